From an optimization exercise on the open Yosys and OpenROAD flow, aimed at small area and a short achievable clock period; shortcuts taken in it are not production practice.
At most, simulation tests tie the RTL to the original design; equivalence was not proved.
The runs stand in the order in which they began. Some may have run side by side, so a run need not build on the results above it, and the first need not be the original design.
Some runs may be left out. An edit can pass the tests and still lose a function that they never use.
No functional check of the RTL was part of runs 1 to 9, 12 to 14, 23 and 24.
Power figures rest on the tool's default switching activity, not on a simulated workload.

## constraint.sdc

```tcl
create_clock -name core_clock -period 8.5 [get_ports {i_clk}]
set_input_delay 1.7000 -clock core_clock [delete_from_list [all_inputs] [get_ports {i_clk}]]
set_output_delay 1.7000 -clock core_clock [all_outputs]
set_load 0.01 [all_outputs]
```

## run.sh

```bash
#!/bin/bash
# synth_recipe.tcl (not shown) runs the flow's synth.tcl, then flattens the netlist and writes it again
# the make line also repeats each setting of config.mk as NAME=value (left out here)
make -C /OpenROAD-flow-scripts/flow DESIGN_CONFIG=/design/flow/config.mk WORK_HOME=/design/flow/orfs CLKGATE_MAP_FILE= SYNTH_SCRIPT=/design/flow/synth_recipe.tcl finish
```

## config.mk

```make
export PLATFORM = sky130hd
export DESIGN_NAME = alu
export DESIGN_NICKNAME = alu
export VERILOG_FILES = /design/flow/design.v
export SDC_FILE = /design/flow/constraint.sdc
export NUM_CORES = 4
export LEC_CHECK = 0
export CAP_MARGIN = 20
export CORE_MARGIN = 2
export CORE_UTILIZATION = 40
export SLEW_MARGIN = 20
```

## design.v

```verilog
module alu #(
    parameter INST_W = 4,
    parameter INT_W  = 6,
    parameter FRAC_W = 10,
    parameter DATA_W = INT_W + FRAC_W
)(
    input                      i_clk,
    input                      i_rst_n,
    input                      i_in_valid,
    output                     o_busy,
    input         [INST_W-1:0] i_inst,
    input  signed [DATA_W-1:0] i_data_a,
    input  signed [DATA_W-1:0] i_data_b,
    output                     o_out_valid,
    output        [DATA_W-1:0] o_data
);
    localparam ADD = 4'b0000,
	       	   SUB = 4'b0001,
	           MUL = 4'b0010,
	           ACC = 4'b0011,
	           SOFTPLUS = 4'b0100,
	       	   XOR = 4'b0101,
	       	   RS = 4'b0110,
	           LR = 4'b0111,
	           CNTZERO = 4'b1000,
	           RMATCH = 4'b1001,
			   DIV3 = 16'b0101_0101_0101_0101,  
			   DIV9 = 16'b0001_1100_0111_0001,
			   BUSY = 1;
	reg signed [DATA_W-1:0] i_data_a_R;
	reg signed [DATA_W-1:0] i_data_b_R;
	reg signed [DATA_W-1:0] o_data_R;
	reg		   [DATA_W-1:0] o_data_lock;
	reg	       [INST_W-1:0]	op;
	reg		   				o_busy_R;
	reg						valid_R;
	reg					    valid_lock;
	reg	signed [31:0]       mul_o;
	reg						mul_busy;
	reg						mul_valid;
	reg						mem_rst;
	reg						acc_valid;
	reg signed [DATA_W:0] add_ext1;
	reg signed [DATA_W:0] sub_ext1;
	reg signed [DATA_W*2-1:0] tmp;
	reg mul_cnt;
	reg 	   [3:0] idx;
	reg signed [DATA_W+3:0] acc_mem[15:0];
	reg signed [DATA_W+3:0] acc_tmp;
	reg 	   [DATA_W-1:0] tmp_lr;
	reg		   [4:0] zcnt;
	reg					fnd;
	reg 	   [DATA_W-4:0] match4;
	integer i;
	integer k;
	assign o_data = o_data_lock;
	assign o_busy = o_busy_R;
	assign o_out_valid = valid_lock;
	function automatic [DATA_W-1:0] rnd32_sat16;
		input [DATA_W*2-1:0] x;
		reg carry;
		reg [DATA_W*2-FRAC_W+1:0] round;		
		begin
			carry = x[FRAC_W-1];
			round = $signed({x[DATA_W*2-1], x[(DATA_W*2-1)-:22]}) + carry;
			rnd32_sat16 = (round[(DATA_W*2-FRAC_W)-:8] == {8{1'b0}} || round[(DATA_W*2-FRAC_W)-:8] == {8{1'b1}})? round[0+:16]: {round[DATA_W*2-FRAC_W], {15{!round[DATA_W*2-FRAC_W]}}};
		end	
	endfunction
	function automatic [DATA_W-1:0] rnd32_sat16_sh4;
		input [DATA_W*2-1:0] x;
		reg carry;
		reg [DATA_W*2-FRAC_W:0] round;
		reg [DATA_W*2-1:0] shift;		
		begin
			shift = x >> 6;
			carry = shift[FRAC_W-1];
			round = $signed({shift[DATA_W*2-1], shift[(DATA_W*2-1)-:22]}) + carry;
			rnd32_sat16_sh4 = (round[(DATA_W*2-FRAC_W)-:8] == {8{1'b0}} || round[(DATA_W*2-FRAC_W)-:8] == {8{1'b1}})? round[0+:16]: {round[DATA_W*2-FRAC_W], {15{!round[DATA_W*2-FRAC_W]}}};
		end	
	endfunction
	function automatic [DATA_W-1:0] sat_ext1;
		input [DATA_W:0] ext1;
		begin
			sat_ext1 = (ext1[DATA_W:DATA_W-1] == 2'b00 || ext1[DATA_W:DATA_W-1] == 2'b11)? ext1[DATA_W-1:0]: {ext1[DATA_W], {15{!ext1[DATA_W]}}};
		end
	endfunction
	function automatic [DATA_W-1:0] softplus;
		input signed [DATA_W-1:0] x;
		reg signed [DATA_W*2-1:0] sf_tmp;
		begin
			if(x >= 2048) begin
				softplus = x;
			end else if((x >= 0) && (x < 2048)) begin
				sf_tmp = $signed($signed({{x[DATA_W-1]}, x[0+:14], {1'b0}}) + 2048) * DIV3;
				softplus = rnd32_sat16_sh4(sf_tmp);
			end else if((x >= -1024) && (x < 0)) begin
				sf_tmp = $signed(x + 2048) * DIV3;
				softplus = rnd32_sat16_sh4(sf_tmp);
			end else if((x >= -2048) && (x < -1024)) begin
				sf_tmp = $signed($signed({{x[DATA_W-1]}, x[0+:14], {1'b0}}) + 5120) * DIV9;
				softplus = rnd32_sat16_sh4(sf_tmp);
			end else if((x >= -3072) && (x < -2048)) begin
				sf_tmp = $signed(x + 3072) * DIV9;
				softplus = rnd32_sat16_sh4(sf_tmp);
			end else if(x < -3072) begin
				softplus = 0;
			end else begin
				softplus = 0;
			end
		end
	endfunction
	always@(*) begin
		add_ext1 = 0;
		sub_ext1 = 0;
		mul_o = 0;
		acc_tmp = 0;
		zcnt = 0;
		match4 = 0;
		i = 0;
		case(op)
			ADD: begin
				add_ext1 = {i_data_a_R[DATA_W-1], i_data_a_R} + {i_data_b_R[DATA_W-1], i_data_b_R};
				o_data_R = sat_ext1(add_ext1);
			end
			SUB: begin
				sub_ext1 = {i_data_a_R[DATA_W-1], i_data_a_R} - {i_data_b_R[DATA_W-1], i_data_b_R};
				o_data_R = sat_ext1(sub_ext1);
			end
			MUL: begin
				mul_o = i_data_a_R * i_data_b_R;
				o_data_R = rnd32_sat16(mul_o);
			end
			ACC: begin 			
				acc_tmp = {{1'b0}, acc_mem[idx]} + {{4{i_data_b_R[DATA_W-1]}}, i_data_b_R};
				o_data_R = (acc_tmp[(DATA_W+3)-:5] == {5{1'b0}} || acc_tmp[(DATA_W+3)-:5] == {5{1'b1}})? acc_tmp[(DATA_W-1)-:16]: {acc_tmp[DATA_W+3], {15{!acc_tmp[DATA_W+3]}}};
			end
			SOFTPLUS: o_data_R = softplus(i_data_a_R);
			XOR: o_data_R = i_data_a_R ^ i_data_b_R;
			RS: o_data_R = i_data_a_R >>> i_data_b_R;
			LR: o_data_R = (i_data_a_R >> (DATA_W - i_data_b_R)) ^ (i_data_a_R << i_data_b_R);
			CNTZERO: begin
				zcnt = 0;
				for(i = 0; i < DATA_W; i = i + 1) begin
					if(i_data_a_R[i] && 1) zcnt = ((DATA_W-1) - i);
				end
				o_data_R = {{11{1'b0}}, zcnt};
			end
			RMATCH: begin
				for(i = 0; i <= DATA_W-4; i = i + 1) begin
					match4[i] = (i_data_a_R[i+:4] == i_data_b_R[(DATA_W-1-i)-:4]);
				end
				o_data_R = {{3{1'b0}}, match4};
			end
			default: o_data_R = 0;
		endcase
	end
	always@(*) begin
		idx = i_data_a_R[0+:4];
	end
    always@(posedge i_clk or negedge i_rst_n) begin
    	if(!i_rst_n) begin
			for(k = 0; k < 16; k = k + 1) begin
				acc_mem[k] <= 0;
			end
		end else if(op == ACC) begin
			acc_mem[idx] <= acc_mem[idx] + {{4{i_data_b_R[DATA_W-1]}}, i_data_b_R};
		end
	end
    always@(posedge i_clk or negedge i_rst_n) begin
    	if(!i_rst_n) begin
			i_data_a_R <= 0;
			i_data_b_R <= 0;
			op <= 0;		
		end else if(i_in_valid) begin
			i_data_a_R <= i_data_a;
			i_data_b_R <= i_data_b;
			op <= i_inst;
		end else begin
			i_data_a_R <= 0;
			i_data_b_R <= 0;
			op <= op;
		end           
    end
	always@(posedge i_clk or negedge i_rst_n) begin
    	if(!i_rst_n) begin
    		o_busy_R <= 0;
    	end else if(i_in_valid) begin
    		o_busy_R <= 1;
    	end else if(valid_R) begin
    		o_busy_R <= 0;
    	end else begin
    		o_busy_R <= 0;
    	end
    end
	always@(posedge i_clk or negedge i_rst_n) begin
    	if(!i_rst_n) begin
    		valid_R <= 0;
    	end else if(i_in_valid) begin
    		valid_R <= 1;
    	end else begin
    		valid_R <= 0;
    	end
    end
	always@(posedge i_clk or negedge i_rst_n) begin
    	if(!i_rst_n) begin
			o_data_lock <= 0;
		end else if(valid_R) begin
			o_data_lock <= o_data_R;
		end else begin
			o_data_lock <= 0;
		end           
    end
    always@(posedge i_clk or negedge i_rst_n) begin
    	if(!i_rst_n) begin
    		valid_lock <= 0;
    	end else if(valid_R) begin
    		valid_lock <= 1;
    	end else begin
    		valid_lock <= 0;
    	end
    end
endmodule
```

==> metrics.cfg, run 1 <==
[power]
static-leakage-power_nw=26.4
worst_ir_drop_vdd_mv=0.483
cell_pwr_density_nw_per_um2=348

[critical_path]
r2r_cells=28
ff2ff_setup_slack_ps=240
critPathLaunch=i_data_a_R[11]$_DFF_PN0_
cp.depth=28
crit_type=reg -> reg
worst_reg2reg_startpoint=i_data_a_R[11]$_DFF_PN0_
crit_family=adder cells
number_of_buffers_and_inverters_on_the_critical_path=7
cp.arrival_ps=8690
required_ps=8930
critPathSlowestCell=fa_1
critical_path_peak_fanout=12
cp-start-kind=flop
cp_common_cell=ha_1
critPathCaptureType=flop
critPathMaxStageDelay_ps=560

[logic_synthesis]
synth.cell_area_um2=49600
number_of_flops_mapped_to_enable_cells_by_yosys=0
synth.largest_area_cell=fa_1
synth_top_cell_area_share=0.213
synth_ff_type=dfrtp_1
yosys-top-cells-count=832 x inv_1, 681 x nand2_1, 528 x fa_1
ys_seq_elements=374
syn-instance-count=5820
ys_top_cells_by_area=fa_1 21%, dfrtp_1 19%, ha_1 13%, inv_1 6.3%, o21ai_0 5.2%
syn-num-nets=6890
netlist-cell-type-count=116
yosys_warnings=2
syn_avg_cell_area_um2=8.53
yosysSeqAreaShare=0.189
yosys.cell_count.top_type=inv_1
synth-async-reset-ratio=1.00

[layout]
drive_above_1_share=0.0928
layout.nets=7004
final_cell_area_um2=55300
utilization=0.448
finish.cell_count_without_fillers=7599
n_fill_cell=12161
layout-area-overhead-vs-synth_pct=11.4

[grt]
remaining_global_route_overflow=0
groute.usage.overall=0.288
grt_first_pass_wirelength_um=277000
largest_net_degree_at_the_start_of_global_routing=149
antenna_violations_before_repair=7
first_global_vias=43315

[run]
maxCapViolCount=0

[clock_network]
clk_pin_slew_worst_paths_ps=60
numCtsBuffers=40
cts_hold_buf=0
clock_root_buffer=clkbuf_16
cts_sinks=374
h-tree-depth=2
clock_tree_from_tritoncts=yes
clockBufferDepth=3
worstSkewPairLatency_ps=620

[route]
num_vias=43289
detail_route.wl_per_cell_um=24.0
detailedRoute.firstPassIterationCount=6
vias_per_cell=5.70
antenna_violating_nets_post_route=0
drt_wl_total_um=183000
drcViolationCount=0
detail_route.iter0.violations=4458

[timing]
final_max_slew_viol_count=0
final.period_utilization=0.971
tightestPinTransition_ps=1120
maximum_clock_rate_mhz=121
final.min_clock_period_ps=8260
final.setup_skew_ps=37.0
hold_violations=0
final-setup-viol-count=0
slew_headroom=0.247

[placed_design]
final_estimated_routing_congestion_in_global_placement=1.01
place_hpwl_um=146000
dpl.cell_count=7511
io_buffers=56
placed_cell_area_um2=53400

[die]
num_rows=129
floorplan.initialDensity=0.402
die_width_um=356
core_um2=123000
num_io_pins=57
die_area_um2=127000
die_h_um=356

[run_status]
outcome=finished clean

[worst_hold_path]
hold-path-cell-count=2
hold_path_startpoint=acc_mem[14][6]$_DFFE_PN0P_
min_path_type=reg -> reg

==> metal layers <==
metal,up-vias,track usage,wire [um]
li1,19853,-,-
met1,21505,0.410,81400
met2,1621,0.438,79300
met3,306,0.0616,15900
met4,4,0.0850,5870
met5,-,0,27
==> state kept, by name, indices dropped and copies added, names as in the netlist <==
name         cells
acc_mem        320
i_data_a_R      16
i_data_b_R      16
o_data_lock     16
op               4
valid_R          1
valid_lock       1
==> cells in the final DEF, fill, tap and decap left out, types with 15 or more instances in the layout <==
cell,instances
xnor2_1,159
o21ai_0,517
clkbuf_16,41
inv_1,826
a31oi_1,21
mux2_2,26
nor4_1,16
ha_1,493
a21oi_1,258
nand2b_1,34
nand4_1,53
nor2b_1,21
o31ai_1,25
xor2_1,79
dfrtp_1,354
nor2_1,341
mux2i_1,24
o21a_1,26
a211oi_1,41
fa_1,528
nand2_1,679
nor3_1,75
nand3_1,125
and3_1,31
o22ai_1,23
a222oi_1,21
a22oi_1,109
dfrtp_2,18
and2_1,92
a21oi_2,15
buf_4,275
a21o_1,46
o221ai_1,19
o211ai_1,51
or4_1,18
or3_1,28
clkdlybuf4s50_1,54
==> worst register-to-register path: cells and delay by family (launching register included) <==
family | cells | cell delay, ps
compound gates | 6 | 1400
xor+xnor | 1 | 140
flops | 1 | 390
fa+ha+maj | 9 | 3630
buf+inv | 7 | 870
simple gates | 5 | 1700
==> power by group <==
group	switching, mW	internal, mW	leakage, nW	total [mW]
Sequential	0.159	2.00	5.07	2.16
Clock	0.817	1.08	0.672	1.90
Combinational	9.60	5.57	20.7	15.2
Total	10.6	8.65	26.4	19.2
==> cell type report <==
class                      count  area [um2]  area share
timing repair buffer         345        2870      0.0518
clock inverter                15         275     0.00498
antenna                        2        5.00   0.0000905
multi-input combinational   4328       36400       0.658
sequential                   374        9390       0.170
clock buffer                  53        1110      0.0201
inverter                     845        3200      0.0578
tap                         1637        2050      0.0370
==> cell families after synthesis <==
logic type               Yosys count  synth area share
AND/OR/NAND/NOR                 1593             0.149
AO/OA/AOI/OAI                   1399             0.180
buffers and inverters           1118            0.0855
adder cells (fa/ha/maj)         1032             0.340
flip-flops                       374             0.189
XOR/XNOR                         249            0.0445
multiplexers                      55            0.0128
==> through the flow <==
step / setup WS [ps] / setup TNS, ps / total power [mW] / hold slack, ps
after floorplan: 49.3 / 0 / 11.8 / 446
after global placement: -116 / -822 / 16.5 / 461
after detailed placement: -192 / -1400 / 16.6 / 470
after CTS: 24.4 / 0 / 18.6 / 484
after global routing: -28.7 / -93.1 / 20.8 / 501
final: 243 / 0 / 19.2 / 480
==> final timing paths <==
path	to
max	o_data_lock[13]$_DFF_PN0_
min	acc_mem[14][6]$_DFFE_PN0P_
max reg2reg	o_data_lock[13]$_DFF_PN0_
min reg2reg	acc_mem[14][6]$_DFFE_PN0P_
max in group asynchronous	i_data_a_R[13]$_DFF_PN0_
min in group asynchronous	i_data_a_R[2]$_DFF_PN0_
==> timing repair <==
action,in CTS,in global routing
cloned,0,1
gates resized for setup,8,93
setup buffers,0,17
endpoints found under the setup margin,15,15
pin swaps,0,16
==> run 2: changes to the inputs <==
==> design.v (replaced) <==
module alu #(
    parameter INST_W = 4,
    parameter INT_W  = 6,
    parameter FRAC_W = 10,
    parameter DATA_W = INT_W + FRAC_W
)(
    input                      i_clk,
    input                      i_rst_n,
    input                      i_in_valid,
    output                     o_busy,
    input         [INST_W-1:0] i_inst,
    input  signed [DATA_W-1:0] i_data_a,
    input  signed [DATA_W-1:0] i_data_b,
    output                     o_out_valid,
    output        [DATA_W-1:0] o_data
);
    reg busy_r;      
    reg ovalid_r;
    always @(posedge i_clk or negedge i_rst_n) begin
        if (!i_rst_n) begin
            busy_r   <= 1'b0;
            ovalid_r <= 1'b0;
        end else begin
            busy_r   <= i_in_valid;
            ovalid_r <= busy_r;
        end
    end
    assign o_busy      = busy_r;
    assign o_out_valid = ovalid_r;
    wire [3:0]  op = i_inst;
    wire [15:0] a  = i_data_a;
    wire [15:0] b  = i_data_b;
    wire op_add = (op == 4'd0);
    wire op_sub = (op == 4'd1);
    wire op_mul = (op == 4'd2);
    wire op_acc = (op == 4'd3);
    wire op_sp  = (op == 4'd4);
    wire op_xor = (op == 4'd5);
    wire op_rs  = (op == 4'd6);
    wire op_lr  = (op == 4'd7);
    wire op_clz = (op == 4'd8);
    wire op_rm  = (op == 4'd9);
    wire a_neg   = a[15];
    wire a_hi    = ~a_neg & (|a[14:11]);           
    wire a_p0    = ~a_neg & ~(|a[14:11]);          
    wire a_top1  = &a[14:10];                      
    wire a_m1    = a_neg & a_top1;
    wire a_m2    = a_neg & (&a[14:11]) & ~a[10];   
    wire a_m3    = a_neg & (&a[14:12]) & ~a[11] & a[10];   
    wire [15:0] sp_v = a_p0 ? {3'b000, a[10], ~a[10], a[9:0], 1'b0} :       
                       a_m1 ? {5'b00000, a[10:0]} :                         
                       a_m2 ? {4'b0000, a[9], ~a[9], a[8:0], 1'b0} :       
                              {6'b000000, a[9:0]};                          
    wire sp_k3 = a_p0 | a_m1;
    wire sp_mid = a_p0 | a_m1 | a_m2 | a_m3;
    wire [15:0] sp_k = sp_k3 ? 16'd21845 : 16'd7281;
    wire [15:0] x_d = (op_sp & sp_mid) ? sp_v : a;
    wire [15:0] y_d = op_sub ? ~b :
                      op_lr  ? {b[15:4], 4'd0 - b[3:0]} :
                      op_sp  ? (sp_mid ? sp_k : 16'd0) :
                      b;
    reg [15:0] x_r, y_r;
    reg s_addsub_r, s_acc_r, s_sum_r, s_cin_r, s_mul_r, s_sp_r, s_xor_r;
    reg s_rs_r, s_lr_r, s_clz_r, s_rm_r;
    always @(posedge i_clk) begin
        x_r        <= x_d;
        y_r        <= y_d;
        s_addsub_r <= op_add | op_sub;
        s_acc_r    <= op_acc;
        s_sum_r    <= op_add | op_sub | op_acc;
        s_cin_r    <= op_sub;
        s_mul_r    <= op_mul;
        s_sp_r     <= op_sp & sp_mid;
        s_xor_r    <= op_xor | (op_sp & a_hi);
        s_rs_r     <= op_rs;
        s_lr_r     <= op_lr;
        s_clz_r    <= op_clz;
        s_rm_r     <= op_rm;
    end
    wire [16:0] ye = {y_r, 1'b0};
    wire [7:0]  m_one, m_two, m_neg;
    genvar gi;
    generate for (gi = 0; gi < 8; gi = gi + 1) begin : g_benc
        assign m_one[gi] = ye[2*gi+1] ^ ye[2*gi];
        assign m_two[gi] = (ye[2*gi+2] & ~ye[2*gi+1] & ~ye[2*gi]) | (~ye[2*gi+2] & ye[2*gi+1] & ye[2*gi]);
        assign m_neg[gi] = ye[2*gi+2];
    end endgenerate
    reg  [19:0] acc [0:15];
    reg  [15:0] acc_v;
    wire [15:0] idx_dec = 16'd1 << x_r[3:0];
    reg  [19:0] op1;
    integer k;
    always @(*) begin
        op1 = {20{s_addsub_r}} & {{4{x_r[15]}}, x_r};
        for (k = 0; k < 16; k = k + 1)
            op1 = op1 | ({20{s_acc_r & idx_dec[k] & acc_v[k]}} & acc[k]);
    end
    wire [19:0] sum = op1 + {{4{y_r[15]}}, y_r} + {19'd0, s_cin_r};
    wire        sum_ok = (sum[19:15] == 5'b00000) | (sum[19:15] == 5'b11111);
    wire [15:0] sum_sat = sum_ok ? sum[15:0] : {sum[19], {15{~sum[19]}}};
    wire acc_we = busy_r & s_acc_r;
    always @(posedge i_clk or negedge i_rst_n) begin
        if (!i_rst_n)
            acc_v <= 16'd0;
        else if (acc_we)
            acc_v <= acc_v | idx_dec;
    end
    always @(posedge i_clk) begin
        for (k = 0; k < 16; k = k + 1)
            if (acc_we & idx_dec[k])
                acc[k] <= sum;
    end
    wire [16:0] xe = {x_r[15], x_r};
    wire [17:0] xs = {x_r[15], x_r, 1'b0};
    wire [16:0] pp0 = ({17{m_one[0]}} & xe | {17{m_two[0]}} & xs[16:0]) ^ {17{m_neg[0]}};
    wire [16:0] pp1 = ({17{m_one[1]}} & xe | {17{m_two[1]}} & xs[16:0]) ^ {17{m_neg[1]}};
    wire [16:0] pp2 = ({17{m_one[2]}} & xe | {17{m_two[2]}} & xs[16:0]) ^ {17{m_neg[2]}};
    wire [16:0] pp3 = ({17{m_one[3]}} & xe | {17{m_two[3]}} & xs[16:0]) ^ {17{m_neg[3]}};
    wire [16:0] pp4 = ({17{m_one[4]}} & xe | {17{m_two[4]}} & xs[16:0]) ^ {17{m_neg[4]}};
    wire [16:0] pp5 = ({17{m_one[5]}} & xe | {17{m_two[5]}} & xs[16:0]) ^ {17{m_neg[5]}};
    wire [16:0] pp6 = ({17{m_one[6]}} & xe | {17{m_two[6]}} & xs[16:0]) ^ {17{m_neg[6]}};
    wire [16:0] pp7 = ({17{m_one[7]}} & xe | {17{m_two[7]}} & xs[16:0]) ^ {17{m_neg[7]}};
    wire hs1;
    wire hc2;
    wire hs3;
    wire hc4;
    wire fs5;
    wire fc6;
    wire hs7;
    wire hc8;
    wire fs9;
    wire fc10;
    wire hs11;
    wire hc12;
    wire fs13;
    wire fc14;
    wire fs15;
    wire fc16;
    wire hs17;
    wire hc18;
    wire fs19;
    wire fc20;
    wire fs21;
    wire fc22;
    wire fs23;
    wire fc24;
    wire fs25;
    wire fc26;
    wire fs27;
    wire fc28;
    wire fs29;
    wire fc30;
    wire fs31;
    wire fc32;
    wire fs33;
    wire fc34;
    wire hs35;
    wire hc36;
    wire fs37;
    wire fc38;
    wire fs39;
    wire fc40;
    wire fs41;
    wire fc42;
    wire hs43;
    wire hc44;
    wire fs45;
    wire fc46;
    wire hs47;
    wire hc48;
    wire hs49;
    wire hc50;
    wire hs51;
    wire hc52;
    wire fs53;
    wire fc54;
    wire hs55;
    wire hc56;
    wire fs57;
    wire fc58;
    wire fs59;
    wire fc60;
    wire fs61;
    wire fc62;
    wire fs63;
    wire fc64;
    wire fs65;
    wire fc66;
    wire fs67;
    wire fc68;
    wire fs69;
    wire fc70;
    wire fs71;
    wire fc72;
    wire fs73;
    wire fc74;
    wire fs75;
    wire fc76;
    wire fs77;
    wire fc78;
    wire fs79;
    wire fc80;
    wire fs81;
    wire fc82;
    wire fs83;
    wire fc84;
    wire fs85;
    wire fc86;
    wire fs87;
    wire fc88;
    wire fs89;
    wire fc90;
    wire fs91;
    wire fc92;
    wire fs93;
    wire fc94;
    wire fs95;
    wire fc96;
    wire fs97;
    wire fc98;
    wire fs99;
    wire fc100;
    wire fs101;
    wire fc102;
    wire fs103;
    wire fc104;
    wire fs105;
    wire fc106;
    wire fs107;
    wire fc108;
    wire fs109;
    wire fc110;
    wire fs111;
    wire fc112;
    wire fs113;
    wire fc114;
    wire hs115;
    wire hc116;
    wire fs117;
    wire fc118;
    wire hs119;
    wire hc120;
    wire hs121;
    wire hc122;
    wire hs123;
    wire hc124;
    wire fs125;
    wire fc126;
    wire fs127;
    wire fc128;
    wire fs129;
    wire fc130;
    wire fs131;
    wire fc132;
    wire fs133;
    wire fc134;
    wire fs135;
    wire fc136;
    wire fs137;
    wire fc138;
    wire fs139;
    wire fc140;
    wire fs141;
    wire fc142;
    wire fs143;
    wire fc144;
    wire fs145;
    wire fc146;
    wire fs147;
    wire fc148;
    wire fs149;
    wire fc150;
    wire fs151;
    wire fc152;
    wire fs153;
    wire fc154;
    wire fs155;
    wire fc156;
    wire fs157;
    wire fc158;
    wire fs159;
    wire fc160;
    wire fs161;
    wire fc162;
    wire fs163;
    wire fc164;
    wire fs165;
    wire fc166;
    wire hs167;
    wire hc168;
    wire hs169;
    wire hc170;
    wire hs171;
    wire hc172;
    wire fs173;
    wire fc174;
    wire fs175;
    wire fc176;
    wire fs177;
    wire fc178;
    wire fs179;
    wire fc180;
    wire fs181;
    wire fc182;
    wire fs183;
    wire fc184;
    wire fs185;
    wire fc186;
    wire fs187;
    wire fc188;
    wire fs189;
    wire fc190;
    wire fs191;
    wire fc192;
    wire fs193;
    wire fc194;
    wire fs195;
    wire fc196;
    wire fs197;
    wire fc198;
    wire fs199;
    wire fc200;
    wire fs201;
    wire fc202;
    wire fs203;
    wire fc204;
    wire fs205;
    wire fc206;
    wire fs207;
    wire fc208;
    wire fs209;
    wire fc210;
    wire fs211;
    wire fc212;
    wire fs213;
    wire fc214;
    wire fs215;
    wire fc216;
    wire fs217;
    wire fc218;
    wire fs219;
    wire fc220;
    wire fs221;
    wire fc222;
    wire hs223;
    wire hc224;
    assign hs1 = m_neg[5] ^ pp0[10];
    assign hc2 = m_neg[5] & pp0[10];
    assign hs3 = pp0[11] ^ pp1[9];
    assign hc4 = pp0[11] & pp1[9];
    assign fs5 = m_neg[6] ^ pp0[12] ^ pp1[10];
    assign fc6 = (m_neg[6] & pp0[12]) | (m_neg[6] & pp1[10]) | (pp0[12] & pp1[10]);
    assign hs7 = pp2[8] ^ pp3[6];
    assign hc8 = pp2[8] & pp3[6];
    assign fs9 = pp0[13] ^ pp1[11] ^ pp2[9];
    assign fc10 = (pp0[13] & pp1[11]) | (pp0[13] & pp2[9]) | (pp1[11] & pp2[9]);
    assign hs11 = pp3[7] ^ pp4[5];
    assign hc12 = pp3[7] & pp4[5];
    assign fs13 = m_neg[7] ^ pp0[14] ^ pp1[12];
    assign fc14 = (m_neg[7] & pp0[14]) | (m_neg[7] & pp1[12]) | (pp0[14] & pp1[12]);
    assign fs15 = pp2[10] ^ pp3[8] ^ pp4[6];
    assign fc16 = (pp2[10] & pp3[8]) | (pp2[10] & pp4[6]) | (pp3[8] & pp4[6]);
    assign hs17 = pp5[4] ^ pp6[2];
    assign hc18 = pp5[4] & pp6[2];
    assign fs19 = s_sp_r ^ pp0[15] ^ pp1[13];
    assign fc20 = (s_sp_r & pp0[15]) | (s_sp_r & pp1[13]) | (pp0[15] & pp1[13]);
    assign fs21 = pp2[11] ^ pp3[9] ^ pp4[7];
    assign fc22 = (pp2[11] & pp3[9]) | (pp2[11] & pp4[7]) | (pp3[9] & pp4[7]);
    assign fs23 = pp5[5] ^ pp6[3] ^ pp7[1];
    assign fc24 = (pp5[5] & pp6[3]) | (pp5[5] & pp7[1]) | (pp6[3] & pp7[1]);
    assign fs25 = 1'b1 ^ pp1[14] ^ pp2[12];
    assign fc26 = (1'b1 & pp1[14]) | (1'b1 & pp2[12]) | (pp1[14] & pp2[12]);
    assign fs27 = pp3[10] ^ pp4[8] ^ pp5[6];
    assign fc28 = (pp3[10] & pp4[8]) | (pp3[10] & pp5[6]) | (pp4[8] & pp5[6]);
    assign fs29 = pp6[4] ^ pp7[2] ^ ~pp0[16];
    assign fc30 = (pp6[4] & pp7[2]) | (pp6[4] & ~pp0[16]) | (pp7[2] & ~pp0[16]);
    assign fs31 = 1'b1 ^ pp1[15] ^ pp2[13];
    assign fc32 = (1'b1 & pp1[15]) | (1'b1 & pp2[13]) | (pp1[15] & pp2[13]);
    assign fs33 = pp3[11] ^ pp4[9] ^ pp5[7];
    assign fc34 = (pp3[11] & pp4[9]) | (pp3[11] & pp5[7]) | (pp4[9] & pp5[7]);
    assign hs35 = pp6[5] ^ pp7[3];
    assign hc36 = pp6[5] & pp7[3];
    assign fs37 = pp2[14] ^ pp3[12] ^ pp4[10];
    assign fc38 = (pp2[14] & pp3[12]) | (pp2[14] & pp4[10]) | (pp3[12] & pp4[10]);
    assign fs39 = pp5[8] ^ pp6[6] ^ pp7[4];
    assign fc40 = (pp5[8] & pp6[6]) | (pp5[8] & pp7[4]) | (pp6[6] & pp7[4]);
    assign fs41 = 1'b1 ^ pp2[15] ^ pp3[13];
    assign fc42 = (1'b1 & pp2[15]) | (1'b1 & pp3[13]) | (pp2[15] & pp3[13]);
    assign hs43 = pp4[11] ^ pp5[9];
    assign hc44 = pp4[11] & pp5[9];
    assign fs45 = pp3[14] ^ pp4[12] ^ pp5[10];
    assign fc46 = (pp3[14] & pp4[12]) | (pp3[14] & pp5[10]) | (pp4[12] & pp5[10]);
    assign hs47 = 1'b1 ^ pp3[15];
    assign hc48 = 1'b1 & pp3[15];
    assign hs49 = m_neg[3] ^ pp0[6];
    assign hc50 = m_neg[3] & pp0[6];
    assign hs51 = pp0[7] ^ pp1[5];
    assign hc52 = pp0[7] & pp1[5];
    assign fs53 = m_neg[4] ^ pp0[8] ^ pp1[6];
    assign fc54 = (m_neg[4] & pp0[8]) | (m_neg[4] & pp1[6]) | (pp0[8] & pp1[6]);
    assign hs55 = pp2[4] ^ pp3[2];
    assign hc56 = pp2[4] & pp3[2];
    assign fs57 = s_mul_r ^ pp0[9] ^ pp1[7];
    assign fc58 = (s_mul_r & pp0[9]) | (s_mul_r & pp1[7]) | (pp0[9] & pp1[7]);
    assign fs59 = pp2[5] ^ pp3[3] ^ pp4[1];
    assign fc60 = (pp2[5] & pp3[3]) | (pp2[5] & pp4[1]) | (pp3[3] & pp4[1]);
    assign fs61 = pp1[8] ^ pp2[6] ^ pp3[4];
    assign fc62 = (pp1[8] & pp2[6]) | (pp1[8] & pp3[4]) | (pp2[6] & pp3[4]);
    assign fs63 = pp4[2] ^ pp5[0] ^ hs1;
    assign fc64 = (pp4[2] & pp5[0]) | (pp4[2] & hs1) | (pp5[0] & hs1);
    assign fs65 = pp2[7] ^ pp3[5] ^ pp4[3];
    assign fc66 = (pp2[7] & pp3[5]) | (pp2[7] & pp4[3]) | (pp3[5] & pp4[3]);
    assign fs67 = pp5[1] ^ hc2 ^ hs3;
    assign fc68 = (pp5[1] & hc2) | (pp5[1] & hs3) | (hc2 & hs3);
    assign fs69 = pp4[4] ^ pp5[2] ^ pp6[0];
    assign fc70 = (pp4[4] & pp5[2]) | (pp4[4] & pp6[0]) | (pp5[2] & pp6[0]);
    assign fs71 = hc4 ^ hs7 ^ fs5;
    assign fc72 = (hc4 & hs7) | (hc4 & fs5) | (hs7 & fs5);
    assign fs73 = pp5[3] ^ pp6[1] ^ hc8;
    assign fc74 = (pp5[3] & pp6[1]) | (pp5[3] & hc8) | (pp6[1] & hc8);
    assign fs75 = hs11 ^ fc6 ^ fs9;
    assign fc76 = (hs11 & fc6) | (hs11 & fs9) | (fc6 & fs9);
    assign fs77 = pp7[0] ^ hc12 ^ hs17;
    assign fc78 = (pp7[0] & hc12) | (pp7[0] & hs17) | (hc12 & hs17);
    assign fs79 = fc10 ^ fs13 ^ fs15;
    assign fc80 = (fc10 & fs13) | (fc10 & fs15) | (fs13 & fs15);
    assign fs81 = hc18 ^ fc14 ^ fc16;
    assign fc82 = (hc18 & fc14) | (hc18 & fc16) | (fc14 & fc16);
    assign fs83 = fs19 ^ fs21 ^ fs23;
    assign fc84 = (fs19 & fs21) | (fs19 & fs23) | (fs21 & fs23);
    assign fs85 = fc20 ^ fc22 ^ fc24;
    assign fc86 = (fc20 & fc22) | (fc20 & fc24) | (fc22 & fc24);
    assign fs87 = fs25 ^ fs27 ^ fs29;
    assign fc88 = (fs25 & fs27) | (fs25 & fs29) | (fs27 & fs29);
    assign fs89 = hs35 ^ fc26 ^ fc28;
    assign fc90 = (hs35 & fc26) | (hs35 & fc28) | (fc26 & fc28);
    assign fs91 = fc30 ^ fs31 ^ fs33;
    assign fc92 = (fc30 & fs31) | (fc30 & fs33) | (fs31 & fs33);
    assign fs93 = ~pp1[16] ^ hc36 ^ fc32;
    assign fc94 = (~pp1[16] & hc36) | (~pp1[16] & fc32) | (hc36 & fc32);
    assign fs95 = fc34 ^ fs37 ^ fs39;
    assign fc96 = (fc34 & fs37) | (fc34 & fs39) | (fs37 & fs39);
    assign fs97 = pp6[7] ^ pp7[5] ^ hs43;
    assign fc98 = (pp6[7] & pp7[5]) | (pp6[7] & hs43) | (pp7[5] & hs43);
    assign fs99 = fc38 ^ fc40 ^ fs41;
    assign fc100 = (fc38 & fc40) | (fc38 & fs41) | (fc40 & fs41);
    assign fs101 = pp6[8] ^ pp7[6] ^ ~pp2[16];
    assign fc102 = (pp6[8] & pp7[6]) | (pp6[8] & ~pp2[16]) | (pp7[6] & ~pp2[16]);
    assign fs103 = hc44 ^ fc42 ^ fs45;
    assign fc104 = (hc44 & fc42) | (hc44 & fs45) | (fc42 & fs45);
    assign fs105 = pp4[13] ^ pp5[11] ^ pp6[9];
    assign fc106 = (pp4[13] & pp5[11]) | (pp4[13] & pp6[9]) | (pp5[11] & pp6[9]);
    assign fs107 = pp7[7] ^ hs47 ^ fc46;
    assign fc108 = (pp7[7] & hs47) | (pp7[7] & fc46) | (hs47 & fc46);
    assign fs109 = pp4[14] ^ pp5[12] ^ pp6[10];
    assign fc110 = (pp4[14] & pp5[12]) | (pp4[14] & pp6[10]) | (pp5[12] & pp6[10]);
    assign fs111 = pp7[8] ^ ~pp3[16] ^ hc48;
    assign fc112 = (pp7[8] & ~pp3[16]) | (pp7[8] & hc48) | (~pp3[16] & hc48);
    assign fs113 = 1'b1 ^ pp4[15] ^ pp5[13];
    assign fc114 = (1'b1 & pp4[15]) | (1'b1 & pp5[13]) | (pp4[15] & pp5[13]);
    assign hs115 = pp6[11] ^ pp7[9];
    assign hc116 = pp6[11] & pp7[9];
    assign fs117 = pp5[14] ^ pp6[12] ^ pp7[10];
    assign fc118 = (pp5[14] & pp6[12]) | (pp5[14] & pp7[10]) | (pp6[12] & pp7[10]);
    assign hs119 = 1'b1 ^ pp5[15];
    assign hc120 = 1'b1 & pp5[15];
    assign hs121 = m_neg[2] ^ pp0[4];
    assign hc122 = m_neg[2] & pp0[4];
    assign hs123 = pp0[5] ^ pp1[3];
    assign hc124 = pp0[5] & pp1[3];
    assign fs125 = pp1[4] ^ pp2[2] ^ pp3[0];
    assign fc126 = (pp1[4] & pp2[2]) | (pp1[4] & pp3[0]) | (pp2[2] & pp3[0]);
    assign fs127 = pp2[3] ^ pp3[1] ^ hc50;
    assign fc128 = (pp2[3] & pp3[1]) | (pp2[3] & hc50) | (pp3[1] & hc50);
    assign fs129 = pp4[0] ^ hc52 ^ hs55;
    assign fc130 = (pp4[0] & hc52) | (pp4[0] & hs55) | (hc52 & hs55);
    assign fs131 = hc56 ^ fc54 ^ fs57;
    assign fc132 = (hc56 & fc54) | (hc56 & fs57) | (fc54 & fs57);
    assign fs133 = fc58 ^ fc60 ^ fs61;
    assign fc134 = (fc58 & fc60) | (fc58 & fs61) | (fc60 & fs61);
    assign fs135 = fc62 ^ fs65 ^ fc64;
    assign fc136 = (fc62 & fs65) | (fc62 & fc64) | (fs65 & fc64);
    assign fs137 = fc66 ^ fs69 ^ fc68;
    assign fc138 = (fc66 & fs69) | (fc66 & fc68) | (fs69 & fc68);
    assign fs139 = fc70 ^ fs73 ^ fc72;
    assign fc140 = (fc70 & fs73) | (fc70 & fc72) | (fs73 & fc72);
    assign fs141 = fc74 ^ fs77 ^ fc76;
    assign fc142 = (fc74 & fs77) | (fc74 & fc76) | (fs77 & fc76);
    assign fs143 = fc78 ^ fs81 ^ fc80;
    assign fc144 = (fc78 & fs81) | (fc78 & fc80) | (fs81 & fc80);
    assign fs145 = fc82 ^ fs85 ^ fc84;
    assign fc146 = (fc82 & fs85) | (fc82 & fc84) | (fs85 & fc84);
    assign fs147 = fc86 ^ fs89 ^ fc88;
    assign fc148 = (fc86 & fs89) | (fc86 & fc88) | (fs89 & fc88);
    assign fs149 = fc90 ^ fs93 ^ fc92;
    assign fc150 = (fc90 & fs93) | (fc90 & fc92) | (fs93 & fc92);
    assign fs151 = fs97 ^ fc94 ^ fc96;
    assign fc152 = (fs97 & fc94) | (fs97 & fc96) | (fc94 & fc96);
    assign fs153 = fs101 ^ fc98 ^ fc100;
    assign fc154 = (fs101 & fc98) | (fs101 & fc100) | (fc98 & fc100);
    assign fs155 = fc102 ^ fs105 ^ fs107;
    assign fc156 = (fc102 & fs105) | (fc102 & fs107) | (fs105 & fs107);
    assign fs157 = fc106 ^ fs109 ^ fs111;
    assign fc158 = (fc106 & fs109) | (fc106 & fs111) | (fs109 & fs111);
    assign fs159 = hs115 ^ fc110 ^ fs113;
    assign fc160 = (hs115 & fc110) | (hs115 & fs113) | (fc110 & fs113);
    assign fs161 = ~pp4[16] ^ hc116 ^ fc114;
    assign fc162 = (~pp4[16] & hc116) | (~pp4[16] & fc114) | (hc116 & fc114);
    assign fs163 = pp6[13] ^ pp7[11] ^ hs119;
    assign fc164 = (pp6[13] & pp7[11]) | (pp6[13] & hs119) | (pp7[11] & hs119);
    assign fs165 = pp6[14] ^ pp7[12] ^ ~pp5[16];
    assign fc166 = (pp6[14] & pp7[12]) | (pp6[14] & ~pp5[16]) | (pp7[12] & ~pp5[16]);
    assign hs167 = 1'b1 ^ pp6[15];
    assign hc168 = 1'b1 & pp6[15];
    assign hs169 = m_neg[1] ^ pp0[2];
    assign hc170 = m_neg[1] & pp0[2];
    assign hs171 = pp0[3] ^ pp1[1];
    assign hc172 = pp0[3] & pp1[1];
    assign fs173 = pp1[2] ^ pp2[0] ^ hs121;
    assign fc174 = (pp1[2] & pp2[0]) | (pp1[2] & hs121) | (pp2[0] & hs121);
    assign fs175 = pp2[1] ^ hc122 ^ hs123;
    assign fc176 = (pp2[1] & hc122) | (pp2[1] & hs123) | (hc122 & hs123);
    assign fs177 = hc124 ^ hs49 ^ fs125;
    assign fc178 = (hc124 & hs49) | (hc124 & fs125) | (hs49 & fs125);
    assign fs179 = hs51 ^ fc126 ^ fs127;
    assign fc180 = (hs51 & fc126) | (hs51 & fs127) | (fc126 & fs127);
    assign fs181 = fs53 ^ fc128 ^ fs129;
    assign fc182 = (fs53 & fc128) | (fs53 & fs129) | (fc128 & fs129);
    assign fs183 = fs59 ^ fc130 ^ fs131;
    assign fc184 = (fs59 & fc130) | (fs59 & fs131) | (fc130 & fs131);
    assign fs185 = fs63 ^ fc132 ^ fs133;
    assign fc186 = (fs63 & fc132) | (fs63 & fs133) | (fc132 & fs133);
    assign fs187 = fs67 ^ fc134 ^ fs135;
    assign fc188 = (fs67 & fc134) | (fs67 & fs135) | (fc134 & fs135);
    assign fs189 = fs71 ^ fc136 ^ fs137;
    assign fc190 = (fs71 & fc136) | (fs71 & fs137) | (fc136 & fs137);
    assign fs191 = fs75 ^ fc138 ^ fs139;
    assign fc192 = (fs75 & fc138) | (fs75 & fs139) | (fc138 & fs139);
    assign fs193 = fs79 ^ fc140 ^ fs141;
    assign fc194 = (fs79 & fc140) | (fs79 & fs141) | (fc140 & fs141);
    assign fs195 = fs83 ^ fc142 ^ fs143;
    assign fc196 = (fs83 & fc142) | (fs83 & fs143) | (fc142 & fs143);
    assign fs197 = fs87 ^ fc144 ^ fs145;
    assign fc198 = (fs87 & fc144) | (fs87 & fs145) | (fc144 & fs145);
    assign fs199 = fs91 ^ fc146 ^ fs147;
    assign fc200 = (fs91 & fc146) | (fs91 & fs147) | (fc146 & fs147);
    assign fs201 = fs95 ^ fc148 ^ fs149;
    assign fc202 = (fs95 & fc148) | (fs95 & fs149) | (fc148 & fs149);
    assign fs203 = fs99 ^ fc150 ^ fs151;
    assign fc204 = (fs99 & fc150) | (fs99 & fs151) | (fc150 & fs151);
    assign fs205 = fs103 ^ fc152 ^ fs153;
    assign fc206 = (fs103 & fc152) | (fs103 & fs153) | (fc152 & fs153);
    assign fs207 = fc104 ^ fc154 ^ fs155;
    assign fc208 = (fc104 & fc154) | (fc104 & fs155) | (fc154 & fs155);
    assign fs209 = fc108 ^ fs157 ^ fc156;
    assign fc210 = (fc108 & fs157) | (fc108 & fc156) | (fs157 & fc156);
    assign fs211 = fc112 ^ fs159 ^ fc158;
    assign fc212 = (fc112 & fs159) | (fc112 & fc158) | (fs159 & fc158);
    assign fs213 = fs117 ^ fs161 ^ fc160;
    assign fc214 = (fs117 & fs161) | (fs117 & fc160) | (fs161 & fc160);
    assign fs215 = fc118 ^ fs163 ^ fc162;
    assign fc216 = (fc118 & fs163) | (fc118 & fc162) | (fs163 & fc162);
    assign fs217 = hc120 ^ fs165 ^ fc164;
    assign fc218 = (hc120 & fs165) | (hc120 & fc164) | (fs165 & fc164);
    assign fs219 = pp7[13] ^ hs167 ^ fc166;
    assign fc220 = (pp7[13] & hs167) | (pp7[13] & fc166) | (hs167 & fc166);
    assign fs221 = pp7[14] ^ ~pp6[16] ^ hc168;
    assign fc222 = (pp7[14] & ~pp6[16]) | (pp7[14] & hc168) | (~pp6[16] & hc168);
    assign hs223 = 1'b1 ^ pp7[15];
    assign hc224 = 1'b1 & pp7[15];
    wire [31:0] pr_a = {1'b1, ~pp7[16], hs223, fs221, fs219, fs217, fs215, fs213, fs211, fs209, fs207, fs205, fs203, fs201, fs199, fs197, fs195, fs193, fs191, fs189, fs187, fs185, fs183, fs181, fs179, fs177, fs175, fs173, hs171, pp1[0], pp0[1], m_neg[0]};
    wire [31:0] pr_b = {1'b0, hc224, fc222, fc220, fc218, fc216, fc214, fc212, fc210, fc208, fc206, fc204, fc202, fc200, fc198, fc196, fc194, fc192, fc190, fc188, fc186, fc184, fc182, fc180, fc178, fc176, fc174, hc172, hc170, hs169, 1'b0, pp0[0]};
    wire [31:0] prod = pr_a + pr_b;    
    wire        mul_ok = (prod[31:25] == 7'b0000000) | (prod[31:25] == 7'b1111111);
    wire [15:0] mul_res = mul_ok ? prod[25:10] : {prod[31], {15{~prod[31]}}};
    wire [15:0] sp_res  = prod[31:16];
    wire [31:0] rot2 = {x_r, x_r} >> y_r[3:0];
    wire [15:0] rot  = rot2[15:0];
    reg  [15:0] rs_res;
    integer j;
    always @(*) begin
        for (j = 0; j < 16; j = j + 1)
            rs_res[j] = (y_r[4] | (j + y_r[3:0] > 15)) ? x_r[15] : rot[j];
    end
    reg [4:0] zcnt;
    always @(*) begin
        zcnt = 5'd0;
        for (j = 0; j < 16; j = j + 1)
            if (x_r[j]) zcnt = 15 - j;
    end
    reg [12:0] match4;
    always @(*) begin
        for (j = 0; j < 13; j = j + 1)
            match4[j] = (x_r[j+:4] == y_r[(15-j)-:4]);
    end
    wire [15:0] res = ({16{s_sum_r}} & sum_sat)
                    | ({16{s_mul_r}} & mul_res)
                    | ({16{s_sp_r }} & sp_res)
                    | ({16{s_xor_r}} & (x_r ^ y_r))
                    | ({16{s_rs_r }} & rs_res)
                    | ({16{s_lr_r }} & rot)
                    | ({16{s_clz_r}} & {11'd0, zcnt})
                    | ({16{s_rm_r }} & {3'd0, match4});
    reg [15:0] odata_r;
    always @(posedge i_clk)
        odata_r <= res;
    assign o_data = odata_r;
endmodule
==> run 2 against run 1 <==
Clock skew shrank 25 ps. Area after synthesis fell by 48%. First-iteration DRC count down 52%. Clock-buffer cell count is 7 lower. Largest power group unchanged. Highest routed layer is now met4.
==> metrics.cfg, run 2 <==
[route]
drt_wl_total_um=94800
num_vias=21374
vias_per_cell=6.30
detailedRoute.firstPassIterationCount=6
detail_route.iter0.violations=2124
detail_route.wl_per_cell_um=27.9
drcViolationCount=0
antenna_violating_nets_post_route=0

[clock_network]
clk_pin_slew_worst_paths_ps=60
worstSkewPairLatency_ps=540
cts_sinks=397
clock_root_buffer=clkbuf_16
clock_tree_from_tritoncts=yes
post_cts.repair.setup_buffers=0
postCtsResizedCells=0
numCtsBuffers=40
clockBufferDepth=3
h-tree-depth=2
cts_hold_buf=0

[logic_synthesis]
netlist-cell-type-count=90
syn_avg_cell_area_um2=10.2
synth_ff_type=edfxtp_1
ys_seq_elements=397
yosys_warnings=2
yosys.cell_count.top_type=edfxtp_1
ys_top_cells_by_area=edfxtp_1 37%, fa_1 7.0%, dfxtp_1 4.5%, ha_1 4.1%, a22oi_1 3.9%
yosysSeqAreaShare=0.433
yosys-top-cells-count=320 x edfxtp_1, 210 x nand2_1, 173 x clkbuf_1
synth.largest_area_cell=edfxtp_1
synth_top_cell_area_share=0.370
synth.cell_area_um2=26000
syn-num-nets=2762
number_of_flops_mapped_to_enable_cells_by_yosys=320
syn-instance-count=2547
synth-async-reset-ratio=0.0453

[grt]
grt_first_pass_wirelength_um=139000
groute.usage.overall=0.279
remaining_global_route_overflow=0
antenna_violations_before_repair=0
first_global_vias=20828
largest_net_degree_at_the_start_of_global_routing=47

[die]
die_area_um2=67000
core_um2=64300
floorplan.initialDensity=0.404
die_width_um=259
die_h_um=259
num_rows=93
num_io_pins=57

[worst_hold_path]
min_path_type=reg -> reg
hold_path_startpoint=acc_v[14]$_DFFE_PN0P_

[layout]
layout.nets=2726
antenna_cells=0
largest-register=acc
final_common_cell=edfxtp_1
n_fill_cell=5971
final_cell_area_um2=28900
drive_above_1_share=0.109
most-common-layout-cells=320 x edfxtp_1, 210 x nand2_1, 152 x o21ai_0, 150 x a21oi_1, 148 x nor2_1
layout-area-overhead-vs-synth_pct=11.2
largest_register_ffs=320

[placed_design]
final_estimated_routing_congestion_in_global_placement=0.960
place_hpwl_um=66000
io_buffers=56
placed_cell_area_um2=27500

[power]
worst_ir_drop_vdd_mv=0.637
cell_pwr_density_nw_per_um2=370
static-leakage-power_nw=10.5

[critical_path]
cp-start-kind=flop
number_of_buffers_and_inverters_on_the_critical_path=1
critPathSlowestCell=dfxtp_1
cp_cell_sequence=nand2_1 > nand2_1 > a21oi_1 > o21ai_0 > fa_1 > fa_1 > inv_1 > fa_1 > fa_1 > ha_1 > nand4_1 > nor3_1 > nand2_1 > a211o_1 > a31oi_2 > a21oi_1 > or3_1 > o41ai_2 > a21boi_2 > o2111ai_1
crit_family=compound AO/OA/AOI/OAI gates
critical_path_peak_fanout=16
cp.arrival_ps=8190
worst_reg2reg_startpoint=y_r[10]$_DFF_P_
required_ps=8870
critPathMaxStageDelay_ps=970
critPathLaunch=y_r[10]$_DFF_P_
crit_type=reg -> reg
critPathCaptureType=flop
cp_common_cell=fa_1

[timing]
final.period_utilization=0.921
tightestPinTransition_ps=1080
slew_headroom=0.278
final_max_slew_viol_count=0
final-setup-viol-count=0
grt_setup_unrepaired=false
final.setup_skew_ps=12.0
hold_violations=0
maximum_clock_rate_mhz=128
timing.setup.tns_ps=0
final.min_clock_period_ps=7820

[run]
maxCapViolCount=0

[run_status]
outcome=finished clean

## run 2: area by class of cell
type                    instances  area (um2)  share of cell area
clock inverters                25         320              0.0111
well taps                     855        1070              0.0370
flip-flops and latches        397       11300               0.390
inverters                     121         454              0.0157
repair buffers                153        1290              0.0447
multi-input cells            1798       13500               0.465
clock buffers                  46        1050              0.0363
## run 2: worst paths after layout
path,to,slack [ps],cells after the start
max reg2reg,odata_r[12]$_DFF_P_,680,20
max,odata_r[12]$_DFF_P_,680,20
min in group asynchronous,acc_v[8]$_DFFE_PN0P_,1660,1
max in group asynchronous,acc_v[6]$_DFFE_PN0P_,6290,1
min,acc_v[14]$_DFFE_PN0P_,460,1
min reg2reg,acc_v[14]$_DFFE_PN0P_,460,1
## run 2: power by group
group / internal, mW / switching (mW)
combinational: 2.23 / 4.35
clock: 1.10 / 0.742
sequential: 2.18 / 0.0831
## run 2: stage by stage
step	instances	worst slack, ps	hold slack [ps]	util	total power, mW
2_1_floorplan	2547	1160	430	-	6.51
3_3_place_gp	3323	1080	442	0.428	8.76
3_5_place_dp	3324	873	444	0.428	8.76
4_1_cts	3395	869	459	0.449	10.6
5_1_grt	3395	341	476	0.449	11.3
6_report	3395	675	458	0.449	10.7
## run 2: routing by layer
metal | share of wire | track usage
met3 | 0.070 | 0.0314
met1 | 0.39 | 0.353
met5 | 0 | 0
met2 | 0.48 | 0.470
met4 | 0.058 | 0.144
## run 2: kinds of logic (layout without fill, tap and decap cells)
family,count (synthesis),in the layout,share of synthesized area
AOI/OAI and AO/OA,799,799,0.217
xor gates and xnor gates,136,136,0.0458
adders and majority gates,196,196,0.119
buffers and inverters,352,345,0.0517
DFF,397,397,0.433
muxes,40,40,0.0209
and+or+nand+nor,627,627,0.114
==> run 3: changes to the inputs <==
--- a/design.v
+++ b/design.v
@@ -77,13 +77,16 @@
         s_clz_r    <= op_clz;
         s_rm_r     <= op_rm;
     end
-    wire [16:0] ye = {y_r, 1'b0};
-    wire [7:0]  m_one, m_two, m_neg;
+    wire [16:0] ye_d = {y_d, 1'b0};
+    reg  [7:0]  m_one, m_two;
+    wire [7:0]  m_neg;
     genvar gi;
     generate for (gi = 0; gi < 8; gi = gi + 1) begin : g_benc
-        assign m_one[gi] = ye[2*gi+1] ^ ye[2*gi];
-        assign m_two[gi] = (ye[2*gi+2] & ~ye[2*gi+1] & ~ye[2*gi]) | (~ye[2*gi+2] & ye[2*gi+1] & ye[2*gi]);
-        assign m_neg[gi] = ye[2*gi+2];
+        always @(posedge i_clk) begin
+            m_one[gi] <= ye_d[2*gi+1] ^ ye_d[2*gi];
+            m_two[gi] <= (ye_d[2*gi+2] & ~ye_d[2*gi+1] & ~ye_d[2*gi]) | (~ye_d[2*gi+2] & ye_d[2*gi+1] & ye_d[2*gi]);
+        end
+        assign m_neg[gi] = y_r[2*gi+1];
     end endgenerate
     reg  [19:0] acc [0:15];
     reg  [15:0] acc_v;
--- a/config.mk
+++ b/config.mk
@@ -5,7 +5,9 @@
 export SDC_FILE = /design/flow/constraint.sdc
 export NUM_CORES = 4
 export LEC_CHECK = 0
+export ABC_CLOCK_PERIOD_IN_PS = 3500
 export CAP_MARGIN = 20
 export CORE_MARGIN = 2
-export CORE_UTILIZATION = 40
+export CORE_UTILIZATION = 60
+export SETUP_SLACK_MARGIN = 5
 export SLEW_MARGIN = 20
==> run 3 against run 2 <==
Final area is 7.1% higher. Area after synthesis is 4.5% lower. Sequential share of layout area is 1.3 points lower. Register-to-register slack better by 2000 ps. Hold slack better by 8.8 ps. Clock-buffer cell count is 3 higher. Clock skew is 31 ps higher. Global-route usage is 12 points higher. Utilization is 31 points higher. Critical path type unchanged.
==> metrics.cfg, run 3 <==
[grt]
antenna_violations_before_repair=0
groute.usage.overall=0.401
first_global_vias=20033
remaining_global_route_overflow=0
grt_first_pass_wirelength_um=129000
largest_net_degree_at_the_start_of_global_routing=43

[worst_hold_path]
hold_path_startpoint=acc_v[15]$_DFFE_PN0P_
min_path_type=reg -> reg

[logic_synthesis]
synth-compound-area-share=0.176
synth.area.mux_share=0.0224
simple_logic_cell_fraction_of_the_synthesized_area=0.0892
synth.largest_area_cell=edfxtp_1
synth.cell_area_um2=24800
yosys-top-cells-count=320 x edfxtp_1, 195 x a22oi_1, 183 x xnor2_1
syn-instance-count=2222
ys_seq_elements=412
yosys_warnings=2
yosysSeqAreaShare=0.465
synth_ff_type=edfxtp_1
ys_top_cells_by_area=edfxtp_1 39%, fa_1 7.3%, xnor2_1 6.5%, dfxtp_1 6.0%, a22oi_1 5.9%
yosys.cell_count.top_type=edfxtp_1
number_of_flops_mapped_to_enable_cells_by_yosys=320
post_synth_fa_ha_maj_area_fraction=0.117
syn-num-nets=2438
syn_avg_cell_area_um2=11.2
synth_top_cell_area_share=0.387
netlist-cell-type-count=81
synth-async-reset-ratio=0.0437
synth_top_family_by_area=compound AO/OA/AOI/OAI gates
synth_area_in_xor_xnor=0.0826

[timing]
timing.hold.ws_ps=467
final.min_clock_period_ps=5790
maximum_clock_rate_mhz=173
final.period_utilization=0.681
grt_setup_unrepaired=true
final_max_slew_viol_count=0
final.setup_skew_ps=42.6
tightestPinTransition_ps=1190
timing.setup.tns_ps=0
slew_headroom=0.203
hold_violations=0
final-setup-viol-count=0

[critical_path]
critPathLaunch=m_one[1]$_DFF_P_
critical_path_peak_fanout=17
worst_reg2reg_startpoint=m_one[1]$_DFF_P_
cp-start-kind=flop
cp.arrival_ps=6310
ff2ff_setup_slack_ps=2710
critPathCaptureType=flop
crit_type=reg -> reg
required_ps=9020

[die]
floorplan.initialDensity=0.608
num_rows=74
num_io_pins=57
die_width_um=207
die_h_um=207
core_um2=40800
die_area_um2=43000

[run]
maxCapViolCount=0

[clock_network]
cts_sinks=412
clock_tree_from_tritoncts=yes
clk_pin_slew_worst_paths_ps=70
h-tree-depth=2
clock_root_buffer=clkbuf_16
clockBufferDepth=3
worstSkewPairLatency_ps=600
numCtsBuffers=41
cts_hold_buf=0

[layout]
largest_register_ffs=320
most-common-layout-cells=320 x edfxtp_1, 179 x a22oi_1, 165 x xnor2_1, 156 x buf_4, 127 x nand2_1
final_common_cell=edfxtp_1
layout.nets=2598
antenna_cells=0
layout-area-overhead-vs-synth_pct=24.8
n_fill_cell=2535
largest-register=acc
drive_above_1_share=0.267

[route]
vias_per_cell=6.97
detail_route.wl_per_cell_um=30.1
detailedRoute.firstPassIterationCount=9
detail_route.iter0.violations=3097
drcViolationCount=0
num_vias=20551
drt_wl_total_um=88600
antenna_violating_nets_post_route=0

[run_status]
outcome=finished clean

[placed_design]
final_estimated_routing_congestion_in_global_placement=0.977
place_hpwl_um=54700
io_buffers=56

## run 3: area by class of cell
cell class,instances,area (um2),share of cell area
clock buffers,49,1110,0.0358
flip-flops and latches,412,11700,0.377
multi-input cells,1507,13800,0.444
inverters,137,567,0.0183
clock inverters,27,299,0.00966
well taps,532,666,0.0215
repair buffers,283,2910,0.0939
## run 3: metrics by stage
step,std cells,util,worst slack [ps],area [um2]
after floorplan,2222,-,2750,25500
after global placement,2702,0.643,1660,26200
after detailed placement,2702,0.643,1380,26300
after CTS,2888,0.735,2920,30000
after global routing,2947,0.759,2580,31000
final,2947,0.759,2710,31000
## run 3: critical path, cell delays in order, from the launching register on
cell and delay, ps:
dfxtp_1 330, buf_6 210, a22oi_2 120, xnor2_1 260, fa_2 500, fa_2 370
inv_2 70, fa_1 440, fa_1 600, ha_4 240, a21oi_4 160, o21ai_2 90
a311oi_2 340, buf_4 180, a21oi_4 60, a21o_1 170, or4_1 500, or4_4 600
o31a_4 200, o2111ai_2 220
## run 3: path summary, 6_finish.rpt
path | to | cells after the start
setup / recovery | odata_r[0]$_DFF_P_ | 19
setup reg to reg | odata_r[0]$_DFF_P_ | 19
min in group asynchronous | acc_v[5]$_DFFE_PN0P_ | 1
hold reg to reg | acc_v[15]$_DFFE_PN0P_ | 1
max in group asynchronous | acc_v[3]$_DFFE_PN0P_ | 1
hold / removal | acc_v[15]$_DFFE_PN0P_ | 1
## run 3: kinds of logic (layout without fill, tap and decap cells)
group           after synthesis  count (layout)
mux                          43              43
buf+inv                     307             496
fa+ha+maj                   177             177
xor+xnor                    234             234
flops                       412             412
simple gates                454             457
compound gates              595             596
## run 3: repair_timing
| action | 4_1_cts | 5_1_grt |
|---|---|---|
| gates cloned | 10 | 3 |
| pin swaps | 83 | 72 |
| setup buffers | 100 | 56 |
| setup endpoints to repair | 368 | 284 |
| resized for setup | 319 | 99 |
## run 3: metal layers
layer	vias up	GRT usage	wire, um
met5	-	0	0
met4	0	0.281	8150
met3	460	0.0809	9420
met2	1521	0.630	39900
met1	9950	0.502	31100
li1	8620	-	-
Power of run 3 is not shown: the default activity estimate is doubtful for this run.
==> run 4: changes to the inputs <==
==> design.v (replaced) <==
module alu #(
    parameter INST_W = 4,
    parameter INT_W  = 6,
    parameter FRAC_W = 10,
    parameter DATA_W = INT_W + FRAC_W
)(
    input                      i_clk,
    input                      i_rst_n,
    input                      i_in_valid,
    output                     o_busy,
    input         [INST_W-1:0] i_inst,
    input  signed [DATA_W-1:0] i_data_a,
    input  signed [DATA_W-1:0] i_data_b,
    output                     o_out_valid,
    output        [DATA_W-1:0] o_data
);
    reg busy_r;      
    reg ovalid_r;
    always @(posedge i_clk or negedge i_rst_n) begin
        if (!i_rst_n) begin
            busy_r   <= 1'b0;
            ovalid_r <= 1'b0;
        end else begin
            busy_r   <= i_in_valid;
            ovalid_r <= busy_r;
        end
    end
    assign o_busy      = busy_r;
    assign o_out_valid = ovalid_r;
    wire [3:0]  op = i_inst;
    wire [15:0] a  = i_data_a;
    wire [15:0] b  = i_data_b;
    wire op_add = (op == 4'd0);
    wire op_sub = (op == 4'd1);
    wire op_mul = (op == 4'd2);
    wire op_acc = (op == 4'd3);
    wire op_sp  = (op == 4'd4);
    wire op_xor = (op == 4'd5);
    wire op_rs  = (op == 4'd6);
    wire op_lr  = (op == 4'd7);
    wire op_clz = (op == 4'd8);
    wire op_rm  = (op == 4'd9);
    wire a_neg   = a[15];
    wire a_hi    = ~a_neg & (|a[14:11]);           
    wire a_p0    = ~a_neg & ~(|a[14:11]);          
    wire a_m1    = a_neg & (&a[14:10]);            
    wire a_m2    = a_neg & (&a[14:11]) & ~a[10];   
    wire a_m3    = a_neg & (&a[14:12]) & ~a[11] & a[10];   
    wire sp_mid = a_p0 | a_m1 | a_m2 | a_m3;
    wire [16:0] ye = {b, 1'b0};
    wire [7:0]  b_one, b_two, b_neg;
    wire [7:0]  m_one, m_two, m_neg;
    wire [16:0] xe = {a[15], a};
    wire [16:0] xs = {a, 1'b0};
    genvar gi;
    generate for (gi = 0; gi < 8; gi = gi + 1) begin : g_benc
        assign b_one[gi] = ye[2*gi+1] ^ ye[2*gi];
        assign b_two[gi] = (ye[2*gi+2] & ~ye[2*gi+1] & ~ye[2*gi]) | (~ye[2*gi+2] & ye[2*gi+1] & ye[2*gi]);
        assign b_neg[gi] = ye[2*gi+2];
    end endgenerate
    wire [7:0] sp_one = {(a[15] ? (a[11] ? (a[10] ? 1'b1 : 1'b1) : 1'b0) : 1'b0), (a[15] ? (a[11] ? (a[10] ? 1'b1 : 1'b0) : 1'b0) : 1'b0), (a[15] ? (a[11] ? (a[10] ? 1'b1 : 1'b0) : 1'b1) : 1'b0), (a[15] ? (a[11] ? (a[10] ? 1'b1 : 1'b1) : 1'b0) : 1'b0), (a[15] ? (a[11] ? (a[10] ? 1'b1 : 1'b0) : 1'b0) : 1'b0), (a[15] ? (a[11] ? (a[10] ? 1'b1 : 1'b0) : 1'b1) : 1'b0), (a[15] ? (a[11] ? (a[10] ? 1'b1 : 1'b1) : 1'b0) : 1'b0), (a[15] ? (a[11] ? (a[10] ? 1'b1 : 1'b0) : 1'b1) : 1'b0)};
    wire [7:0] sp_two = {(a[15] ? (a[11] ? (a[10] ? 1'b0 : 1'b0) : 1'b0) : 1'b1), (a[15] ? (a[11] ? (a[10] ? 1'b0 : 1'b0) : 1'b1) : 1'b1), (a[15] ? (a[11] ? (a[10] ? 1'b0 : 1'b1) : 1'b0) : 1'b1), (a[15] ? (a[11] ? (a[10] ? 1'b0 : 1'b0) : 1'b0) : 1'b1), (a[15] ? (a[11] ? (a[10] ? 1'b0 : 1'b0) : 1'b1) : 1'b1), (a[15] ? (a[11] ? (a[10] ? 1'b0 : 1'b1) : 1'b0) : 1'b1), (a[15] ? (a[11] ? (a[10] ? 1'b0 : 1'b0) : 1'b0) : 1'b1), (a[15] ? (a[11] ? (a[10] ? 1'b0 : 1'b1) : 1'b0) : 1'b1)};
    wire [7:0] sp_neg = {(a[15] ? (a[11] ? (a[10] ? 1'b0 : 1'b0) : 1'b0) : 1'b0), (a[15] ? (a[11] ? (a[10] ? 1'b0 : 1'b0) : 1'b0) : 1'b0), (a[15] ? (a[11] ? (a[10] ? 1'b0 : 1'b1) : 1'b1) : 1'b0), (a[15] ? (a[11] ? (a[10] ? 1'b0 : 1'b0) : 1'b0) : 1'b0), (a[15] ? (a[11] ? (a[10] ? 1'b0 : 1'b0) : 1'b0) : 1'b0), (a[15] ? (a[11] ? (a[10] ? 1'b0 : 1'b1) : 1'b1) : 1'b0), (a[15] ? (a[11] ? (a[10] ? 1'b0 : 1'b0) : 1'b0) : 1'b0), (a[15] ? (a[11] ? (a[10] ? 1'b0 : 1'b1) : 1'b0) : 1'b0)};
    assign m_one = op_sp ? sp_one : b_one;
    assign m_two = op_sp ? sp_two : b_two;
    assign m_neg = op_sp ? sp_neg : b_neg;
    wire [16:0] pp0 = ({17{m_one[0]}} & xe | {17{m_two[0]}} & xs) ^ {17{m_neg[0]}};
    wire [16:0] pp1 = ({17{m_one[1]}} & xe | {17{m_two[1]}} & xs) ^ {17{m_neg[1]}};
    wire [16:0] pp2 = ({17{m_one[2]}} & xe | {17{m_two[2]}} & xs) ^ {17{m_neg[2]}};
    wire [16:0] pp3 = ({17{m_one[3]}} & xe | {17{m_two[3]}} & xs) ^ {17{m_neg[3]}};
    wire [16:0] pp4 = ({17{m_one[4]}} & xe | {17{m_two[4]}} & xs) ^ {17{m_neg[4]}};
    wire [16:0] pp5 = ({17{m_one[5]}} & xe | {17{m_two[5]}} & xs) ^ {17{m_neg[5]}};
    wire [16:0] pp6 = ({17{m_one[6]}} & xe | {17{m_two[6]}} & xs) ^ {17{m_neg[6]}};
    wire [16:0] pp7 = ({17{m_one[7]}} & xe | {17{m_two[7]}} & xs) ^ {17{m_neg[7]}};
    wire fs1;
    wire fc2;
    wire fs3;
    wire fc4;
    wire fs5;
    wire fc6;
    wire fs7;
    wire fc8;
    wire fs9;
    wire fc10;
    wire fs11;
    wire fc12;
    wire hs13;
    wire hc14;
    wire fs15;
    wire fc16;
    wire fs17;
    wire fc18;
    wire fs19;
    wire fc20;
    wire fs21;
    wire fc22;
    wire fs23;
    wire fc24;
    wire fs25;
    wire fc26;
    wire fs27;
    wire fc28;
    wire fs29;
    wire fc30;
    wire fs31;
    wire fc32;
    wire fs33;
    wire fc34;
    wire fs35;
    wire fc36;
    wire hs37;
    wire hc38;
    wire fs39;
    wire fc40;
    wire fs41;
    wire fc42;
    wire hs43;
    wire hc44;
    wire fs45;
    wire fc46;
    wire fs47;
    wire fc48;
    wire fs49;
    wire fc50;
    wire hs51;
    wire hc52;
    wire fs53;
    wire fc54;
    wire hs55;
    wire hc56;
    wire hs57;
    wire hc58;
    wire hs59;
    wire hc60;
    wire fs61;
    wire fc62;
    wire hs63;
    wire hc64;
    wire fs65;
    wire fc66;
    wire fs67;
    wire fc68;
    wire fs69;
    wire fc70;
    wire fs71;
    wire fc72;
    wire fs73;
    wire fc74;
    wire fs75;
    wire fc76;
    wire fs77;
    wire fc78;
    wire fs79;
    wire fc80;
    wire fs81;
    wire fc82;
    wire fs83;
    wire fc84;
    wire fs85;
    wire fc86;
    wire fs87;
    wire fc88;
    wire fs89;
    wire fc90;
    wire fs91;
    wire fc92;
    wire fs93;
    wire fc94;
    wire fs95;
    wire fc96;
    wire fs97;
    wire fc98;
    wire fs99;
    wire fc100;
    wire fs101;
    wire fc102;
    wire fs103;
    wire fc104;
    wire fs105;
    wire fc106;
    wire fs107;
    wire fc108;
    wire fs109;
    wire fc110;
    wire fs111;
    wire fc112;
    wire fs113;
    wire fc114;
    wire fs115;
    wire fc116;
    wire fs117;
    wire fc118;
    wire fs119;
    wire fc120;
    wire fs121;
    wire fc122;
    wire fs123;
    wire fc124;
    wire fs125;
    wire fc126;
    wire hs127;
    wire hc128;
    wire fs129;
    wire fc130;
    wire hs131;
    wire hc132;
    wire hs133;
    wire hc134;
    wire hs135;
    wire hc136;
    wire fs137;
    wire fc138;
    wire fs139;
    wire fc140;
    wire fs141;
    wire fc142;
    wire fs143;
    wire fc144;
    wire fs145;
    wire fc146;
    wire fs147;
    wire fc148;
    wire fs149;
    wire fc150;
    wire fs151;
    wire fc152;
    wire fs153;
    wire fc154;
    wire fs155;
    wire fc156;
    wire fs157;
    wire fc158;
    wire fs159;
    wire fc160;
    wire fs161;
    wire fc162;
    wire fs163;
    wire fc164;
    wire fs165;
    wire fc166;
    wire fs167;
    wire fc168;
    wire fs169;
    wire fc170;
    wire fs171;
    wire fc172;
    wire fs173;
    wire fc174;
    wire fs175;
    wire fc176;
    wire fs177;
    wire fc178;
    wire fs179;
    wire fc180;
    wire hs181;
    wire hc182;
    wire hs183;
    wire hc184;
    wire fs185;
    wire fc186;
    wire fs187;
    wire fc188;
    wire fs189;
    wire fc190;
    wire fs191;
    wire fc192;
    wire fs193;
    wire fc194;
    wire fs195;
    wire fc196;
    wire fs197;
    wire fc198;
    wire fs199;
    wire fc200;
    wire fs201;
    wire fc202;
    wire fs203;
    wire fc204;
    wire fs205;
    wire fc206;
    wire fs207;
    wire fc208;
    wire fs209;
    wire fc210;
    wire fs211;
    wire fc212;
    wire fs213;
    wire fc214;
    wire fs215;
    wire fc216;
    wire fs217;
    wire fc218;
    wire fs219;
    wire fc220;
    wire fs221;
    wire fc222;
    wire fs223;
    wire fc224;
    wire fs225;
    wire fc226;
    wire fs227;
    wire fc228;
    wire fs229;
    wire fc230;
    wire fs231;
    wire fc232;
    wire fs233;
    wire fc234;
    wire hs235;
    wire hc236;
    wire kc9_0 = op_sp ? (a[15] ? (a[11] ? (a[10] ? 1'b0 : 1'b0) : 1'b0) : 1'b0) : 1'b1;
    wire kc10_0 = op_sp ? (a[15] ? (a[11] ? (a[10] ? 1'b0 : 1'b1) : 1'b1) : 1'b0) : 1'b0;
    wire kc11_0 = op_sp ? (a[15] ? (a[11] ? (a[10] ? 1'b1 : 1'b0) : 1'b1) : 1'b1) : 1'b0;
    wire kc12_0 = op_sp ? (a[15] ? (a[11] ? (a[10] ? 1'b0 : 1'b1) : 1'b0) : 1'b0) : 1'b0;
    wire kc13_0 = op_sp ? (a[15] ? (a[11] ? (a[10] ? 1'b1 : 1'b1) : 1'b1) : 1'b1) : 1'b0;
    wire kc13_1 = op_sp ? (a[15] ? (a[11] ? (a[10] ? 1'b0 : 1'b1) : 1'b1) : 1'b0) : 1'b0;
    wire kc15_0 = op_sp ? (a[15] ? (a[11] ? (a[10] ? 1'b0 : 1'b0) : 1'b1) : 1'b0) : 1'b0;
    wire kc16_0 = op_sp ? (a[15] ? (a[11] ? (a[10] ? 1'b0 : 1'b0) : 1'b0) : 1'b0) : 1'b1;
    wire kc17_0 = op_sp ? (a[15] ? (a[11] ? (a[10] ? 1'b1 : 1'b0) : 1'b0) : 1'b1) : 1'b1;
    wire kc18_0 = op_sp ? (a[15] ? (a[11] ? (a[10] ? 1'b1 : 1'b1) : 1'b0) : 1'b1) : 1'b0;
    wire kc19_0 = op_sp ? (a[15] ? (a[11] ? (a[10] ? 1'b0 : 1'b0) : 1'b0) : 1'b0) : 1'b1;
    wire kc20_0 = op_sp ? (a[15] ? (a[11] ? (a[10] ? 1'b1 : 1'b0) : 1'b0) : 1'b1) : 1'b0;
    wire kc21_0 = op_sp ? (a[15] ? (a[11] ? (a[10] ? 1'b0 : 1'b1) : 1'b0) : 1'b0) : 1'b1;
    wire kc22_0 = op_sp ? (a[15] ? (a[11] ? (a[10] ? 1'b1 : 1'b1) : 1'b0) : 1'b1) : 1'b0;
    wire kc23_0 = op_sp ? (a[15] ? (a[11] ? (a[10] ? 1'b0 : 1'b1) : 1'b0) : 1'b0) : 1'b1;
    wire kc24_0 = op_sp ? (a[15] ? (a[11] ? (a[10] ? 1'b1 : 1'b0) : 1'b0) : 1'b1) : 1'b0;
    wire kc25_0 = op_sp ? (a[15] ? (a[11] ? (a[10] ? 1'b0 : 1'b0) : 1'b0) : 1'b0) : 1'b1;
    wire kc26_0 = op_sp ? (a[15] ? (a[11] ? (a[10] ? 1'b1 : 1'b1) : 1'b1) : 1'b1) : 1'b0;
    assign fs1 = m_neg[5] ^ kc10_0 ^ pp0[10];
    assign fc2 = (m_neg[5] & kc10_0) | (m_neg[5] & pp0[10]) | (kc10_0 & pp0[10]);
    assign fs3 = kc11_0 ^ pp0[11] ^ pp1[9];
    assign fc4 = (kc11_0 & pp0[11]) | (kc11_0 & pp1[9]) | (pp0[11] & pp1[9]);
    assign fs5 = m_neg[6] ^ kc12_0 ^ pp0[12];
    assign fc6 = (m_neg[6] & kc12_0) | (m_neg[6] & pp0[12]) | (kc12_0 & pp0[12]);
    assign fs7 = pp1[10] ^ pp2[8] ^ pp3[6];
    assign fc8 = (pp1[10] & pp2[8]) | (pp1[10] & pp3[6]) | (pp2[8] & pp3[6]);
    assign fs9 = kc13_0 ^ kc13_1 ^ pp0[13];
    assign fc10 = (kc13_0 & kc13_1) | (kc13_0 & pp0[13]) | (kc13_1 & pp0[13]);
    assign fs11 = pp1[11] ^ pp2[9] ^ pp3[7];
    assign fc12 = (pp1[11] & pp2[9]) | (pp1[11] & pp3[7]) | (pp2[9] & pp3[7]);
    assign hs13 = pp4[5] ^ pp5[3];
    assign hc14 = pp4[5] & pp5[3];
    assign fs15 = m_neg[7] ^ pp0[14] ^ pp1[12];
    assign fc16 = (m_neg[7] & pp0[14]) | (m_neg[7] & pp1[12]) | (pp0[14] & pp1[12]);
    assign fs17 = pp2[10] ^ pp3[8] ^ pp4[6];
    assign fc18 = (pp2[10] & pp3[8]) | (pp2[10] & pp4[6]) | (pp3[8] & pp4[6]);
    assign fs19 = pp5[4] ^ pp6[2] ^ pp7[0];
    assign fc20 = (pp5[4] & pp6[2]) | (pp5[4] & pp7[0]) | (pp6[2] & pp7[0]);
    assign fs21 = kc15_0 ^ pp0[15] ^ pp1[13];
    assign fc22 = (kc15_0 & pp0[15]) | (kc15_0 & pp1[13]) | (pp0[15] & pp1[13]);
    assign fs23 = pp2[11] ^ pp3[9] ^ pp4[7];
    assign fc24 = (pp2[11] & pp3[9]) | (pp2[11] & pp4[7]) | (pp3[9] & pp4[7]);
    assign fs25 = pp5[5] ^ pp6[3] ^ pp7[1];
    assign fc26 = (pp5[5] & pp6[3]) | (pp5[5] & pp7[1]) | (pp6[3] & pp7[1]);
    assign fs27 = kc16_0 ^ pp1[14] ^ pp2[12];
    assign fc28 = (kc16_0 & pp1[14]) | (kc16_0 & pp2[12]) | (pp1[14] & pp2[12]);
    assign fs29 = pp3[10] ^ pp4[8] ^ pp5[6];
    assign fc30 = (pp3[10] & pp4[8]) | (pp3[10] & pp5[6]) | (pp4[8] & pp5[6]);
    assign fs31 = pp6[4] ^ pp7[2] ^ ~pp0[16];
    assign fc32 = (pp6[4] & pp7[2]) | (pp6[4] & ~pp0[16]) | (pp7[2] & ~pp0[16]);
    assign fs33 = kc17_0 ^ pp1[15] ^ pp2[13];
    assign fc34 = (kc17_0 & pp1[15]) | (kc17_0 & pp2[13]) | (pp1[15] & pp2[13]);
    assign fs35 = pp3[11] ^ pp4[9] ^ pp5[7];
    assign fc36 = (pp3[11] & pp4[9]) | (pp3[11] & pp5[7]) | (pp4[9] & pp5[7]);
    assign hs37 = pp6[5] ^ pp7[3];
    assign hc38 = pp6[5] & pp7[3];
    assign fs39 = kc18_0 ^ pp2[14] ^ pp3[12];
    assign fc40 = (kc18_0 & pp2[14]) | (kc18_0 & pp3[12]) | (pp2[14] & pp3[12]);
    assign fs41 = pp4[10] ^ pp5[8] ^ pp6[6];
    assign fc42 = (pp4[10] & pp5[8]) | (pp4[10] & pp6[6]) | (pp5[8] & pp6[6]);
    assign hs43 = pp7[4] ^ ~pp1[16];
    assign hc44 = pp7[4] & ~pp1[16];
    assign fs45 = kc19_0 ^ pp2[15] ^ pp3[13];
    assign fc46 = (kc19_0 & pp2[15]) | (kc19_0 & pp3[13]) | (pp2[15] & pp3[13]);
    assign fs47 = pp4[11] ^ pp5[9] ^ pp6[7];
    assign fc48 = (pp4[11] & pp5[9]) | (pp4[11] & pp6[7]) | (pp5[9] & pp6[7]);
    assign fs49 = kc20_0 ^ pp3[14] ^ pp4[12];
    assign fc50 = (kc20_0 & pp3[14]) | (kc20_0 & pp4[12]) | (pp3[14] & pp4[12]);
    assign hs51 = pp5[10] ^ pp6[8];
    assign hc52 = pp5[10] & pp6[8];
    assign fs53 = kc21_0 ^ pp3[15] ^ pp4[13];
    assign fc54 = (kc21_0 & pp3[15]) | (kc21_0 & pp4[13]) | (pp3[15] & pp4[13]);
    assign hs55 = kc22_0 ^ pp4[14];
    assign hc56 = kc22_0 & pp4[14];
    reg  [19:0] acc [0:15];
    reg  [15:0] acc_v;
    wire [15:0] a_dec = 16'd1 << a[3:0];
    reg  [19:0] acc_rd;
    integer k;
    always @(*) begin
        acc_rd = 20'd0;
        for (k = 0; k < 16; k = k + 1)
            acc_rd = acc_rd | ({20{a_dec[k] & acc_v[k]}} & acc[k]);
    end
    wire [19:0] x_d = op_acc ? acc_rd : {{4{a[15]}}, a};
    wire [15:0] y_d = op_sub ? ~b :
                      op_lr  ? {b[15:4], 4'd0 - b[3:0]} :
                      op_sp  ? 16'd0 :
                      b;
    reg [19:0] x_r;
    reg [15:0] y_r;
    reg [3:0]  idx_r;
    reg [138:0] mr;
    reg s_acc_r, s_sum_r, s_cin_r, s_mul_r, s_sp_r, s_xor_r;
    reg s_rs_r, s_lr_r, s_clz_r, s_rm_r;
    always @(posedge i_clk) begin
        x_r        <= x_d;
        y_r        <= y_d;
        idx_r      <= a[3:0];
        mr         <= {~pp7[16], pp7[15], ~pp6[16], pp7[14], pp7[13], pp6[15], ~pp5[16], pp7[12], pp6[14], kc26_0, pp7[11], pp6[13], pp5[15], kc25_0, ~pp4[16], pp7[10], pp6[12], pp5[14], kc24_0, hc56, pp7[9], pp6[11], pp5[13], pp4[15], kc23_0, fc54, hs55, ~pp3[16], pp7[8], pp6[10], pp5[12], hc52, fc50, fs53, pp7[7], pp6[9], pp5[11], fc48, fc46, fs49, hs51, ~pp2[16], pp7[6], hc44, fc42, fc40, fs47, fs45, pp7[5], hc38, fc36, fc34, fs41, fs39, hs43, fc32, fc30, fc28, fs35, fs33, hs37, fc26, fc24, fc22, fs31, fs29, fs27, fc20, fc18, fc16, fs25, fs23, fs21, hc14, fc12, fc10, fs19, fs17, fs15, fc8, fc6, fs11, fs9, hs13, pp6[1], fc4, fs7, fs5, pp6[0], pp5[2], pp4[4], fc2, fs3, pp5[1], pp4[3], pp3[5], pp2[7], fs1, pp5[0], pp4[2], pp3[4], pp2[6], pp1[8], pp4[1], pp3[3], pp2[5], pp1[7], pp0[9], kc9_0, pp4[0], pp3[2], pp2[4], pp1[6], pp0[8], m_neg[4], pp3[1], pp2[3], pp1[5], pp0[7], pp3[0], pp2[2], pp1[4], pp0[6], m_neg[3], pp2[1], pp1[3], pp0[5], pp2[0], pp1[2], pp0[4], m_neg[2], pp1[1], pp0[3], pp1[0], pp0[2], m_neg[1], pp0[1], pp0[0], m_neg[0]};
        s_acc_r    <= op_acc;
        s_sum_r    <= op_add | op_sub | op_acc;
        s_cin_r    <= op_sub;
        s_mul_r    <= op_mul;
        s_sp_r     <= op_sp & sp_mid;
        s_xor_r    <= op_xor | (op_sp & a_hi);
        s_rs_r     <= op_rs;
        s_lr_r     <= op_lr;
        s_clz_r    <= op_clz;
        s_rm_r     <= op_rm;
    end
    wire [15:0] idx_dec = 16'd1 << idx_r;
    wire [19:0] sum = x_r + {{4{y_r[15]}}, y_r} + {19'd0, s_cin_r};
    wire        sum_ok = (sum[19:15] == 5'b00000) | (sum[19:15] == 5'b11111);
    wire [15:0] sum_sat = sum_ok ? sum[15:0] : {sum[19], {15{~sum[19]}}};
    wire acc_we = busy_r & s_acc_r;
    always @(posedge i_clk or negedge i_rst_n) begin
        if (!i_rst_n)
            acc_v <= 16'd0;
        else if (acc_we)
            acc_v <= acc_v | idx_dec;
    end
    always @(posedge i_clk) begin
        for (k = 0; k < 16; k = k + 1)
            if (acc_we & idx_dec[k])
                acc[k] <= sum;
    end
    assign hs57 = mr[15] ^ mr[16];
    assign hc58 = mr[15] & mr[16];
    assign hs59 = mr[20] ^ mr[21];
    assign hc60 = mr[20] & mr[21];
    assign fs61 = mr[24] ^ mr[25] ^ mr[26];
    assign fc62 = (mr[24] & mr[25]) | (mr[24] & mr[26]) | (mr[25] & mr[26]);
    assign hs63 = mr[27] ^ mr[28];
    assign hc64 = mr[27] & mr[28];
    assign fs65 = mr[30] ^ mr[31] ^ mr[32];
    assign fc66 = (mr[30] & mr[31]) | (mr[30] & mr[32]) | (mr[31] & mr[32]);
    assign fs67 = mr[33] ^ mr[34] ^ mr[35];
    assign fc68 = (mr[33] & mr[34]) | (mr[33] & mr[35]) | (mr[34] & mr[35]);
    assign fs69 = mr[36] ^ mr[37] ^ mr[38];
    assign fc70 = (mr[36] & mr[37]) | (mr[36] & mr[38]) | (mr[37] & mr[38]);
    assign fs71 = mr[39] ^ mr[40] ^ mr[41];
    assign fc72 = (mr[39] & mr[40]) | (mr[39] & mr[41]) | (mr[40] & mr[41]);
    assign fs73 = mr[42] ^ mr[43] ^ mr[44];
    assign fc74 = (mr[42] & mr[43]) | (mr[42] & mr[44]) | (mr[43] & mr[44]);
    assign fs75 = mr[45] ^ mr[46] ^ mr[47];
    assign fc76 = (mr[45] & mr[46]) | (mr[45] & mr[47]) | (mr[46] & mr[47]);
    assign fs77 = mr[48] ^ mr[49] ^ mr[50];
    assign fc78 = (mr[48] & mr[49]) | (mr[48] & mr[50]) | (mr[49] & mr[50]);
    assign fs79 = mr[51] ^ mr[52] ^ mr[53];
    assign fc80 = (mr[51] & mr[52]) | (mr[51] & mr[53]) | (mr[52] & mr[53]);
    assign fs81 = mr[54] ^ mr[55] ^ mr[56];
    assign fc82 = (mr[54] & mr[55]) | (mr[54] & mr[56]) | (mr[55] & mr[56]);
    assign fs83 = mr[57] ^ mr[58] ^ mr[59];
    assign fc84 = (mr[57] & mr[58]) | (mr[57] & mr[59]) | (mr[58] & mr[59]);
    assign fs85 = mr[60] ^ mr[61] ^ mr[62];
    assign fc86 = (mr[60] & mr[61]) | (mr[60] & mr[62]) | (mr[61] & mr[62]);
    assign fs87 = mr[63] ^ mr[64] ^ mr[65];
    assign fc88 = (mr[63] & mr[64]) | (mr[63] & mr[65]) | (mr[64] & mr[65]);
    assign fs89 = mr[66] ^ mr[67] ^ mr[68];
    assign fc90 = (mr[66] & mr[67]) | (mr[66] & mr[68]) | (mr[67] & mr[68]);
    assign fs91 = mr[69] ^ mr[70] ^ mr[71];
    assign fc92 = (mr[69] & mr[70]) | (mr[69] & mr[71]) | (mr[70] & mr[71]);
    assign fs93 = mr[72] ^ mr[73] ^ mr[74];
    assign fc94 = (mr[72] & mr[73]) | (mr[72] & mr[74]) | (mr[73] & mr[74]);
    assign fs95 = mr[75] ^ mr[76] ^ mr[77];
    assign fc96 = (mr[75] & mr[76]) | (mr[75] & mr[77]) | (mr[76] & mr[77]);
    assign fs97 = mr[78] ^ mr[79] ^ mr[80];
    assign fc98 = (mr[78] & mr[79]) | (mr[78] & mr[80]) | (mr[79] & mr[80]);
    assign fs99 = mr[81] ^ mr[82] ^ mr[83];
    assign fc100 = (mr[81] & mr[82]) | (mr[81] & mr[83]) | (mr[82] & mr[83]);
    assign fs101 = mr[84] ^ mr[85] ^ mr[86];
    assign fc102 = (mr[84] & mr[85]) | (mr[84] & mr[86]) | (mr[85] & mr[86]);
    assign fs103 = mr[87] ^ mr[88] ^ mr[89];
    assign fc104 = (mr[87] & mr[88]) | (mr[87] & mr[89]) | (mr[88] & mr[89]);
    assign fs105 = mr[90] ^ mr[91] ^ mr[92];
    assign fc106 = (mr[90] & mr[91]) | (mr[90] & mr[92]) | (mr[91] & mr[92]);
    assign fs107 = mr[93] ^ mr[94] ^ mr[95];
    assign fc108 = (mr[93] & mr[94]) | (mr[93] & mr[95]) | (mr[94] & mr[95]);
    assign fs109 = mr[96] ^ mr[97] ^ mr[98];
    assign fc110 = (mr[96] & mr[97]) | (mr[96] & mr[98]) | (mr[97] & mr[98]);
    assign fs111 = mr[99] ^ mr[100] ^ mr[101];
    assign fc112 = (mr[99] & mr[100]) | (mr[99] & mr[101]) | (mr[100] & mr[101]);
    assign fs113 = mr[102] ^ mr[103] ^ mr[104];
    assign fc114 = (mr[102] & mr[103]) | (mr[102] & mr[104]) | (mr[103] & mr[104]);
    assign fs115 = mr[105] ^ mr[106] ^ mr[107];
    assign fc116 = (mr[105] & mr[106]) | (mr[105] & mr[107]) | (mr[106] & mr[107]);
    assign fs117 = mr[108] ^ mr[109] ^ mr[110];
    assign fc118 = (mr[108] & mr[109]) | (mr[108] & mr[110]) | (mr[109] & mr[110]);
    assign fs119 = mr[111] ^ mr[112] ^ mr[113];
    assign fc120 = (mr[111] & mr[112]) | (mr[111] & mr[113]) | (mr[112] & mr[113]);
    assign fs121 = mr[114] ^ mr[115] ^ mr[116];
    assign fc122 = (mr[114] & mr[115]) | (mr[114] & mr[116]) | (mr[115] & mr[116]);
    assign fs123 = mr[117] ^ mr[118] ^ mr[119];
    assign fc124 = (mr[117] & mr[118]) | (mr[117] & mr[119]) | (mr[118] & mr[119]);
    assign fs125 = mr[120] ^ mr[121] ^ mr[122];
    assign fc126 = (mr[120] & mr[121]) | (mr[120] & mr[122]) | (mr[121] & mr[122]);
    assign hs127 = mr[123] ^ mr[124];
    assign hc128 = mr[123] & mr[124];
    assign fs129 = mr[125] ^ mr[126] ^ mr[127];
    assign fc130 = (mr[125] & mr[126]) | (mr[125] & mr[127]) | (mr[126] & mr[127]);
    assign hs131 = mr[129] ^ mr[130];
    assign hc132 = mr[129] & mr[130];
    assign hs133 = mr[8] ^ mr[9];
    assign hc134 = mr[8] & mr[9];
    assign hs135 = mr[12] ^ mr[13];
    assign hc136 = mr[12] & mr[13];
    assign fs137 = mr[17] ^ mr[18] ^ mr[19];
    assign fc138 = (mr[17] & mr[18]) | (mr[17] & mr[19]) | (mr[18] & mr[19]);
    assign fs139 = mr[22] ^ mr[23] ^ hc58;
    assign fc140 = (mr[22] & mr[23]) | (mr[22] & hc58) | (mr[23] & hc58);
    assign fs141 = mr[29] ^ hc60 ^ hs63;
    assign fc142 = (mr[29] & hc60) | (mr[29] & hs63) | (hc60 & hs63);
    assign fs143 = hc64 ^ fc62 ^ fs65;
    assign fc144 = (hc64 & fc62) | (hc64 & fs65) | (fc62 & fs65);
    assign fs145 = fc66 ^ fc68 ^ fs69;
    assign fc146 = (fc66 & fc68) | (fc66 & fs69) | (fc68 & fs69);
    assign fs147 = fc70 ^ fc72 ^ fs73;
    assign fc148 = (fc70 & fc72) | (fc70 & fs73) | (fc72 & fs73);
    assign fs149 = fc74 ^ fc76 ^ fs77;
    assign fc150 = (fc74 & fc76) | (fc74 & fs77) | (fc76 & fs77);
    assign fs151 = fc78 ^ fc80 ^ fs81;
    assign fc152 = (fc78 & fc80) | (fc78 & fs81) | (fc80 & fs81);
    assign fs153 = fc82 ^ fc84 ^ fs85;
    assign fc154 = (fc82 & fc84) | (fc82 & fs85) | (fc84 & fs85);
    assign fs155 = fc86 ^ fc88 ^ fs89;
    assign fc156 = (fc86 & fc88) | (fc86 & fs89) | (fc88 & fs89);
    assign fs157 = fc90 ^ fc92 ^ fs93;
    assign fc158 = (fc90 & fc92) | (fc90 & fs93) | (fc92 & fs93);
    assign fs159 = fc94 ^ fc96 ^ fs97;
    assign fc160 = (fc94 & fc96) | (fc94 & fs97) | (fc96 & fs97);
    assign fs161 = fc98 ^ fc100 ^ fs101;
    assign fc162 = (fc98 & fc100) | (fc98 & fs101) | (fc100 & fs101);
    assign fs163 = fc102 ^ fc104 ^ fs105;
    assign fc164 = (fc102 & fc104) | (fc102 & fs105) | (fc104 & fs105);
    assign fs165 = fc106 ^ fc108 ^ fs109;
    assign fc166 = (fc106 & fc108) | (fc106 & fs109) | (fc108 & fs109);
    assign fs167 = fc110 ^ fc112 ^ fs113;
    assign fc168 = (fc110 & fc112) | (fc110 & fs113) | (fc112 & fs113);
    assign fs169 = fc114 ^ fc116 ^ fs117;
    assign fc170 = (fc114 & fc116) | (fc114 & fs117) | (fc116 & fs117);
    assign fs171 = fc118 ^ fc120 ^ fs121;
    assign fc172 = (fc118 & fc120) | (fc118 & fs121) | (fc120 & fs121);
    assign fs173 = hs127 ^ fc122 ^ fc124;
    assign fc174 = (hs127 & fc122) | (hs127 & fc124) | (fc122 & fc124);
    assign fs175 = mr[128] ^ hc128 ^ fc126;
    assign fc176 = (mr[128] & hc128) | (mr[128] & fc126) | (hc128 & fc126);
    assign fs177 = mr[131] ^ mr[132] ^ hs131;
    assign fc178 = (mr[131] & mr[132]) | (mr[131] & hs131) | (mr[132] & hs131);
    assign fs179 = 1'b1 ^ mr[133] ^ mr[134];
    assign fc180 = (1'b1 & mr[133]) | (1'b1 & mr[134]) | (mr[133] & mr[134]);
    assign hs181 = mr[3] ^ mr[4];
    assign hc182 = mr[3] & mr[4];
    assign hs183 = mr[6] ^ mr[7];
    assign hc184 = mr[6] & mr[7];
    assign fs185 = mr[10] ^ mr[11] ^ hs133;
    assign fc186 = (mr[10] & mr[11]) | (mr[10] & hs133) | (mr[11] & hs133);
    assign fs187 = mr[14] ^ hc134 ^ hs135;
    assign fc188 = (mr[14] & hc134) | (mr[14] & hs135) | (hc134 & hs135);
    assign fs189 = hc136 ^ hs57 ^ fs137;
    assign fc190 = (hc136 & hs57) | (hc136 & fs137) | (hs57 & fs137);
    assign fs191 = hs59 ^ fc138 ^ fs139;
    assign fc192 = (hs59 & fc138) | (hs59 & fs139) | (fc138 & fs139);
    assign fs193 = fs61 ^ fc140 ^ fs141;
    assign fc194 = (fs61 & fc140) | (fs61 & fs141) | (fc140 & fs141);
    assign fs195 = fs67 ^ fc142 ^ fs143;
    assign fc196 = (fs67 & fc142) | (fs67 & fs143) | (fc142 & fs143);
    assign fs197 = fs71 ^ fc144 ^ fs145;
    assign fc198 = (fs71 & fc144) | (fs71 & fs145) | (fc144 & fs145);
    assign fs199 = fs75 ^ fc146 ^ fs147;
    assign fc200 = (fs75 & fc146) | (fs75 & fs147) | (fc146 & fs147);
    assign fs201 = fs79 ^ fc148 ^ fs149;
    assign fc202 = (fs79 & fc148) | (fs79 & fs149) | (fc148 & fs149);
    assign fs203 = fs83 ^ fc150 ^ fs151;
    assign fc204 = (fs83 & fc150) | (fs83 & fs151) | (fc150 & fs151);
    assign fs205 = fs87 ^ fc152 ^ fs153;
    assign fc206 = (fs87 & fc152) | (fs87 & fs153) | (fc152 & fs153);
    assign fs207 = fs91 ^ fc154 ^ fs155;
    assign fc208 = (fs91 & fc154) | (fs91 & fs155) | (fc154 & fs155);
    assign fs209 = fs95 ^ fc156 ^ fs157;
    assign fc210 = (fs95 & fc156) | (fs95 & fs157) | (fc156 & fs157);
    assign fs211 = fs99 ^ fc158 ^ fs159;
    assign fc212 = (fs99 & fc158) | (fs99 & fs159) | (fc158 & fs159);
    assign fs213 = fs103 ^ fc160 ^ fs161;
    assign fc214 = (fs103 & fc160) | (fs103 & fs161) | (fc160 & fs161);
    assign fs215 = fs107 ^ fc162 ^ fs163;
    assign fc216 = (fs107 & fc162) | (fs107 & fs163) | (fc162 & fs163);
    assign fs217 = fs111 ^ fc164 ^ fs165;
    assign fc218 = (fs111 & fc164) | (fs111 & fs165) | (fc164 & fs165);
    assign fs219 = fs115 ^ fc166 ^ fs167;
    assign fc220 = (fs115 & fc166) | (fs115 & fs167) | (fc166 & fs167);
    assign fs221 = fs119 ^ fc168 ^ fs169;
    assign fc222 = (fs119 & fc168) | (fs119 & fs169) | (fc168 & fs169);
    assign fs223 = fs123 ^ fc170 ^ fs171;
    assign fc224 = (fs123 & fc170) | (fs123 & fs171) | (fc170 & fs171);
    assign fs225 = fs125 ^ fs173 ^ fc172;
    assign fc226 = (fs125 & fs173) | (fs125 & fc172) | (fs173 & fc172);
    assign fs227 = fs129 ^ fc174 ^ fs175;
    assign fc228 = (fs129 & fc174) | (fs129 & fs175) | (fc174 & fs175);
    assign fs229 = fc130 ^ fs177 ^ fc176;
    assign fc230 = (fc130 & fs177) | (fc130 & fc176) | (fs177 & fc176);
    assign fs231 = hc132 ^ fs179 ^ fc178;
    assign fc232 = (hc132 & fs179) | (hc132 & fc178) | (fs179 & fc178);
    assign fs233 = mr[135] ^ mr[136] ^ fc180;
    assign fc234 = (mr[135] & mr[136]) | (mr[135] & fc180) | (mr[136] & fc180);
    assign hs235 = 1'b1 ^ mr[137];
    assign hc236 = 1'b1 & mr[137];
    wire [31:0] pr_a = {1'b1, mr[138], hs235, fs233, fs231, fs229, fs227, fs225, fs223, fs221, fs219, fs217, fs215, fs213, fs211, fs209, fs207, fs205, fs203, fs201, fs199, fs197, fs195, fs193, fs191, fs189, fs187, fs185, hs183, mr[5], mr[2], mr[0]};
    wire [31:0] pr_b = {1'b0, hc236, fc234, fc232, fc230, fc228, fc226, fc224, fc222, fc220, fc218, fc216, fc214, fc212, fc210, fc208, fc206, fc204, fc202, fc200, fc198, fc196, fc194, fc192, fc190, fc188, fc186, hc184, hc182, hs181, 1'b0, mr[1]};
    wire [31:0] prod = pr_a + pr_b;    
    wire        mul_ok = (prod[31:25] == 7'b0000000) | (prod[31:25] == 7'b1111111);
    wire [15:0] mul_res = mul_ok ? prod[25:10] : {prod[31], {15{~prod[31]}}};
    wire [15:0] sp_res  = prod[31:16];
    wire [15:0] xa = x_r[15:0];
    wire [31:0] rot2 = {xa, xa} >> y_r[3:0];
    wire [15:0] rot  = rot2[15:0];
    reg  [15:0] rs_res;
    integer j;
    always @(*) begin
        for (j = 0; j < 16; j = j + 1)
            rs_res[j] = (y_r[4] | (j + y_r[3:0] > 15)) ? xa[15] : rot[j];
    end
    reg [4:0] zcnt;
    always @(*) begin
        zcnt = 5'd0;
        for (j = 0; j < 16; j = j + 1)
            if (xa[j]) zcnt = 15 - j;
    end
    reg [12:0] match4;
    always @(*) begin
        for (j = 0; j < 13; j = j + 1)
            match4[j] = (xa[j+:4] == y_r[(15-j)-:4]);
    end
    wire [15:0] res = ({16{s_sum_r}} & sum_sat)
                    | ({16{s_mul_r}} & mul_res)
                    | ({16{s_sp_r }} & sp_res)
                    | ({16{s_xor_r}} & (xa ^ y_r))
                    | ({16{s_rs_r }} & rs_res)
                    | ({16{s_lr_r }} & rot)
                    | ({16{s_clz_r}} & {11'd0, zcnt})
                    | ({16{s_rm_r }} & {3'd0, match4});
    reg [15:0] odata_r;
    always @(posedge i_clk)
        odata_r <= res;
    assign o_data = odata_r;
endmodule
--- a/config.mk
+++ b/config.mk
@@ -8,6 +8,6 @@
 export ABC_CLOCK_PERIOD_IN_PS = 3500
 export CAP_MARGIN = 20
 export CORE_MARGIN = 2
-export CORE_UTILIZATION = 60
+export CORE_UTILIZATION = 50
 export SETUP_SLACK_MARGIN = 5
 export SLEW_MARGIN = 20
==> run 4 against run 3 <==
Still clean on timing, DRC and antenna. Synthesized cell count is 14% higher. Highest routed layer unchanged. Critical path type unchanged. Final area is 10% higher. First-iteration DRC count is 29% lower. Cell count is 17% higher.
==> metrics.cfg, run 4 <==
[critical_path]
critPathSlowestCell=fa_1
ff2ff_setup_slack_ps=3770
cp_cell_sequence=inv_2 > fa_1 > inv_1 > fa_1 > fa_1 > ha_4 > nand2_4 > o21ai_4 > a31oi_4 > or4b_4 > o211a_4 > buf_4 > xnor2_1 > nand3_1 > o21ai_1 > o221ai_1
required_ps=8990
cp_common_cell=fa_1
critPathCaptureType=flop
cp.arrival_ps=5210
cp-start-kind=flop
critical_path_peak_fanout=5
worst_r2r_endpoint=odata_r[14]$_DFF_P_
crit_type=reg -> reg
critPathMaxStageDelay_ps=580
r2r_cells=16
critPathLaunch=mr[60]$_DFF_P_
worst_reg2reg_startpoint=mr[60]$_DFF_P_

[grt]
globalRouteMet2Util=0.496
first_global_vias=20557
grt_first_pass_wirelength_um=136000
remaining_global_route_overflow=0
groute.layer.met1.usage=0.437
grt_most_used_layer=met2
largest_net_degree_at_the_start_of_global_routing=39
groute.usage.overall=0.310
antenna_violations_before_repair=2
met3_usage=0.0463

[logic_synthesis]
netlist-cell-type-count=83
syn-instance-count=2532
synth.cell_area_um2=28300
syn_avg_cell_area_um2=11.2
synth-async-reset-ratio=0.0332
yosys-top-cells-count=320 x edfxtp_1, 234 x inv_1, 211 x a22oi_1
yosysSeqAreaShare=0.501
synth.largest_area_cell=edfxtp_1
number_of_flops_mapped_to_enable_cells_by_yosys=320
ys_seq_elements=542
yosys.cell_count.top_type=edfxtp_1
yosys_warnings=2
ys_top_cells_by_area=edfxtp_1 34%, dfxtp_1 14%, fa_1 7.2%, a22oi_1 5.6%, xnor2_1 4.4%
syn-num-nets=2755
synth_ff_type=edfxtp_1
synth_top_cell_area_share=0.340

[die]
die_area_um2=58400
core_um2=56200
floorplan.initialDensity=0.503
die_h_um=242
die_width_um=242
num_io_pins=57
num_rows=87

[worst_hold_path]
hold_path_startpoint=acc_v[0]$_DFFE_PN0P_
min_path_type=reg -> reg
hold-path-cell-count=1
min_delay_worst_endpoint=acc_v[0]$_DFFE_PN0P_

[layout]
drive_above_1_share=0.204
largest_register_ffs=320
most-common-layout-cells=320 x edfxtp_1, 227 x inv_1, 199 x dfxtp_1, 165 x a22oi_1, 139 x nand2_1
layout-area-overhead-vs-synth_pct=21.0
largestRegisters=acc (320), mr (138), x_r (20)
n_fill_cell=4485
final_common_cell=edfxtp_1
largest-register=acc
layout.nets=2867

[clock_network]
cts_hold_buf=0
clk_pin_slew_worst_paths_ps=60
h-tree-depth=2
cts_sinks=542
clock_tree_from_tritoncts=yes
numCtsBuffers=57
worstSkewPairLatency_ps=630
clockBufferDepth=3
clock_root_buffer=clkbuf_16

[placed_design]
io_buffers=56
place_hpwl_um=58300
final_estimated_routing_congestion_in_global_placement=0.955

[timing]
maximum_clock_rate_mhz=212
final.setup_skew_ps=28.4
final.min_clock_period_ps=4730
final-setup-viol-count=0
hold_violations=0
final.period_utilization=0.556
final_max_slew_viol_count=0
timing.setup.tns_ps=0
grt_setup_unrepaired=true
slew_headroom=0.232
tightestPinTransition_ps=1150

[route]
detail_route.iter0.violations=2209
num_vias=21292
vias_per_cell=6.18
drcViolationCount=0
detail_route.wl_per_cell_um=26.9
detailedRoute.firstPassIterationCount=8
antenna_violating_nets_post_route=0
drt_wl_total_um=92700

[run]
maxCapViolCount=0

[run_status]
outcome=finished clean

run 4: cell type report:
type	count	area, um2	area share
Antenna cell	1	2.50	0.0000732
Clock buffer	80	1600	0.0469
Clock inverter	26	299	0.00875
Inverter	242	933	0.0273
Multi-Input combinational cell	1588	14000	0.410
Sequential cell	542	14100	0.414
Tap cell	756	946	0.0277
Timing Repair Buffer	213	2230	0.0652
run 4: kinds of logic (layout without fill, tap and decap cells):
| kind of cell | Yosys count | count (layout) | share of synthesized area |
|---|---|---|---|
| flops | 542 | 542 | 0.501 |
| xor+xnor | 223 | 223 | 0.0691 |
| compound gates | 632 | 634 | 0.163 |
| other cells | 0 | 1 | 0 |
| fa+ha+maj | 184 | 184 | 0.108 |
| buf+inv | 407 | 561 | 0.0550 |
| simple gates | 508 | 511 | 0.0846 |
| mux | 36 | 36 | 0.0195 |
run 4: worst max-delay path by stage:
stage / slack (ps) / endpoint / depth (start not counted)
6_report: 3770 / odata_r[14]$_DFF_P_ / 16
2_1_floorplan: 4090 / odata_r[0]$_DFF_P_ / 16
3_3_place_gp: 3110 / mr[92]$_DFF_P_ / 11
5_1_grt: 3680 / odata_r[9]$_DFF_P_ / 15
4_1_cts: 3830 / odata_r[4]$_DFF_P_ / 15
3_5_place_dp: 3030 / mr[91]$_DFF_P_ / 12
run 4: per-stage QoR:
| stage | instance area (um2) | setup WS [ps] | utilization | hold WS (ps) | std cells |
|---|---|---|---|---|---|
| 6_report | 34200 | 3770 | 0.608 | 458 | 3448 |
| 3_5_place_dp | 30300 | 3030 | 0.540 | 445 | 3235 |
| 3_3_place_gp | 30300 | 3110 | 0.540 | 445 | 3235 |
| 5_1_grt | 34200 | 3680 | 0.608 | 479 | 3447 |
| 2_1_floorplan | 29300 | 4090 | - | 430 | 2532 |
| 4_1_cts | 33600 | 3830 | 0.598 | 461 | 3421 |
run 4: layer usage:
layer / wire [um] / vias to the layer above / share of wire
met5: 0 / - / 0
met4: 2880 / 0 / 0.031
met3: 7860 / 165 / 0.085
met2: 43100 / 1076 / 0.46
met1: 38900 / 10703 / 0.42
li1: - / 9348 / -
run 4: worst max-delay path, delay by kind of cell (launching register included):
| family | cells | cell delay, ps |
|---|---|---|
| AO/OA/AOI/OAI | 5 | 920 |
| AND/OR/NAND/NOR | 3 | 740 |
| adder cells (fa/ha/maj) | 4 | 1890 |
| XOR/XNOR | 1 | 470 |
| flip-flops | 1 | 320 |
| buffers and inverters | 3 | 250 |
run 4: timing repair:
item | 4_1_cts | 5_1_grt
resized for setup | 151 | 65
endpoints found under the setup margin | 243 | 166
cloned | 7 | 3
pin swaps | 39 | 31
setup buffers | 73 | 23
Power of run 4 is not shown: the default activity estimate is doubtful for this run.
==> run 5: changes to the inputs <==
--- a/design.v
+++ b/design.v
@@ -382,6 +382,82 @@
     assign fc54 = (kc21_0 & pp3[15]) | (kc21_0 & pp4[13]) | (pp3[15] & pp4[13]);
     assign hs55 = kc22_0 ^ pp4[14];
     assign hc56 = kc22_0 & pp4[14];
+    assign hs57 = m_neg[3] ^ pp0[6];
+    assign hc58 = m_neg[3] & pp0[6];
+    assign hs59 = pp0[7] ^ pp1[5];
+    assign hc60 = pp0[7] & pp1[5];
+    assign fs61 = m_neg[4] ^ pp0[8] ^ pp1[6];
+    assign fc62 = (m_neg[4] & pp0[8]) | (m_neg[4] & pp1[6]) | (pp0[8] & pp1[6]);
+    assign hs63 = pp2[4] ^ pp3[2];
+    assign hc64 = pp2[4] & pp3[2];
+    assign fs65 = kc9_0 ^ pp0[9] ^ pp1[7];
+    assign fc66 = (kc9_0 & pp0[9]) | (kc9_0 & pp1[7]) | (pp0[9] & pp1[7]);
+    assign fs67 = pp2[5] ^ pp3[3] ^ pp4[1];
+    assign fc68 = (pp2[5] & pp3[3]) | (pp2[5] & pp4[1]) | (pp3[3] & pp4[1]);
+    assign fs69 = pp1[8] ^ pp2[6] ^ pp3[4];
+    assign fc70 = (pp1[8] & pp2[6]) | (pp1[8] & pp3[4]) | (pp2[6] & pp3[4]);
+    assign fs71 = pp4[2] ^ pp5[0] ^ fs1;
+    assign fc72 = (pp4[2] & pp5[0]) | (pp4[2] & fs1) | (pp5[0] & fs1);
+    assign fs73 = pp2[7] ^ pp3[5] ^ pp4[3];
+    assign fc74 = (pp2[7] & pp3[5]) | (pp2[7] & pp4[3]) | (pp3[5] & pp4[3]);
+    assign fs75 = pp5[1] ^ fc2 ^ fs3;
+    assign fc76 = (pp5[1] & fc2) | (pp5[1] & fs3) | (fc2 & fs3);
+    assign fs77 = pp4[4] ^ pp5[2] ^ pp6[0];
+    assign fc78 = (pp4[4] & pp5[2]) | (pp4[4] & pp6[0]) | (pp5[2] & pp6[0]);
+    assign fs79 = fc4 ^ fs5 ^ fs7;
+    assign fc80 = (fc4 & fs5) | (fc4 & fs7) | (fs5 & fs7);
+    assign fs81 = pp6[1] ^ hs13 ^ fc6;
+    assign fc82 = (pp6[1] & hs13) | (pp6[1] & fc6) | (hs13 & fc6);
+    assign fs83 = fc8 ^ fs9 ^ fs11;
+    assign fc84 = (fc8 & fs9) | (fc8 & fs11) | (fs9 & fs11);
+    assign fs85 = hc14 ^ fc10 ^ fc12;
+    assign fc86 = (hc14 & fc10) | (hc14 & fc12) | (fc10 & fc12);
+    assign fs87 = fs15 ^ fs17 ^ fs19;
+    assign fc88 = (fs15 & fs17) | (fs15 & fs19) | (fs17 & fs19);
+    assign fs89 = fc16 ^ fc18 ^ fc20;
+    assign fc90 = (fc16 & fc18) | (fc16 & fc20) | (fc18 & fc20);
+    assign fs91 = fs21 ^ fs23 ^ fs25;
+    assign fc92 = (fs21 & fs23) | (fs21 & fs25) | (fs23 & fs25);
+    assign fs93 = fc22 ^ fc24 ^ fc26;
+    assign fc94 = (fc22 & fc24) | (fc22 & fc26) | (fc24 & fc26);
+    assign fs95 = fs27 ^ fs29 ^ fs31;
+    assign fc96 = (fs27 & fs29) | (fs27 & fs31) | (fs29 & fs31);
+    assign fs97 = hs37 ^ fc28 ^ fc30;
+    assign fc98 = (hs37 & fc28) | (hs37 & fc30) | (fc28 & fc30);
+    assign fs99 = fc32 ^ fs33 ^ fs35;
+    assign fc100 = (fc32 & fs33) | (fc32 & fs35) | (fs33 & fs35);
+    assign fs101 = hc38 ^ hs43 ^ fc34;
+    assign fc102 = (hc38 & hs43) | (hc38 & fc34) | (hs43 & fc34);
+    assign fs103 = fc36 ^ fs39 ^ fs41;
+    assign fc104 = (fc36 & fs39) | (fc36 & fs41) | (fs39 & fs41);
+    assign fs105 = pp7[5] ^ hc44 ^ fc40;
+    assign fc106 = (pp7[5] & hc44) | (pp7[5] & fc40) | (hc44 & fc40);
+    assign fs107 = fc42 ^ fs45 ^ fs47;
+    assign fc108 = (fc42 & fs45) | (fc42 & fs47) | (fs45 & fs47);
+    assign fs109 = pp7[6] ^ ~pp2[16] ^ hs51;
+    assign fc110 = (pp7[6] & ~pp2[16]) | (pp7[6] & hs51) | (~pp2[16] & hs51);
+    assign fs111 = fc46 ^ fc48 ^ fs49;
+    assign fc112 = (fc46 & fc48) | (fc46 & fs49) | (fc48 & fs49);
+    assign fs113 = pp5[11] ^ pp6[9] ^ pp7[7];
+    assign fc114 = (pp5[11] & pp6[9]) | (pp5[11] & pp7[7]) | (pp6[9] & pp7[7]);
+    assign fs115 = hc52 ^ fc50 ^ fs53;
+    assign fc116 = (hc52 & fc50) | (hc52 & fs53) | (fc50 & fs53);
+    assign fs117 = pp5[12] ^ pp6[10] ^ pp7[8];
+    assign fc118 = (pp5[12] & pp6[10]) | (pp5[12] & pp7[8]) | (pp6[10] & pp7[8]);
+    assign fs119 = ~pp3[16] ^ hs55 ^ fc54;
+    assign fc120 = (~pp3[16] & hs55) | (~pp3[16] & fc54) | (hs55 & fc54);
+    assign fs121 = kc23_0 ^ pp4[15] ^ pp5[13];
+    assign fc122 = (kc23_0 & pp4[15]) | (kc23_0 & pp5[13]) | (pp4[15] & pp5[13]);
+    assign fs123 = pp6[11] ^ pp7[9] ^ hc56;
+    assign fc124 = (pp6[11] & pp7[9]) | (pp6[11] & hc56) | (pp7[9] & hc56);
+    assign fs125 = kc24_0 ^ pp5[14] ^ pp6[12];
+    assign fc126 = (kc24_0 & pp5[14]) | (kc24_0 & pp6[12]) | (pp5[14] & pp6[12]);
+    assign hs127 = pp7[10] ^ ~pp4[16];
+    assign hc128 = pp7[10] & ~pp4[16];
+    assign fs129 = kc25_0 ^ pp5[15] ^ pp6[13];
+    assign fc130 = (kc25_0 & pp5[15]) | (kc25_0 & pp6[13]) | (pp5[15] & pp6[13]);
+    assign hs131 = kc26_0 ^ pp6[14];
+    assign hc132 = kc26_0 & pp6[14];
     reg  [19:0] acc [0:15];
     reg  [15:0] acc_v;
     wire [15:0] a_dec = 16'd1 << a[3:0];
@@ -400,14 +476,14 @@
     reg [19:0] x_r;
     reg [15:0] y_r;
     reg [3:0]  idx_r;
-    reg [138:0] mr;
+    reg [105:0] mr;
     reg s_acc_r, s_sum_r, s_cin_r, s_mul_r, s_sp_r, s_xor_r;
     reg s_rs_r, s_lr_r, s_clz_r, s_rm_r;
     always @(posedge i_clk) begin
         x_r        <= x_d;
         y_r        <= y_d;
         idx_r      <= a[3:0];
-        mr         <= {~pp7[16], pp7[15], ~pp6[16], pp7[14], pp7[13], pp6[15], ~pp5[16], pp7[12], pp6[14], kc26_0, pp7[11], pp6[13], pp5[15], kc25_0, ~pp4[16], pp7[10], pp6[12], pp5[14], kc24_0, hc56, pp7[9], pp6[11], pp5[13], pp4[15], kc23_0, fc54, hs55, ~pp3[16], pp7[8], pp6[10], pp5[12], hc52, fc50, fs53, pp7[7], pp6[9], pp5[11], fc48, fc46, fs49, hs51, ~pp2[16], pp7[6], hc44, fc42, fc40, fs47, fs45, pp7[5], hc38, fc36, fc34, fs41, fs39, hs43, fc32, fc30, fc28, fs35, fs33, hs37, fc26, fc24, fc22, fs31, fs29, fs27, fc20, fc18, fc16, fs25, fs23, fs21, hc14, fc12, fc10, fs19, fs17, fs15, fc8, fc6, fs11, fs9, hs13, pp6[1], fc4, fs7, fs5, pp6[0], pp5[2], pp4[4], fc2, fs3, pp5[1], pp4[3], pp3[5], pp2[7], fs1, pp5[0], pp4[2], pp3[4], pp2[6], pp1[8], pp4[1], pp3[3], pp2[5], pp1[7], pp0[9], kc9_0, pp4[0], pp3[2], pp2[4], pp1[6], pp0[8], m_neg[4], pp3[1], pp2[3], pp1[5], pp0[7], pp3[0], pp2[2], pp1[4], pp0[6], m_neg[3], pp2[1], pp1[3], pp0[5], pp2[0], pp1[2], pp0[4], m_neg[2], pp1[1], pp0[3], pp1[0], pp0[2], m_neg[1], pp0[1], pp0[0], m_neg[0]};
+        mr         <= {~pp7[16], pp7[15], ~pp6[16], pp7[14], hc132, pp7[13], pp6[15], fc130, hs131, ~pp5[16], pp7[12], hc128, fc126, fs129, pp7[11], fc124, fc122, fs125, hs127, fc120, fc118, fs123, fs121, fc116, fc114, fs119, fs117, fc112, fc110, fs115, fs113, fc108, fc106, fs111, fs109, fc104, fc102, fs107, fs105, fc100, fc98, fs103, fs101, fc96, fc94, fs99, fs97, fc92, fc90, fs95, fs93, fc88, fc86, fs91, fs89, fc84, fc82, fs87, fs85, fc80, fc78, fs83, fs81, fc76, fc74, fs79, fs77, fc72, fc70, fs75, fs73, fc68, fc66, fs71, fs69, hc64, fc62, fs67, fs65, hc60, fs61, hs63, pp4[0], hc58, hs59, pp3[1], pp2[3], hs57, pp3[0], pp2[2], pp1[4], pp2[1], pp1[3], pp0[5], pp2[0], pp1[2], pp0[4], m_neg[2], pp1[1], pp0[3], pp1[0], pp0[2], m_neg[1], pp0[1], pp0[0], m_neg[0]};
         s_acc_r    <= op_acc;
         s_sum_r    <= op_add | op_sub | op_acc;
         s_cin_r    <= op_sub;
@@ -435,130 +511,54 @@
             if (acc_we & idx_dec[k])
                 acc[k] <= sum;
     end
-    assign hs57 = mr[15] ^ mr[16];
-    assign hc58 = mr[15] & mr[16];
-    assign hs59 = mr[20] ^ mr[21];
-    assign hc60 = mr[20] & mr[21];
-    assign fs61 = mr[24] ^ mr[25] ^ mr[26];
-    assign fc62 = (mr[24] & mr[25]) | (mr[24] & mr[26]) | (mr[25] & mr[26]);
-    assign hs63 = mr[27] ^ mr[28];
-    assign hc64 = mr[27] & mr[28];
-    assign fs65 = mr[30] ^ mr[31] ^ mr[32];
-    assign fc66 = (mr[30] & mr[31]) | (mr[30] & mr[32]) | (mr[31] & mr[32]);
-    assign fs67 = mr[33] ^ mr[34] ^ mr[35];
-    assign fc68 = (mr[33] & mr[34]) | (mr[33] & mr[35]) | (mr[34] & mr[35]);
-    assign fs69 = mr[36] ^ mr[37] ^ mr[38];
-    assign fc70 = (mr[36] & mr[37]) | (mr[36] & mr[38]) | (mr[37] & mr[38]);
-    assign fs71 = mr[39] ^ mr[40] ^ mr[41];
-    assign fc72 = (mr[39] & mr[40]) | (mr[39] & mr[41]) | (mr[40] & mr[41]);
-    assign fs73 = mr[42] ^ mr[43] ^ mr[44];
-    assign fc74 = (mr[42] & mr[43]) | (mr[42] & mr[44]) | (mr[43] & mr[44]);
-    assign fs75 = mr[45] ^ mr[46] ^ mr[47];
-    assign fc76 = (mr[45] & mr[46]) | (mr[45] & mr[47]) | (mr[46] & mr[47]);
-    assign fs77 = mr[48] ^ mr[49] ^ mr[50];
-    assign fc78 = (mr[48] & mr[49]) | (mr[48] & mr[50]) | (mr[49] & mr[50]);
-    assign fs79 = mr[51] ^ mr[52] ^ mr[53];
-    assign fc80 = (mr[51] & mr[52]) | (mr[51] & mr[53]) | (mr[52] & mr[53]);
-    assign fs81 = mr[54] ^ mr[55] ^ mr[56];
-    assign fc82 = (mr[54] & mr[55]) | (mr[54] & mr[56]) | (mr[55] & mr[56]);
-    assign fs83 = mr[57] ^ mr[58] ^ mr[59];
-    assign fc84 = (mr[57] & mr[58]) | (mr[57] & mr[59]) | (mr[58] & mr[59]);
-    assign fs85 = mr[60] ^ mr[61] ^ mr[62];
-    assign fc86 = (mr[60] & mr[61]) | (mr[60] & mr[62]) | (mr[61] & mr[62]);
-    assign fs87 = mr[63] ^ mr[64] ^ mr[65];
-    assign fc88 = (mr[63] & mr[64]) | (mr[63] & mr[65]) | (mr[64] & mr[65]);
-    assign fs89 = mr[66] ^ mr[67] ^ mr[68];
-    assign fc90 = (mr[66] & mr[67]) | (mr[66] & mr[68]) | (mr[67] & mr[68]);
-    assign fs91 = mr[69] ^ mr[70] ^ mr[71];
-    assign fc92 = (mr[69] & mr[70]) | (mr[69] & mr[71]) | (mr[70] & mr[71]);
-    assign fs93 = mr[72] ^ mr[73] ^ mr[74];
-    assign fc94 = (mr[72] & mr[73]) | (mr[72] & mr[74]) | (mr[73] & mr[74]);
-    assign fs95 = mr[75] ^ mr[76] ^ mr[77];
-    assign fc96 = (mr[75] & mr[76]) | (mr[75] & mr[77]) | (mr[76] & mr[77]);
-    assign fs97 = mr[78] ^ mr[79] ^ mr[80];
-    assign fc98 = (mr[78] & mr[79]) | (mr[78] & mr[80]) | (mr[79] & mr[80]);
-    assign fs99 = mr[81] ^ mr[82] ^ mr[83];
-    assign fc100 = (mr[81] & mr[82]) | (mr[81] & mr[83]) | (mr[82] & mr[83]);
-    assign fs101 = mr[84] ^ mr[85] ^ mr[86];
-    assign fc102 = (mr[84] & mr[85]) | (mr[84] & mr[86]) | (mr[85] & mr[86]);
-    assign fs103 = mr[87] ^ mr[88] ^ mr[89];
-    assign fc104 = (mr[87] & mr[88]) | (mr[87] & mr[89]) | (mr[88] & mr[89]);
-    assign fs105 = mr[90] ^ mr[91] ^ mr[92];
-    assign fc106 = (mr[90] & mr[91]) | (mr[90] & mr[92]) | (mr[91] & mr[92]);
-    assign fs107 = mr[93] ^ mr[94] ^ mr[95];
-    assign fc108 = (mr[93] & mr[94]) | (mr[93] & mr[95]) | (mr[94] & mr[95]);
-    assign fs109 = mr[96] ^ mr[97] ^ mr[98];
-    assign fc110 = (mr[96] & mr[97]) | (mr[96] & mr[98]) | (mr[97] & mr[98]);
-    assign fs111 = mr[99] ^ mr[100] ^ mr[101];
-    assign fc112 = (mr[99] & mr[100]) | (mr[99] & mr[101]) | (mr[100] & mr[101]);
-    assign fs113 = mr[102] ^ mr[103] ^ mr[104];
-    assign fc114 = (mr[102] & mr[103]) | (mr[102] & mr[104]) | (mr[103] & mr[104]);
-    assign fs115 = mr[105] ^ mr[106] ^ mr[107];
-    assign fc116 = (mr[105] & mr[106]) | (mr[105] & mr[107]) | (mr[106] & mr[107]);
-    assign fs117 = mr[108] ^ mr[109] ^ mr[110];
-    assign fc118 = (mr[108] & mr[109]) | (mr[108] & mr[110]) | (mr[109] & mr[110]);
-    assign fs119 = mr[111] ^ mr[112] ^ mr[113];
-    assign fc120 = (mr[111] & mr[112]) | (mr[111] & mr[113]) | (mr[112] & mr[113]);
-    assign fs121 = mr[114] ^ mr[115] ^ mr[116];
-    assign fc122 = (mr[114] & mr[115]) | (mr[114] & mr[116]) | (mr[115] & mr[116]);
-    assign fs123 = mr[117] ^ mr[118] ^ mr[119];
-    assign fc124 = (mr[117] & mr[118]) | (mr[117] & mr[119]) | (mr[118] & mr[119]);
-    assign fs125 = mr[120] ^ mr[121] ^ mr[122];
-    assign fc126 = (mr[120] & mr[121]) | (mr[120] & mr[122]) | (mr[121] & mr[122]);
-    assign hs127 = mr[123] ^ mr[124];
-    assign hc128 = mr[123] & mr[124];
-    assign fs129 = mr[125] ^ mr[126] ^ mr[127];
-    assign fc130 = (mr[125] & mr[126]) | (mr[125] & mr[127]) | (mr[126] & mr[127]);
-    assign hs131 = mr[129] ^ mr[130];
-    assign hc132 = mr[129] & mr[130];
     assign hs133 = mr[8] ^ mr[9];
     assign hc134 = mr[8] & mr[9];
     assign hs135 = mr[12] ^ mr[13];
     assign hc136 = mr[12] & mr[13];
-    assign fs137 = mr[17] ^ mr[18] ^ mr[19];
-    assign fc138 = (mr[17] & mr[18]) | (mr[17] & mr[19]) | (mr[18] & mr[19]);
-    assign fs139 = mr[22] ^ mr[23] ^ hc58;
-    assign fc140 = (mr[22] & mr[23]) | (mr[22] & hc58) | (mr[23] & hc58);
-    assign fs141 = mr[29] ^ hc60 ^ hs63;
-    assign fc142 = (mr[29] & hc60) | (mr[29] & hs63) | (hc60 & hs63);
-    assign fs143 = hc64 ^ fc62 ^ fs65;
-    assign fc144 = (hc64 & fc62) | (hc64 & fs65) | (fc62 & fs65);
-    assign fs145 = fc66 ^ fc68 ^ fs69;
-    assign fc146 = (fc66 & fc68) | (fc66 & fs69) | (fc68 & fs69);
-    assign fs147 = fc70 ^ fc72 ^ fs73;
-    assign fc148 = (fc70 & fc72) | (fc70 & fs73) | (fc72 & fs73);
-    assign fs149 = fc74 ^ fc76 ^ fs77;
-    assign fc150 = (fc74 & fc76) | (fc74 & fs77) | (fc76 & fs77);
-    assign fs151 = fc78 ^ fc80 ^ fs81;
-    assign fc152 = (fc78 & fc80) | (fc78 & fs81) | (fc80 & fs81);
-    assign fs153 = fc82 ^ fc84 ^ fs85;
-    assign fc154 = (fc82 & fc84) | (fc82 & fs85) | (fc84 & fs85);
-    assign fs155 = fc86 ^ fc88 ^ fs89;
-    assign fc156 = (fc86 & fc88) | (fc86 & fs89) | (fc88 & fs89);
-    assign fs157 = fc90 ^ fc92 ^ fs93;
-    assign fc158 = (fc90 & fc92) | (fc90 & fs93) | (fc92 & fs93);
-    assign fs159 = fc94 ^ fc96 ^ fs97;
-    assign fc160 = (fc94 & fc96) | (fc94 & fs97) | (fc96 & fs97);
-    assign fs161 = fc98 ^ fc100 ^ fs101;
-    assign fc162 = (fc98 & fc100) | (fc98 & fs101) | (fc100 & fs101);
-    assign fs163 = fc102 ^ fc104 ^ fs105;
-    assign fc164 = (fc102 & fc104) | (fc102 & fs105) | (fc104 & fs105);
-    assign fs165 = fc106 ^ fc108 ^ fs109;
-    assign fc166 = (fc106 & fc108) | (fc106 & fs109) | (fc108 & fs109);
-    assign fs167 = fc110 ^ fc112 ^ fs113;
-    assign fc168 = (fc110 & fc112) | (fc110 & fs113) | (fc112 & fs113);
-    assign fs169 = fc114 ^ fc116 ^ fs117;
-    assign fc170 = (fc114 & fc116) | (fc114 & fs117) | (fc116 & fs117);
-    assign fs171 = fc118 ^ fc120 ^ fs121;
-    assign fc172 = (fc118 & fc120) | (fc118 & fs121) | (fc120 & fs121);
-    assign fs173 = hs127 ^ fc122 ^ fc124;
-    assign fc174 = (hs127 & fc122) | (hs127 & fc124) | (fc122 & fc124);
-    assign fs175 = mr[128] ^ hc128 ^ fc126;
-    assign fc176 = (mr[128] & hc128) | (mr[128] & fc126) | (hc128 & fc126);
-    assign fs177 = mr[131] ^ mr[132] ^ hs131;
-    assign fc178 = (mr[131] & mr[132]) | (mr[131] & hs131) | (mr[132] & hs131);
-    assign fs179 = 1'b1 ^ mr[133] ^ mr[134];
-    assign fc180 = (1'b1 & mr[133]) | (1'b1 & mr[134]) | (mr[133] & mr[134]);
+    assign fs137 = mr[15] ^ mr[16] ^ mr[17];
+    assign fc138 = (mr[15] & mr[16]) | (mr[15] & mr[17]) | (mr[16] & mr[17]);
+    assign fs139 = mr[19] ^ mr[20] ^ mr[21];
+    assign fc140 = (mr[19] & mr[20]) | (mr[19] & mr[21]) | (mr[20] & mr[21]);
+    assign fs141 = mr[23] ^ mr[24] ^ mr[25];
+    assign fc142 = (mr[23] & mr[24]) | (mr[23] & mr[25]) | (mr[24] & mr[25]);
+    assign fs143 = mr[27] ^ mr[28] ^ mr[29];
+    assign fc144 = (mr[27] & mr[28]) | (mr[27] & mr[29]) | (mr[28] & mr[29]);
+    assign fs145 = mr[31] ^ mr[32] ^ mr[33];
+    assign fc146 = (mr[31] & mr[32]) | (mr[31] & mr[33]) | (mr[32] & mr[33]);
+    assign fs147 = mr[35] ^ mr[36] ^ mr[37];
+    assign fc148 = (mr[35] & mr[36]) | (mr[35] & mr[37]) | (mr[36] & mr[37]);
+    assign fs149 = mr[39] ^ mr[40] ^ mr[41];
+    assign fc150 = (mr[39] & mr[40]) | (mr[39] & mr[41]) | (mr[40] & mr[41]);
+    assign fs151 = mr[43] ^ mr[44] ^ mr[45];
+    assign fc152 = (mr[43] & mr[44]) | (mr[43] & mr[45]) | (mr[44] & mr[45]);
+    assign fs153 = mr[47] ^ mr[48] ^ mr[49];
+    assign fc154 = (mr[47] & mr[48]) | (mr[47] & mr[49]) | (mr[48] & mr[49]);
+    assign fs155 = mr[51] ^ mr[52] ^ mr[53];
+    assign fc156 = (mr[51] & mr[52]) | (mr[51] & mr[53]) | (mr[52] & mr[53]);
+    assign fs157 = mr[55] ^ mr[56] ^ mr[57];
+    assign fc158 = (mr[55] & mr[56]) | (mr[55] & mr[57]) | (mr[56] & mr[57]);
+    assign fs159 = mr[59] ^ mr[60] ^ mr[61];
+    assign fc160 = (mr[59] & mr[60]) | (mr[59] & mr[61]) | (mr[60] & mr[61]);
+    assign fs161 = mr[63] ^ mr[64] ^ mr[65];
+    assign fc162 = (mr[63] & mr[64]) | (mr[63] & mr[65]) | (mr[64] & mr[65]);
+    assign fs163 = mr[67] ^ mr[68] ^ mr[69];
+    assign fc164 = (mr[67] & mr[68]) | (mr[67] & mr[69]) | (mr[68] & mr[69]);
+    assign fs165 = mr[71] ^ mr[72] ^ mr[73];
+    assign fc166 = (mr[71] & mr[72]) | (mr[71] & mr[73]) | (mr[72] & mr[73]);
+    assign fs167 = mr[75] ^ mr[76] ^ mr[77];
+    assign fc168 = (mr[75] & mr[76]) | (mr[75] & mr[77]) | (mr[76] & mr[77]);
+    assign fs169 = mr[79] ^ mr[80] ^ mr[81];
+    assign fc170 = (mr[79] & mr[80]) | (mr[79] & mr[81]) | (mr[80] & mr[81]);
+    assign fs171 = mr[83] ^ mr[84] ^ mr[85];
+    assign fc172 = (mr[83] & mr[84]) | (mr[83] & mr[85]) | (mr[84] & mr[85]);
+    assign fs173 = mr[87] ^ mr[88] ^ mr[89];
+    assign fc174 = (mr[87] & mr[88]) | (mr[87] & mr[89]) | (mr[88] & mr[89]);
+    assign fs175 = mr[91] ^ mr[92] ^ mr[93];
+    assign fc176 = (mr[91] & mr[92]) | (mr[91] & mr[93]) | (mr[92] & mr[93]);
+    assign fs177 = mr[95] ^ mr[96] ^ mr[97];
+    assign fc178 = (mr[95] & mr[96]) | (mr[95] & mr[97]) | (mr[96] & mr[97]);
+    assign fs179 = 1'b1 ^ mr[99] ^ mr[100];
+    assign fc180 = (1'b1 & mr[99]) | (1'b1 & mr[100]) | (mr[99] & mr[100]);
     assign hs181 = mr[3] ^ mr[4];
     assign hc182 = mr[3] & mr[4];
     assign hs183 = mr[6] ^ mr[7];
@@ -567,55 +567,55 @@
     assign fc186 = (mr[10] & mr[11]) | (mr[10] & hs133) | (mr[11] & hs133);
     assign fs187 = mr[14] ^ hc134 ^ hs135;
     assign fc188 = (mr[14] & hc134) | (mr[14] & hs135) | (hc134 & hs135);
-    assign fs189 = hc136 ^ hs57 ^ fs137;
-    assign fc190 = (hc136 & hs57) | (hc136 & fs137) | (hs57 & fs137);
-    assign fs191 = hs59 ^ fc138 ^ fs139;
-    assign fc192 = (hs59 & fc138) | (hs59 & fs139) | (fc138 & fs139);
-    assign fs193 = fs61 ^ fc140 ^ fs141;
-    assign fc194 = (fs61 & fc140) | (fs61 & fs141) | (fc140 & fs141);
-    assign fs195 = fs67 ^ fc142 ^ fs143;
-    assign fc196 = (fs67 & fc142) | (fs67 & fs143) | (fc142 & fs143);
-    assign fs197 = fs71 ^ fc144 ^ fs145;
-    assign fc198 = (fs71 & fc144) | (fs71 & fs145) | (fc144 & fs145);
-    assign fs199 = fs75 ^ fc146 ^ fs147;
-    assign fc200 = (fs75 & fc146) | (fs75 & fs147) | (fc146 & fs147);
-    assign fs201 = fs79 ^ fc148 ^ fs149;
-    assign fc202 = (fs79 & fc148) | (fs79 & fs149) | (fc148 & fs149);
-    assign fs203 = fs83 ^ fc150 ^ fs151;
-    assign fc204 = (fs83 & fc150) | (fs83 & fs151) | (fc150 & fs151);
-    assign fs205 = fs87 ^ fc152 ^ fs153;
-    assign fc206 = (fs87 & fc152) | (fs87 & fs153) | (fc152 & fs153);
-    assign fs207 = fs91 ^ fc154 ^ fs155;
-    assign fc208 = (fs91 & fc154) | (fs91 & fs155) | (fc154 & fs155);
-    assign fs209 = fs95 ^ fc156 ^ fs157;
-    assign fc210 = (fs95 & fc156) | (fs95 & fs157) | (fc156 & fs157);
-    assign fs211 = fs99 ^ fc158 ^ fs159;
-    assign fc212 = (fs99 & fc158) | (fs99 & fs159) | (fc158 & fs159);
-    assign fs213 = fs103 ^ fc160 ^ fs161;
-    assign fc214 = (fs103 & fc160) | (fs103 & fs161) | (fc160 & fs161);
-    assign fs215 = fs107 ^ fc162 ^ fs163;
-    assign fc216 = (fs107 & fc162) | (fs107 & fs163) | (fc162 & fs163);
-    assign fs217 = fs111 ^ fc164 ^ fs165;
-    assign fc218 = (fs111 & fc164) | (fs111 & fs165) | (fc164 & fs165);
-    assign fs219 = fs115 ^ fc166 ^ fs167;
-    assign fc220 = (fs115 & fc166) | (fs115 & fs167) | (fc166 & fs167);
-    assign fs221 = fs119 ^ fc168 ^ fs169;
-    assign fc222 = (fs119 & fc168) | (fs119 & fs169) | (fc168 & fs169);
-    assign fs223 = fs123 ^ fc170 ^ fs171;
-    assign fc224 = (fs123 & fc170) | (fs123 & fs171) | (fc170 & fs171);
-    assign fs225 = fs125 ^ fs173 ^ fc172;
-    assign fc226 = (fs125 & fs173) | (fs125 & fc172) | (fs173 & fc172);
-    assign fs227 = fs129 ^ fc174 ^ fs175;
-    assign fc228 = (fs129 & fc174) | (fs129 & fs175) | (fc174 & fs175);
-    assign fs229 = fc130 ^ fs177 ^ fc176;
-    assign fc230 = (fc130 & fs177) | (fc130 & fc176) | (fs177 & fc176);
-    assign fs231 = hc132 ^ fs179 ^ fc178;
-    assign fc232 = (hc132 & fs179) | (hc132 & fc178) | (fs179 & fc178);
-    assign fs233 = mr[135] ^ mr[136] ^ fc180;
-    assign fc234 = (mr[135] & mr[136]) | (mr[135] & fc180) | (mr[136] & fc180);
-    assign hs235 = 1'b1 ^ mr[137];
-    assign hc236 = 1'b1 & mr[137];
-    wire [31:0] pr_a = {1'b1, mr[138], hs235, fs233, fs231, fs229, fs227, fs225, fs223, fs221, fs219, fs217, fs215, fs213, fs211, fs209, fs207, fs205, fs203, fs201, fs199, fs197, fs195, fs193, fs191, fs189, fs187, fs185, hs183, mr[5], mr[2], mr[0]};
+    assign fs189 = mr[18] ^ hc136 ^ fs137;
+    assign fc190 = (mr[18] & hc136) | (mr[18] & fs137) | (hc136 & fs137);
+    assign fs191 = mr[22] ^ fc138 ^ fs139;
+    assign fc192 = (mr[22] & fc138) | (mr[22] & fs139) | (fc138 & fs139);
+    assign fs193 = mr[26] ^ fc140 ^ fs141;
+    assign fc194 = (mr[26] & fc140) | (mr[26] & fs141) | (fc140 & fs141);
+    assign fs195 = mr[30] ^ fc142 ^ fs143;
+    assign fc196 = (mr[30] & fc142) | (mr[30] & fs143) | (fc142 & fs143);
+    assign fs197 = mr[34] ^ fc144 ^ fs145;
+    assign fc198 = (mr[34] & fc144) | (mr[34] & fs145) | (fc144 & fs145);
+    assign fs199 = mr[38] ^ fc146 ^ fs147;
+    assign fc200 = (mr[38] & fc146) | (mr[38] & fs147) | (fc146 & fs147);
+    assign fs201 = mr[42] ^ fc148 ^ fs149;
+    assign fc202 = (mr[42] & fc148) | (mr[42] & fs149) | (fc148 & fs149);
+    assign fs203 = mr[46] ^ fc150 ^ fs151;
+    assign fc204 = (mr[46] & fc150) | (mr[46] & fs151) | (fc150 & fs151);
+    assign fs205 = mr[50] ^ fc152 ^ fs153;
+    assign fc206 = (mr[50] & fc152) | (mr[50] & fs153) | (fc152 & fs153);
+    assign fs207 = mr[54] ^ fc154 ^ fs155;
+    assign fc208 = (mr[54] & fc154) | (mr[54] & fs155) | (fc154 & fs155);
+    assign fs209 = mr[58] ^ fc156 ^ fs157;
+    assign fc210 = (mr[58] & fc156) | (mr[58] & fs157) | (fc156 & fs157);
+    assign fs211 = mr[62] ^ fc158 ^ fs159;
+    assign fc212 = (mr[62] & fc158) | (mr[62] & fs159) | (fc158 & fs159);
+    assign fs213 = mr[66] ^ fc160 ^ fs161;
+    assign fc214 = (mr[66] & fc160) | (mr[66] & fs161) | (fc160 & fs161);
+    assign fs215 = mr[70] ^ fc162 ^ fs163;
+    assign fc216 = (mr[70] & fc162) | (mr[70] & fs163) | (fc162 & fs163);
+    assign fs217 = mr[74] ^ fc164 ^ fs165;
+    assign fc218 = (mr[74] & fc164) | (mr[74] & fs165) | (fc164 & fs165);
+    assign fs219 = mr[78] ^ fc166 ^ fs167;
+    assign fc220 = (mr[78] & fc166) | (mr[78] & fs167) | (fc166 & fs167);
+    assign fs221 = mr[82] ^ fc168 ^ fs169;
+    assign fc222 = (mr[82] & fc168) | (mr[82] & fs169) | (fc168 & fs169);
+    assign fs223 = mr[86] ^ fc170 ^ fs171;
+    assign fc224 = (mr[86] & fc170) | (mr[86] & fs171) | (fc170 & fs171);
+    assign fs225 = mr[90] ^ fc172 ^ fs173;
+    assign fc226 = (mr[90] & fc172) | (mr[90] & fs173) | (fc172 & fs173);
+    assign fs227 = mr[94] ^ fc174 ^ fs175;
+    assign fc228 = (mr[94] & fc174) | (mr[94] & fs175) | (fc174 & fs175);
+    assign fs229 = mr[98] ^ fc176 ^ fs177;
+    assign fc230 = (mr[98] & fc176) | (mr[98] & fs177) | (fc176 & fs177);
+    assign fs231 = mr[101] ^ fc178 ^ fs179;
+    assign fc232 = (mr[101] & fc178) | (mr[101] & fs179) | (fc178 & fs179);
+    assign fs233 = mr[102] ^ mr[103] ^ fc180;
+    assign fc234 = (mr[102] & mr[103]) | (mr[102] & fc180) | (mr[103] & fc180);
+    assign hs235 = 1'b1 ^ mr[104];
+    assign hc236 = 1'b1 & mr[104];
+    wire [31:0] pr_a = {1'b1, mr[105], hs235, fs233, fs231, fs229, fs227, fs225, fs223, fs221, fs219, fs217, fs215, fs213, fs211, fs209, fs207, fs205, fs203, fs201, fs199, fs197, fs195, fs193, fs191, fs189, fs187, fs185, hs183, mr[5], mr[2], mr[0]};
     wire [31:0] pr_b = {1'b0, hc236, fc234, fc232, fc230, fc228, fc226, fc224, fc222, fc220, fc218, fc216, fc214, fc212, fc210, fc208, fc206, fc204, fc202, fc200, fc198, fc196, fc194, fc192, fc190, fc188, fc186, hc184, hc182, hs181, 1'b0, mr[1]};
     wire [31:0] prod = pr_a + pr_b;    
     wire        mul_ok = (prod[31:25] == 7'b0000000) | (prod[31:25] == 7'b1111111);
==> run 5 against run 4 <==
Still clean on timing, DRC and antenna. Clock-buffer cell count fell by 13. Final area fell by 0.80%. First-iteration DRC count is 16% higher. Non-clock buffer count increased by 78. Die area down 3.3%. Synthesized cell count decreased by 2.9%. Largest cell class is now multi-input combinational cells.
==> metrics.cfg, run 5 <==
[timing]
final.setup_skew_ps=27.5
slew_headroom=0.151
hold_violations=0
timing.setup.tns_ps=0
final_max_slew_viol_count=0
final.period_utilization=0.522
maximum_clock_rate_mhz=225
grt_setup_unrepaired=true
final.min_clock_period_ps=4440
final-setup-viol-count=0
tightestPinTransition_ps=1270

[route]
detail_route.wl_per_cell_um=28.3
num_vias=21563
drt_wl_total_um=95500
detailedRoute.firstPassIterationCount=5
antenna_violating_nets_post_route=0
vias_per_cell=6.39
detail_route.iter0.violations=2567
drcViolationCount=0

[die]
die_width_um=238
core_um2=53900
num_io_pins=57
die_area_um2=56500
num_rows=85
floorplan.initialDensity=0.506
die_h_um=238

[critical_path]
required_ps=8970
crit_type=reg -> reg
critical_path_peak_fanout=7
cp-start-kind=flop
worst_reg2reg_startpoint=mr[61]$_DFF_P_
critPathCaptureType=flop
critPathLaunch=mr[61]$_DFF_P_
cp.arrival_ps=4910

[power]
power.switching_fraction=0.440
static-leakage-power_nw=13.1
seq_power_share=0.235
report.power.total_mw=13.1
worst_ir_drop_vdd_mv=0.465
power.combinational.fraction=0.587
internal_power_mw=7.34
cell_pwr_density_nw_per_um2=387
clock_power_share=0.179
power_switching_mw=5.77

[grt]
groute.usage.overall=0.334
largest_net_degree_at_the_start_of_global_routing=33
grt_first_pass_wirelength_um=138000
remaining_global_route_overflow=0
antenna_violations_before_repair=6
first_global_vias=20879

[logic_synthesis]
synth_top_cell_area_share=0.352
syn_avg_cell_area_um2=11.1
ys_seq_elements=510
yosys_warnings=2
yosysSeqAreaShare=0.494
synth-async-reset-ratio=0.0353
synth.largest_area_cell=edfxtp_1
yosys.cell_count.top_type=edfxtp_1
syn-instance-count=2459
syn-num-nets=2682
number_of_flops_mapped_to_enable_cells_by_yosys=320
synth.cell_area_um2=27300
netlist-cell-type-count=80
yosys-top-cells-count=320 x edfxtp_1, 210 x a22oi_1, 206 x inv_1
synth_ff_type=edfxtp_1
ys_top_cells_by_area=edfxtp_1 35%, dfxtp_1 13%, fa_1 7.4%, a22oi_1 5.8%, xnor2_1 4.9%

[placed_design]
place_hpwl_um=58000
final_estimated_routing_congestion_in_global_placement=0.958
io_buffers=56

[worst_hold_path]
hold_path_startpoint=acc_v[3]$_DFFE_PN0P_
min_path_type=reg -> reg

[layout]
layout.nets=2863
final_common_cell=edfxtp_1
drive_above_1_share=0.255
layout-area-overhead-vs-synth_pct=24.1
largest_register_ffs=320
most-common-layout-cells=320 x edfxtp_1, 176 x inv_1, 162 x a22oi_1, 162 x dfxtp_1, 150 x buf_4
largest-register=acc
largestRegisters=acc (320), mr (106), x_r (20)

[clock_network]
numCtsBuffers=53
cts_hold_buf=0
clock_root_buffer=clkbuf_16
h-tree-depth=2
worstSkewPairLatency_ps=630
clock_tree_from_tritoncts=yes
clockBufferDepth=3
cts_sinks=510
clk_pin_slew_worst_paths_ps=70

[run_status]
outcome=finished clean

[run]
maxCapViolCount=0

==> run 5: cell count changes after synthesis, moves of 8 or more <==
cell | before | now
o21a_1 | 11 | 3
o21ai_1 | 16 | 8
a21oi_2 | 1 | 10
nand2_1 | 151 | 135
dfxtp_1 | 204 | 172
o221ai_2 | 10 | 0
a21oi_1 | 88 | 114
nor3_1 | 34 | 42
nand3_1 | 73 | 60
xnor2_1 | 143 | 152
nor2_1 | 128 | 110
o21ai_0 | 81 | 95
inv_1 | 234 | 206
==> run 5: routing by layer <==
| layer | vias up | share of wire | GRT usage |
|---|---|---|---|
| met5 | - | 0.00066 | 0 |
| met4 | 10 | 0.056 | 0.157 |
| met3 | 377 | 0.092 | 0.0646 |
| met2 | 1272 | 0.46 | 0.533 |
| met1 | 10646 | 0.39 | 0.440 |
| li1 | 9258 | - | - |
==> run 5: cells by family after synthesis <==
| group | count (synthesis) | share of synthesized area |
|---|---|---|
| muxes | 33 | 0.0159 |
| adders and majority gates | 184 | 0.112 |
| and+or+nand+nor | 464 | 0.0808 |
| DFF | 510 | 0.494 |
| buffers and inverters | 383 | 0.0541 |
| xor gates and xnor gates | 231 | 0.0741 |
| AOI/OAI and AO/OA | 654 | 0.168 |
==> run 5: layout make-up <==
type / count / area, um2
Clock buffer: 67 / 1400
Tap cell: 696 / 871
Antenna cell: 1 / 2.50
Clock inverter: 27 / 320
Multi-Input combinational cell: 1570 / 14000
Fill cell: 4085 / 20000
Timing Repair Buffer: 291 / 2970
Sequential cell: 510 / 13500
Inverter: 214 / 848
==> run 5: power by group through the flow <==
| stage | logic (mW) | clock network, mW | registers (mW) |
|---|---|---|---|
| global placement | 5.97 | 0 | 3.11 |
| floorplan | 4.16 | 0 | 3.07 |
| finish | 7.69 | 2.34 | 3.08 |
| detailed placement | 5.95 | 0 | 3.12 |
| CTS | 6.85 | 2.35 | 3.07 |
| global route | 8.11 | 2.46 | 3.09 |
==> run 5: repair_timing <==
action                     4_1_cts  5_1_grt
cloned                          12        0
setup endpoints to repair      219      185
resized for setup              340      129
pin swaps                      156      111
setup buffers                  138       33
==> run 5: path summary, 6_finish.rpt <==
| path | slack (ps) | depth (start not counted) | end |
|---|---|---|---|
| max | 4060 | 18 | odata_r[3]$_DFF_P_ |
| min | 460 | 1 | acc_v[3]$_DFFE_PN0P_ |
| max reg2reg | 4060 | 18 | odata_r[3]$_DFF_P_ |
| min reg2reg | 460 | 1 | acc_v[3]$_DFFE_PN0P_ |
| max in group asynchronous | 6410 | 1 | acc_v[1]$_DFFE_PN0P_ |
| min in group asynchronous | 1570 | 1 | acc_v[14]$_DFFE_PN0P_ |
==> run 5: critical path: stages, from the launching register on <==
cell	delay [ps]
dfxtp_1	380
inv_1	80
fa_1	460
fa_1	510
inv_1	40
ha_2	380
nand2_1	110
nor2_2	190
nor2_1	80
o311ai_2	300
o41a_4	240
buf_4	120
o2111ai_1	130
a311o_1	310
or4_4	460
buf_12	160
buf_4	130
a21oi_2	110
o211ai_1	90
==> run 5: metrics by stage <==
stage / utilization / instance area, um2 / std cells / hold slack [ps] / worst slack, ps
floorplan: - / 27700 / 2459 / 430 / 4000
global placement: 0.534 / 28800 / 3098 / 432 / 2500
detailed placement: 0.534 / 28800 / 3098 / 447 / 2400
CTS: 0.614 / 33100 / 3342 / 462 / 3880
global route: 0.629 / 33900 / 3375 / 471 / 3940
finish: 0.629 / 33900 / 3376 / 461 / 4060
==> run 6: changes to the inputs <==
--- a/design.v
+++ b/design.v
@@ -495,9 +495,16 @@
         s_clz_r    <= op_clz;
         s_rm_r     <= op_rm;
     end
+    wire [15:0] xa = x_r[15:0];
     wire [15:0] idx_dec = 16'd1 << idx_r;
-    wire [19:0] sum = x_r + {{4{y_r[15]}}, y_r} + {19'd0, s_cin_r};
-    wire        sum_ok = (sum[19:15] == 5'b00000) | (sum[19:15] == 5'b11111);
+    wire [15:0] slo = {1'b0, x_r[14:0]} + {1'b0, y_r[14:0]} + {15'd0, s_cin_r};
+    wire        c15 = slo[15];
+    wire [4:0]  shi = x_r[19:15] + {5{y_r[15]}};
+    wire [4:0]  shi1 = shi + 5'd1;
+    wire [19:0] sum = {c15 ? shi1 : shi, slo[14:0]};
+    wire        sok0 = (shi == 5'd0)  | (shi == 5'd31);
+    wire        sok1 = (shi == 5'd31) | (shi == 5'd30);
+    wire        sum_ok = c15 ? sok1 : sok0;
     wire [15:0] sum_sat = sum_ok ? sum[15:0] : {sum[19], {15{~sum[19]}}};
     wire acc_we = busy_r & s_acc_r;
     always @(posedge i_clk or negedge i_rst_n) begin
@@ -617,11 +624,17 @@
     assign hc236 = 1'b1 & mr[104];
     wire [31:0] pr_a = {1'b1, mr[105], hs235, fs233, fs231, fs229, fs227, fs225, fs223, fs221, fs219, fs217, fs215, fs213, fs211, fs209, fs207, fs205, fs203, fs201, fs199, fs197, fs195, fs193, fs191, fs189, fs187, fs185, hs183, mr[5], mr[2], mr[0]};
     wire [31:0] pr_b = {1'b0, hc236, fc234, fc232, fc230, fc228, fc226, fc224, fc222, fc220, fc218, fc216, fc214, fc212, fc210, fc208, fc206, fc204, fc202, fc200, fc198, fc196, fc194, fc192, fc190, fc188, fc186, hc184, hc182, hs181, 1'b0, mr[1]};
-    wire [31:0] prod = pr_a + pr_b;    
-    wire        mul_ok = (prod[31:25] == 7'b0000000) | (prod[31:25] == 7'b1111111);
-    wire [15:0] mul_res = mul_ok ? prod[25:10] : {prod[31], {15{~prod[31]}}};
-    wire [15:0] sp_res  = prod[31:16];
-    wire [15:0] xa = x_r[15:0];
+    wire [25:0] lo  = {1'b0, pr_a[24:0]} + {1'b0, pr_b[24:0]};
+    wire        c25 = lo[25];
+    wire [6:0]  hi  = pr_a[31:25] + pr_b[31:25];
+    wire        ok0 = (hi == 7'd0)   | (hi == 7'd127);    
+    wire        ok1 = (hi == 7'd127) | (hi == 7'd126);
+    wire        mul_ok = c25 ? ok1 : ok0;
+    wire        p25 = hi[0] ^ c25;
+    wire        p26 = hi[1] ^ (hi[0] & c25);
+    wire        mul_sgn = xa[15] ^ y_r[15];    
+    wire [15:0] mul_res = mul_ok ? {p25, lo[24:10]} : {mul_sgn, {15{~mul_sgn}}};
+    wire [15:0] sp_res  = {5'd0, p26, p25, lo[24:16]};    
     wire [31:0] rot2 = {xa, xa} >> y_r[3:0];
     wire [15:0] rot  = rot2[15:0];
     reg  [15:0] rs_res;
==> flow/run.sh (new file) <==
#!/bin/bash
# Standard layout, with the port buffers made as buf_2 cells (the standard
# port buffering picks a slow delay cell).
set -euo pipefail
bash standard.sh BUFFER_PORTS_ARGS="-buffer_cell sky130_fd_sc_hd__buf_2" finish > flow_standard.log 2>&1
==> standard.sh (new file) <==
#!/bin/bash
# synth_recipe.tcl (not shown) runs the flow's synth.tcl, then flattens the netlist and writes it again
# the make line also repeats each setting of config.mk as NAME=value (left out here)
make -C /OpenROAD-flow-scripts/flow DESIGN_CONFIG=/design/flow/config.mk WORK_HOME=/design/flow/orfs CLKGATE_MAP_FILE= SYNTH_SCRIPT=/design/flow/synth_recipe.tcl "${@:-finish}"
removed: run.sh
==> run 6 against run 5 <==
Critical path type is now in -> reg. Largest power group unchanged. Final area shrank 2.8%. Routed wire length fell by 6.3%. Register-to-register slack better by 510 ps. First-iteration DRC count down 17%. Combinational power shrank 5.7%. Clock power about the same. Highest routed layer is now met4. Flip-flop and latch count is the same. Clock-buffer cell count decreased by 2.
==> metrics.cfg, run 6 <==
[timing]
final.setup_skew_ps=41.5
final_max_slew_viol_count=0
final.period_utilization=0.480
final-setup-viol-count=0
slew_headroom=0.255
timing.hold.ws_ps=459
timing.setup.tns_ps=0
maximum_clock_rate_mhz=245
final.min_clock_period_ps=4080
tightestPinTransition_ps=1110
hold_violations=0
grt_setup_unrepaired=true

[critical_path]
r2r_cells=14
crit_type=in -> reg
crit_family=adder cells
cp_cell_sequence=buf_8 > nand2b_4 > or3_4 > inv_8 > nand2_4 > a21oi_4 > buf_6 > a21oi_4 > mux2i_4 > buf_6 > a22oi_2 > xnor2_2 > fa_2 > inv_1 > fa_2
critPathSlowestCell=fa_2
critical_path_peak_fanout=8
cp.arrival_ps=4650
cp-start-kind=input pin
critPathMaxStageDelay_ps=530
number_of_buffers_and_inverters_on_the_critical_path=5
worst_reg2reg_startpoint=mr[59]$_DFF_P_
critPathLaunch=i_inst[3]
required_ps=9070
critPathCaptureType=flop
worst_r2r_endpoint=odata_r[9]$_DFF_P_
ff2ff_setup_slack_ps=4570

[layout]
antenna_cells=0
finish.cell_count_without_fillers=3250
largest_register_ffs=320
layout.nets=2742
largestRegisters=acc (320), mr (106), x_r (20)
layout-area-overhead-vs-synth_pct=21.4
final_common_cell=edfxtp_1
most-common-layout-cells=320 x edfxtp_1, 175 x inv_1, 167 x a22oi_1, 159 x dfxtp_1, 141 x buf_4
largest-register=acc
utilization=0.613
drive_above_1_share=0.267
final_cell_area_um2=32900

[grt]
largest_net_degree_at_the_start_of_global_routing=34
grt_first_pass_wirelength_um=131000
met3_usage=0.0512
grt_most_used_layer=met2
remaining_global_route_overflow=0
groute.layer.met1.usage=0.430
globalRouteMet2Util=0.511
first_global_vias=20010
antenna_violations_before_repair=2
groute.usage.overall=0.316

[clock_network]
cts_sinks=510
clock_root_buffer=clkbuf_16
worstSkewPairLatency_ps=640
h-tree-depth=2
clockBufferDepth=3
numCtsBuffers=51
clk_pin_slew_worst_paths_ps=70
clock_tree_from_tritoncts=yes

[route]
detail_route.iter0.violations=2126
detailedRoute.firstPassIterationCount=7
detail_route.wl_per_cell_um=27.5
num_vias=20292
antenna_violating_nets_post_route=0
drt_wl_total_um=89500
vias_per_cell=6.24
drcViolationCount=0

[power]
power.switching_fraction=0.420
cell_pwr_density_nw_per_um2=384
worst_ir_drop_vdd_mv=0.568
static-leakage-power_nw=12.7
internal_power_mw=7.35
seq_power_share=0.242
power.combinational.fraction=0.572
clock_power_share=0.185
power_switching_mw=5.32

[placed_design]
place_hpwl_um=56300
dpl.cell_count=3007
placed_cell_area_um2=28500
io_buffers=56
final_estimated_routing_congestion_in_global_placement=0.946

[worst_hold_path]
hold-path-cell-count=1
min_delay_worst_endpoint=acc_v[1]$_DFFE_PN0P_
min_path_type=reg -> reg
hold_path_startpoint=acc_v[1]$_DFFE_PN0P_

[logic_synthesis]
synth.largest_area_cell=edfxtp_1
syn-instance-count=2347
synth_top_cell_area_share=0.354
syn_avg_cell_area_um2=11.6
yosys-top-cells-count=320 x edfxtp_1, 212 x a22oi_1, 198 x inv_1
netlist-cell-type-count=84
ys_top_cells_by_area=edfxtp_1 35%, dfxtp_1 13%, fa_1 7.6%, a22oi_1 5.9%, xnor2_1 5.0%
synth.cell_area_um2=27100
number_of_flops_mapped_to_enable_cells_by_yosys=320
syn-num-nets=2577
synth_ff_type=edfxtp_1
yosysSeqAreaShare=0.497
yosys.cell_count.top_type=edfxtp_1
ys_seq_elements=510
yosys_warnings=2
synth-async-reset-ratio=0.0353

[die]
num_rows=85
die_area_um2=56200
die_width_um=237
num_io_pins=57
die_h_um=237
floorplan.initialDensity=0.505
core_um2=53700

[run]
maxCapViolCount=0

[run_status]
outcome=finished clean

==> run 6: changes by cell type in the layout (fill, tap and decap cells not counted), moves of 12 or more <==
cell             before  now
xnor2_2              34   21
xnor2_1             118  132
nand3_1              60   47
mux4_2                8   20
dlygate4sd2_1        12    0
a21o_1               26   12
buf_2                 1   50
buf_6                58   39
nand2_1             126  113
nor3_1               33   19
a21oi_1              83   58
clkdlybuf4s50_1      32    0
==> run 6: layout make-up <==
class | count | area, um2
Multi-Input combinational cell | 1490 | 13700
Inverter | 204 | 798
Tap cell | 696 | 871
Fill cell | 4059 | 20800
Clock buffer | 65 | 1360
Timing Repair Buffer | 255 | 2260
Clock inverter | 30 | 405
Sequential cell | 510 | 13500
==> run 6: logic make-up after synthesis <==
| family | after synthesis | synth area share |
|---|---|---|
| and+or+nand+nor | 427 | 0.0757 |
| buffers and inverters | 348 | 0.0519 |
| AOI/OAI and AO/OA | 599 | 0.158 |
| DFF | 510 | 0.497 |
| xor gates and xnor gates | 226 | 0.0729 |
| adders and majority gates | 191 | 0.117 |
| muxes | 46 | 0.0277 |
==> run 6: layer usage <==
metal  vias up  routed length [um]
li1       8848                   -
met1     10143               36200
met2      1088               42300
met3       213                7750
met4         0                3300
met5         -                   0
==> run 6: worst reg2reg max path, delay by kind of cell, from the launching register on <==
family	cells	cell delay, ps
AOI/OAI and AO/OA	5	1090
DFF	1	350
and+or+nand+nor	3	530
buffers and inverters	2	150
adders and majority gates	4	1660
==> run 6: through the flow <==
stage	power [mW]	setup WS, ps
finish	12.7	4420
global route	13.3	4400
CTS	12.0	4560
detailed placement	8.69	2770
global placement	8.67	2880
floorplan	6.94	4100
==> run 6: worst max path at each step <==
| stage | to | slack [ps] | depth (start not counted) |
|---|---|---|---|
| after floorplan | mr[56]$_DFF_P_ | 4100 | 11 |
| after global placement | mr[60]$_DFF_P_ | 2880 | 10 |
| after detailed placement | mr[52]$_DFF_P_ | 2770 | 9 |
| after CTS | mr[64]$_DFF_P_ | 4560 | 14 |
| after global routing | mr[48]$_DFF_P_ | 4400 | 15 |
| final | mr[48]$_DFF_P_ | 4420 | 15 |
==> run 6: power by group through the flow <==
stage | combinational, mW | clock (mW) | sequential [mW]
final | 7.25 | 2.35 | 3.07
after global routing | 7.72 | 2.48 | 3.09
after CTS | 6.60 | 2.37 | 3.06
after detailed placement | 5.58 | 0 | 3.11
after global placement | 5.55 | 0 | 3.11
after floorplan | 3.87 | 0 | 3.07
==> run 6: repair_timing <==
action	CTS	global route
cloned	4	2
setup endpoints to repair	168	156
pin swaps	91	99
hold buffers	0	0
setup buffers	98	44
resized for setup	176	139
==> run 7: changes to the inputs <==
==> run.sh (new file) <==
#!/bin/bash
# synth_recipe.tcl (not shown) runs the flow's synth.tcl, then flattens the netlist and writes it again
# the make line also repeats each setting of config.mk as NAME=value (left out here)
make -C /OpenROAD-flow-scripts/flow DESIGN_CONFIG=/design/flow/config.mk WORK_HOME=/design/flow/orfs CLKGATE_MAP_FILE= SYNTH_SCRIPT=/design/flow/synth_recipe.tcl finish
removed: flow/run.sh
removed: standard.sh
==> run 7 against run 6 <==
Final area barely moved. Synthesized cell count unchanged. Via count about the same. Critical path depth is 1 higher. Area after synthesis is the same. Setup slack lost 79 ps. Utilization about the same. Hold slack improved by 2.9 ps. Largest cell class unchanged. Cell count decreased by 0.80%. Clock power is essentially flat. Maximum frequency fell by 1.9%. Register-to-register slack lost 80 ps.
==> metrics.cfg, run 7 <==
[logic_synthesis]
syn_avg_cell_area_um2=11.6
netlist-cell-type-count=84
ys_seq_elements=510
synth_top_cell_area_share=0.354
yosys_warnings=2
yosys.cell_count.top_type=edfxtp_1
synth_ff_type=edfxtp_1
synth-async-reset-ratio=0.0353
synth.largest_area_cell=edfxtp_1
syn-instance-count=2347
yosys-top-cells-count=320 x edfxtp_1, 212 x a22oi_1, 198 x inv_1
number_of_flops_mapped_to_enable_cells_by_yosys=320
syn-num-nets=2577
synth.cell_area_um2=27100
ys_top_cells_by_area=edfxtp_1 35%, dfxtp_1 13%, fa_1 7.6%, a22oi_1 5.9%, xnor2_1 5.0%
yosysSeqAreaShare=0.497

[placed_design]
placed_cell_area_um2=28900
io_buffers=56
final_estimated_routing_congestion_in_global_placement=0.970
place_hpwl_um=56800

[route]
detail_route.wl_per_cell_um=27.9
detail_route.iter0.violations=2027
num_vias=20274
drcViolationCount=0
detailedRoute.firstPassIterationCount=6
drt_wl_total_um=90100
antenna_violating_nets_post_route=0
vias_per_cell=6.29

[timing]
slew_headroom=0.120
maximum_clock_rate_mhz=240
hold_violations=0
tightestPinTransition_ps=1320
final.period_utilization=0.489
final.setup_skew_ps=45.5
timing.setup.tns_ps=0
final.min_clock_period_ps=4160
grt_setup_unrepaired=true
final-setup-viol-count=0
final_max_slew_viol_count=0

[layout]
largestRegisters=acc (320), mr (106), x_r (20)
sequential_cell_area_um2=13500
multi_input_comb_area_um2=13700
most-common-layout-cells=320 x edfxtp_1, 182 x inv_1, 172 x a22oi_1, 168 x dfxtp_1, 128 x xnor2_1
largest_register_ffs=320
antenna_cells=0
largest-register=acc
layout-area-overhead-vs-synth_pct=21.5
drive_above_1_share=0.229
final_common_cell=edfxtp_1
n_fill_cell=4187
layout.nets=2715
final_cell_area_um2=33000

[run_status]
outcome=finished clean

[clock_network]
h-tree-depth=2
clockBufferDepth=3
numCtsBuffers=52
clock_tree_from_tritoncts=yes
cts_sinks=510
cts_hold_buf=0
worstSkewPairLatency_ps=630
clock_root_buffer=clkbuf_16
clk_pin_slew_worst_paths_ps=60

[critical_path]
cp.arrival_ps=4720
required_ps=9060
critPathCaptureType=flop
crit_type=in -> reg
critPathLaunch=i_inst[3]
critical_path_peak_fanout=5
cp-start-kind=input pin
worst_reg2reg_startpoint=mr[55]$_DFF_P_

[die]
num_rows=85
core_um2=53700
die_width_um=237
die_h_um=237
die_area_um2=56200
num_io_pins=57
floorplan.initialDensity=0.505

[grt]
first_global_vias=20138
grt_first_pass_wirelength_um=131000
antenna_violations_before_repair=2
remaining_global_route_overflow=0
groute.usage.overall=0.314
largest_net_degree_at_the_start_of_global_routing=34

[worst_hold_path]
hold_path_startpoint=acc_v[3]$_DFFE_PN0P_
min_path_type=reg -> reg

[power]
static-leakage-power_nw=12.6
worst_ir_drop_vdd_mv=0.422
cell_pwr_density_nw_per_um2=365

[run]
maxCapViolCount=0

run 7: changes by cell type in the layout (fill, tap and decap cells not counted), sizes merged:
cell / before / now
buf: 253 / 170
clkdlybuf4s50: 0 / 30
dlygate4sd2: 0 / 11
clkbuf: 66 / 76
dlymetal6s2s: 0 / 5
inv: 202 / 199
bufbuf: 1 / 3
clkdlybuf4s15: 0 / 2
a21o: 15 / 14
and3: 20 / 21
clkinv: 21 / 20
or3: 7 / 8
run 7: cell families after synthesis:
family                   after synthesis  synth area share
XOR/XNOR                             226            0.0729
buffers and inverters                348            0.0519
AND/OR/NAND/NOR                      427            0.0757
AO/OA/AOI/OAI                        599             0.158
adder cells (fa/ha/maj)              191             0.117
flip-flops                           510             0.497
multiplexers                          46            0.0277
run 7: through the flow:
step,std cells,power [mW],util,setup slack (ps),hold slack (ps)
3_3_place_gp,3010,8.69,0.537,2570,447
6_report,3224,12.0,0.614,4340,462
4_1_cts,3190,11.7,0.600,4480,462
2_1_floorplan,2347,6.94,-,4100,430
3_5_place_dp,3010,8.76,0.537,2460,447
5_1_grt,3224,12.6,0.614,4290,468
run 7: timing repair:
action | 4_1_cts | 5_1_grt
setup buffers | 77 | 30
pin swaps | 84 | 74
hold endpoints to repair | 0 | 0
gates resized for setup | 235 | 110
endpoints found under the setup margin | 192 | 137
cloned | 6 | 4
run 7: path summary, 6_finish.rpt:
path	end	slack, ps	cells past startpoint
min in group asynchronous	ovalid_r$_DFF_PN0_	1540	1
hold reg to reg	acc_v[3]$_DFFE_PN0P_	460	1
setup reg to reg	odata_r[9]$_DFF_P_	4490	15
hold / removal	acc_v[3]$_DFFE_PN0P_	460	1
setup / recovery	mr[52]$_DFF_P_	4340	16
max in group asynchronous	acc_v[10]$_DFFE_PN0P_	6440	1
run 7: metal layers:
layer	share of wire	global-route usage
met1	0.40	0.424
met2	0.47	0.517
met3	0.091	0.0471
met4	0.037	0.115
met5	0	0
run 7: layout make-up:
type / count / share of cell area
Clock inverter: 26 / 0.0104
Tap cell: 696 / 0.0264
Inverter: 204 / 0.0241
Timing Repair Buffer: 226 / 0.0708
Sequential cell: 510 / 0.410
Clock buffer: 71 / 0.0428
Multi-Input combinational cell: 1491 / 0.416
run 7: worst max-delay path, cell delays in order:
cell,delay (ps)
buf_8,100
nand2b_4,130
or3_4,490
inv_8,90
nand2_4,60
a21oi_4,200
buf_6,140
a21oi_4,30
mux2i_4,190
buf_6,140
buf_6,110
a22oi_2,60
xnor2_2,200
fa_1,520
inv_2,50
fa_2,500
run 7: power breakdown:
group | total [mW] | internal [mW] | switching [mW]
registers | 3.07 | 2.96 | 0.110
logic | 6.63 | 2.66 | 3.97
clock network | 2.35 | 1.36 | 0.989
total | 12.0 | 6.98 | 5.07
==> run 8: changes to the inputs <==
--- a/design.v
+++ b/design.v
@@ -61,9 +61,10 @@
     wire [7:0] sp_one = {(a[15] ? (a[11] ? (a[10] ? 1'b1 : 1'b1) : 1'b0) : 1'b0), (a[15] ? (a[11] ? (a[10] ? 1'b1 : 1'b0) : 1'b0) : 1'b0), (a[15] ? (a[11] ? (a[10] ? 1'b1 : 1'b0) : 1'b1) : 1'b0), (a[15] ? (a[11] ? (a[10] ? 1'b1 : 1'b1) : 1'b0) : 1'b0), (a[15] ? (a[11] ? (a[10] ? 1'b1 : 1'b0) : 1'b0) : 1'b0), (a[15] ? (a[11] ? (a[10] ? 1'b1 : 1'b0) : 1'b1) : 1'b0), (a[15] ? (a[11] ? (a[10] ? 1'b1 : 1'b1) : 1'b0) : 1'b0), (a[15] ? (a[11] ? (a[10] ? 1'b1 : 1'b0) : 1'b1) : 1'b0)};
     wire [7:0] sp_two = {(a[15] ? (a[11] ? (a[10] ? 1'b0 : 1'b0) : 1'b0) : 1'b1), (a[15] ? (a[11] ? (a[10] ? 1'b0 : 1'b0) : 1'b1) : 1'b1), (a[15] ? (a[11] ? (a[10] ? 1'b0 : 1'b1) : 1'b0) : 1'b1), (a[15] ? (a[11] ? (a[10] ? 1'b0 : 1'b0) : 1'b0) : 1'b1), (a[15] ? (a[11] ? (a[10] ? 1'b0 : 1'b0) : 1'b1) : 1'b1), (a[15] ? (a[11] ? (a[10] ? 1'b0 : 1'b1) : 1'b0) : 1'b1), (a[15] ? (a[11] ? (a[10] ? 1'b0 : 1'b0) : 1'b0) : 1'b1), (a[15] ? (a[11] ? (a[10] ? 1'b0 : 1'b1) : 1'b0) : 1'b1)};
     wire [7:0] sp_neg = {(a[15] ? (a[11] ? (a[10] ? 1'b0 : 1'b0) : 1'b0) : 1'b0), (a[15] ? (a[11] ? (a[10] ? 1'b0 : 1'b0) : 1'b0) : 1'b0), (a[15] ? (a[11] ? (a[10] ? 1'b0 : 1'b1) : 1'b1) : 1'b0), (a[15] ? (a[11] ? (a[10] ? 1'b0 : 1'b0) : 1'b0) : 1'b0), (a[15] ? (a[11] ? (a[10] ? 1'b0 : 1'b0) : 1'b0) : 1'b0), (a[15] ? (a[11] ? (a[10] ? 1'b0 : 1'b1) : 1'b1) : 1'b0), (a[15] ? (a[11] ? (a[10] ? 1'b0 : 1'b0) : 1'b0) : 1'b0), (a[15] ? (a[11] ? (a[10] ? 1'b0 : 1'b1) : 1'b0) : 1'b0)};
-    assign m_one = op_sp ? sp_one : b_one;
-    assign m_two = op_sp ? sp_two : b_two;
-    assign m_neg = op_sp ? sp_neg : b_neg;
+    wire use_sp = op[2];
+    assign m_one = use_sp ? sp_one : b_one;
+    assign m_two = use_sp ? sp_two : b_two;
+    assign m_neg = use_sp ? sp_neg : b_neg;
     wire [16:0] pp0 = ({17{m_one[0]}} & xe | {17{m_two[0]}} & xs) ^ {17{m_neg[0]}};
     wire [16:0] pp1 = ({17{m_one[1]}} & xe | {17{m_two[1]}} & xs) ^ {17{m_neg[1]}};
     wire [16:0] pp2 = ({17{m_one[2]}} & xe | {17{m_two[2]}} & xs) ^ {17{m_neg[2]}};
@@ -308,24 +309,24 @@
     wire fc234;
     wire hs235;
     wire hc236;
-    wire kc9_0 = op_sp ? (a[15] ? (a[11] ? (a[10] ? 1'b0 : 1'b0) : 1'b0) : 1'b0) : 1'b1;
-    wire kc10_0 = op_sp ? (a[15] ? (a[11] ? (a[10] ? 1'b0 : 1'b1) : 1'b1) : 1'b0) : 1'b0;
-    wire kc11_0 = op_sp ? (a[15] ? (a[11] ? (a[10] ? 1'b1 : 1'b0) : 1'b1) : 1'b1) : 1'b0;
-    wire kc12_0 = op_sp ? (a[15] ? (a[11] ? (a[10] ? 1'b0 : 1'b1) : 1'b0) : 1'b0) : 1'b0;
-    wire kc13_0 = op_sp ? (a[15] ? (a[11] ? (a[10] ? 1'b1 : 1'b1) : 1'b1) : 1'b1) : 1'b0;
-    wire kc13_1 = op_sp ? (a[15] ? (a[11] ? (a[10] ? 1'b0 : 1'b1) : 1'b1) : 1'b0) : 1'b0;
-    wire kc15_0 = op_sp ? (a[15] ? (a[11] ? (a[10] ? 1'b0 : 1'b0) : 1'b1) : 1'b0) : 1'b0;
-    wire kc16_0 = op_sp ? (a[15] ? (a[11] ? (a[10] ? 1'b0 : 1'b0) : 1'b0) : 1'b0) : 1'b1;
-    wire kc17_0 = op_sp ? (a[15] ? (a[11] ? (a[10] ? 1'b1 : 1'b0) : 1'b0) : 1'b1) : 1'b1;
-    wire kc18_0 = op_sp ? (a[15] ? (a[11] ? (a[10] ? 1'b1 : 1'b1) : 1'b0) : 1'b1) : 1'b0;
-    wire kc19_0 = op_sp ? (a[15] ? (a[11] ? (a[10] ? 1'b0 : 1'b0) : 1'b0) : 1'b0) : 1'b1;
-    wire kc20_0 = op_sp ? (a[15] ? (a[11] ? (a[10] ? 1'b1 : 1'b0) : 1'b0) : 1'b1) : 1'b0;
-    wire kc21_0 = op_sp ? (a[15] ? (a[11] ? (a[10] ? 1'b0 : 1'b1) : 1'b0) : 1'b0) : 1'b1;
-    wire kc22_0 = op_sp ? (a[15] ? (a[11] ? (a[10] ? 1'b1 : 1'b1) : 1'b0) : 1'b1) : 1'b0;
-    wire kc23_0 = op_sp ? (a[15] ? (a[11] ? (a[10] ? 1'b0 : 1'b1) : 1'b0) : 1'b0) : 1'b1;
-    wire kc24_0 = op_sp ? (a[15] ? (a[11] ? (a[10] ? 1'b1 : 1'b0) : 1'b0) : 1'b1) : 1'b0;
-    wire kc25_0 = op_sp ? (a[15] ? (a[11] ? (a[10] ? 1'b0 : 1'b0) : 1'b0) : 1'b0) : 1'b1;
-    wire kc26_0 = op_sp ? (a[15] ? (a[11] ? (a[10] ? 1'b1 : 1'b1) : 1'b1) : 1'b1) : 1'b0;
+    wire kc9_0 = use_sp ? (a[15] ? (a[11] ? (a[10] ? 1'b0 : 1'b0) : 1'b0) : 1'b0) : 1'b1;
+    wire kc10_0 = use_sp ? (a[15] ? (a[11] ? (a[10] ? 1'b0 : 1'b1) : 1'b1) : 1'b0) : 1'b0;
+    wire kc11_0 = use_sp ? (a[15] ? (a[11] ? (a[10] ? 1'b1 : 1'b0) : 1'b1) : 1'b1) : 1'b0;
+    wire kc12_0 = use_sp ? (a[15] ? (a[11] ? (a[10] ? 1'b0 : 1'b1) : 1'b0) : 1'b0) : 1'b0;
+    wire kc13_0 = use_sp ? (a[15] ? (a[11] ? (a[10] ? 1'b1 : 1'b1) : 1'b1) : 1'b1) : 1'b0;
+    wire kc13_1 = use_sp ? (a[15] ? (a[11] ? (a[10] ? 1'b0 : 1'b1) : 1'b1) : 1'b0) : 1'b0;
+    wire kc15_0 = use_sp ? (a[15] ? (a[11] ? (a[10] ? 1'b0 : 1'b0) : 1'b1) : 1'b0) : 1'b0;
+    wire kc16_0 = use_sp ? (a[15] ? (a[11] ? (a[10] ? 1'b0 : 1'b0) : 1'b0) : 1'b0) : 1'b1;
+    wire kc17_0 = use_sp ? (a[15] ? (a[11] ? (a[10] ? 1'b1 : 1'b0) : 1'b0) : 1'b1) : 1'b1;
+    wire kc18_0 = use_sp ? (a[15] ? (a[11] ? (a[10] ? 1'b1 : 1'b1) : 1'b0) : 1'b1) : 1'b0;
+    wire kc19_0 = use_sp ? (a[15] ? (a[11] ? (a[10] ? 1'b0 : 1'b0) : 1'b0) : 1'b0) : 1'b1;
+    wire kc20_0 = use_sp ? (a[15] ? (a[11] ? (a[10] ? 1'b1 : 1'b0) : 1'b0) : 1'b1) : 1'b0;
+    wire kc21_0 = use_sp ? (a[15] ? (a[11] ? (a[10] ? 1'b0 : 1'b1) : 1'b0) : 1'b0) : 1'b1;
+    wire kc22_0 = use_sp ? (a[15] ? (a[11] ? (a[10] ? 1'b1 : 1'b1) : 1'b0) : 1'b1) : 1'b0;
+    wire kc23_0 = use_sp ? (a[15] ? (a[11] ? (a[10] ? 1'b0 : 1'b1) : 1'b0) : 1'b0) : 1'b1;
+    wire kc24_0 = use_sp ? (a[15] ? (a[11] ? (a[10] ? 1'b1 : 1'b0) : 1'b0) : 1'b1) : 1'b0;
+    wire kc25_0 = use_sp ? (a[15] ? (a[11] ? (a[10] ? 1'b0 : 1'b0) : 1'b0) : 1'b0) : 1'b1;
+    wire kc26_0 = use_sp ? (a[15] ? (a[11] ? (a[10] ? 1'b1 : 1'b1) : 1'b1) : 1'b1) : 1'b0;
     assign fs1 = m_neg[5] ^ kc10_0 ^ pp0[10];
     assign fc2 = (m_neg[5] & kc10_0) | (m_neg[5] & pp0[10]) | (kc10_0 & pp0[10]);
     assign fs3 = kc11_0 ^ pp0[11] ^ pp1[9];
@@ -654,16 +655,19 @@
         for (j = 0; j < 13; j = j + 1)
             match4[j] = (xa[j+:4] == y_r[(15-j)-:4]);
     end
-    wire [15:0] res = ({16{s_sum_r}} & sum_sat)
-                    | ({16{s_mul_r}} & mul_res)
-                    | ({16{s_sp_r }} & sp_res)
-                    | ({16{s_xor_r}} & (xa ^ y_r))
-                    | ({16{s_rs_r }} & rs_res)
-                    | ({16{s_lr_r }} & rot)
-                    | ({16{s_clz_r}} & {11'd0, zcnt})
-                    | ({16{s_rm_r }} & {3'd0, match4});
-    reg [15:0] odata_r;
-    always @(posedge i_clk)
-        odata_r <= res;
-    assign o_data = odata_r;
+    wire [15:0] res_m = s_sp_r ? sp_res : mul_res;
+    wire [15:0] res_o = ({16{s_sum_r}} & sum_sat)
+                      | ({16{s_xor_r}} & (xa ^ y_r))
+                      | ({16{s_rs_r }} & rs_res)
+                      | ({16{s_lr_r }} & rot)
+                      | ({16{s_clz_r}} & {11'd0, zcnt})
+                      | ({16{s_rm_r }} & {3'd0, match4});
+    reg [15:0] odata_m, odata_o;
+    reg        osel_m;
+    always @(posedge i_clk) begin
+        odata_m <= res_m;
+        odata_o <= res_o;
+        osel_m  <= s_mul_r | s_sp_r;
+    end
+    assign o_data = osel_m ? odata_m : odata_o;
 endmodule
==> flow/run.sh (new file) <==
#!/bin/bash
# Standard layout, except: synthesis leaves full/half adders to ABC's
# timing-driven mapping (no adder cell extraction), and the port buffers are
# buf_2 cells (the standard port buffering picks a slow delay cell).
set -euo pipefail
bash standard.sh ADDER_MAP_FILE= BUFFER_PORTS_ARGS="-buffer_cell sky130_fd_sc_hd__buf_2" finish > flow_standard.log 2>&1
==> standard.sh (new file) <==
#!/bin/bash
# synth_recipe.tcl (not shown) runs the flow's synth.tcl, then flattens the netlist and writes it again
# the make line also repeats each setting of config.mk as NAME=value (left out here)
make -C /OpenROAD-flow-scripts/flow DESIGN_CONFIG=/design/flow/config.mk WORK_HOME=/design/flow/orfs CLKGATE_MAP_FILE= SYNTH_SCRIPT=/design/flow/synth_recipe.tcl "${@:-finish}"
removed: run.sh
==> run 8 against run 7 <==
Still clean. Maximum frequency rose by 5.8%. Routed wire length up 3.6%. Cell count is 9.5% higher. Sequential share of layout area grew 0.062 points. Hold slack got worse by 53 ps. Clock skew fell by 7.7 ps. Power down 0.99%. First-iteration DRC count is 12% higher. Register-to-register slack better by 80 ps. Setup slack improved by 230 ps. Via count up 8.5%. Critical path type is now reg -> reg. Critical endpoint is now odata_m[2]$_DFF_P_. Largest cell class unchanged. Largest power group unchanged.
==> metrics.cfg, run 8 <==
[logic_synthesis]
yosys.cell_count.top_type=edfxtp_1
yosysSeqAreaShare=0.496
syn-num-nets=2624
yosys-top-cells-count=320 x edfxtp_1, 303 x xnor2_1, 202 x nor2_1
synth_ff_type=edfxtp_1
yosys_warnings=2
synth.largest_area_cell=edfxtp_1
number_of_flops_mapped_to_enable_cells_by_yosys=320
ys_top_cells_by_area=edfxtp_1 34%, dfxtp_1 14%, xnor2_1 9.5%, a22oi_1 5.1%, xor2_1 3.7%
netlist-cell-type-count=88
syn-instance-count=2585
synth-async-reset-ratio=0.0342
ys_seq_elements=527
syn_avg_cell_area_um2=10.8
synth_top_cell_area_share=0.344
synth.cell_area_um2=27900

[timing]
final.setup_skew_ps=37.8
timing.setup.tns_ps=0
maximum_clock_rate_mhz=254
final_max_slew_viol_count=0
slew_headroom=0.227
hold_violations=0
grt_setup_unrepaired=true
final.min_clock_period_ps=3930
final-setup-viol-count=0
tightestPinTransition_ps=1150
final.period_utilization=0.463

[clock_network]
numCtsBuffers=56
cts_sinks=527
clock_tree_from_tritoncts=yes
clock_root_buffer=clkbuf_16
cts_hold_buf=0
clk_pin_slew_worst_paths_ps=60
h-tree-depth=2
clockBufferDepth=3
worstSkewPairLatency_ps=640

[placed_design]
place_hpwl_um=57100
final_estimated_routing_congestion_in_global_placement=0.919
dpl.cell_count=3273
io_buffers=56

[route]
detail_route.iter0.violations=2267
vias_per_cell=6.23
detailedRoute.firstPassIterationCount=6
detail_route.wl_per_cell_um=26.4
drcViolationCount=0
num_vias=21989
drt_wl_total_um=93300
antenna_violating_nets_post_route=0

[layout]
layout-area-overhead-vs-synth_pct=21.3
layout.nets=2769
largestRegisters=acc (320), mr (106), x_r (20)
n_fill_cell=4441
final_common_cell=edfxtp_1
most-common-layout-cells=320 x edfxtp_1, 280 x xnor2_1, 175 x a22oi_1, 172 x nor2_1, 164 x dfxtp_1
largest_register_ffs=320
largest-register=acc
drive_above_1_share=0.229
finish.cell_count_without_fillers=3530

[run_status]
outcome=finished clean

[critical_path]
r2r_cells=13
critical_path_peak_fanout=6
critPathSlowestCell=or4b_4
ff2ff_setup_slack_ps=4570
worst_reg2reg_startpoint=mr[48]$_DFF_P_
crit_type=reg -> reg
required_ps=9030
cp.arrival_ps=4460
cp_cell_sequence=xor3_1 > maj3_2 > a21o_1 > a211o_4 > or4_1 > and3_4 > or4b_4 > a221o_1 > buf_4 > nor2_4 > buf_4 > o32ai_1 > a31oi_1
critPathCaptureType=flop
number_of_buffers_and_inverters_on_the_critical_path=2
crit_family=simple AND/OR/NAND/NOR gates
worst_r2r_endpoint=odata_m[2]$_DFF_P_
critPathLaunch=mr[48]$_DFF_P_
cp_common_cell=buf_4
critPathMaxStageDelay_ps=550
cp-start-kind=flop

[die]
num_rows=86
core_um2=55200
floorplan.initialDensity=0.506
num_io_pins=57
die_width_um=240
die_h_um=240
die_area_um2=57700

[power]
worst_ir_drop_vdd_mv=0.593
static-leakage-power_nw=12.4
cell_pwr_density_nw_per_um2=352

[grt]
groute.usage.overall=0.317
first_global_vias=20693
antenna_violations_before_repair=6
remaining_global_route_overflow=0
grt_first_pass_wirelength_um=135000
largest_net_degree_at_the_start_of_global_routing=48

[worst_hold_path]
min_delay_worst_endpoint=osel_m$_DFF_P_
min_path_type=reg -> reg
hold_path_startpoint=s_mul_r$_DFF_P_
hold-path-cell-count=1

[run]
maxCapViolCount=0

run 8: cell types whose count changed after synthesis, sizes merged, moves of 86 or more:
| cell | change |
|---|---|
| fa | -103 |
| ha | -88 |
| xnor2 | +147 |
| nor2 | +97 |
| maj3 | +86 |
| inv | -166 |
run 8: where the power goes:
part	switching, mW	internal, mW	total (mW)	leakage (nW)
clock	1.04	1.47	2.52	0.934
sequential	0.264	3.07	3.33	4.71
combinational	3.53	2.54	6.07	6.71
total	4.84	7.08	11.9	12.4
run 8: how the worst max path moves through the flow:
| stage | depth (start not counted) | endpoint |
|---|---|---|
| 2_1_floorplan | 11 | odata_m[9]$_DFF_P_ |
| 3_3_place_gp | 7 | mr[62]$_DFF_P_ |
| 3_5_place_dp | 9 | mr[54]$_DFF_P_ |
| 4_1_cts | 12 | odata_m[9]$_DFF_P_ |
| 5_1_grt | 13 | odata_m[2]$_DFF_P_ |
| 6_report | 13 | odata_m[2]$_DFF_P_ |
run 8: area by class of cell:
class,count,area (um2),share of cell area
antenna,4,10.0,0.000296
inverter,36,158,0.00466
timing repair buffer,261,2390,0.0705
clock buffer,68,1460,0.0430
multi-input combinational,1848,14600,0.430
sequential,527,13900,0.410
clock inverter,38,458,0.0135
tap,748,936,0.0276
run 8: stage by stage:
stage | area, um2 | worst slack [ps] | total power, mW | hold slack, ps | util
2_1_floorplan | 28500 | 4680 | 7.31 | 389 | -
3_3_place_gp | 29400 | 3800 | 8.59 | 394 | 0.532
3_5_place_dp | 29400 | 3690 | 8.70 | 395 | 0.532
4_1_cts | 32800 | 4530 | 11.5 | 409 | 0.594
5_1_grt | 33900 | 4500 | 12.4 | 427 | 0.613
6_report | 33900 | 4570 | 11.9 | 408 | 0.613
run 8: per-layer routing:
layer	vias to the layer above	part of all wire	GRT usage
met4	2	0.045	0.137
met1	10816	0.41	0.428
met3	247	0.083	0.0491
met2	1072	0.46	0.506
li1	9852	-	-
met5	-	0.00011	0
run 8: cells by family after synthesis:
| group | after synthesis | share of synthesized area |
|---|---|---|
| adder cells (fa/ha/maj) | 86 | 0.0309 |
| buffers and inverters | 211 | 0.0286 |
| multiplexers | 55 | 0.0220 |
| AO/OA/AOI/OAI | 662 | 0.166 |
| flip-flops | 527 | 0.496 |
| XOR/XNOR | 449 | 0.155 |
| AND/OR/NAND/NOR | 595 | 0.101 |
run 8: worst register-to-register path, cell delays in order (launching register included):
cell	delay, ps
dfxtp_2	330
xor3_1	440
maj3_2	360
a21o_1	180
a211o_4	370
or4_1	400
and3_4	200
or4b_4	550
a221o_1	340
buf_4	150
nor2_4	140
buf_4	160
o32ai_1	70
a31oi_1	170
run 8: repair_timing:
item	CTS	global route
resized for setup	147	118
gates cloned	9	5
pin swaps	53	52
setup buffers	71	62
endpoints found under the setup margin	264	213
==> run 9: changes to the inputs <==
==> run.sh (new file) <==
#!/bin/bash
# synth_recipe.tcl (not shown) runs the flow's synth.tcl, then flattens the netlist and writes it again
# the make line also repeats each setting of config.mk as NAME=value (left out here)
make -C /OpenROAD-flow-scripts/flow DESIGN_CONFIG=/design/flow/config.mk WORK_HOME=/design/flow/orfs CLKGATE_MAP_FILE= SYNTH_SCRIPT=/design/flow/synth_recipe.tcl finish
removed: flow/run.sh
removed: standard.sh
==> run 9 against run 8 <==
Sequential share of layout area grew 0.53 points. Cell count fell by 7.7%. Highest routed layer is now met4. Setup slack better by 13 ps. Clock power down 7%. Routed wire length decreased by 2.6%. Critical path depth fell by 1. Final area shrank 1.6%. Critical path type unchanged.
==> metrics.cfg, run 9 <==
[run_status]
outcome=finished clean

[die]
num_rows=85
num_io_pins=57
core_um2=53900
die_area_um2=56600
floorplan.initialDensity=0.508
die_h_um=238
die_width_um=238

[power]
worst_ir_drop_vdd_mv=0.608
static-leakage-power_nw=13.0
power.combinational.fraction=0.540
power_switching_mw=5.40
cell_pwr_density_nw_per_um2=362
clock_power_share=0.195
internal_power_mw=6.68
seq_power_share=0.266
power.switching_fraction=0.447

[placed_design]
place_hpwl_um=55200
pre_cts_slack_ps=3400
io_buffers=56
final_estimated_routing_congestion_in_global_placement=0.929

[clock_network]
cts_sinks=527
h-tree-depth=2
clk_pin_slew_worst_paths_ps=60
clockBufferDepth=3
worstSkewPairLatency_ps=660
numCtsBuffers=54
clock_tree_from_tritoncts=yes
clock_root_buffer=clkbuf_16

[grt]
remaining_global_route_overflow=0
groute.usage.overall=0.315
largest_net_degree_at_the_start_of_global_routing=36
first_global_vias=19934
antenna_violations_before_repair=3
grt_first_pass_wirelength_um=131000

[logic_synthesis]
synth_ff_type=edfxtp_1
yosys_warnings=2
yosys-top-cells-count=320 x edfxtp_1, 211 x a22oi_1, 189 x dfxtp_1
syn_avg_cell_area_um2=11.6
synth.cell_area_um2=27400
yosys.cell_count.top_type=edfxtp_1
netlist-cell-type-count=83
syn-num-nets=2596
synth.largest_area_cell=edfxtp_1
synth-async-reset-ratio=0.0342
ys_top_cells_by_area=edfxtp_1 35%, dfxtp_1 14%, fa_1 7.5%, a22oi_1 5.8%, xnor2_1 5.0%
ys_seq_elements=527
number_of_flops_mapped_to_enable_cells_by_yosys=320
syn-instance-count=2366
yosysSeqAreaShare=0.506
synth_top_cell_area_share=0.351

[critical_path]
cp.arrival_ps=4390
required_ps=8970
cp-start-kind=flop
ff2ff_setup_slack_ps=4580
critPathCaptureType=flop
worst_r2r_endpoint=odata_m[7]$_DFF_P_
worst_reg2reg_startpoint=mr[93]$_DFF_P_
crit_type=reg -> reg
r2r_cells=12
critical_path_peak_fanout=6

[route]
detail_route.wl_per_cell_um=27.9
detail_route.iter0.violations=2544
detailedRoute.firstPassIterationCount=6
drt_wl_total_um=90900
num_vias=20694
vias_per_cell=6.35
drcViolationCount=0
antenna_violating_nets_post_route=0

[layout]
layout-area-overhead-vs-synth_pct=21.8
n_fill_cell=4180
sequential_cell_area_um2=13900
multi_input_comb_area_um2=13600
most-common-layout-cells=320 x edfxtp_1, 181 x dfxtp_1, 175 x a22oi_1, 166 x inv_1, 134 x xnor2_1
final_common_cell=edfxtp_1
layout.nets=2745
largestRegisters=acc (320), mr (106), x_r (20)
largest-register=acc
largest_register_ffs=320
drive_above_1_share=0.229

[timing]
slew_headroom=0.290
final.setup_skew_ps=63.1
layout_setup_ws_ps=4580
final_max_slew_viol_count=0
final.min_clock_period_ps=3920
hold_violations=0
timing.setup.tns_ps=0
grt_setup_unrepaired=true
maximum_clock_rate_mhz=255
tightestPinTransition_ps=1060
final.period_utilization=0.461
final-setup-viol-count=0

[worst_hold_path]
min_delay_worst_endpoint=osel_m$_DFF_P_
hold-path-cell-count=1
min_path_type=reg -> reg
hold_path_startpoint=s_mul_r$_DFF_P_

[run]
maxCapViolCount=0

==> run 9: cell types whose count changed after synthesis, moves of 28 or more <==
cell,delta
nand2_1,-36
xnor2_1,-148
clkbuf_1,-28
fa_1,+103
xor2_1,-44
maj3_1,-84
nor2_1,-82
inv_1,+151
ha_1,+88
a21oi_1,-34
==> run 9: logic make-up after synthesis <==
| logic type | count (synthesis) | synth area share |
|---|---|---|
| xor+xnor | 230 | 0.0736 |
| flops | 527 | 0.506 |
| simple gates | 448 | 0.0796 |
| buf+inv | 337 | 0.0470 |
| compound gates | 583 | 0.154 |
| fa+ha+maj | 191 | 0.116 |
| mux | 50 | 0.0245 |
==> run 9: what timing repair did <==
action / CTS / global route
hold buffers: 0 / 0
resized for setup: 248 / 163
setup buffers: 83 / 32
cloned: 6 / 4
endpoints found under the setup margin: 254 / 122
pin swaps: 46 / 85
==> run 9: per-layer routing <==
metal,global-route usage,vias up,part of all wire
met2,0.482,1190,0.45
met5,0,-,0
met1,0.445,10391,0.41
met3,0.0729,217,0.11
met4,0.0993,0,0.036
li1,-,8896,-
==> run 9: power by group through the flow <==
stage	registers, mW	clock network, mW	logic [mW]
6_report	3.21	2.35	6.52
3_5_place_dp	3.26	0	5.37
3_3_place_gp	3.26	0	5.29
2_1_floorplan	3.19	0	3.55
4_1_cts	3.21	2.38	5.89
5_1_grt	3.23	2.48	7.02
==> run 9: layout make-up <==
cell class	count	share of cell area
repair buffers	240	0.0745
flip-flops and latches	527	0.416
clock inverters	35	0.00995
multi-input cells	1503	0.408
well taps	696	0.0261
clock buffers	67	0.0432
diodes	1	0.0000751
inverters	189	0.0228
==> run 9: worst max-delay path: stages, from the launching register on <==
cell and delay (ps):
dfxtp_1 320, fa_1 620, fa_1 450, ha_2 220
fa_2 420, a21o_1 200, a21oi_2 200, xnor2_1 170
nand3_2 180, nor3_4 290, a31o_4 270, nor4_4 80
a221o_1 340
==> run 9: metrics by stage <==
step	power (mW)	utilization	std cells	hold WS, ps	area, um2
3_3_place_gp	8.55	0.539	3030	408	29100
4_1_cts	11.5	0.600	3221	425	32300
6_report	12.1	0.618	3258	417	33300
3_5_place_dp	8.63	0.540	3030	405	29100
5_1_grt	12.7	0.618	3258	442	33300
2_1_floorplan	6.75	-	2366	389	28000
==> run 9: worst max path at each step <==
stage	cells after the start	endpoint	from	slack, ps
2_1_floorplan	9	mr[48]$_DFF_P_	i_data_b[3]	4550
3_3_place_gp	8	mr[76]$_DFF_P_	i_data_b[7]	3460
3_5_place_dp	8	mr[64]$_DFF_P_	i_data_a[11]	3400
4_1_cts	13	odata_m[7]$_DFF_P_	mr[15]$_DFF_P_	4600
5_1_grt	14	odata_m[7]$_DFF_P_	mr[15]$_DFF_P_	4490
6_report	12	odata_m[7]$_DFF_P_	mr[93]$_DFF_P_	4580
==> run 10: changes to the inputs <==
--- a/design.v
+++ b/design.v
@@ -627,12 +627,15 @@
     wire [31:0] pr_b = {1'b0, hc236, fc234, fc232, fc230, fc228, fc226, fc224, fc222, fc220, fc218, fc216, fc214, fc212, fc210, fc208, fc206, fc204, fc202, fc200, fc198, fc196, fc194, fc192, fc190, fc188, fc186, hc184, hc182, hs181, 1'b0, mr[1]};
     wire [25:0] lo  = {1'b0, pr_a[24:0]} + {1'b0, pr_b[24:0]};
     wire        c25 = lo[25];
-    wire [6:0]  hi  = pr_a[31:25] + pr_b[31:25];
-    wire        ok0 = (hi == 7'd0)   | (hi == 7'd127);    
-    wire        ok1 = (hi == 7'd127) | (hi == 7'd126);
+    wire [6:0]  ha_ = pr_a[31:25], hb_ = pr_b[31:25];
+    wire [6:0]  hx  = ha_ ^ hb_;
+    wire        z0  = &(hx[6:1] ~^ (ha_[5:0] | hb_[5:0]));    
+    wire        z1  = &(~hx[6:1] ~^ (ha_[5:0] & hb_[5:0]));   
+    wire        ok0 = (z0 & ~hx[0]) | (z1 & hx[0]);           
+    wire        ok1 = (z0 & hx[0]) | (z1 & ~hx[0]);           
     wire        mul_ok = c25 ? ok1 : ok0;
-    wire        p25 = hi[0] ^ c25;
-    wire        p26 = hi[1] ^ (hi[0] & c25);
+    wire        p25 = hx[0] ^ c25;
+    wire        p26 = hx[1] ^ ((ha_[0] & hb_[0]) | (hx[0] & c25));
     wire        mul_sgn = xa[15] ^ y_r[15];    
     wire [15:0] mul_res = mul_ok ? {p25, lo[24:10]} : {mul_sgn, {15{~mul_sgn}}};
     wire [15:0] sp_res  = {5'd0, p26, p25, lo[24:16]};    
--- a/config.mk
+++ b/config.mk
@@ -8,6 +8,8 @@
 export ABC_CLOCK_PERIOD_IN_PS = 3500
 export CAP_MARGIN = 20
 export CORE_MARGIN = 2
-export CORE_UTILIZATION = 50
+export CORE_UTILIZATION = 55
+export CTS_BUF_LIST = sky130_fd_sc_hd__clkbuf_4 sky130_fd_sc_hd__clkbuf_8
 export SETUP_SLACK_MARGIN = 5
 export SLEW_MARGIN = 20
+export TNS_END_PERCENT = 10
==> run 10 against run 9 <==
Hold slack about the same. Sequential power about the same. Clock power decreased by 3%.
==> metrics.cfg, run 10 <==
[power]
worst_ir_drop_vdd_mv=0.494
cell_pwr_density_nw_per_um2=348
static-leakage-power_nw=12.4
report.power.total_mw=11.2

[logic_synthesis]
synth_area_in_xor_xnor=0.0756
synth_ff_type=edfxtp_1
yosys.cell_count.top_type=edfxtp_1
ys_seq_elements=527
syn_avg_cell_area_um2=11.6
synth_top_family_by_area=compound AO/OA/AOI/OAI gates
synth.largest_area_cell=edfxtp_1
netlist-cell-type-count=83
simple_logic_cell_fraction_of_the_synthesized_area=0.0743
ys_top_cells_by_area=edfxtp_1 35%, dfxtp_1 14%, fa_1 7.5%, a22oi_1 5.8%, xnor2_1 5.1%
yosys-top-cells-count=320 x edfxtp_1, 212 x a22oi_1, 189 x dfxtp_1, 189 x inv_1, 161 x xnor2_1
synth-async-reset-ratio=0.0342
synth_top_cell_area_share=0.349
number_of_flops_mapped_to_enable_cells_by_yosys=320
post_synth_fa_ha_maj_area_fraction=0.117
synth-compound-area-share=0.154
syn-instance-count=2368
yosysSeqAreaShare=0.502
synth.area.mux_share=0.0274
yosys_warnings=2
synth.cell_area_um2=27600
syn-num-nets=2602

[clock_network]
clock_root_buffer=clkbuf_8
clk_pin_slew_worst_paths_ps=50
cts_sinks=527
numCtsBuffers=88
h-tree-depth=3
clockBufferDepth=3
clock_tree_from_tritoncts=yes
worstSkewPairLatency_ps=710

[timing]
timing.setup.tns_ps=0
hold_violations=0
final-setup-viol-count=0
final.min_clock_period_ps=3860
maximum_clock_rate_mhz=259
tightestPinTransition_ps=1080
final.setup_skew_ps=45.6
final_max_slew_viol_count=0
final.period_utilization=0.454
slew_headroom=0.281
grt_setup_unrepaired=true
timing.hold.ws_ps=416

[placed_design]
dpl.cell_count=2999
io_buffers=56
place_hpwl_um=56300
final_estimated_routing_congestion_in_global_placement=0.900

[critical_path]
required_ps=9060
critPathCaptureType=flop
worst_reg2reg_startpoint=mr[31]$_DFF_P_
crit_type=in -> reg
cp-start-kind=input pin
critPathLaunch=i_data_a[0]
critical_path_peak_fanout=22
cp.arrival_ps=4420
ff2ff_setup_slack_ps=4720

[layout]
finish.cell_count_without_fillers=3246
layout.nets=2735
most-common-layout-cells=320 x edfxtp_1, 201 x a22oi_1, 185 x dfxtp_1, 177 x inv_1, 155 x xnor2_1
largestRegisters=acc (320), mr (106), x_r (20)
layout-area-overhead-vs-synth_pct=17.3
final_common_cell=edfxtp_1
drive_above_1_share=0.196
largest_register_ffs=320
largest-register=acc

[worst_hold_path]
min_path_type=reg -> reg
hold_path_startpoint=s_mul_r$_DFF_P_

[route]
antenna_violating_nets_post_route=0
vias_per_cell=6.22
drt_wl_total_um=88100
drcViolationCount=0
detailedRoute.firstPassIterationCount=6
detail_route.wl_per_cell_um=27.1
num_vias=20196
detail_route.iter0.violations=2286

[grt]
remaining_global_route_overflow=0
antenna_violations_before_repair=9
grt_first_pass_wirelength_um=131000
largest_net_degree_at_the_start_of_global_routing=38
first_global_vias=20274
groute.usage.overall=0.340

[run]
maxCapViolCount=0

[die]
num_io_pins=57
die_width_um=228
core_um2=49800
num_rows=82
floorplan.initialDensity=0.554
die_h_um=228
die_area_um2=51900

[run_status]
outcome=finished clean

[run 10: layout make-up]
class / instances / area [um2]
flip-flops and latches: 527 / 13900
clock inverters: 30 / 220
diodes: 3 / 7.51
multi-input cells: 1497 / 13300
clock buffers: 130 / 1570
fillers: 3911 / 17400
well taps: 672 / 841
repair buffers: 192 / 1800
inverters: 195 / 771
[run 10: report_power, final]
part / leakage [nW] / internal (mW) / total [mW] / switching [mW]
combinational: 6.79 / 2.23 / 5.76 / 3.52
sequential: 4.72 / 3.09 / 3.22 / 0.126
clock: 0.943 / 1.25 / 2.27 / 1.02
[run 10: logic make-up (layout without fill, tap and decap cells)]
group / Yosys count / count (layout)
compound gates: 596 / 600
xor+xnor: 238 / 238
fa+ha+maj: 195 / 195
buf+inv: 349 / 547
flops: 527 / 527
mux: 49 / 49
other cells: 0 / 3
simple gates: 414 / 415
[run 10: worst max-delay path, cell delays in order]
cell and delay, ps:
clkdlybuf4s50_1 450, buf_4 340, nor2b_1 390, and3_2 500
buf_4 360, a22o_1 190, a221oi_1 50, nand3_1 120
nor2_1 60, a21oi_1 240
[run 10: layer usage]
| layer | track usage | routed length, um |
|---|---|---|
| met4 | 0.131 | 3600 |
| met5 | 0 | 77 |
| met3 | 0.0786 | 8000 |
| met2 | 0.544 | 41300 |
| met1 | 0.453 | 35100 |
[run 10: stage by stage]
stage	setup WS [ps]	instance area (um2)	util
after floorplan	4570	28000	-
after global placement	3050	29000	0.583
after detailed placement	2920	29000	0.583
after CTS	4750	32000	0.642
after global routing	4640	32300	0.650
final	4640	32300	0.650
[run 10: path summary, 6_finish.rpt]
| kind | endpoint | cells past startpoint |
|---|---|---|
| setup reg to reg | odata_m[5]$_DFF_P_ | 14 |
| setup / recovery | x_r[3]$_DFF_P_ | 10 |
| hold reg to reg | osel_m$_DFF_P_ | 1 |
| min in group asynchronous | acc_v[5]$_DFFE_PN0P_ | 1 |
| max in group asynchronous | acc_v[6]$_DFFE_PN0P_ | 1 |
| hold / removal | osel_m$_DFF_P_ | 1 |
[run 10: timing repair]
action	4_1_cts	5_1_grt
hold buffers	0	0
resized for setup	169	43
endpoints found under the setup margin	250	241
hold endpoints to repair	0	0
pin swaps	24	25
cloned	9	0
setup buffers	59	16
==> run 11: changes to the inputs <==
--- a/config.mk
+++ b/config.mk
@@ -8,8 +8,6 @@
 export ABC_CLOCK_PERIOD_IN_PS = 3500
 export CAP_MARGIN = 20
 export CORE_MARGIN = 2
-export CORE_UTILIZATION = 55
-export CTS_BUF_LIST = sky130_fd_sc_hd__clkbuf_4 sky130_fd_sc_hd__clkbuf_8
+export CORE_UTILIZATION = 50
 export SETUP_SLACK_MARGIN = 5
 export SLEW_MARGIN = 20
-export TNS_END_PERCENT = 10
==> run 11 against run 10 <==
Largest power group unchanged. Largest cell class unchanged. Register-to-register slack improved by 70 ps. Routed wire length increased by 3.6%. Critical endpoint is now odata_m[8]$_DFF_P_. Critical path depth increased by 5. Synthesized cell count unchanged. Still clean. Via count increased by 1.8%.
==> metrics.cfg, run 11 <==
[power]
internal_power_mw=6.80
cell_pwr_density_nw_per_um2=348
power.switching_fraction=0.418
worst_ir_drop_vdd_mv=0.531
power_switching_mw=4.88
power.combinational.fraction=0.528
seq_power_share=0.275
static-leakage-power_nw=13.0
clock_power_share=0.196

[critical_path]
number_of_buffers_and_inverters_on_the_critical_path=4
critPathMaxStageDelay_ps=620
cp_cell_sequence=inv_1 > fa_1 > fa_1 > inv_2 > ha_4 > a21o_1 > a21o_1 > a31oi_2 > o211ai_1 > a211oi_2 > buf_4 > nor3_4 > buf_6 > o21ai_4 > o221ai_2
crit_type=reg -> reg
crit_family=compound AO/OA/AOI/OAI gates
critPathSlowestCell=fa_1
cp.arrival_ps=4170
required_ps=8960
critPathCaptureType=flop
cp-start-kind=flop
critical_path_peak_fanout=6

[clock_network]
clockBufferDepth=3
clk_pin_slew_worst_paths_ps=60
h-tree-depth=2
cts_sinks=527
clock_root_buffer=clkbuf_16
cts_hold_buf=0
clock_tree_from_tritoncts=yes
numCtsBuffers=55
worstSkewPairLatency_ps=650

[timing]
grt_setup_unrepaired=true
final.min_clock_period_ps=3710
final-setup-viol-count=0
timing.setup.tns_ps=0
layout_setup_ws_ps=4790
timing.hold.ws_ps=427
final.setup_skew_ps=51.6
hold_violations=0
maximum_clock_rate_mhz=269
slew_headroom=0.400
final_max_slew_viol_count=0
tightestPinTransition_ps=897
final.period_utilization=0.437

[logic_synthesis]
ys_seq_elements=527
synth.largest_area_cell=edfxtp_1
number_of_flops_mapped_to_enable_cells_by_yosys=320
syn-num-nets=2602
syn_avg_cell_area_um2=11.6
yosys.cell_count.top_type=edfxtp_1
ys_top_cells_by_area=edfxtp_1 35%, dfxtp_1 14%, fa_1 7.5%, a22oi_1 5.8%, xnor2_1 5.1%
synth-compound-area-share=0.154
synth-async-reset-ratio=0.0342
synth.area.mux_share=0.0274
synth.cell_area_um2=27600
synth_top_cell_area_share=0.349
yosysSeqAreaShare=0.502
netlist-cell-type-count=83
synth_area_in_xor_xnor=0.0756
yosys-top-cells-count=320 x edfxtp_1, 212 x a22oi_1, 189 x dfxtp_1, 189 x inv_1, 161 x xnor2_1
yosys_warnings=2
synth_top_family_by_area=compound AO/OA/AOI/OAI gates
post_synth_fa_ha_maj_area_fraction=0.117
syn-instance-count=2368
simple_logic_cell_fraction_of_the_synthesized_area=0.0743
synth_ff_type=edfxtp_1

[grt]
grt_first_pass_wirelength_um=132000
groute.usage.overall=0.315
largest_net_degree_at_the_start_of_global_routing=38
antenna_violations_before_repair=1
remaining_global_route_overflow=0
first_global_vias=20088

[die]
die_area_um2=57000
die_width_um=239
floorplan.initialDensity=0.503
num_rows=86
core_um2=54800
die_h_um=239
num_io_pins=57

[route]
detailedRoute.firstPassIterationCount=6
vias_per_cell=6.29
detail_route.iter0.violations=2113
drcViolationCount=0
detail_route.wl_per_cell_um=27.9
drt_wl_total_um=91200
antenna_violating_nets_post_route=0
num_vias=20555

[run_status]
outcome=finished clean

[placed_design]
place_hpwl_um=55500
final_estimated_routing_congestion_in_global_placement=0.919
dpl.cell_count=3040
pre_cts_slack_ps=3140
io_buffers=56

[layout]
drive_above_1_share=0.234
final_common_cell=edfxtp_1
most-common-layout-cells=320 x edfxtp_1, 177 x dfxtp_1, 172 x a22oi_1, 169 x inv_1, 141 x xnor2_1
multi_input_comb_area_um2=13800
n_fill_cell=4293
layout-area-overhead-vs-synth_pct=21.7
largestRegisters=acc (320), mr (106), x_r (20)
sequential_cell_area_um2=13900
finish.cell_count_without_fillers=3268
layout.nets=2754
largest_register_ffs=320
antenna_cells=0
largest-register=acc

[worst_hold_path]
min_path_type=reg -> reg

[run]
maxCapViolCount=0

## run 11: cell counts after synthesis
No cell type changed its count.
## run 11: final timing paths
check / startpoint / end / slack [ps] / cells past startpoint
min in group asynchronous: i_rst_n / busy_r$_DFF_PN0_ / 1570 / 1
setup / recovery: mr[48]$_DFF_P_ / odata_m[8]$_DFF_P_ / 4790 / 15
hold reg to reg: s_mul_r$_DFF_P_ / osel_m$_DFF_P_ / 430 / 1
hold / removal: s_mul_r$_DFF_P_ / osel_m$_DFF_P_ / 430 / 1
max in group asynchronous: i_rst_n / acc_v[3]$_DFFE_PN0P_ / 6370 / 1
setup reg to reg: mr[48]$_DFF_P_ / odata_m[8]$_DFF_P_ / 4790 / 15
## run 11: layout make-up
class / instances / area share
Multi-Input combinational cell: 1496 / 0.411
Clock buffer: 71 / 0.0431
Sequential cell: 527 / 0.413
Timing Repair Buffer: 245 / 0.0756
Tap cell: 704 / 0.0263
Inverter: 195 / 0.0232
Clock inverter: 30 / 0.00798
## run 11: stage by stage
stage / utilization / total power [mW] / instance area (um2)
after floorplan: - / 6.60 / 28100
after global placement: 0.533 / 7.98 / 29200
after detailed placement: 0.533 / 8.07 / 29200
after CTS: 0.596 / 11.2 / 32700
after global routing: 0.613 / 12.3 / 33600
final: 0.613 / 11.7 / 33600
## run 11: repair_timing
| item | in CTS | in global routing |
|---|---|---|
| cloned | 9 | 5 |
| pin swaps | 55 | 93 |
| endpoints found under the setup margin | 225 | 157 |
| resized for setup | 283 | 155 |
| buffers inserted | 81 | 32 |
## run 11: cells by family after synthesis
| logic type | after synthesis |
|---|---|
| AO/OA/AOI/OAI | 596 |
| XOR/XNOR | 238 |
| adder cells (fa/ha/maj) | 195 |
| buffers and inverters | 349 |
| flip-flops | 527 |
| multiplexers | 49 |
| AND/OR/NAND/NOR | 414 |
## run 11: power groups by stage
stage	clock [mW]	combinational (mW)	sequential, mW
after floorplan	0	3.40	3.21
after global placement	0	4.72	3.26
after detailed placement	0	4.81	3.27
after CTS	2.33	5.66	3.21
after global routing	2.43	6.65	3.24
final	2.29	6.17	3.22
## run 11: routing by layer
metal,part of all wire,track usage,up-vias
li1,-,-,8940
met2,0.47,0.509,1058
met1,0.41,0.426,10312
met4,0.042,0.129,0
met3,0.085,0.0484,245
met5,0,0,-
==> run 12: changes to the inputs <==
--- a/design.v
+++ b/design.v
@@ -637,7 +637,6 @@
     wire        p25 = hx[0] ^ c25;
     wire        p26 = hx[1] ^ ((ha_[0] & hb_[0]) | (hx[0] & c25));
     wire        mul_sgn = xa[15] ^ y_r[15];    
-    wire [15:0] mul_res = mul_ok ? {p25, lo[24:10]} : {mul_sgn, {15{~mul_sgn}}};
     wire [15:0] sp_res  = {5'd0, p26, p25, lo[24:16]};    
     wire [31:0] rot2 = {xa, xa} >> y_r[3:0];
     wire [15:0] rot  = rot2[15:0];
@@ -658,8 +657,9 @@
         for (j = 0; j < 13; j = j + 1)
             match4[j] = (xa[j+:4] == y_r[(15-j)-:4]);
     end
-    wire [15:0] res_m = s_sp_r ? sp_res : mul_res;
+    wire [15:0] res_m = s_sp_r ? sp_res : {p25, lo[24:10]};
     wire [15:0] res_o = ({16{s_sum_r}} & sum_sat)
+                      | ({16{s_mul_r}} & {mul_sgn, {15{~mul_sgn}}})
                       | ({16{s_xor_r}} & (xa ^ y_r))
                       | ({16{s_rs_r }} & rs_res)
                       | ({16{s_lr_r }} & rot)
@@ -670,7 +670,7 @@
     always @(posedge i_clk) begin
         odata_m <= res_m;
         odata_o <= res_o;
-        osel_m  <= s_mul_r | s_sp_r;
+        osel_m  <= s_sp_r | (s_mul_r & mul_ok);
     end
     assign o_data = osel_m ? odata_m : odata_o;
 endmodule
==> run 12 against run 11 <==
Non-clock buffer count fell by 11. Final area fell by 2.0%. Flip-flop and latch count did not move. Clock skew fell by 9.2 ps. Critical endpoint is now odata_m[10]$_DFF_P_. Largest cell class unchanged. Area after synthesis fell by 2.0%. Die area fell by 2.0%. Cell count fell by 1.8%. Clock-buffer cell count rose by 5. Hold slack improved by 31 ps.
==> metrics.cfg, run 12 <==
[layout]
layout-area-overhead-vs-synth_pct=21.7
drive_above_1_share=0.235
largest-register=acc
largestRegisters=acc (320), mr (106), x_r (20)
n_fill_cell=4169
most-common-layout-cells=320 x edfxtp_1, 181 x dfxtp_1, 170 x a22oi_1, 159 x inv_1, 127 x buf_4
antenna_cells=0
largest_register_ffs=320
sequential_cell_area_um2=13900
final_common_cell=edfxtp_1
layout.nets=2701
multi_input_comb_area_um2=13200

[worst_hold_path]
min_path_type=reg -> reg

[logic_synthesis]
yosysSeqAreaShare=0.513
syn-instance-count=2323
syn_avg_cell_area_um2=11.6
yosys-top-cells-count=320 x edfxtp_1, 213 x a22oi_1, 189 x dfxtp_1
synth_ff_type=edfxtp_1
synth-async-reset-ratio=0.0342
number_of_flops_mapped_to_enable_cells_by_yosys=320
synth.cell_area_um2=27000
ys_seq_elements=527
synth.largest_area_cell=edfxtp_1
netlist-cell-type-count=71
syn-num-nets=2557
yosys_warnings=2
yosys.cell_count.top_type=edfxtp_1
synth_top_cell_area_share=0.356
ys_top_cells_by_area=edfxtp_1 36%, dfxtp_1 14%, fa_1 7.6%, a22oi_1 5.9%, xnor2_1 5.1%

[die]
die_area_um2=55900
floorplan.initialDensity=0.504
core_um2=53600
die_h_um=236
num_rows=85
num_io_pins=57
die_width_um=236

[critical_path]
cp_cell_sequence=inv_2 > fa_1 > fa_1 > inv_1 > ha_2 > a21o_1 > a21oi_2 > and3_4 > a22oi_2 > a31o_2 > a211o_4 > a21oi_2 > a211o_2 > inv_2 > fa_2 > xor2_4 > nand2_1 > o21ai_2
critical_path_peak_fanout=2
critPathMaxStageDelay_ps=550
cp.arrival_ps=4690
crit_type=reg -> reg
critPathCaptureType=flop
critPathSlowestCell=fa_1
required_ps=8970
cp-start-kind=flop

[power]
worst_ir_drop_vdd_mv=0.414
static-leakage-power_nw=12.8
cell_pwr_density_nw_per_um2=352
report.power.total_mw=11.6

[grt]
groute.usage.overall=0.305
antenna_violations_before_repair=2
remaining_global_route_overflow=0
largest_net_degree_at_the_start_of_global_routing=38
first_global_vias=19540
grt_first_pass_wirelength_um=126000

[route]
detail_route.wl_per_cell_um=27.0
vias_per_cell=6.22
num_vias=19972
drcViolationCount=0
detailedRoute.firstPassIterationCount=6
antenna_violating_nets_post_route=0
detail_route.iter0.violations=1992
drt_wl_total_um=86800

[placed_design]
io_buffers=56
place_hpwl_um=52800
final_estimated_routing_congestion_in_global_placement=0.897

[timing]
final.min_clock_period_ps=4220
grt_setup_unrepaired=true
tightestPinTransition_ps=977
final_max_slew_viol_count=0
slew_headroom=0.346
final.period_utilization=0.496
final.setup_skew_ps=42.4
hold_violations=0
final-setup-viol-count=0
timing.setup.tns_ps=0
maximum_clock_rate_mhz=237

[clock_network]
clk_pin_slew_worst_paths_ps=60
clock_root_buffer=clkbuf_16
clockBufferDepth=3
h-tree-depth=2
cts_hold_buf=0
worstSkewPairLatency_ps=630
clock_tree_from_tritoncts=yes
numCtsBuffers=55
cts_sinks=527

[run]
maxCapViolCount=0

[run_status]
outcome=finished clean

## run 12: changes by cell type in the layout (fill, tap and decap cells not counted), sizes merged, moves of 11 or more
cell / before / now
o221ai: 12 / 1
nand2: 91 / 117
a21oi: 110 / 69
buf: 196 / 184
o2111ai: 3 / 14
o21ai: 74 / 92
## run 12: cells by family (layout without fill, tap and decap cells)
group,count (synthesis),after routing,share of synthesized area
flops,527,527,0.513
xor+xnor,239,239,0.0775
simple gates,435,435,0.0784
mux,49,49,0.0220
buf+inv,335,523,0.0470
fa+ha+maj,195,195,0.119
compound gates,543,546,0.143
## run 12: layout make-up
| cell class | count | share of cell area |
|---|---|---|
| inverters | 185 | 0.0222 |
| repair buffers | 234 | 0.0711 |
| flip-flops and latches | 527 | 0.421 |
| clock buffers | 76 | 0.0470 |
| clock inverters | 28 | 0.00963 |
| well taps | 696 | 0.0265 |
| multi-input cells | 1464 | 0.402 |
## run 12: stage by stage
| step | hold WS [ps] | setup WS (ps) | util | cells | area [um2] |
|---|---|---|---|---|---|
| 2_1_floorplan | 430 | 4570 | - | 2323 | 27700 |
| 3_3_place_gp | 439 | 3390 | 0.537 | 2986 | 28800 |
| 3_5_place_dp | 440 | 3360 | 0.537 | 2987 | 28800 |
| 4_1_cts | 455 | 4340 | 0.596 | 3176 | 32000 |
| 5_1_grt | 471 | 4140 | 0.613 | 3210 | 32900 |
| 6_report | 458 | 4280 | 0.613 | 3210 | 32900 |
## run 12: critical path, delay by kind of cell (launching register included)
kind            cells  cell delay, ps
fa+ha+maj           4            1610
compound gates      8            1530
xor+xnor            1             180
flops               1             320
buf+inv             3             120
simple gates        2             320
## run 12: timing repair
action	in CTS	in global routing
pin swaps	39	93
gates cloned	6	5
buffers inserted	79	29
resized for setup	226	157
endpoints found under the setup margin	185	118
## run 12: where the power goes
part,switching (mW),internal [mW],total (mW)
combinational,3.27,2.61,5.88
clock,1.03,1.41,2.44
sequential,0.128,3.14,3.27
## run 12: worst paths after layout
check	startpoint	endpoint	slack, ps	depth (start not counted)
max in group asynchronous	i_rst_n	acc_v[11]$_DFFE_PN0P_	6350	1
min in group asynchronous	i_rst_n	acc_v[7]$_DFFE_PN0P_	1570	1
setup reg to reg	mr[29]$_DFF_P_	odata_m[10]$_DFF_P_	4280	18
setup / recovery	mr[29]$_DFF_P_	odata_m[10]$_DFF_P_	4280	18
hold reg to reg	busy_r$_DFF_PN0_	ovalid_r$_DFF_PN0_	460	0
hold / removal	busy_r$_DFF_PN0_	ovalid_r$_DFF_PN0_	460	0
## run 12: per-layer routing
| metal | part of all wire | global-route usage |
|---|---|---|
| met2 | 0.48 | 0.510 |
| met3 | 0.085 | 0.0444 |
| met1 | 0.40 | 0.409 |
| met5 | 0.00015 | 0 |
| met4 | 0.035 | 0.104 |
==> run 13: changes to the inputs <==
--- a/design.v
+++ b/design.v
@@ -625,7 +625,43 @@
     assign hc236 = 1'b1 & mr[104];
     wire [31:0] pr_a = {1'b1, mr[105], hs235, fs233, fs231, fs229, fs227, fs225, fs223, fs221, fs219, fs217, fs215, fs213, fs211, fs209, fs207, fs205, fs203, fs201, fs199, fs197, fs195, fs193, fs191, fs189, fs187, fs185, hs183, mr[5], mr[2], mr[0]};
     wire [31:0] pr_b = {1'b0, hc236, fc234, fc232, fc230, fc228, fc226, fc224, fc222, fc220, fc218, fc216, fc214, fc212, fc210, fc208, fc206, fc204, fc202, fc200, fc198, fc196, fc194, fc192, fc190, fc188, fc186, hc184, hc182, hs181, 1'b0, mr[1]};
-    wire [25:0] lo  = {1'b0, pr_a[24:0]} + {1'b0, pr_b[24:0]};
+    wire [24:0] kg0 = pr_a[24:0] & pr_b[24:0];
+    wire [24:0] kp0 = pr_a[24:0] ^ pr_b[24:0];
+    wire [24:0] kg1, kp1;
+    assign kg1[0:0] = kg0[0:0];
+    assign kp1[0:0] = kp0[0:0];
+    assign kg1[24:1] = kg0[24:1] | (kp0[24:1] & kg0[23:0]);
+    assign kp1[24:1] = kp0[24:1] & kp0[23:0];
+    wire [24:0] kg2, kp2;
+    assign kg2[1:0] = kg1[1:0];
+    assign kp2[1:0] = kp1[1:0];
+    assign kg2[24:2] = kg1[24:2] | (kp1[24:2] & kg1[22:0]);
+    assign kp2[24:2] = kp1[24:2] & kp1[22:0];
+    wire [24:0] kg3, kp3;
+    assign kg3[3:0] = kg2[3:0];
+    assign kp3[3:0] = kp2[3:0];
+    assign kg3[24:4] = kg2[24:4] | (kp2[24:4] & kg2[20:0]);
+    assign kp3[24:4] = kp2[24:4] & kp2[20:0];
+    wire [24:0] kg4, kp4;
+    assign kg4[7:0] = kg3[7:0];
+    assign kp4[7:0] = kp3[7:0];
+    assign kg4[24:8] = kg3[24:8] | (kp3[24:8] & kg3[16:0]);
+    assign kp4[24:8] = kp3[24:8] & kp3[16:0];
+    wire [24:0] kg5, kp5;
+    assign kg5[15:0] = kg4[15:0];
+    assign kp5[15:0] = kp4[15:0];
+    assign kg5[24:16] = kg4[24:16] | (kp4[24:16] & kg4[8:0]);
+    assign kp5[24:16] = kp4[24:16] & kp4[8:0];
+    wire [25:0] kc  = {kg5, 1'b0};             
+    wire [24:0] ksel1 = {kp0[24:1] ^ (kg0[23:0] | kp0[23:0]), kp0[0]};    
+    wire [24:0] ksel0 = {kp0[24:1] ^ kg0[23:0], kp0[0]};                 
+    wire [25:0] lo;
+    assign lo[25] = kc[25];
+    assign lo[0]  = kp0[0];
+    genvar gk;
+    generate for (gk = 1; gk < 25; gk = gk + 1) begin : g_sum
+        assign lo[gk] = kc[gk-1] ? ksel1[gk] : ksel0[gk];
+    end endgenerate
     wire        c25 = lo[25];
     wire [6:0]  ha_ = pr_a[31:25], hb_ = pr_b[31:25];
     wire [6:0]  hx  = ha_ ^ hb_;
@@ -634,7 +670,7 @@
     wire        ok0 = (z0 & ~hx[0]) | (z1 & hx[0]);           
     wire        ok1 = (z0 & hx[0]) | (z1 & ~hx[0]);           
     wire        mul_ok = c25 ? ok1 : ok0;
-    wire        p25 = hx[0] ^ c25;
+    wire        p25 = kc[24] ? (hx[0] ^ (kg0[24] | kp0[24])) : (hx[0] ^ kg0[24]);
     wire        p26 = hx[1] ^ ((ha_[0] & hb_[0]) | (hx[0] & c25));
     wire        mul_sgn = xa[15] ^ y_r[15];    
     wire [15:0] sp_res  = {5'd0, p26, p25, lo[24:16]};    
--- a/config.mk
+++ b/config.mk
@@ -8,6 +8,8 @@
 export ABC_CLOCK_PERIOD_IN_PS = 3500
 export CAP_MARGIN = 20
 export CORE_MARGIN = 2
-export CORE_UTILIZATION = 50
+export CORE_UTILIZATION = 55
+export CTS_CLUSTER_DIAMETER = 60
+export CTS_CLUSTER_SIZE = 30
 export SETUP_SLACK_MARGIN = 5
 export SLEW_MARGIN = 20
==> run 13 against run 12 <==
Still clean. Utilization increased by 5.8 points. Synthesized cell count increased by 4.2%. Non-clock buffer count grew 17. Routed wire length increased by 5.4%. Combinational power up 44%. Setup slack better by 450 ps. Die area fell by 5.1%. Power is 19% higher.
==> metrics.cfg, run 13 <==
[run_status]
outcome=finished clean

[die]
num_rows=82
num_io_pins=57
floorplan.initialDensity=0.559
die_area_um2=53000
die_h_um=230
die_width_um=230
core_um2=50400

[route]
drcViolationCount=0
detailedRoute.firstPassIterationCount=6
num_vias=20616
antenna_violating_nets_post_route=0
detail_route.wl_per_cell_um=28.1
vias_per_cell=6.33
drt_wl_total_um=91500
detail_route.iter0.violations=2360

[placed_design]
final_estimated_routing_congestion_in_global_placement=0.915
placed_cell_area_um2=29800
dpl.cell_count=3053
place_hpwl_um=58400
io_buffers=56

[timing]
grt_setup_unrepaired=true
final_max_slew_viol_count=0
timing.hold.ws_ps=461
final.min_clock_period_ps=3770
slew_headroom=0.259
hold_violations=0
final.setup_skew_ps=55.9
timing.setup.tns_ps=0
tightestPinTransition_ps=1110
final-setup-viol-count=0
maximum_clock_rate_mhz=265
final.period_utilization=0.443

[critical_path]
critPathMaxStageDelay_ps=600
cp-start-kind=flop
cp_cell_sequence=inv_2 > fa_2 > fa_1 > inv_2 > ha_4 > fa_2 > nor4_4 > nand2b_1 > nor4_4 > buf_4 > buf_4 > buf_6 > buf_6 > o31ai_2 > o21ai_2 > mux2i_1
cp.arrival_ps=4210
r2r_cells=16
critical_path_peak_fanout=3
crit_type=reg -> reg
critPathCaptureType=flop
critPathSlowestCell=fa_1
required_ps=8940

[logic_synthesis]
syn-num-nets=2686
netlist-cell-type-count=81
number_of_flops_mapped_to_enable_cells_by_yosys=320
yosys-top-cells-count=320 x edfxtp_1, 211 x a22oi_1, 192 x inv_1
synth.cell_area_um2=28200
yosys.cell_count.top_type=edfxtp_1
ys_top_cells_by_area=edfxtp_1 34%, dfxtp_1 13%, fa_1 8.3%, a22oi_1 5.6%, xnor2_1 5.0%
synth-async-reset-ratio=0.0342
synth_ff_type=edfxtp_1
yosys_warnings=2
syn-instance-count=2421
ys_seq_elements=527
syn_avg_cell_area_um2=11.6
synth_top_cell_area_share=0.341
yosysSeqAreaShare=0.492
synth.largest_area_cell=edfxtp_1

[grt]
antenna_violations_before_repair=2
remaining_global_route_overflow=0
first_global_vias=19890
met3_usage=0.0675
globalRouteMet2Util=0.544
grt_most_used_layer=met2
groute.layer.met1.usage=0.441
grt_first_pass_wirelength_um=129000
groute.usage.overall=0.333
largest_net_degree_at_the_start_of_global_routing=36

[layout]
layout-area-overhead-vs-synth_pct=20.0
finish.cell_count_without_fillers=3258
largestRegisters=acc (320), mr (106), x_r (20)
largest_register_ffs=320
antenna_cells=0
largest-register=acc
drive_above_1_share=0.234
most-common-layout-cells=320 x edfxtp_1, 179 x dfxtp_1, 175 x a22oi_1, 174 x inv_1, 146 x buf_4
final_cell_area_um2=33800
utilization=0.671
layout.nets=2821
final_common_cell=edfxtp_1

[power]
cell_pwr_density_nw_per_um2=407
worst_ir_drop_vdd_mv=0.580
static-leakage-power_nw=13.0

[clock_network]
clock_tree_from_tritoncts=yes
numCtsBuffers=38
cts_sinks=527
clockBufferDepth=3
clk_pin_slew_worst_paths_ps=100
h-tree-depth=2
worstSkewPairLatency_ps=630
clock_root_buffer=clkbuf_16

[run]
maxCapViolCount=0

[worst_hold_path]
min_path_type=reg -> reg
hold-path-cell-count=0

run 13: changes by cell type after synthesis, moves of 12 or more:
cell,previous run,this run
buf_2,8,23
inv_1,180,192
fa_1,103,117
ha_1,92,109
o2111ai_1,14,1
clkbuf_1,116,102
a21oi_1,68,100
o21ai_0,84,69
run 13: worst paths after layout:
| check | startpoint | endpoint | slack [ps] |
|---|---|---|---|
| setup / recovery | mr[36]$_DFF_P_ | odata_m[4]$_DFF_P_ | 4730 |
| hold / removal | busy_r$_DFF_PN0_ | ovalid_r$_DFF_PN0_ | 460 |
| setup reg to reg | mr[36]$_DFF_P_ | odata_m[4]$_DFF_P_ | 4730 |
| hold reg to reg | busy_r$_DFF_PN0_ | ovalid_r$_DFF_PN0_ | 460 |
| max in group asynchronous | i_rst_n | acc_v[9]$_DFFE_PN0P_ | 6480 |
| min in group asynchronous | i_rst_n | busy_r$_DFF_PN0_ | 1520 |
run 13: worst max-delay path: cells and delay by family (launching register included):
family / cells / cell delay, ps
adder cells (fa/ha/maj): 4 / 1650
AO/OA/AOI/OAI: 2 / 310
multiplexers: 1 / 140
AND/OR/NAND/NOR: 3 / 580
flip-flops: 1 / 350
buffers and inverters: 6 / 560
run 13: through the flow:
| step | total power, mW | worst slack (ps) |
|---|---|---|
| 2_1_floorplan | 7.52 | 4570 |
| 3_5_place_dp | 9.61 | 2900 |
| 4_1_cts | 12.8 | 4660 |
| 3_3_place_gp | 9.39 | 2940 |
| 5_1_grt | 14.6 | 4600 |
| 6_report | 13.8 | 4730 |
run 13: layout make-up:
type                            count  area (um2)
Fill cell                        3638       16600
Clock inverter                     31         484
Timing Repair Buffer              251        2600
Clock buffer                       39         965
Inverter                          198         783
Sequential cell                   527       13900
Tap cell                          672         841
Multi-Input combinational cell   1540       14300
run 13: logic make-up (layout without fill, tap and decap cells):
| logic type | after synthesis | after routing | synth area share |
|---|---|---|---|
| adders and majority gates | 226 | 226 | 0.132 |
| DFF | 527 | 527 | 0.492 |
| buffers and inverters | 356 | 519 | 0.0497 |
| and+or+nand+nor | 427 | 427 | 0.0747 |
| xor gates and xnor gates | 239 | 239 | 0.0746 |
| muxes | 68 | 68 | 0.0322 |
| AOI/OAI and AO/OA | 578 | 580 | 0.146 |
run 13: power breakdown:
group	internal (mW)	switching, mW	total [mW]
Clock	0.960	1.08	2.04
Combinational	3.65	4.80	8.45
Sequential	3.13	0.138	3.27
run 13: per-layer routing:
layer,vias to the layer above,wire [um]
met5,-,23
met4,4,4270
met3,292,9270
met2,1142,42600
met1,10159,35400
li1,9019,-
run 13: timing repair:
item | in CTS | in global routing
buffers inserted | 71 | 49
pin swaps | 59 | 81
hold buffers | 0 | 0
gates resized for setup | 285 | 158
endpoints found under the setup margin | 184 | 98
gates cloned | 3 | 12
==> run 14: changes to the inputs <==
--- a/config.mk
+++ b/config.mk
@@ -8,8 +8,6 @@
 export ABC_CLOCK_PERIOD_IN_PS = 3500
 export CAP_MARGIN = 20
 export CORE_MARGIN = 2
-export CORE_UTILIZATION = 55
-export CTS_CLUSTER_DIAMETER = 60
-export CTS_CLUSTER_SIZE = 30
+export CORE_UTILIZATION = 50
 export SETUP_SLACK_MARGIN = 5
 export SLEW_MARGIN = 20
==> run 14 against run 13 <==
Non-clock buffer count down 16. Synthesized cell count unchanged. Via count down 0.58%. Sequential power about the same. Power about the same. Routed wire length up 1.3%. Clock power up 25%. Clock-buffer cell count up 20. Critical endpoint is now odata_m[8]$_DFF_P_. Largest cell class unchanged.
==> metrics.cfg, run 14 <==
[layout]
largest_register_ffs=320
drive_above_1_share=0.239
antenna_cells=0
final_common_cell=edfxtp_1
utilization=0.617
layout.nets=2820
largest-register=acc
sequential_cell_area_um2=13900
largestRegisters=acc (320), mr (106), x_r (20)
finish.cell_count_without_fillers=3347
multi_input_comb_area_um2=14300
layout-area-overhead-vs-synth_pct=21.4
most-common-layout-cells=320 x edfxtp_1, 182 x a22oi_1, 179 x dfxtp_1, 167 x inv_1, 143 x xnor2_1
n_fill_cell=4377

[logic_synthesis]
synth_top_family_by_area=compound AO/OA/AOI/OAI gates
yosys.cell_count.top_type=edfxtp_1
synth_top_cell_area_share=0.341
ys_seq_elements=527
synth_ff_type=edfxtp_1
yosysSeqAreaShare=0.492
synth_area_in_xor_xnor=0.0746
synth-compound-area-share=0.146
netlist-cell-type-count=81
syn-num-nets=2686
simple_logic_cell_fraction_of_the_synthesized_area=0.0747
yosys-top-cells-count=320 x edfxtp_1, 211 x a22oi_1, 192 x inv_1
ys_top_cells_by_area=edfxtp_1 34%, dfxtp_1 13%, fa_1 8.3%, a22oi_1 5.6%, xnor2_1 5.0%
number_of_flops_mapped_to_enable_cells_by_yosys=320
yosys_warnings=2
synth-async-reset-ratio=0.0342
syn_avg_cell_area_um2=11.6
synth.cell_area_um2=28200
post_synth_fa_ha_maj_area_fraction=0.132
syn-instance-count=2421
synth.area.mux_share=0.0322
synth.largest_area_cell=edfxtp_1

[placed_design]
pre_cts_slack_ps=3220
dpl.cell_count=3129
io_buffers=56
final_estimated_routing_congestion_in_global_placement=0.905
place_hpwl_um=59300

[critical_path]
critical_path_peak_fanout=4
required_ps=9050
crit_type=reg -> reg
r2r_cells=14
ff2ff_setup_slack_ps=4820
worst_reg2reg_startpoint=mr[44]$_DFF_P_
worst_r2r_endpoint=odata_m[8]$_DFF_P_
cp.arrival_ps=4230
cp-start-kind=flop
critPathCaptureType=flop

[die]
floorplan.initialDensity=0.508
die_h_um=241
num_io_pins=57
die_width_um=241
die_area_um2=58200
num_rows=86
core_um2=55400

[worst_hold_path]
hold-path-cell-count=0
min_path_type=reg -> reg
hold_path_startpoint=busy_r$_DFF_PN0_
min_delay_worst_endpoint=ovalid_r$_DFF_PN0_

[clock_network]
worstSkewPairLatency_ps=630
clock_tree_from_tritoncts=yes
cts_sinks=527
h-tree-depth=2
cts_hold_buf=0
clock_root_buffer=clkbuf_16
clockBufferDepth=3
numCtsBuffers=53
clk_pin_slew_worst_paths_ps=70

[power]
power.switching_fraction=0.413
clock_power_share=0.185
power_switching_mw=5.69
worst_ir_drop_vdd_mv=0.665
power.combinational.fraction=0.578
internal_power_mw=8.09
static-leakage-power_nw=13.2
seq_power_share=0.238
report.power.total_mw=13.8
cell_pwr_density_nw_per_um2=403

[route]
detailedRoute.firstPassIterationCount=8
drt_wl_total_um=92800
vias_per_cell=6.12
detail_route.wl_per_cell_um=27.7
antenna_violating_nets_post_route=0
drcViolationCount=0
num_vias=20496
detail_route.iter0.violations=2141

[grt]
largest_net_degree_at_the_start_of_global_routing=36
grt_first_pass_wirelength_um=132000
remaining_global_route_overflow=0
antenna_violations_before_repair=5
groute.usage.overall=0.314
first_global_vias=20388

[run]
maxCapViolCount=0

[timing]
final.period_utilization=0.433
slew_headroom=0.417
final-setup-viol-count=0
grt_setup_unrepaired=true
hold_violations=0
final.setup_skew_ps=22.0
final_max_slew_viol_count=0
final.min_clock_period_ps=3680
layout_setup_ws_ps=4820
maximum_clock_rate_mhz=272
timing.setup.tns_ps=0
tightestPinTransition_ps=870

[run_status]
outcome=finished clean

## run 14: how the worst max path moves through the flow
stage / startpoint / endpoint / slack, ps / depth (start not counted)
finish: mr[44]$_DFF_P_ / odata_m[8]$_DFF_P_ / 4820 / 14
global route: mr[44]$_DFF_P_ / odata_m[8]$_DFF_P_ / 4680 / 14
CTS: mr[37]$_DFF_P_ / odata_m[8]$_DFF_P_ / 4770 / 14
detailed placement: i_data_a[15] / mr[44]$_DFF_P_ / 3220 / 10
global placement: i_data_a[15] / mr[48]$_DFF_P_ / 3370 / 10
floorplan: i_data_b[3] / mr[64]$_DFF_P_ / 4570 / 8
## run 14: power by group through the flow
| stage | clock network, mW | registers, mW | logic [mW] |
|---|---|---|---|
| after CTS | 2.58 | 3.27 | 7.45 |
| final | 2.54 | 3.27 | 7.96 |
| after global placement | 0 | 3.32 | 6.12 |
| after detailed placement | 0 | 3.32 | 6.26 |
| after global routing | 2.67 | 3.29 | 8.58 |
| after floorplan | 0 | 3.25 | 4.27 |
## run 14: critical path, stage by stage (launching register included)
cell      delay, ps
dfxtp_2         330
inv_2            40
fa_1            470
fa_1            570
inv_2            70
ha_4            160
fa_2            390
nor4_4          330
nand2b_1        140
nor4_4          140
buf_4           180
o31ai_4         100
a31oi_1         210
mux2_4          350
mux2i_1         130
## run 14: layer usage
layer,up-vias,part of all wire,GRT usage
li1,9019,-,-
met1,10278,0.40,0.403
met2,956,0.48,0.522
met3,237,0.082,0.0657
met4,6,0.041,0.123
met5,-,0.00037,0
## run 14: cell families after synthesis
group	after synthesis
flip-flops	527
buffers and inverters	356
AND/OR/NAND/NOR	427
adder cells (fa/ha/maj)	226
XOR/XNOR	239
AO/OA/AOI/OAI	578
multiplexers	68
## run 14: through the flow
step | instance area [um2] | hold slack (ps)
6_report | 34200 | 428
5_1_grt | 34200 | 441
4_1_cts | 33200 | 434
3_5_place_dp | 29900 | 421
3_3_place_gp | 29900 | 416
2_1_floorplan | 28700 | 430
## run 14: cell type report
| cell class | count | share of cell area |
|---|---|---|
| inverter | 198 | 0.0229 |
| clock inverter | 40 | 0.0161 |
| timing repair buffer | 235 | 0.0697 |
| sequential | 527 | 0.405 |
| multi-input combinational | 1540 | 0.418 |
| tap | 748 | 0.0274 |
| clock buffer | 59 | 0.0400 |
## run 14: what timing repair did
action                                  4_1_cts  5_1_grt
endpoints found under the setup margin      181      127
endpoints found under the hold margin         0        0
pin swaps                                    49       80
gates cloned                                  4        7
resized for setup                           275      168
setup buffers                                80       28
==> run 15: changes to the inputs <==
--- a/design.v
+++ b/design.v
@@ -653,15 +653,7 @@
     assign kg5[24:16] = kg4[24:16] | (kp4[24:16] & kg4[8:0]);
     assign kp5[24:16] = kp4[24:16] & kp4[8:0];
     wire [25:0] kc  = {kg5, 1'b0};             
-    wire [24:0] ksel1 = {kp0[24:1] ^ (kg0[23:0] | kp0[23:0]), kp0[0]};    
-    wire [24:0] ksel0 = {kp0[24:1] ^ kg0[23:0], kp0[0]};                 
-    wire [25:0] lo;
-    assign lo[25] = kc[25];
-    assign lo[0]  = kp0[0];
-    genvar gk;
-    generate for (gk = 1; gk < 25; gk = gk + 1) begin : g_sum
-        assign lo[gk] = kc[gk-1] ? ksel1[gk] : ksel0[gk];
-    end endgenerate
+    wire [25:0] lo  = {kc[25], kp0 ^ kc[24:0]};
     wire        c25 = lo[25];
     wire [6:0]  ha_ = pr_a[31:25], hb_ = pr_b[31:25];
     wire [6:0]  hx  = ha_ ^ hb_;
@@ -670,7 +662,7 @@
     wire        ok0 = (z0 & ~hx[0]) | (z1 & hx[0]);           
     wire        ok1 = (z0 & hx[0]) | (z1 & ~hx[0]);           
     wire        mul_ok = c25 ? ok1 : ok0;
-    wire        p25 = kc[24] ? (hx[0] ^ (kg0[24] | kp0[24])) : (hx[0] ^ kg0[24]);
+    wire        p25 = hx[0] ^ c25;
     wire        p26 = hx[1] ^ ((ha_[0] & hb_[0]) | (hx[0] & c25));
     wire        mul_sgn = xa[15] ^ y_r[15];    
     wire [15:0] sp_res  = {5'd0, p26, p25, lo[24:16]};    
==> run 15 against run 14 <==
Largest cell class is now sequential cells. First-iteration DRC count down 4.6%. Utilization down 0.90 points. Routed wire length down 7.3%.
==> metrics.cfg, run 15 <==
[run_status]
outcome=finished clean

[critical_path]
crit_family=adder cells
critPathLaunch=mr[53]$_DFF_P_
critPathSlowestCell=fa_1
crit_type=reg -> reg
cp.arrival_ps=4270
critical_path_peak_fanout=4
number_of_buffers_and_inverters_on_the_critical_path=3
critPathMaxStageDelay_ps=540
critPathCaptureType=flop
cp-start-kind=flop
required_ps=9040
cp_cell_sequence=inv_1 > fa_2 > fa_1 > inv_2 > ha_4 > a2111o_1 > o2111a_1 > o2111a_1 > a21oi_2 > a211o_2 > inv_2 > fa_2 > nand2_1 > o21ai_1
worst_reg2reg_startpoint=mr[53]$_DFF_P_

[timing]
slew_headroom=0.268
grt_setup_unrepaired=true
final.min_clock_period_ps=3740
timing.setup.tns_ps=0
tightestPinTransition_ps=1090
maximum_clock_rate_mhz=267
final_max_slew_viol_count=0
final.setup_skew_ps=35.9
final.period_utilization=0.440
hold_violations=0
final-setup-viol-count=0

[clock_network]
clock_root_buffer=clkbuf_16
numCtsBuffers=54
clock_tree_from_tritoncts=yes
h-tree-depth=2
clk_pin_slew_worst_paths_ps=60
clockBufferDepth=3
worstSkewPairLatency_ps=630
cts_sinks=527

[placed_design]
dpl.cell_count=2991
io_buffers=56
place_hpwl_um=54500
final_estimated_routing_congestion_in_global_placement=0.900
placed_cell_area_um2=28800

[logic_synthesis]
synth.cell_area_um2=27100
syn-instance-count=2329
yosys.cell_count.top_type=edfxtp_1
ys_seq_elements=527
synth-async-reset-ratio=0.0342
syn_avg_cell_area_um2=11.6
syn-num-nets=2556
netlist-cell-type-count=81
synth_top_cell_area_share=0.355
synth.largest_area_cell=edfxtp_1
ys_top_cells_by_area=edfxtp_1 35%, dfxtp_1 14%, fa_1 7.6%, a22oi_1 5.8%, xnor2_1 5.5%
synth_ff_type=edfxtp_1
number_of_flops_mapped_to_enable_cells_by_yosys=320
yosysSeqAreaShare=0.511
yosys-top-cells-count=320 x edfxtp_1, 210 x a22oi_1, 189 x dfxtp_1
yosys_warnings=2

[route]
detailedRoute.firstPassIterationCount=6
num_vias=19636
detail_route.wl_per_cell_um=26.8
antenna_violating_nets_post_route=0
drcViolationCount=0
drt_wl_total_um=85900
detail_route.iter0.violations=2043
vias_per_cell=6.13

[power]
internal_power_mw=7.10
static-leakage-power_nw=12.6
power_switching_mw=4.55
cell_pwr_density_nw_per_um2=357
power.switching_fraction=0.391
worst_ir_drop_vdd_mv=0.529
report.power.total_mw=11.7
power.combinational.fraction=0.508
seq_power_share=0.281
clock_power_share=0.211

[worst_hold_path]
min_path_type=reg -> reg
hold_path_startpoint=acc_v[10]$_DFFE_PN0P_

[layout]
most-common-layout-cells=320 x edfxtp_1, 183 x dfxtp_1, 174 x a22oi_1, 164 x inv_1, 147 x xnor2_1
layout-area-overhead-vs-synth_pct=20.5
final_cell_area_um2=32600
largest_register_ffs=320
final_common_cell=edfxtp_1
largestRegisters=acc (320), mr (106), x_r (20)
antenna_cells=0
layout.nets=2688
largest-register=acc
drive_above_1_share=0.225
finish.cell_count_without_fillers=3203

[run]
maxCapViolCount=0

[die]
core_um2=53700
num_io_pins=57
num_rows=85
die_area_um2=56100
die_width_um=237
die_h_um=237
floorplan.initialDensity=0.504

[grt]
largest_net_degree_at_the_start_of_global_routing=40
first_global_vias=19314
grt_first_pass_wirelength_um=125000
antenna_violations_before_repair=4
remaining_global_route_overflow=0
groute.usage.overall=0.304

## run 15: cell count changes after synthesis, sizes merged, moves of 7 or more
cell   delta
a31oi     -7
fa       -14
ha       -24
inv      -13
mux2i    -11
nor2     +21
nor3      +7
or3       -7
xnor2     +9
xor2     -11
## run 15: what timing repair did
action | in CTS | in global routing
hold buffers | 0 | 0
pin swaps | 45 | 56
gates cloned | 8 | 2
setup buffers | 72 | 28
endpoints found under the setup margin | 185 | 126
resized for setup | 241 | 132
## run 15: power groups by stage
stage	sequential, mW	clock [mW]	combinational [mW]
after floorplan	3.26	0	3.24
after global placement	3.33	0	4.67
after detailed placement	3.33	0	4.79
after CTS	3.28	2.49	5.50
after global routing	3.30	2.59	6.43
final	3.28	2.46	5.92
## run 15: worst paths after layout
check / end / slack [ps] / cells after the start
max: odata_m[9]$_DFF_P_ / 4760 / 14
min: acc_v[10]$_DFFE_PN0P_ / 460 / 1
max reg2reg: odata_m[9]$_DFF_P_ / 4760 / 14
min reg2reg: acc_v[10]$_DFFE_PN0P_ / 460 / 1
max in group asynchronous: acc_v[3]$_DFFE_PN0P_ / 6410 / 1
min in group asynchronous: acc_v[9]$_DFFE_PN0P_ / 1560 / 1
## run 15: worst reg2reg max path, stage by stage (launching register included)
cell and delay, ps:
dfxtp_1 310, inv_1 50, fa_2 480, fa_1 540, inv_2 50, ha_4 160, a2111o_1 440, o2111a_1 300
o2111a_1 290, a21oi_2 170, a211o_2 180, inv_2 40, fa_2 530, nand2_1 50, o21ai_1 100
## run 15: cell type report
type,count,area [um2]
fillers,4231,21100
flip-flops and latches,527,13900
multi-input cells,1468,13100
well taps,696,871
clock buffers,77,1550
inverters,186,737
repair buffers,224,2210
clock inverters,25,329
## run 15: per-stage QoR
step,setup WS [ps],util,hold slack [ps]
2_1_floorplan,4580,-,430
3_3_place_gp,3330,0.536,442
3_5_place_dp,3230,0.537,446
4_1_cts,4740,0.594,460
5_1_grt,4650,0.608,468
6_report,4760,0.608,458
## run 15: cells by family (layout without fill, tap and decap cells)
logic type               count (synthesis)  count (layout)  share of synthesized area
AO/OA/AOI/OAI                          556             560                      0.144
XOR/XNOR                               237             237                     0.0766
adder cells (fa/ha/maj)                188             188                      0.115
flip-flops                             527             527                      0.511
buffers and inverters                  338             512                     0.0486
AND/OR/NAND/NOR                        427             427                     0.0751
multiplexers                            56              56                     0.0291
## run 15: per-layer routing
layer	part of all wire	routed length [um]	track usage	up-vias
met5	0.00015	13	0	-
met4	0.043	3670	0.124	2
met3	0.083	7170	0.0497	250
met2	0.47	40800	0.500	997
met1	0.40	34300	0.403	9715
li1	-	-	-	8672
==> run 16: changes to the inputs <==
--- a/config.mk
+++ b/config.mk
@@ -9,5 +9,5 @@
 export CAP_MARGIN = 20
 export CORE_MARGIN = 2
 export CORE_UTILIZATION = 50
-export SETUP_SLACK_MARGIN = 5
+export SETUP_SLACK_MARGIN = 4.8
 export SLEW_MARGIN = 20
==> run 16 against run 15 <==
Clock power is 7% lower. Largest power group unchanged. Largest cell class unchanged. Highest routed layer unchanged. Maximum frequency is 2.4% lower. Non-clock buffer count is 32 lower.
==> metrics.cfg, run 16 <==
[timing]
final.setup_skew_ps=38.1
final-setup-viol-count=0
final.period_utilization=0.451
tightestPinTransition_ps=1160
timing.hold.ws_ps=452
layout_setup_ws_ps=4670
hold_violations=0
grt_setup_unrepaired=true
timing.setup.tns_ps=0
final_max_slew_viol_count=0
final.min_clock_period_ps=3830
maximum_clock_rate_mhz=261
slew_headroom=0.226

[logic_synthesis]
yosys-top-cells-count=320 x edfxtp_1, 210 x a22oi_1, 189 x dfxtp_1
yosysSeqAreaShare=0.511
netlist-cell-type-count=81
synth.area.mux_share=0.0291
synth_top_family_by_area=compound AO/OA/AOI/OAI gates
synth_ff_type=edfxtp_1
synth.largest_area_cell=edfxtp_1
simple_logic_cell_fraction_of_the_synthesized_area=0.0751
syn-num-nets=2556
yosys.cell_count.top_type=edfxtp_1
yosys_warnings=2
syn-instance-count=2329
post_synth_fa_ha_maj_area_fraction=0.115
ys_seq_elements=527
synth-async-reset-ratio=0.0342
ys_top_cells_by_area=edfxtp_1 35%, dfxtp_1 14%, fa_1 7.6%, a22oi_1 5.8%, xnor2_1 5.5%
synth_top_cell_area_share=0.355
synth.cell_area_um2=27100
synth_area_in_xor_xnor=0.0766
number_of_flops_mapped_to_enable_cells_by_yosys=320
synth-compound-area-share=0.144
syn_avg_cell_area_um2=11.6

[layout]
sequential_cell_area_um2=13900
layout-area-overhead-vs-synth_pct=17.0
largest_register_ffs=320
multi_input_comb_area_um2=12700
most-common-layout-cells=320 x edfxtp_1, 187 x a22oi_1, 185 x dfxtp_1, 170 x inv_1, 151 x xnor2_1
layout.nets=2653
drive_above_1_share=0.180
largest-register=acc
largestRegisters=acc (320), mr (106), x_r (20)
utilization=0.590
n_fill_cell=4408
final_common_cell=edfxtp_1

[route]
vias_per_cell=6.15
antenna_violating_nets_post_route=0
drt_wl_total_um=85200
detail_route.wl_per_cell_um=26.9
detail_route.iter0.violations=2075
detailedRoute.firstPassIterationCount=6
num_vias=19467
drcViolationCount=0

[power]
worst_ir_drop_vdd_mv=0.440
static-leakage-power_nw=12.2
cell_pwr_density_nw_per_um2=343

[worst_hold_path]
min_path_type=reg -> reg

[critical_path]
cp_common_cell=inv_2
critPathMaxStageDelay_ps=530
critPathSlowestCell=fa_1
critical_path_peak_fanout=3
crit_family=adder cells
required_ps=8960
critPathCaptureType=flop
cp-start-kind=flop
crit_type=reg -> reg
number_of_buffers_and_inverters_on_the_critical_path=3
cp_cell_sequence=inv_2 > fa_1 > fa_1 > inv_2 > ha_4 > a2111o_1 > o2111a_2 > o2111a_1 > a21oi_2 > a211o_2 > inv_2 > fa_2 > xor2_1 > nand2_1 > o21ai_1
cp.arrival_ps=4290

[grt]
grt_first_pass_wirelength_um=125000
groute.usage.overall=0.303
antenna_violations_before_repair=5
first_global_vias=19261
remaining_global_route_overflow=0
largest_net_degree_at_the_start_of_global_routing=40

[clock_network]
clk_pin_slew_worst_paths_ps=60
numCtsBuffers=54
worstSkewPairLatency_ps=640
clockBufferDepth=3
clock_tree_from_tritoncts=yes
clock_root_buffer=clkbuf_16
cts_sinks=527
h-tree-depth=2

[die]
die_area_um2=56100
die_width_um=237
floorplan.initialDensity=0.504
num_rows=85
die_h_um=237
num_io_pins=57
core_um2=53700

[placed_design]
final_estimated_routing_congestion_in_global_placement=0.871
io_buffers=56
place_hpwl_um=53800
pre_cts_slack_ps=3210

[run_status]
outcome=finished clean

[run]
maxCapViolCount=0

[run 16: cell counts after synthesis]
No cell type changed its count.
[run 16: timing repair]
| action | in CTS | in global routing |
|---|---|---|
| hold buffers | 0 | 0 |
| setup endpoints to repair | 127 | 75 |
| setup buffers | 51 | 22 |
| pin swaps | 27 | 23 |
| gates resized for setup | 120 | 70 |
| cloned | 4 | 1 |
[run 16: layer usage]
layer  routed length (um)  GRT usage  part of all wire  up-vias
li1                     -          -                 -     8609
met1                34100      0.400              0.40     9740
met2                40800      0.501              0.48      911
met3                 6940     0.0505             0.082      199
met4                 3350      0.119             0.039        8
met5                   50          0           0.00059        -
[run 16: path summary, 6_finish.rpt]
check                           cells past startpoint                   end  slack [ps]              from
max in group asynchronous                           1  acc_v[9]$_DFFE_PN0P_        6440           i_rst_n
worst min-delay path                                0    ovalid_r$_DFF_PN0_         450  busy_r$_DFF_PN0_
worst min register to register                      0    ovalid_r$_DFF_PN0_         450  busy_r$_DFF_PN0_
worst max register to register                     15   odata_m[10]$_DFF_P_        4670    mr[55]$_DFF_P_
min in group asynchronous                           1      busy_r$_DFF_PN0_        1540           i_rst_n
worst max-delay path                               15   odata_m[10]$_DFF_P_        4670    mr[55]$_DFF_P_
[run 16: cell families (layout without fill, tap and decap cells)]
group | Yosys count | after routing
buf+inv | 338 | 477
xor+xnor | 237 | 237
other cells | 0 | 2
simple gates | 427 | 427
mux | 56 | 56
flops | 527 | 527
fa+ha+maj | 188 | 188
compound gates | 556 | 557
[run 16: metrics by stage]
step	instances	total power, mW	instance area, um2
floorplan	2329	6.47	27700
global placement	2988	7.93	28800
detailed placement	2988	8.05	28800
CTS	3142	10.6	31300
global route	3165	11.5	31700
finish	3167	10.9	31700
[run 16: power by group]
part,switching [mW],leakage [nW],internal [mW]
registers,0.136,4.71,3.15
clock network,1.01,0.822,1.27
logic,3.18,6.62,2.12
[run 16: area by class of cell]
type	instances	share of cell area
flip-flops and latches	527	0.437
multi-input cells	1465	0.402
repair buffers	192	0.0575
clock buffers	79	0.0475
well taps	696	0.0275
inverters	186	0.0229
clock inverters	20	0.00596
diodes	2	0.000158
==> run 17: changes to the inputs <==
--- a/config.mk
+++ b/config.mk
@@ -9,5 +9,6 @@
 export CAP_MARGIN = 20
 export CORE_MARGIN = 2
 export CORE_UTILIZATION = 50
-export SETUP_SLACK_MARGIN = 4.8
+export CTS_BUF_LIST = sky130_fd_sc_hd__clkbuf_8
+export SETUP_SLACK_MARGIN = 5
 export SLEW_MARGIN = 20
==> run 17 against run 16 <==
Clock power is 2% higher. Setup slack better by 110 ps. Clock-buffer cell count is 21 higher. Critical path depth is 1 lower. Final area is 1.9% higher. Maximum frequency is 2.9% higher. Critical endpoint is now odata_m[9]$_DFF_P_. Die area stayed put.
==> metrics.cfg, run 17 <==
[run_status]
outcome=finished clean

[die]
floorplan.initialDensity=0.504
die_area_um2=56100
core_um2=53700
die_h_um=237
num_io_pins=57
num_rows=85
die_width_um=237

[clock_network]
clk_pin_slew_worst_paths_ps=60
cts_sinks=527
h-tree-depth=3
worstSkewPairLatency_ps=720
cts_hold_buf=0
clock_root_buffer=clkbuf_8
clockBufferDepth=3
numCtsBuffers=88
clock_tree_from_tritoncts=yes

[timing]
hold_violations=0
tightestPinTransition_ps=1100
final.min_clock_period_ps=3720
maximum_clock_rate_mhz=269
slew_headroom=0.265
final.setup_skew_ps=33.6
final.period_utilization=0.438
timing.setup.tns_ps=0
final_max_slew_viol_count=0
final-setup-viol-count=0
grt_setup_unrepaired=true

[power]
seq_power_share=0.281
clock_power_share=0.199
power.combinational.fraction=0.520
power.switching_fraction=0.403
static-leakage-power_nw=12.6
cell_pwr_density_nw_per_um2=361
power_switching_mw=4.70
worst_ir_drop_vdd_mv=0.548
internal_power_mw=6.97

[layout]
largest-register=acc
largest_register_ffs=320
layout.nets=2712
largestRegisters=acc (320), mr (106), x_r (20)
antenna_cells=0
final_cell_area_um2=32300
layout-area-overhead-vs-synth_pct=19.2
finish.cell_count_without_fillers=3257
most-common-layout-cells=320 x edfxtp_1, 199 x inv_1, 183 x dfxtp_1, 180 x a22oi_1, 153 x xnor2_1
drive_above_1_share=0.232
final_common_cell=edfxtp_1

[logic_synthesis]
ys_top_cells_by_area=edfxtp_1 35%, dfxtp_1 14%, fa_1 7.6%, a22oi_1 5.8%, xnor2_1 5.5%
yosysSeqAreaShare=0.511
number_of_flops_mapped_to_enable_cells_by_yosys=320
syn-instance-count=2329
ys_seq_elements=527
syn_avg_cell_area_um2=11.6
synth_top_cell_area_share=0.355
synth.cell_area_um2=27100
yosys.cell_count.top_type=edfxtp_1
netlist-cell-type-count=81
synth_ff_type=edfxtp_1
syn-num-nets=2556
synth.largest_area_cell=edfxtp_1
synth-async-reset-ratio=0.0342
yosys-top-cells-count=320 x edfxtp_1, 210 x a22oi_1, 189 x dfxtp_1
yosys_warnings=2

[grt]
largest_net_degree_at_the_start_of_global_routing=40
antenna_violations_before_repair=8
groute.usage.overall=0.305
grt_first_pass_wirelength_um=126000
remaining_global_route_overflow=0
first_global_vias=19550

[run]
maxCapViolCount=0

[critical_path]
cp-start-kind=flop
required_ps=9110
worst_r2r_endpoint=odata_m[9]$_DFF_P_
r2r_cells=14
cp.arrival_ps=4340
worst_setup_path_endpoint=odata_m[9]$_DFF_P_
critPathLaunch=mr[57]$_DFF_P_
critical_path_peak_fanout=2
ff2ff_setup_slack_ps=4780
crit_type=reg -> reg
worst_reg2reg_startpoint=mr[57]$_DFF_P_
critPathCaptureType=flop

[placed_design]
final_estimated_routing_congestion_in_global_placement=0.900
placed_cell_area_um2=28800
dpl.cell_count=2991
place_hpwl_um=54500
io_buffers=56

[route]
detailedRoute.firstPassIterationCount=8
detail_route.iter0.violations=2251
detail_route.wl_per_cell_um=26.6
antenna_violating_nets_post_route=0
drcViolationCount=0
drt_wl_total_um=86700
vias_per_cell=6.09
num_vias=19846

[worst_hold_path]
min_path_type=reg -> reg

-- run 17: worst min path at each step --
stage               slack (ps)                     to  depth (start not counted)                  start
global placement           440   acc_v[6]$_DFFE_PN0P_                          1   acc_v[6]$_DFFE_PN0P_
detailed placement         450   acc_v[2]$_DFFE_PN0P_                          1   acc_v[2]$_DFFE_PN0P_
finish                     460  acc_v[10]$_DFFE_PN0P_                          1  acc_v[10]$_DFFE_PN0P_
global route               470   acc_v[2]$_DFFE_PN0P_                          1   acc_v[2]$_DFFE_PN0P_
floorplan                  430   acc_v[0]$_DFFE_PN0P_                          1   acc_v[0]$_DFFE_PN0P_
CTS                        460   acc_v[1]$_DFFE_PN0P_                          1   acc_v[1]$_DFFE_PN0P_
-- run 17: layer usage --
layer / GRT usage / up-vias / share of wire / wire length (um)
met2: 0.508 / 976 / 0.48 / 41400
li1: - / 8738 / - / -
met4: 0.109 / 8 / 0.035 / 3000
met1: 0.399 / 9904 / 0.40 / 34800
met3: 0.0603 / 220 / 0.086 / 7450
met5: 0 / - / 0.00061 / 53
-- run 17: power by group through the flow --
stage | Sequential [mW] | Clock (mW) | Combinational, mW
final | 3.28 | 2.32 | 6.07
after global routing | 3.30 | 2.47 | 6.58
after CTS | 3.28 | 2.36 | 5.59
after detailed placement | 3.33 | 0 | 4.79
after global placement | 3.33 | 0 | 4.67
after floorplan | 3.26 | 0 | 3.24
-- run 17: repair_timing --
action	CTS	global route
pin swaps	40	31
gates resized for setup	219	126
buffers inserted	65	27
cloned	4	4
setup endpoints to repair	180	127
endpoints found under the hold margin	0	0
-- run 17: layout make-up --
type	instances	area [um2]
sequential	527	13900
tap	696	871
clock buffer	100	1380
fill	4345	21400
multi-input combinational	1468	13000
inverter	186	731
clock inverter	66	473
timing repair buffer	214	1980
-- run 17: worst max-delay path, cell delays in order, from the launching register on --
cell and delay (ps):
dfxtp_2 330, inv_2 40, fa_1 480, fa_1 510, inv_2 50, ha_4 230
a2111o_1 400, o2111a_1 290, o2111a_1 270, a21oi_2 160, a211o_2 180, inv_2 40
fa_2 530, nand2_1 50, o21ai_1 100
-- run 17: cell families after synthesis --
logic type      Yosys count  synth area share
buf+inv                 338            0.0486
xor+xnor                237            0.0766
mux                      56            0.0291
simple gates            427            0.0751
fa+ha+maj               188             0.115
compound gates          556             0.144
flops                   527             0.511
-- run 17: metrics by stage --
stage	utilization	power (mW)	setup slack (ps)	hold slack (ps)
after floorplan	-	6.50	4580	430
after global placement	0.536	8.00	3330	442
after detailed placement	0.537	8.12	3230	446
after CTS	0.592	11.2	4780	459
after global routing	0.601	12.4	4640	468
final	0.601	11.7	4780	455
==> run 18: changes to the inputs <==
--- a/config.mk
+++ b/config.mk
@@ -5,7 +5,7 @@
 export SDC_FILE = /design/flow/constraint.sdc
 export NUM_CORES = 4
 export LEC_CHECK = 0
-export ABC_CLOCK_PERIOD_IN_PS = 3500
+export ABC_AREA = 1
 export CAP_MARGIN = 20
 export CORE_MARGIN = 2
 export CORE_UTILIZATION = 50
==> run 18 against run 17 <==
Still clean. Utilization grew 0.20 points. Power grew 4.9%. Die area grew 3.8%. Setup slack gained 130 ps. Global-route usage grew 3.0 points. Via count grew 14%. Register-to-register slack gained 170 ps. Maximum frequency grew 3.6%. Routed wire length grew 12%. Largest cell class unchanged.
==> metrics.cfg, run 18 <==
[critical_path]
worst_reg2reg_startpoint=mr[52]$_DFF_P_
critPathMaxStageDelay_ps=530
number_of_buffers_and_inverters_on_the_critical_path=4
critical_path_peak_fanout=7
critPathLaunch=i_data_b[8]
cp-start-kind=input pin
cp.arrival_ps=4130
required_ps=9040
cp_cell_sequence=clkbuf_4 > nor2_2 > inv_1 > nand2_1 > o21ai_4 > clkinvlp_4 > buf_4 > o22ai_2 > xor2_1 > fa_2 > fa_1
critPathCaptureType=flop
ff2ff_setup_slack_ps=4950
crit_family=adder cells
critPathSlowestCell=fa_2
worst_setup_path_endpoint=mr[64]$_DFF_P_
worst_r2r_endpoint=odata_m[4]$_DFF_P_
r2r_cells=13
cp.depth=11
crit_type=in -> reg

[route]
detailedRoute.firstPassIterationCount=7
drcViolationCount=0
num_vias=22630
vias_per_cell=5.82
detail_route.wl_per_cell_um=24.9
detail_route.iter0.violations=2255
drt_wl_total_um=96800
antenna_violating_nets_post_route=0

[layout]
final_cell_area_um2=33400
drive_above_1_share=0.179
finish.cell_count_without_fillers=3887
largest_register_ffs=320
largestRegisters=acc (320), mr (106), x_r (20)
most-common-layout-cells=519 x nand2_1, 331 x inv_1, 320 x edfxtp_1, 185 x dfxtp_1, 147 x xor2_1
final_common_cell=nand2_1
utilization=0.603
layout.nets=3291
n_fill_cell=4763
largest-register=acc
layout-area-overhead-vs-synth_pct=18.6

[run]
maxCapViolCount=0

[placed_design]
pre_cts_slack_ps=3100
placed_cell_area_um2=29600
dpl.cell_count=3597
place_hpwl_um=65400
io_buffers=56
final_estimated_routing_congestion_in_global_placement=0.960

[grt]
largest_net_degree_at_the_start_of_global_routing=41
first_global_vias=21786
grt_first_pass_wirelength_um=140000
groute.usage.overall=0.335
antenna_violations_before_repair=7
remaining_global_route_overflow=0

[power]
report.power.total_mw=12.2
cell_pwr_density_nw_per_um2=367
worst_ir_drop_vdd_mv=0.559
static-leakage-power_nw=14.0

[logic_synthesis]
syn-instance-count=2868
netlist-cell-type-count=60
synth_ff_type=edfxtp_1
yosys_warnings=2
yosys.cell_count.top_type=nand2_1
ys_seq_elements=527
synth.cell_area_um2=28100
yosys-top-cells-count=523 x nand2_1, 326 x inv_1, 320 x edfxtp_1
number_of_flops_mapped_to_enable_cells_by_yosys=320
ys_top_cells_by_area=edfxtp_1 34%, dfxtp_1 13%, fa_1 7.3%, nand2_1 7.0%, xor2_1 5.0%
synth-async-reset-ratio=0.0342
synth_top_cell_area_share=0.342
syn_avg_cell_area_um2=9.81
yosysSeqAreaShare=0.492
synth.largest_area_cell=edfxtp_1
syn-num-nets=3096

[run_status]
outcome=finished clean

[die]
num_io_pins=57
num_rows=86
die_width_um=241
die_h_um=241
die_area_um2=58200
floorplan.initialDensity=0.509
core_um2=55300

[timing]
tightestPinTransition_ps=1090
layout_setup_ws_ps=4910
timing.setup.tns_ps=0
slew_headroom=0.274
final-setup-viol-count=0
final.min_clock_period_ps=3590
hold_violations=0
final.period_utilization=0.423
timing.hold.ws_ps=456
grt_setup_unrepaired=true
final_max_slew_viol_count=0
maximum_clock_rate_mhz=278
final.setup_skew_ps=45.2

[clock_network]
cts_hold_buf=0
clock_tree_from_tritoncts=yes
clockBufferDepth=3
worstSkewPairLatency_ps=700
cts_sinks=527
clock_root_buffer=clkbuf_8
clk_pin_slew_worst_paths_ps=50
h-tree-depth=3
numCtsBuffers=88

[worst_hold_path]
min_path_type=reg -> reg

run 18: final cells by class:
class,instances,area (um2),area share
antenna,2,5.00,0.000150
clock buffer,107,1470,0.0441
clock inverter,57,460,0.0138
inverter,352,1440,0.0431
multi-input combinational,1874,13200,0.395
sequential,527,13900,0.415
tap,748,936,0.0280
timing repair buffer,219,2010,0.0602
timing repair inverter,1,5.00,0.000150
run 18: routing by layer:
metal / up-vias / share of wire / track usage
met5: - / 0.00032 / 0
met4: 4 / 0.046 / 0.143
met3: 287 / 0.079 / 0.0607
met2: 1189 / 0.46 / 0.546
met1: 10941 / 0.41 / 0.442
li1: 10209 / - / -
run 18: power breakdown:
| group | internal, mW | switching [mW] | leakage, nW | total [mW] |
|---|---|---|---|---|
| logic | 2.30 | 4.26 | 8.20 | 6.57 |
| clock network | 1.34 | 1.05 | 1.09 | 2.40 |
| registers | 3.14 | 0.139 | 4.70 | 3.28 |
run 18: logic make-up after synthesis:
logic type / count (synthesis) / synth area share
AND/OR/NAND/NOR: 919 / 0.140
buffers and inverters: 468 / 0.0678
AO/OA/AOI/OAI: 569 / 0.125
flip-flops: 527 / 0.492
multiplexers: 22 / 0.00854
XOR/XNOR: 174 / 0.0542
adder cells (fa/ha/maj): 189 / 0.112
run 18: worst min-delay path by stage:
stage          depth (start not counted)                  from              endpoint
6_report                               0      busy_r$_DFF_PN0_    ovalid_r$_DFF_PN0_
3_5_place_dp                           0      busy_r$_DFF_PN0_    ovalid_r$_DFF_PN0_
4_1_cts                                0      busy_r$_DFF_PN0_    ovalid_r$_DFF_PN0_
3_3_place_gp                           2  acc_v[2]$_DFFE_PN0P_  acc_v[2]$_DFFE_PN0P_
5_1_grt                                2  acc_v[2]$_DFFE_PN0P_  acc_v[2]$_DFFE_PN0P_
2_1_floorplan                          2  acc_v[2]$_DFFE_PN0P_  acc_v[2]$_DFFE_PN0P_
run 18: what timing repair did:
| action | 4_1_cts | 5_1_grt |
|---|---|---|
| setup buffers | 96 | 23 |
| gates cloned | 4 | 1 |
| gates resized for setup | 198 | 96 |
| pin swaps | 34 | 34 |
| endpoints found under the setup margin | 155 | 87 |
==> run 19: changes to the inputs <==
--- a/config.mk
+++ b/config.mk
@@ -5,10 +5,10 @@
 export SDC_FILE = /design/flow/constraint.sdc
 export NUM_CORES = 4
 export LEC_CHECK = 0
-export ABC_AREA = 1
+export ABC_CLOCK_PERIOD_IN_PS = 3500
 export CAP_MARGIN = 20
 export CORE_MARGIN = 2
-export CORE_UTILIZATION = 50
+export CORE_UTILIZATION = 58
 export CTS_BUF_LIST = sky130_fd_sc_hd__clkbuf_8
 export SETUP_SLACK_MARGIN = 5
 export SLEW_MARGIN = 20
==> run 19 against run 18 <==
Routed wire length decreased by 12%. Still clean. First-iteration DRC count decreased by 16%. Cell count decreased by 19%. Area after synthesis decreased by 3.7%. Clock-buffer cell count decreased by 10. Highest routed layer unchanged. Critical path type is now reg -> reg. Clock skew decreased by 2.7 ps. Utilization increased by 8.7 points. Clock power decreased by 6%. Maximum frequency decreased by 4.0%. Critical path depth increased by 4.
==> metrics.cfg, run 19 <==
[grt]
first_global_vias=19389
largest_net_degree_at_the_start_of_global_routing=40
antenna_violations_before_repair=3
grt_first_pass_wirelength_um=124000
remaining_global_route_overflow=0
groute.usage.overall=0.353

[route]
detailedRoute.firstPassIterationCount=5
antenna_violating_nets_post_route=0
drcViolationCount=0
detail_route.wl_per_cell_um=26.8
detail_route.iter0.violations=1899
drt_wl_total_um=84700
num_vias=19878
vias_per_cell=6.30

[logic_synthesis]
ys_top_cells_by_area=edfxtp_1 35%, dfxtp_1 14%, fa_1 7.6%, a22oi_1 5.8%, xnor2_1 5.5%
post_synth_fa_ha_maj_area_fraction=0.115
syn-instance-count=2329
synth_top_cell_area_share=0.355
ys_seq_elements=527
yosys.cell_count.top_type=edfxtp_1
yosysSeqAreaShare=0.511
synth_ff_type=edfxtp_1
yosys_warnings=2
netlist-cell-type-count=81
number_of_flops_mapped_to_enable_cells_by_yosys=320
simple_logic_cell_fraction_of_the_synthesized_area=0.0751
synth-async-reset-ratio=0.0342
syn_avg_cell_area_um2=11.6
synth-compound-area-share=0.144
yosys-top-cells-count=320 x edfxtp_1, 210 x a22oi_1, 189 x dfxtp_1
synth_top_family_by_area=compound AO/OA/AOI/OAI gates
synth.cell_area_um2=27100
syn-num-nets=2556
synth_area_in_xor_xnor=0.0766
synth.area.mux_share=0.0291
synth.largest_area_cell=edfxtp_1

[timing]
grt_setup_unrepaired=true
hold_violations=0
final-setup-viol-count=0
slew_headroom=0.302
final.setup_skew_ps=42.5
maximum_clock_rate_mhz=267
timing.setup.tns_ps=0
final.min_clock_period_ps=3750
final_max_slew_viol_count=0
final.period_utilization=0.441
tightestPinTransition_ps=1040

[worst_hold_path]
hold-path-cell-count=1
min_path_type=reg -> reg
min_delay_worst_endpoint=acc_v[4]$_DFFE_PN0P_
hold_path_startpoint=acc_v[4]$_DFFE_PN0P_

[critical_path]
r2r_cells=15
number_of_buffers_and_inverters_on_the_critical_path=3
ff2ff_setup_slack_ps=4750
cp.depth=15
required_ps=9020
cp_cell_sequence=inv_2 > fa_1 > fa_1 > inv_2 > ha_4 > a2111o_1 > o2111a_1 > o2111a_1 > a21oi_2 > a211o_2 > inv_2 > fa_2 > xor2_1 > nand2_1 > o21ai_1
cp.arrival_ps=4260
critical_path_peak_fanout=2
crit_family=adder cells
critPathMaxStageDelay_ps=500
worst_reg2reg_startpoint=mr[57]$_DFF_P_
cp-start-kind=flop
critPathSlowestCell=fa_1
crit_type=reg -> reg
worst_r2r_endpoint=odata_m[10]$_DFF_P_
critPathCaptureType=flop
cp_common_cell=inv_2

[power]
static-leakage-power_nw=12.5
power.combinational.fraction=0.513
internal_power_mw=6.80
power_switching_mw=4.56
cell_pwr_density_nw_per_um2=355
power.switching_fraction=0.402
clock_power_share=0.198
worst_ir_drop_vdd_mv=1.07
seq_power_share=0.290

[die]
num_io_pins=57
num_rows=79
die_width_um=220
die_area_um2=48500
floorplan.initialDensity=0.584
core_um2=46400
die_h_um=220

[layout]
most-common-layout-cells=320 x edfxtp_1, 190 x inv_1, 180 x a22oi_1, 176 x dfxtp_1, 152 x xnor2_1
layout-area-overhead-vs-synth_pct=18.2
n_fill_cell=3373
largestRegisters=acc (320), mr (106), x_r (20)
layout.nets=2702
final_common_cell=edfxtp_1
drive_above_1_share=0.221
largest_register_ffs=320
utilization=0.690
largest-register=acc

[placed_design]
io_buffers=56
place_hpwl_um=52900
final_estimated_routing_congestion_in_global_placement=0.937

[clock_network]
clk_pin_slew_worst_paths_ps=60
clock_tree_from_tritoncts=yes
cts_sinks=527
numCtsBuffers=85
cts_hold_buf=0
worstSkewPairLatency_ps=690
clockBufferDepth=3
clock_root_buffer=clkbuf_8
h-tree-depth=3

[run_status]
outcome=finished clean

[run]
maxCapViolCount=0

## run 19: cell count changes after synthesis, moves of 34 or more
cell      previous run  this run
a22oi_1             12       210
clkbuf_1            38        96
inv_1              326       180
nand2_1            523       112
nand3_1            105        56
nand4_1             47        13
nor2_1             156       118
o21ai_0            146        63
o22ai_1            140         0
xnor2_1             14       170
xor2_1             160        67
## run 19: power by group through the flow
stage / clock network, mW / registers (mW) / logic [mW]
after floorplan: 0 / 3.26 / 3.24
after global placement: 0 / 3.34 / 4.63
after detailed placement: 0 / 3.34 / 4.73
after CTS: 2.27 / 3.29 / 5.39
after global routing: 2.38 / 3.31 / 6.23
final: 2.25 / 3.29 / 5.82
## run 19: through the flow
stage               setup WS, ps  hold WS (ps)  cells  total power, mW  cell area [um2]
finish                      4750           455   3157             11.4            32000
floorplan                   4580           430   2329             6.50            27700
CTS                         4750           458   3138             10.9            31600
global placement            3330           440   2899             7.97            28700
detailed placement          3230           444   2899             8.07            28700
global route                4660           465   3155             11.9            32000
## run 19: repair_timing
action / CTS / global route
resized for setup: 209 / 109
pin swaps: 35 / 26
setup buffers: 74 / 17
cloned: 5 / 0
hold endpoints to repair: 0 / 0
endpoints found under the setup margin: 238 / 102
## run 19: cell type report
class | count | area [um2] | share of cell area
clock buffers | 97 | 1340 | 0.0417
clock inverters | 63 | 439 | 0.0137
well taps | 607 | 759 | 0.0237
multi-input cells | 1465 | 12900 | 0.403
diodes | 2 | 5.00 | 0.000156
repair buffers | 210 | 1970 | 0.0616
flip-flops and latches | 527 | 13900 | 0.433
inverters | 186 | 733 | 0.0229
## run 19: logic make-up after synthesis
family	count (synthesis)
mux	56
xor+xnor	237
buf+inv	338
fa+ha+maj	188
flops	527
compound gates	556
simple gates	427
## run 19: metal layers
| metal | vias up | wire, um | track usage | part of all wire |
|---|---|---|---|---|
| met5 | - | 45 | 0 | 0.00053 |
| met4 | 6 | 4270 | 0.166 | 0.050 |
| met3 | 274 | 8150 | 0.0701 | 0.096 |
| met2 | 1107 | 39100 | 0.556 | 0.46 |
| met1 | 9780 | 33200 | 0.475 | 0.39 |
| li1 | 8711 | - | - | - |
## run 19: worst max path at each step
stage / start / end / slack [ps]
floorplan: i_data_b[3] / mr[68]$_DFF_P_ / 4580
global placement: i_data_a[11] / mr[48]$_DFF_P_ / 3330
detailed placement: i_data_a[11] / mr[48]$_DFF_P_ / 3230
CTS: mr[57]$_DFF_P_ / odata_m[10]$_DFF_P_ / 4750
global route: mr[31]$_DFF_P_ / odata_m[9]$_DFF_P_ / 4660
finish: mr[57]$_DFF_P_ / odata_m[10]$_DFF_P_ / 4750
==> run 20: changes to the inputs <==
--- a/config.mk
+++ b/config.mk
@@ -5,7 +5,7 @@
 export SDC_FILE = /design/flow/constraint.sdc
 export NUM_CORES = 4
 export LEC_CHECK = 0
-export ABC_CLOCK_PERIOD_IN_PS = 3500
+export ABC_AREA = 1
 export CAP_MARGIN = 20
 export CORE_MARGIN = 2
 export CORE_UTILIZATION = 58
==> run 20 against run 19 <==
Critical endpoint is now mr[40]$_DFF_P_. Clock-buffer cell count grew 5. Die area grew 3.8%. Maximum frequency grew 0.85%.
==> metrics.cfg, run 20 <==
[timing]
slew_headroom=0.345
final.min_clock_period_ps=3710
final.period_utilization=0.437
tightestPinTransition_ps=982
timing.hold.ws_ps=433
timing.setup.tns_ps=0
maximum_clock_rate_mhz=269
layout_setup_ws_ps=4790
final.setup_skew_ps=33.5
hold_violations=0
grt_setup_unrepaired=true
final_max_slew_viol_count=0
final-setup-viol-count=0

[logic_synthesis]
syn-num-nets=3096
synth_ff_type=edfxtp_1
syn-instance-count=2868
ys_seq_elements=527
ys_top_cells_by_area=edfxtp_1 34%, dfxtp_1 13%, fa_1 7.3%, nand2_1 7.0%, xor2_1 5.0%
yosys_warnings=2
synth-async-reset-ratio=0.0342
yosysSeqAreaShare=0.492
synth_top_cell_area_share=0.342
yosys-top-cells-count=523 x nand2_1, 326 x inv_1, 320 x edfxtp_1
netlist-cell-type-count=60
synth.largest_area_cell=edfxtp_1
syn_avg_cell_area_um2=9.81
number_of_flops_mapped_to_enable_cells_by_yosys=320
synth.cell_area_um2=28100
yosys.cell_count.top_type=nand2_1

[die]
num_rows=80
core_um2=47800
die_area_um2=50300
floorplan.initialDensity=0.588
num_io_pins=57
die_width_um=224
die_h_um=224

[placed_design]
place_hpwl_um=62500
pre_cts_slack_ps=2830
final_estimated_routing_congestion_in_global_placement=1.00
io_buffers=56

[clock_network]
clockBufferDepth=3
clock_tree_from_tritoncts=yes
clk_pin_slew_worst_paths_ps=60
h-tree-depth=3
numCtsBuffers=85
worstSkewPairLatency_ps=690
cts_hold_buf=0
clock_root_buffer=clkbuf_8
cts_sinks=527

[layout]
final_common_cell=nand2_1
layout-area-overhead-vs-synth_pct=16.8
utilization=0.687
largest-register=acc
largest_register_ffs=320
layout.nets=3280
drive_above_1_share=0.171
most-common-layout-cells=520 x nand2_1, 345 x inv_1, 320 x edfxtp_1, 186 x dfxtp_1, 145 x xor2_1
largestRegisters=acc (320), mr (106), x_r (20)
n_fill_cell=3616

[run]
maxCapViolCount=0

[grt]
remaining_global_route_overflow=0
antenna_violations_before_repair=2
largest_net_degree_at_the_start_of_global_routing=41
grt_first_pass_wirelength_um=136000
groute.usage.overall=0.367
first_global_vias=22110

[route]
drt_wl_total_um=94700
detail_route.iter0.violations=2932
detail_route.wl_per_cell_um=25.3
antenna_violating_nets_post_route=0
num_vias=23027
detailedRoute.firstPassIterationCount=8
vias_per_cell=6.15
drcViolationCount=0

[critical_path]
critPathCaptureType=flop
cp.depth=9
worst_reg2reg_startpoint=mr[19]$_DFF_P_
cp_cell_sequence=buf_2 > nand2_1 > inv_1 > nor2_4 > a21oi_4 > inv_4 > xor2_1 > fa_1 > fa_1
critPathLaunch=i_data_a[10]
cp.arrival_ps=4250
cp-start-kind=input pin
critPathMaxStageDelay_ps=540
cp_common_cell=fa_1
required_ps=9030
r2r_cells=13
worst_setup_path_endpoint=mr[40]$_DFF_P_
critPathSlowestCell=fa_1
number_of_buffers_and_inverters_on_the_critical_path=3
crit_family=adder cells
critical_path_peak_fanout=13
crit_type=in -> reg
ff2ff_setup_slack_ps=5100
worst_r2r_endpoint=odata_m[9]$_DFF_P_

[worst_hold_path]
min_path_type=reg -> reg

[power]
report.power.total_mw=11.7
cell_pwr_density_nw_per_um2=357
worst_ir_drop_vdd_mv=0.371
static-leakage-power_nw=13.7

[run_status]
outcome=finished clean

==> run 20: how the worst min path moves through the flow <==
stage	startpoint	to	depth (start not counted)
CTS	busy_r$_DFF_PN0_	ovalid_r$_DFF_PN0_	0
finish	busy_r$_DFF_PN0_	ovalid_r$_DFF_PN0_	0
global placement	busy_r$_DFF_PN0_	ovalid_r$_DFF_PN0_	0
global route	busy_r$_DFF_PN0_	ovalid_r$_DFF_PN0_	0
detailed placement	busy_r$_DFF_PN0_	ovalid_r$_DFF_PN0_	0
floorplan	acc_v[2]$_DFFE_PN0P_	acc_v[2]$_DFFE_PN0P_	2
==> run 20: kinds of logic after synthesis <==
group	Yosys count	share of synthesized area
XOR/XNOR	174	0.0542
flip-flops	527	0.492
adder cells (fa/ha/maj)	189	0.112
multiplexers	22	0.00854
AND/OR/NAND/NOR	919	0.140
buffers and inverters	468	0.0678
AO/OA/AOI/OAI	569	0.125
==> run 20: through the flow <==
stage,instances,area (um2)
after floorplan,2868,28400
after global placement,3462,29400
after detailed placement,3463,29400
after CTS,3705,32200
after global routing,3742,32800
final,3743,32800
==> run 20: layer usage <==
layer  up-vias  global-route usage  part of all wire
met5         -                   0          0.000084
met4         2               0.192             0.057
met3       371              0.0703              0.11
met2      1488               0.586              0.46
met1     10997               0.481              0.38
li1      10169                   -                 -
==> run 20: power breakdown <==
part / switching, mW / internal, mW / total [mW] / leakage (nW)
registers: 0.137 / 3.14 / 3.28 / 4.70
clock network: 1.04 / 1.13 / 2.17 / 1.03
logic: 4.03 / 2.26 / 6.29 / 8.01
==> run 20: repair_timing <==
action / CTS / global route
gates cloned: 2 / 2
pin swaps: 20 / 30
buffers inserted: 80 / 33
endpoints found under the setup margin: 166 / 72
endpoints found under the hold margin: 0 / 0
resized for setup: 201 / 110
==> run 20: layout make-up <==
| type | instances | area, um2 | share of cell area |
|---|---|---|---|
| Antenna cell | 3 | 7.51 | 0.000229 |
| Clock buffer | 102 | 1400 | 0.0427 |
| Clock inverter | 58 | 313 | 0.00952 |
| Inverter | 352 | 1430 | 0.0436 |
| Multi-Input combinational cell | 1874 | 13200 | 0.402 |
| Sequential cell | 527 | 13800 | 0.422 |
| Tap cell | 615 | 769 | 0.0234 |
| Timing Repair Buffer | 209 | 1850 | 0.0563 |
| Timing Repair inverter | 3 | 20.0 | 0.000609 |
==> run 21: changes to the inputs <==
--- a/config.mk
+++ b/config.mk
@@ -8,7 +8,7 @@
 export ABC_AREA = 1
 export CAP_MARGIN = 20
 export CORE_MARGIN = 2
-export CORE_UTILIZATION = 58
+export CORE_UTILIZATION = 50
 export CTS_BUF_LIST = sky130_fd_sc_hd__clkbuf_8
-export SETUP_SLACK_MARGIN = 5
+export SETUP_SLACK_MARGIN = 4.8
 export SLEW_MARGIN = 20
==> run 21 against run 20 <==
Largest cell class unchanged. Utilization shrank 9.8 points. Setup slack gained 5.2 ps. Sequential share of layout area grew 0.36 points. Routed wire length grew 2.0%. Global-route usage shrank 3.6 points. Clock skew shrank 6.5 ps. Non-clock buffer count shrank 21. Cell count grew 3.0%. Hold slack gained 8.6 ps. Register-to-register slack lost 130 ps. Critical path type unchanged.
==> metrics.cfg, run 21 <==
[route]
drt_wl_total_um=96600
detailedRoute.firstPassIterationCount=6
antenna_violating_nets_post_route=0
vias_per_cell=5.82
drcViolationCount=0
num_vias=22440
detail_route.wl_per_cell_um=25.1
detail_route.iter0.violations=2458

[placed_design]
io_buffers=56
place_hpwl_um=64800
pre_cts_slack_ps=3130
final_estimated_routing_congestion_in_global_placement=0.937

[run_status]
outcome=finished clean

[logic_synthesis]
synth_top_cell_area_share=0.342
ys_seq_elements=527
syn-num-nets=3096
post_synth_fa_ha_maj_area_fraction=0.112
synth.largest_area_cell=edfxtp_1
synth_area_in_xor_xnor=0.0542
synth_ff_type=edfxtp_1
number_of_flops_mapped_to_enable_cells_by_yosys=320
yosys_warnings=2
synth.area.mux_share=0.00854
yosys-top-cells-count=523 x nand2_1, 326 x inv_1, 320 x edfxtp_1
syn-instance-count=2868
synth_top_family_by_area=simple AND/OR/NAND/NOR gates
synth-compound-area-share=0.125
netlist-cell-type-count=60
synth-async-reset-ratio=0.0342
ys_top_cells_by_area=edfxtp_1 34%, dfxtp_1 13%, fa_1 7.3%, nand2_1 7.0%, xor2_1 5.0%
syn_avg_cell_area_um2=9.81
yosys.cell_count.top_type=nand2_1
synth.cell_area_um2=28100
simple_logic_cell_fraction_of_the_synthesized_area=0.140
yosysSeqAreaShare=0.492

[worst_hold_path]
min_path_type=reg -> reg
hold-path-cell-count=0
min_delay_worst_endpoint=ovalid_r$_DFF_PN0_
hold_path_startpoint=busy_r$_DFF_PN0_

[timing]
timing.setup.tns_ps=0
grt_setup_unrepaired=true
final.period_utilization=0.436
final-setup-viol-count=0
final.min_clock_period_ps=3710
final.setup_skew_ps=27.0
tightestPinTransition_ps=1050
final_max_slew_viol_count=0
maximum_clock_rate_mhz=270
slew_headroom=0.299
hold_violations=0
layout_setup_ws_ps=4790

[critical_path]
ff2ff_setup_slack_ps=4970
r2r_cells=13
required_ps=9020
crit_type=in -> reg
critPathCaptureType=flop
cp.arrival_ps=4230
cp-start-kind=input pin
critical_path_peak_fanout=25
worst_r2r_endpoint=odata_m[9]$_DFF_P_
worst_reg2reg_startpoint=mr[39]$_DFF_P_

[layout]
final_common_cell=nand2_1
largest-register=acc
layout.nets=3263
utilization=0.589
largestRegisters=acc (320), mr (106), x_r (20)
largest_register_ffs=320
drive_above_1_share=0.142
layout-area-overhead-vs-synth_pct=15.8
most-common-layout-cells=521 x nand2_1, 345 x inv_1, 320 x edfxtp_1, 188 x dfxtp_1, 155 x xor2_1

[clock_network]
clockBufferDepth=3
clk_pin_slew_worst_paths_ps=60
cts_sinks=527
numCtsBuffers=88
clock_tree_from_tritoncts=yes
clock_root_buffer=clkbuf_8
worstSkewPairLatency_ps=700
h-tree-depth=3

[die]
die_area_um2=58200
die_width_um=241
floorplan.initialDensity=0.509
num_rows=86
core_um2=55300
die_h_um=241
num_io_pins=57

[power]
cell_pwr_density_nw_per_um2=349
static-leakage-power_nw=13.8
worst_ir_drop_vdd_mv=0.462

[run]
maxCapViolCount=0

[grt]
antenna_violations_before_repair=6
first_global_vias=21563
remaining_global_route_overflow=0
groute.usage.overall=0.331
largest_net_degree_at_the_start_of_global_routing=41
grt_first_pass_wirelength_um=140000

==> run 21: cell types whose count changed in the layout (fill, tap and decap cells not counted), moves of 9 or more <==
cell and delta:
o22ai_1 +17, o22ai_2 -14, xor2_1 +10, clkdlybuf4s15_1 -12, ha_1 +9, buf_4 -17
dlymetal6s2s_1 +17, xor2_2 -10
==> run 21: report_power, final <==
group | internal [mW] | total (mW) | switching (mW) | leakage, nW
combinational | 2.04 | 5.88 | 3.84 | 8.06
clock | 1.15 | 2.22 | 1.06 | 0.999
sequential | 3.14 | 3.27 | 0.128 | 4.70
total | 6.33 | 11.4 | 5.03 | 13.8
==> run 21: final cells by class <==
cell class                      count  area [um2]
Multi-Input combinational cell   1875       12900
Fill cell                        4819       22700
Timing Repair inverter              3        20.0
Clock buffer                      100        1380
Sequential cell                   527       13800
Antenna cell                        3        7.51
Clock inverter                     59         372
Inverter                          352        1420
Tap cell                          748         936
Timing Repair Buffer              188        1730
==> run 21: kinds of logic after synthesis <==
| family | after synthesis |
|---|---|
| buffers and inverters | 468 |
| multiplexers | 22 |
| AO/OA/AOI/OAI | 569 |
| flip-flops | 527 |
| AND/OR/NAND/NOR | 919 |
| XOR/XNOR | 174 |
| adder cells (fa/ha/maj) | 189 |
==> run 21: routing by layer <==
metal | vias up | track usage | share of wire
met1 | 10893 | 0.432 | 0.40
li1 | 10145 | - | -
met5 | - | 0 | 0.00040
met2 | 1147 | 0.543 | 0.47
met4 | 6 | 0.148 | 0.045
met3 | 249 | 0.0576 | 0.083
==> run 21: worst max-delay path by stage <==
stage	start	to	cells past startpoint
5_1_grt	i_inst[3]	x_r[12]$_DFF_P_	10
6_report	i_inst[3]	x_r[12]$_DFF_P_	10
2_1_floorplan	i_inst[2]	mr[52]$_DFF_P_	10
3_5_place_dp	i_inst[2]	mr[52]$_DFF_P_	12
3_3_place_gp	i_data_a[15]	mr[36]$_DFF_P_	10
4_1_cts	i_data_a[7]	mr[52]$_DFF_P_	7
==> run 21: worst max-delay path, cell delays in order <==
cell and delay, ps:
clkdlybuf4s50_1 560, nor2_1 160, inv_1 90, nor2_2 100, buf_4 430, inv_1 490
a21oi_1 250, nand4_1 110, nor2_1 220, a21oi_1 90
==> run 21: what timing repair did <==
| action | CTS | global route |
|---|---|---|
| endpoints found under the setup margin | 109 | 78 |
| resized for setup | 89 | 76 |
| cloned | 3 | 4 |
| pin swaps | 15 | 11 |
| hold buffers | 0 | 0 |
| hold endpoints to repair | 0 | 0 |
| buffers inserted | 62 | 31 |
==> run 21: metrics by stage <==
stage / instances / area (um2) / hold WS [ps] / total power, mW
after CTS: 3817 / 32100 / 436 / 11.3
after detailed placement: 3593 / 29600 / 421 / 8.86
after global routing: 3854 / 32600 / 456 / 12.1
final: 3855 / 32600 / 442 / 11.4
after global placement: 3592 / 29500 / 422 / 8.83
after floorplan: 2868 / 28400 / 427 / 6.92
==> run 22: changes to the inputs <==
--- a/config.mk
+++ b/config.mk
@@ -5,7 +5,7 @@
 export SDC_FILE = /design/flow/constraint.sdc
 export NUM_CORES = 4
 export LEC_CHECK = 0
-export ABC_AREA = 1
+export ABC_CLOCK_PERIOD_IN_PS = 3500
 export CAP_MARGIN = 20
 export CORE_MARGIN = 2
 export CORE_UTILIZATION = 50
==> run 22 against run 21 <==
Still clean. Die area fell by 3.6%. Clock-buffer cell count unchanged. Maximum frequency fell by 2.9%. Setup slack got worse by 110 ps. Critical path depth up 5. Via count is 13% lower. Largest power group unchanged. Highest routed layer unchanged.
==> metrics.cfg, run 22 <==
[power]
seq_power_share=0.310
power.combinational.fraction=0.494
power_switching_mw=4.32
internal_power_mw=6.29
static-leakage-power_nw=12.4
cell_pwr_density_nw_per_um2=337
clock_power_share=0.197
worst_ir_drop_vdd_mv=0.472
power.switching_fraction=0.407

[die]
num_io_pins=57
die_area_um2=56100
num_rows=85
core_um2=53700
floorplan.initialDensity=0.504
die_width_um=237
die_h_um=237

[logic_synthesis]
synth-compound-area-share=0.144
ys_seq_elements=527
syn-num-nets=2556
yosysSeqAreaShare=0.511
synth.area.mux_share=0.0291
synth_ff_type=edfxtp_1
yosys-top-cells-count=320 x edfxtp_1, 210 x a22oi_1, 189 x dfxtp_1
yosys.cell_count.top_type=edfxtp_1
yosys_warnings=2
syn_avg_cell_area_um2=11.6
synth.largest_area_cell=edfxtp_1
post_synth_fa_ha_maj_area_fraction=0.115
syn-instance-count=2329
netlist-cell-type-count=81
synth_top_cell_area_share=0.355
synth_top_family_by_area=compound AO/OA/AOI/OAI gates
synth.cell_area_um2=27100
simple_logic_cell_fraction_of_the_synthesized_area=0.0751
number_of_flops_mapped_to_enable_cells_by_yosys=320
synth_area_in_xor_xnor=0.0766
synth-async-reset-ratio=0.0342
ys_top_cells_by_area=edfxtp_1 35%, dfxtp_1 14%, fa_1 7.6%, a22oi_1 5.8%, xnor2_1 5.5%

[layout]
largestRegisters=acc (320), mr (106), x_r (20)
sequential_cell_area_um2=13800
utilization=0.586
final_common_cell=edfxtp_1
layout-area-overhead-vs-synth_pct=16.2
multi_input_comb_area_um2=12700
n_fill_cell=4451
layout.nets=2668
most-common-layout-cells=320 x edfxtp_1, 206 x inv_1, 187 x a22oi_1, 186 x dfxtp_1, 153 x xnor2_1
largest-register=acc
finish.cell_count_without_fillers=3208
drive_above_1_share=0.180
largest_register_ffs=320
final_cell_area_um2=31500

[grt]
globalRouteMet2Util=0.499
largest_net_degree_at_the_start_of_global_routing=40
antenna_violations_before_repair=5
remaining_global_route_overflow=0
met3_usage=0.0588
groute.layer.met1.usage=0.399
groute.usage.overall=0.304
first_global_vias=19572
grt_first_pass_wirelength_um=125000
grt_most_used_layer=met2

[placed_design]
io_buffers=56
placed_cell_area_um2=28800
pre_cts_slack_ps=3210
dpl.cell_count=2988
place_hpwl_um=53800
final_estimated_routing_congestion_in_global_placement=0.871

[worst_hold_path]
min_path_type=reg -> reg
hold-path-cell-count=0

[route]
drt_wl_total_um=85500
drcViolationCount=0
detail_route.wl_per_cell_um=26.7
detailedRoute.firstPassIterationCount=5
detail_route.iter0.violations=1976
antenna_violating_nets_post_route=0
num_vias=19604
vias_per_cell=6.11

[critical_path]
r2r_cells=15
critPathCaptureType=flop
required_ps=9010
cp.arrival_ps=4330
cp-start-kind=flop
crit_type=reg -> reg
critical_path_peak_fanout=3

[timing]
final.period_utilization=0.449
grt_setup_unrepaired=true
final.setup_skew_ps=39.2
hold_violations=0
maximum_clock_rate_mhz=262
tightestPinTransition_ps=1140
final-setup-viol-count=0
timing.setup.tns_ps=0
final_max_slew_viol_count=0
slew_headroom=0.237
layout_setup_ws_ps=4680
final.min_clock_period_ps=3820

[run_status]
outcome=finished clean

[clock_network]
cts_hold_buf=0
worstSkewPairLatency_ps=680
clockBufferDepth=3
cts_sinks=527
h-tree-depth=3
clock_root_buffer=clkbuf_8
clock_tree_from_tritoncts=yes
numCtsBuffers=85
clk_pin_slew_worst_paths_ps=60

[run]
maxCapViolCount=0

==> run 22: cell count changes after synthesis, moves of 93 or more <==
| cell | delta |
|---|---|
| a22oi_1 | +198 |
| inv_1 | -146 |
| o22ai_1 | -140 |
| nand2_1 | -411 |
| xor2_1 | -93 |
| xnor2_1 | +156 |
==> run 22: timing repair <==
action,CTS,global route
cloned,3,4
buffers inserted,49,6
resized for setup,104,75
pin swaps,23,26
hold endpoints to repair,0,0
endpoints found under the setup margin,120,84
==> run 22: final timing paths <==
check / from / end / slack [ps]
worst min register to register: busy_r$_DFF_PN0_ / ovalid_r$_DFF_PN0_ / 450
worst min-delay path: busy_r$_DFF_PN0_ / ovalid_r$_DFF_PN0_ / 450
min in group asynchronous: i_rst_n / busy_r$_DFF_PN0_ / 1490
worst max-delay path: mr[55]$_DFF_P_ / odata_m[10]$_DFF_P_ / 4680
max in group asynchronous: i_rst_n / acc_v[7]$_DFFE_PN0P_ / 6500
worst max register to register: mr[55]$_DFF_P_ / odata_m[10]$_DFF_P_ / 4680
==> run 22: cell type report <==
class / count / area share
antenna: 3 / 0.000239
timing repair buffer: 174 / 0.0535
multi-input combinational: 1467 / 0.404
clock inverter: 55 / 0.00799
clock buffer: 100 / 0.0437
inverter: 186 / 0.0231
sequential: 527 / 0.440
tap: 696 / 0.0277
==> run 22: through the flow <==
step | hold slack [ps] | power (mW)
5_1_grt | 465 | 11.2
2_1_floorplan | 430 | 6.47
6_report | 452 | 10.6
3_3_place_gp | 430 | 7.93
3_5_place_dp | 440 | 8.05
4_1_cts | 451 | 10.4
==> run 22: logic make-up (layout without fill, tap and decap cells) <==
logic type,Yosys count,after routing
buf+inv,338,515
fa+ha+maj,188,188
compound gates,556,559
simple gates,427,427
xor+xnor,237,237
flops,527,527
mux,56,56
other cells,0,3
==> run 22: power by group through the flow <==
stage | clock network, mW | registers, mW | logic (mW)
floorplan | 0 | 3.26 | 3.21
global placement | 0 | 3.34 | 4.59
detailed placement | 0 | 3.34 | 4.71
finish | 2.09 | 3.28 | 5.24
global route | 2.24 | 3.30 | 5.70
CTS | 2.12 | 3.28 | 4.98
==> run 22: metal layers <==
layer,wire (um),share of wire,vias up
li1,-,-,8635
met1,34400,0.40,9812
met2,40700,0.48,947
met3,7130,0.083,202
met4,3310,0.039,8
met5,54,0.00063,-
==> run 22: critical path, cell delays in order (launching register included) <==
cell and delay, ps:
dfxtp_2 370, inv_2 50, fa_1 490, fa_1 530, inv_2 50, ha_4 210, a2111o_1 380, o2111a_2 280
o2111a_1 260, a21oi_2 180, a211o_2 190, inv_2 40, fa_2 350, xor2_1 140, nand2_1 60, o21ai_1 70
==> run 23: changes to the inputs <==
--- a/design.v
+++ b/design.v
@@ -653,7 +653,15 @@
     assign kg5[24:16] = kg4[24:16] | (kp4[24:16] & kg4[8:0]);
     assign kp5[24:16] = kp4[24:16] & kp4[8:0];
     wire [25:0] kc  = {kg5, 1'b0};             
-    wire [25:0] lo  = {kc[25], kp0 ^ kc[24:0]};
+    wire [24:0] ksel1 = {kp0[24:1] ^ (kg0[23:0] | kp0[23:0]), kp0[0]};    
+    wire [24:0] ksel0 = {kp0[24:1] ^ kg0[23:0], kp0[0]};                 
+    wire [25:0] lo;
+    assign lo[25] = kc[25];
+    assign lo[0]  = kp0[0];
+    genvar gk;
+    generate for (gk = 1; gk < 25; gk = gk + 1) begin : g_sum
+        assign lo[gk] = kc[gk-1] ? ksel1[gk] : ksel0[gk];
+    end endgenerate
     wire        c25 = lo[25];
     wire [6:0]  ha_ = pr_a[31:25], hb_ = pr_b[31:25];
     wire [6:0]  hx  = ha_ ^ hb_;
@@ -662,7 +670,7 @@
     wire        ok0 = (z0 & ~hx[0]) | (z1 & hx[0]);           
     wire        ok1 = (z0 & hx[0]) | (z1 & ~hx[0]);           
     wire        mul_ok = c25 ? ok1 : ok0;
-    wire        p25 = hx[0] ^ c25;
+    wire        p25 = kc[24] ? (hx[0] ^ (kg0[24] | kp0[24])) : (hx[0] ^ kg0[24]);
     wire        p26 = hx[1] ^ ((ha_[0] & hb_[0]) | (hx[0] & c25));
     wire        mul_sgn = xa[15] ^ y_r[15];    
     wire [15:0] sp_res  = {5'd0, p26, p25, lo[24:16]};    
==> run 23 against run 22 <==
Hold slack lost 13 ps. Synthesized cell count grew 4.0%. Combinational power grew 35%. Clock power is essentially flat. Final area grew 3.7%. Routed wire length grew 3.8%. Non-clock buffer count grew 13. Flip-flop and latch count is the same. Largest cell class unchanged. Largest power group unchanged.
==> metrics.cfg, run 23 <==
[timing]
final.setup_skew_ps=40.2
final_max_slew_viol_count=0
final.period_utilization=0.435
layout_setup_ws_ps=4800
slew_headroom=0.238
tightestPinTransition_ps=1140
maximum_clock_rate_mhz=270
final-setup-viol-count=0
grt_setup_unrepaired=true
timing.setup.tns_ps=0
hold_violations=0
final.min_clock_period_ps=3700

[logic_synthesis]
ys_seq_elements=527
synth.largest_area_cell=edfxtp_1
syn-instance-count=2421
yosys_warnings=2
yosys.cell_count.top_type=edfxtp_1
netlist-cell-type-count=81
yosysSeqAreaShare=0.492
synth-async-reset-ratio=0.0342
synth_top_cell_area_share=0.341
syn_avg_cell_area_um2=11.6
ys_top_cells_by_area=edfxtp_1 34%, dfxtp_1 13%, fa_1 8.3%, a22oi_1 5.6%, xnor2_1 5.0%
syn-num-nets=2686
synth_ff_type=edfxtp_1
number_of_flops_mapped_to_enable_cells_by_yosys=320
synth.cell_area_um2=28200
yosys-top-cells-count=320 x edfxtp_1, 211 x a22oi_1, 192 x inv_1

[power]
cell_pwr_density_nw_per_um2=381
static-leakage-power_nw=12.9
worst_ir_drop_vdd_mv=0.665

[critical_path]
ff2ff_setup_slack_ps=4800
critical_path_peak_fanout=15
critPathLaunch=x_r[15]$_DFF_P_
required_ps=9040
worst_r2r_endpoint=odata_o[2]$_DFF_P_
cp_cell_sequence=ha_1 > fa_1 > a21o_1 > a21oi_1 > xnor2_2 > ha_1 > nor2b_1 > and4_4 > or3_1 > o221ai_1
critPathMaxStageDelay_ps=610
worst_reg2reg_startpoint=x_r[15]$_DFF_P_
crit_type=reg -> reg
r2r_cells=10
crit_family=adder cells
number_of_buffers_and_inverters_on_the_critical_path=0
critPathCaptureType=flop
cp_common_cell=ha_1
cp.arrival_ps=4240
cp-start-kind=flop
critPathSlowestCell=or3_1

[route]
detail_route.iter0.violations=1916
detail_route.wl_per_cell_um=26.4
drt_wl_total_um=88800
vias_per_cell=6.03
detailedRoute.firstPassIterationCount=6
drcViolationCount=0
antenna_violating_nets_post_route=0
num_vias=20258

[placed_design]
place_hpwl_um=57300
dpl.cell_count=3124
final_estimated_routing_congestion_in_global_placement=0.909
io_buffers=56
pre_cts_slack_ps=3000
placed_cell_area_um2=29800

[clock_network]
clock_tree_from_tritoncts=yes
h-tree-depth=3
clock_root_buffer=clkbuf_8
clk_pin_slew_worst_paths_ps=60
numCtsBuffers=87
cts_sinks=527
clockBufferDepth=3
worstSkewPairLatency_ps=700

[grt]
grt_first_pass_wirelength_um=130000
groute.usage.overall=0.309
first_global_vias=20226
remaining_global_route_overflow=0
antenna_violations_before_repair=9
largest_net_degree_at_the_start_of_global_routing=36

[die]
die_width_um=241
core_um2=55400
num_rows=86
num_io_pins=57
floorplan.initialDensity=0.508
die_area_um2=58200
die_h_um=241

[layout]
finish.cell_count_without_fillers=3359
layout.nets=2804
final_common_cell=edfxtp_1
layout-area-overhead-vs-synth_pct=15.9
final_cell_area_um2=32700
largest-register=acc
drive_above_1_share=0.183
most-common-layout-cells=320 x edfxtp_1, 217 x inv_1, 200 x a22oi_1, 179 x dfxtp_1, 153 x xnor2_1
largest_register_ffs=320
largestRegisters=acc (320), mr (106), x_r (20)

[worst_hold_path]
hold_path_startpoint=busy_r$_DFF_PN0_
min_delay_worst_endpoint=ovalid_r$_DFF_PN0_
min_path_type=reg -> reg
hold-path-cell-count=0

[run]
maxCapViolCount=0

[run_status]
outcome=finished clean

[run 23: cell types whose count changed after synthesis, sizes merged, moves of 7 or more]
cell / delta
fa: +14
xnor2: -9
nor2: -21
or3: +7
a31oi: +7
mux2i: +11
xor2: +11
inv: +13
ha: +24
nor3: -7
[run 23: report_power, final]
| part | total [mW] | internal [mW] | switching (mW) |
|---|---|---|---|
| combinational | 7.06 | 2.91 | 4.15 |
| clock | 2.11 | 1.09 | 1.01 |
| sequential | 3.28 | 3.14 | 0.145 |
[run 23: logic make-up after synthesis]
family | count (synthesis) | share of synthesized area
AO/OA/AOI/OAI | 578 | 0.146
flip-flops | 527 | 0.492
AND/OR/NAND/NOR | 427 | 0.0747
buffers and inverters | 356 | 0.0497
XOR/XNOR | 239 | 0.0746
adder cells (fa/ha/maj) | 226 | 0.132
multiplexers | 68 | 0.0322
[run 23: what timing repair did]
item / 4_1_cts / 5_1_grt
resized for setup: 132 / 71
gates cloned: 2 / 0
endpoints found under the setup margin: 121 / 94
setup buffers: 67 / 5
pin swaps: 36 / 12
hold endpoints to repair: 0 / 0
hold buffers: 0 / 0
[run 23: worst register-to-register path: stages (launching register included)]
cell	delay, ps
dfxtp_2	450
ha_1	300
fa_1	440
a21o_1	190
a21oi_1	240
xnor2_2	210
ha_1	300
nor2b_1	140
and4_4	200
or3_1	610
o221ai_1	490
[run 23: routing by layer]
layer | up-vias | routed length (um) | track usage
met5 | - | 47 | 0
met4 | 8 | 3580 | 0.129
met3 | 220 | 8300 | 0.0720
met2 | 1004 | 41800 | 0.497
met1 | 10027 | 35000 | 0.403
li1 | 8999 | - | -
[run 23: per-stage QoR]
| step | power, mW | utilization | hold WS, ps |
|---|---|---|---|
| global placement | 9.23 | 0.537 | 438 |
| global route | 13.3 | 0.589 | 447 |
| detailed placement | 9.36 | 0.538 | 445 |
| finish | 12.5 | 0.589 | 440 |
| floorplan | 7.42 | - | 430 |
| CTS | 12.2 | 0.585 | 451 |
[run 23: how the worst max path moves through the flow]
| stage | slack (ps) | cells after the start | to |
|---|---|---|---|
| detailed placement | 3000 | 9 | mr[48]$_DFF_P_ |
| global placement | 3050 | 9 | mr[48]$_DFF_P_ |
| CTS | 4740 | 3 | o_data[9] |
| global route | 4710 | 14 | odata_m[0]$_DFF_P_ |
| floorplan | 4570 | 8 | mr[64]$_DFF_P_ |
| finish | 4800 | 10 | odata_o[2]$_DFF_P_ |
[run 23: layout make-up]
cell class / instances / area (um2)
flip-flops and latches: 527 / 13900
diodes: 3 / 7.51
repair buffers: 187 / 1710
well taps: 748 / 936
clock buffers: 98 / 1350
multi-input cells: 1538 / 13700
inverters: 198 / 769
clock inverters: 60 / 317
fillers: 4657 / 22800
==> run 24: changes to the inputs <==
--- a/design.v
+++ b/design.v
@@ -459,22 +459,12 @@
     assign fc130 = (kc25_0 & pp5[15]) | (kc25_0 & pp6[13]) | (pp5[15] & pp6[13]);
     assign hs131 = kc26_0 ^ pp6[14];
     assign hc132 = kc26_0 & pp6[14];
-    reg  [19:0] acc [0:15];
-    reg  [15:0] acc_v;
-    wire [15:0] a_dec = 16'd1 << a[3:0];
-    reg  [19:0] acc_rd;
-    integer k;
-    always @(*) begin
-        acc_rd = 20'd0;
-        for (k = 0; k < 16; k = k + 1)
-            acc_rd = acc_rd | ({20{a_dec[k] & acc_v[k]}} & acc[k]);
-    end
-    wire [19:0] x_d = op_acc ? acc_rd : {{4{a[15]}}, a};
+    wire [15:0] x_d = a;
     wire [15:0] y_d = op_sub ? ~b :
                       op_lr  ? {b[15:4], 4'd0 - b[3:0]} :
                       op_sp  ? 16'd0 :
                       b;
-    reg [19:0] x_r;
+    reg [15:0] x_r;
     reg [15:0] y_r;
     reg [3:0]  idx_r;
     reg [105:0] mr;
@@ -496,11 +486,20 @@
         s_clz_r    <= op_clz;
         s_rm_r     <= op_rm;
     end
-    wire [15:0] xa = x_r[15:0];
+    wire [15:0] xa = x_r;
+    reg  [19:0] acc [0:15];
+    reg  [15:0] acc_v;
     wire [15:0] idx_dec = 16'd1 << idx_r;
-    wire [15:0] slo = {1'b0, x_r[14:0]} + {1'b0, y_r[14:0]} + {15'd0, s_cin_r};
+    reg  [19:0] op1;
+    integer k;
+    always @(*) begin
+        op1 = {20{~s_acc_r}} & {{4{x_r[15]}}, x_r};
+        for (k = 0; k < 16; k = k + 1)
+            op1 = op1 | ({20{s_acc_r & idx_dec[k] & acc_v[k]}} & acc[k]);
+    end
+    wire [15:0] slo = {1'b0, op1[14:0]} + {1'b0, y_r[14:0]} + {15'd0, s_cin_r};
     wire        c15 = slo[15];
-    wire [4:0]  shi = x_r[19:15] + {5{y_r[15]}};
+    wire [4:0]  shi = op1[19:15] + {5{y_r[15]}};
     wire [4:0]  shi1 = shi + 5'd1;
     wire [19:0] sum = {c15 ? shi1 : shi, slo[14:0]};
     wire        sok0 = (shi == 5'd0)  | (shi == 5'd31);
@@ -653,15 +652,7 @@
     assign kg5[24:16] = kg4[24:16] | (kp4[24:16] & kg4[8:0]);
     assign kp5[24:16] = kp4[24:16] & kp4[8:0];
     wire [25:0] kc  = {kg5, 1'b0};             
-    wire [24:0] ksel1 = {kp0[24:1] ^ (kg0[23:0] | kp0[23:0]), kp0[0]};    
-    wire [24:0] ksel0 = {kp0[24:1] ^ kg0[23:0], kp0[0]};                 
-    wire [25:0] lo;
-    assign lo[25] = kc[25];
-    assign lo[0]  = kp0[0];
-    genvar gk;
-    generate for (gk = 1; gk < 25; gk = gk + 1) begin : g_sum
-        assign lo[gk] = kc[gk-1] ? ksel1[gk] : ksel0[gk];
-    end endgenerate
+    wire [25:0] lo  = {kc[25], kp0 ^ kc[24:0]};
     wire        c25 = lo[25];
     wire [6:0]  ha_ = pr_a[31:25], hb_ = pr_b[31:25];
     wire [6:0]  hx  = ha_ ^ hb_;
@@ -670,7 +661,7 @@
     wire        ok0 = (z0 & ~hx[0]) | (z1 & hx[0]);           
     wire        ok1 = (z0 & hx[0]) | (z1 & ~hx[0]);           
     wire        mul_ok = c25 ? ok1 : ok0;
-    wire        p25 = kc[24] ? (hx[0] ^ (kg0[24] | kp0[24])) : (hx[0] ^ kg0[24]);
+    wire        p25 = hx[0] ^ c25;
     wire        p26 = hx[1] ^ ((ha_[0] & hb_[0]) | (hx[0] & c25));
     wire        mul_sgn = xa[15] ^ y_r[15];    
     wire [15:0] sp_res  = {5'd0, p26, p25, lo[24:16]};    
==> run 24 against run 23 <==
Combinational power decreased by 21%. Die area fell by 5.4%. Register-to-register slack lost 690 ps. First-iteration DRC count up 7.3%. Still clean. Clock-buffer cell count increased by 1. Critical path type unchanged. Final area up 0.87%. Cell count shrank 5.3%. Area after synthesis shrank 5.4%.
==> metrics.cfg, run 24 <==
[logic_synthesis]
syn_avg_cell_area_um2=11.9
ys_top_cells_by_area=edfxtp_1 36%, dfxtp_1 14%, fa_1 7.7%, xnor2_1 5.8%, a22oi_1 5.5%
synth_top_cell_area_share=0.361
ys_seq_elements=519
syn-instance-count=2241
netlist-cell-type-count=72
number_of_flops_mapped_to_enable_cells_by_yosys=320
yosys-top-cells-count=320 x edfxtp_1, 195 x a22oi_1, 181 x dfxtp_1
synth.cell_area_um2=26600
yosysSeqAreaShare=0.514
synth.largest_area_cell=edfxtp_1
synth-async-reset-ratio=0.0347
yosys_warnings=2
syn-num-nets=2467
yosys.cell_count.top_type=edfxtp_1
synth_ff_type=edfxtp_1

[die]
num_io_pins=57
core_um2=52700
floorplan.initialDensity=0.506
die_width_um=235
die_h_um=235
num_rows=84
die_area_um2=55100

[power]
cell_pwr_density_nw_per_um2=333
power_switching_mw=4.26
seq_power_share=0.297
worst_ir_drop_vdd_mv=0.321
power.combinational.fraction=0.506
report.power.total_mw=11.0
power.switching_fraction=0.388
clock_power_share=0.197
static-leakage-power_nw=12.6
internal_power_mw=6.71

[route]
drcViolationCount=0
num_vias=19936
detail_route.iter0.violations=2055
detailedRoute.firstPassIterationCount=6
drt_wl_total_um=90600
antenna_violating_nets_post_route=0
detail_route.wl_per_cell_um=28.5
vias_per_cell=6.27

[grt]
first_global_vias=20302
remaining_global_route_overflow=0
groute.usage.overall=0.325
antenna_violations_before_repair=3
largest_net_degree_at_the_start_of_global_routing=35
grt_first_pass_wirelength_um=133000

[layout]
most-common-layout-cells=320 x edfxtp_1, 177 x a22oi_1, 172 x dfxtp_1, 162 x xnor2_1, 132 x buf_4
layout.nets=2654
drive_above_1_share=0.260
largest-register=acc
layout-area-overhead-vs-synth_pct=23.7
largestRegisters=acc (320), mr (106)
largest_register_ffs=320
final_common_cell=edfxtp_1

[timing]
maximum_clock_rate_mhz=228
final.min_clock_period_ps=4400
layout_setup_ws_ps=4100
grt_setup_unrepaired=true
timing.setup.tns_ps=0
final.period_utilization=0.517
final-setup-viol-count=0
hold_violations=0
tightestPinTransition_ps=1200
slew_headroom=0.193
final.setup_skew_ps=46.2
final_max_slew_viol_count=0
timing.hold.ws_ps=464

[clock_network]
cts_sinks=519
numCtsBuffers=87
clk_pin_slew_worst_paths_ps=60
h-tree-depth=3
worstSkewPairLatency_ps=700
cts_hold_buf=0
clockBufferDepth=3
clock_root_buffer=clkbuf_8
clock_tree_from_tritoncts=yes

[critical_path]
critPathCaptureType=flop
cp.arrival_ps=5000
crit_type=reg -> reg
ff2ff_setup_slack_ps=4100
cp-start-kind=flop
critical_path_peak_fanout=7
number_of_buffers_and_inverters_on_the_critical_path=0
crit_family=compound AO/OA/AOI/OAI gates
cp_cell_sequence=and3b_2 > and3_4 > a22o_1 > a221oi_2 > nand4_1 > a211o_1 > ha_1 > nor2b_1 > o21a_1 > o21ai_2 > a21oi_2 > o2111ai_2 > a21oi_2 > o211a_4 > o311a_4 > o32ai_4 > a221o_1
critPathSlowestCell=o311a_4
critPathMaxStageDelay_ps=420
cp_common_cell=a21oi_2
required_ps=9110

[worst_hold_path]
min_path_type=reg -> reg

[placed_design]
final_estimated_routing_congestion_in_global_placement=0.909
pre_cts_slack_ps=2740
io_buffers=56
place_hpwl_um=55400

[run_status]
outcome=finished clean

[run]
maxCapViolCount=0

[run 24: cell types whose count changed after synthesis, moves of 15 or more]
cell	before	now
inv_1	192	95
nand3_1	58	25
nor3_1	28	54
ha_1	109	84
clkbuf_1	102	123
buf_2	23	3
o21ai_0	69	49
xnor2_1	160	177
a22oi_1	211	195
a21oi_1	100	85
[run 24: layer usage]
layer  GRT usage  up-vias  wire length [um]
met5           0        -                 0
met4       0.153        0              4900
met3      0.0552      280              7530
met2       0.550     1089             44300
met1       0.406     9952             33900
li1            -     8615                 -
[run 24: worst paths after layout]
check	from	endpoint	cells past startpoint
min	acc_v[1]$_DFFE_PN0P_	acc_v[1]$_DFFE_PN0P_	1
max	x_r[3]$_DFF_P_	odata_o[15]$_DFF_P_	17
min in group asynchronous	i_rst_n	acc_v[11]$_DFFE_PN0P_	1
max reg2reg	x_r[3]$_DFF_P_	odata_o[15]$_DFF_P_	17
max in group asynchronous	i_rst_n	acc_v[7]$_DFFE_PN0P_	1
min reg2reg	acc_v[1]$_DFFE_PN0P_	acc_v[1]$_DFFE_PN0P_	1
[run 24: cell families after synthesis]
| kind of cell | Yosys count | synth area share |
|---|---|---|
| AND/OR/NAND/NOR | 406 | 0.0749 |
| adder cells (fa/ha/maj) | 187 | 0.117 |
| AO/OA/AOI/OAI | 549 | 0.148 |
| flip-flops | 519 | 0.514 |
| XOR/XNOR | 249 | 0.0826 |
| multiplexers | 62 | 0.0257 |
| buffers and inverters | 269 | 0.0384 |
[run 24: power groups by stage]
stage          registers (mW)  logic [mW]  clock network, mW
5_1_grt                  3.28        6.02               2.31
4_1_cts                  3.26        4.96               2.19
6_report                 3.26        5.55               2.16
2_1_floorplan            3.24        2.97                  0
3_5_place_dp             3.32        4.25                  0
3_3_place_gp             3.32        4.18                  0
[run 24: what timing repair did]
item / CTS / global route
buffers inserted: 107 / 32
pin swaps: 79 / 43
gates cloned: 12 / 4
gates resized for setup: 245 / 90
setup endpoints to repair: 448 / 339
[run 24: layout make-up]
type / count / area [um2]
diodes: 1 / 2.50
clock inverters: 55 / 323
well taps: 688 / 861
multi-input cells: 1462 / 13700
flip-flops and latches: 519 / 13700
clock buffers: 99 / 1360
fillers: 4081 / 19700
inverters: 104 / 420
repair buffers: 254 / 2590
[run 24: metrics by stage]
| step | instances | utilization | cell area (um2) |
|---|---|---|---|
| final | 3182 | 0.625 | 32900 |
| after global routing | 3182 | 0.625 | 32900 |
| after CTS | 3145 | 0.613 | 32300 |
| after detailed placement | 2872 | 0.542 | 28600 |
| after global placement | 2872 | 0.542 | 28500 |
| after floorplan | 2241 | - | 27800 |
==> run 25: changes to the inputs <==
--- a/design.v
+++ b/design.v
@@ -459,12 +459,22 @@
     assign fc130 = (kc25_0 & pp5[15]) | (kc25_0 & pp6[13]) | (pp5[15] & pp6[13]);
     assign hs131 = kc26_0 ^ pp6[14];
     assign hc132 = kc26_0 & pp6[14];
-    wire [15:0] x_d = a;
+    reg  [19:0] acc [0:15];
+    reg  [15:0] acc_v;
+    wire [15:0] a_dec = 16'd1 << a[3:0];
+    reg  [19:0] acc_rd;
+    integer k;
+    always @(*) begin
+        acc_rd = 20'd0;
+        for (k = 0; k < 16; k = k + 1)
+            acc_rd = acc_rd | ({20{a_dec[k] & acc_v[k]}} & acc[k]);
+    end
+    wire [19:0] x_d = op_acc ? acc_rd : {{4{a[15]}}, a};
     wire [15:0] y_d = op_sub ? ~b :
                       op_lr  ? {b[15:4], 4'd0 - b[3:0]} :
                       op_sp  ? 16'd0 :
                       b;
-    reg [15:0] x_r;
+    reg [19:0] x_r;
     reg [15:0] y_r;
     reg [3:0]  idx_r;
     reg [105:0] mr;
@@ -486,20 +496,11 @@
         s_clz_r    <= op_clz;
         s_rm_r     <= op_rm;
     end
-    wire [15:0] xa = x_r;
-    reg  [19:0] acc [0:15];
-    reg  [15:0] acc_v;
+    wire [15:0] xa = x_r[15:0];
     wire [15:0] idx_dec = 16'd1 << idx_r;
-    reg  [19:0] op1;
-    integer k;
-    always @(*) begin
-        op1 = {20{~s_acc_r}} & {{4{x_r[15]}}, x_r};
-        for (k = 0; k < 16; k = k + 1)
-            op1 = op1 | ({20{s_acc_r & idx_dec[k] & acc_v[k]}} & acc[k]);
-    end
-    wire [15:0] slo = {1'b0, op1[14:0]} + {1'b0, y_r[14:0]} + {15'd0, s_cin_r};
+    wire [15:0] slo = {1'b0, x_r[14:0]} + {1'b0, y_r[14:0]} + {15'd0, s_cin_r};
     wire        c15 = slo[15];
-    wire [4:0]  shi = op1[19:15] + {5{y_r[15]}};
+    wire [4:0]  shi = x_r[19:15] + {5{y_r[15]}};
     wire [4:0]  shi1 = shi + 5'd1;
     wire [19:0] sum = {c15 ? shi1 : shi, slo[14:0]};
     wire        sok0 = (shi == 5'd0)  | (shi == 5'd31);
==> flow/run.sh (new file) <==
#!/bin/bash
# The standard layout (standard.sh, all ORFS steps to finish), with one
# change: the port buffers are made as buf_2 cells instead of the slow delay
# buffer ORFS's port buffering picks by default. The tools' full output goes
# to flow_standard.log.
set -euo pipefail
bash standard.sh BUFFER_PORTS_ARGS="-buffer_cell sky130_fd_sc_hd__buf_2" finish > flow_standard.log 2>&1
==> standard.sh (new file) <==
#!/bin/bash
# synth_recipe.tcl (not shown) runs the flow's synth.tcl, then flattens the netlist and writes it again
# the make line also repeats each setting of config.mk as NAME=value (left out here)
make -C /OpenROAD-flow-scripts/flow DESIGN_CONFIG=/design/flow/config.mk WORK_HOME=/design/flow/orfs CLKGATE_MAP_FILE= SYNTH_SCRIPT=/design/flow/synth_recipe.tcl "${@:-finish}"
removed: run.sh
==> run 25 against run 24 <==
Still clean. Cell count increased by 0.22%. Synthesized cell count grew 3.9%. Sequential share of layout area increased by 3.2 points. Via count decreased by 2.9%. Utilization fell by 5.1 points. Routed wire length is 8.1% lower. Clock power about the same. Die area up 1.7%. Final area decreased by 6.3%. Register-to-register slack improved by 550 ps. Clock skew down 9.5 ps. Area after synthesis rose by 1.7%. Largest cell class unchanged. Largest power group unchanged. Highest routed layer is now met5.
==> metrics.cfg, run 25 <==
[critical_path]
crit_family=adder cells
critical_path_peak_fanout=5
r2r_cells=15
worst_reg2reg_startpoint=mr[51]$_DFF_P_
cp_cell_sequence=inv_1 > fa_2 > fa_1 > inv_1 > ha_2 > a2111o_1 > o2111a_2 > o2111a_1 > a21oi_2 > a211o_2 > inv_2 > fa_2 > xor2_1 > nand2_1 > o21ai_1
ff2ff_setup_slack_ps=4650
worst_r2r_endpoint=odata_m[10]$_DFF_P_
required_ps=9030
critPathLaunch=mr[51]$_DFF_P_
critPathMaxStageDelay_ps=560
critPathCaptureType=flop
crit_type=reg -> reg
cp-start-kind=flop
number_of_buffers_and_inverters_on_the_critical_path=3
cp.depth=15
cp.arrival_ps=4380
critPathSlowestCell=fa_1
worst_setup_path_endpoint=odata_m[10]$_DFF_P_

[timing]
final.setup_skew_ps=36.7
final-setup-viol-count=0
grt_setup_unrepaired=true
slew_headroom=0.279
tightestPinTransition_ps=1080
hold_violations=0
timing.setup.tns_ps=0
maximum_clock_rate_mhz=260
timing.hold.ws_ps=455
final.min_clock_period_ps=3850
final_max_slew_viol_count=0
final.period_utilization=0.452

[run]
maxCapViolCount=0

[power]
worst_ir_drop_vdd_mv=0.442
static-leakage-power_nw=12.0
cell_pwr_density_nw_per_um2=336

[layout]
final_common_cell=edfxtp_1
layout.nets=2651
largest_register_ffs=320
drive_above_1_share=0.187
most-common-layout-cells=320 x edfxtp_1, 195 x inv_1, 187 x a22oi_1, 184 x dfxtp_1, 158 x xnor2_1
largestRegisters=acc (320), mr (106), x_r (20)
n_fill_cell=4440
layout-area-overhead-vs-synth_pct=14.0
largest-register=acc

[clock_network]
cts_sinks=527
clock_root_buffer=clkbuf_8
clock_tree_from_tritoncts=yes
h-tree-depth=3
clk_pin_slew_worst_paths_ps=60
clockBufferDepth=3
cts_hold_buf=0
worstSkewPairLatency_ps=700
numCtsBuffers=86

[placed_design]
place_hpwl_um=52800
final_estimated_routing_congestion_in_global_placement=0.908
io_buffers=56

[worst_hold_path]
hold-path-cell-count=0
min_path_type=reg -> reg

[logic_synthesis]
ys_seq_elements=527
syn-num-nets=2556
synth.largest_area_cell=edfxtp_1
ys_top_cells_by_area=edfxtp_1 35%, dfxtp_1 14%, fa_1 7.6%, a22oi_1 5.8%, xnor2_1 5.5%
synth_top_family_by_area=compound AO/OA/AOI/OAI gates
syn_avg_cell_area_um2=11.6
simple_logic_cell_fraction_of_the_synthesized_area=0.0751
synth.cell_area_um2=27100
netlist-cell-type-count=81
post_synth_fa_ha_maj_area_fraction=0.115
yosys_warnings=2
synth_ff_type=edfxtp_1
yosys-top-cells-count=320 x edfxtp_1, 210 x a22oi_1, 189 x dfxtp_1
yosys.cell_count.top_type=edfxtp_1
yosysSeqAreaShare=0.511
number_of_flops_mapped_to_enable_cells_by_yosys=320
synth_top_cell_area_share=0.355
syn-instance-count=2329
synth.area.mux_share=0.0291
synth-compound-area-share=0.144
synth-async-reset-ratio=0.0342
synth_area_in_xor_xnor=0.0766

[die]
die_width_um=237
num_rows=85
core_um2=53700
num_io_pins=57
floorplan.initialDensity=0.504
die_h_um=237
die_area_um2=56100

[grt]
groute.usage.overall=0.297
remaining_global_route_overflow=0
antenna_violations_before_repair=7
first_global_vias=19383
grt_first_pass_wirelength_um=123000
largest_net_degree_at_the_start_of_global_routing=40

[route]
num_vias=19362
detailedRoute.firstPassIterationCount=6
antenna_violating_nets_post_route=0
detail_route.wl_per_cell_um=26.1
drt_wl_total_um=83200
drcViolationCount=0
detail_route.iter0.violations=1887
vias_per_cell=6.07

[run_status]
outcome=finished clean

==> run 25: cell count changes in the layout (fill, tap and decap cells not counted), moves of 27 or more <==
cell     previous run  this run
a21oi_1            67        94
buf_2               4        53
buf_4             132        94
buf_6              35         2
inv_1             121       195
nand3_1            24        54
nor2_1             72       104
==> run 25: final cells by class <==
class	instances	area (um2)	share of cell area
clock inverter	59	370	0.0120
multi-input combinational	1464	12500	0.406
antenna	2	5.00	0.000162
clock buffer	96	1320	0.0428
tap	696	871	0.0282
timing repair buffer	159	1200	0.0388
inverter	186	724	0.0235
sequential	527	13800	0.449
==> run 25: how the worst min path moves through the flow <==
stage	startpoint	to	slack (ps)
floorplan	acc_v[0]$_DFFE_PN0P_	acc_v[0]$_DFFE_PN0P_	430
global placement	busy_r$_DFF_PN0_	ovalid_r$_DFF_PN0_	430
detailed placement	acc_v[11]$_DFFE_PN0P_	acc_v[11]$_DFFE_PN0P_	440
CTS	acc_v[11]$_DFFE_PN0P_	acc_v[11]$_DFFE_PN0P_	460
global route	acc_v[8]$_DFFE_PN0P_	acc_v[8]$_DFFE_PN0P_	470
finish	busy_r$_DFF_PN0_	ovalid_r$_DFF_PN0_	460
==> run 25: power breakdown <==
group	internal, mW	switching (mW)	leakage, nW
clock network	1.14	1.02	0.941
logic	1.95	2.98	6.31
registers	3.15	0.134	4.71
total	6.23	4.14	12.0
==> run 25: logic make-up after synthesis <==
group / count (synthesis)
AO/OA/AOI/OAI: 556
XOR/XNOR: 237
adder cells (fa/ha/maj): 188
buffers and inverters: 338
flip-flops: 527
multiplexers: 56
AND/OR/NAND/NOR: 427
==> run 25: timing repair <==
action | CTS | global route
resized for setup | 41 | 21
pin swaps | 13 | 17
setup endpoints to repair | 75 | 55
setup buffers | 24 | 30
gates cloned | 0 | 1
==> run 25: worst register-to-register path: cells and delay by family, from the launching register on <==
kind            cells  cell delay [ps]
buf+inv             3              160
flops               1              320
xor+xnor            1              140
fa+ha+maj           4             1580
simple gates        1               70
compound gates      6             1400
==> run 25: per-layer routing <==
metal	vias up	global-route usage	wire (um)
met1	9638	0.396	34300
met3	214	0.0564	6550
met2	919	0.482	39200
met4	8	0.116	3110
met5	-	0	49
li1	8583	-	-
==> run 25: through the flow <==
stage | setup WS [ps] | utilization | power, mW | std cells | area [um2]
floorplan | 4580 | - | 6.47 | 2329 | 27700
global placement | 3470 | 0.529 | 7.84 | 2977 | 28400
detailed placement | 3410 | 0.529 | 7.94 | 2977 | 28400
CTS | 4670 | 0.567 | 10.3 | 3156 | 30500
global route | 4510 | 0.575 | 11.0 | 3187 | 30900
finish | 4650 | 0.575 | 10.4 | 3189 | 30900
==> run 26: changes to the inputs <==
--- a/config.mk
+++ b/config.mk
@@ -10,5 +10,5 @@
 export CORE_MARGIN = 2
 export CORE_UTILIZATION = 50
 export CTS_BUF_LIST = sky130_fd_sc_hd__clkbuf_8
-export SETUP_SLACK_MARGIN = 4.8
+export SETUP_SLACK_MARGIN = 5
 export SLEW_MARGIN = 20
==> run 26 against run 25 <==
Power is 7.1% higher. Setup slack better by 17 ps. Die area stayed put. Cell count rose by 0.72%. Critical path type unchanged. Largest cell class unchanged. Largest power group unchanged.
==> metrics.cfg, run 26 <==
[run_status]
outcome=finished clean

[logic_synthesis]
synth-compound-area-share=0.144
yosys-top-cells-count=320 x edfxtp_1, 210 x a22oi_1, 189 x dfxtp_1
number_of_flops_mapped_to_enable_cells_by_yosys=320
netlist-cell-type-count=81
yosys_warnings=2
ys_seq_elements=527
syn_avg_cell_area_um2=11.6
post_synth_fa_ha_maj_area_fraction=0.115
synth_top_family_by_area=compound AO/OA/AOI/OAI gates
syn-instance-count=2329
yosys.cell_count.top_type=edfxtp_1
synth_ff_type=edfxtp_1
syn-num-nets=2556
yosysSeqAreaShare=0.511
simple_logic_cell_fraction_of_the_synthesized_area=0.0751
ys_top_cells_by_area=edfxtp_1 35%, dfxtp_1 14%, fa_1 7.6%, a22oi_1 5.8%, xnor2_1 5.5%
synth_top_cell_area_share=0.355
synth.cell_area_um2=27100
synth_area_in_xor_xnor=0.0766
synth.area.mux_share=0.0291
synth.largest_area_cell=edfxtp_1
synth-async-reset-ratio=0.0342

[timing]
grt_setup_unrepaired=true
final.min_clock_period_ps=3830
final.period_utilization=0.450
timing.hold.ws_ps=457
slew_headroom=0.277
layout_setup_ws_ps=4670
final_max_slew_viol_count=0
final.setup_skew_ps=40.8
hold_violations=0
maximum_clock_rate_mhz=261
final-setup-viol-count=0
tightestPinTransition_ps=1080
timing.setup.tns_ps=0

[placed_design]
place_hpwl_um=53800
pre_cts_slack_ps=3380
final_estimated_routing_congestion_in_global_placement=0.908
placed_cell_area_um2=28500
io_buffers=56
dpl.cell_count=2982

[layout]
most-common-layout-cells=320 x edfxtp_1, 198 x inv_1, 182 x a22oi_1, 179 x dfxtp_1, 156 x xnor2_1
utilization=0.585
layout.nets=2665
largest-register=acc
largest_register_ffs=320
largestRegisters=acc (320), mr (106), x_r (20)
final_common_cell=edfxtp_1
drive_above_1_share=0.211
finish.cell_count_without_fillers=3212
layout-area-overhead-vs-synth_pct=15.9
final_cell_area_um2=31400

[route]
drcViolationCount=0
detail_route.wl_per_cell_um=26.3
detail_route.iter0.violations=2059
antenna_violating_nets_post_route=0
detailedRoute.firstPassIterationCount=5
num_vias=19359
vias_per_cell=6.03
drt_wl_total_um=84300

[die]
core_um2=53700
num_rows=85
die_area_um2=56100
num_io_pins=57
die_h_um=237
die_width_um=237
floorplan.initialDensity=0.504

[power]
seq_power_share=0.295
report.power.total_mw=11.1
cell_pwr_density_nw_per_um2=354
static-leakage-power_nw=12.2
internal_power_mw=6.67
power.switching_fraction=0.400
power_switching_mw=4.45
worst_ir_drop_vdd_mv=0.617
power.combinational.fraction=0.509
clock_power_share=0.196

[clock_network]
clk_pin_slew_worst_paths_ps=60
clock_root_buffer=clkbuf_8
clockBufferDepth=3
h-tree-depth=3
worstSkewPairLatency_ps=700
cts_sinks=527
clock_tree_from_tritoncts=yes
numCtsBuffers=87

[worst_hold_path]
hold_path_startpoint=acc_v[5]$_DFFE_PN0P_
min_path_type=reg -> reg

[critical_path]
number_of_buffers_and_inverters_on_the_critical_path=3
crit_family=adder cells
critPathMaxStageDelay_ps=540
cp-start-kind=flop
cp_cell_sequence=inv_2 > fa_1 > fa_1 > inv_2 > ha_4 > a2111o_1 > o2111a_1 > o2111a_1 > a21oi_2 > a211o_2 > inv_2 > fa_2 > xor2_1 > nand2_1 > o21ai_2
critPathLaunch=mr[57]$_DFF_P_
cp.arrival_ps=4360
critPathSlowestCell=fa_1
critPathCaptureType=flop
crit_type=reg -> reg
critical_path_peak_fanout=2
worst_reg2reg_startpoint=mr[57]$_DFF_P_
required_ps=9040
cp_common_cell=inv_2

[grt]
largest_net_degree_at_the_start_of_global_routing=40
first_global_vias=19169
antenna_violations_before_repair=6
groute.usage.overall=0.299
remaining_global_route_overflow=0
grt_first_pass_wirelength_um=123000

[run]
maxCapViolCount=0

run 26: cell families (layout without fill, tap and decap cells):
kind of cell	count (synthesis)	after routing
AO/OA/AOI/OAI	556	558
flip-flops	527	527
AND/OR/NAND/NOR	427	427
buffers and inverters	338	518
XOR/XNOR	237	237
adder cells (fa/ha/maj)	188	188
multiplexers	56	56
other	0	5
run 26: area by class of cell:
class                           count  area (um2)
Fill cell                        4465       22300
Sequential cell                   527       13900
Multi-Input combinational cell   1466       12800
Timing Repair Buffer              170        1360
Clock buffer                       95        1310
Tap cell                          696         871
Inverter                          186         729
Clock inverter                     67         420
Antenna cell                        5        12.5
run 26: final timing paths:
check / depth (start not counted) / endpoint / slack (ps)
min in group asynchronous: 1 / ovalid_r$_DFF_PN0_ / 950
max in group asynchronous: 1 / acc_v[12]$_DFFE_PN0P_ / 7240
min reg2reg: 1 / acc_v[5]$_DFFE_PN0P_ / 460
min: 1 / acc_v[5]$_DFFE_PN0P_ / 460
max: 15 / odata_m[10]$_DFF_P_ / 4670
max reg2reg: 15 / odata_m[10]$_DFF_P_ / 4670
run 26: power by group through the flow:
stage          sequential, mW  combinational, mW  clock, mW
3_3_place_gp             3.33               4.55          0
4_1_cts                  3.28               5.17       2.23
5_1_grt                  3.30               6.13       2.33
2_1_floorplan            3.26               3.24          0
6_report                 3.28               5.66       2.18
3_5_place_dp             3.33               4.68          0
run 26: routing by layer:
metal  routed length, um  share of wire  vias to the layer above  track usage
li1                    -              -                     8637            -
met1               34900           0.41                     9643        0.404
met2               39600           0.47                      877        0.482
met3                6670          0.079                      198       0.0536
met4                3160          0.037                        4        0.116
met5                  22        0.00026                        -            0
run 26: timing repair:
item,in CTS,in global routing
buffers inserted,37,22
hold buffers,0,0
resized for setup,66,66
endpoints found under the setup margin,134,134
pin swaps,23,28
gates cloned,0,4
==> run 27: changes to the inputs <==
--- a/config.mk
+++ b/config.mk
@@ -8,7 +8,7 @@
 export ABC_CLOCK_PERIOD_IN_PS = 3500
 export CAP_MARGIN = 20
 export CORE_MARGIN = 2
-export CORE_UTILIZATION = 50
+export CORE_UTILIZATION = 58
 export CTS_BUF_LIST = sky130_fd_sc_hd__clkbuf_8
-export SETUP_SLACK_MARGIN = 5
+export SETUP_SLACK_MARGIN = 4.8
 export SLEW_MARGIN = 20
==> run 27 against run 26 <==
Utilization grew 7.6 points. Global-route usage grew 4.1 points. Sequential share of layout area grew 1.1 points. Still clean on timing, DRC and antenna. Setup slack lost 26 ps. Cell count shrank 3.8%. Register-to-register slack lost 30 ps.
==> metrics.cfg, run 27 <==
[logic_synthesis]
ys_seq_elements=527
synth.largest_area_cell=edfxtp_1
synth_top_family_by_area=compound AO/OA/AOI/OAI gates
yosys.cell_count.top_type=edfxtp_1
synth_ff_type=edfxtp_1
syn-num-nets=2556
syn-instance-count=2329
ys_top_cells_by_area=edfxtp_1 35%, dfxtp_1 14%, fa_1 7.6%, a22oi_1 5.8%, xnor2_1 5.5%
synth-compound-area-share=0.144
synth_top_cell_area_share=0.355
yosysSeqAreaShare=0.511
syn_avg_cell_area_um2=11.6
synth_area_in_xor_xnor=0.0766
yosys_warnings=2
simple_logic_cell_fraction_of_the_synthesized_area=0.0751
post_synth_fa_ha_maj_area_fraction=0.115
netlist-cell-type-count=81
number_of_flops_mapped_to_enable_cells_by_yosys=320
synth-async-reset-ratio=0.0342
synth.cell_area_um2=27100
yosys-top-cells-count=320 x edfxtp_1, 210 x a22oi_1, 189 x dfxtp_1
synth.area.mux_share=0.0291

[critical_path]
crit_family=adder cells
number_of_buffers_and_inverters_on_the_critical_path=3
critPathMaxStageDelay_ps=580
critical_path_peak_fanout=4
required_ps=9030
cp.arrival_ps=4380
crit_type=reg -> reg
critPathCaptureType=flop
cp-start-kind=flop
cp_common_cell=inv_2
critPathSlowestCell=fa_1
cp_cell_sequence=inv_2 > fa_1 > fa_1 > inv_2 > ha_4 > a2111o_1 > o2111a_1 > o2111a_1 > a21oi_2 > a211o_2 > inv_2 > fa_2 > xor2_1 > nand2_1 > o21ai_2

[timing]
slew_headroom=0.273
final-setup-viol-count=0
final.setup_skew_ps=43.1
final.min_clock_period_ps=3850
tightestPinTransition_ps=1090
final_max_slew_viol_count=0
maximum_clock_rate_mhz=259
timing.hold.ws_ps=459
final.period_utilization=0.453
hold_violations=0
timing.setup.tns_ps=0
grt_setup_unrepaired=true

[grt]
first_global_vias=18833
remaining_global_route_overflow=0
grt_first_pass_wirelength_um=119000
antenna_violations_before_repair=4
largest_net_degree_at_the_start_of_global_routing=40
groute.usage.overall=0.340

[placed_design]
place_hpwl_um=53100
final_estimated_routing_congestion_in_global_placement=0.911
io_buffers=56

[die]
die_h_um=220
num_rows=79
floorplan.initialDensity=0.584
num_io_pins=57
core_um2=46400
die_area_um2=48500
die_width_um=220

[layout]
layout.nets=2643
largestRegisters=acc (320), mr (106), x_r (20)
final_common_cell=edfxtp_1
most-common-layout-cells=320 x edfxtp_1, 193 x inv_1, 187 x a22oi_1, 185 x dfxtp_1, 159 x xnor2_1
largest-register=acc
layout-area-overhead-vs-synth_pct=13.1
largest_register_ffs=320
drive_above_1_share=0.185

[clock_network]
clockBufferDepth=3
clock_root_buffer=clkbuf_8
numCtsBuffers=85
cts_sinks=527
clock_tree_from_tritoncts=yes
worstSkewPairLatency_ps=710
h-tree-depth=3
cts_hold_buf=0
clk_pin_slew_worst_paths_ps=60

[power]
clock_power_share=0.192
power.combinational.fraction=0.497
internal_power_mw=6.28
cell_pwr_density_nw_per_um2=345
static-leakage-power_nw=11.9
power.switching_fraction=0.405
worst_ir_drop_vdd_mv=0.878
power_switching_mw=4.28
seq_power_share=0.310

[route]
detail_route.iter0.violations=1858
antenna_violating_nets_post_route=0
detail_route.wl_per_cell_um=26.3
drcViolationCount=0
drt_wl_total_um=81400
detailedRoute.firstPassIterationCount=6
vias_per_cell=6.26
num_vias=19345

[worst_hold_path]
min_path_type=reg -> reg

[run]
maxCapViolCount=0

[run_status]
outcome=finished clean

-- run 27: what timing repair did --
item	4_1_cts	5_1_grt
hold endpoints to repair	0	0
buffers inserted	18	27
resized for setup	43	35
pin swaps	13	16
setup endpoints to repair	77	78
cloned	0	0
-- run 27: cell type report --
cell class	count	area (um2)
fillers	3620	15700
inverters	186	724
flip-flops and latches	527	13800
repair buffers	152	1140
well taps	607	759
clock buffers	93	1280
clock inverters	58	293
diodes	2	5.00
multi-input cells	1464	12600
-- run 27: through the flow --
stage	util	instance area [um2]	setup WS, ps	power, mW	instances
2_1_floorplan	-	27700	4580	6.47	2329
3_3_place_gp	0.611	28300	3490	7.83	2891
3_5_place_dp	0.611	28300	3390	7.96	2891
4_1_cts	0.652	30200	4620	10.3	3060
5_1_grt	0.661	30600	4550	11.2	3088
6_report	0.661	30600	4650	10.6	3089
-- run 27: cells by family after synthesis --
| kind of cell | count (synthesis) |
|---|---|
| AOI/OAI and AO/OA | 556 |
| xor gates and xnor gates | 237 |
| adders and majority gates | 188 |
| buffers and inverters | 338 |
| DFF | 527 |
| muxes | 56 |
| and+or+nand+nor | 427 |
-- run 27: worst paths after layout --
kind	slack, ps	from	endpoint	cells past startpoint
worst min register to register	460	busy_r$_DFF_PN0_	ovalid_r$_DFF_PN0_	0
worst max register to register	4650	mr[51]$_DFF_P_	odata_m[10]$_DFF_P_	15
max in group asynchronous	7270	i_rst_n	acc_v[6]$_DFFE_PN0P_	1
min in group asynchronous	920	i_rst_n	acc_v[15]$_DFFE_PN0P_	1
worst max-delay path	4650	mr[51]$_DFF_P_	odata_m[10]$_DFF_P_	15
worst min-delay path	460	busy_r$_DFF_PN0_	ovalid_r$_DFF_PN0_	0
-- run 27: layer usage --
metal,global-route usage,share of wire
met1,0.452,0.40
met2,0.553,0.48
met3,0.0650,0.086
met4,0.139,0.038
met5,0,0.00028
-- run 27: power by group through the flow --
| stage | combinational, mW | sequential [mW] | clock (mW) |
|---|---|---|---|
| global placement | 4.51 | 3.33 | 0 |
| global route | 5.68 | 3.30 | 2.18 |
| floorplan | 3.21 | 3.26 | 0 |
| finish | 5.25 | 3.28 | 2.03 |
| detailed placement | 4.63 | 3.33 | 0 |
| CTS | 4.94 | 3.28 | 2.07 |
-- run 27: worst register-to-register path, delay by kind of cell, from the launching register on --
kind | cells | cell delay, ps
AND/OR/NAND/NOR | 1 | 90
adder cells (fa/ha/maj) | 4 | 1560
XOR/XNOR | 1 | 160
buffers and inverters | 3 | 140
AO/OA/AOI/OAI | 6 | 1420
flip-flops | 1 | 320
==> run 28: changes to the inputs <==
--- a/config.mk
+++ b/config.mk
@@ -8,7 +8,8 @@
 export ABC_CLOCK_PERIOD_IN_PS = 3500
 export CAP_MARGIN = 20
 export CORE_MARGIN = 2
-export CORE_UTILIZATION = 58
+export CORE_UTILIZATION = 50
 export CTS_BUF_LIST = sky130_fd_sc_hd__clkbuf_8
 export SETUP_SLACK_MARGIN = 4.8
 export SLEW_MARGIN = 20
+export TNS_END_PERCENT = 20
==> run 28 against run 27 <==
Critical endpoint is now mr[52]$_DFF_P_. Area after synthesis is the same. Non-clock buffer count fell by 29. Sequential share of layout area rose by 0.46 points. Utilization decreased by 9.6 points. Combinational power fell by 6.7%. Clock skew is 5.5 ps higher. Clock power is 5% higher. Die area up 16%. Sequential power is essentially flat. Final area decreased by 1.0%.
==> metrics.cfg, run 28 <==
[grt]
remaining_global_route_overflow=0
grt_first_pass_wirelength_um=122000
largest_net_degree_at_the_start_of_global_routing=40
groute.usage.overall=0.297
first_global_vias=18715
antenna_violations_before_repair=10

[logic_synthesis]
ys_top_cells_by_area=edfxtp_1 35%, dfxtp_1 14%, fa_1 7.6%, a22oi_1 5.8%, xnor2_1 5.5%
synth.cell_area_um2=27100
number_of_flops_mapped_to_enable_cells_by_yosys=320
yosys-top-cells-count=320 x edfxtp_1, 210 x a22oi_1, 189 x dfxtp_1
synth.largest_area_cell=edfxtp_1
syn-num-nets=2556
syn-instance-count=2329
synth_ff_type=edfxtp_1
yosys_warnings=2
synth_top_cell_area_share=0.355
ys_seq_elements=527
yosys.cell_count.top_type=edfxtp_1
yosysSeqAreaShare=0.511
syn_avg_cell_area_um2=11.6
synth-async-reset-ratio=0.0342
netlist-cell-type-count=81

[die]
core_um2=53700
num_rows=85
die_h_um=237
die_width_um=237
floorplan.initialDensity=0.504
num_io_pins=57
die_area_um2=56100

[power]
static-leakage-power_nw=11.7
cell_pwr_density_nw_per_um2=340
worst_ir_drop_vdd_mv=0.418

[critical_path]
critPathLaunch=i_inst[2]
required_ps=9040
critPathCaptureType=flop
critical_path_peak_fanout=37
cp.arrival_ps=4380
ff2ff_setup_slack_ps=4670
worst_setup_path_endpoint=mr[52]$_DFF_P_
cp-start-kind=input pin
worst_r2r_endpoint=odata_m[10]$_DFF_P_
crit_type=in -> reg
r2r_cells=15
worst_reg2reg_startpoint=mr[57]$_DFF_P_

[route]
detail_route.wl_per_cell_um=26.2
drt_wl_total_um=82500
route.met2.wl_um=38800
detailroute.wirelength.met3_um=5940
routedLengthMet1_um=34900
vias_per_cell=6.01
drcViolationCount=0
antenna_violating_nets_post_route=0
dr.max_layer_used=met5
num_vias=18943
detail_route.iter0.violations=1921
detailedRoute.firstPassIterationCount=6

[placed_design]
dpl.cell_count=2979
place_hpwl_um=54900
final_estimated_routing_congestion_in_global_placement=0.909
io_buffers=56

[clock_network]
clock_root_buffer=clkbuf_8
cts_hold_buf=0
h-tree-depth=3
worstSkewPairLatency_ps=700
clockBufferDepth=3
clk_pin_slew_worst_paths_ps=60
numCtsBuffers=86
cts_sinks=527
clock_tree_from_tritoncts=yes

[timing]
hold_violations=0
grt_setup_unrepaired=true
final-setup-viol-count=0
final.setup_skew_ps=48.6
timing.setup.tns_ps=0
final_max_slew_viol_count=0
tightestPinTransition_ps=1100
maximum_clock_rate_mhz=261
slew_headroom=0.262
final.period_utilization=0.451
final.min_clock_period_ps=3840

[layout]
largest_register_ffs=320
largest-register=acc
layout.nets=2615
utilization=0.565
finish.cell_count_without_fillers=3150
most-common-layout-cells=320 x edfxtp_1, 196 x inv_1, 193 x a22oi_1, 184 x dfxtp_1, 163 x xnor2_1
drive_above_1_share=0.166
layout-area-overhead-vs-synth_pct=12.0
final_common_cell=edfxtp_1
largestRegisters=acc (320), mr (106), x_r (20)

[run]
maxCapViolCount=0

[worst_hold_path]
min_path_type=reg -> reg

[run_status]
outcome=finished clean

run 28: metal layers:
metal  track usage  vias to the layer above
met5             0                        -
met4         0.101                       14
met3        0.0596                      187
met2         0.482                      771
met1         0.398                     9450
li1              -                     8521
run 28: worst min-delay path by stage:
stage                     startpoint  slack [ps]                    end  depth (start not counted)
2_1_floorplan   acc_v[0]$_DFFE_PN0P_         430   acc_v[0]$_DFFE_PN0P_                          1
3_3_place_gp    acc_v[6]$_DFFE_PN0P_         440   acc_v[6]$_DFFE_PN0P_                          1
3_5_place_dp   acc_v[15]$_DFFE_PN0P_         440  acc_v[15]$_DFFE_PN0P_                          1
4_1_cts        acc_v[15]$_DFFE_PN0P_         460  acc_v[15]$_DFFE_PN0P_                          1
5_1_grt        acc_v[10]$_DFFE_PN0P_         470  acc_v[10]$_DFFE_PN0P_                          1
6_report       acc_v[15]$_DFFE_PN0P_         460  acc_v[15]$_DFFE_PN0P_                          1
run 28: kinds of logic (layout without fill, tap and decap cells):
kind of cell / count (synthesis) / count (layout) / synth area share
AO/OA/AOI/OAI: 556 / 556 / 0.144
flip-flops: 527 / 527 / 0.511
AND/OR/NAND/NOR: 427 / 427 / 0.0751
buffers and inverters: 338 / 461 / 0.0486
XOR/XNOR: 237 / 237 / 0.0766
adder cells (fa/ha/maj): 188 / 188 / 0.115
multiplexers: 56 / 56 / 0.0291
other: 0 / 2 / 0
run 28: critical path, stage by stage:
cell,delay [ps]
buf_2,100
buf_8,290
o31a_1,780
a22oi_1,220
xnor2_1,210
fa_1,530
inv_1,50
fa_1,420
run 28: power breakdown:
group | leakage [nW] | total, mW | switching, mW | internal [mW]
registers | 4.71 | 3.28 | 0.135 | 3.15
logic | 6.07 | 4.90 | 3.03 | 1.87
clock network | 0.961 | 2.13 | 1.02 | 1.11
total | 11.7 | 10.3 | 4.19 | 6.13
run 28: what timing repair did:
item,4_1_cts,5_1_grt
buffers inserted,16,1
hold endpoints to repair,0,0
gates cloned,0,0
resized for setup,44,4
setup endpoints to repair,123,113
pin swaps,12,1
run 28: area by class of cell:
cell class | instances | area, um2
clock inverter | 56 | 345
inverter | 186 | 718
timing repair buffer | 123 | 827
multi-input combinational | 1464 | 12400
sequential | 527 | 13800
fill | 4498 | 23400
antenna | 2 | 5.00
tap | 696 | 871
clock buffer | 96 | 1320
run 28: metrics by stage:
step,hold slack (ps),area [um2],power (mW),setup slack (ps)
after floorplan,430,27600,6.43,4580
after global placement,444,28300,7.87,3550
after detailed placement,444,28400,7.96,3430
after CTS,458,30300,10.4,4640
after global routing,473,30300,11.0,4550
final,459,30300,10.3,4660
==> run 29: changes to the inputs <==
--- a/config.mk
+++ b/config.mk
@@ -8,8 +8,8 @@
 export ABC_CLOCK_PERIOD_IN_PS = 3500
 export CAP_MARGIN = 20
 export CORE_MARGIN = 2
-export CORE_UTILIZATION = 50
+export CORE_UTILIZATION = 58
 export CTS_BUF_LIST = sky130_fd_sc_hd__clkbuf_8
 export SETUP_SLACK_MARGIN = 4.8
 export SLEW_MARGIN = 20
-export TNS_END_PERCENT = 20
+export TNS_END_PERCENT = 10
==> run 29 against run 28 <==
Still clean. Clock-buffer cell count fell by 4. Via count rose by 1.9%. First-iteration DRC count is 7.0% higher. Die area down 14%. Routed wire length decreased by 1.2%. Setup slack got worse by 87 ps. Critical path depth grew 7. Clock power is 4% lower. Synthesized cell count unchanged. Non-clock buffer count rose by 36. Sequential power about the same. Largest cell class unchanged.
==> metrics.cfg, run 29 <==
[worst_hold_path]
min_path_type=reg -> reg
hold_path_startpoint=acc_v[9]$_DFFE_PN0P_

[logic_synthesis]
synth-async-reset-ratio=0.0342
ys_top_cells_by_area=edfxtp_1 35%, dfxtp_1 14%, fa_1 7.6%, a22oi_1 5.8%, xnor2_1 5.5%
synth_ff_type=edfxtp_1
synth-compound-area-share=0.144
post_synth_fa_ha_maj_area_fraction=0.115
syn_avg_cell_area_um2=11.6
synth_top_family_by_area=compound AO/OA/AOI/OAI gates
synth_top_cell_area_share=0.355
synth.cell_area_um2=27100
yosys-top-cells-count=320 x edfxtp_1, 210 x a22oi_1, 189 x dfxtp_1
syn-instance-count=2329
number_of_flops_mapped_to_enable_cells_by_yosys=320
yosys.cell_count.top_type=edfxtp_1
yosysSeqAreaShare=0.511
netlist-cell-type-count=81
yosys_warnings=2
ys_seq_elements=527
synth_area_in_xor_xnor=0.0766
synth.area.mux_share=0.0291
synth.largest_area_cell=edfxtp_1
simple_logic_cell_fraction_of_the_synthesized_area=0.0751
syn-num-nets=2556

[critical_path]
cp_common_cell=inv_2
required_ps=9020
critPathSlowestCell=fa_1
cp.depth=15
critical_path_peak_fanout=2
crit_family=adder cells
number_of_buffers_and_inverters_on_the_critical_path=3
critPathMaxStageDelay_ps=600
worst_reg2reg_startpoint=mr[56]$_DFF_P_
ff2ff_setup_slack_ps=4580
cp_cell_sequence=inv_2 > fa_1 > fa_1 > inv_2 > ha_4 > a2111o_1 > o2111a_1 > o2111a_1 > a21oi_2 > a211o_2 > inv_2 > fa_2 > xor2_1 > nand2_1 > o21ai_2
cp.arrival_ps=4440
cp-start-kind=flop
r2r_cells=15
worst_r2r_endpoint=odata_m[10]$_DFF_P_
critPathLaunch=mr[56]$_DFF_P_
crit_type=reg -> reg
critPathCaptureType=flop
worst_setup_path_endpoint=odata_m[10]$_DFF_P_

[route]
antenna_violating_nets_post_route=0
detail_route.iter0.violations=2055
drcViolationCount=0
vias_per_cell=6.23
num_vias=19309
detail_route.wl_per_cell_um=26.3
drt_wl_total_um=81500
detailedRoute.firstPassIterationCount=6

[timing]
final.min_clock_period_ps=3920
final_max_slew_viol_count=0
final.period_utilization=0.461
maximum_clock_rate_mhz=255
final-setup-viol-count=0
timing.hold.ws_ps=455
grt_setup_unrepaired=true
layout_setup_ws_ps=4580
hold_violations=0
slew_headroom=0.233
final.setup_skew_ps=45.5
timing.setup.tns_ps=0
tightestPinTransition_ps=1150

[grt]
groute.usage.overall=0.336
remaining_global_route_overflow=0
largest_net_degree_at_the_start_of_global_routing=40
first_global_vias=18454
grt_first_pass_wirelength_um=118000
antenna_violations_before_repair=6

[die]
num_rows=79
floorplan.initialDensity=0.584
die_width_um=220
num_io_pins=57
die_h_um=220
die_area_um2=48500
core_um2=46400

[layout]
largestRegisters=acc (320), mr (106), x_r (20)
sequential_cell_area_um2=13800
layout.nets=2651
multi_input_comb_area_um2=12400
finish.cell_count_without_fillers=3099
most-common-layout-cells=320 x edfxtp_1, 212 x inv_1, 196 x a22oi_1, 186 x dfxtp_1, 160 x xnor2_1
largest-register=acc
final_common_cell=edfxtp_1
layout-area-overhead-vs-synth_pct=12.6
drive_above_1_share=0.175
n_fill_cell=3554
largest_register_ffs=320

[placed_design]
io_buffers=56
pre_cts_slack_ps=3370
final_estimated_routing_congestion_in_global_placement=0.948
dpl.cell_count=2889
place_hpwl_um=52700

[power]
static-leakage-power_nw=12.0
power_switching_mw=4.28
report.power.total_mw=10.5
internal_power_mw=6.24
clock_power_share=0.195
seq_power_share=0.312
power.combinational.fraction=0.493
power.switching_fraction=0.407
cell_pwr_density_nw_per_um2=345
worst_ir_drop_vdd_mv=1.04

[clock_network]
clk_pin_slew_worst_paths_ps=60
clockBufferDepth=3
cts_hold_buf=0
clock_root_buffer=clkbuf_8
numCtsBuffers=86
worstSkewPairLatency_ps=700
cts_sinks=527
clock_tree_from_tritoncts=yes
h-tree-depth=3

[run]
maxCapViolCount=0

[run_status]
outcome=finished clean

-- run 29: cell types whose count changed in the layout (fill, tap and decap cells not counted), sizes merged, moves of 2 or more --
cell      change
clkinvlp      +2
buf          +36
clkbuf        -4
clkinv       -11
inv          +13
diode         +3
-- run 29: final cells by class --
| cell class | count | area share |
|---|---|---|
| flip-flops and latches | 527 | 0.454 |
| inverters | 186 | 0.0235 |
| diodes | 5 | 0.000410 |
| well taps | 607 | 0.0249 |
| repair buffers | 159 | 0.0372 |
| clock buffers | 92 | 0.0415 |
| clock inverters | 59 | 0.0109 |
| multi-input cells | 1464 | 0.408 |
-- run 29: what timing repair did --
action                                  in CTS  in global routing
endpoints found under the setup margin      94                116
resized for setup                           31                 24
pin swaps                                   11                 20
buffers inserted                            14                 40
-- run 29: how the worst min path moves through the flow --
| stage | end | slack, ps | cells after the start |
|---|---|---|---|
| 3_3_place_gp | ovalid_r$_DFF_PN0_ | 430 | 0 |
| 3_5_place_dp | acc_v[1]$_DFFE_PN0P_ | 440 | 1 |
| 6_report | acc_v[9]$_DFFE_PN0P_ | 460 | 1 |
| 5_1_grt | acc_v[9]$_DFFE_PN0P_ | 460 | 1 |
| 2_1_floorplan | acc_v[0]$_DFFE_PN0P_ | 430 | 1 |
| 4_1_cts | acc_v[1]$_DFFE_PN0P_ | 460 | 1 |
-- run 29: cells by family (layout without fill, tap and decap cells) --
group,after synthesis,count (layout)
buffers and inverters,338,496
adder cells (fa/ha/maj),188,188
other,0,5
AO/OA/AOI/OAI,556,556
multiplexers,56,56
XOR/XNOR,237,237
flip-flops,527,527
AND/OR/NAND/NOR,427,427
-- run 29: layer usage --
layer / global-route usage / wire (um)
met1: 0.452 / 32800
met2: 0.538 / 38000
met3: 0.0683 / 7440
met4: 0.132 / 3220
met5: 0 / 38
-- run 29: worst register-to-register path: cells and delay by family, from the launching register on --
family | cells | cell delay (ps)
buf+inv | 3 | 150
simple gates | 1 | 80
fa+ha+maj | 4 | 1670
xor+xnor | 1 | 170
compound gates | 6 | 1360
flops | 1 | 340
-- run 29: through the flow --
| step | utilization | area, um2 |
|---|---|---|
| floorplan | - | 27500 |
| global placement | 0.608 | 28200 |
| detailed placement | 0.608 | 28200 |
| CTS | 0.648 | 30000 |
| global route | 0.658 | 30500 |
| finish | 0.658 | 30500 |
-- run 29: power by group through the flow --
stage | combinational, mW | sequential, mW | clock [mW]
after global routing | 5.62 | 3.30 | 2.19
after detailed placement | 4.59 | 3.33 | 0
after CTS | 4.79 | 3.28 | 2.08
after floorplan | 3.16 | 3.26 | 0
final | 5.19 | 3.28 | 2.05
after global placement | 4.48 | 3.33 | 0
==> run 30: changes to the inputs <==
==> config.mk (replaced) <==
export PLATFORM = sky130hd
export DESIGN_NAME = alu
export DESIGN_NICKNAME = alu
export VERILOG_FILES = /design/flow/design.v
export SDC_FILE = /design/flow/constraint.sdc
export NUM_CORES = 4
export LEC_CHECK = 0
export ABC_AREA = 1
export CAP_MARGIN = 20
export CORE_MARGIN = 2
export CORE_UTILIZATION = 50
export CTS_BUF_LIST = sky130_fd_sc_hd__clkbuf_8
export SETUP_SLACK_MARGIN = 4.8
export SLEW_MARGIN = 20
export TNS_END_PERCENT = 20
==> run 30 against run 29 <==
Still clean. Routed wire length increased by 15%. Power increased by 11%. Global-route usage decreased by 1.2 points. Cell count rose by 22%. Hold slack worse by 9.9 ps. Die area rose by 20%. Register-to-register slack better by 280 ps. Area after synthesis is 3.8% higher. Final area increased by 3.4%. Via count grew 13%. Sequential power barely moved. Synthesized cell count increased by 23%.
==> metrics.cfg, run 30 <==
[run_status]
outcome=finished clean

[logic_synthesis]
ys_top_cells_by_area=edfxtp_1 34%, dfxtp_1 13%, fa_1 7.3%, nand2_1 7.0%, xor2_1 5.0%
syn-num-nets=3096
syn-instance-count=2868
number_of_flops_mapped_to_enable_cells_by_yosys=320
synth_ff_type=edfxtp_1
yosys_warnings=2
synth.cell_area_um2=28100
synth.largest_area_cell=edfxtp_1
netlist-cell-type-count=60
yosys.cell_count.top_type=nand2_1
synth-async-reset-ratio=0.0342
yosys-top-cells-count=523 x nand2_1, 326 x inv_1, 320 x edfxtp_1
synth_top_cell_area_share=0.342
syn_avg_cell_area_um2=9.81
ys_seq_elements=527
yosysSeqAreaShare=0.492

[critical_path]
required_ps=9080
cp-start-kind=input pin
cp_cell_sequence=buf_2 > clkinvlp_4 > nand4_1 > clkinvlp_2 > a21oi_1 > nand4_1 > nor3_1 > a21oi_1
critical_path_peak_fanout=10
crit_family=buffers and inverters
critPathSlowestCell=clkinvlp_2
cp.arrival_ps=4530
number_of_buffers_and_inverters_on_the_critical_path=3
critPathLaunch=i_data_a[2]
critPathMaxStageDelay_ps=810
worst_reg2reg_startpoint=x_r[15]$_DFF_P_
crit_type=in -> reg
critPathCaptureType=flop

[route]
num_vias=21832
detail_route.iter0.violations=1922
detail_route.wl_per_cell_um=24.9
vias_per_cell=5.78
route.met2.wl_um=43700
detailroute.wirelength.met3_um=7390
dr.max_layer_used=met5
drcViolationCount=0
antenna_violating_nets_post_route=0
detailedRoute.firstPassIterationCount=7
drt_wl_total_um=93900
routedLengthMet1_um=38800

[placed_design]
placed_cell_area_um2=29300
final_estimated_routing_congestion_in_global_placement=0.951
pre_cts_slack_ps=3250
dpl.cell_count=3593
place_hpwl_um=62900
io_buffers=56

[timing]
final-setup-viol-count=0
timing.setup.tns_ps=0
grt_setup_unrepaired=true
final_max_slew_viol_count=0
final.setup_skew_ps=54.9
slew_headroom=0.255
hold_violations=0
final.period_utilization=0.465
tightestPinTransition_ps=1120
final.min_clock_period_ps=3950
maximum_clock_rate_mhz=253
layout_setup_ws_ps=4550
timing.hold.ws_ps=445

[worst_hold_path]
min_path_type=reg -> reg
hold_path_startpoint=busy_r$_DFF_PN0_

[run]
maxCapViolCount=0

[die]
die_h_um=241
num_rows=86
num_io_pins=57
die_width_um=241
die_area_um2=58200
floorplan.initialDensity=0.509
core_um2=55300

[clock_network]
clock_tree_from_tritoncts=yes
numCtsBuffers=88
clock_root_buffer=clkbuf_8
worstSkewPairLatency_ps=730
clk_pin_slew_worst_paths_ps=60
cts_sinks=527
clockBufferDepth=3
h-tree-depth=3
cts_hold_buf=0

[power]
power.combinational.fraction=0.522
report.power.total_mw=11.7
static-leakage-power_nw=13.2
worst_ir_drop_vdd_mv=0.392
clock_power_share=0.199
seq_power_share=0.279
internal_power_mw=6.39
power.switching_fraction=0.455
power_switching_mw=5.33
cell_pwr_density_nw_per_um2=371

[layout]
largest_register_ffs=320
finish.cell_count_without_fillers=3778
utilization=0.570
final_common_cell=nand2_1
layout-area-overhead-vs-synth_pct=12.1
most-common-layout-cells=522 x nand2_1, 355 x inv_1, 320 x edfxtp_1, 188 x dfxtp_1, 156 x xor2_1
largest-register=acc
layout.nets=3183
largestRegisters=acc (320), mr (106), x_r (20)
final_cell_area_um2=31500
drive_above_1_share=0.131

[grt]
largest_net_degree_at_the_start_of_global_routing=41
groute.usage.overall=0.324
grt_first_pass_wirelength_um=137000
antenna_violations_before_repair=2
remaining_global_route_overflow=0
first_global_vias=21370

## run 30: cell types whose count changed after synthesis, sizes merged, moves of 44 or more
cell | previous run | this run
clkbuf | 96 | 38
nor2 | 118 | 162
o22ai | 0 | 140
xnor2 | 170 | 14
inv | 183 | 343
nand3 | 56 | 106
nand2 | 112 | 534
xor2 | 67 | 160
a22oi | 210 | 12
o21ai | 80 | 156
## run 30: logic make-up after synthesis
| kind of cell | synth area share |
|---|---|
| simple gates | 0.140 |
| compound gates | 0.125 |
| flops | 0.492 |
| buf+inv | 0.0678 |
| fa+ha+maj | 0.112 |
| xor+xnor | 0.0542 |
| mux | 0.00854 |
## run 30: worst paths after layout
check / slack (ps) / end / cells after the start
min in group asynchronous: 930 / acc_v[5]$_DFFE_PN0P_ / 1
worst max-delay path: 4550 / x_r[6]$_DFF_P_ / 8
worst min-delay path: 450 / ovalid_r$_DFF_PN0_ / 0
worst max register to register: 4860 / odata_o[2]$_DFF_P_ / 12
max in group asynchronous: 7250 / acc_v[9]$_DFFE_PN0P_ / 1
worst min register to register: 450 / ovalid_r$_DFF_PN0_ / 0
## run 30: worst register-to-register path: cells and delay by family (launching register included)
kind                       cells  cell delay (ps)
and+or+nand+nor                7             1130
buffers and inverters          1              140
DFF                            1              890
adders and majority gates      4             1360
## run 30: power by group through the flow
stage	Sequential, mW	Combinational [mW]	Clock (mW)
after floorplan	3.25	3.66	0
after global placement	3.32	5.56	0
after detailed placement	3.32	5.61	0
after CTS	3.27	5.85	2.37
after global routing	3.29	6.70	2.49
final	3.27	6.11	2.33
## run 30: layer usage
layer  global-route usage  vias to the layer above
met1                0.424                    10594
met5                    0                        -
met4                0.145                        2
li1                     -                    10000
met2                0.521                     1011
met3               0.0681                      225
## run 30: area by class of cell
type                            instances  area [um2]
Fill cell                            4932       23800
Sequential cell                       527       13800
Multi-Input combinational cell       1873       12800
Clock buffer                          106        1460
Inverter                              352        1350
Tap cell                              748         936
Timing Repair Buffer                  111         764
Clock inverter                         57         408
Timing Repair inverter                  2        10.0
Antenna cell                            2        5.00
## run 30: repair_timing
item / CTS / global route
pin swaps: 5 / 4
gates cloned: 0 / 2
setup endpoints to repair: 86 / 67
resized for setup: 26 / 17
setup buffers: 14 / 4
==> run 31: changes to the inputs <==
--- a/config.mk
+++ b/config.mk
@@ -10,6 +10,6 @@
 export CORE_MARGIN = 2
 export CORE_UTILIZATION = 50
 export CTS_BUF_LIST = sky130_fd_sc_hd__clkbuf_8
-export SETUP_SLACK_MARGIN = 4.8
+export SETUP_SLACK_MARGIN = 5
 export SLEW_MARGIN = 20
 export TNS_END_PERCENT = 20
==> run 31 against run 30 <==
Combinational power rose by 5.7%. Flip-flop and latch count unchanged. Register-to-register slack better by 140 ps. Clock skew increased by 7.7 ps. Cell count rose by 1.1%. Routed wire length increased by 1.1%. Critical endpoint is now x_r[4]$_DFF_P_. Largest cell class unchanged.
==> metrics.cfg, run 31 <==
[grt]
groute.usage.overall=0.327
globalRouteMet2Util=0.531
largest_net_degree_at_the_start_of_global_routing=41
antenna_violations_before_repair=8
first_global_vias=21255
remaining_global_route_overflow=0
groute.layer.met1.usage=0.429
grt_first_pass_wirelength_um=138000
met3_usage=0.0597
grt_most_used_layer=met2

[critical_path]
cp-start-kind=input pin
crit_type=in -> reg
critical_path_peak_fanout=18
ff2ff_setup_slack_ps=5000
critPathMaxStageDelay_ps=480
cp.arrival_ps=4060
cp_cell_sequence=buf_2 > clkinvlp_4 > nand3_1 > nor3_4 > buf_4 > nand2_1 > o21ai_0 > a211oi_1 > a31oi_1
critPathSlowestCell=a211oi_1
critPathCaptureType=flop
required_ps=9050

[placed_design]
io_buffers=56
pre_cts_slack_ps=3340
final_estimated_routing_congestion_in_global_placement=0.973
place_hpwl_um=63900

[logic_synthesis]
synth_top_cell_area_share=0.342
yosysSeqAreaShare=0.492
synth_ff_type=edfxtp_1
syn-num-nets=3096
ys_seq_elements=527
synth.largest_area_cell=edfxtp_1
synth.cell_area_um2=28100
ys_top_cells_by_area=edfxtp_1 34%, dfxtp_1 13%, fa_1 7.3%, nand2_1 7.0%, xor2_1 5.0%
yosys_warnings=2
netlist-cell-type-count=60
syn-instance-count=2868
yosys-top-cells-count=523 x nand2_1, 326 x inv_1, 320 x edfxtp_1
number_of_flops_mapped_to_enable_cells_by_yosys=320
syn_avg_cell_area_um2=9.81
synth-async-reset-ratio=0.0342
yosys.cell_count.top_type=nand2_1

[layout]
largest-register=acc
final_common_cell=nand2_1
most-common-layout-cells=519 x nand2_1, 353 x inv_1, 320 x edfxtp_1, 186 x dfxtp_1, 157 x xor2_1
largest_register_ffs=320
utilization=0.578
layout-area-overhead-vs-synth_pct=13.6
largestRegisters=acc (320), mr (106), x_r (20)
drive_above_1_share=0.147
layout.nets=3225

[timing]
timing.setup.tns_ps=0
layout_setup_ws_ps=4990
final.setup_skew_ps=62.6
final_max_slew_viol_count=0
maximum_clock_rate_mhz=285
grt_setup_unrepaired=true
slew_headroom=0.194
final.period_utilization=0.413
hold_violations=0
final.min_clock_period_ps=3510
timing.hold.ws_ps=427
tightestPinTransition_ps=1180
final-setup-viol-count=0

[route]
detail_route.iter0.violations=2205
vias_per_cell=5.84
drcViolationCount=0
detailedRoute.firstPassIterationCount=6
drt_wl_total_um=94900
antenna_violating_nets_post_route=0
detail_route.wl_per_cell_um=24.9
num_vias=22309

[power]
power_switching_mw=5.50
seq_power_share=0.275
internal_power_mw=6.43
power.switching_fraction=0.461
cell_pwr_density_nw_per_um2=373
report.power.total_mw=11.9
clock_power_share=0.183
static-leakage-power_nw=13.4
power.combinational.fraction=0.542
worst_ir_drop_vdd_mv=0.681

[die]
die_area_um2=58200
num_io_pins=57
num_rows=86
core_um2=55300
die_width_um=241
die_h_um=241
floorplan.initialDensity=0.509

[clock_network]
h-tree-depth=3
clock_root_buffer=clkbuf_8
clock_tree_from_tritoncts=yes
clockBufferDepth=3
clk_pin_slew_worst_paths_ps=60
worstSkewPairLatency_ps=730
cts_hold_buf=0
numCtsBuffers=87
cts_sinks=527

[worst_hold_path]
min_path_type=reg -> reg

[run]
maxCapViolCount=0

[run_status]
outcome=finished clean

[run 31: cell types whose count changed in the layout (fill, tap and decap cells not counted), moves of 4 or more]
| cell | delta |
|---|---|
| buf_4 | +37 |
| ha_1 | -5 |
| o21ai_0 | -4 |
| clkinv_2 | +4 |
| buf_12 | +4 |
| ha_4 | +5 |
| clkbuf_8 | -10 |
[run 31: kinds of logic (layout without fill, tap and decap cells)]
kind of cell / Yosys count / in the layout / synth area share
AOI/OAI and AO/OA: 569 / 569 / 0.125
and+or+nand+nor: 919 / 919 / 0.140
other: 0 / 4 / 0
buffers and inverters: 468 / 666 / 0.0678
DFF: 527 / 527 / 0.492
xor gates and xnor gates: 174 / 174 / 0.0542
adders and majority gates: 189 / 189 / 0.112
muxes: 22 / 22 / 0.00854
[run 31: path summary, 6_finish.rpt]
kind	startpoint	to	cells after the start
worst max-delay path	i_data_a[2]	x_r[4]$_DFF_P_	9
worst min-delay path	busy_r$_DFF_PN0_	ovalid_r$_DFF_PN0_	0
worst max register to register	x_r[0]$_DFF_P_	acc[7][10]$_DFFE_PP_	9
worst min register to register	busy_r$_DFF_PN0_	ovalid_r$_DFF_PN0_	0
max in group asynchronous	i_rst_n	acc_v[8]$_DFFE_PN0P_	1
min in group asynchronous	i_rst_n	acc_v[12]$_DFFE_PN0P_	1
[run 31: routing by layer]
metal | share of wire | vias up
met1 | 0.41 | 10864
met4 | 0.047 | 4
met5 | 0.00047 | -
met3 | 0.077 | 243
li1 | - | 10074
met2 | 0.47 | 1124
[run 31: area by class of cell]
class / count / area (um2)
repair buffers: 155 / 1190
inverters: 352 / 1370
clock buffers: 96 / 1320
flip-flops and latches: 527 / 13800
multi-input cells: 1873 / 12900
clock inverters: 62 / 377
well taps: 748 / 936
diodes: 4 / 10.0
fillers: 4868 / 23300
repair inverters: 1 / 5.00
[run 31: power groups by stage]
stage / Combinational (mW) / Sequential [mW] / Clock, mW
after global routing: 7.00 / 3.30 / 2.33
after global placement: 5.60 / 3.33 / 0
after detailed placement: 5.66 / 3.33 / 0
after floorplan: 3.66 / 3.25 / 0
after CTS: 6.14 / 3.28 / 2.22
final: 6.46 / 3.28 / 2.19
[run 31: metrics by stage]
| stage | cell area [um2] | cells |
|---|---|---|
| after global placement | 29300 | 3593 |
| after floorplan | 28400 | 2868 |
| after global routing | 32000 | 3815 |
| final | 32000 | 3818 |
| after detailed placement | 29300 | 3593 |
| after CTS | 31500 | 3782 |
[run 31: critical path: cells and delay by family]
| kind | cells | cell delay [ps] |
|---|---|---|
| buf+inv | 3 | 980 |
| simple gates | 3 | 520 |
| compound gates | 3 | 830 |
[run 31: what timing repair did]
| item | 4_1_cts | 5_1_grt |
|---|---|---|
| gates resized for setup | 50 | 45 |
| buffers inserted | 31 | 30 |
| setup endpoints to repair | 116 | 92 |
| pin swaps | 13 | 16 |
| cloned | 0 | 2 |
==> run 32: changes to the inputs <==
--- a/config.mk
+++ b/config.mk
@@ -12,4 +12,3 @@
 export CTS_BUF_LIST = sky130_fd_sc_hd__clkbuf_8
 export SETUP_SLACK_MARGIN = 5
 export SLEW_MARGIN = 20
-export TNS_END_PERCENT = 20
==> run 32 against run 31 <==
Highest routed layer unchanged. Largest power group unchanged. Largest cell class unchanged. Utilization is 0.24 points higher. Still clean on timing, DRC and antenna. Combinational power is 4.2% lower. Clock power is 5% lower. Critical endpoint is now odata_m[10]$_DFF_P_. Via count is 0.52% higher. Die area stayed put. Power is 3.2% lower. Cell count hardly changed.
==> metrics.cfg, run 32 <==
[run_status]
outcome=finished clean

[timing]
timing.hold.ws_ps=436
final.period_utilization=0.415
final_max_slew_viol_count=0
hold_violations=0
tightestPinTransition_ps=1060
final-setup-viol-count=0
maximum_clock_rate_mhz=283
slew_headroom=0.289
timing.setup.tns_ps=0
grt_setup_unrepaired=true
final.min_clock_period_ps=3530
final.setup_skew_ps=43.4

[grt]
groute.usage.overall=0.328
grt_first_pass_wirelength_um=138000
first_global_vias=21546
largest_net_degree_at_the_start_of_global_routing=41
remaining_global_route_overflow=0
antenna_violations_before_repair=5

[critical_path]
critPathMaxStageDelay_ps=560
cp-start-kind=flop
critical_path_peak_fanout=3
critPathCaptureType=flop
required_ps=9060
worst_r2r_endpoint=odata_m[10]$_DFF_P_
worst_reg2reg_startpoint=mr[23]$_DFF_P_
r2r_cells=14
cp_cell_sequence=inv_1 > fa_1 > fa_1 > inv_1 > ha_1 > nand2_1 > nand2_1 > o21bai_2 > a21oi_1 > nand3b_1 > nand2_2 > fa_2 > xnor2_2 > o21ai_2
crit_type=reg -> reg
critPathSlowestCell=fa_1
ff2ff_setup_slack_ps=4970
cp.arrival_ps=4090

[layout]
n_fill_cell=4841
final_common_cell=nand2_1
largest_register_ffs=320
layout-area-overhead-vs-synth_pct=14.1
largestRegisters=acc (320), mr (106), x_r (20)
most-common-layout-cells=518 x nand2_1, 354 x inv_1, 320 x edfxtp_1, 186 x dfxtp_1, 151 x xor2_1
utilization=0.580
drive_above_1_share=0.156
largest-register=acc
layout.nets=3237

[logic_synthesis]
netlist-cell-type-count=60
yosysSeqAreaShare=0.492
synth_ff_type=edfxtp_1
yosys.cell_count.top_type=nand2_1
syn_avg_cell_area_um2=9.81
synth.cell_area_um2=28100
number_of_flops_mapped_to_enable_cells_by_yosys=320
synth-compound-area-share=0.125
synth_top_cell_area_share=0.342
synth-async-reset-ratio=0.0342
yosys_warnings=2
post_synth_fa_ha_maj_area_fraction=0.112
synth_top_family_by_area=simple AND/OR/NAND/NOR gates
syn-num-nets=3096
synth.area.mux_share=0.00854
ys_top_cells_by_area=edfxtp_1 34%, dfxtp_1 13%, fa_1 7.3%, nand2_1 7.0%, xor2_1 5.0%
synth.largest_area_cell=edfxtp_1
ys_seq_elements=527
simple_logic_cell_fraction_of_the_synthesized_area=0.140
synth_area_in_xor_xnor=0.0542
yosys-top-cells-count=523 x nand2_1, 326 x inv_1, 320 x edfxtp_1
syn-instance-count=2868

[power]
cell_pwr_density_nw_per_um2=360
static-leakage-power_nw=13.4
worst_ir_drop_vdd_mv=0.443

[worst_hold_path]
hold_path_startpoint=busy_r$_DFF_PN0_
min_delay_worst_endpoint=ovalid_r$_DFF_PN0_
min_path_type=reg -> reg
hold-path-cell-count=0

[die]
num_io_pins=57
die_h_um=241
die_area_um2=58200
die_width_um=241
num_rows=86
core_um2=55300
floorplan.initialDensity=0.509

[route]
detail_route.iter0.violations=2159
antenna_violating_nets_post_route=0
detail_route.wl_per_cell_um=25.0
num_vias=22425
drt_wl_total_um=95700
drcViolationCount=0
detailedRoute.firstPassIterationCount=5
vias_per_cell=5.87

[clock_network]
numCtsBuffers=86
clockBufferDepth=3
clk_pin_slew_worst_paths_ps=60
h-tree-depth=3
worstSkewPairLatency_ps=700
clock_tree_from_tritoncts=yes
clock_root_buffer=clkbuf_8
cts_sinks=527

[placed_design]
io_buffers=56
final_estimated_routing_congestion_in_global_placement=0.964
place_hpwl_um=64000

[run]
maxCapViolCount=0

## run 32: changes by cell type in the layout (fill, tap and decap cells not counted), sizes merged
cell      change
diode         -1
buf           +8
o211ai        +1
o21ai         +1
clkbuf        +1
clkinv        -6
clkinvlp      +1
inv           -2
## run 32: what timing repair did
| action | 4_1_cts | 5_1_grt |
|---|---|---|
| gates resized for setup | 64 | 61 |
| cloned | 4 | 2 |
| hold buffers | 0 | 0 |
| pin swaps | 18 | 17 |
| setup endpoints to repair | 118 | 60 |
| buffers inserted | 44 | 26 |
| endpoints found under the hold margin | 0 | 0 |
## run 32: worst max path at each step
stage | startpoint | end | depth (start not counted)
after floorplan | i_inst[2] | mr[52]$_DFF_P_ | 10
after global placement | i_inst[2] | mr[52]$_DFF_P_ | 11
after detailed placement | i_inst[2] | mr[52]$_DFF_P_ | 11
after CTS | i_inst[2] | mr[52]$_DFF_P_ | 11
after global routing | mr[59]$_DFF_P_ | osel_m$_DFF_P_ | 18
final | mr[23]$_DFF_P_ | odata_m[10]$_DFF_P_ | 14
## run 32: cell families after synthesis
logic type	after synthesis
fa+ha+maj	189
xor+xnor	174
flops	527
mux	22
buf+inv	468
simple gates	919
compound gates	569
## run 32: layout make-up
cell class | instances | area, um2 | share of cell area
sequential | 527 | 13900 | 0.432
multi-input combinational | 1875 | 13000 | 0.406
inverter | 352 | 1380 | 0.0428
clock buffer | 96 | 1320 | 0.0412
timing repair buffer | 164 | 1260 | 0.0392
tap | 748 | 936 | 0.0292
clock inverter | 53 | 282 | 0.00877
timing repair inverter | 3 | 20.0 | 0.000624
antenna | 3 | 7.51 | 0.000234
## run 32: metrics by stage
stage / cell area (um2) / cells / setup WS [ps] / power [mW]
floorplan: 28400 / 2868 / 4640 / 6.92
global placement: 29300 / 3593 / 3430 / 8.69
CTS: 31500 / 3790 / 4970 / 11.2
global route: 32100 / 3819 / 4950 / 12.3
detailed placement: 29300 / 3593 / 3390 / 8.74
finish: 32100 / 3821 / 4970 / 11.5
## run 32: routing by layer
metal  global-route usage  vias to the layer above  routed length (um)
met3               0.0584                      277                8350
met1                0.436                    10872               38900
li1                     -                    10085                   -
met5                    0                        -                   9
met2                0.524                     1189               43800
met4                0.155                        2                4660
## run 32: worst max-delay path, delay by kind of cell (launching register included)
kind	cells	cell delay [ps]
AOI/OAI and AO/OA	3	610
adders and majority gates	4	1730
xor gates and xnor gates	1	170
DFF	1	330
buffers and inverters	2	120
and+or+nand+nor	4	410
## run 32: power breakdown
| part | internal, mW | switching, mW | leakage, nW |
|---|---|---|---|
| Sequential | 3.14 | 0.143 | 4.70 |
| Clock | 1.07 | 1.01 | 0.943 |
| Combinational | 2.22 | 3.97 | 7.74 |
==> run 33: changes to the inputs <==
--- a/config.mk
+++ b/config.mk
@@ -8,7 +8,7 @@
 export ABC_AREA = 1
 export CAP_MARGIN = 20
 export CORE_MARGIN = 2
-export CORE_UTILIZATION = 50
+export CORE_UTILIZATION = 55
 export CTS_BUF_LIST = sky130_fd_sc_hd__clkbuf_8
 export SETUP_SLACK_MARGIN = 5
 export SLEW_MARGIN = 20
==> run 33 against run 32 <==
Synthesized cell count stayed put. Setup slack improved by 2.5 ps. Hold slack improved by 11 ps. First-iteration DRC count increased by 16%. Via count decreased by 0.28%. Maximum frequency barely moved. Register-to-register slack gained 50 ps. Flip-flop and latch count unchanged.
==> metrics.cfg, run 33 <==
[layout]
most-common-layout-cells=515 x nand2_1, 355 x inv_1, 320 x edfxtp_1, 186 x dfxtp_1, 154 x xor2_1
final_common_cell=nand2_1
largestRegisters=acc (320), mr (106), x_r (20)
layout.nets=3227
drive_above_1_share=0.152
largest-register=acc
largest_register_ffs=320
layout-area-overhead-vs-synth_pct=14.0
multi_input_comb_area_um2=13000
n_fill_cell=4093
sequential_cell_area_um2=13800

[logic_synthesis]
ys_seq_elements=527
ys_top_cells_by_area=edfxtp_1 34%, dfxtp_1 13%, fa_1 7.3%, nand2_1 7.0%, xor2_1 5.0%
synth-async-reset-ratio=0.0342
syn-num-nets=3096
synth_top_cell_area_share=0.342
yosys-top-cells-count=523 x nand2_1, 326 x inv_1, 320 x edfxtp_1
syn-instance-count=2868
yosysSeqAreaShare=0.492
synth.cell_area_um2=28100
yosys.cell_count.top_type=nand2_1
synth.largest_area_cell=edfxtp_1
syn_avg_cell_area_um2=9.81
yosys_warnings=2
number_of_flops_mapped_to_enable_cells_by_yosys=320
synth_ff_type=edfxtp_1
netlist-cell-type-count=60

[grt]
grt_first_pass_wirelength_um=136000
remaining_global_route_overflow=0
first_global_vias=21507
largest_net_degree_at_the_start_of_global_routing=41
groute.usage.overall=0.348
antenna_violations_before_repair=2

[route]
vias_per_cell=5.97
detail_route.iter0.violations=2502
antenna_violating_nets_post_route=0
detail_route.wl_per_cell_um=24.7
drcViolationCount=0
drt_wl_total_um=92500
num_vias=22363
detailedRoute.firstPassIterationCount=6

[timing]
timing.hold.ws_ps=447
final.min_clock_period_ps=3530
final_max_slew_viol_count=0
layout_setup_ws_ps=4970
slew_headroom=0.243
final.period_utilization=0.415
tightestPinTransition_ps=1130
maximum_clock_rate_mhz=284
final.setup_skew_ps=57.5
timing.setup.tns_ps=0
final-setup-viol-count=0
hold_violations=0
grt_setup_unrepaired=true

[die]
floorplan.initialDensity=0.560
num_rows=82
die_area_um2=53000
core_um2=50300
die_h_um=230
die_width_um=230
num_io_pins=57

[critical_path]
cp.arrival_ps=4080
required_ps=9050
worst_reg2reg_startpoint=mr[68]$_DFF_P_
critical_path_peak_fanout=9
ff2ff_setup_slack_ps=5020
critPathCaptureType=flop
worst_r2r_endpoint=odata_m[10]$_DFF_P_
crit_type=in -> reg
cp-start-kind=input pin
r2r_cells=14

[power]
static-leakage-power_nw=13.4
worst_ir_drop_vdd_mv=0.450
cell_pwr_density_nw_per_um2=370

[clock_network]
clock_root_buffer=clkbuf_8
clk_pin_slew_worst_paths_ps=60
clockBufferDepth=3
h-tree-depth=3
worstSkewPairLatency_ps=740
numCtsBuffers=89
cts_sinks=527
clock_tree_from_tritoncts=yes

[placed_design]
final_estimated_routing_congestion_in_global_placement=0.981
pre_cts_slack_ps=3410
io_buffers=56
place_hpwl_um=62900

[worst_hold_path]
hold-path-cell-count=0
min_delay_worst_endpoint=ovalid_r$_DFF_PN0_
hold_path_startpoint=busy_r$_DFF_PN0_
min_path_type=reg -> reg

[run_status]
outcome=finished clean

[run]
maxCapViolCount=0

[run 33: cell counts after synthesis]
No cell type changed its count.
[run 33: worst max path at each step]
stage / from / end / slack (ps) / cells after the start
5_1_grt: i_data_a[2] / x_r[8]$_DFF_P_ / 4960 / 9
3_3_place_gp: i_inst[2] / mr[52]$_DFF_P_ / 3480 / 11
6_report: i_data_b[9] / mr[48]$_DFF_P_ / 4970 / 12
3_5_place_dp: i_inst[2] / mr[56]$_DFF_P_ / 3410 / 10
4_1_cts: i_data_a[12] / mr[48]$_DFF_P_ / 5000 / 6
2_1_floorplan: i_inst[2] / mr[52]$_DFF_P_ / 4640 / 10
[run 33: what timing repair did]
item,4_1_cts,5_1_grt
hold buffers,0,0
endpoints found under the setup margin,81,55
gates resized for setup,60,63
pin swaps,14,29
setup buffers,40,20
gates cloned,0,1
[run 33: critical path, stage by stage]
cell and delay, ps:
clkbuf_4 150, inv_1 80, nor2_2 140, buf_6 160, inv_6 80, o211ai_4 260
buf_6 140, o22ai_1 70, xor2_1 240, fa_1 550, inv_1 60, fa_1 440
[run 33: metal layers]
layer / GRT usage / share of wire / routed length (um)
met2: 0.561 / 0.47 / 43100
met1: 0.467 / 0.40 / 36900
met4: 0.141 / 0.042 / 3910
met5: 0 / 0.00014 / 13
met3: 0.0621 / 0.093 / 8590
[run 33: layout make-up]
cell class | instances | share of cell area
clock inverter | 61 | 0.0138
multi-input combinational | 1873 | 0.406
timing repair buffer | 156 | 0.0367
clock buffer | 96 | 0.0412
inverter | 352 | 0.0432
sequential | 527 | 0.432
tap | 672 | 0.0262
antenna | 6 | 0.000468
[run 33: through the flow]
stage               total power [mW]  utilization  cells  area (um2)
floorplan                       6.92            -   2868       28400
global placement                8.74        0.581   3519       29200
detailed placement              8.81        0.581   3519       29200
CTS                             11.4        0.629   3716       31600
global route                    12.5        0.637   3737       32000
finish                          11.9        0.638   3743       32100
[run 33: where the power goes]
group,switching (mW),leakage [nW],internal (mW)
logic,4.06,7.69,2.27
clock network,1.06,1.03,1.18
registers,0.143,4.70,3.14
[run 33: cell families (layout without fill, tap and decap cells)]
group / after synthesis / after routing / share of synthesized area
AOI/OAI and AO/OA: 569 / 569 / 0.125
xor gates and xnor gates: 174 / 174 / 0.0542
adders and majority gates: 189 / 189 / 0.112
buffers and inverters: 468 / 665 / 0.0678
DFF: 527 / 527 / 0.492
muxes: 22 / 22 / 0.00854
other: 0 / 6 / 0
and+or+nand+nor: 919 / 919 / 0.140

afterwards: timing with drivers on the ports:
In the flow no input, the clock included, has a driving cell. The finished layouts below were timed again as built, in two steps.
Step 1 (the two cells are an assumption about what drives the block):
set clk [get_ports {i_clk}]
set_driving_cell -lib_cell sky130_fd_sc_hd__clkbuf_16 $clk
set_driving_cell -lib_cell sky130_fd_sc_hd__buf_2 [delete_from_list [all_inputs] $clk]
Step 2 also shifts input and output timing later by t, the mid clock arrival at the registers, as if the neighbouring blocks saw the same clock.
Slacks: ideal / step 1 / step 2; pairs: ideal / step 1.
run	t, ns	setup slack, ns	worst setup path at the end	worst data-port slew with drivers (ns)	pins driven straight from the clock port
run 1	0.667	0.243 / 0.243 / 0.243	register to register	0.07	1
run 2	0.589	0.675 / 0.675 / 0.675	register to register	0.05	1
run 3	0.635	2.713 / 2.713 / 2.713	register to register	0.05	1
run 4	0.677	3.775 / 3.775 / 3.775	register to register	0.06	1
run 5	0.676	4.062 / 4.062 / 3.702	input to register	0.12	1
run 6	0.677	4.420 / 4.436 / 3.759	input to register	0.07	1
run 7	0.665	4.341 / 4.354 / 3.689	input to register	0.06	1
run 8	0.678	4.568 / 4.568 / 4.262	input to register	0.15	1
run 9	0.690	4.582 / 4.582 / 4.251	input to register	0.10	1
run 10	0.745	4.641 / 4.673 / 3.928	input to register	0.13	1
run 11	0.677	4.786 / 4.786 / 4.240	input to register	0.14	1
run 12	0.676	4.283 / 4.283 / 4.231	input to register	0.06	1
run 13	0.666	4.731 / 4.731 / 4.119	input to register	0.26	1
run 14	0.676	4.819 / 4.819 / 4.306	input to register	0.12	1
run 15	0.666	4.762 / 4.762 / 4.264	input to register	0.14	1
run 16	0.673	4.668 / 4.668 / 4.166	input to register	0.11	1
run 17	0.750	4.776 / 4.776 / 4.231	input to register	0.11	1
run 18	0.742	4.905 / 4.915 / 4.173	input to register	0.08	1
run 19	0.730	4.754 / 4.754 / 4.239	input to register	0.11	1
run 20	0.736	4.785 / 4.818 / 4.082	input to register	0.10	1
run 21	0.744	4.791 / 4.814 / 4.070	input to register	0.13	1
run 22	0.716	4.679 / 4.679 / 4.104	input to register	0.12	1
run 23	0.732	4.799 / 4.799 / 4.127	input to register	0.12	1
run 24	0.737	4.105 / 4.105 / 4.087	input to register	0.04	1
run 25	0.734	4.655 / 4.655 / 4.119	input to register	0.11	1
run 26	0.734	4.672 / 4.672 / 4.270	input to register	0.12	1
run 27	0.748	4.646 / 4.646 / 4.116	input to register	0.11	1
run 28	0.732	4.665 / 4.592 / 3.860	input to register	0.14	1
run 29	0.731	4.578 / 4.578 / 4.011	input to register	0.11	1
run 30	0.762	4.550 / 4.587 / 3.824	input to register	0.10	1
run 31	0.752	4.987 / 4.946 / 4.193	input to register	0.19	1
run 32	0.738	4.971 / 4.903 / 4.165	input to register	0.18	1
run 33	0.767	4.973 / 4.928 / 4.161	input to register	0.11	1
After both steps every run listed still meets setup and hold. The setup slack of run 33, which loses most, moves by -0.045 ns with the drivers and by -0.812 ns with both steps.
